What follows belongs to an exercise in optimizing a design on an open flow for small area, a short achievable clock period and few clock cycles per item; a production flow would make more cautious choices. Where RTL was checked, it was by simulation tests only, not by an equivalence proof against the original. Order is by start time. A run may have started before the one above it ended, and the first run may already hold edits. The series may have gaps, and a smaller design here may also do less where the tests do not look. For runs 2 to 9, 12 to 14, 21 and 22, only the layout was checked, not whether the RTL still works.

==> design.v <==
module LUT (input [3:0] adr, output [15:0] data);
reg [15:0] datat;
	always @(adr) begin
		case(adr)
			0: datat = 16'hFFFF;
			1: datat = 16'h8000; 
			2: datat = 16'h5555; 
			3: datat = 16'h4000; 
			4: datat = 16'h3333; 
			5: datat = 16'h2AAA; 
			6: datat = 16'h2492; 
			7: datat = 16'h2000; 
			default : datat = 16'h0;
		endcase
	end
assign data = datat;
endmodule
`timescale 1 ns/ 100 ps
module counter (input clk,rst,zero,ld,enb, input [2:0] in ,output reg [3:0] out, output  co);
	always@(posedge clk, posedge rst)begin
		if(rst == 1'b1)
			out <= 0;
		else
			if(zero == 1'b1)
				out <= 0;
			else if(ld == 1'b1)
				out <= in;
			else if(enb == 1'b1)
				out <= out + 1'b1;
	end
	assign co = (out >= 4'b1000)? 1'b1: 1'b0;
endmodule 
`timescale 1 ns/ 100 ps
module register (input clk,rst,zero,init,ld, input [15:0] r_in, output reg [15:0] r_out);
	always@(posedge clk, posedge rst)begin
		if(rst == 1'b1)
			r_out <= 0;
		else
			if(zero == 1'b1)
				r_out <= 0;
			else if (init == 1'b1)
				r_out <= 16'hFFFF;
			else if(ld == 1'b1)
				r_out <= r_in;
	end
 endmodule
`timescale 1 ns/ 100 ps
module register18 (input clk,rst,zero,init,ld, input [17:0] r_in, output reg [17:0] r_out);
	always@(posedge clk, posedge rst)begin
		if(rst == 1'b1)
			r_out <= 0;
		else
			if(zero == 1'b1)
				r_out <= 0;
			else if (init == 1'b1)
				r_out <= 16'hFFFF;
			else if(ld == 1'b1)
				r_out <= r_in;
	end
 endmodule
`timescale 1 ns/ 100 ps
module mux2to1(input [15:0] a,b, input s, output [15:0] y);
	assign y = (~s)? a:b;
endmodule 
`timescale 1 ns/ 100 ps
module multiplier(input [15:0] a,b, output [15:0] c);
wire [31:0]temp;
	assign temp = a*b;
	assign c = temp[31:16];
endmodule
module adder(input [17:0] a,b, output [17:0] s);
assign s = a+b;
endmodule
module datapath(input clk,rst, zx,initx,ldx, zt,initt,ldt, zr,initr,ldr, zc,ldc,enc, s,
		 input [15:0] x, output co,output [17:0]result);
	wire [15:0] xptwo;
	wire [2:0] c_in = 0;
	wire [15:0] data,m_out,temp_in,ymux;
	wire [15:0] xptwor,temp_out, xr;
	wire [17:0] res_in;
	wire [3:0] adr;
	register regx(clk,rst,zx,initx,ldx,x,xr);
	counter count(clk,rst,zc,ldc,enc,c_in,adr,co);
	LUT lut(adr,data);
	mux2to1 mux(xr,data,s,m_out);
	multiplier mult(m_out,temp_out,temp_in);
	register rtemp(clk,rst,zt,initt,ldt,temp_in,temp_out);
	adder add(result,{2'b00,temp_out},res_in);
	register18 rres(clk,rst,zr,initr,ldr,res_in,result);
endmodule
module controller(input clk,rst,start,co,
		    output reg done, zx,initx,ldx, zt,initt,ldt, zr,initr,ldr, zc,ldc,enc, s);
	reg [2:0] ps, ns;
	parameter [2:0]
	Idle = 0, Initialization = 1, Begin = 2, Mult1 = 3, Mult2 = 4, Add=5;
	always@(ps,co,start)begin
		ns = Idle;
		case(ps)
			Idle:
				ns = (start)? Initialization : Idle;
			Initialization:
				ns = (start)? Initialization : Begin;
			Begin:
				ns = Mult1;
			Mult1:
				ns = Mult2;
			Mult2:
				ns = Add;
			Add:
				ns = (co)? Idle : Mult1;
		endcase
	end
	always@(ps,co,start)begin
	done = 1'b0; zx = 1'b0; initx = 1'b0; ldx = 1'b0; zt = 1'b0; initt = 1'b0; ldt = 1'b0; 
	zr = 1'b0; initr = 1'b0; ldr = 1'b0;  zc = 1'b0; ldc = 1'b0; enc = 1'b0; s = 1'b0;
		case(ps)
			Idle:begin
				zx = 1'b1;
				zt = 1'b1;
				zc = 1'b1;
				done = 1'b1;
			end
			Initialization: begin
				ldx = 1'b1;
			end
			Begin:begin
				initr = 1'b1;
				initt = 1'b1;
			end
			Mult1:begin
				s = 1'b0;
				ldt = 1'b1;
			end
			Mult2:begin
				s = 1'b1;
				ldt = 1'b1;
			end
			Add:begin
				enc =1'b1;
				ldr = 1'b1;
			end
		endcase
	end
	always@(posedge clk,posedge rst)begin
		if(rst == 1'b1)
			ps <= Idle;
		else
			ps <= ns;
	end
endmodule
module exponential(input clk,rst,start, input [15:0] x, 
		   output done, output[1:0] intpart, output [15:0]fracpart);
	wire co,zx,initx,ldx,zt,initt,ldt,zr,initr,ldr,zc,ldc,enc,s;
	controller control(clk,rst,start,co,done, zx,initx,ldx, 
			  zt,initt,ldt, zr,initr,ldr, zc,ldc,enc, s);
	datapath dP(clk,rst, zx,initx,ldx, zt,initt,ldt,
		    zr,initr,ldr, zc,ldc,enc, s,x,co,{intpart,fracpart});
endmodule
==> run.sh <==
#!/bin/bash
# synth_recipe.tcl (not shown) runs the flow's synth.tcl, then flattens the netlist and writes it again
# the make line also repeats each setting of config.mk as NAME=value (left out here)
make -C /OpenROAD-flow-scripts/flow DESIGN_CONFIG=/design/flow/config.mk WORK_HOME=/design/flow/orfs CLKGATE_MAP_FILE= SYNTH_SCRIPT=/design/flow/synth_recipe.tcl finish
==> config.mk <==
export PLATFORM = sky130hd
export DESIGN_NAME = exponential
export DESIGN_NICKNAME = exponential
export VERILOG_FILES = /design/flow/design.v
export SDC_FILE = /design/flow/constraint.sdc
export NUM_CORES = 4
export LEC_CHECK = 0
export CAP_MARGIN = 20
export CORE_MARGIN = 2
export CORE_UTILIZATION = 40
export SLEW_MARGIN = 20
==> constraint.sdc <==
create_clock -name core_clock -period 9.0 [get_ports {clk}]
set_input_delay 1.8000 -clock core_clock [delete_from_list [all_inputs] [get_ports {clk}]]
set_output_delay 1.8000 -clock core_clock [all_outputs]
set_load 0.01 [all_outputs]
==> run summary, run 1 <==
crit path max fanout 31; met1 WL between 10 and 15 mm; met3 wire len just under 1 mm; global route total overflow 0; Distinct cells, synth 60; kind of critical path reg -> reg; worst hold path type reg -> reg; CORE AREA 27700 um2; Multi-input gate area 8740 um2; CTS clk-pin slew, worst paths around 0.060 ns; area leader, netlist fa_1; Reg area 1430 um2; # resized after CTS 0; Slew Viols, Final 0; final setup violation count 0; cell mode on critical path fa_1; Post-DP HPWL 21.2 mm; Commonest cells post-synth inv_1 (238), nand2_1 (195), fa_1 (194), ha_1 (122), and2_1 (115); maxcap violations 0; Final Critical Period between 8 and 9 ns; mapped cell area between 10000 and 15000 um2; number of synthesized flops with an enable pin 0; Top Ports 38; Worst Path Required approximately 9.2 ns; status complete, no violations; Seq/Total Area, Yosys 0.127; first-pass GRT wire length 45.8 mm; largest net degree at the start of global routing 58; worst-path cell chain or3b_4, a211oi_2, a21o_1, nand2_1, fa_1, fa_1, inv_1, fa_1, fa_1, fa_1, inv_1, fa_1, inv_1, ha_1, a21o_1, a21o_1, a211oi_1, o21ai_0, o211ai_2, o21ai_2, a221o_2, a211o_1, o211ai_1, o211ai_1; initial antenna violation count 0; share of post-route cells with drive strength above 1 0.0382; Clk Latency, worst-skew pair ~0.33 ns; Fillers 2711; setup slack, reg-to-reg 0.66 ns; Slowest Stage Delay on Critical Path approximately 0.73 ns; Routed WL per cell between 15 and 20 um; vias in the first global route 8844; main flop type after synthesis dfrtp_1; Syn Area/Cell 8.98 um2; fmax ~120 MHz; final hold vios 0; Die H around 170 um; cells after synthesis around 1300; Worst path slowest cell dfrtp_1; Synth top area share 0.345; DR pass1 iterations 5; Starting DRT DRC Count about 420; routability cong. 0.847; GRT Util Overall 0.198; CTS Buf Count 9; top-count cell post-synth inv_1; CP Launch Type flop; Longest Clk Path Bufs 2; vias roughly 8300; hold path endpoint dP.rres.r_out[17]; FF-to-FF path depth 24; Worst Skew between 0.007 and 0.008 ns; Worst Tran Pin Value between 1 and 1.5 ns; FF-to-FF Start control.ps[2]; antenna cells 0; Nets roughly 1600; Vias/cell between 5 and 6; ranking of synthesized cells by area fa_1 (35%), ha_1 (14%), dfrtp_1 (13%), inv_1 (7.9%), nand2_1 (6.5%); Port Buffers 37; post-route ant nets 0; Slew headroom 0.270; Final Util 0.444; Top Metal Used met4; flops & latches, synth between 50 and 60; Syn. warnings 5; Setup Buffers After CTS 0; wire length on met2 13.1 mm; H-tree depth 3; DR DRC count 0; Die Footprint around 29000 um2; CP arrival between 8 and 9 ns; drt total wl about 27 mm; CTS tree done; Async SR Flop Fraction 1.00; # rows between 60 and 70; Hold Crit Depth 1; R2R Path End dP.rtemp.r_out[15]; CTS root buf clkbuf_16; total negative slack 0 ns; area grow syn2layout 9.30%; Initial Util 0.406; crit share post-route 0.927; die width about 170 um; unrepaired setup endpoints after global routing false; worst hold start dP.rres.r_out[17]; Clock Sinks 57; CTS Hold Bufs 0; syn nets ~1600; crit end category flop
cell families (layout without fill, tap and decap cells):
group,Yosys count,in the layout,share of synthesized area
buffers and inverters,294,299,0.0988
adder cells (fa/ha/maj),316,316,0.481
AO/OA/AOI/OAI,166,166,0.101
flip-flops,57,57,0.127
AND/OR/NAND/NOR,386,386,0.165
XOR/XNOR,28,28,0.0218
multiplexers,6,6,0.00556
cell usage in the layout, fill, tap and decap left out, types with 3 or more instances in the layout:
master,instances
nor2b_1,4
o22ai_1,8
a21oi_1,43
xnor2_1,17
nand2b_1,5
o31ai_2,3
inv_1,237
a21o_1,20
or3_1,3
nor3_1,7
a21boi_0,3
or2_2,5
ha_1,122
o21a_1,3
clkdlybuf4s50_1,37
o21bai_1,3
nand2_1,195
and2_1,115
fa_1,194
nand4_1,4
a22o_1,16
clkbuf_16,9
buf_4,8
o211ai_1,13
nor2_1,27
dfrtp_1,57
nand3_1,11
xor2_1,11
o21ai_0,25
o21ai_1,3
mux2i_1,4
through the flow:
stage | cell area (um2) | hold slack (ns) | setup slack [ns] | std cells
after floorplan | 11200 | 0.461 | 1.59 | 1253
after global placement | 12000 | 0.469 | 1.03 | 1620
after detailed placement | 12000 | 0.482 | 0.732 | 1620
after CTS | 12300 | 0.489 | 0.724 | 1636
after global routing | 12300 | 0.527 | 0.172 | 1636
final | 12300 | 0.484 | 0.657 | 1636
sequential cells by signal, summed over array words and instances, names as in the netlist:
| register | count |
|---|---|
| dP.rres.r_out | 18 |
| dP.regx.r_out | 16 |
| dP.rtemp.r_out | 16 |
| dP.count.out | 4 |
| control.ps | 3 |
worst max-delay path by stage:
stage | start | end | slack [ns] | cells after the start
CTS | control.ps[2] | dP.rtemp.r_out[15] | 0.72 | 24
detailed placement | control.ps[2] | dP.rtemp.r_out[15] | 0.73 | 24
global route | control.ps[2] | dP.rtemp.r_out[15] | 0.17 | 24
finish | control.ps[2] | dP.rtemp.r_out[15] | 0.66 | 24
global placement | control.ps[2] | dP.rtemp.r_out[15] | 1.03 | 24
floorplan | control.ps[1] | dP.rtemp.r_out[15] | 1.59 | 26
worst max-delay path, delay by kind of cell, from the launching register on:
| family | cells | cell delay, ns |
|---|---|---|
| AOI/OAI and AO/OA | 12 | 3.15 |
| buffers and inverters | 3 | 0.16 |
| adders and majority gates | 7 | 3.32 |
| and+or+nand+nor | 2 | 0.80 |
| DFF | 1 | 0.73 |
metal layers:
layer	vias up	track usage
li1	3894	-
met1	4178	0.269
met2	161	0.340
met3	27	0.0255
met4	0	0.0409
met5	-	0
final cells by class:
type / count / share of cell area
clock buffer: 11 / 0.0206
clock inverter: 5 / 0.00631
inverter: 238 / 0.0727
multi-input combinational: 902 / 0.711
sequential: 57 / 0.116
tap: 378 / 0.0385
timing repair buffer: 45 / 0.0350
Testbench counts, summed over its fixed seeds: cycles 240,000, items 8,000.
Power of run 1 is not shown: default switching activity piles up to over one toggle a cycle in this logic, so the estimate is an artifact.
==> run 2, diff against run 1 <==
==> design.v (replaced) <==
module exponential(input clk, rst, start, input [15:0] x,
                   output done, output [1:0] intpart, output [15:0] fracpart);
  reg  [3:0]  s;
  wire        idle = ~|s;
  reg  [15:0] u;
  reg  [17:0] r;
  always @(posedge clk or posedge rst)
    if (rst) s <= 4'b0;
    else     s <= {s[2:0], idle & start};
  assign done = idle;
  wire [30:0] p5555 = 16'h5555 * u[14:0];
  wire [27:0] p3333 = 16'h3333 * u[11:0];
  wire [25:0] p2aaa = 16'h2AAA * u[9:0];
  reg  [15:0] t;
  always @* begin
    case (1'b1)
      s[0]:    t = {1'b0, u[15:1]};
      s[1]:    t = {2'b0, p5555[29:16]};
      s[2]:    t = {2'b0, u[15:2]};
      s[3]:    t = {4'b0, p3333[27:16]};
      default: t = {6'b0, p2aaa[25:16]};
    endcase
  end
  wire        xge2 = |x[15:1];
  wire [15:0] t0 = xge2 ? x - 16'd2 : 16'd0;
  wire [3:0] t67 = (x >= 16'd46904) + (x >= 16'd51031) + (x >= 16'd53627) +
                   (x >= 16'd55899) + (x >= 16'd57544) + (x >= 16'd58980) +
                   (x >= 16'd60309) + (x >= 16'd61357) +
                   ((x >= 16'd62481) ? 4'd2 : 4'd0) +
                   (x >= 16'd63365) + (x >= 16'd64192) + (x >= 16'd64957);
  wire [17:0] r0 = 18'h0FFFF + {2'b0, t0} + {14'b0, t67};
  wire [15:0] b = idle ? t0 : t;
  wire [31:0] prod = x * b;
  wire [17:0] sum = r + {2'b0, t};
  always @(posedge clk)
    if (start | ~idle) begin
      u <= prod[31:16];
      r <= idle ? r0 : sum;
    end
  assign {intpart, fracpart} = sum;
endmodule
==> run summary, run 2 <==
largest net degree at the start of global routing 36 (-38%); routability cong. 0.933 (+10%); final hold vios 0 (unchanged); Slowest Stage Delay on Critical Path 0.55 ns (-0.18 ns); unrepaired setup endpoints after global routing true; CORE AREA 47900 um2 (+73%); GRT Util Overall 0.237 (+0.0385); most common cell after layout, fill and taps aside inv_1; CTS tree done; syn nets 2858 (+80%); H-tree depth 2 (-1); DR pass1 iterations 6 (+1); Syn. warnings 1 (-4); crit path max fanout 6 (-81%); crit share post-route 1.21 (+0.283); # rows 80 (+31%); drt total wl 59.1 mm (+120%); CTS clk-pin slew, worst paths 0.07 ns (about the same); Initial Util 0.407 (+0.000925); Seq/Total Area, Yosys 0.0575 (-0.0693); crit end category flop; status finished with violations; Post-DP HPWL 48.0 mm (+130%); flops & latches, synth 38 (-33%); Worst Tran Pin Value 1.02 ns (-0.0768 ns); Failed Checks negative setup slack; CP arrival 10.96 ns (+2.43 ns); DR DRC count 0 (unchanged); FF-to-FF Start u[9]; Critical Path Source u[9]; share of post-route cells with drive strength above 1 0.256 (+0.218); Routed WL per cell 18.5 um (+12%); Commonest cells post-synth inv_1 (433), ha_1 (384), fa_1 (303), nand2_1 (183), nor2_1 (89); setup slack, reg-to-reg -1.89 ns (-2.55 ns); Slew headroom 0.321 (+0.0512); Top Registers r (18), u (16), s (4); cells after synthesis 2152 (+72%); Async SR Flop Fraction 0.105 (-0.895); placed inst area 23700 um2 (+98%); final setup violation count 24 (+24); Clk Latency, worst-skew pair 0.32 ns (about the same); Die Footprint 50600 um2 (+72%); Vias/cell 5.24 (+3.8%); Syn Area/Cell 9.07 um2 (+0.99%); worst hold start s[1]; CTS Buf Count 5 (-4); Top Ports 38 (unchanged); kind of critical path reg -> reg; most frequent cells in the layout inv_1 (420), buf_4 (419), ha_1 (361); Final Util 0.523 (+0.0793); Longest Clk Path Bufs 2 (unchanged); maxcap violations 0 (unchanged); number of synthesized flops with an enable pin 34 (+34); Clock Sinks 38 (-33%); ranking of synthesized cells by area fa_1 (31%), ha_1 (25%), inv_1 (8.3%), edfxtp_1 (5.2%), nand2_1 (3.5%); Port Buffers 37 (unchanged); Setup WS post-layout -1.89 ns (-2.55 ns); CTS root buf clkbuf_16; max reg flops 18 (unchanged); CP Launch Type flop; fmax 91.8 MHz (-23%); first-pass GRT wire length 94.4 mm (+110%); mapped cell area 19500 um2 (+73%); Starting DRT DRC Count 1003 (+140%); CTS Hold Bufs 0 (unchanged); Slew Viols, Final 0 (unchanged); antenna cells 0 (unchanged); Worst Skew 0.0149 ns (+0.00740 ns); Worst Path Required 9.07 ns (-0.12 ns); worst hold path type reg -> reg; initial antenna violation count 0 (unchanged); area grow syn2layout 28.5%; post-route ant nets 0 (unchanged); Final Critical Period 10.89 ns (+2.55 ns); Nets 3279 (+110%); cell mode on critical path fa_1; Largest Register r; Synth top area share 0.311 (-0.0344); Die H 225 um (+31%); vias in the first global route 17900 (+100%); Distinct cells, synth 89 (+48%); vias 16700 (+100%); area leader, netlist fa_1; die width 225 um (+31%); final instance area 25100 um2 (+100%); top-count cell post-synth inv_1; global route total overflow 0 (unchanged); Worst path slowest cell fa_1; main flop type after synthesis edfxtp_1; total negative slack -32.00 ns (-32.00 ns)
==> run 2: area by class of cell <==
type | instances | area (um2)
repair buffers | 484 | 3900
flip-flops and latches | 38 | 1120
fillers | 4343 | 22900
clock inverters | 3 | 68.8
multi-input cells | 1611 | 17500
well taps | 615 | 769
inverters | 433 | 1630
clock buffers | 5 | 125
==> run 2: cell families after synthesis <==
kind of cell / count (synthesis) / share of synthesized area
adder cells (fa/ha/maj): 687 / 0.557
AND/OR/NAND/NOR: 519 / 0.129
buffers and inverters: 505 / 0.0991
AO/OA/AOI/OAI: 308 / 0.113
XOR/XNOR: 85 / 0.0382
flip-flops: 38 / 0.0575
multiplexers: 10 / 0.00596
==> run 2: critical path: cells and delay by family (launching register included) <==
| kind | cells | cell delay [ns] |
|---|---|---|
| AOI/OAI and AO/OA | 12 | 2.35 |
| xor gates and xnor gates | 2 | 0.23 |
| adders and majority gates | 14 | 6.26 |
| buffers and inverters | 10 | 0.68 |
| DFF | 1 | 0.52 |
| muxes | 1 | 0.30 |
| and+or+nand+nor | 2 | 0.25 |
==> run 2: path summary, 6_finish.rpt <==
path	endpoint	cells past startpoint
max in group asynchronous	s[3]	2
worst max-delay path	u[13]	41
worst min register to register	s[2]	0
min in group asynchronous	s[0]	2
worst max register to register	u[13]	41
worst min-delay path	s[2]	0
==> run 2: repair_timing <==
action                                 4_1_cts  5_1_grt
pin swaps                                   74       64
gates resized for setup                    133       77
endpoints found under the hold margin        0        0
setup endpoints to repair                   30       33
cloned                                       1        2
buffers inserted                            28       24
==> run 2: metrics by stage <==
step / setup slack (ns) / cells / hold WS, ns
floorplan: -1.68 / 2152 / 0.352
global placement: -2.31 / 3129 / 0.476
detailed placement: -2.46 / 3129 / 0.471
CTS: -1.92 / 3164 / 0.486
global route: -2.25 / 3189 / 0.528
finish: -1.89 / 3189 / 0.519
==> run 2: layer usage <==
layer / share of wire / up-vias / track usage
li1: - / 7870 / -
met1: 0.44 / 8364 / 0.316
met2: 0.49 / 398 / 0.415
met3: 0.042 / 81 / 0.0226
met4: 0.026 / 0 / 0.0553
met5: 0 / - / 0
Power of run 2 is left out for the same reason.
==> run 3, diff against run 2 <==
--- a/design.v
+++ b/design.v
@@ -31,11 +31,35 @@
   wire [17:0] r0 = 18'h0FFFF + {2'b0, t0} + {14'b0, t67};
   wire [15:0] b = idle ? t0 : t;
-  wire [31:0] prod = x * b;
+  wire [15:0] prod_hi;
+  booth_mul16 mul(.a(x), .b(b), .hi(prod_hi));
   wire [17:0] sum = r + {2'b0, t};
   always @(posedge clk)
     if (start | ~idle) begin
-      u <= prod[31:16];
+      u <= prod_hi;
       r <= idle ? r0 : sum;
     end
   assign {intpart, fracpart} = sum;
 endmodule
+module booth_mul16(input [15:0] a, input [15:0] b, output [15:0] hi);
+  wire [17:0] ae = {1'b0, a, 1'b0};
+  wire [31:0] rows [0:8];
+  wire [8:0]  neg;
+  genvar i;
+  generate
+    for (i = 0; i < 8; i = i + 1) begin : g
+      wire x0 = ae[2*i], x1 = ae[2*i+1], x2 = ae[2*i+2];
+      wire one = x1 ^ x0;
+      wire two = (x2 & ~x1 & ~x0) | (~x2 & x1 & x0);
+      assign neg[i] = x2;
+      wire [16:0] m = ({17{one}} & {1'b0, b}) | ({17{two}} & {b, 1'b0});
+      wire [16:0] p = m ^ {17{x2}};
+      assign rows[i] = {13'b0, ~x2, p} << (2*i);
+    end
+  endgenerate
+  assign neg[8] = 1'b0;
+  assign rows[8] = a[15] ? {b, 16'b0} : 32'b0;
+  localparam [31:0] K = 32'h5556_0000;
+  wire [31:0] negs = {15'b0, 1'b0, neg[7], 1'b0, neg[6], 1'b0, neg[5], 1'b0, neg[4], 1'b0, neg[3], 1'b0, neg[2], 1'b0, neg[1], 1'b0, neg[0]};
+  wire [31:0] s = rows[0] + rows[1] + rows[2] + rows[3] + rows[4] + rows[5] + rows[6] + rows[7] + rows[8] + negs + K;
+  assign hi = s[31:16];
+endmodule
==> run summary, run 3 <==
CP arrival 12.04 ns (+1.08 ns); Largest Register r; placed inst area 23800 um2 (+0.42%); post-route ant nets 0 (unchanged); Worst Skew 0.00717 ns (-0.00776 ns); initial antenna violation count 1 (+1); Worst path slowest cell fa_2; Worst Tran Pin Value 0.819 ns (-0.200 ns); Syn Area/Cell 8.56 um2 (-5.6%); flops & latches, synth 38 (unchanged); global route total overflow 0 (unchanged); Synth Area in Compound Gates 0.191 (+0.0773); CTS clk-pin slew, worst paths 0.06 ns (about the same); Syn. warnings 2 (+1); Commonest cells post-synth ha_1 (389), inv_1 (321), fa_1 (195), xnor2_1 (157), nand2_1 (130); area leader, netlist ha_1; vias 18500 (+11%); Slowest Stage Delay on Critical Path 0.56 ns (about the same); routability cong. 0.962 (+3.1%); crit end category flop; Fillers 4413 (+1.6%); Post-DP HPWL 52.2 mm (+8.8%); maxcap violations 0 (unchanged); Failed Checks negative setup slack; Reg area 1120 um2 (unchanged); Hold Crit Depth 0 (unchanged); Clock Sinks 38 (unchanged); Seq/Total Area, Yosys 0.0584 (+0.000989); FF-to-FF path depth 52 (+27%); drt total wl 64.5 mm (+9.2%); # rows 80 (unchanged); grt met3 use 0.0157 (-0.00693); Final Critical Period 12.00 ns (+1.11 ns); Worst Path Required 9.04 ns (-0.03 ns); Vias/cell 5.57 (+6.2%); number of synthesized flops with an enable pin 34 (unchanged); Multi-input gate area 17400 um2 (-0.68%); Distinct cells, synth 87 (-2.2%); area grow syn2layout 30.1%; pre-CTS setup slack -3.26 ns (-0.803 ns); max reg flops 18 (unchanged); main flop type after synthesis edfxtp_1; kind of critical path reg -> reg; Starting DRT DRC Count 1331 (+33%); crit share post-route 1.33 (+0.124); final hold vios 0 (unchanged); GRT Util Overall 0.259 (+0.0219); CORE AREA 47500 um2 (-0.84%); CTS root buf clkbuf_16; Die Footprint 49700 um2 (-1.7%); final setup violation count 28 (+17%); CP Launch Type flop; Die H 223 um (-0.84%); worst hold path type reg -> reg; global routing's busiest layer met2; cells after synthesis 2240 (+4.1%); Top Registers r (18), u (16), s (4); largest net degree at the start of global routing 35 (-2.8%); DR DRC count 0 (unchanged); unrepaired setup endpoints after global routing true; Synth top area share 0.254 (-0.0571); Nets 3313 (+1.0%); Simple-Gate Fraction of Synth Area 0.109 (-0.0201); mux cell area share after synthesis 0.0172 (+0.0113); top-count cell post-synth ha_1; Clk Latency, worst-skew pair 0.29 ns (-0.03 ns); Routed WL per cell 19.4 um (+4.7%); CTS tree done; Top Ports 38 (unchanged); Slew headroom 0.454 (+0.133); Initial Util 0.403 (-0.00352); first-pass GRT wire length 103 mm (+9.0%); share of post-route cells with drive strength above 1 0.275 (+0.0188); H-tree depth 2 (unchanged); Setup WS post-layout -3.00 ns (-1.11 ns); CTS Buf Count 5 (unchanged); Synth Area in XOR/XNOR 0.0813 (+0.0431); die width 223 um (-0.84%); final instance area 25000 um2 (-0.46%); CTS Hold Bufs 0 (unchanged); Synth Area in Adders 0.458 (-0.0987); DR pass1 iterations 5 (-1); crit path max fanout 4 (-2); largest family of logic cells by synthesized area adder cells; most common cell after layout, fill and taps aside buf_4; vias in the first global route 19200 (+7.2%); Async SR Flop Fraction 0.105 (unchanged); ranking of synthesized cells by area ha_1 (25%), fa_1 (20%), xnor2_1 (7.2%), inv_1 (6.3%), edfxtp_1 (5.3%); GR Util met2 0.447 (+0.0328); status finished with violations; Port Buffers 37 (unchanged); syn nets 2843 (-0.52%); fmax 83.3 MHz (-9.3%); Longest Clk Path Bufs 2 (unchanged); Slew Viols, Final 0 (unchanged); mapped cell area 19200 um2 (-1.7%); most frequent cells in the layout buf_4 (514), ha_1 (368), inv_1 (312); met1 GRT Util 0.336 (+0.0200)
-- run 3: cell count changes in the layout (fill, tap and decap cells not counted), sizes merged, moves of 21 or more --
cell and delta:
a21oi +45, a22oi +92, and2 -67, buf +83, fa -108, inv -108
nand2 -53, nor2 +21, nor3 +22, o21ai +54, xnor2 +106
-- run 3: timing repair --
item                       CTS  global route
buffers inserted            26            16
pin swaps                   91            94
gates cloned                 0             0
gates resized for setup    131            96
setup endpoints to repair   34            38
-- run 3: worst max-delay path: cells and delay by family (launching register included) --
kind | cells | cell delay (ns)
AOI/OAI and AO/OA | 22 | 3.92
xor gates and xnor gates | 2 | 0.28
adders and majority gates | 13 | 5.40
buffers and inverters | 10 | 0.99
DFF | 1 | 0.39
and+or+nand+nor | 5 | 0.78
-- run 3: through the flow --
stage | utilization | cells | hold WS [ns] | setup TNS (ns)
after floorplan | - | 2240 | 0.352 | -37.41
after global placement | 0.500 | 3278 | 0.568 | -58.28
after detailed placement | 0.500 | 3278 | 0.571 | -63.34
after CTS | 0.513 | 3310 | 0.580 | -56.60
after global routing | 0.525 | 3326 | 0.621 | -67.31
final | 0.525 | 3327 | 0.593 | -56.24
-- run 3: cells by family (layout without fill, tap and decap cells) --
group,count (synthesis),after routing
fa+ha+maj,586,586
compound gates,540,540
simple gates,438,438
buf+inv,429,900
xor+xnor,178,178
flops,38,38
mux,31,31
other cells,0,1
-- run 3: layout make-up --
class / count / area share
Tap cell: 615 / 0.0308
Multi-Input combinational cell: 1773 / 0.695
Inverter: 328 / 0.0493
Sequential cell: 38 / 0.0449
Timing Repair Buffer: 564 / 0.174
Clock buffer: 5 / 0.00501
Clock inverter: 3 / 0.000652
Antenna cell: 1 / 0.000100
-- run 3: final timing paths --
path	from	end	slack (ns)
setup / recovery	u[0]	u[8]	-3.00
hold reg to reg	s[2]	s[3]	0.59
setup reg to reg	u[0]	u[8]	-3.00
max in group asynchronous	rst	s[1]	7.10
min in group asynchronous	rst	s[2]	1.74
hold / removal	s[2]	s[3]	0.59
-- run 3: routing by layer --
metal | wire, um | vias to the layer above
met5 | 0 | -
met4 | 3050 | 0
met3 | 3530 | 159
met2 | 30800 | 629
met1 | 27100 | 8981
li1 | - | 8756
Power of run 3 is left out for the same reason.
==> run 4, diff against run 3 <==
==> design.v (replaced) <==
module exponential(input clk, rst, start, input [15:0] x,
                   output done, output [1:0] intpart, output [15:0] fracpart);
  reg  [5:0]  s;           
  wire        idle = ~|s;
  reg  [15:0] u;
  reg  [17:0] r;
  always @(posedge clk or posedge rst)
    if (rst) s <= 6'b0;
    else     s <= {s[4:0], idle & start};
  assign done = idle;
  wire        xge2 = |x[15:1];
  wire [15:0] t0 = xge2 ? x - 16'd2 : 16'd0;
  wire [11:0] g;
  assign g[0]  = x >= 16'd46904;
  assign g[1]  = x >= 16'd51031;
  assign g[2]  = x >= 16'd53627;
  assign g[3]  = x >= 16'd55899;
  assign g[4]  = x >= 16'd57544;
  assign g[5]  = x >= 16'd58980;
  assign g[6]  = x >= 16'd60309;
  assign g[7]  = x >= 16'd61357;
  assign g[8]  = x >= 16'd62481;
  assign g[9]  = x >= 16'd63365;
  assign g[10] = x >= 16'd64192;
  assign g[11] = x >= 16'd64957;
  reg [3:0] t67;
  always @* begin
    casez (g)
      12'b1???????????: t67 = 4'd13;
      12'b01??????????: t67 = 4'd12;
      12'b001?????????: t67 = 4'd11;
      12'b0001????????: t67 = 4'd10;
      12'b00001???????: t67 = 4'd8;
      12'b000001??????: t67 = 4'd7;
      12'b0000001?????: t67 = 4'd6;
      12'b00000001????: t67 = 4'd5;
      12'b000000001???: t67 = 4'd4;
      12'b0000000001??: t67 = 4'd3;
      12'b00000000001?: t67 = 4'd2;
      12'b000000000001: t67 = 4'd1;
      default:          t67 = 4'd0;
    endcase
  end
  wire [17:0] r0 = 18'h0FFFF + {2'b0, t0} + {14'b0, t67};
  wire [15:0] b = idle ? t0 : s[0] ? {1'b0, u[15:1]} : s[3] ? {2'b0, u[15:2]} : u;
  wire [15:0] a = s[1] ? 16'h5555 : s[4] ? 16'h3333 : x;
  wire [15:0] hi;
  mul16hi mul(.a(a), .b(b), .hi(hi));
  wire [21:0] p5 = 12'h2AA * u[9:0];
  wire [15:0] t5 = {9'b0, p5[18:12]};
  wire [17:0] sum = r + {2'b0, idle ? t5 : b};
  always @(posedge clk) begin
    if (start | ~idle) u <= hi;
    if (idle & start)  r <= r0;
    else if (s[0] | s[2] | s[3] | s[5]) r <= sum;
  end
  assign {intpart, fracpart} = sum;
endmodule
module mul16hi(input [15:0] a, input [15:0] b, output [15:0] hi);
  wire [17:0] be = {1'b0, b, 1'b0};
  wire [31:0] rows [0:8];
  wire [7:0]  neg;
  genvar i;
  generate
    for (i = 0; i < 8; i = i + 1) begin : g
      wire y0 = be[2*i], y1 = be[2*i+1], y2 = be[2*i+2];
      wire one = y1 ^ y0;
      wire two = (y2 & ~y1 & ~y0) | (~y2 & y1 & y0);
      assign neg[i] = y2;
      wire [16:0] m = ({17{one}} & {1'b0, a}) | ({17{two}} & {a, 1'b0});
      wire [16:0] p = m ^ {17{y2}};
      assign rows[i] = {13'b0, ~y2, p} << (2*i);
    end
  endgenerate
  assign rows[8] = b[15] ? {a, 16'b0} : 32'b0;
  wire [31:0] negs = {16'b0, 1'b0, neg[7], 1'b0, neg[6], 1'b0, neg[5], 1'b0, neg[4],
                      1'b0, neg[3], 1'b0, neg[2], 1'b0, neg[1], 1'b0, neg[0]};
  wire [31:0] s = rows[0] + rows[1] + rows[2] + rows[3] + rows[4] + rows[5] +
                  rows[6] + rows[7] + rows[8] + negs + 32'h5556_0000;
  assign hi = s[31:16];
endmodule
==> run summary, run 4 <==
area leader, netlist fa_1; Setup WS post-layout -0.381 ns (+2.62 ns); global route total overflow 0 (unchanged); Clk Latency, worst-skew pair 0.29 ns (about the same); Commonest cells post-synth a21oi_1 (204), o21ai_0 (178), ha_1 (166), inv_1 (165), nand2_1 (141); Starting DRT DRC Count 1708 (+28%); CORE AREA 35300 um2 (-26%); Failed Checks negative setup slack; crit end category flop; Die Footprint 37100 um2 (-25%); Seq/Total Area, Yosys 0.0823 (+0.0239); Vias/cell 6.13 (+10%); Async SR Flop Fraction 0.150 (+0.0447); maxcap violations 0 (unchanged); ranking of synthesized cells by area fa_1 (15%), ha_1 (15%), a21oi_1 (7.2%), edfxtp_1 (7.2%), o21ai_0 (6.3%); Worst path slowest cell fa_2; max reg flops 18 (unchanged); DR pass1 iterations 8 (+3); Worst Path Required 9.04 ns (about the same); CTS clk-pin slew, worst paths 0.06 ns (about the same); kind of cell adding the most delay to the critical path adder cells; Worst Tran Pin Value 0.878 ns (+0.0591 ns); routability cong. 0.961 (about the same); drt total wl 54.1 mm (-16%); CTS tree done; CTS root buf clkbuf_16; DR DRC count 0 (unchanged); Syn. warnings 2 (unchanged); cells after synthesis 1904 (-15%); Slew headroom 0.413 (-0.0408); final hold vios 0 (unchanged); Longest Clk Path Bufs 2 (unchanged); unrepaired setup endpoints after global routing true; Hold Worst Slack 0.393 ns (-0.200 ns); vias 15800 (-15%); crit share post-route 1.04 (-0.291); most common cell after layout, fill and taps aside buf_4; CP Launch Type input pin; Final Util 0.505 (-0.0199); vias in the first global route 15200 (-21%); number of synthesized flops with an enable pin 34 (unchanged); Port Buffers 37 (unchanged); Post-DP HPWL 42.5 mm (-19%); final setup violation count 12 (-57%); Reg area 1170 um2 (+4.5%); Clock Sinks 40 (+5.3%); die width 193 um (-14%); crit path max fanout 8 (+4); # rows 69 (-14%); Synth top area share 0.148 (-0.106); Top Registers r (18), u (16), s (6); Slew Viols, Final 0 (unchanged); antenna cells 0 (-1); Final Critical Period 9.38 ns (-2.62 ns); Distinct cells, synth 82 (-5.7%); syn nets 2194 (-23%); Fillers 3453 (-22%); Syn Area/Cell 7.47 um2 (-13%); mapped cell area 14200 um2 (-26%); Top Ports 38 (unchanged); GRT Util Overall 0.291 (+0.0320); Worst Skew 0.00764 ns (+0.000467 ns); cell mode on critical path ha_4; largest net degree at the start of global routing 30 (-14%); CTS Buf Count 5 (unchanged); status finished with violations; area grow syn2layout 25.4%; share of post-route cells with drive strength above 1 0.231 (-0.0440); flops & latches, synth 40 (+5.3%); initial antenna violation count 0 (-1); kind of critical path in -> reg; CP arrival 9.42 ns (-2.62 ns); most frequent cells in the layout buf_4 (326), a21oi_1 (188), o21ai_0 (168); Nets 2408 (-27%); Routed WL per cell 21.0 um (+8.2%); Largest Register r; H-tree depth 2 (unchanged); Initial Util 0.403 (-0.000662); Buf/Inv on CP 4 (-6); first-pass GRT wire length 84.3 mm (-18%); Multi-input gate area 12300 um2 (-29%); Slowest Stage Delay on Critical Path 0.55 ns (about the same); main flop type after synthesis edfxtp_1; fmax 107 MHz (+28%); post-route ant nets 0 (unchanged); worst hold path type reg -> reg; top-count cell post-synth a21oi_1; Die H 193 um (-14%)
-- run 4: cell families (layout without fill, tap and decap cells) --
| kind of cell | after synthesis | in the layout | synth area share |
|---|---|---|---|
| AO/OA/AOI/OAI | 722 | 722 | 0.318 |
| AND/OR/NAND/NOR | 420 | 420 | 0.140 |
| buffers and inverters | 337 | 552 | 0.0925 |
| adder cells (fa/ha/maj) | 282 | 282 | 0.302 |
| XOR/XNOR | 85 | 85 | 0.0523 |
| flip-flops | 40 | 40 | 0.0823 |
| multiplexers | 18 | 18 | 0.0133 |
-- run 4: per-layer routing --
layer  global-route usage  wire length, um  vias to the layer above
met5                    0                0                        -
met4                0.107             2150                        0
met3               0.0375             4370                      153
met2                0.480            24900                      729
met1                0.388            22700                     7614
li1                     -                -                     7316
-- run 4: cell type report --
type,count,share of cell area
Multi-Input combinational cell,1527,0.691
Timing Repair Buffer,372,0.165
Tap cell,461,0.0323
Sequential cell,40,0.0657
Clock buffer,7,0.00863
Clock inverter,1,0.000281
Inverter,172,0.0369
-- run 4: path summary, 6_finish.rpt --
path	start	endpoint	slack, ns	cells past startpoint
setup / recovery	x[1]	u[8]	-0.38	36
hold / removal	s[2]	s[3]	0.39	0
setup reg to reg	s[3]	u[8]	0.54	33
hold reg to reg	s[2]	s[3]	0.39	0
max in group asynchronous	rst	s[0]	7.06	2
min in group asynchronous	rst	s[3]	1.75	2
-- run 4: through the flow --
step	TNS (ns)	worst slack, ns	std cells	instance area [um2]
2_1_floorplan	-3.02	-0.427	1904	14600
3_3_place_gp	-12.88	-1.05	2547	17200
3_5_place_dp	-14.99	-1.21	2547	17200
4_1_cts	-2.83	-0.325	2566	17600
5_1_grt	-7.03	-0.657	2580	17800
6_report	-3.87	-0.381	2580	17800
-- run 4: worst reg2reg max path: cells and delay by family (launching register included) --
family | cells | cell delay, ns
AO/OA/AOI/OAI | 16 | 3.23
XOR/XNOR | 2 | 0.36
adder cells (fa/ha/maj) | 6 | 2.41
buffers and inverters | 3 | 0.30
flip-flops | 1 | 0.46
AND/OR/NAND/NOR | 6 | 1.45
-- run 4: timing repair --
item	in CTS	in global routing
hold buffers	0	0
pin swaps	50	31
endpoints found under the setup margin	18	19
setup buffers	11	14
gates resized for setup	71	40
Power of run 4 is left out for the same reason.
==> run 5, diff against run 4 <==
==> design.v (replaced) <==
module mul16hi(input [15:0] b, input [7:0] one, input [7:0] two, input [7:0] neg,
               input d8, output [15:0] hi);
  wire [16:0] pp0, pp1, pp2, pp3, pp4, pp5, pp6, pp7;
  wire [15:0] p8 = b & {16{d8}};
  wire [7:0] ng = neg, nn = ~neg;
  wire [17:0] be = {1'b0, b, 1'b0};
  assign pp0 = (({17{one[0]}} & {1'b0, b}) | ({17{two[0]}} & {b, 1'b0})) ^ {17{neg[0]}};
  assign pp1 = (({17{one[1]}} & {1'b0, b}) | ({17{two[1]}} & {b, 1'b0})) ^ {17{neg[1]}};
  assign pp2 = (({17{one[2]}} & {1'b0, b}) | ({17{two[2]}} & {b, 1'b0})) ^ {17{neg[2]}};
  assign pp3 = (({17{one[3]}} & {1'b0, b}) | ({17{two[3]}} & {b, 1'b0})) ^ {17{neg[3]}};
  assign pp4 = (({17{one[4]}} & {1'b0, b}) | ({17{two[4]}} & {b, 1'b0})) ^ {17{neg[4]}};
  assign pp5 = (({17{one[5]}} & {1'b0, b}) | ({17{two[5]}} & {b, 1'b0})) ^ {17{neg[5]}};
  assign pp6 = (({17{one[6]}} & {1'b0, b}) | ({17{two[6]}} & {b, 1'b0})) ^ {17{neg[6]}};
  assign pp7 = (({17{one[7]}} & {1'b0, b}) | ({17{two[7]}} & {b, 1'b0})) ^ {17{neg[7]}};
  wire n1, n2, n3, n4, n5, n6, n7, n8, n9, n10, n11, n12, n13, n14, n15, n16, n17, n18, n19, n20, n21, n22, n23, n24, n25, n26, n27, n28, n29, n30, n31, n32, n33, n34, n35, n36, n37, n38, n39, n40, n41, n42, n43, n44, n45, n46, n47, n48, n49, n50, n51, n52, n53, n54, n55, n56, n57, n58, n59, n60, n61, n62, n63, n64, n65, n66, n67, n68, n69, n70, n71, n72, n73, n74, n75, n76, n77, n78, n79, n80, n81, n82, n83, n84, n85, n86, n87, n88, n89, n90, n91, n92, n93, n94, n95, n96, n97, n98, n99, n100, n101, n102, n103, n104, n105, n106, n107, n108, n109, n110, n111, n112, n113, n114, n115, n116, n117, n118, n119, n120, n121, n122, n123, n124, n125, n126, n127, n128, n129, n130, n131, n132, n133, n134, n135, n136, n137, n138, n139, n140, n141, n142, n143, n144, n145, n146, n147, n148, n149, n150, n151, n152, n153, n154, n155, n156, n157, n158, n159, n160, n161, n162, n163, n164, n165, n166, n167, n168, n169, n170, n171, n172, n173, n174, n175, n176, n177, n178, n179, n180, n181, n182, n183, n184, n185, n186, n187, n188, n189, n190, n191, n192, n193, n194, n195, n196, n197, n198, n199, n200, n201, n202, n203, n204, n205, n206, n207, n208, n209, n210, n211, n212, n213, n214, n215, n216, n217, n218, n219, n220, n221, n222, n223, n224, n225, n226, n227, n228, n229, n230, n231, n232, n233, n234, n235, n236, n237, n238, n239, n240, n241, n242, n243, n244, n245, n246, n247, n248, n249, n250, n251, n252, n253, n254, n255, n256, n257, n258, n259, n260, n261, n262, n263, n264, n265, n266, n267, n268;
  assign n1 = nn[0] ^ pp1[15];
  assign n2 = nn[0] & pp1[15];
  assign n3 = pp1[16] ^ pp2[14];
  assign n4 = pp1[16] & pp2[14];
  assign n5 = pp0[10] ^ pp1[8];
  assign n6 = pp0[10] & pp1[8];
  assign n7 = pp0[11] ^ pp1[9];
  assign n8 = pp0[11] & pp1[9];
  assign n9 = pp0[12] ^ pp1[10] ^ pp2[8];
  assign n10 = (pp0[12] & pp1[10]) | (pp0[12] & pp2[8]) | (pp1[10] & pp2[8]);
  assign n11 = pp3[6] ^ pp4[4];
  assign n12 = pp3[6] & pp4[4];
  assign n13 = pp0[13] ^ pp1[11] ^ pp2[9];
  assign n14 = (pp0[13] & pp1[11]) | (pp0[13] & pp2[9]) | (pp1[11] & pp2[9]);
  assign n15 = pp3[7] ^ pp4[5];
  assign n16 = pp3[7] & pp4[5];
  assign n17 = pp0[14] ^ pp1[12] ^ pp2[10];
  assign n18 = (pp0[14] & pp1[12]) | (pp0[14] & pp2[10]) | (pp1[12] & pp2[10]);
  assign n19 = pp3[8] ^ pp4[6] ^ pp5[4];
  assign n20 = (pp3[8] & pp4[6]) | (pp3[8] & pp5[4]) | (pp4[6] & pp5[4]);
  assign n21 = pp6[2] ^ pp7[0];
  assign n22 = pp6[2] & pp7[0];
  assign n23 = pp0[15] ^ pp1[13] ^ pp2[11];
  assign n24 = (pp0[15] & pp1[13]) | (pp0[15] & pp2[11]) | (pp1[13] & pp2[11]);
  assign n25 = pp3[9] ^ pp4[7] ^ pp5[5];
  assign n26 = (pp3[9] & pp4[7]) | (pp3[9] & pp5[5]) | (pp4[7] & pp5[5]);
  assign n27 = pp6[3] ^ pp7[1];
  assign n28 = pp6[3] & pp7[1];
  assign n29 = pp0[16] ^ pp1[14] ^ pp2[12];
  assign n30 = (pp0[16] & pp1[14]) | (pp0[16] & pp2[12]) | (pp1[14] & pp2[12]);
  assign n31 = pp3[10] ^ pp4[8] ^ pp5[6];
  assign n32 = (pp3[10] & pp4[8]) | (pp3[10] & pp5[6]) | (pp4[8] & pp5[6]);
  assign n33 = pp6[4] ^ pp7[2] ^ p8[0];
  assign n34 = (pp6[4] & pp7[2]) | (pp6[4] & p8[0]) | (pp7[2] & p8[0]);
  assign n35 = pp2[13] ^ pp3[11] ^ pp4[9];
  assign n36 = (pp2[13] & pp3[11]) | (pp2[13] & pp4[9]) | (pp3[11] & pp4[9]);
  assign n37 = pp5[7] ^ pp6[5] ^ pp7[3];
  assign n38 = (pp5[7] & pp6[5]) | (pp5[7] & pp7[3]) | (pp6[5] & pp7[3]);
  assign n39 = p8[1] ^ 1'b1 ^ n1;
  assign n40 = (p8[1] & 1'b1) | (p8[1] & n1) | (1'b1 & n1);
  assign n41 = pp3[12] ^ pp4[10] ^ pp5[8];
  assign n42 = (pp3[12] & pp4[10]) | (pp3[12] & pp5[8]) | (pp4[10] & pp5[8]);
  assign n43 = pp6[6] ^ pp7[4] ^ p8[2];
  assign n44 = (pp6[6] & pp7[4]) | (pp6[6] & p8[2]) | (pp7[4] & p8[2]);
  assign n45 = 1'b1 ^ n2 ^ n3;
  assign n46 = (1'b1 & n2) | (1'b1 & n3) | (n2 & n3);
  assign n47 = nn[1] ^ pp2[15] ^ pp3[13];
  assign n48 = (nn[1] & pp2[15]) | (nn[1] & pp3[13]) | (pp2[15] & pp3[13]);
  assign n49 = pp4[11] ^ pp5[9] ^ pp6[7];
  assign n50 = (pp4[11] & pp5[9]) | (pp4[11] & pp6[7]) | (pp5[9] & pp6[7]);
  assign n51 = pp7[5] ^ p8[3] ^ n4;
  assign n52 = (pp7[5] & p8[3]) | (pp7[5] & n4) | (p8[3] & n4);
  assign n53 = pp2[16] ^ pp3[14] ^ pp4[12];
  assign n54 = (pp2[16] & pp3[14]) | (pp2[16] & pp4[12]) | (pp3[14] & pp4[12]);
  assign n55 = pp5[10] ^ pp6[8] ^ pp7[6];
  assign n56 = (pp5[10] & pp6[8]) | (pp5[10] & pp7[6]) | (pp6[8] & pp7[6]);
  assign n57 = p8[4] ^ 1'b1;
  assign n58 = p8[4] & 1'b1;
  assign n59 = nn[2] ^ pp3[15] ^ pp4[13];
  assign n60 = (nn[2] & pp3[15]) | (nn[2] & pp4[13]) | (pp3[15] & pp4[13]);
  assign n61 = pp5[11] ^ pp6[9] ^ pp7[7];
  assign n62 = (pp5[11] & pp6[9]) | (pp5[11] & pp7[7]) | (pp6[9] & pp7[7]);
  assign n63 = pp3[16] ^ pp4[14] ^ pp5[12];
  assign n64 = (pp3[16] & pp4[14]) | (pp3[16] & pp5[12]) | (pp4[14] & pp5[12]);
  assign n65 = pp6[10] ^ pp7[8];
  assign n66 = pp6[10] & pp7[8];
  assign n67 = nn[3] ^ pp4[15] ^ pp5[13];
  assign n68 = (nn[3] & pp4[15]) | (nn[3] & pp5[13]) | (pp4[15] & pp5[13]);
  assign n69 = pp4[16] ^ pp5[14];
  assign n70 = pp4[16] & pp5[14];
  assign n71 = pp0[6] ^ pp1[4];
  assign n72 = pp0[6] & pp1[4];
  assign n73 = pp0[7] ^ pp1[5];
  assign n74 = pp0[7] & pp1[5];
  assign n75 = pp0[8] ^ pp1[6] ^ pp2[4];
  assign n76 = (pp0[8] & pp1[6]) | (pp0[8] & pp2[4]) | (pp1[6] & pp2[4]);
  assign n77 = pp3[2] ^ pp4[0];
  assign n78 = pp3[2] & pp4[0];
  assign n79 = pp0[9] ^ pp1[7] ^ pp2[5];
  assign n80 = (pp0[9] & pp1[7]) | (pp0[9] & pp2[5]) | (pp1[7] & pp2[5]);
  assign n81 = pp3[3] ^ pp4[1];
  assign n82 = pp3[3] & pp4[1];
  assign n83 = pp2[6] ^ pp3[4] ^ pp4[2];
  assign n84 = (pp2[6] & pp3[4]) | (pp2[6] & pp4[2]) | (pp3[4] & pp4[2]);
  assign n85 = pp5[0] ^ ng[5] ^ n5;
  assign n86 = (pp5[0] & ng[5]) | (pp5[0] & n5) | (ng[5] & n5);
  assign n87 = pp2[7] ^ pp3[5] ^ pp4[3];
  assign n88 = (pp2[7] & pp3[5]) | (pp2[7] & pp4[3]) | (pp3[5] & pp4[3]);
  assign n89 = pp5[1] ^ n6 ^ n7;
  assign n90 = (pp5[1] & n6) | (pp5[1] & n7) | (n6 & n7);
  assign n91 = pp5[2] ^ pp6[0] ^ ng[6];
  assign n92 = (pp5[2] & pp6[0]) | (pp5[2] & ng[6]) | (pp6[0] & ng[6]);
  assign n93 = n8 ^ n9 ^ n11;
  assign n94 = (n8 & n9) | (n8 & n11) | (n9 & n11);
  assign n95 = pp5[3] ^ pp6[1] ^ n10;
  assign n96 = (pp5[3] & pp6[1]) | (pp5[3] & n10) | (pp6[1] & n10);
  assign n97 = n12 ^ n13 ^ n15;
  assign n98 = (n12 & n13) | (n12 & n15) | (n13 & n15);
  assign n99 = ng[7] ^ n14 ^ n16;
  assign n100 = (ng[7] & n14) | (ng[7] & n16) | (n14 & n16);
  assign n101 = n17 ^ n19 ^ n21;
  assign n102 = (n17 & n19) | (n17 & n21) | (n19 & n21);
  assign n103 = n18 ^ n20 ^ n22;
  assign n104 = (n18 & n20) | (n18 & n22) | (n20 & n22);
  assign n105 = n23 ^ n25 ^ n27;
  assign n106 = (n23 & n25) | (n23 & n27) | (n25 & n27);
  assign n107 = n24 ^ n26 ^ n28;
  assign n108 = (n24 & n26) | (n24 & n28) | (n26 & n28);
  assign n109 = n29 ^ n31 ^ n33;
  assign n110 = (n29 & n31) | (n29 & n33) | (n31 & n33);
  assign n111 = n30 ^ n32 ^ n34;
  assign n112 = (n30 & n32) | (n30 & n34) | (n32 & n34);
  assign n113 = n35 ^ n37 ^ n39;
  assign n114 = (n35 & n37) | (n35 & n39) | (n37 & n39);
  assign n115 = n36 ^ n38 ^ n40;
  assign n116 = (n36 & n38) | (n36 & n40) | (n38 & n40);
  assign n117 = n41 ^ n43 ^ n45;
  assign n118 = (n41 & n43) | (n41 & n45) | (n43 & n45);
  assign n119 = n42 ^ n44 ^ n46;
  assign n120 = (n42 & n44) | (n42 & n46) | (n44 & n46);
  assign n121 = n47 ^ n49 ^ n51;
  assign n122 = (n47 & n49) | (n47 & n51) | (n49 & n51);
  assign n123 = n48 ^ n50 ^ n52;
  assign n124 = (n48 & n50) | (n48 & n52) | (n50 & n52);
  assign n125 = n53 ^ n55 ^ n57;
  assign n126 = (n53 & n55) | (n53 & n57) | (n55 & n57);
  assign n127 = p8[5] ^ n54 ^ n56;
  assign n128 = (p8[5] & n54) | (p8[5] & n56) | (n54 & n56);
  assign n129 = n58 ^ n59 ^ n61;
  assign n130 = (n58 & n59) | (n58 & n61) | (n59 & n61);
  assign n131 = p8[6] ^ 1'b1 ^ n60;
  assign n132 = (p8[6] & 1'b1) | (p8[6] & n60) | (1'b1 & n60);
  assign n133 = n62 ^ n63 ^ n65;
  assign n134 = (n62 & n63) | (n62 & n65) | (n63 & n65);
  assign n135 = pp6[11] ^ pp7[9] ^ p8[7];
  assign n136 = (pp6[11] & pp7[9]) | (pp6[11] & p8[7]) | (pp7[9] & p8[7]);
  assign n137 = n64 ^ n66 ^ n67;
  assign n138 = (n64 & n66) | (n64 & n67) | (n66 & n67);
  assign n139 = pp6[12] ^ pp7[10] ^ p8[8];
  assign n140 = (pp6[12] & pp7[10]) | (pp6[12] & p8[8]) | (pp7[10] & p8[8]);
  assign n141 = 1'b1 ^ n68 ^ n69;
  assign n142 = (1'b1 & n68) | (1'b1 & n69) | (n68 & n69);
  assign n143 = nn[4] ^ pp5[15] ^ pp6[13];
  assign n144 = (nn[4] & pp5[15]) | (nn[4] & pp6[13]) | (pp5[15] & pp6[13]);
  assign n145 = pp7[11] ^ p8[9] ^ n70;
  assign n146 = (pp7[11] & p8[9]) | (pp7[11] & n70) | (p8[9] & n70);
  assign n147 = pp5[16] ^ pp6[14] ^ pp7[12];
  assign n148 = (pp5[16] & pp6[14]) | (pp5[16] & pp7[12]) | (pp6[14] & pp7[12]);
  assign n149 = p8[10] ^ 1'b1;
  assign n150 = p8[10] & 1'b1;
  assign n151 = nn[5] ^ pp6[15] ^ pp7[13];
  assign n152 = (nn[5] & pp6[15]) | (nn[5] & pp7[13]) | (pp6[15] & pp7[13]);
  assign n153 = pp6[16] ^ pp7[14];
  assign n154 = pp6[16] & pp7[14];
  assign n155 = pp0[4] ^ pp1[2];
  assign n156 = pp0[4] & pp1[2];
  assign n157 = pp0[5] ^ pp1[3];
  assign n158 = pp0[5] & pp1[3];
  assign n159 = pp2[2] ^ pp3[0] ^ ng[3];
  assign n160 = (pp2[2] & pp3[0]) | (pp2[2] & ng[3]) | (pp3[0] & ng[3]);
  assign n161 = pp2[3] ^ pp3[1] ^ n72;
  assign n162 = (pp2[3] & pp3[1]) | (pp2[3] & n72) | (pp3[1] & n72);
  assign n163 = ng[4] ^ n74 ^ n75;
  assign n164 = (ng[4] & n74) | (ng[4] & n75) | (n74 & n75);
  assign n165 = n76 ^ n78 ^ n79;
  assign n166 = (n76 & n78) | (n76 & n79) | (n78 & n79);
  assign n167 = n80 ^ n82 ^ n83;
  assign n168 = (n80 & n82) | (n80 & n83) | (n82 & n83);
  assign n169 = n84 ^ n86 ^ n87;
  assign n170 = (n84 & n86) | (n84 & n87) | (n86 & n87);
  assign n171 = n88 ^ n90 ^ n91;
  assign n172 = (n88 & n90) | (n88 & n91) | (n90 & n91);
  assign n173 = n92 ^ n94 ^ n95;
  assign n174 = (n92 & n94) | (n92 & n95) | (n94 & n95);
  assign n175 = n96 ^ n98 ^ n99;
  assign n176 = (n96 & n98) | (n96 & n99) | (n98 & n99);
  assign n177 = n100 ^ n102 ^ n103;
  assign n178 = (n100 & n102) | (n100 & n103) | (n102 & n103);
  assign n179 = n104 ^ n106 ^ n107;
  assign n180 = (n104 & n106) | (n104 & n107) | (n106 & n107);
  assign n181 = n108 ^ n110 ^ n111;
  assign n182 = (n108 & n110) | (n108 & n111) | (n110 & n111);
  assign n183 = n112 ^ n114 ^ n115;
  assign n184 = (n112 & n114) | (n112 & n115) | (n114 & n115);
  assign n185 = n116 ^ n118 ^ n119;
  assign n186 = (n116 & n118) | (n116 & n119) | (n118 & n119);
  assign n187 = n120 ^ n122 ^ n123;
  assign n188 = (n120 & n122) | (n120 & n123) | (n122 & n123);
  assign n189 = n124 ^ n126 ^ n127;
  assign n190 = (n124 & n126) | (n124 & n127) | (n126 & n127);
  assign n191 = n128 ^ n130 ^ n131;
  assign n192 = (n128 & n130) | (n128 & n131) | (n130 & n131);
  assign n193 = n132 ^ n134 ^ n135;
  assign n194 = (n132 & n134) | (n132 & n135) | (n134 & n135);
  assign n195 = n136 ^ n138 ^ n139;
  assign n196 = (n136 & n138) | (n136 & n139) | (n138 & n139);
  assign n197 = n140 ^ n142 ^ n143;
  assign n198 = (n140 & n142) | (n140 & n143) | (n142 & n143);
  assign n199 = n144 ^ n146 ^ n147;
  assign n200 = (n144 & n146) | (n144 & n147) | (n146 & n147);
  assign n201 = p8[11] ^ n148 ^ n150;
  assign n202 = (p8[11] & n148) | (p8[11] & n150) | (n148 & n150);
  assign n203 = p8[12] ^ 1'b1 ^ n152;
  assign n204 = (p8[12] & 1'b1) | (p8[12] & n152) | (1'b1 & n152);
  assign n205 = nn[6] ^ pp7[15] ^ p8[13];
  assign n206 = (nn[6] & pp7[15]) | (nn[6] & p8[13]) | (pp7[15] & p8[13]);
  assign n207 = pp7[16] ^ p8[14];
  assign n208 = pp7[16] & p8[14];
  assign n209 = pp0[2] ^ pp1[0];
  assign n210 = pp0[2] & pp1[0];
  assign n211 = pp0[3] ^ pp1[1];
  assign n212 = pp0[3] & pp1[1];
  assign n213 = pp2[0] ^ ng[2] ^ n155;
  assign n214 = (pp2[0] & ng[2]) | (pp2[0] & n155) | (ng[2] & n155);
  assign n215 = pp2[1] ^ n156 ^ n157;
  assign n216 = (pp2[1] & n156) | (pp2[1] & n157) | (n156 & n157);
  assign n217 = n71 ^ n158 ^ n159;
  assign n218 = (n71 & n158) | (n71 & n159) | (n158 & n159);
  assign n219 = n73 ^ n160 ^ n161;
  assign n220 = (n73 & n160) | (n73 & n161) | (n160 & n161);
  assign n221 = n77 ^ n162 ^ n163;
  assign n222 = (n77 & n162) | (n77 & n163) | (n162 & n163);
  assign n223 = n81 ^ n164 ^ n165;
  assign n224 = (n81 & n164) | (n81 & n165) | (n164 & n165);
  assign n225 = n85 ^ n166 ^ n167;
  assign n226 = (n85 & n166) | (n85 & n167) | (n166 & n167);
  assign n227 = n89 ^ n168 ^ n169;
  assign n228 = (n89 & n168) | (n89 & n169) | (n168 & n169);
  assign n229 = n93 ^ n170 ^ n171;
  assign n230 = (n93 & n170) | (n93 & n171) | (n170 & n171);
  assign n231 = n97 ^ n172 ^ n173;
  assign n232 = (n97 & n172) | (n97 & n173) | (n172 & n173);
  assign n233 = n101 ^ n174 ^ n175;
  assign n234 = (n101 & n174) | (n101 & n175) | (n174 & n175);
  assign n235 = n105 ^ n176 ^ n177;
  assign n236 = (n105 & n176) | (n105 & n177) | (n176 & n177);
  assign n237 = n109 ^ n178 ^ n179;
  assign n238 = (n109 & n178) | (n109 & n179) | (n178 & n179);
  assign n239 = n113 ^ n180 ^ n181;
  assign n240 = (n113 & n180) | (n113 & n181) | (n180 & n181);
  assign n241 = n117 ^ n182 ^ n183;
  assign n242 = (n117 & n182) | (n117 & n183) | (n182 & n183);
  assign n243 = n121 ^ n184 ^ n185;
  assign n244 = (n121 & n184) | (n121 & n185) | (n184 & n185);
  assign n245 = n125 ^ n186 ^ n187;
  assign n246 = (n125 & n186) | (n125 & n187) | (n186 & n187);
  assign n247 = n129 ^ n188 ^ n189;
  assign n248 = (n129 & n188) | (n129 & n189) | (n188 & n189);
  assign n249 = n133 ^ n190 ^ n191;
  assign n250 = (n133 & n190) | (n133 & n191) | (n190 & n191);
  assign n251 = n137 ^ n192 ^ n193;
  assign n252 = (n137 & n192) | (n137 & n193) | (n192 & n193);
  assign n253 = n141 ^ n194 ^ n195;
  assign n254 = (n141 & n194) | (n141 & n195) | (n194 & n195);
  assign n255 = n145 ^ n196 ^ n197;
  assign n256 = (n145 & n196) | (n145 & n197) | (n196 & n197);
  assign n257 = n149 ^ n198 ^ n199;
  assign n258 = (n149 & n198) | (n149 & n199) | (n198 & n199);
  assign n259 = n151 ^ n200 ^ n201;
  assign n260 = (n151 & n200) | (n151 & n201) | (n200 & n201);
  assign n261 = n153 ^ n202 ^ n203;
  assign n262 = (n153 & n202) | (n153 & n203) | (n202 & n203);
  assign n263 = n154 ^ n204 ^ n205;
  assign n264 = (n154 & n204) | (n154 & n205) | (n204 & n205);
  assign n265 = 1'b1 ^ n206 ^ n207;
  assign n266 = (1'b1 & n206) | (1'b1 & n207) | (n206 & n207);
  assign n267 = nn[7] ^ p8[15] ^ n208;
  assign n268 = (nn[7] & p8[15]) | (nn[7] & n208) | (p8[15] & n208);
  wire [31:0] ra = {n266, n264, n262, n260, n258, n256, n254, n252, n250, n248, n246, n244, n242, n240, n238, n236, n234, n232, n230, n228, n226, n224, n222, n220, n218, n216, n214, n212, n210, ng[1], pp0[1], pp0[0]};
  wire [31:0] rb = {n267, n265, n263, n261, n259, n257, n255, n253, n251, n249, n247, n245, n243, n241, n239, n237, n235, n233, n231, n229, n227, n225, n223, n221, n219, n217, n215, n213, n211, n209, 1'b0, ng[0]};
  wire [31:0] s = ra + rb;
  assign hi = s[31:16];
endmodule
module exponential(input clk, rst, start, input [15:0] x,
                   output done, output [1:0] intpart, output [15:0] fracpart);
  reg  [7:1]  s;           
  wire        idle = ~|s;
  reg  [15:0] u;
  reg  [17:0] r;
  reg  [7:0]  xone, xtwo, xneg;    
  reg         x15;
  always @(posedge clk or posedge rst)
    if (rst) s <= 7'b0;
    else     s <= {s[6:1], idle & start};
  assign done = idle;
  wire [16:0] xe = {x, 1'b0};
  wire [7:0]  eone, etwo, eneg;
  genvar k;
  generate
    for (k = 0; k < 8; k = k + 1) begin : enc
      assign eone[k] = xe[2*k+1] ^ xe[2*k];
      assign etwo[k] = (xe[2*k+2] & ~xe[2*k+1] & ~xe[2*k]) |
                       (~xe[2*k+2] & xe[2*k+1] & xe[2*k]);
      assign eneg[k] = xe[2*k+2];
    end
  endgenerate
  wire [11:0] g;
  assign g[0]  = x >= 16'd46904;
  assign g[1]  = x >= 16'd51031;
  assign g[2]  = x >= 16'd53627;
  assign g[3]  = x >= 16'd55899;
  assign g[4]  = x >= 16'd57544;
  assign g[5]  = x >= 16'd58980;
  assign g[6]  = x >= 16'd60309;
  assign g[7]  = x >= 16'd61357;
  assign g[8]  = x >= 16'd62481;
  assign g[9]  = x >= 16'd63365;
  assign g[10] = x >= 16'd64192;
  assign g[11] = x >= 16'd64957;
  reg [17:0] r0;
  always @* begin
    casez (g)
      12'b1???????????: r0 = 18'h0FFFF + 18'd13;
      12'b01??????????: r0 = 18'h0FFFF + 18'd12;
      12'b001?????????: r0 = 18'h0FFFF + 18'd11;
      12'b0001????????: r0 = 18'h0FFFF + 18'd10;
      12'b00001???????: r0 = 18'h0FFFF + 18'd8;
      12'b000001??????: r0 = 18'h0FFFF + 18'd7;
      12'b0000001?????: r0 = 18'h0FFFF + 18'd6;
      12'b00000001????: r0 = 18'h0FFFF + 18'd5;
      12'b000000001???: r0 = 18'h0FFFF + 18'd4;
      12'b0000000001??: r0 = 18'h0FFFF + 18'd3;
      12'b00000000001?: r0 = 18'h0FFFF + 18'd2;
      12'b000000000001: r0 = 18'h0FFFF + 18'd1;
      default:          r0 = 18'h0FFFF;
    endcase
  end
  wire [15:0] t0 = |x[15:1] ? x - 16'd2 : 16'd0;
  wire c5 = s[3], c3 = s[6], c = c5 | c3;
  wire [7:0] one = c ? 8'hFF : xone;
  wire [7:0] two = c ? 8'h00 : xtwo;
  wire [7:0] neg = c5 ? 8'h00 : c3 ? 8'h55 : xneg;
  wire       d8  = ~c & x15;
  wire [15:0] b = s[2] ? {1'b0, u[15:1]} : s[5] ? {2'b0, u[15:2]} : u;
  wire [15:0] hi;
  mul16hi mul(.b(b), .one(one), .two(two), .neg(neg), .d8(d8), .hi(hi));
  wire [21:0] p5 = 12'h2AA * u[9:0];
  wire [6:0]  t5 = p5[18:12];
  always @(posedge clk) begin
    if (idle & start) begin
      xone <= eone; xtwo <= etwo; xneg <= eneg; x15 <= x[15];
      u <= t0;
      r <= r0;
    end else if (~idle) begin
      u <= hi;
      if (s[1] | s[2] | s[4] | s[5] | s[7]) r <= r + {2'b0, b};
    end
  end
  assign {intpart, fracpart} = r + {11'b0, t5};
endmodule
==> run summary, run 5 <==
vias 12300 (-22%); CTS root buf clkbuf_16; fmax 123 MHz (+15%); unrepaired setup endpoints after global routing false; cells after synthesis 1590 (-16%); Worst Skew 0.0110 ns (+0.00334 ns); main flop type after synthesis edfxtp_1; area leader, netlist fa_1; Syn Area/Cell 8.46 um2 (+13%); flops & latches, synth 65 (+63%); final hold vios 0 (unchanged); Commonest cells post-synth inv_1 (198), ha_1 (132), fa_1 (120), o21ai_0 (104), nand2_1 (95); H-tree depth 3 (+1); antenna cells 0 (unchanged); Longest Clk Path Bufs 2 (unchanged); Synth top area share 0.178 (+0.0307); CORE AREA 33400 um2 (-5.5%); Clk Latency, worst-skew pair 0.34 ns (+0.05 ns); total negative slack 0 ns (+3.87 ns); status complete, no violations; Die H 187 um (-2.7%); Vias/cell 6.09 (-0.59%); number of synthesized flops with an enable pin 58 (+71%); area grow syn2layout 8.65%; CTS Hold Bufs 0 (unchanged); initial antenna violation count 0 (unchanged); CP arrival 6.35 ns (-3.07 ns); routability cong. 0.979 (+1.9%); CTS clk-pin slew, worst paths 0.06 ns (about the same); drt total wl 44.2 mm (-18%); kind of critical path reg -> out; post-route ant nets 0 (unchanged); Slew headroom 0.245 (-0.168); Die Footprint 35100 um2 (-5.3%); share of post-route cells with drive strength above 1 0.0773 (-0.153); CTS tree done; global route total overflow 0 (unchanged); Top Registers r (18), u (16); met1 GRT Util 0.354 (-0.0337); CP Launch Type flop; Setup Buffers After CTS 0 (-11); largest net degree at the start of global routing 50 (+67%); Syn. warnings 1 (-1); most common cell after layout, fill and taps aside inv_1; Port Buffers 37 (unchanged); Post-DP HPWL 33.8 mm (-21%); # rows 67 (-2.9%); Routed WL per cell 21.8 um (+3.9%); GRT Util Overall 0.250 (-0.0409); Largest Register r; Worst Tran Pin Value 1.13 ns (+0.250 ns); # resized after CTS 0 (-100%); Slew Viols, Final 0 (unchanged); Final Critical Period 8.15 ns (-1.23 ns); Seq/Total Area, Yosys 0.142 (+0.0601); Initial Util 0.403 (+0.000612); crit end category output port; crit share post-route 0.905 (-0.137); grt met3 use 0.0341 (-0.00332); most frequent cells in the layout inv_1 (197), ha_1 (132), fa_1 (120); top-count cell post-synth inv_1; syn nets 1861 (-15%); crit path max fanout 7 (-1); Top Ports 38 (unchanged); first-pass GRT wire length 68.9 mm (-18%); GR Util met2 0.391 (-0.0887); vias in the first global route 11900 (-22%); Clock Sinks 65 (+63%); die width 187 um (-2.7%); ranking of synthesized cells by area fa_1 (18%), edfxtp_1 (13%), ha_1 (12%), xnor2_1 (5.5%), inv_1 (5.5%); global routing's busiest layer met2; FF-to-FF path depth 19 (-42%); Hold Crit Depth 0 (unchanged); Distinct cells, synth 85 (+3.7%); DR DRC count 0 (unchanged); Starting DRT DRC Count 1238 (-28%); mapped cell area 13500 um2 (-5.4%); final setup violation count 0 (-12); DR pass1 iterations 6 (-2); Nets 1844 (-23%); worst hold path type reg -> reg; max reg flops 18 (unchanged); Worst Path Required 7.20 ns (-1.84 ns); CTS Buf Count 9 (+4); Async SR Flop Fraction 0.108 (-0.0423); maxcap violations 0 (unchanged)
-- run 5: changes by cell type in the layout (fill, tap and decap cells not counted), moves of 25 or more --
cell / before / now
buf_4: 326 / 50
a21oi_1: 188 / 55
o21ai_0: 168 / 104
nand2_1: 135 / 95
nor2_1: 104 / 64
inv_1: 161 / 197
xnor2_1: 53 / 85
and3_1: 12 / 38
ha_1: 157 / 132
-- run 5: path summary, 6_finish.rpt --
kind                            from            to  slack [ns]
worst max register to register  s[5]         u[14]        1.62
max in group asynchronous        rst          s[1]        7.03
worst max-delay path            u[2]  fracpart[13]        0.85
min in group asynchronous        rst          s[6]        1.75
worst min-delay path            s[4]          s[5]        0.38
worst min register to register  s[4]          s[5]        0.38
-- run 5: layer usage --
layer	wire, um	share of wire	vias up
met5	0	0	-
met4	1590	0.036	0
met3	3670	0.083	99
met2	19500	0.44	634
met1	19400	0.44	5932
li1	-	-	5679
-- run 5: layout make-up --
cell class | count | area [um2]
inverters | 202 | 758
fillers | 3352 | 18700
repair buffers | 87 | 746
clock inverters | 6 | 67.6
multi-input cells | 1208 | 10300
clock buffers | 10 | 229
well taps | 448 | 561
flip-flops and latches | 65 | 1920
-- run 5: cells by family (layout without fill, tap and decap cells) --
logic type,Yosys count,after routing,share of synthesized area
compound gates,501,501,0.255
xor+xnor,126,126,0.0820
fa+ha+maj,253,253,0.302
buf+inv,317,305,0.0905
flops,65,65,0.142
mux,16,16,0.0119
simple gates,312,312,0.116
-- run 5: critical path: stages (launching register included) --
cell,delay [ns]
edfxtp_1,0.49
ha_1,0.39
fa_1,0.52
inv_1,0.06
fa_1,0.53
inv_1,0.05
fa_1,0.48
ha_1,0.33
inv_1,0.08
nor2_1,0.04
o21ai_0,0.19
nand2_1,0.12
nor2_1,0.14
xnor2_1,0.19
ha_1,0.30
a21o_1,0.18
a21oi_1,0.22
o21bai_1,0.09
a21oi_1,0.22
o21bai_1,0.09
a21oi_1,0.45
nor4b_1,0.14
xor2_1,0.17
clkdlybuf4s50_1,0.56
-- run 5: stage by stage --
step | area, um2 | std cells | hold WS [ns] | util | setup slack [ns]
after floorplan | 13500 | 1590 | 0.349 | - | 2.14
after global placement | 14300 | 2010 | 0.359 | 0.429 | 1.31
after detailed placement | 14300 | 2010 | 0.363 | 0.429 | 1.14
after CTS | 14600 | 2026 | 0.376 | 0.438 | 0.780
after global routing | 14600 | 2026 | 0.403 | 0.438 | 0.248
final | 14600 | 2026 | 0.377 | 0.438 | 0.852
Power of run 5 is left out for the same reason.
==> run 6, diff against run 5 <==
--- a/design.v
+++ b/design.v
@@ -289,5 +289,5 @@
 module exponential(input clk, rst, start, input [15:0] x,
                    output done, output [1:0] intpart, output [15:0] fracpart);
-  reg  [7:1]  s;           
+  reg  [8:1]  s;           
   wire        idle = ~|s;
   reg  [15:0] u;
@@ -296,31 +296,46 @@
   reg         x15;
   always @(posedge clk or posedge rst)
-    if (rst) s <= 7'b0;
-    else     s <= {s[6:1], idle & start};
+    if (rst) s <= 8'b0;
+    else     s <= {s[7:1], idle & start};
   assign done = idle;
-  wire [16:0] xe = {x, 1'b0};
-  wire [7:0]  eone, etwo, eneg;
-  genvar k;
-  generate
-    for (k = 0; k < 8; k = k + 1) begin : enc
-      assign eone[k] = xe[2*k+1] ^ xe[2*k];
-      assign etwo[k] = (xe[2*k+2] & ~xe[2*k+1] & ~xe[2*k]) |
-                       (~xe[2*k+2] & xe[2*k+1] & xe[2*k]);
-      assign eneg[k] = xe[2*k+2];
+  function ge(input [15:0] v, input [15:0] k);
+    integer i;
+    reg q;
+    begin
+      q = 1'b1;
+      for (i = 0; i < 16; i = i + 1)
+        q = k[i] ? (v[i] & q) : (v[i] | q);
+      ge = q;
     end
-  endgenerate
+  endfunction
+  function [23:0] enc(input [15:0] v);
+    integer i;
+    reg [16:0] e;
+    reg [7:0] o, t, n;
+    begin
+      e = {v, 1'b0};
+      for (i = 0; i < 8; i = i + 1) begin
+        o[i] = e[2*i+1] ^ e[2*i];
+        t[i] = (e[2*i+2] & ~e[2*i+1] & ~e[2*i]) | (~e[2*i+2] & e[2*i+1] & e[2*i]);
+        n[i] = e[2*i+2];
+      end
+      enc = {o, t, n};
+    end
+  endfunction
+  wire [7:0] eone, etwo, eneg;
+  assign {eone, etwo, eneg} = enc(x);
   wire [11:0] g;
-  assign g[0]  = x >= 16'd46904;
-  assign g[1]  = x >= 16'd51031;
-  assign g[2]  = x >= 16'd53627;
-  assign g[3]  = x >= 16'd55899;
-  assign g[4]  = x >= 16'd57544;
-  assign g[5]  = x >= 16'd58980;
-  assign g[6]  = x >= 16'd60309;
-  assign g[7]  = x >= 16'd61357;
-  assign g[8]  = x >= 16'd62481;
-  assign g[9]  = x >= 16'd63365;
-  assign g[10] = x >= 16'd64192;
-  assign g[11] = x >= 16'd64957;
+  assign g[0] = ge(x, 16'd46904);
+  assign g[1] = ge(x, 16'd51031);
+  assign g[2] = ge(x, 16'd53627);
+  assign g[3] = ge(x, 16'd55899);
+  assign g[4] = ge(x, 16'd57544);
+  assign g[5] = ge(x, 16'd58980);
+  assign g[6] = ge(x, 16'd60309);
+  assign g[7] = ge(x, 16'd61357);
+  assign g[8] = ge(x, 16'd62481);
+  assign g[9] = ge(x, 16'd63365);
+  assign g[10] = ge(x, 16'd64192);
+  assign g[11] = ge(x, 16'd64957);
   reg [17:0] r0;
   always @* begin
@@ -342,24 +357,23 @@
   end
   wire [15:0] t0 = |x[15:1] ? x - 16'd2 : 16'd0;
-  wire c5 = s[3], c3 = s[6], c = c5 | c3;
-  wire [7:0] one = c ? 8'hFF : xone;
-  wire [7:0] two = c ? 8'h00 : xtwo;
-  wire [7:0] neg = c5 ? 8'h00 : c3 ? 8'h55 : xneg;
-  wire       d8  = ~c & x15;
+  localparam [23:0] E5 = enc(16'h5555), E3 = enc(16'h3333), E2 = enc(16'h2AAA);
+  wire c5 = s[3], c3 = s[6], c2 = s[8];
+  wire [7:0] one, two, neg;
+  assign {one, two, neg} = c5 ? E5 : c3 ? E3 : c2 ? E2 : {xone, xtwo, xneg};
+  wire       d8  = ~(c5 | c3 | c2) & x15;
   wire [15:0] b = s[2] ? {1'b0, u[15:1]} : s[5] ? {2'b0, u[15:2]} : u;
   wire [15:0] hi;
   mul16hi mul(.b(b), .one(one), .two(two), .neg(neg), .d8(d8), .hi(hi));
-  wire [21:0] p5 = 12'h2AA * u[9:0];
-  wire [6:0]  t5 = p5[18:12];
+  wire [17:0] sum = r + {2'b0, b};
   always @(posedge clk) begin
+    xone <= eone; xtwo <= etwo; xneg <= eneg; x15 <= x[15];
     if (idle & start) begin
-      xone <= eone; xtwo <= etwo; xneg <= eneg; x15 <= x[15];
       u <= t0;
       r <= r0;
     end else if (~idle) begin
       u <= hi;
-      if (s[1] | s[2] | s[4] | s[5] | s[7]) r <= r + {2'b0, b};
+      if (s[1] | s[2] | s[4] | s[5] | s[7]) r <= sum;
     end
   end
-  assign {intpart, fracpart} = r + {11'b0, t5};
+  assign {intpart, fracpart} = sum;
 endmodule
==> run summary, run 6 <==
status complete, no violations; CORE AREA 25300 um2 (-24%); routability cong. 0.904 (-7.6%); setup slack, reg-to-reg 1.85 ns (+0.23 ns); # rows 58 (-13%); CTS clk-pin slew, worst paths 0.06 ns (about the same); total negative slack 0 ns (unchanged); CTS Buf Count 9 (unchanged); Starting DRT DRC Count 591 (-52%); final setup violation count 0 (unchanged); Slew Viols, Final 0 (unchanged); FF-to-FF Start s[5]; GRT Util Overall 0.240 (-0.0101); top-count cell post-synth xnor2_1; largest net degree at the start of global routing 35 (-30%); maxcap violations 0 (unchanged); Routed WL per cell 20.3 um (-6.8%); Slew headroom 0.241 (-0.00487); die width 165 um (-12%); Final Critical Period 7.15 ns (-0.993 ns); # resized after CTS 0 (unchanged); CTS tree done; unrepaired setup endpoints after global routing false; flops & latches, synth 66 (+1.5%); Die H 165 um (-12%); crit share post-route 0.795 (-0.110); worst hold path type reg -> reg; number of synthesized flops with an enable pin 34 (-41%); Seq/Total Area, Yosys 0.165 (+0.0225); Commonest cells post-synth xnor2_1 (142), inv_1 (140), o22ai_1 (129), fa_1 (102), nor2_1 (85); Clock Sinks 66 (+1.5%); syn nets 1394 (-25%); first-pass GRT wire length 50.5 mm (-27%); fmax 140 MHz (+14%); final hold vios 0 (unchanged); vias in the first global route 9281 (-22%); Port Buffers 37 (unchanged); Worst Skew 0.00809 ns (-0.00289 ns); Die Footprint 27100 um2 (-23%); Top Registers r (18), u (16); DR pass1 iterations 5 (-1); kind of critical path reg -> reg; worst hold start s[4]; Longest Clk Path Bufs 2 (unchanged); Clk Latency, worst-skew pair 0.33 ns (about the same); most common cell after layout, fill and taps aside xnor2_1; Synth top area share 0.198 (+0.0194); crit end category flop; area grow syn2layout 10.4%; Worst Path Required 9.08 ns (+1.88 ns); Syn Area/Cell 8.64 um2 (+2.1%); Initial Util 0.409 (+0.00519); Top Ports 38 (unchanged); Largest Register r; CP arrival 7.23 ns (+0.88 ns); DR DRC count 0 (unchanged); most frequent cells in the layout xnor2_1 (142), inv_1 (140), o22ai_1 (129); main flop type after synthesis edfxtp_1; crit path max fanout 16 (+9); Setup Buffers After CTS 0 (unchanged); CTS root buf clkbuf_16; ranking of synthesized cells by area fa_1 (20%), xnor2_1 (12%), edfxtp_1 (9.9%), ha_1 (9.6%), o22ai_1 (7.8%); Distinct cells, synth 66 (-22%); area leader, netlist fa_1; Vias/cell 5.88 (-3.5%); Post-DP HPWL 23.8 mm (-30%); cells after synthesis 1194 (-25%); vias 9034 (-27%); share of post-route cells with drive strength above 1 0.0531 (-0.0242); drt total wl 31.2 mm (-29%); initial antenna violation count 1 (+1); Nets 1401 (-24%); Worst Tran Pin Value 1.14 ns (+0.00727 ns); Syn. warnings 1 (unchanged); CP Launch Type flop; Async SR Flop Fraction 0.121 (+0.0135); H-tree depth 3 (unchanged); post-route ant nets 0 (unchanged); mapped cell area 10300 um2 (-23%); max reg flops 18 (unchanged); global route total overflow 0 (unchanged); CTS Hold Bufs 0 (unchanged); Critical Path Source s[5]
## run 6: cell count changes after synthesis, moves of 24 or more
cell and change:
inv_1 -58, and3_1 -29, dfxtp_1 +24, ha_1 -53
xnor2_1 +57, nand2_1 -40, a221oi_1 -56, edfxtp_1 -24
o21ai_0 -65, o22ai_1 +52
## run 6: cell families after synthesis
| logic type | synth area share |
|---|---|
| DFF | 0.165 |
| muxes | 0.0215 |
| buffers and inverters | 0.0787 |
| AOI/OAI and AO/OA | 0.195 |
| adders and majority gates | 0.294 |
| and+or+nand+nor | 0.102 |
| xor gates and xnor gates | 0.144 |
## run 6: final cells by class
| type | instances | area (um2) |
|---|---|---|
| Sequential cell | 66 | 1700 |
| Antenna cell | 1 | 2.50 |
| Tap cell | 330 | 413 |
| Multi-Input combinational cell | 914 | 7820 |
| Clock buffer | 9 | 225 |
| Inverter | 144 | 541 |
| Fill cell | 2538 | 13900 |
| Timing Repair Buffer | 66 | 592 |
| Clock inverter | 7 | 101 |
## run 6: through the flow
step / instance area, um2 / worst slack [ns] / utilization / cells / hold slack, ns
floorplan: 10300 / 2.83 / - / 1194 / 0.349
global placement: 11000 / 1.74 / 0.437 / 1519 / 0.359
detailed placement: 11100 / 1.93 / 0.438 / 1520 / 0.364
CTS: 11400 / 1.91 / 0.451 / 1536 / 0.378
global route: 11400 / 1.42 / 0.451 / 1536 / 0.380
finish: 11400 / 1.85 / 0.451 / 1537 / 0.377
## run 6: path summary, 6_finish.rpt
kind | depth (start not counted) | endpoint
setup / recovery | 19 | u[15]
max in group asynchronous | 2 | s[5]
min in group asynchronous | 2 | s[7]
hold reg to reg | 0 | s[5]
hold / removal | 0 | s[5]
setup reg to reg | 19 | u[15]
## run 6: critical path, stage by stage (launching register included)
cell and delay (ns):
dfrtp_1 0.88, mux2i_1 0.26, nor2_1 0.06, a21oi_1 0.69, buf_4 0.35, o22ai_1 0.10
xnor2_1 0.24, fa_1 0.47, fa_1 0.43, fa_1 0.54, fa_1 0.41, ha_1 0.32
a21oi_1 0.24, o21ai_0 0.15, a311oi_1 0.56, a2bb2oi_1 0.39, and3_4 0.28, nor3_1 0.09
nor4_1 0.32, o31ai_2 0.11
## run 6: layer usage
metal  GRT usage  share of wire  vias up
met5           0              0        -
met4      0.0858          0.026        0
met3      0.0319          0.068       60
met2       0.397           0.47      372
met1       0.322           0.43     4432
li1            -              -     4170
Power of run 6 is left out for the same reason.
==> run 7, diff against run 6 <==
--- a/config.mk
+++ b/config.mk
@@ -9,3 +9,4 @@
 export CORE_MARGIN = 2
 export CORE_UTILIZATION = 40
+export SETUP_SLACK_MARGIN = 2.5
 export SLEW_MARGIN = 20
==> run summary, run 7 <==
Worst Path Required 9.12 ns (+0.04 ns); share of post-route cells with drive strength above 1 0.0868 (+0.0337); Buf/Inv on CP 6 (+5); CTS root buf clkbuf_16; Distinct cells, synth 66 (unchanged); Nets 1416 (+1.1%); Final Critical Period 6.20 ns (-0.956 ns); Worst path slowest cell fa_1; Top Registers r (18), u (16); setup slack, reg-to-reg 2.80 ns (+0.96 ns); global route total overflow 0 (unchanged); status complete, no violations; R2R Path End u[13]; placed inst area 11100 um2 (unchanged); first-pass GRT wire length 50.8 mm (+0.73%); Syn. warnings 1 (unchanged); Slowest Stage Delay on Critical Path 0.55 ns (-0.33 ns); routability cong. 0.904 (unchanged); Post-DP HPWL 23.8 mm (unchanged); # rows 58 (unchanged); Starting DRT DRC Count 651 (+10%); number of synthesized flops with an enable pin 34 (unchanged); main flop type after synthesis edfxtp_1; Setup WS post-layout 2.80 ns (+0.956 ns); CTS Hold Bufs 0 (unchanged); GRT Util Overall 0.242 (+0.00203); top-count cell post-synth xnor2_1; Top Ports 38 (unchanged); total negative slack 0 ns (unchanged); Final Util 0.461 (+0.00981); cells after synthesis 1194 (unchanged); Seq/Total Area, Yosys 0.165 (unchanged); DR pass1 iterations 5 (unchanged); Slew Viols, Final 0 (unchanged); CP arrival 6.32 ns (-0.91 ns); die width 165 um (unchanged); crit share post-route 0.689 (-0.106); DR DRC count 0 (unchanged); Clk Latency, worst-skew pair 0.33 ns (about the same); fmax 161 MHz (+15%); max reg flops 18 (unchanged); Largest Register r; kind of cell adding the most delay to the critical path adder cells; Async SR Flop Fraction 0.121 (unchanged); crit end category flop; Synth top area share 0.198 (unchanged); mapped cell area 10300 um2 (unchanged); final hold vios 0 (unchanged); Die Footprint 27100 um2 (unchanged); syn nets 1394 (unchanged); CTS tree done; FF-to-FF path depth 22 (+3); crit path max fanout 8 (-8); worst-path cell chain nor2_2, o21a_1, clkinvlp_4, buf_4, buf_4, buf_4, xnor2_1, fa_1, inv_1, fa_1, inv_1, fa_1, fa_1, ha_1, a21o_1, a21oi_1, o21ai_0, a21oi_1, o21ai_0, o31ai_1, nand4_1, o311ai_0; vias 9033 (-0.011%); ranking of synthesized cells by area fa_1 (20%), xnor2_1 (12%), edfxtp_1 (9.9%), ha_1 (9.6%), o22ai_1 (7.8%); Worst Tran Pin Value 1.00 ns (-0.135 ns); unrepaired setup endpoints after global routing true; kind of critical path reg -> reg; CTS Buf Count 9 (unchanged); Longest Clk Path Bufs 2 (unchanged); worst hold path type reg -> reg; Routed WL per cell 20.3 um (about the same); H-tree depth 3 (unchanged); most frequent cells in the layout xnor2_1 (142), inv_1 (136), o22ai_1 (129); post-route ant nets 0 (unchanged); Initial Util 0.409 (unchanged); Fillers 2512 (-1.0%); vias in the first global route 9310 (+0.31%); final instance area 11600 um2 (+2.2%); Die H 165 um (unchanged); cell mode on critical path fa_1; area grow syn2layout 12.8%; maxcap violations 0 (unchanged); Syn Area/Cell 8.64 um2 (unchanged); drt total wl 31.6 mm (+1.0%); Hold Crit Depth 0 (unchanged); CORE AREA 25300 um2 (unchanged); most common cell after layout, fill and taps aside xnor2_1; worst hold start s[4]; flops & latches, synth 66 (unchanged); Vias/cell 5.82 (-0.98%); Commonest cells post-synth xnor2_1 (142), inv_1 (140), o22ai_1 (129), fa_1 (102), nor2_1 (85); initial antenna violation count 1 (unchanged); area leader, netlist fa_1; CP Launch Type flop; FF-to-FF Start s[3]; Port Buffers 37 (unchanged); CTS clk-pin slew, worst paths 0.06 ns (about the same); largest net degree at the start of global routing 35 (unchanged); Slew headroom 0.331 (+0.0910); Worst Skew 0.00675 ns (-0.00134 ns); final setup violation count 0 (unchanged); Critical Path Source s[3]; Clock Sinks 66 (unchanged); pre-CTS setup slack 1.93 ns (unchanged); hold path endpoint s[5]
==> run 7: metal layers <==
layer / GRT usage / up-vias / routed length, um
met3: 0.0316 / 62 / 2010
met4: 0.0854 / 0 / 944
met1: 0.326 / 4410 / 13900
met2: 0.399 / 363 / 14700
li1: - / 4198 / -
met5: 0 / - / 0
==> run 7: cell families after synthesis <==
logic type,after synthesis,share of synthesized area
AOI/OAI and AO/OA,312,0.195
and+or+nand+nor,231,0.102
buffers and inverters,214,0.0787
adders and majority gates,181,0.294
xor gates and xnor gates,170,0.144
DFF,66,0.165
muxes,20,0.0215
==> run 7: area by class of cell <==
type,instances,area [um2],share of cell area
multi-input cells,914,7910,0.680
well taps,330,413,0.0355
repair buffers,81,717,0.0616
diodes,1,2.50,0.000215
inverters,144,558,0.0479
flip-flops and latches,66,1710,0.147
clock inverters,7,101,0.00871
clock buffers,9,225,0.0194
==> run 7: timing repair <==
item / CTS / global route
setup endpoints to repair: 21 / 13
buffers inserted: 9 / 6
gates resized for setup: 20 / 14
pin swaps: 1 / 1
==> run 7: worst register-to-register path, delay by kind of cell, from the launching register on <==
family,cells,cell delay (ns)
adder cells (fa/ha/maj),5,2.29
AO/OA/AOI/OAI,8,1.84
buffers and inverters,6,0.80
flip-flops,1,0.50
AND/OR/NAND/NOR,2,0.43
XOR/XNOR,1,0.15
==> run 7: metrics by stage <==
step,hold slack [ns],cells
finish,0.379,1552
global route,0.380,1551
CTS,0.378,1545
detailed placement,0.364,1520
global placement,0.359,1519
floorplan,0.349,1194
==> run 7: how the worst max path moves through the flow <==
stage	slack [ns]	endpoint	depth (start not counted)
2_1_floorplan	2.83	u[15]	21
3_3_place_gp	1.74	u[15]	18
3_5_place_dp	1.93	u[15]	17
4_1_cts	2.48	u[15]	19
5_1_grt	2.49	u[15]	19
6_report	2.80	u[13]	22
Power of run 7 is left out for the same reason.
==> run 8, diff against run 7 <==
--- a/design.v
+++ b/design.v
@@ -358,19 +358,18 @@
   wire [15:0] t0 = |x[15:1] ? x - 16'd2 : 16'd0;
   localparam [23:0] E5 = enc(16'h5555), E3 = enc(16'h3333), E2 = enc(16'h2AAA);
-  wire c5 = s[3], c3 = s[6], c2 = s[8];
-  wire [7:0] one, two, neg;
-  assign {one, two, neg} = c5 ? E5 : c3 ? E3 : c2 ? E2 : {xone, xtwo, xneg};
-  wire       d8  = ~(c5 | c3 | c2) & x15;
-  wire [15:0] b = s[2] ? {1'b0, u[15:1]} : s[5] ? {2'b0, u[15:2]} : u;
+  wire [7:0] one = xone, two = xtwo, neg = xneg;
+  wire       d8  = x15;
+  wire [15:0] b = u;
   wire [15:0] hi;
   mul16hi mul(.b(b), .one(one), .two(two), .neg(neg), .d8(d8), .hi(hi));
   wire [17:0] sum = r + {2'b0, b};
   always @(posedge clk) begin
-    xone <= eone; xtwo <= etwo; xneg <= eneg; x15 <= x[15];
+    {xone, xtwo, xneg} <= s[2] ? E5 : s[5] ? E3 : s[7] ? E2 : {eone, etwo, eneg};
+    x15 <= ~(s[2] | s[5] | s[7]) & x[15];
     if (idle & start) begin
       u <= t0;
       r <= r0;
     end else if (~idle) begin
-      u <= hi;
+      u <= s[1] ? {1'b0, hi[15:1]} : s[4] ? {2'b0, hi[15:2]} : hi;
       if (s[1] | s[2] | s[4] | s[5] | s[7]) r <= sum;
     end
--- a/config.mk
+++ b/config.mk
@@ -9,4 +9,4 @@
 export CORE_MARGIN = 2
 export CORE_UTILIZATION = 40
-export SETUP_SLACK_MARGIN = 2.5
+export SETUP_SLACK_MARGIN = 3.5
 export SLEW_MARGIN = 20
==> run summary, run 8 <==
routability cong. 0.894 (-1.2%); Worst Path Required 9.09 ns (-0.03 ns); met1 WL 14.3 mm (+3.3%); CTS clk-pin slew, worst paths 0.06 ns (about the same); Worst Tran Pin Value 1.14 ns (+0.138 ns); flops & latches, synth 67 (+1.5%); GRT Util Overall 0.239 (-0.00308); CORE AREA 27000 um2 (+6.7%); met3 wire len 2.48 mm (+23%); CTS root buf clkbuf_16; top-count cell post-synth inv_1; CTS tree done; Worst Skew 0.00905 ns (+0.00230 ns); cells after synthesis 1302 (+9.0%); Simple-Gate Fraction of Synth Area 0.108 (+0.00614); Hold Crit Depth 0 (unchanged); crit path max fanout 5 (-3); most frequent cells in the layout inv_1 (207), xnor2_1 (140), fa_1 (93); Synth Area in Adders 0.276 (-0.0175); H-tree depth 3 (unchanged); share of post-route cells with drive strength above 1 0.181 (+0.0947); CTS Hold Bufs 0 (unchanged); main flop type after synthesis edfxtp_1; Slew Viols, Final 0 (unchanged); vias 9760 (+8.0%); total negative slack 0 ns (unchanged); status complete, no violations; R2R Path End u[12]; Vias/cell 5.81 (-0.24%); FF-to-FF Start u[6]; Post-DP HPWL 24.3 mm (+2.2%); kind of critical path reg -> reg; vias in the first global route 9599 (+3.1%); wire length on met2 16.0 mm (+8.5%); first-pass GRT wire length 53.2 mm (+4.6%); mapped cell area 11000 um2 (+6.3%); area grow syn2layout 18.8%; largest net degree at the start of global routing 24 (-31%); Final Critical Period 5.57 ns (-0.633 ns); mux cell area share after synthesis 0.00764 (-0.0138); Multi-input gate area 8600 um2 (+8.7%); final hold vios 0 (unchanged); setup slack, reg-to-reg 3.43 ns (+0.63 ns); final setup violation count 0 (unchanged); die width 170 um (+3.0%); max reg flops 18 (unchanged); DR pass1 iterations 5 (unchanged); crit share post-route 0.618 (-0.0704); drt total wl 34.7 mm (+10%); Top Metal Used met4; syn nets 1502 (+7.7%); DR DRC count 0 (unchanged); hold path endpoint s[4]; Distinct cells, synth 70 (+6.1%); Synth top area share 0.186 (-0.0118); Seq/Total Area, Yosys 0.157 (-0.00801); Nets 1534 (+8.3%); Fillers 2599 (+3.5%); ranking of synthesized cells by area fa_1 (19%), xnor2_1 (12%), edfxtp_1 (9.3%), ha_1 (9.0%), a22oi_1 (8.3%); Die H 170 um (+3.0%); Final Util 0.484 (+0.0230); Slew headroom 0.236 (-0.0959); CTS Buf Count 9 (unchanged); Commonest cells post-synth inv_1 (216), xnor2_1 (152), a22oi_1 (122), fa_1 (102), clkbuf_1 (93); Reg area 1790 um2 (+5.0%); Syn Area/Cell 8.43 um2 (-2.5%); Top Registers r (18), u (16); fmax 180 MHz (+11%); Async SR Flop Fraction 0.119 (-0.00181); initial antenna violation count 1 (unchanged); maxcap violations 0 (unchanged); worst hold start s[3]; FF-to-FF path depth 21 (-4.5%); Routed WL per cell 20.6 um (+1.5%); crit end category flop; Synth Area in Compound Gates 0.203 (+0.00739); Die Footprint 28800 um2 (+6.2%); CP Launch Type flop; Top Ports 38 (unchanged); most common cell after layout, fill and taps aside inv_1; Longest Clk Path Bufs 2 (unchanged); area leader, netlist fa_1; unrepaired setup endpoints after global routing true; Clock Sinks 67 (+1.5%); cell count after placement 1584 (+4.2%); # rows 60 (+3.4%); global route total overflow 0 (unchanged); Syn. warnings 1 (unchanged); Initial Util 0.407 (-0.00144); Non-Filler Instances 1681 (+8.3%); CP arrival 5.65 ns (-0.67 ns); Starting DRT DRC Count 876 (+35%); placed inst area 11400 um2 (+3.2%); final instance area 13000 um2 (+12%); Largest Register r; largest family of logic cells by synthesized area adder cells; Clk Latency, worst-skew pair 0.35 ns (+0.02 ns); number of synthesized flops with an enable pin 34 (unchanged); worst hold path type reg -> reg; Synth Area in XOR/XNOR 0.137 (-0.00701); Port Buffers 37 (unchanged); post-route ant nets 0 (unchanged)
run 8: changes by cell type after synthesis, sizes merged, moves of 12 or more:
| cell | before | now |
|---|---|---|
| and2 | 4 | 18 |
| inv | 140 | 220 |
| o22ai | 129 | 3 |
| clkbuf | 61 | 93 |
| a22oi | 1 | 122 |
| nand3 | 29 | 17 |
| nor2 | 86 | 68 |
run 8: layer usage:
metal,track usage,vias up
met3,0.0415,115
met2,0.381,440
met1,0.310,4755
li1,-,4450
met4,0.124,0
met5,0,-
run 8: critical path, stage by stage, from the launching register on:
cell and delay, ns:
edfxtp_1 0.51, buf_4 0.19, buf_4 0.15, a22oi_2 0.13, xnor2_1 0.17, fa_2 0.22, inv_1 0.05, fa_1 0.50
inv_1 0.05, fa_1 0.60, inv_2 0.05, fa_1 0.51, inv_2 0.05, ha_4 0.24, nand4_1 0.22, nor2_4 0.09
a22oi_2 0.31, nand4_1 0.28, a31oi_1 0.27, xor2_1 0.24, o22ai_1 0.15, a221o_1 0.32
run 8: worst max path at each step:
stage	startpoint	end	cells after the start	slack [ns]
2_1_floorplan	xtwo[7]	u[13]	21	3.50
3_3_place_gp	xneg[4]	u[12]	18	2.67
3_5_place_dp	xneg[4]	u[12]	18	2.67
4_1_cts	u[6]	u[13]	18	3.43
5_1_grt	u[5]	u[12]	22	3.25
6_report	u[6]	u[12]	21	3.43
run 8: metrics by stage:
step	setup WS, ns	hold slack (ns)
after floorplan	3.50	0.347
after global placement	2.67	0.348
after detailed placement	2.67	0.361
after CTS	3.43	0.373
after global routing	3.25	0.387
final	3.43	0.371
run 8: area by class of cell:
class | count | area share
Multi-Input combinational cell | 912 | 0.660
Sequential cell | 67 | 0.138
Timing Repair Buffer | 122 | 0.0822
Inverter | 222 | 0.0639
Tap cell | 341 | 0.0327
Clock buffer | 12 | 0.0214
Clock inverter | 4 | 0.00221
Antenna cell | 1 | 0.000192
run 8: logic make-up (layout without fill, tap and decap cells):
group,count (synthesis),in the layout
buffers and inverters,323,360
AOI/OAI and AO/OA,307,307
and+or+nand+nor,244,244
adders and majority gates,181,181
xor gates and xnor gates,172,172
DFF,67,67
muxes,8,8
other,0,1
run 8: what timing repair did:
action                                  4_1_cts  5_1_grt
hold endpoints to repair                      0        0
pin swaps                                     8       61
cloned                                        0        3
resized for setup                            61      114
setup buffers                                51       26
endpoints found under the setup margin       21       17
Power of run 8 is left out for the same reason.
==> run 9, diff against run 8 <==
--- a/design.v
+++ b/design.v
@@ -358,18 +358,19 @@
   wire [15:0] t0 = |x[15:1] ? x - 16'd2 : 16'd0;
   localparam [23:0] E5 = enc(16'h5555), E3 = enc(16'h3333), E2 = enc(16'h2AAA);
-  wire [7:0] one = xone, two = xtwo, neg = xneg;
-  wire       d8  = x15;
-  wire [15:0] b = u;
+  wire c5 = s[3], c3 = s[6], c2 = s[8];
+  wire [7:0] one, two, neg;
+  assign {one, two, neg} = c5 ? E5 : c3 ? E3 : c2 ? E2 : {xone, xtwo, xneg};
+  wire       d8  = ~(c5 | c3 | c2) & x15;
+  wire [15:0] b = s[2] ? {1'b0, u[15:1]} : s[5] ? {2'b0, u[15:2]} : u;
   wire [15:0] hi;
   mul16hi mul(.b(b), .one(one), .two(two), .neg(neg), .d8(d8), .hi(hi));
   wire [17:0] sum = r + {2'b0, b};
   always @(posedge clk) begin
-    {xone, xtwo, xneg} <= s[2] ? E5 : s[5] ? E3 : s[7] ? E2 : {eone, etwo, eneg};
-    x15 <= ~(s[2] | s[5] | s[7]) & x[15];
+    xone <= eone; xtwo <= etwo; xneg <= eneg; x15 <= x[15];
     if (idle & start) begin
       u <= t0;
       r <= r0;
     end else if (~idle) begin
-      u <= s[1] ? {1'b0, hi[15:1]} : s[4] ? {2'b0, hi[15:2]} : hi;
+      u <= hi;
       if (s[1] | s[2] | s[4] | s[5] | s[7]) r <= sum;
     end
--- a/config.mk
+++ b/config.mk
@@ -9,4 +9,4 @@
 export CORE_MARGIN = 2
 export CORE_UTILIZATION = 40
-export SETUP_SLACK_MARGIN = 3.5
+export SETUP_SLACK_MARGIN = 4
 export SLEW_MARGIN = 20
==> run summary, run 9 <==
status complete, no violations; area grow syn2layout 36.8%; largest net degree at the start of global routing 36 (+50%); DR DRC count 0 (unchanged); cells after synthesis 1194 (-8.3%); share of post-route cells with drive strength above 1 0.310 (+0.128); CTS Buf Count 9 (unchanged); Buf/Inv on CP 10 (+4); unrepaired setup endpoints after global routing true; CTS Hold Bufs 0 (unchanged); Fillers 2201 (-15%); most common cell after layout, fill and taps aside buf_4; top-count cell post-synth xnor2_1; Synth top area share 0.198 (+0.0118); Die H 165 um (-3.0%); cell mode on critical path buf_4; CTS root buf clkbuf_16; CP arrival 5.77 ns (+0.12 ns); drt total wl 37.1 mm (+6.9%); final hold vios 0 (unchanged); crit end category flop; Largest Register r; Nets 1554 (+1.3%); Syn Area/Cell 8.64 um2 (+2.5%); global route total overflow 0 (unchanged); Slowest Stage Delay on Critical Path 0.52 ns (-0.08 ns); mapped cell area 10300 um2 (-6.0%); Slew Viols, Final 0 (unchanged); fmax 175 MHz (-2.5%); Worst Tran Pin Value 0.967 ns (-0.171 ns); final instance area 14100 um2 (+8.2%); crit share post-route 0.634 (+0.0161); CTS clk-pin slew, worst paths 0.06 ns (about the same); Top Registers r (18), u (16); kind of cell adding the most delay to the critical path adder cells; Port Buffers 37 (unchanged); Final Critical Period 5.71 ns (+0.145 ns); Clock Sinks 66 (-1.5%); Seq/Total Area, Yosys 0.165 (+0.00801); kind of critical path reg -> reg; antenna cells 0 (-1); Commonest cells post-synth xnor2_1 (142), inv_1 (140), o22ai_1 (129), fa_1 (102), nor2_1 (85); maxcap violations 0 (unchanged); total negative slack 0 ns (unchanged); GRT Util Overall 0.274 (+0.0349); final setup violation count 0 (unchanged); ranking of synthesized cells by area fa_1 (20%), xnor2_1 (12%), edfxtp_1 (9.9%), ha_1 (9.6%), o22ai_1 (7.8%); crit path max fanout 9 (+4); Slew headroom 0.353 (+0.118); syn nets 1394 (-7.2%); routability cong. 0.880 (-1.6%); vias in the first global route 10200 (+6.8%); Worst path slowest cell fa_1; Routed WL per cell 22.0 um (+6.3%); CORE AREA 25300 um2 (-6.3%); vias 10000 (+2.9%); Syn. warnings 1 (unchanged); first-pass GRT wire length 56.9 mm (+7.0%); most frequent cells in the layout buf_4 (137), xnor2_1 (130), inv_1 (126); Final Util 0.559 (+0.0750); flops & latches, synth 66 (-1.5%); post-route ant nets 0 (unchanged); Worst Skew 0.0105 ns (+0.00149 ns); placed inst area 11300 um2 (-1.5%); Initial Util 0.409 (+0.00144); max reg flops 18 (unchanged); H-tree depth 3 (unchanged); Die Footprint 27100 um2 (-5.8%); area leader, netlist fa_1; worst hold path type reg -> reg; initial antenna violation count 0 (-1); CP Launch Type flop; Worst Path Required 9.06 ns (-0.03 ns); Top Ports 38 (unchanged); die width 165 um (-3.0%); Distinct cells, synth 66 (-5.7%); # rows 58 (-3.3%); Async SR Flop Fraction 0.121 (+0.00181); CTS tree done; number of synthesized flops with an enable pin 34 (unchanged); DR pass1 iterations 5 (unchanged); main flop type after synthesis edfxtp_1; Post-DP HPWL 24.1 mm (-0.57%); Clk Latency, worst-skew pair 0.34 ns (about the same); Vias/cell 5.94 (+2.4%); Starting DRT DRC Count 743 (-15%); Longest Clk Path Bufs 2 (unchanged)
## run 9: cell types whose count changed after synthesis, sizes merged, moves of 14 or more
cell	previous run	this run
o22ai	3	129
nor2	68	86
inv	220	140
clkbuf	93	61
a22oi	122	1
and2	18	4
## run 9: cell families after synthesis
kind of cell	Yosys count	synth area share
AO/OA/AOI/OAI	312	0.195
XOR/XNOR	170	0.144
adder cells (fa/ha/maj)	181	0.294
buffers and inverters	214	0.0787
flip-flops	66	0.165
multiplexers	20	0.0215
AND/OR/NAND/NOR	231	0.102
## run 9: stage by stage
step / cells / hold WS [ns] / setup WS (ns)
finish: 1689 / 0.379 / 3.29
global route: 1689 / 0.386 / 3.15
CTS: 1650 / 0.381 / 3.34
detailed placement: 1509 / 0.371 / 2.33
global placement: 1509 / 0.365 / 2.21
floorplan: 1194 / 0.349 / 3.73
## run 9: metal layers
metal	routed length (um)	vias up	GRT usage
met5	0	-	0
met4	1430	0	0.0996
met3	2690	118	0.0324
met2	18200	502	0.467
met1	14800	4947	0.357
li1	-	4474	-
## run 9: path summary, 6_finish.rpt
check	startpoint	end	slack, ns	cells after the start
setup / recovery	s[5]	u[12]	3.29	27
hold / removal	s[1]	s[2]	0.38	0
setup reg to reg	s[5]	u[12]	3.29	27
hold reg to reg	s[1]	s[2]	0.38	0
max in group asynchronous	rst	s[5]	7.02	2
min in group asynchronous	rst	s[4]	1.70	2
## run 9: timing repair
action,CTS,global route
pin swaps,89,88
gates cloned,0,1
endpoints found under the setup margin,34,29
setup buffers,125,38
gates resized for setup,196,97
## run 9: worst reg2reg max path: stages, from the launching register on
cell       delay [ns]
dfrtp_4          0.51
buf_8            0.15
buf_4            0.15
mux2i_1          0.19
nor2_1           0.07
a21oi_2          0.12
buf_6            0.16
buf_4            0.13
buf_12           0.10
buf_4            0.11
o22ai_2          0.06
xnor2_1          0.14
fa_1             0.37
inv_1            0.11
fa_1             0.44
inv_1            0.09
fa_1             0.41
fa_1             0.52
ha_4             0.31
and3_4           0.20
nand2_1          0.08
a2bb2oi_2        0.18
buf_4            0.15
buf_4            0.13
a21oi_4          0.20
nor3_2           0.07
xnor2_1          0.15
o22ai_1          0.10
## run 9: cell type report
class	count	area (um2)	share of cell area
Clock inverter	7	73.8	0.00523
Tap cell	330	413	0.0293
Inverter	144	574	0.0407
Multi-Input combinational cell	914	9100	0.645
Sequential cell	66	1710	0.121
Clock buffer	9	225	0.0160
Timing Repair Buffer	219	2020	0.143
Power of run 9 is left out for the same reason.
==> run 10, diff against run 9 <==
==> design.v (replaced) <==
module mul16hi(input [15:0] b, input [7:0] one, input [7:0] two, input [7:0] neg,
               input d8, output [15:0] hi);
  wire [16:0] pp0, pp1, pp2, pp3, pp4, pp5, pp6, pp7;
  wire [15:0] p8 = b & {16{d8}};
  wire [7:0] ng = neg, nn = ~neg;
  wire [17:0] be = {1'b0, b, 1'b0};
  assign pp0 = (({17{one[0]}} & {1'b0, b}) | ({17{two[0]}} & {b, 1'b0})) ^ {17{neg[0]}};
  assign pp1 = (({17{one[1]}} & {1'b0, b}) | ({17{two[1]}} & {b, 1'b0})) ^ {17{neg[1]}};
  assign pp2 = (({17{one[2]}} & {1'b0, b}) | ({17{two[2]}} & {b, 1'b0})) ^ {17{neg[2]}};
  assign pp3 = (({17{one[3]}} & {1'b0, b}) | ({17{two[3]}} & {b, 1'b0})) ^ {17{neg[3]}};
  assign pp4 = (({17{one[4]}} & {1'b0, b}) | ({17{two[4]}} & {b, 1'b0})) ^ {17{neg[4]}};
  assign pp5 = (({17{one[5]}} & {1'b0, b}) | ({17{two[5]}} & {b, 1'b0})) ^ {17{neg[5]}};
  assign pp6 = (({17{one[6]}} & {1'b0, b}) | ({17{two[6]}} & {b, 1'b0})) ^ {17{neg[6]}};
  assign pp7 = (({17{one[7]}} & {1'b0, b}) | ({17{two[7]}} & {b, 1'b0})) ^ {17{neg[7]}};
  wire n1, n2, n3, n4, n5, n6, n7, n8, n9, n10, n11, n12, n13, n14, n15, n16, n17, n18, n19, n20, n21, n22, n23, n24, n25, n26, n27, n28, n29, n30, n31, n32, n33, n34, n35, n36, n37, n38, n39, n40, n41, n42, n43, n44, n45, n46, n47, n48, n49, n50, n51, n52, n53, n54, n55, n56, n57, n58, n59, n60, n61, n62, n63, n64, n65, n66, n67, n68, n69, n70, n71, n72, n73, n74, n75, n76, n77, n78, n79, n80, n81, n82, n83, n84, n85, n86, n87, n88, n89, n90, n91, n92, n93, n94, n95, n96, n97, n98, n99, n100, n101, n102, n103, n104, n105, n106, n107, n108, n109, n110, n111, n112, n113, n114, n115, n116, n117, n118, n119, n120, n121, n122, n123, n124, n125, n126, n127, n128, n129, n130, n131, n132, n133, n134, n135, n136, n137, n138, n139, n140, n141, n142, n143, n144, n145, n146, n147, n148, n149, n150, n151, n152, n153, n154, n155, n156, n157, n158, n159, n160, n161, n162, n163, n164, n165, n166, n167, n168, n169, n170, n171, n172, n173, n174, n175, n176, n177, n178, n179, n180, n181, n182, n183, n184, n185, n186, n187, n188, n189, n190, n191, n192, n193, n194, n195, n196, n197, n198, n199, n200, n201, n202, n203, n204, n205, n206, n207, n208, n209, n210, n211, n212, n213, n214, n215, n216, n217, n218, n219, n220, n221, n222, n223, n224, n225, n226, n227, n228, n229, n230, n231, n232, n233, n234, n235, n236, n237, n238, n239, n240, n241, n242, n243, n244, n245, n246, n247, n248, n249, n250, n251, n252, n253, n254, n255, n256, n257, n258, n259, n260, n261, n262, n263, n264;
  assign n1 = pp0[10] ^ pp1[8];
  assign n2 = pp0[10] & pp1[8];
  assign n3 = pp0[11] ^ pp1[9];
  assign n4 = pp0[11] & pp1[9];
  assign n5 = pp0[12] ^ pp1[10] ^ pp2[8];
  assign n6 = (pp0[12] & pp1[10]) | (pp0[12] & pp2[8]) | (pp1[10] & pp2[8]);
  assign n7 = pp3[6] ^ pp4[4];
  assign n8 = pp3[6] & pp4[4];
  assign n9 = pp0[13] ^ pp1[11] ^ pp2[9];
  assign n10 = (pp0[13] & pp1[11]) | (pp0[13] & pp2[9]) | (pp1[11] & pp2[9]);
  assign n11 = pp3[7] ^ pp4[5];
  assign n12 = pp3[7] & pp4[5];
  assign n13 = pp0[14] ^ pp1[12] ^ pp2[10];
  assign n14 = (pp0[14] & pp1[12]) | (pp0[14] & pp2[10]) | (pp1[12] & pp2[10]);
  assign n15 = pp3[8] ^ pp4[6] ^ pp5[4];
  assign n16 = (pp3[8] & pp4[6]) | (pp3[8] & pp5[4]) | (pp4[6] & pp5[4]);
  assign n17 = pp6[2] ^ pp7[0];
  assign n18 = pp6[2] & pp7[0];
  assign n19 = pp0[15] ^ pp1[13] ^ pp2[11];
  assign n20 = (pp0[15] & pp1[13]) | (pp0[15] & pp2[11]) | (pp1[13] & pp2[11]);
  assign n21 = pp3[9] ^ pp4[7] ^ pp5[5];
  assign n22 = (pp3[9] & pp4[7]) | (pp3[9] & pp5[5]) | (pp4[7] & pp5[5]);
  assign n23 = pp6[3] ^ pp7[1];
  assign n24 = pp6[3] & pp7[1];
  assign n25 = pp0[16] ^ pp1[14] ^ pp2[12];
  assign n26 = (pp0[16] & pp1[14]) | (pp0[16] & pp2[12]) | (pp1[14] & pp2[12]);
  assign n27 = pp3[10] ^ pp4[8] ^ pp5[6];
  assign n28 = (pp3[10] & pp4[8]) | (pp3[10] & pp5[6]) | (pp4[8] & pp5[6]);
  assign n29 = pp6[4] ^ pp7[2] ^ p8[0];
  assign n30 = (pp6[4] & pp7[2]) | (pp6[4] & p8[0]) | (pp7[2] & p8[0]);
  assign n31 = ng[0] ^ pp1[15] ^ pp2[13];
  assign n32 = (ng[0] & pp1[15]) | (ng[0] & pp2[13]) | (pp1[15] & pp2[13]);
  assign n33 = pp3[11] ^ pp4[9] ^ pp5[7];
  assign n34 = (pp3[11] & pp4[9]) | (pp3[11] & pp5[7]) | (pp4[9] & pp5[7]);
  assign n35 = pp6[5] ^ pp7[3] ^ p8[1];
  assign n36 = (pp6[5] & pp7[3]) | (pp6[5] & p8[1]) | (pp7[3] & p8[1]);
  assign n37 = ng[0] ^ pp1[16] ^ pp2[14];
  assign n38 = (ng[0] & pp1[16]) | (ng[0] & pp2[14]) | (pp1[16] & pp2[14]);
  assign n39 = pp3[12] ^ pp4[10] ^ pp5[8];
  assign n40 = (pp3[12] & pp4[10]) | (pp3[12] & pp5[8]) | (pp4[10] & pp5[8]);
  assign n41 = pp6[6] ^ pp7[4] ^ p8[2];
  assign n42 = (pp6[6] & pp7[4]) | (pp6[6] & p8[2]) | (pp7[4] & p8[2]);
  assign n43 = nn[0] ^ nn[1] ^ pp2[15];
  assign n44 = (nn[0] & nn[1]) | (nn[0] & pp2[15]) | (nn[1] & pp2[15]);
  assign n45 = pp3[13] ^ pp4[11] ^ pp5[9];
  assign n46 = (pp3[13] & pp4[11]) | (pp3[13] & pp5[9]) | (pp4[11] & pp5[9]);
  assign n47 = pp6[7] ^ pp7[5] ^ p8[3];
  assign n48 = (pp6[7] & pp7[5]) | (pp6[7] & p8[3]) | (pp7[5] & p8[3]);
  assign n49 = 1'b1 ^ pp2[16] ^ pp3[14];
  assign n50 = (1'b1 & pp2[16]) | (1'b1 & pp3[14]) | (pp2[16] & pp3[14]);
  assign n51 = pp4[12] ^ pp5[10] ^ pp6[8];
  assign n52 = (pp4[12] & pp5[10]) | (pp4[12] & pp6[8]) | (pp5[10] & pp6[8]);
  assign n53 = pp7[6] ^ p8[4];
  assign n54 = pp7[6] & p8[4];
  assign n55 = nn[2] ^ pp3[15] ^ pp4[13];
  assign n56 = (nn[2] & pp3[15]) | (nn[2] & pp4[13]) | (pp3[15] & pp4[13]);
  assign n57 = pp5[11] ^ pp6[9] ^ pp7[7];
  assign n58 = (pp5[11] & pp6[9]) | (pp5[11] & pp7[7]) | (pp6[9] & pp7[7]);
  assign n59 = 1'b1 ^ pp3[16] ^ pp4[14];
  assign n60 = (1'b1 & pp3[16]) | (1'b1 & pp4[14]) | (pp3[16] & pp4[14]);
  assign n61 = pp5[12] ^ pp6[10];
  assign n62 = pp5[12] & pp6[10];
  assign n63 = nn[3] ^ pp4[15] ^ pp5[13];
  assign n64 = (nn[3] & pp4[15]) | (nn[3] & pp5[13]) | (pp4[15] & pp5[13]);
  assign n65 = 1'b1 ^ pp4[16];
  assign n66 = 1'b1 & pp4[16];
  assign n67 = pp0[6] ^ pp1[4];
  assign n68 = pp0[6] & pp1[4];
  assign n69 = pp0[7] ^ pp1[5];
  assign n70 = pp0[7] & pp1[5];
  assign n71 = pp0[8] ^ pp1[6] ^ pp2[4];
  assign n72 = (pp0[8] & pp1[6]) | (pp0[8] & pp2[4]) | (pp1[6] & pp2[4]);
  assign n73 = pp3[2] ^ pp4[0];
  assign n74 = pp3[2] & pp4[0];
  assign n75 = pp0[9] ^ pp1[7] ^ pp2[5];
  assign n76 = (pp0[9] & pp1[7]) | (pp0[9] & pp2[5]) | (pp1[7] & pp2[5]);
  assign n77 = pp3[3] ^ pp4[1];
  assign n78 = pp3[3] & pp4[1];
  assign n79 = pp2[6] ^ pp3[4] ^ pp4[2];
  assign n80 = (pp2[6] & pp3[4]) | (pp2[6] & pp4[2]) | (pp3[4] & pp4[2]);
  assign n81 = pp5[0] ^ ng[5] ^ n1;
  assign n82 = (pp5[0] & ng[5]) | (pp5[0] & n1) | (ng[5] & n1);
  assign n83 = pp2[7] ^ pp3[5] ^ pp4[3];
  assign n84 = (pp2[7] & pp3[5]) | (pp2[7] & pp4[3]) | (pp3[5] & pp4[3]);
  assign n85 = pp5[1] ^ n2 ^ n3;
  assign n86 = (pp5[1] & n2) | (pp5[1] & n3) | (n2 & n3);
  assign n87 = pp5[2] ^ pp6[0] ^ ng[6];
  assign n88 = (pp5[2] & pp6[0]) | (pp5[2] & ng[6]) | (pp6[0] & ng[6]);
  assign n89 = n4 ^ n5 ^ n7;
  assign n90 = (n4 & n5) | (n4 & n7) | (n5 & n7);
  assign n91 = pp5[3] ^ pp6[1] ^ n6;
  assign n92 = (pp5[3] & pp6[1]) | (pp5[3] & n6) | (pp6[1] & n6);
  assign n93 = n8 ^ n9 ^ n11;
  assign n94 = (n8 & n9) | (n8 & n11) | (n9 & n11);
  assign n95 = ng[7] ^ n10 ^ n12;
  assign n96 = (ng[7] & n10) | (ng[7] & n12) | (n10 & n12);
  assign n97 = n13 ^ n15 ^ n17;
  assign n98 = (n13 & n15) | (n13 & n17) | (n15 & n17);
  assign n99 = n14 ^ n16 ^ n18;
  assign n100 = (n14 & n16) | (n14 & n18) | (n16 & n18);
  assign n101 = n19 ^ n21 ^ n23;
  assign n102 = (n19 & n21) | (n19 & n23) | (n21 & n23);
  assign n103 = n20 ^ n22 ^ n24;
  assign n104 = (n20 & n22) | (n20 & n24) | (n22 & n24);
  assign n105 = n25 ^ n27 ^ n29;
  assign n106 = (n25 & n27) | (n25 & n29) | (n27 & n29);
  assign n107 = n26 ^ n28 ^ n30;
  assign n108 = (n26 & n28) | (n26 & n30) | (n28 & n30);
  assign n109 = n31 ^ n33 ^ n35;
  assign n110 = (n31 & n33) | (n31 & n35) | (n33 & n35);
  assign n111 = n32 ^ n34 ^ n36;
  assign n112 = (n32 & n34) | (n32 & n36) | (n34 & n36);
  assign n113 = n37 ^ n39 ^ n41;
  assign n114 = (n37 & n39) | (n37 & n41) | (n39 & n41);
  assign n115 = n38 ^ n40 ^ n42;
  assign n116 = (n38 & n40) | (n38 & n42) | (n40 & n42);
  assign n117 = n43 ^ n45 ^ n47;
  assign n118 = (n43 & n45) | (n43 & n47) | (n45 & n47);
  assign n119 = n44 ^ n46 ^ n48;
  assign n120 = (n44 & n46) | (n44 & n48) | (n46 & n48);
  assign n121 = n49 ^ n51 ^ n53;
  assign n122 = (n49 & n51) | (n49 & n53) | (n51 & n53);
  assign n123 = p8[5] ^ n50 ^ n52;
  assign n124 = (p8[5] & n50) | (p8[5] & n52) | (n50 & n52);
  assign n125 = n54 ^ n55 ^ n57;
  assign n126 = (n54 & n55) | (n54 & n57) | (n55 & n57);
  assign n127 = pp7[8] ^ p8[6] ^ n56;
  assign n128 = (pp7[8] & p8[6]) | (pp7[8] & n56) | (p8[6] & n56);
  assign n129 = n58 ^ n59 ^ n61;
  assign n130 = (n58 & n59) | (n58 & n61) | (n59 & n61);
  assign n131 = pp6[11] ^ pp7[9] ^ p8[7];
  assign n132 = (pp6[11] & pp7[9]) | (pp6[11] & p8[7]) | (pp7[9] & p8[7]);
  assign n133 = n60 ^ n62 ^ n63;
  assign n134 = (n60 & n62) | (n60 & n63) | (n62 & n63);
  assign n135 = pp5[14] ^ pp6[12] ^ pp7[10];
  assign n136 = (pp5[14] & pp6[12]) | (pp5[14] & pp7[10]) | (pp6[12] & pp7[10]);
  assign n137 = p8[8] ^ n64 ^ n65;
  assign n138 = (p8[8] & n64) | (p8[8] & n65) | (n64 & n65);
  assign n139 = nn[4] ^ pp5[15] ^ pp6[13];
  assign n140 = (nn[4] & pp5[15]) | (nn[4] & pp6[13]) | (pp5[15] & pp6[13]);
  assign n141 = pp7[11] ^ p8[9] ^ n66;
  assign n142 = (pp7[11] & p8[9]) | (pp7[11] & n66) | (p8[9] & n66);
  assign n143 = 1'b1 ^ pp5[16] ^ pp6[14];
  assign n144 = (1'b1 & pp5[16]) | (1'b1 & pp6[14]) | (pp5[16] & pp6[14]);
  assign n145 = pp7[12] ^ p8[10];
  assign n146 = pp7[12] & p8[10];
  assign n147 = nn[5] ^ pp6[15] ^ pp7[13];
  assign n148 = (nn[5] & pp6[15]) | (nn[5] & pp7[13]) | (pp6[15] & pp7[13]);
  assign n149 = 1'b1 ^ pp6[16];
  assign n150 = 1'b1 & pp6[16];
  assign n151 = pp0[4] ^ pp1[2];
  assign n152 = pp0[4] & pp1[2];
  assign n153 = pp0[5] ^ pp1[3];
  assign n154 = pp0[5] & pp1[3];
  assign n155 = pp2[2] ^ pp3[0] ^ ng[3];
  assign n156 = (pp2[2] & pp3[0]) | (pp2[2] & ng[3]) | (pp3[0] & ng[3]);
  assign n157 = pp2[3] ^ pp3[1] ^ n68;
  assign n158 = (pp2[3] & pp3[1]) | (pp2[3] & n68) | (pp3[1] & n68);
  assign n159 = ng[4] ^ n70 ^ n71;
  assign n160 = (ng[4] & n70) | (ng[4] & n71) | (n70 & n71);
  assign n161 = n72 ^ n74 ^ n75;
  assign n162 = (n72 & n74) | (n72 & n75) | (n74 & n75);
  assign n163 = n76 ^ n78 ^ n79;
  assign n164 = (n76 & n78) | (n76 & n79) | (n78 & n79);
  assign n165 = n80 ^ n82 ^ n83;
  assign n166 = (n80 & n82) | (n80 & n83) | (n82 & n83);
  assign n167 = n84 ^ n86 ^ n87;
  assign n168 = (n84 & n86) | (n84 & n87) | (n86 & n87);
  assign n169 = n88 ^ n90 ^ n91;
  assign n170 = (n88 & n90) | (n88 & n91) | (n90 & n91);
  assign n171 = n92 ^ n94 ^ n95;
  assign n172 = (n92 & n94) | (n92 & n95) | (n94 & n95);
  assign n173 = n96 ^ n98 ^ n99;
  assign n174 = (n96 & n98) | (n96 & n99) | (n98 & n99);
  assign n175 = n100 ^ n102 ^ n103;
  assign n176 = (n100 & n102) | (n100 & n103) | (n102 & n103);
  assign n177 = n104 ^ n106 ^ n107;
  assign n178 = (n104 & n106) | (n104 & n107) | (n106 & n107);
  assign n179 = n108 ^ n110 ^ n111;
  assign n180 = (n108 & n110) | (n108 & n111) | (n110 & n111);
  assign n181 = n112 ^ n114 ^ n115;
  assign n182 = (n112 & n114) | (n112 & n115) | (n114 & n115);
  assign n183 = n116 ^ n118 ^ n119;
  assign n184 = (n116 & n118) | (n116 & n119) | (n118 & n119);
  assign n185 = n120 ^ n122 ^ n123;
  assign n186 = (n120 & n122) | (n120 & n123) | (n122 & n123);
  assign n187 = n124 ^ n126 ^ n127;
  assign n188 = (n124 & n126) | (n124 & n127) | (n126 & n127);
  assign n189 = n128 ^ n130 ^ n131;
  assign n190 = (n128 & n130) | (n128 & n131) | (n130 & n131);
  assign n191 = n132 ^ n134 ^ n135;
  assign n192 = (n132 & n134) | (n132 & n135) | (n134 & n135);
  assign n193 = n136 ^ n138 ^ n139;
  assign n194 = (n136 & n138) | (n136 & n139) | (n138 & n139);
  assign n195 = n140 ^ n142 ^ n143;
  assign n196 = (n140 & n142) | (n140 & n143) | (n142 & n143);
  assign n197 = p8[11] ^ n144 ^ n146;
  assign n198 = (p8[11] & n144) | (p8[11] & n146) | (n144 & n146);
  assign n199 = pp7[14] ^ p8[12] ^ n148;
  assign n200 = (pp7[14] & p8[12]) | (pp7[14] & n148) | (p8[12] & n148);
  assign n201 = nn[6] ^ pp7[15] ^ p8[13];
  assign n202 = (nn[6] & pp7[15]) | (nn[6] & p8[13]) | (pp7[15] & p8[13]);
  assign n203 = 1'b1 ^ pp7[16];
  assign n204 = 1'b1 & pp7[16];
  assign n205 = pp0[2] ^ pp1[0];
  assign n206 = pp0[2] & pp1[0];
  assign n207 = pp0[3] ^ pp1[1];
  assign n208 = pp0[3] & pp1[1];
  assign n209 = pp2[0] ^ ng[2] ^ n151;
  assign n210 = (pp2[0] & ng[2]) | (pp2[0] & n151) | (ng[2] & n151);
  assign n211 = pp2[1] ^ n152 ^ n153;
  assign n212 = (pp2[1] & n152) | (pp2[1] & n153) | (n152 & n153);
  assign n213 = n67 ^ n154 ^ n155;
  assign n214 = (n67 & n154) | (n67 & n155) | (n154 & n155);
  assign n215 = n69 ^ n156 ^ n157;
  assign n216 = (n69 & n156) | (n69 & n157) | (n156 & n157);
  assign n217 = n73 ^ n158 ^ n159;
  assign n218 = (n73 & n158) | (n73 & n159) | (n158 & n159);
  assign n219 = n77 ^ n160 ^ n161;
  assign n220 = (n77 & n160) | (n77 & n161) | (n160 & n161);
  assign n221 = n81 ^ n162 ^ n163;
  assign n222 = (n81 & n162) | (n81 & n163) | (n162 & n163);
  assign n223 = n85 ^ n164 ^ n165;
  assign n224 = (n85 & n164) | (n85 & n165) | (n164 & n165);
  assign n225 = n89 ^ n166 ^ n167;
  assign n226 = (n89 & n166) | (n89 & n167) | (n166 & n167);
  assign n227 = n93 ^ n168 ^ n169;
  assign n228 = (n93 & n168) | (n93 & n169) | (n168 & n169);
  assign n229 = n97 ^ n170 ^ n171;
  assign n230 = (n97 & n170) | (n97 & n171) | (n170 & n171);
  assign n231 = n101 ^ n172 ^ n173;
  assign n232 = (n101 & n172) | (n101 & n173) | (n172 & n173);
  assign n233 = n105 ^ n174 ^ n175;
  assign n234 = (n105 & n174) | (n105 & n175) | (n174 & n175);
  assign n235 = n109 ^ n176 ^ n177;
  assign n236 = (n109 & n176) | (n109 & n177) | (n176 & n177);
  assign n237 = n113 ^ n178 ^ n179;
  assign n238 = (n113 & n178) | (n113 & n179) | (n178 & n179);
  assign n239 = n117 ^ n180 ^ n181;
  assign n240 = (n117 & n180) | (n117 & n181) | (n180 & n181);
  assign n241 = n121 ^ n182 ^ n183;
  assign n242 = (n121 & n182) | (n121 & n183) | (n182 & n183);
  assign n243 = n125 ^ n184 ^ n185;
  assign n244 = (n125 & n184) | (n125 & n185) | (n184 & n185);
  assign n245 = n129 ^ n186 ^ n187;
  assign n246 = (n129 & n186) | (n129 & n187) | (n186 & n187);
  assign n247 = n133 ^ n188 ^ n189;
  assign n248 = (n133 & n188) | (n133 & n189) | (n188 & n189);
  assign n249 = n137 ^ n190 ^ n191;
  assign n250 = (n137 & n190) | (n137 & n191) | (n190 & n191);
  assign n251 = n141 ^ n192 ^ n193;
  assign n252 = (n141 & n192) | (n141 & n193) | (n192 & n193);
  assign n253 = n145 ^ n194 ^ n195;
  assign n254 = (n145 & n194) | (n145 & n195) | (n194 & n195);
  assign n255 = n147 ^ n196 ^ n197;
  assign n256 = (n147 & n196) | (n147 & n197) | (n196 & n197);
  assign n257 = n149 ^ n198 ^ n199;
  assign n258 = (n149 & n198) | (n149 & n199) | (n198 & n199);
  assign n259 = n150 ^ n200 ^ n201;
  assign n260 = (n150 & n200) | (n150 & n201) | (n200 & n201);
  assign n261 = p8[14] ^ n202 ^ n203;
  assign n262 = (p8[14] & n202) | (p8[14] & n203) | (n202 & n203);
  assign n263 = nn[7] ^ p8[15] ^ n204;
  assign n264 = (nn[7] & p8[15]) | (nn[7] & n204) | (p8[15] & n204);
  wire [31:0] ra = {n262, n260, n258, n256, n254, n252, n250, n248, n246, n244, n242, n240, n238, n236, n234, n232, n230, n228, n226, n224, n222, n220, n218, n216, n214, n212, n210, n208, n206, ng[1], pp0[1], pp0[0]};
  wire [31:0] rb = {n263, n261, n259, n257, n255, n253, n251, n249, n247, n245, n243, n241, n239, n237, n235, n233, n231, n229, n227, n225, n223, n221, n219, n217, n215, n213, n211, n209, n207, n205, 1'b0, ng[0]};
  wire [31:0] s = ra + rb;
  assign hi = s[31:16];
endmodule
module exponential(input clk, rst, start, input [15:0] x,
                   output done, output [1:0] intpart, output [15:0] fracpart);
  reg  [8:1]  s;           
  wire        idle = ~|s;
  reg  [15:0] u;
  reg  [17:0] r;
  reg  [7:0]  xone, xtwo, xneg;    
  reg         x15;
  always @(posedge clk or posedge rst)
    if (rst) s <= 8'b0;
    else     s <= {s[7:1], idle & start};
  assign done = idle;
  function ge(input [15:0] v, input [15:0] k);
    integer i;
    reg q;
    begin
      q = 1'b1;
      for (i = 0; i < 16; i = i + 1)
        q = k[i] ? (v[i] & q) : (v[i] | q);
      ge = q;
    end
  endfunction
  function [23:0] enc(input [15:0] v);
    integer i;
    reg [16:0] e;
    reg [7:0] o, t, n;
    begin
      e = {v, 1'b0};
      for (i = 0; i < 8; i = i + 1) begin
        o[i] = e[2*i+1] ^ e[2*i];
        t[i] = (e[2*i+2] & ~e[2*i+1] & ~e[2*i]) | (~e[2*i+2] & e[2*i+1] & e[2*i]);
        n[i] = e[2*i+2];
      end
      enc = {o, t, n};
    end
  endfunction
  wire [7:0] eone, etwo, eneg;
  assign {eone, etwo, eneg} = enc(x);
  wire [11:0] g;
  assign g[0] = ge(x, 16'd46904);
  assign g[1] = ge(x, 16'd51031);
  assign g[2] = ge(x, 16'd53627);
  assign g[3] = ge(x, 16'd55899);
  assign g[4] = ge(x, 16'd57544);
  assign g[5] = ge(x, 16'd58980);
  assign g[6] = ge(x, 16'd60309);
  assign g[7] = ge(x, 16'd61357);
  assign g[8] = ge(x, 16'd62481);
  assign g[9] = ge(x, 16'd63365);
  assign g[10] = ge(x, 16'd64192);
  assign g[11] = ge(x, 16'd64957);
  reg [17:0] r0;
  always @* begin
    casez (g)
      12'b1???????????: r0 = 18'h0FFFF + 18'd13;
      12'b01??????????: r0 = 18'h0FFFF + 18'd12;
      12'b001?????????: r0 = 18'h0FFFF + 18'd11;
      12'b0001????????: r0 = 18'h0FFFF + 18'd10;
      12'b00001???????: r0 = 18'h0FFFF + 18'd8;
      12'b000001??????: r0 = 18'h0FFFF + 18'd7;
      12'b0000001?????: r0 = 18'h0FFFF + 18'd6;
      12'b00000001????: r0 = 18'h0FFFF + 18'd5;
      12'b000000001???: r0 = 18'h0FFFF + 18'd4;
      12'b0000000001??: r0 = 18'h0FFFF + 18'd3;
      12'b00000000001?: r0 = 18'h0FFFF + 18'd2;
      12'b000000000001: r0 = 18'h0FFFF + 18'd1;
      default:          r0 = 18'h0FFFF;
    endcase
  end
  wire [15:0] t0 = |x[15:1] ? x - 16'd2 : 16'd0;
  localparam [23:0] E5 = enc(16'h5555), E3 = enc(16'h3333), E2 = enc(16'h2AAA);
  wire [7:0] one = xone, two = xtwo, neg = xneg;
  wire       d8  = x15;
  wire [15:0] b = u;
  wire [15:0] hi;
  mul16hi mul(.b(b), .one(one), .two(two), .neg(neg), .d8(d8), .hi(hi));
  wire [17:0] sum = r + {2'b0, b};
  always @(posedge clk) begin
    {xone, xtwo, xneg} <= s[2] ? E5 : s[5] ? E3 : s[7] ? E2 : {eone, etwo, eneg};
    x15 <= ~(s[2] | s[5] | s[7]) & x[15];
    if (idle & start) begin
      u <= t0;
      r <= r0;
    end else if (~idle) begin
      u <= s[1] ? {1'b0, hi[15:1]} : s[4] ? {2'b0, hi[15:2]} : hi;
      if (s[1] | s[2] | s[4] | s[5] | s[7]) r <= sum;
    end
  end
  assign {intpart, fracpart} = sum;
endmodule
--- a/config.mk
+++ b/config.mk
@@ -9,4 +9,4 @@
 export CORE_MARGIN = 2
 export CORE_UTILIZATION = 40
-export SETUP_SLACK_MARGIN = 4
+export SETUP_SLACK_MARGIN = 2
 export SLEW_MARGIN = 20
==> run summary, run 10 <==
status complete, no violations; drt total wl 30.3 mm (-18%); final setup violation count 0 (unchanged); Top Registers r (18), u (16); Buf/Inv on CP 4 (-6); Nets 1405 (-9.6%); Syn. warnings 1 (unchanged); total negative slack 0 ns (unchanged); Die H 166 um (+1.1%); CTS Hold Bufs 0 (unchanged); Initial Util 0.406 (-0.00224); Commonest cells post-synth inv_1 (196), xnor2_1 (150), a22oi_1 (125), fa_1 (105), clkbuf_1 (92); CTS root buf clkbuf_16; Longest Clk Path Bufs 2 (unchanged); CTS clk-pin slew, worst paths 0.05 ns (about the same); ranking of synthesized cells by area fa_1 (20%), xnor2_1 (12%), edfxtp_1 (9.7%), a22oi_1 (8.9%), ha_1 (8.7%); Worst Tran Pin Value 1.05 ns (+0.0862 ns); most frequent cells in the layout inv_1 (196), xnor2_1 (150), a22oi_1 (125); H-tree depth 3 (unchanged); share of post-route cells with drive strength above 1 0.0347 (-0.275); worst hold path type reg -> reg; crit path max fanout 11 (+2); FF-to-FF Start xneg[6]; cells after synthesis 1246 (+4.4%); Synth top area share 0.199 (+0.00119); CORE AREA 26000 um2 (+2.9%); flops & latches, synth 67 (+1.5%); most common cell after layout, fill and taps aside inv_1; routability cong. 0.960 (+9.2%); Worst Skew 0.00569 ns (-0.00485 ns); kind of critical path reg -> reg; # rows 59 (+1.7%); global route total overflow 0 (unchanged); Slew Viols, Final 0 (unchanged); Vias/cell 5.61 (-5.6%); Slew headroom 0.293 (-0.0604); crit share post-route 0.736 (+0.102); CTS tree done; Syn Area/Cell 8.47 um2 (-1.9%); Clk Latency, worst-skew pair 0.33 ns (about the same); Post-DP HPWL 23.0 mm (-4.8%); Largest Register r; GRT Util Overall 0.223 (-0.0509); Setup Buffers After CTS 0 (-100%); top-count cell post-synth inv_1; area leader, netlist fa_1; Async SR Flop Fraction 0.119 (-0.00181); Top Ports 38 (unchanged); initial antenna violation count 0 (unchanged); mapped cell area 10600 um2 (+2.3%); fmax 151 MHz (-14%); main flop type after synthesis edfxtp_1; post-route ant nets 0 (unchanged); Seq/Total Area, Yosys 0.163 (-0.00186); syn nets 1443 (+3.5%); Slowest Stage Delay on Critical Path 0.73 ns (+0.21 ns); Starting DRT DRC Count 701 (-5.7%); Die Footprint 27700 um2 (+2.3%); vias in the first global route 8793 (-14%); Critical Path Source xneg[6]; max reg flops 18 (unchanged); worst-path cell chain inv_1, xnor2_1, fa_1, fa_1, inv_1, fa_1, inv_1, fa_1, inv_1, ha_1, a211o_1, o32a_1, and4_4, a21boi_4, o21ai_2, a311o_1, a21oi_2, xor2_1, a221o_1; kind of cell adding the most delay to the critical path adder cells; antenna cells 0 (unchanged); crit end category flop; CTS Buf Count 9 (unchanged); unrepaired setup endpoints after global routing false; worst hold start s[6]; CP Launch Type flop; Clock Sinks 67 (+1.5%); Worst Path Required 9.08 ns (+0.02 ns); Routed WL per cell 19.6 um (-11%); DR pass1 iterations 6 (+1); DR DRC count 0 (unchanged); die width 166 um (+1.1%); Final Critical Period 6.63 ns (+0.918 ns); area grow syn2layout 7.55%; maxcap violations 0 (unchanged); Fillers 2625 (+19%); first-pass GRT wire length 49.2 mm (-14%); vias 8686 (-13%); final hold vios 0 (unchanged); number of synthesized flops with an enable pin 34 (unchanged); Port Buffers 37 (unchanged); Worst path slowest cell dfxtp_1; # resized after CTS 0 (-100%); CP arrival 6.70 ns (+0.93 ns); largest net degree at the start of global routing 23 (-36%); Distinct cells, synth 66 (unchanged)
[run 10: metrics by stage]
| step | setup WS (ns) | utilization | instances | hold WS, ns | cell area, um2 |
|---|---|---|---|---|---|
| 2_1_floorplan | 2.99 | - | 1246 | 0.347 | 10600 |
| 3_3_place_gp | 2.44 | 0.426 | 1532 | 0.352 | 11100 |
| 3_5_place_dp | 2.40 | 0.426 | 1532 | 0.360 | 11100 |
| 4_1_cts | 2.39 | 0.437 | 1547 | 0.371 | 11400 |
| 5_1_grt | 2.09 | 0.437 | 1547 | 0.398 | 11400 |
| 6_report | 2.37 | 0.437 | 1547 | 0.366 | 11400 |
[run 10: cells by family (layout without fill, tap and decap cells)]
kind of cell             after synthesis  count (layout)  synth area share
adder cells (fa/ha/maj)              178             178             0.286
flip-flops                            67              67             0.163
AND/OR/NAND/NOR                      226             226            0.0973
buffers and inverters                300             266             0.107
XOR/XNOR                             176             176             0.146
AO/OA/AOI/OAI                        292             292             0.194
multiplexers                           7               7           0.00711
[run 10: worst paths after layout]
kind	to	slack, ns	cells after the start
setup / recovery	u[14]	2.37	19
hold / removal	s[7]	0.37	0
setup reg to reg	u[14]	2.37	19
min in group asynchronous	s[8]	1.74	2
hold reg to reg	s[7]	0.37	0
max in group asynchronous	s[4]	7.03	2
[run 10: layout make-up]
type                    count  area (um2)  area share
clock buffers              11         233      0.0205
repair buffers             50         468      0.0412
clock inverters             4        45.0     0.00397
multi-input cells         879        7710       0.679
inverters                 201         754      0.0664
flip-flops and latches     67        1720       0.152
well taps                 335         419      0.0369
[run 10: routing by layer]
| metal | track usage | vias to the layer above | routed length (um) |
|---|---|---|---|
| met5 | 0 | - | 0 |
| met4 | 0.0720 | 0 | 758 |
| met3 | 0.0404 | 50 | 2170 |
| met2 | 0.342 | 347 | 13600 |
| met1 | 0.319 | 4223 | 13900 |
| li1 | - | 4066 | - |
Testbench counts for the RTL of run 10, summed over its fixed seeds: cycles 72,000, items 8,000.
Power of run 10 is left out for the same reason.
==> run 11, diff against run 10 <==
--- a/config.mk
+++ b/config.mk
@@ -9,4 +9,4 @@
 export CORE_MARGIN = 2
 export CORE_UTILIZATION = 40
-export SETUP_SLACK_MARGIN = 2
+export SETUP_SLACK_MARGIN = 3
 export SLEW_MARGIN = 20
==> run summary, run 11 <==
status complete, no violations; top-count cell post-synth inv_1; Port Buffers 37 (unchanged); worst-path cell chain buf_4, a22oi_1, xnor2_1, fa_2, fa_1, inv_1, fa_1, inv_1, fa_1, inv_1, ha_1, a211o_1, o32a_4, and4_4, a21boi_4, o21ai_2, a311o_1, a21oi_2, xor2_1, a221o_1; Simple-Gate Fraction of Synth Area 0.0973 (unchanged); Final Util 0.458 (+0.0207); initial antenna violation count 0 (unchanged); Buf/Inv on CP 4 (unchanged); first-pass GRT wire length 49.9 mm (+1.6%); # rows 59 (unchanged); most common cell after layout, fill and taps aside inv_1; CTS Buf Count 9 (unchanged); hold path endpoint s[7]; DR DRC count 0 (unchanged); fmax 173 MHz (+14%); most frequent cells in the layout inv_1 (195), xnor2_1 (150), a22oi_1 (123); Nets 1464 (+4.2%); Hold Crit Depth 0 (unchanged); Slew headroom 0.293 (about the same); Commonest cells post-synth inv_1 (196), xnor2_1 (150), a22oi_1 (125), fa_1 (105), clkbuf_1 (92); Synth Area in Compound Gates 0.194 (unchanged); Routed WL per cell 19.5 um (-0.82%); antenna cells 0 (unchanged); mux cell area share after synthesis 0.00711 (unchanged); routability cong. 0.947 (-1.4%); unrepaired setup endpoints after global routing true; CTS tree done; share of post-route cells with drive strength above 1 0.102 (+0.0675); CP Launch Type flop; drt total wl 31.3 mm (+3.0%); Top Registers r (18), u (16); FF-to-FF path depth 20 (+1); final setup violation count 0 (unchanged); crit path max fanout 5 (-6); Syn Area/Cell 8.47 um2 (unchanged); Final Critical Period 5.79 ns (-0.838 ns); CTS clk-pin slew, worst paths 0.06 ns (about the same); Worst Path Required 9.07 ns (about the same); global route total overflow 0 (unchanged); Initial Util 0.406 (unchanged); Longest Clk Path Bufs 2 (unchanged); vias 8880 (+2.2%); Largest Register r; area leader, netlist fa_1; Async SR Flop Fraction 0.119 (unchanged); CTS Hold Bufs 0 (unchanged); crit share post-route 0.643 (-0.0931); CORE AREA 26000 um2 (unchanged); vias in the first global route 8897 (+1.2%); Synth top area share 0.199 (unchanged); flops & latches, synth 67 (unchanged); worst hold path type reg -> reg; setup slack, reg-to-reg 3.21 ns (+0.84 ns); CTS root buf clkbuf_16; main flop type after synthesis edfxtp_1; Setup WS post-layout 3.21 ns (+0.838 ns); mapped cell area 10600 um2 (unchanged); kind of critical path reg -> reg; worst hold start s[6]; Hold Worst Slack 0.369 ns (+0.00239 ns); Clock Sinks 67 (unchanged); pre-CTS setup slack 2.36 ns (-0.0380 ns); post-route ant nets 0 (unchanged); total negative slack 0 ns (unchanged); GRT Util Overall 0.226 (+0.00304); Top Ports 38 (unchanged); Slew Viols, Final 0 (unchanged); Synth Area in XOR/XNOR 0.146 (unchanged); Worst path slowest cell fa_1; Starting DRT DRC Count 857 (+22%); final hold vios 0 (unchanged); Worst Skew 0.0123 ns (+0.00659 ns); number of synthesized flops with an enable pin 34 (unchanged); Fillers 2593 (-1.2%); CP arrival 5.86 ns (-0.84 ns); Die H 166 um (unchanged); Syn. warnings 1 (unchanged); largest net degree at the start of global routing 22 (-4.3%); H-tree depth 3 (unchanged); cells after synthesis 1246 (unchanged); FF-to-FF Start u[3]; area grow syn2layout 12.6%; max reg flops 18 (unchanged); syn nets 1443 (unchanged); Seq/Total Area, Yosys 0.163 (unchanged); crit end category flop; ranking of synthesized cells by area fa_1 (20%), xnor2_1 (12%), edfxtp_1 (9.7%), a22oi_1 (8.9%), ha_1 (8.7%); Distinct cells, synth 66 (unchanged); DR pass1 iterations 6 (unchanged); R2R Path End u[14]; Slowest Stage Delay on Critical Path 0.54 ns (-0.19 ns); maxcap violations 0 (unchanged); die width 166 um (unchanged); kind of cell adding the most delay to the critical path adder cells; Worst Tran Pin Value 1.05 ns (-0.0000450 ns); largest family of logic cells by synthesized area adder cells; Vias/cell 5.53 (-1.6%); Die Footprint 27700 um2 (unchanged); Clk Latency, worst-skew pair 0.33 ns (about the same); Post-DP HPWL 23.0 mm (-0.11%); Synth Area in Adders 0.286 (unchanged)
run 11: changes by cell type in the layout (fill, tap and decap cells not counted), moves of 3 or more:
cell / change
buf_4: +56
dfxtp_1: -20
dfxtp_2: +11
dfxtp_4: +9
clkinvlp_4: +3
run 11: logic make-up after synthesis:
group / after synthesis
AOI/OAI and AO/OA: 292
xor gates and xnor gates: 176
adders and majority gates: 178
buffers and inverters: 300
DFF: 67
muxes: 7
and+or+nand+nor: 226
run 11: how the worst max path moves through the flow:
stage	start	endpoint	slack, ns	cells after the start
after global placement	xneg[6]	u[14]	2.44	19
after CTS	xtwo[1]	u[14]	3.00	20
final	u[3]	u[14]	3.21	20
after floorplan	xneg[6]	u[14]	3.05	21
after detailed placement	xneg[6]	u[14]	2.36	19
after global routing	u[5]	u[10]	2.99	23
run 11: worst reg2reg max path: cells and delay by family, from the launching register on:
kind / cells / cell delay [ns]
XOR/XNOR: 2 / 0.24
adder cells (fa/ha/maj): 5 / 2.18
buffers and inverters: 4 / 0.35
AO/OA/AOI/OAI: 8 / 2.09
flip-flops: 1 / 0.46
AND/OR/NAND/NOR: 1 / 0.21
run 11: area by class of cell:
type	instances	area (um2)	share of cell area
multi-input combinational	879	7740	0.651
tap	335	419	0.0352
inverter	201	762	0.0641
clock inverter	6	41.3	0.00347
clock buffer	10	229	0.0193
sequential	67	1770	0.149
timing repair buffer	109	931	0.0783
run 11: repair_timing:
| action | CTS | global route |
|---|---|---|
| pin swaps | 0 | 3 |
| setup endpoints to repair | 15 | 10 |
| buffers inserted | 51 | 10 |
| gates resized for setup | 21 | 19 |
run 11: metrics by stage:
stage	cell area, um2	std cells
after global placement	11100	1530
after detailed placement	11100	1530
after CTS	11800	1597
final	11900	1607
after global routing	11900	1607
after floorplan	10600	1246
run 11: metal layers:
layer | up-vias | GRT usage | wire (um)
met5 | - | 0 | 0
met4 | 0 | 0.0577 | 587
met3 | 29 | 0.0418 | 2430
met2 | 347 | 0.358 | 14300
met1 | 4313 | 0.318 | 14000
li1 | 4191 | - | -
Power of run 11 is left out for the same reason.
==> run 12, diff against run 11 <==
==> design.v (replaced) <==
module mul16hi(input [15:0] b, input [7:0] one, input [7:0] two, input [7:0] neg,
               input d8, output [15:0] hi);
  wire [16:0] pp0, pp1, pp2, pp3, pp4, pp5, pp6, pp7;
  wire [15:0] p8 = b & {16{d8}};
  wire [7:0] ng = neg, nn = ~neg;
  wire [17:0] be = {1'b0, b, 1'b0};
  assign pp0 = (({17{one[0]}} & {1'b0, b}) | ({17{two[0]}} & {b, 1'b0})) ^ {17{neg[0]}};
  assign pp1 = (({17{one[1]}} & {1'b0, b}) | ({17{two[1]}} & {b, 1'b0})) ^ {17{neg[1]}};
  assign pp2 = (({17{one[2]}} & {1'b0, b}) | ({17{two[2]}} & {b, 1'b0})) ^ {17{neg[2]}};
  assign pp3 = (({17{one[3]}} & {1'b0, b}) | ({17{two[3]}} & {b, 1'b0})) ^ {17{neg[3]}};
  assign pp4 = (({17{one[4]}} & {1'b0, b}) | ({17{two[4]}} & {b, 1'b0})) ^ {17{neg[4]}};
  assign pp5 = (({17{one[5]}} & {1'b0, b}) | ({17{two[5]}} & {b, 1'b0})) ^ {17{neg[5]}};
  assign pp6 = (({17{one[6]}} & {1'b0, b}) | ({17{two[6]}} & {b, 1'b0})) ^ {17{neg[6]}};
  assign pp7 = (({17{one[7]}} & {1'b0, b}) | ({17{two[7]}} & {b, 1'b0})) ^ {17{neg[7]}};
  wire n1, n2, n3, n4, n5, n6, n7, n8, n9, n10, n11, n12, n13, n14, n15, n16, n17, n18, n19, n20, n21, n22, n23, n24, n25, n26, n27, n28, n29, n30, n31, n32, n33, n34, n35, n36, n37, n38, n39, n40, n41, n42, n43, n44, n45, n46, n47, n48, n49, n50, n51, n52, n53, n54, n55, n56, n57, n58, n59, n60, n61, n62, n63, n64, n65, n66, n67, n68, n69, n70, n71, n72, n73, n74, n75, n76, n77, n78, n79, n80, n81, n82, n83, n84, n85, n86, n87, n88, n89, n90, n91, n92, n93, n94, n95, n96, n97, n98, n99, n100, n101, n102, n103, n104, n105, n106, n107, n108, n109, n110, n111, n112, n113, n114, n115, n116, n117, n118, n119, n120, n121, n122, n123, n124, n125, n126, n127, n128, n129, n130, n131, n132, n133, n134, n135, n136, n137, n138, n139, n140, n141, n142, n143, n144, n145, n146, n147, n148, n149, n150, n151, n152, n153, n154, n155, n156, n157, n158, n159, n160, n161, n162, n163, n164, n165, n166, n167, n168, n169, n170, n171, n172, n173, n174, n175, n176, n177, n178, n179, n180, n181, n182, n183, n184, n185, n186, n187, n188, n189, n190, n191, n192, n193, n194, n195, n196, n197, n198, n199, n200, n201, n202, n203, n204, n205, n206, n207, n208, n209, n210, n211, n212, n213, n214, n215, n216, n217, n218, n219, n220, n221, n222, n223, n224, n225, n226, n227, n228, n229, n230, n231, n232, n233, n234, n235, n236, n237, n238, n239, n240, n241, n242, n243, n244, n245, n246, n247, n248, n249, n250, n251, n252, n253, n254, n255, n256, n257, n258, n259, n260, n261, n262, n263, n264;
  assign n1 = pp0[10] ^ pp1[8];
  assign n2 = pp0[10] & pp1[8];
  assign n3 = pp0[11] ^ pp1[9];
  assign n4 = pp0[11] & pp1[9];
  assign n5 = (pp0[12] ^ pp1[10]) ^ pp2[8];
  assign n6 = (pp0[12] & pp1[10]) | ((pp0[12] ^ pp1[10]) & pp2[8]);
  assign n7 = pp3[6] ^ pp4[4];
  assign n8 = pp3[6] & pp4[4];
  assign n9 = (pp0[13] ^ pp1[11]) ^ pp2[9];
  assign n10 = (pp0[13] & pp1[11]) | ((pp0[13] ^ pp1[11]) & pp2[9]);
  assign n11 = pp3[7] ^ pp4[5];
  assign n12 = pp3[7] & pp4[5];
  assign n13 = (pp0[14] ^ pp1[12]) ^ pp2[10];
  assign n14 = (pp0[14] & pp1[12]) | ((pp0[14] ^ pp1[12]) & pp2[10]);
  assign n15 = (pp3[8] ^ pp4[6]) ^ pp5[4];
  assign n16 = (pp3[8] & pp4[6]) | ((pp3[8] ^ pp4[6]) & pp5[4]);
  assign n17 = pp6[2] ^ pp7[0];
  assign n18 = pp6[2] & pp7[0];
  assign n19 = (pp0[15] ^ pp1[13]) ^ pp2[11];
  assign n20 = (pp0[15] & pp1[13]) | ((pp0[15] ^ pp1[13]) & pp2[11]);
  assign n21 = (pp3[9] ^ pp4[7]) ^ pp5[5];
  assign n22 = (pp3[9] & pp4[7]) | ((pp3[9] ^ pp4[7]) & pp5[5]);
  assign n23 = pp6[3] ^ pp7[1];
  assign n24 = pp6[3] & pp7[1];
  assign n25 = (pp0[16] ^ pp1[14]) ^ pp2[12];
  assign n26 = (pp0[16] & pp1[14]) | ((pp0[16] ^ pp1[14]) & pp2[12]);
  assign n27 = (pp3[10] ^ pp4[8]) ^ pp5[6];
  assign n28 = (pp3[10] & pp4[8]) | ((pp3[10] ^ pp4[8]) & pp5[6]);
  assign n29 = (pp6[4] ^ pp7[2]) ^ p8[0];
  assign n30 = (pp6[4] & pp7[2]) | ((pp6[4] ^ pp7[2]) & p8[0]);
  assign n31 = (ng[0] ^ pp1[15]) ^ pp2[13];
  assign n32 = (ng[0] & pp1[15]) | ((ng[0] ^ pp1[15]) & pp2[13]);
  assign n33 = (pp3[11] ^ pp4[9]) ^ pp5[7];
  assign n34 = (pp3[11] & pp4[9]) | ((pp3[11] ^ pp4[9]) & pp5[7]);
  assign n35 = (pp6[5] ^ pp7[3]) ^ p8[1];
  assign n36 = (pp6[5] & pp7[3]) | ((pp6[5] ^ pp7[3]) & p8[1]);
  assign n37 = (ng[0] ^ pp1[16]) ^ pp2[14];
  assign n38 = (ng[0] & pp1[16]) | ((ng[0] ^ pp1[16]) & pp2[14]);
  assign n39 = (pp3[12] ^ pp4[10]) ^ pp5[8];
  assign n40 = (pp3[12] & pp4[10]) | ((pp3[12] ^ pp4[10]) & pp5[8]);
  assign n41 = (pp6[6] ^ pp7[4]) ^ p8[2];
  assign n42 = (pp6[6] & pp7[4]) | ((pp6[6] ^ pp7[4]) & p8[2]);
  assign n43 = (nn[0] ^ nn[1]) ^ pp2[15];
  assign n44 = (nn[0] & nn[1]) | ((nn[0] ^ nn[1]) & pp2[15]);
  assign n45 = (pp3[13] ^ pp4[11]) ^ pp5[9];
  assign n46 = (pp3[13] & pp4[11]) | ((pp3[13] ^ pp4[11]) & pp5[9]);
  assign n47 = (pp6[7] ^ pp7[5]) ^ p8[3];
  assign n48 = (pp6[7] & pp7[5]) | ((pp6[7] ^ pp7[5]) & p8[3]);
  assign n49 = (1'b1 ^ pp2[16]) ^ pp3[14];
  assign n50 = (1'b1 & pp2[16]) | ((1'b1 ^ pp2[16]) & pp3[14]);
  assign n51 = (pp4[12] ^ pp5[10]) ^ pp6[8];
  assign n52 = (pp4[12] & pp5[10]) | ((pp4[12] ^ pp5[10]) & pp6[8]);
  assign n53 = pp7[6] ^ p8[4];
  assign n54 = pp7[6] & p8[4];
  assign n55 = (nn[2] ^ pp3[15]) ^ pp4[13];
  assign n56 = (nn[2] & pp3[15]) | ((nn[2] ^ pp3[15]) & pp4[13]);
  assign n57 = (pp5[11] ^ pp6[9]) ^ pp7[7];
  assign n58 = (pp5[11] & pp6[9]) | ((pp5[11] ^ pp6[9]) & pp7[7]);
  assign n59 = (1'b1 ^ pp3[16]) ^ pp4[14];
  assign n60 = (1'b1 & pp3[16]) | ((1'b1 ^ pp3[16]) & pp4[14]);
  assign n61 = pp5[12] ^ pp6[10];
  assign n62 = pp5[12] & pp6[10];
  assign n63 = (nn[3] ^ pp4[15]) ^ pp5[13];
  assign n64 = (nn[3] & pp4[15]) | ((nn[3] ^ pp4[15]) & pp5[13]);
  assign n65 = 1'b1 ^ pp4[16];
  assign n66 = 1'b1 & pp4[16];
  assign n67 = pp0[6] ^ pp1[4];
  assign n68 = pp0[6] & pp1[4];
  assign n69 = pp0[7] ^ pp1[5];
  assign n70 = pp0[7] & pp1[5];
  assign n71 = (pp0[8] ^ pp1[6]) ^ pp2[4];
  assign n72 = (pp0[8] & pp1[6]) | ((pp0[8] ^ pp1[6]) & pp2[4]);
  assign n73 = pp3[2] ^ pp4[0];
  assign n74 = pp3[2] & pp4[0];
  assign n75 = (pp0[9] ^ pp1[7]) ^ pp2[5];
  assign n76 = (pp0[9] & pp1[7]) | ((pp0[9] ^ pp1[7]) & pp2[5]);
  assign n77 = pp3[3] ^ pp4[1];
  assign n78 = pp3[3] & pp4[1];
  assign n79 = (pp2[6] ^ pp3[4]) ^ pp4[2];
  assign n80 = (pp2[6] & pp3[4]) | ((pp2[6] ^ pp3[4]) & pp4[2]);
  assign n81 = (pp5[0] ^ ng[5]) ^ n1;
  assign n82 = (pp5[0] & ng[5]) | ((pp5[0] ^ ng[5]) & n1);
  assign n83 = (pp2[7] ^ pp3[5]) ^ pp4[3];
  assign n84 = (pp2[7] & pp3[5]) | ((pp2[7] ^ pp3[5]) & pp4[3]);
  assign n85 = (pp5[1] ^ n2) ^ n3;
  assign n86 = (pp5[1] & n2) | ((pp5[1] ^ n2) & n3);
  assign n87 = (pp5[2] ^ pp6[0]) ^ ng[6];
  assign n88 = (pp5[2] & pp6[0]) | ((pp5[2] ^ pp6[0]) & ng[6]);
  assign n89 = (n4 ^ n5) ^ n7;
  assign n90 = (n4 & n5) | ((n4 ^ n5) & n7);
  assign n91 = (pp5[3] ^ pp6[1]) ^ n6;
  assign n92 = (pp5[3] & pp6[1]) | ((pp5[3] ^ pp6[1]) & n6);
  assign n93 = (n8 ^ n9) ^ n11;
  assign n94 = (n8 & n9) | ((n8 ^ n9) & n11);
  assign n95 = (ng[7] ^ n10) ^ n12;
  assign n96 = (ng[7] & n10) | ((ng[7] ^ n10) & n12);
  assign n97 = (n13 ^ n15) ^ n17;
  assign n98 = (n13 & n15) | ((n13 ^ n15) & n17);
  assign n99 = (n14 ^ n16) ^ n18;
  assign n100 = (n14 & n16) | ((n14 ^ n16) & n18);
  assign n101 = (n19 ^ n21) ^ n23;
  assign n102 = (n19 & n21) | ((n19 ^ n21) & n23);
  assign n103 = (n20 ^ n22) ^ n24;
  assign n104 = (n20 & n22) | ((n20 ^ n22) & n24);
  assign n105 = (n25 ^ n27) ^ n29;
  assign n106 = (n25 & n27) | ((n25 ^ n27) & n29);
  assign n107 = (n26 ^ n28) ^ n30;
  assign n108 = (n26 & n28) | ((n26 ^ n28) & n30);
  assign n109 = (n31 ^ n33) ^ n35;
  assign n110 = (n31 & n33) | ((n31 ^ n33) & n35);
  assign n111 = (n32 ^ n34) ^ n36;
  assign n112 = (n32 & n34) | ((n32 ^ n34) & n36);
  assign n113 = (n37 ^ n39) ^ n41;
  assign n114 = (n37 & n39) | ((n37 ^ n39) & n41);
  assign n115 = (n38 ^ n40) ^ n42;
  assign n116 = (n38 & n40) | ((n38 ^ n40) & n42);
  assign n117 = (n43 ^ n45) ^ n47;
  assign n118 = (n43 & n45) | ((n43 ^ n45) & n47);
  assign n119 = (n44 ^ n46) ^ n48;
  assign n120 = (n44 & n46) | ((n44 ^ n46) & n48);
  assign n121 = (n49 ^ n51) ^ n53;
  assign n122 = (n49 & n51) | ((n49 ^ n51) & n53);
  assign n123 = (p8[5] ^ n50) ^ n52;
  assign n124 = (p8[5] & n50) | ((p8[5] ^ n50) & n52);
  assign n125 = (n54 ^ n55) ^ n57;
  assign n126 = (n54 & n55) | ((n54 ^ n55) & n57);
  assign n127 = (pp7[8] ^ p8[6]) ^ n56;
  assign n128 = (pp7[8] & p8[6]) | ((pp7[8] ^ p8[6]) & n56);
  assign n129 = (n58 ^ n59) ^ n61;
  assign n130 = (n58 & n59) | ((n58 ^ n59) & n61);
  assign n131 = (pp6[11] ^ pp7[9]) ^ p8[7];
  assign n132 = (pp6[11] & pp7[9]) | ((pp6[11] ^ pp7[9]) & p8[7]);
  assign n133 = (n60 ^ n62) ^ n63;
  assign n134 = (n60 & n62) | ((n60 ^ n62) & n63);
  assign n135 = (pp5[14] ^ pp6[12]) ^ pp7[10];
  assign n136 = (pp5[14] & pp6[12]) | ((pp5[14] ^ pp6[12]) & pp7[10]);
  assign n137 = (p8[8] ^ n64) ^ n65;
  assign n138 = (p8[8] & n64) | ((p8[8] ^ n64) & n65);
  assign n139 = (nn[4] ^ pp5[15]) ^ pp6[13];
  assign n140 = (nn[4] & pp5[15]) | ((nn[4] ^ pp5[15]) & pp6[13]);
  assign n141 = (pp7[11] ^ p8[9]) ^ n66;
  assign n142 = (pp7[11] & p8[9]) | ((pp7[11] ^ p8[9]) & n66);
  assign n143 = (1'b1 ^ pp5[16]) ^ pp6[14];
  assign n144 = (1'b1 & pp5[16]) | ((1'b1 ^ pp5[16]) & pp6[14]);
  assign n145 = pp7[12] ^ p8[10];
  assign n146 = pp7[12] & p8[10];
  assign n147 = (nn[5] ^ pp6[15]) ^ pp7[13];
  assign n148 = (nn[5] & pp6[15]) | ((nn[5] ^ pp6[15]) & pp7[13]);
  assign n149 = 1'b1 ^ pp6[16];
  assign n150 = 1'b1 & pp6[16];
  assign n151 = pp0[4] ^ pp1[2];
  assign n152 = pp0[4] & pp1[2];
  assign n153 = pp0[5] ^ pp1[3];
  assign n154 = pp0[5] & pp1[3];
  assign n155 = (pp2[2] ^ pp3[0]) ^ ng[3];
  assign n156 = (pp2[2] & pp3[0]) | ((pp2[2] ^ pp3[0]) & ng[3]);
  assign n157 = (pp2[3] ^ pp3[1]) ^ n68;
  assign n158 = (pp2[3] & pp3[1]) | ((pp2[3] ^ pp3[1]) & n68);
  assign n159 = (ng[4] ^ n70) ^ n71;
  assign n160 = (ng[4] & n70) | ((ng[4] ^ n70) & n71);
  assign n161 = (n72 ^ n74) ^ n75;
  assign n162 = (n72 & n74) | ((n72 ^ n74) & n75);
  assign n163 = (n76 ^ n78) ^ n79;
  assign n164 = (n76 & n78) | ((n76 ^ n78) & n79);
  assign n165 = (n80 ^ n82) ^ n83;
  assign n166 = (n80 & n82) | ((n80 ^ n82) & n83);
  assign n167 = (n84 ^ n86) ^ n87;
  assign n168 = (n84 & n86) | ((n84 ^ n86) & n87);
  assign n169 = (n88 ^ n90) ^ n91;
  assign n170 = (n88 & n90) | ((n88 ^ n90) & n91);
  assign n171 = (n92 ^ n94) ^ n95;
  assign n172 = (n92 & n94) | ((n92 ^ n94) & n95);
  assign n173 = (n96 ^ n98) ^ n99;
  assign n174 = (n96 & n98) | ((n96 ^ n98) & n99);
  assign n175 = (n100 ^ n102) ^ n103;
  assign n176 = (n100 & n102) | ((n100 ^ n102) & n103);
  assign n177 = (n104 ^ n106) ^ n107;
  assign n178 = (n104 & n106) | ((n104 ^ n106) & n107);
  assign n179 = (n108 ^ n110) ^ n111;
  assign n180 = (n108 & n110) | ((n108 ^ n110) & n111);
  assign n181 = (n112 ^ n114) ^ n115;
  assign n182 = (n112 & n114) | ((n112 ^ n114) & n115);
  assign n183 = (n116 ^ n118) ^ n119;
  assign n184 = (n116 & n118) | ((n116 ^ n118) & n119);
  assign n185 = (n120 ^ n122) ^ n123;
  assign n186 = (n120 & n122) | ((n120 ^ n122) & n123);
  assign n187 = (n124 ^ n126) ^ n127;
  assign n188 = (n124 & n126) | ((n124 ^ n126) & n127);
  assign n189 = (n128 ^ n130) ^ n131;
  assign n190 = (n128 & n130) | ((n128 ^ n130) & n131);
  assign n191 = (n132 ^ n134) ^ n135;
  assign n192 = (n132 & n134) | ((n132 ^ n134) & n135);
  assign n193 = (n136 ^ n138) ^ n139;
  assign n194 = (n136 & n138) | ((n136 ^ n138) & n139);
  assign n195 = (n140 ^ n142) ^ n143;
  assign n196 = (n140 & n142) | ((n140 ^ n142) & n143);
  assign n197 = (p8[11] ^ n144) ^ n146;
  assign n198 = (p8[11] & n144) | ((p8[11] ^ n144) & n146);
  assign n199 = (pp7[14] ^ p8[12]) ^ n148;
  assign n200 = (pp7[14] & p8[12]) | ((pp7[14] ^ p8[12]) & n148);
  assign n201 = (nn[6] ^ pp7[15]) ^ p8[13];
  assign n202 = (nn[6] & pp7[15]) | ((nn[6] ^ pp7[15]) & p8[13]);
  assign n203 = 1'b1 ^ pp7[16];
  assign n204 = 1'b1 & pp7[16];
  assign n205 = pp0[2] ^ pp1[0];
  assign n206 = pp0[2] & pp1[0];
  assign n207 = pp0[3] ^ pp1[1];
  assign n208 = pp0[3] & pp1[1];
  assign n209 = (pp2[0] ^ ng[2]) ^ n151;
  assign n210 = (pp2[0] & ng[2]) | ((pp2[0] ^ ng[2]) & n151);
  assign n211 = (pp2[1] ^ n152) ^ n153;
  assign n212 = (pp2[1] & n152) | ((pp2[1] ^ n152) & n153);
  assign n213 = (n67 ^ n154) ^ n155;
  assign n214 = (n67 & n154) | ((n67 ^ n154) & n155);
  assign n215 = (n69 ^ n156) ^ n157;
  assign n216 = (n69 & n156) | ((n69 ^ n156) & n157);
  assign n217 = (n73 ^ n158) ^ n159;
  assign n218 = (n73 & n158) | ((n73 ^ n158) & n159);
  assign n219 = (n77 ^ n160) ^ n161;
  assign n220 = (n77 & n160) | ((n77 ^ n160) & n161);
  assign n221 = (n81 ^ n162) ^ n163;
  assign n222 = (n81 & n162) | ((n81 ^ n162) & n163);
  assign n223 = (n85 ^ n164) ^ n165;
  assign n224 = (n85 & n164) | ((n85 ^ n164) & n165);
  assign n225 = (n89 ^ n166) ^ n167;
  assign n226 = (n89 & n166) | ((n89 ^ n166) & n167);
  assign n227 = (n93 ^ n168) ^ n169;
  assign n228 = (n93 & n168) | ((n93 ^ n168) & n169);
  assign n229 = (n97 ^ n170) ^ n171;
  assign n230 = (n97 & n170) | ((n97 ^ n170) & n171);
  assign n231 = (n101 ^ n172) ^ n173;
  assign n232 = (n101 & n172) | ((n101 ^ n172) & n173);
  assign n233 = (n105 ^ n174) ^ n175;
  assign n234 = (n105 & n174) | ((n105 ^ n174) & n175);
  assign n235 = (n109 ^ n176) ^ n177;
  assign n236 = (n109 & n176) | ((n109 ^ n176) & n177);
  assign n237 = (n113 ^ n178) ^ n179;
  assign n238 = (n113 & n178) | ((n113 ^ n178) & n179);
  assign n239 = (n117 ^ n180) ^ n181;
  assign n240 = (n117 & n180) | ((n117 ^ n180) & n181);
  assign n241 = (n121 ^ n182) ^ n183;
  assign n242 = (n121 & n182) | ((n121 ^ n182) & n183);
  assign n243 = (n125 ^ n184) ^ n185;
  assign n244 = (n125 & n184) | ((n125 ^ n184) & n185);
  assign n245 = (n129 ^ n186) ^ n187;
  assign n246 = (n129 & n186) | ((n129 ^ n186) & n187);
  assign n247 = (n133 ^ n188) ^ n189;
  assign n248 = (n133 & n188) | ((n133 ^ n188) & n189);
  assign n249 = (n137 ^ n190) ^ n191;
  assign n250 = (n137 & n190) | ((n137 ^ n190) & n191);
  assign n251 = (n141 ^ n192) ^ n193;
  assign n252 = (n141 & n192) | ((n141 ^ n192) & n193);
  assign n253 = (n145 ^ n194) ^ n195;
  assign n254 = (n145 & n194) | ((n145 ^ n194) & n195);
  assign n255 = (n147 ^ n196) ^ n197;
  assign n256 = (n147 & n196) | ((n147 ^ n196) & n197);
  assign n257 = (n149 ^ n198) ^ n199;
  assign n258 = (n149 & n198) | ((n149 ^ n198) & n199);
  assign n259 = (n150 ^ n200) ^ n201;
  assign n260 = (n150 & n200) | ((n150 ^ n200) & n201);
  assign n261 = (p8[14] ^ n202) ^ n203;
  assign n262 = (p8[14] & n202) | ((p8[14] ^ n202) & n203);
  assign n263 = (nn[7] ^ p8[15]) ^ n204;
  assign n264 = (nn[7] & p8[15]) | ((nn[7] ^ p8[15]) & n204);
  wire [31:0] ra = {n262, n260, n258, n256, n254, n252, n250, n248, n246, n244, n242, n240, n238, n236, n234, n232, n230, n228, n226, n224, n222, n220, n218, n216, n214, n212, n210, n208, n206, ng[1], pp0[1], pp0[0]};
  wire [31:0] rb = {n263, n261, n259, n257, n255, n253, n251, n249, n247, n245, n243, n241, n239, n237, n235, n233, n231, n229, n227, n225, n223, n221, n219, n217, n215, n213, n211, n209, n207, n205, 1'b0, ng[0]};
  wire [31:0] s = ra + rb;
  assign hi = s[31:16];
endmodule
module exponential(input clk, rst, start, input [15:0] x,
                   output done, output [1:0] intpart, output [15:0] fracpart);
  reg  [8:1]  s;           
  wire        idle = ~|s;
  reg  [15:0] u;
  reg  [17:0] r;
  reg  [7:0]  xone, xtwo, xneg;    
  reg         x15;
  always @(posedge clk or posedge rst)
    if (rst) s <= 8'b0;
    else     s <= {s[7:1], idle & start};
  assign done = idle;
  function ge(input [15:0] v, input [15:0] k);
    integer i;
    reg q;
    begin
      q = 1'b1;
      for (i = 0; i < 16; i = i + 1)
        q = k[i] ? (v[i] & q) : (v[i] | q);
      ge = q;
    end
  endfunction
  function [23:0] enc(input [15:0] v);
    integer i;
    reg [16:0] e;
    reg [7:0] o, t, n;
    begin
      e = {v, 1'b0};
      for (i = 0; i < 8; i = i + 1) begin
        o[i] = e[2*i+1] ^ e[2*i];
        t[i] = (e[2*i+2] & ~e[2*i+1] & ~e[2*i]) | (~e[2*i+2] & e[2*i+1] & e[2*i]);
        n[i] = e[2*i+2];
      end
      enc = {o, t, n};
    end
  endfunction
  wire [7:0] eone, etwo, eneg;
  assign {eone, etwo, eneg} = enc(x);
  wire [11:0] g;
  assign g[0] = ge(x, 16'd46904);
  assign g[1] = ge(x, 16'd51031);
  assign g[2] = ge(x, 16'd53627);
  assign g[3] = ge(x, 16'd55899);
  assign g[4] = ge(x, 16'd57544);
  assign g[5] = ge(x, 16'd58980);
  assign g[6] = ge(x, 16'd60309);
  assign g[7] = ge(x, 16'd61357);
  assign g[8] = ge(x, 16'd62481);
  assign g[9] = ge(x, 16'd63365);
  assign g[10] = ge(x, 16'd64192);
  assign g[11] = ge(x, 16'd64957);
  reg [17:0] r0;
  always @* begin
    casez (g)
      12'b1???????????: r0 = 18'h0FFFF + 18'd13;
      12'b01??????????: r0 = 18'h0FFFF + 18'd12;
      12'b001?????????: r0 = 18'h0FFFF + 18'd11;
      12'b0001????????: r0 = 18'h0FFFF + 18'd10;
      12'b00001???????: r0 = 18'h0FFFF + 18'd8;
      12'b000001??????: r0 = 18'h0FFFF + 18'd7;
      12'b0000001?????: r0 = 18'h0FFFF + 18'd6;
      12'b00000001????: r0 = 18'h0FFFF + 18'd5;
      12'b000000001???: r0 = 18'h0FFFF + 18'd4;
      12'b0000000001??: r0 = 18'h0FFFF + 18'd3;
      12'b00000000001?: r0 = 18'h0FFFF + 18'd2;
      12'b000000000001: r0 = 18'h0FFFF + 18'd1;
      default:          r0 = 18'h0FFFF;
    endcase
  end
  wire [15:0] t0 = |x[15:1] ? x - 16'd2 : 16'd0;
  localparam [23:0] E5 = enc(16'h5555), E3 = enc(16'h3333), E2 = enc(16'h2AAA);
  wire [7:0] one = xone, two = xtwo, neg = xneg;
  wire       d8  = x15;
  wire [15:0] b = u;
  wire [15:0] hi;
  mul16hi mul(.b(b), .one(one), .two(two), .neg(neg), .d8(d8), .hi(hi));
  wire [17:0] sum = r + {2'b0, b};
  always @(posedge clk) begin
    {xone, xtwo, xneg} <= s[2] ? E5 : s[5] ? E3 : s[7] ? E2 : {eone, etwo, eneg};
    x15 <= ~(s[2] | s[5] | s[7]) & x[15];
    if (idle & start) begin
      u <= t0;
      r <= r0;
    end else if (~idle) begin
      u <= s[1] ? {1'b0, hi[15:1]} : s[4] ? {2'b0, hi[15:2]} : hi;
      if (s[1] | s[2] | s[4] | s[5] | s[7]) r <= sum;
    end
  end
  assign {intpart, fracpart} = sum;
endmodule
==> run summary, run 12 <==
Slew Viols, Final 0 (unchanged); area leader, netlist fa_1; Longest Clk Path Bufs 2 (unchanged); Final Critical Period 5.79 ns (+0.00452 ns); Top Registers r (18), u (16); status complete, no violations; Clock Sinks 67 (unchanged); Slowest Stage Delay on Critical Path 0.61 ns (+0.07 ns); unrepaired setup endpoints after global routing false; Worst Skew 0.0112 ns (-0.00104 ns); drt total wl 30.2 mm (-3.3%); Routed WL per cell 20.2 um (+3.6%); final setup violation count 0 (unchanged); hold path endpoint s[7]; Seq/Total Area, Yosys 0.166 (+0.00297); # rows 58 (-1.7%); Top Ports 38 (unchanged); kind of critical path reg -> out; total negative slack 0 ns (unchanged); main flop type after synthesis edfxtp_1; Die Footprint 27200 um2 (-1.7%); initial antenna violation count 0 (unchanged); FF-to-FF path depth 18 (-10%); R2R Path End u[5]; Async SR Flop Fraction 0.119 (unchanged); die width 165 um (-0.88%); DR DRC count 0 (unchanged); worst hold path type reg -> reg; Commonest cells post-synth inv_1 (131), a22oi_1 (121), xnor2_1 (114), fa_1 (105), clkbuf_1 (92); syn nets 1361 (-5.7%); Clk Latency, worst-skew pair 0.33 ns (about the same); Nets 1361 (-7.0%); fmax 173 MHz (about the same); vias in the first global route 8749 (-1.7%); vias 8607 (-3.1%); crit path max fanout 19 (+14); area grow syn2layout 12.0%; first-pass GRT wire length 48.6 mm (-2.7%); top-count cell post-synth inv_1; Die H 165 um (-0.88%); Distinct cells, synth 70 (+6.1%); Syn Area/Cell 8.91 um2 (+5.1%); Starting DRT DRC Count 778 (-9.2%); worst-path cell chain buf_4, ha_1, a21o_1, a21oi_1, o211ai_1, a41o_1, a31o_2, a2111oi_2, o31ai_1, xnor2_1, clkdlybuf4s50_1; Worst Tran Pin Value 0.897 ns (-0.156 ns); most common cell after layout, fill and taps aside inv_1; GRT Util Overall 0.230 (+0.00391); Initial Util 0.409 (+0.00310); ranking of synthesized cells by area fa_1 (20%), edfxtp_1 (9.8%), xnor2_1 (9.6%), ha_1 (8.8%), a22oi_1 (8.8%); crit share post-route 0.644 (about the same); Reg area 1740 um2 (-1.5%); CP Launch Type flop; most frequent cells in the layout inv_1 (131), a22oi_1 (121), xnor2_1 (114); flops & latches, synth 67 (unchanged); max reg flops 18 (unchanged); CTS clk-pin slew, worst paths 0.06 ns (about the same); Worst Path Required 7.20 ns (-1.87 ns); Vias/cell 5.74 (+3.9%); Slew headroom 0.400 (+0.107); Port Buffers 37 (unchanged); CTS root buf clkbuf_16; CTS Buf Count 9 (unchanged); largest net degree at the start of global routing 20 (-9.1%); CTS Hold Bufs 0 (unchanged); H-tree depth 3 (unchanged); mapped cell area 10400 um2 (-1.8%); number of synthesized flops with an enable pin 34 (unchanged); setup slack, reg-to-reg 3.35 ns (+0.14 ns); final hold vios 0 (unchanged); maxcap violations 0 (unchanged); CP arrival 3.99 ns (-1.87 ns); Post-DP HPWL 22.1 mm (-3.5%); Hold Crit Depth 0 (unchanged); Syn. warnings 1 (unchanged); antenna cells 0 (unchanged); worst hold start s[6]; cells after synthesis 1164 (-6.6%); FF-to-FF Start u[10]; Worst path slowest cell clkdlybuf4s50_1; crit end category output port; DR pass1 iterations 6 (unchanged); share of post-route cells with drive strength above 1 0.0924 (-0.00981); Synth top area share 0.203 (+0.00363); Multi-input gate area 7770 um2 (+0.34%); post-route ant nets 0 (unchanged); Largest Register r; Fillers 2439 (-5.9%); global route total overflow 0 (unchanged); CTS tree done; routability cong. 0.863 (-8.9%); CORE AREA 25300 um2 (-2.5%)
==> run 12: cell types whose count changed in the layout (fill, tap and decap cells not counted), sizes merged, moves of 6 or more <==
cell / previous run / this run
o21ba: 0 / 6
o211ai: 2 / 10
nor3: 22 / 16
a211oi: 12 / 3
inv: 199 / 134
o21a: 14 / 5
xnor2: 150 / 114
o21ai: 40 / 31
nor2: 81 / 50
xor2: 26 / 62
a21o: 8 / 17
buf: 72 / 53
==> run 12: layout make-up <==
cell class	count	share of cell area
flip-flops and latches	67	0.150
clock inverters	4	0.00399
multi-input cells	859	0.669
well taps	330	0.0356
clock buffers	12	0.0231
inverters	137	0.0445
repair buffers	90	0.0739
==> run 12: worst max-delay path by stage <==
stage	startpoint	to	slack [ns]
2_1_floorplan	xneg[4]	u[13]	3.25
3_3_place_gp	xneg[4]	u[8]	2.83
3_5_place_dp	xneg[4]	u[8]	2.72
4_1_cts	u[8]	u[8]	3.02
5_1_grt	u[11]	u[5]	2.97
6_report	u[1]	fracpart[15]	3.21
==> run 12: metrics by stage <==
step	cell area [um2]	hold WS, ns	std cells	setup WS, ns	utilization
after global placement	10900	0.353	1443	2.83	0.429
after CTS	11400	0.375	1486	3.02	0.452
final	11600	0.368	1499	3.21	0.459
after detailed placement	10900	0.363	1443	2.72	0.429
after floorplan	10400	0.347	1164	3.25	-
after global routing	11600	0.388	1499	2.97	0.459
==> run 12: logic make-up (layout without fill, tap and decap cells) <==
group | Yosys count | in the layout | synth area share
multiplexers | 6 | 6 | 0.00591
buffers and inverters | 238 | 243 | 0.0874
AO/OA/AOI/OAI | 298 | 298 | 0.208
AND/OR/NAND/NOR | 201 | 201 | 0.0934
adder cells (fa/ha/maj) | 178 | 178 | 0.291
XOR/XNOR | 176 | 176 | 0.149
flip-flops | 67 | 67 | 0.166
==> run 12: repair_timing <==
action	in CTS	in global routing
setup endpoints to repair	13	15
pin swaps	1	2
hold endpoints to repair	0	0
gates resized for setup	5	21
setup buffers	27	13
==> run 12: layer usage <==
| metal | track usage | part of all wire |
|---|---|---|
| met5 | 0 | 0 |
| met3 | 0.0357 | 0.066 |
| met2 | 0.365 | 0.46 |
| met4 | 0.0866 | 0.037 |
| met1 | 0.315 | 0.43 |
==> run 12: critical path, delay by kind of cell (launching register included) <==
kind / cells / cell delay, ns
fa+ha+maj: 1 / 0.32
flops: 1 / 0.35
buf+inv: 2 / 0.83
compound gates: 7 / 1.95
xor+xnor: 1 / 0.21
Power of run 12 is left out for the same reason.
==> run 13, diff against run 12 <==
--- a/design.v
+++ b/design.v
@@ -360,14 +360,11 @@
   mul16hi mul(.b(b), .one(one), .two(two), .neg(neg), .d8(d8), .hi(hi));
   wire [17:0] sum = r + {2'b0, b};
+  wire nxt_idle = s[8] | (idle & ~start);
   always @(posedge clk) begin
-    {xone, xtwo, xneg} <= s[2] ? E5 : s[5] ? E3 : s[7] ? E2 : {eone, etwo, eneg};
-    x15 <= ~(s[2] | s[5] | s[7]) & x[15];
-    if (idle & start) begin
-      u <= t0;
-      r <= r0;
-    end else if (~idle) begin
-      u <= s[1] ? {1'b0, hi[15:1]} : s[4] ? {2'b0, hi[15:2]} : hi;
-      if (s[1] | s[2] | s[4] | s[5] | s[7]) r <= sum;
-    end
+    {xone, xtwo, xneg} <= s[2] ? E5 : s[5] ? E3 : s[7] ? E2 : nxt_idle ? 24'b0 : {eone, etwo, eneg};
+    x15 <= nxt_idle | (~(s[2] | s[5] | s[7]) & x[15]);
+    u <= (idle & start) ? t0 : s[1] ? {1'b0, hi[15:1]} : s[4] ? {2'b0, hi[15:2]} : hi;
+    if (idle & start) r <= r0;
+    else if (s[1] | s[2] | s[4] | s[5] | s[7]) r <= sum;
   end
   assign {intpart, fracpart} = sum;
==> run summary, run 13 <==
Clock Sinks 67 (unchanged); Setup Buffers After CTS 0 (-100%); post-route ant nets 0 (unchanged); final setup violation count 0 (unchanged); DR pass1 iterations 7 (+1); area leader, netlist fa_1; DR DRC count 0 (unchanged); share of post-route cells with drive strength above 1 0.0618 (-0.0306); Worst Skew 0.0101 ns (-0.00116 ns); unrepaired setup endpoints after global routing false; CTS clk-pin slew, worst paths 0.07 ns (about the same); Top Ports 38 (unchanged); initial antenna violation count 0 (unchanged); Slowest Stage Delay on Critical Path 0.84 ns (+0.23 ns); maxcap violations 0 (unchanged); Port Buffers 37 (unchanged); Commonest cells post-synth a22oi_1 (126), inv_1 (126), xnor2_1 (115), fa_1 (105), nand2_1 (101); Distinct cells, synth 70 (unchanged); crit share post-route 0.631 (-0.0132); Hold Worst Slack 0.373 ns (+0.00536 ns); Starting DRT DRC Count 795 (+2.2%); Simple-Gate Fraction of Synth Area 0.105 (+0.0114); Nets 1389 (+2.1%); mux cell area share after synthesis 0.00789 (+0.00198); vias 9042 (+5.1%); CP Launch Type flop; flops & latches, synth 67 (unchanged); Fillers 2590 (+6.2%); status complete, no violations; final instance area 11400 um2 (-2.2%); Initial Util 0.404 (-0.00537); most frequent cells in the layout inv_1 (126), a22oi_1 (126), xnor2_1 (115); kind of cell adding the most delay to the critical path adder cells; routability cong. 0.925 (+7.2%); total negative slack 0 ns (unchanged); largest family of logic cells by synthesized area adder cells; Synth Area in Adders 0.288 (-0.00278); first-pass GRT wire length 51.4 mm (+5.7%); Synth Area in Compound Gates 0.221 (+0.0131); global route total overflow 0 (unchanged); Buf/Inv on CP 1 (-1); vias in the first global route 9176 (+4.9%); Final Critical Period 5.68 ns (-0.119 ns); Longest Clk Path Bufs 2 (unchanged); crit end category flop; crit path max fanout 16 (-3); Synth top area share 0.201 (-0.00194); area grow syn2layout 8.51%; antenna cells 0 (unchanged); cell mode on critical path fa_1; Worst path slowest cell dfxtp_1; worst-path cell chain a22oi_1, xnor2_1, fa_1, fa_1, fa_1, fa_1, inv_1, ha_1, a21oi_1, o21ai_0, a21oi_1, o31ai_1, a221o_1, a21oi_1, xor2_1, a221o_1; Vias/cell 5.90 (+2.8%); die width 166 um (+0.47%); Synth Area in XOR/XNOR 0.145 (-0.00393); Worst Tran Pin Value 0.851 ns (-0.0467 ns); Syn Area/Cell 8.54 um2 (-4.1%); Post-DP HPWL 23.5 mm (+6.1%); cell count after placement 1516 (+5.1%); Slew Viols, Final 0 (unchanged); final hold vios 0 (unchanged); syn nets 1423 (+4.6%); H-tree depth 3 (unchanged); CTS tree done; Largest Register r; max reg flops 18 (unchanged); Top Registers r (18), u (16); main flop type after synthesis dfxtp_1; Async SR Flop Fraction 0.119 (unchanged); Seq/Total Area, Yosys 0.149 (-0.0169); largest net degree at the start of global routing 20 (unchanged); Die H 166 um (+0.47%); fmax 176 MHz (+2.1%); GRT Util Overall 0.234 (+0.00424); mapped cell area 10500 um2 (+0.97%); number of synthesized flops with an enable pin 18 (-47%); drt total wl 32.1 mm (+6.2%); worst hold path type reg -> reg; CTS Buf Count 9 (unchanged); CTS root buf clkbuf_16; kind of critical path reg -> reg; Die Footprint 27500 um2 (+0.94%); cells after synthesis 1226 (+5.3%); Routed WL per cell 20.9 um (+3.9%); placed inst area 11000 um2 (+1.5%); Clk Latency, worst-skew pair 0.34 ns (about the same); Syn. warnings 1 (unchanged); Slew headroom 0.432 (+0.0312); Non-Filler Instances 1532 (+2.2%); ranking of synthesized cells by area fa_1 (20%), xnor2_1 (9.6%), a22oi_1 (9.0%), ha_1 (8.7%), dfxtp_1 (7.8%); CP arrival 5.91 ns (+1.92 ns); Worst Path Required 9.23 ns (+2.03 ns); CORE AREA 25900 um2 (+2.3%); # rows 59 (+1.7%)
-- run 13: area by class of cell --
class / count / area, um2 / share of cell area
timing repair buffer: 58 / 528 / 0.0465
multi-input combinational: 926 / 8030 / 0.707
clock inverter: 5 / 40.0 / 0.00352
clock buffer: 11 / 275 / 0.0242
sequential: 67 / 1580 / 0.139
tap: 335 / 419 / 0.0369
inverter: 130 / 490 / 0.0432
-- run 13: timing repair --
item                       in CTS  in global routing
pin swaps                       0                  0
hold endpoints to repair        0                  0
gates cloned                    0                  0
hold buffers                    0                  0
gates resized for setup         1                 16
setup endpoints to repair       8                 10
-- run 13: logic make-up (layout without fill, tap and decap cells) --
logic type               Yosys count  after routing
XOR/XNOR                         173            173
AO/OA/AOI/OAI                    326            326
flip-flops                        67             67
AND/OR/NAND/NOR                  241            241
adder cells (fa/ha/maj)          178            178
multiplexers                       8              8
buffers and inverters            233            204
-- run 13: metal layers --
metal / vias up / track usage / part of all wire
li1: 4143 / - / -
met1: 4478 / 0.318 / 0.43
met2: 355 / 0.389 / 0.48
met3: 66 / 0.0241 / 0.062
met4: 0 / 0.0828 / 0.028
met5: - / 0 / 0
-- run 13: worst paths after layout --
kind                          from    end  slack (ns)  depth (start not counted)
hold reg to reg               s[6]   s[7]        0.37                          0
max in group asynchronous      rst   s[1]        7.08                          2
min in group asynchronous      rst   s[5]        1.70                          2
hold / removal                s[6]   s[7]        0.37                          0
setup reg to reg           xone[6]  u[14]        3.32                         16
setup / recovery           xone[6]  u[14]        3.32                         16
-- run 13: worst reg2reg max path, cell delays in order, from the launching register on --
cell and delay, ns:
dfxtp_1 0.84, a22oi_1 0.23, xnor2_1 0.24, fa_1 0.49, fa_1 0.46, fa_1 0.50
fa_1 0.55, inv_1 0.06, ha_1 0.33, a21oi_1 0.20, o21ai_0 0.15, a21oi_1 0.30
o31ai_1 0.16, a221o_1 0.40, a21oi_1 0.18, xor2_1 0.11, a221o_1 0.37
-- run 13: metrics by stage --
step | setup slack, ns | util
final | 3.32 | 0.438
after global routing | 3.00 | 0.438
after global placement | 2.76 | 0.425
after CTS | 3.12 | 0.438
after floorplan | 3.57 | -
after detailed placement | 2.75 | 0.425
Power of run 13 is left out for the same reason.
==> run 14, diff against run 13 <==
--- a/design.v
+++ b/design.v
@@ -360,11 +360,14 @@
   mul16hi mul(.b(b), .one(one), .two(two), .neg(neg), .d8(d8), .hi(hi));
   wire [17:0] sum = r + {2'b0, b};
-  wire nxt_idle = s[8] | (idle & ~start);
   always @(posedge clk) begin
-    {xone, xtwo, xneg} <= s[2] ? E5 : s[5] ? E3 : s[7] ? E2 : nxt_idle ? 24'b0 : {eone, etwo, eneg};
-    x15 <= nxt_idle | (~(s[2] | s[5] | s[7]) & x[15]);
-    u <= (idle & start) ? t0 : s[1] ? {1'b0, hi[15:1]} : s[4] ? {2'b0, hi[15:2]} : hi;
-    if (idle & start) r <= r0;
-    else if (s[1] | s[2] | s[4] | s[5] | s[7]) r <= sum;
+    {xone, xtwo, xneg} <= s[2] ? E5 : s[5] ? E3 : s[7] ? E2 : {eone, etwo, eneg};
+    x15 <= ~(s[2] | s[5] | s[7]) & x[15];
+    if (idle & start) begin
+      u <= t0;
+      r <= r0;
+    end else if (~idle) begin
+      u <= s[1] ? {1'b0, hi[15:1]} : s[4] ? {2'b0, hi[15:2]} : hi;
+      if (s[1] | s[2] | s[4] | s[5] | s[7]) r <= sum;
+    end
   end
   assign {intpart, fracpart} = sum;
--- a/config.mk
+++ b/config.mk
@@ -8,5 +8,5 @@
 export CAP_MARGIN = 20
 export CORE_MARGIN = 2
-export CORE_UTILIZATION = 40
+export CORE_UTILIZATION = 65
 export SETUP_SLACK_MARGIN = 3
 export SLEW_MARGIN = 20
==> run summary, run 14 <==
Async SR Flop Fraction 0.119 (unchanged); Nets 1352 (-2.7%); Worst Skew 0.00529 ns (-0.00480 ns); maxcap violations 0 (unchanged); # rows 46 (-22%); Distinct cells, synth 70 (unchanged); Synth top area share 0.203 (+0.00194); DR pass1 iterations 8 (+1); Worst Path Required 9.09 ns (-0.14 ns); CP Launch Type flop; largest net degree at the start of global routing 23 (+15%); Worst path slowest cell dfxtp_1; Post-DP HPWL 20.5 mm (-13%); Largest Register r; Clk Latency, worst-skew pair 0.33 ns (about the same); Reg area 1750 um2 (+11%); CORE AREA 15700 um2 (-39%); Top Registers r (18), u (16); cell count after placement 1326 (-13%); vias 8762 (-3.1%); Final Critical Period 5.76 ns (+0.0830 ns); pre-CTS setup slack 2.81 ns (+0.0627 ns); Die Footprint 17000 um2 (-38%); routability cong. 0.952 (+2.9%); die width 130 um (-21%); drt total wl 28.8 mm (-10%); DR DRC count 0 (unchanged); Slew Viols, Final 0 (unchanged); worst-path cell chain buf_4, xnor2_1, ha_1, inv_1, fa_1, fa_1, fa_1, inv_1, ha_1, a21oi_1, o21ai_0, o21ai_0, nor2_2, a221oi_4, a31oi_4, a211o_1, a32o_1, a221o_1; cells after synthesis 1164 (-5.1%); Clock Sinks 67 (unchanged); unrepaired setup endpoints after global routing false; post-route ant nets 0 (unchanged); status complete, no violations; crit end category flop; CTS tree done; Syn Area/Cell 8.91 um2 (+4.3%); Worst Tran Pin Value 0.855 ns (+0.00417 ns); Seq/Total Area, Yosys 0.166 (+0.0169); mapped cell area 10400 um2 (-0.96%); Port Buffers 37 (unchanged); fmax 174 MHz (-1.4%); final setup violation count 0 (unchanged); Commonest cells post-synth inv_1 (131), a22oi_1 (121), xnor2_1 (114), fa_1 (105), clkbuf_1 (92); crit path max fanout 15 (-1); kind of critical path reg -> reg; cell mode on critical path fa_1; Initial Util 0.660 (+0.256); worst hold path type reg -> reg; most common cell after layout, fill and taps aside inv_1; Multi-input gate area 7760 um2 (-3.4%); Die H 130 um (-21%); ranking of synthesized cells by area fa_1 (20%), edfxtp_1 (9.8%), xnor2_1 (9.6%), ha_1 (8.8%), a22oi_1 (8.8%); Longest Clk Path Bufs 2 (unchanged); CTS Hold Bufs 0 (unchanged); Top Ports 38 (unchanged); kind of cell adding the most delay to the critical path compound AO/OA/AOI/OAI gates; first-pass GRT wire length 44.8 mm (-13%); global route total overflow 0 (unchanged); CTS Buf Count 9 (unchanged); initial antenna violation count 0 (unchanged); placed inst area 10700 um2 (-3.0%); Routed WL per cell 20.9 um (-0.24%); Slowest Stage Delay on Critical Path 0.55 ns (-0.29 ns); share of post-route cells with drive strength above 1 0.0853 (+0.0235); GRT Util Overall 0.347 (+0.113); CP arrival 5.85 ns (-0.06 ns); CTS clk-pin slew, worst paths 0.06 ns (about the same); syn nets 1361 (-4.4%); final hold vios 0 (unchanged); Vias/cell 6.37 (+7.9%); Fillers 1253 (-52%); number of synthesized flops with an enable pin 34 (+16); area leader, netlist fa_1; crit share post-route 0.640 (+0.00922); Setup WS post-layout 3.24 ns (-0.0829 ns); main flop type after synthesis edfxtp_1; vias in the first global route 8300 (-9.5%); CTS root buf clkbuf_16; total negative slack 0 ns (unchanged); area grow syn2layout 9.59%; Syn. warnings 1 (unchanged); top-count cell post-synth inv_1; final instance area 11400 um2 (about the same); H-tree depth 3 (unchanged); Slew headroom 0.429 (-0.00279); Non-Filler Instances 1376 (-10%); max reg flops 18 (unchanged); antenna cells 0 (unchanged); Starting DRT DRC Count 1139 (+43%); flops & latches, synth 67 (unchanged); most frequent cells in the layout inv_1 (131), a22oi_1 (121), xnor2_1 (114); Buf/Inv on CP 3 (+2)
==> run 14: logic make-up (layout without fill, tap and decap cells) <==
group | Yosys count | after routing | share of synthesized area
compound gates | 298 | 298 | 0.208
simple gates | 201 | 201 | 0.0934
mux | 6 | 6 | 0.00591
fa+ha+maj | 178 | 178 | 0.291
buf+inv | 238 | 234 | 0.0874
xor+xnor | 176 | 176 | 0.149
flops | 67 | 67 | 0.166
==> run 14: worst paths after layout <==
| check | slack, ns | cells after the start | start | end |
|---|---|---|---|---|
| hold / removal | 0.38 | 0 | s[3] | s[4] |
| max in group asynchronous | 7.06 | 2 | rst | s[2] |
| hold reg to reg | 0.38 | 0 | s[3] | s[4] |
| setup reg to reg | 3.24 | 18 | xneg[1] | u[13] |
| min in group asynchronous | 1.72 | 2 | rst | s[4] |
| setup / recovery | 3.24 | 18 | xneg[1] | u[13] |
==> run 14: timing repair <==
action                     CTS  global route
setup endpoints to repair   11            16
buffers inserted             6            28
pin swaps                    0             0
resized for setup            1            22
==> run 14: area by class of cell <==
class                   instances  share of cell area
clock inverters                 5             0.00517
inverters                     137              0.0455
multi-input cells             859               0.682
well taps                     216              0.0238
repair buffers                 81              0.0672
flip-flops and latches         67               0.154
clock buffers                  11              0.0223
==> run 14: per-layer routing <==
metal / part of all wire / global-route usage / wire (um)
met1: 0.41 / 0.484 / 11900
met4: 0.034 / 0.133 / 984
met3: 0.089 / 0.0590 / 2550
met5: 0 / 0 / 0
met2: 0.46 / 0.544 / 13300
==> run 14: metrics by stage <==
stage,utilization,hold slack (ns)
global placement,0.681,0.357
CTS,0.703,0.368
detailed placement,0.681,0.355
floorplan,-,0.347
global route,0.723,0.383
finish,0.723,0.378
Power of run 14 is left out for the same reason.
==> run 15, diff against run 14 <==
--- a/design.v
+++ b/design.v
@@ -334,23 +334,24 @@
   assign g[10] = ge(x, 16'd64192);
   assign g[11] = ge(x, 16'd64957);
-  reg [17:0] r0;
+  reg [17:0] r0g;
   always @* begin
     casez (g)
-      12'b1???????????: r0 = 18'h0FFFF + 18'd13;
-      12'b01??????????: r0 = 18'h0FFFF + 18'd12;
-      12'b001?????????: r0 = 18'h0FFFF + 18'd11;
-      12'b0001????????: r0 = 18'h0FFFF + 18'd10;
-      12'b00001???????: r0 = 18'h0FFFF + 18'd8;
-      12'b000001??????: r0 = 18'h0FFFF + 18'd7;
-      12'b0000001?????: r0 = 18'h0FFFF + 18'd6;
-      12'b00000001????: r0 = 18'h0FFFF + 18'd5;
-      12'b000000001???: r0 = 18'h0FFFF + 18'd4;
-      12'b0000000001??: r0 = 18'h0FFFF + 18'd3;
-      12'b00000000001?: r0 = 18'h0FFFF + 18'd2;
-      12'b000000000001: r0 = 18'h0FFFF + 18'd1;
-      default:          r0 = 18'h0FFFF;
+      12'b1???????????: r0g = 18'h0FFFF + 18'd13;
+      12'b01??????????: r0g = 18'h0FFFF + 18'd12;
+      12'b001?????????: r0g = 18'h0FFFF + 18'd11;
+      12'b0001????????: r0g = 18'h0FFFF + 18'd10;
+      12'b00001???????: r0g = 18'h0FFFF + 18'd8;
+      12'b000001??????: r0g = 18'h0FFFF + 18'd7;
+      12'b0000001?????: r0g = 18'h0FFFF + 18'd6;
+      12'b00000001????: r0g = 18'h0FFFF + 18'd5;
+      12'b000000001???: r0g = 18'h0FFFF + 18'd4;
+      12'b0000000001??: r0g = 18'h0FFFF + 18'd3;
+      12'b00000000001?: r0g = 18'h0FFFF + 18'd2;
+      12'b000000000001: r0g = 18'h0FFFF + 18'd1;
+      default:          r0g = 18'h0FFFF;
     endcase
   end
-  wire [15:0] t0 = |x[15:1] ? x - 16'd2 : 16'd0;
+  wire [15:0] t0 = x - 16'd2;
+  wire [17:0] r0 = |x[15:1] ? r0g : {17'b0, ~x[0]};
   localparam [23:0] E5 = enc(16'h5555), E3 = enc(16'h3333), E2 = enc(16'h2AAA);
   wire [7:0] one = xone, two = xtwo, neg = xneg;
@@ -360,14 +361,11 @@
   mul16hi mul(.b(b), .one(one), .two(two), .neg(neg), .d8(d8), .hi(hi));
   wire [17:0] sum = r + {2'b0, b};
+  wire nxt_idle = s[8] | (idle & ~start);
   always @(posedge clk) begin
-    {xone, xtwo, xneg} <= s[2] ? E5 : s[5] ? E3 : s[7] ? E2 : {eone, etwo, eneg};
-    x15 <= ~(s[2] | s[5] | s[7]) & x[15];
-    if (idle & start) begin
-      u <= t0;
-      r <= r0;
-    end else if (~idle) begin
-      u <= s[1] ? {1'b0, hi[15:1]} : s[4] ? {2'b0, hi[15:2]} : hi;
-      if (s[1] | s[2] | s[4] | s[5] | s[7]) r <= sum;
-    end
+    {xone, xtwo, xneg} <= s[2] ? E5 : s[5] ? E3 : s[7] ? E2 : nxt_idle ? 24'b0 : {eone, etwo, eneg};
+    x15 <= nxt_idle | (~(s[2] | s[5] | s[7]) & x[15]);
+    u <= (idle & start) ? t0 : s[1] ? {1'b0, hi[15:1]} : s[4] ? {2'b0, hi[15:2]} : hi;
+    if (idle & start) r <= r0;
+    else if (s[1] | s[2] | s[4] | s[5] | s[7]) r <= sum;
   end
   assign {intpart, fracpart} = sum;
--- a/config.mk
+++ b/config.mk
@@ -8,5 +8,5 @@
 export CAP_MARGIN = 20
 export CORE_MARGIN = 2
-export CORE_UTILIZATION = 65
+export CORE_UTILIZATION = 40
 export SETUP_SLACK_MARGIN = 3
 export SLEW_MARGIN = 20
==> run summary, run 15 <==
kind of critical path reg -> reg; unrepaired setup endpoints after global routing true; CORE AREA 25100 um2 (+60%); Seq/Total Area, Yosys 0.153 (-0.0130); Slew Viols, Final 0 (unchanged); FF-to-FF path depth 18 (unchanged); Synth Area in Compound Gates 0.202 (-0.00608); CP Launch Type flop; Clk Latency, worst-skew pair 0.34 ns (about the same); Longest Clk Path Bufs 2 (unchanged); R2R Path End u[7]; Final Critical Period 5.73 ns (-0.0333 ns); DR pass1 iterations 10 (+2); drt total wl 30.2 mm (+5.0%); Reg area 1610 um2 (-7.6%); Async SR Flop Fraction 0.119 (unchanged); crit path max fanout 18 (+3); DR DRC count 0 (unchanged); worst hold start s[6]; Post-DP HPWL 21.7 mm (+5.8%); Worst Path Required 9.27 ns (+0.18 ns); # rows 58 (+26%); Nets 1348 (-0.30%); hold path endpoint s[7]; max reg flops 18 (unchanged); Port Buffers 37 (unchanged); Top Registers r (18), u (16); maxcap violations 0 (unchanged); vias 8663 (-1.1%); cells after synthesis 1184 (+1.7%); Starting DRT DRC Count 827 (-27%); CP arrival 5.99 ns (+0.14 ns); Vias/cell 5.83 (-8.4%); area leader, netlist fa_1; crit end category flop; Die Footprint 26800 um2 (+58%); Die H 164 um (+26%); most common cell after layout, fill and taps aside inv_1; Synth Area in Adders 0.297 (+0.00593); mux cell area share after synthesis 0.00699 (+0.00108); global route total overflow 0 (unchanged); largest family of logic cells by synthesized area adder cells; die width 164 um (+26%); Initial Util 0.406 (-0.254); top-count cell post-synth inv_1; crit share post-route 0.636 (-0.00370); GRT Util Overall 0.234 (-0.113); CTS tree done; fmax 175 MHz (+0.58%); Multi-input gate area 7790 um2 (+0.44%); Non-Filler Instances 1485 (+7.9%); share of post-route cells with drive strength above 1 0.0788 (-0.00656); Largest Register r; CTS Hold Bufs 0 (unchanged); Fillers 2513 (+100%); final setup violation count 0 (unchanged); final hold vios 0 (unchanged); status complete, no violations; ranking of synthesized cells by area fa_1 (21%), xnor2_1 (10%), a22oi_1 (9.1%), ha_1 (9.1%), dfxtp_1 (8.0%); Distinct cells, synth 73 (+4.3%); antenna cells 0 (unchanged); Synth top area share 0.206 (+0.00328); Worst Skew 0.00882 ns (+0.00353 ns); Setup WS post-layout 3.27 ns (+0.0333 ns); Syn. warnings 1 (unchanged); routability cong. 0.922 (-3.1%); setup slack, reg-to-reg 3.27 ns (+0.03 ns); Synth Area in XOR/XNOR 0.151 (+0.00228); Syn Area/Cell 8.62 um2 (-3.3%); largest net degree at the start of global routing 36 (+57%); H-tree depth 3 (unchanged); Simple-Gate Fraction of Synth Area 0.105 (+0.0117); Hold Crit Depth 0 (unchanged); Hold Worst Slack 0.379 ns (+0.000671 ns); Routed WL per cell 20.3 um (-2.7%); Clock Sinks 67 (unchanged); main flop type after synthesis dfxtp_1; Worst Tran Pin Value 0.842 ns (-0.0125 ns); Slew headroom 0.437 (+0.00836); cell count after placement 1466 (+11%); vias in the first global route 8891 (+7.1%); initial antenna violation count 0 (unchanged); pre-CTS setup slack 2.70 ns (-0.113 ns); mapped cell area 10200 um2 (-1.6%); post-route ant nets 0 (unchanged); syn nets 1382 (+1.5%); Commonest cells post-synth inv_1 (126), a22oi_1 (124), xnor2_1 (116), fa_1 (105), nand2_1 (100); flops & latches, synth 67 (unchanged); area grow syn2layout 9.22%; CTS Buf Count 9 (unchanged); FF-to-FF Start u[15]; CTS root buf clkbuf_16; Top Ports 38 (unchanged); most frequent cells in the layout inv_1 (125), a22oi_1 (124), xnor2_1 (115); total negative slack 0 ns (unchanged); first-pass GRT wire length 48.5 mm (+8.2%); CTS clk-pin slew, worst paths 0.07 ns (about the same); number of synthesized flops with an enable pin 18 (-47%); worst hold path type reg -> reg
## run 15: repair_timing
action,4_1_cts,5_1_grt
pin swaps,0,1
resized for setup,12,34
setup buffers,0,3
gates cloned,0,0
endpoints found under the setup margin,13,17
## run 15: how the worst max path moves through the flow
stage	from	end	slack, ns
after floorplan	xneg[4]	u[11]	3.30
after global placement	xneg[4]	u[12]	2.89
after detailed placement	xneg[4]	u[12]	2.70
after CTS	u[2]	intpart[0]	2.97
after global routing	u[1]	intpart[0]	2.96
final	u[15]	u[7]	3.27
## run 15: final cells by class
cell class              instances  share of cell area
clock buffers                   9              0.0202
clock inverters                 7             0.00741
inverters                     131              0.0447
multi-input cells             885               0.699
flip-flops and latches         67               0.145
well taps                     330              0.0370
repair buffers                 56              0.0470
## run 15: cells by family (layout without fill, tap and decap cells)
group                    Yosys count  after routing
flip-flops                        67             67
buffers and inverters            232            203
multiplexers                       7              7
AND/OR/NAND/NOR                  235            235
adder cells (fa/ha/maj)          179            179
AO/OA/AOI/OAI                    289            289
XOR/XNOR                         175            175
## run 15: metal layers
metal	vias to the layer above	track usage	wire, um
met1	4303	0.317	13200
met5	-	0	0
met3	55	0.0409	2230
li1	3955	-	-
met2	350	0.382	14100
met4	0	0.0690	673
## run 15: through the flow
stage          area [um2]   util
2_1_floorplan       10200      -
6_report            11100  0.444
3_3_place_gp        10700  0.427
4_1_cts             11100  0.440
3_5_place_dp        10700  0.427
5_1_grt             11100  0.444
## run 15: critical path: stages, from the launching register on
cell and delay, ns:
dfxtp_2 0.65, a22oi_1 0.15, xor2_1 0.19, fa_1 0.54
fa_1 0.46, fa_1 0.49, fa_1 0.50, inv_1 0.05
ha_1 0.35, and4_4 0.23, and2_1 0.18, a221o_1 0.34
a21oi_1 0.25, a21oi_2 0.14, or3_1 0.40, a31oi_2 0.21
xnor2_1 0.23, mux2i_1 0.13, a21oi_1 0.16
Testbench counts for the RTL of run 15, summed over its fixed seeds: cycles 72,000, items 8,000.
Power of run 15 is left out for the same reason.
==> run 16, diff against run 15 <==
--- a/config.mk
+++ b/config.mk
@@ -6,4 +6,5 @@
 export NUM_CORES = 4
 export LEC_CHECK = 0
+export ABC_CLOCK_PERIOD_IN_PS = 4000
 export CAP_MARGIN = 20
 export CORE_MARGIN = 2
==> run summary, run 16 <==
status complete, no violations; FF-to-FF path depth 18 (unchanged); CTS clk-pin slew, worst paths 0.07 ns (about the same); Clk Latency, worst-skew pair 0.34 ns (about the same); Clock Sinks 67 (unchanged); Syn Area/Cell 8.62 um2 (unchanged); kind of critical path reg -> reg; CORE AREA 25100 um2 (unchanged); CTS Buf Count 9 (unchanged); top-count cell post-synth inv_1; kind of cell adding the most delay to the critical path adder cells; area grow syn2layout 9.22% (unchanged); largest net degree at the start of global routing 36 (unchanged); Commonest cells post-synth inv_1 (126), a22oi_1 (124), xnor2_1 (116), fa_1 (105), nand2_1 (100); CP arrival 5.99 ns (about the same); Initial Util 0.406 (unchanged); Top Registers r (18), u (16); Multi-input gate area 7790 um2 (unchanged); Synth top area share 0.206 (unchanged); vias 8663 (unchanged); vias in the first global route 8891 (unchanged); CTS Hold Bufs 0 (unchanged); Syn. warnings 1 (unchanged); main flop type after synthesis dfxtp_1; Async SR Flop Fraction 0.119 (unchanged); Port Buffers 37 (unchanged); cells after synthesis 1184 (unchanged); crit share post-route 0.636 (unchanged); crit end category flop; Nets 1348 (unchanged); worst hold start s[6]; initial antenna violation count 0 (unchanged); maxcap violations 0 (unchanged); Reg area 1610 um2 (unchanged); final hold vios 0 (unchanged); routability cong. 0.922 (unchanged); number of synthesized flops with an enable pin 18 (unchanged); Largest Register r; Worst path slowest cell dfxtp_2; Routed WL per cell 20.3 um (unchanged); drt total wl 30.2 mm (unchanged); fmax 175 MHz (unchanged); # rows 58 (unchanged); R2R Path End u[7]; CTS root buf clkbuf_16; Worst Tran Pin Value 0.842 ns (unchanged); most frequent cells in the layout inv_1 (125), a22oi_1 (124), xnor2_1 (115); mapped cell area 10200 um2 (unchanged); GRT Util Overall 0.234 (unchanged); Worst Path Required 9.27 ns (about the same); Seq/Total Area, Yosys 0.153 (unchanged); worst hold path type reg -> reg; Buf/Inv on CP 1 (unchanged); Longest Clk Path Bufs 2 (unchanged); worst-path cell chain a22oi_1, xor2_1, fa_1, fa_1, fa_1, fa_1, inv_1, ha_1, and4_4, and2_1, a221o_1, a21oi_1, a21oi_2, or3_1, a31oi_2, xnor2_1, mux2i_1, a21oi_1; Top Ports 38 (unchanged); DR DRC count 0 (unchanged); setup slack, reg-to-reg 3.27 ns (about the same); Slowest Stage Delay on Critical Path 0.65 ns (about the same); DR pass1 iterations 10 (unchanged); final setup violation count 0 (unchanged); H-tree depth 3 (unchanged); Post-DP HPWL 21.7 mm (unchanged); die width 164 um (unchanged); hold path endpoint s[7]; Die H 164 um (unchanged); CP Launch Type flop; cell mode on critical path fa_1; syn nets 1382 (unchanged); most common cell after layout, fill and taps aside inv_1; Vias/cell 5.83 (unchanged); FF-to-FF Start u[15]; global route total overflow 0 (unchanged); post-route ant nets 0 (unchanged); Distinct cells, synth 73 (unchanged); Slew Viols, Final 0 (unchanged); Worst Skew 0.00882 ns (unchanged); CTS tree done; unrepaired setup endpoints after global routing true; Die Footprint 26800 um2 (unchanged); Hold Crit Depth 0 (unchanged); max reg flops 18 (unchanged); ranking of synthesized cells by area fa_1 (21%), xnor2_1 (10%), a22oi_1 (9.1%), ha_1 (9.1%), dfxtp_1 (8.0%); Starting DRT DRC Count 827 (unchanged); Final Critical Period 5.73 ns (unchanged); share of post-route cells with drive strength above 1 0.0788 (unchanged); cell count after placement 1466 (unchanged); crit path max fanout 18 (unchanged); total negative slack 0 ns (unchanged); flops & latches, synth 67 (unchanged); Slew headroom 0.437 (unchanged); antenna cells 0 (unchanged); Fillers 2513 (unchanged); area leader, netlist fa_1; Non-Filler Instances 1485 (unchanged); first-pass GRT wire length 48.5 mm (unchanged)
-- run 16: cell counts in the layout (fill, tap and decap cells not counted) --
No cell type changed its count.
-- run 16: how the worst max path moves through the flow --
| stage | cells past startpoint | end | start | slack [ns] |
|---|---|---|---|---|
| final | 18 | u[7] | u[15] | 3.27 |
| after global routing | 14 | intpart[0] | u[1] | 2.96 |
| after CTS | 12 | intpart[0] | u[2] | 2.97 |
| after detailed placement | 18 | u[12] | xneg[4] | 2.70 |
| after global placement | 18 | u[12] | xneg[4] | 2.89 |
| after floorplan | 19 | u[11] | xneg[4] | 3.30 |
-- run 16: repair_timing --
action,in CTS,in global routing
endpoints found under the setup margin,13,17
resized for setup,12,34
buffers inserted,0,3
pin swaps,0,1
-- run 16: metal layers --
metal	share of wire	wire length, um	GRT usage
met3	0.074	2230	0.0409
met5	0	0	0
met2	0.47	14100	0.382
met1	0.44	13200	0.317
met4	0.022	673	0.0690
-- run 16: area by class of cell --
class / count / share of cell area
multi-input combinational: 885 / 0.699
sequential: 67 / 0.145
timing repair buffer: 56 / 0.0470
inverter: 131 / 0.0447
tap: 330 / 0.0370
clock buffer: 9 / 0.0202
clock inverter: 7 / 0.00741
-- run 16: worst register-to-register path: stages, from the launching register on --
cell     delay [ns]
dfxtp_2        0.65
a22oi_1        0.16
xor2_1         0.19
fa_1           0.54
fa_1           0.46
fa_1           0.49
fa_1           0.50
inv_1          0.05
ha_1           0.35
and4_4         0.23
and2_1         0.18
a221o_1        0.34
a21oi_1        0.25
a21oi_2        0.14
or3_1          0.40
a31oi_2        0.21
xnor2_1        0.23
mux2i_1        0.13
a21oi_1        0.16
-- run 16: kinds of logic (layout without fill, tap and decap cells) --
logic type	count (synthesis)	count (layout)	synth area share
adder cells (fa/ha/maj)	179	179	0.297
AND/OR/NAND/NOR	235	235	0.105
buffers and inverters	232	203	0.0855
flip-flops	67	67	0.153
XOR/XNOR	175	175	0.151
multiplexers	7	7	0.00699
AO/OA/AOI/OAI	289	289	0.202
-- run 16: stage by stage --
stage,setup WS (ns),cell area (um2),util,hold WS (ns)
6_report,3.27,11100,0.444,0.379
5_1_grt,2.96,11100,0.444,0.399
4_1_cts,2.97,11100,0.440,0.378
3_5_place_dp,2.70,10700,0.427,0.363
3_3_place_gp,2.89,10700,0.427,0.361
2_1_floorplan,3.30,10200,-,0.352
Power of run 16 is left out for the same reason.
==> run 17, diff against run 16 <==
--- a/config.mk
+++ b/config.mk
@@ -6,5 +6,5 @@
 export NUM_CORES = 4
 export LEC_CHECK = 0
-export ABC_CLOCK_PERIOD_IN_PS = 4000
+export ABC_AREA = 1
 export CAP_MARGIN = 20
 export CORE_MARGIN = 2
==> run summary, run 17 <==
flops & latches, synth 67 (unchanged); largest net degree at the start of global routing 37 (+2.8%); first-pass GRT wire length 59.9 mm (+24%); worst hold path type reg -> reg; final setup violation count 0 (unchanged); mux cell area share after synthesis 0.00101 (-0.00598); CTS Hold Bufs 0 (unchanged); largest family of logic cells by synthesized area adder cells; Synth top area share 0.188 (-0.0181); post-route ant nets 0 (unchanged); mapped cell area 11200 um2 (+9.6%); Commonest cells post-synth nand2_1 (308), inv_1 (251), xor2_1 (148), o22ai_1 (119), fa_1 (105); Final Util 0.441 (-0.00312); total negative slack 0 ns (unchanged); routability cong. 0.965 (+4.6%); number of synthesized flops with an enable pin 18 (unchanged); CP Launch Type flop; Syn. warnings 1 (unchanged); Worst Path Required 9.24 ns (-0.03 ns); syn nets 1753 (+27%); Simple-Gate Fraction of Synth Area 0.215 (+0.110); Largest Register r; Slowest Stage Delay on Critical Path 0.58 ns (-0.07 ns); Post-DP HPWL 30.5 mm (+41%); pre-CTS setup slack 3.09 ns (+0.393 ns); area grow syn2layout 8.83%; final hold vios 0 (unchanged); Worst Tran Pin Value 0.841 ns (-0.00170 ns); vias 10700 (+24%); global route total overflow 0 (unchanged); die width 171 um (+4.6%); cell mode on critical path fa_1; initial antenna violation count 1 (+1); CORE AREA 27600 um2 (+10%); DR pass1 iterations 7 (-3); CTS Buf Count 9 (unchanged); CTS tree done; crit end category flop; Syn Area/Cell 7.20 um2 (-17%); CTS root buf clkbuf_16; Seq/Total Area, Yosys 0.140 (-0.0135); Top Ports 38 (unchanged); Slew Viols, Final 0 (unchanged); Top Registers r (18), u (16); area leader, netlist fa_1; Synth Area in XOR/XNOR 0.121 (-0.0296); fmax 179 MHz (+2.7%); Die H 171 um (+4.6%); H-tree depth 3 (unchanged); Nets 1752 (+30%); Vias/cell 5.53 (-5.2%); Initial Util 0.405 (-0.00143); Port Buffers 37 (unchanged); max reg flops 18 (unchanged); Distinct cells, synth 47 (-36%); Final Critical Period 5.57 ns (-0.151 ns); Worst Skew 0.0152 ns (+0.00641 ns); share of post-route cells with drive strength above 1 0.0308 (-0.0480); GRT Util Overall 0.269 (+0.0355); Setup WS post-layout 3.43 ns (+0.151 ns); placed inst area 11800 um2 (+10%); ranking of synthesized cells by area fa_1 (19%), xor2_1 (12%), nand2_1 (10%), inv_1 (8.4%), ha_1 (8.3%); vias in the first global route 10600 (+20%); maxcap violations 0 (unchanged); Die Footprint 29300 um2 (+9.4%); crit share post-route 0.619 (-0.0168); drt total wl 38.4 mm (+27%); most frequent cells in the layout nand2_1 (308), inv_1 (250), xor2_1 (148); Synth Area in Compound Gates 0.142 (-0.0594); status complete, no violations; worst-path cell chain inv_1, o22ai_1, xor2_1, fa_1, fa_1, fa_1, fa_1, inv_1, ha_1, nand2_1, nor2_1, inv_1, nor3_1, nand4_1, nand4_1, nand2_1, nand2_1, nand3_1, nor2_1, nor2_1; CP arrival 5.82 ns (-0.17 ns); Worst path slowest cell dfxtp_1; final instance area 12200 um2 (+9.3%); unrepaired setup endpoints after global routing false; top-count cell post-synth nand2_1; Fillers 2965 (+18%); Async SR Flop Fraction 0.119 (unchanged); Synth Area in Adders 0.271 (-0.0261); Slew headroom 0.438 (+0.00113); Starting DRT DRC Count 899 (+8.7%); crit path max fanout 16 (-2); # rows 61 (+5.2%); Clock Sinks 67 (unchanged); cells after synthesis 1555 (+31%); kind of critical path reg -> reg; most common cell after layout, fill and taps aside nand2_1; Clk Latency, worst-skew pair 0.36 ns (+0.02 ns); main flop type after synthesis dfxtp_1; DR DRC count 0 (unchanged); CTS clk-pin slew, worst paths 0.06 ns (about the same); Routed WL per cell 19.8 um (-2.6%); antenna cells 0 (unchanged); Longest Clk Path Bufs 2 (unchanged)
## run 17: changes by cell type after synthesis, sizes merged, moves of 9 or more
cell,delta
a21oi,+24
nor2,+57
o22ai,+112
and3,-9
xnor2,-110
inv,+130
a22oi,-124
buf,+20
clkbuf,-61
nand4,+14
o21ai,+11
nand3,+72
xor2,+90
nand2,+211
## run 17: worst max-delay path: cells and delay by family, from the launching register on
kind | cells | cell delay, ns
adders and majority gates | 5 | 2.27
and+or+nand+nor | 10 | 1.49
DFF | 1 | 0.58
buffers and inverters | 3 | 0.56
AOI/OAI and AO/OA | 1 | 0.31
xor gates and xnor gates | 1 | 0.23
## run 17: logic make-up after synthesis
| logic type | after synthesis |
|---|---|
| AO/OA/AOI/OAI | 271 |
| XOR/XNOR | 155 |
| buffers and inverters | 321 |
| flip-flops | 67 |
| adder cells (fa/ha/maj) | 179 |
| AND/OR/NAND/NOR | 561 |
| multiplexers | 1 |
## run 17: stage by stage
| step | hold slack (ns) | cells |
|---|---|---|
| detailed placement | 0.402 | 1915 |
| global route | 0.454 | 1937 |
| global placement | 0.417 | 1915 |
| finish | 0.421 | 1937 |
| floorplan | 0.352 | 1555 |
| CTS | 0.427 | 1931 |
## run 17: final cells by class
type	count	area [um2]	share of cell area
repair buffers	48	453	0.0372
inverters	261	987	0.0811
well taps	378	473	0.0388
clock inverters	6	71.3	0.00586
clock buffers	10	239	0.0196
multi-input cells	1167	8390	0.689
flip-flops and latches	67	1560	0.128
## run 17: what timing repair did
item / 4_1_cts / 5_1_grt
endpoints found under the setup margin: 0 / 15
endpoints found under the hold margin: 0 / 0
resized for setup: 0 / 3
buffers inserted: 0 / 6
## run 17: final timing paths
path	cells after the start	start	slack, ns	end
max	20	u[4]	3.43	u[2]
min	0	s[5]	0.42	s[6]
max reg2reg	20	u[4]	3.43	u[2]
min reg2reg	0	s[5]	0.42	s[6]
max in group asynchronous	2	rst	7.09	s[2]
min in group asynchronous	2	rst	1.69	s[6]
## run 17: metal layers
layer / vias up / global-route usage / wire, um
li1: 5064 / - / -
met1: 5127 / 0.344 / 16000
met2: 425 / 0.444 / 18000
met3: 98 / 0.0527 / 2820
met4: 2 / 0.113 / 1480
met5: - / 0 / 13
Power of run 17 is left out for the same reason.
==> run 18, diff against run 17 <==
--- a/config.mk
+++ b/config.mk
@@ -6,8 +6,7 @@
 export NUM_CORES = 4
 export LEC_CHECK = 0
-export ABC_AREA = 1
 export CAP_MARGIN = 20
 export CORE_MARGIN = 2
 export CORE_UTILIZATION = 40
-export SETUP_SLACK_MARGIN = 3
+export SETUP_SLACK_MARGIN = 3.6
 export SLEW_MARGIN = 20
==> run summary, run 18 <==
global route total overflow 0 (unchanged); CTS tree done; maxcap violations 0 (unchanged); ranking of synthesized cells by area fa_1 (21%), xnor2_1 (10%), a22oi_1 (9.1%), ha_1 (9.1%), dfxtp_1 (8.0%); Final Util 0.489 (+0.0486); Nets 1410 (-20%); CTS clk-pin slew, worst paths 0.07 ns (about the same); crit end category flop; total negative slack 0 ns (unchanged); Syn Area/Cell 8.62 um2 (+20%); Hold Worst Slack 0.373 ns (-0.0478 ns); post-route ant nets 0 (unchanged); Synth Area in Compound Gates 0.202 (+0.0594); antenna cells 0 (unchanged); Distinct cells, synth 73 (+55%); mapped cell area 10200 um2 (-8.8%); Final Critical Period 5.27 ns (-0.307 ns); Top Ports 38 (unchanged); number of synthesized flops with an enable pin 18 (unchanged); worst hold start s[6]; Post-DP HPWL 21.5 mm (-30%); Top Registers r (18), u (16); Die H 164 um (-4.4%); drt total wl 31.4 mm (-18%); final instance area 12300 um2 (+0.89%); DR pass1 iterations 5 (-2); top-count cell post-synth inv_1; CTS Buf Count 9 (unchanged); FF-to-FF path depth 21 (+5.0%); Synth Area in XOR/XNOR 0.151 (+0.0296); Worst Skew 0.00818 ns (-0.00705 ns); CP Launch Type flop; FF-to-FF Start u[12]; final setup violation count 0 (unchanged); Port Buffers 37 (unchanged); Slew Viols, Final 0 (unchanged); CORE AREA 25100 um2 (-9.1%); GRT Util Overall 0.234 (-0.0350); Worst Path Required 9.27 ns (+0.03 ns); Vias/cell 5.83 (+5.4%); Synth Area in Adders 0.297 (+0.0261); status complete, no violations; Syn. warnings 1 (unchanged); CP arrival 5.54 ns (-0.28 ns); Die Footprint 26800 um2 (-8.6%); max reg flops 18 (unchanged); mux cell area share after synthesis 0.00699 (+0.00598); Largest Register r; initial antenna violation count 0 (-1); Commonest cells post-synth inv_1 (126), a22oi_1 (124), xnor2_1 (116), fa_1 (105), nand2_1 (100); Starting DRT DRC Count 748 (-17%); final hold vios 0 (unchanged); crit path max fanout 12 (-4); Initial Util 0.406 (+0.00143); area grow syn2layout 20.4%; largest family of logic cells by synthesized area adder cells; share of post-route cells with drive strength above 1 0.197 (+0.166); CTS root buf clkbuf_16; largest net degree at the start of global routing 36 (-2.7%); most frequent cells in the layout inv_1 (121), xnor2_1 (111), nand2_1 (100); Synth top area share 0.206 (+0.0181); kind of critical path reg -> reg; area leader, netlist fa_1; routability cong. 0.915 (-5.2%); # rows 58 (-4.9%); Clk Latency, worst-skew pair 0.35 ns (about the same); main flop type after synthesis dfxtp_1; Worst Tran Pin Value 0.881 ns (+0.0400 ns); Seq/Total Area, Yosys 0.153 (+0.0135); most common cell after layout, fill and taps aside inv_1; syn nets 1382 (-21%); first-pass GRT wire length 48.5 mm (-19%); vias in the first global route 8841 (-17%); DR DRC count 0 (unchanged); placed inst area 10700 um2 (-9.1%); unrepaired setup endpoints after global routing true; Longest Clk Path Bufs 2 (unchanged); Hold Crit Depth 0 (unchanged); worst hold path type reg -> reg; Simple-Gate Fraction of Synth Area 0.105 (-0.110); Critical Path Source u[12]; Clock Sinks 67 (unchanged); vias 9018 (-16%); Slew headroom 0.411 (-0.0267); Routed WL per cell 20.3 um (+2.5%); H-tree depth 3 (unchanged); Async SR Flop Fraction 0.119 (unchanged); fmax 190 MHz (+5.8%); crit share post-route 0.585 (-0.0341); flops & latches, synth 67 (unchanged); cells after synthesis 1184 (-24%); die width 164 um (-4.4%)
==> run 18: cell type report <==
cell class,count,area (um2)
Multi-Input combinational cell,885,8230
Inverter,131,510
Fill cell,2413,12800
Sequential cell,67,1670
Tap cell,330,413
Clock inverter,7,80.1
Clock buffer,9,225
Timing Repair Buffer,118,1160
==> run 18: layer usage <==
layer  routed length, um  vias to the layer above  global-route usage
met5                   0                        -                   0
met4                 639                        0              0.0754
met3                2060                       49              0.0374
met2               15000                      363               0.375
met1               13700                     4527               0.324
li1                    -                     4079                   -
==> run 18: worst paths after layout <==
kind | endpoint | slack [ns]
min reg2reg | s[7] | 0.37
min in group asynchronous | s[8] | 1.70
max reg2reg | u[13] | 3.73
max | u[13] | 3.73
max in group asynchronous | s[2] | 7.07
min | s[7] | 0.37
==> run 18: worst max-delay path, stage by stage (launching register included) <==
cell	delay [ns]
dfxtp_4	0.36
buf_12	0.15
a22oi_2	0.13
xor2_1	0.22
fa_2	0.48
fa_2	0.34
fa_1	0.47
fa_1	0.57
inv_2	0.05
ha_4	0.26
o21ai_2	0.05
o21bai_1	0.25
buf_4	0.16
o21a_1	0.26
o2111ai_4	0.19
a21oi_4	0.24
a311oi_4	0.11
buf_4	0.17
a21oi_2	0.13
xor2_1	0.29
nor2_1	0.09
a211oi_2	0.19
==> run 18: through the flow <==
stage,instances,setup WS [ns]
2_1_floorplan,1184,3.60
3_3_place_gp,1468,2.89
3_5_place_dp,1468,2.77
4_1_cts,1492,3.61
5_1_grt,1547,3.56
6_report,1547,3.73
==> run 18: cell families (layout without fill, tap and decap cells) <==
| logic type | count (synthesis) | in the layout |
|---|---|---|
| AO/OA/AOI/OAI | 289 | 289 |
| XOR/XNOR | 175 | 175 |
| adder cells (fa/ha/maj) | 179 | 179 |
| buffers and inverters | 232 | 265 |
| flip-flops | 67 | 67 |
| multiplexers | 7 | 7 |
| AND/OR/NAND/NOR | 235 | 235 |
==> run 18: what timing repair did <==
action | 4_1_cts | 5_1_grt
hold buffers | 0 | 0
pin swaps | 8 | 73
resized for setup | 101 | 108
setup buffers | 8 | 55
endpoints found under the setup margin | 23 | 18
Power of run 18 is left out for the same reason.
==> run 19, diff against run 18 <==
--- a/config.mk
+++ b/config.mk
@@ -8,5 +8,5 @@
 export CAP_MARGIN = 20
 export CORE_MARGIN = 2
-export CORE_UTILIZATION = 40
-export SETUP_SLACK_MARGIN = 3.6
+export CORE_UTILIZATION = 60
+export SETUP_SLACK_MARGIN = 3.2
 export SLEW_MARGIN = 20
==> run summary, run 19 <==
Clock Sinks 67 (unchanged); most frequent cells in the layout inv_1 (125), a22oi_1 (121), xnor2_1 (116); Worst Tran Pin Value 0.841 ns (-0.0398 ns); CTS tree done; largest net degree at the start of global routing 36 (unchanged); Port Buffers 37 (unchanged); CP arrival 5.78 ns (+0.24 ns); flops & latches, synth 67 (unchanged); Hold Crit Depth 0 (unchanged); top-count cell post-synth inv_1; maxcap violations 0 (unchanged); crit path max fanout 18 (+6); DR pass1 iterations 6 (+1); CTS Buf Count 9 (unchanged); CTS root buf clkbuf_16; Worst Skew 0.0115 ns (+0.00337 ns); FF-to-FF path depth 19 (-9.5%); Slew Viols, Final 0 (unchanged); Commonest cells post-synth inv_1 (126), a22oi_1 (124), xnor2_1 (116), fa_1 (105), nand2_1 (100); Top Ports 38 (unchanged); CTS Hold Bufs 0 (unchanged); Die Footprint 18100 um2 (-33%); syn nets 1382 (unchanged); R2R Path End u[11]; CORE AREA 16600 um2 (-34%); final setup violation count 0 (unchanged); Largest Register r; CP Launch Type flop; Final Critical Period 5.55 ns (+0.286 ns); area grow syn2layout 8.89%; Syn. warnings 1 (unchanged); first-pass GRT wire length 47.5 mm (-2.0%); ranking of synthesized cells by area fa_1 (21%), xnor2_1 (10%), a22oi_1 (9.1%), ha_1 (9.1%), dfxtp_1 (8.0%); Routed WL per cell 21.1 um (+3.8%); crit end category flop; Longest Clk Path Bufs 2 (unchanged); routability cong. 0.928 (+1.4%); Seq/Total Area, Yosys 0.153 (unchanged); Nets 1353 (-4.0%); area leader, netlist fa_1; Worst Path Required 9.23 ns (-0.04 ns); mapped cell area 10200 um2 (unchanged); Post-DP HPWL 21.0 mm (-2.6%); Distinct cells, synth 73 (unchanged); Die H 134 um (-18%); # rows 47 (-19%); global route total overflow 0 (unchanged); final hold vios 0 (unchanged); setup slack, reg-to-reg 3.45 ns (-0.29 ns); DR DRC count 0 (unchanged); fmax 180 MHz (-5.2%); total negative slack 0 ns (unchanged); H-tree depth 3 (unchanged); Async SR Flop Fraction 0.119 (unchanged); Syn Area/Cell 8.62 um2 (unchanged); hold path endpoint s[4]; status complete, no violations; Initial Util 0.615 (+0.209); post-route ant nets 0 (unchanged); die width 134 um (-18%); drt total wl 29.1 mm (-7.3%); worst hold path type reg -> reg; number of synthesized flops with an enable pin 18 (unchanged); Vias/cell 6.25 (+7.3%); Top Registers r (18), u (16); vias in the first global route 8713 (-1.4%); max reg flops 18 (unchanged); GRT Util Overall 0.341 (+0.107); worst hold start s[3]; FF-to-FF Start u[15]; most common cell after layout, fill and taps aside inv_1; cells after synthesis 1184 (unchanged); Synth top area share 0.206 (unchanged); Starting DRT DRC Count 855 (+14%); unrepaired setup endpoints after global routing false; share of post-route cells with drive strength above 1 0.0871 (-0.110); Clk Latency, worst-skew pair 0.34 ns (about the same); crit share post-route 0.617 (+0.0318); CTS clk-pin slew, worst paths 0.06 ns (about the same); initial antenna violation count 0 (unchanged); main flop type after synthesis dfxtp_1; kind of critical path reg -> reg; vias 8635 (-4.2%); Slew headroom 0.438 (+0.0266)
==> run 19: logic make-up (layout without fill, tap and decap cells) <==
group | count (synthesis) | after routing | synth area share
buf+inv | 232 | 208 | 0.0855
compound gates | 289 | 289 | 0.202
other cells | 0 | 1 | 0
xor+xnor | 175 | 175 | 0.151
mux | 7 | 7 | 0.00699
flops | 67 | 67 | 0.153
simple gates | 235 | 235 | 0.105
fa+ha+maj | 179 | 179 | 0.297
==> run 19: layer usage <==
layer  up-vias  track usage  wire length, um  part of all wire
met5         -            0                0                 0
met4         0        0.105              839             0.029
met3        56       0.0695             2530             0.087
met2       428        0.544            13500              0.46
met1      4186        0.470            12200              0.42
li1       3965            -                -                 -
==> run 19: stage by stage <==
stage	hold WS, ns	instance area (um2)	cells	util	setup WS (ns)
2_1_floorplan	0.352	10200	1184	-	3.30
3_3_place_gp	0.357	10600	1353	0.637	2.83
3_5_place_dp	0.359	10600	1353	0.637	2.71
4_1_cts	0.373	10900	1371	0.660	3.20
5_1_grt	0.381	11100	1380	0.670	3.20
6_report	0.374	11100	1381	0.670	3.45
==> run 19: repair_timing <==
item	4_1_cts	5_1_grt
endpoints found under the setup margin	17	15
pin swaps	1	6
buffers inserted	2	9
endpoints found under the hold margin	0	0
cloned	0	0
resized for setup	30	37
==> run 19: worst max path at each step <==
stage | from | to | cells after the start
6_report | u[15] | u[11] | 19
3_5_place_dp | xneg[4] | u[12] | 18
5_1_grt | u[9] | u[11] | 18
2_1_floorplan | xneg[4] | u[11] | 19
3_3_place_gp | xneg[4] | u[12] | 18
4_1_cts | xone[7] | u[12] | 18
==> run 19: cell type report <==
cell class	instances	area, um2
inverters	131	503
clock buffers	10	250
clock inverters	6	70.1
well taps	220	275
fillers	1425	5470
multi-input cells	885	7800
flip-flops and latches	67	1660
repair buffers	61	557
diodes	1	2.50
==> run 19: critical path, stage by stage, from the launching register on <==
cell	delay, ns
dfxtp_1	0.30
buf_4	0.30
a22oi_2	0.12
xor2_2	0.18
fa_1	0.53
fa_1	0.46
fa_1	0.48
fa_1	0.49
inv_1	0.04
ha_1	0.35
and4_4	0.23
and2_1	0.17
a221o_1	0.34
a21oi_2	0.18
a21oi_2	0.12
a311oi_4	0.37
buf_4	0.19
a21oi_1	0.07
xor2_1	0.19
a221o_1	0.35
Power of run 19 is left out for the same reason.
==> run 20, diff against run 19 <==
--- a/config.mk
+++ b/config.mk
@@ -8,5 +8,5 @@
 export CAP_MARGIN = 20
 export CORE_MARGIN = 2
-export CORE_UTILIZATION = 60
-export SETUP_SLACK_MARGIN = 3.2
+export CORE_UTILIZATION = 75
+export SETUP_SLACK_MARGIN = 3.4
 export SLEW_MARGIN = 20
==> run summary, run 20 <==
status complete, no violations; Largest Register r; Hold Crit Depth 0 (unchanged); Die Footprint 14600 um2 (-19%); area leader, netlist fa_1; Syn. warnings 1 (unchanged); vias 9259 (+7.2%); Port Buffers 37 (unchanged); area grow syn2layout 11.3%; Starting DRT DRC Count 1525 (+78%); mapped cell area 10200 um2 (unchanged); Top Registers r (18), u (16); Clk Latency, worst-skew pair 0.34 ns (about the same); number of synthesized flops with an enable pin 18 (unchanged); CTS tree done; crit path max fanout 4 (-14); Clock Sinks 67 (unchanged); share of post-route cells with drive strength above 1 0.120 (+0.0329); crit share post-route 0.610 (-0.00751); syn nets 1382 (unchanged); Top Ports 38 (unchanged); hold path endpoint s[7]; worst hold path type reg -> reg; Longest Clk Path Bufs 2 (unchanged); Nets 1368 (+1.1%); total negative slack 0 ns (unchanged); antenna cells 0 (-1); Final Critical Period 5.49 ns (-0.0676 ns); Worst Path Required 7.20 ns (-2.03 ns); Slew headroom 0.419 (-0.0189); Slew Viols, Final 0 (unchanged); Commonest cells post-synth inv_1 (126), a22oi_1 (124), xnor2_1 (116), fa_1 (105), nand2_1 (100); Routed WL per cell 22.3 um (+6.0%); final setup violation count 0 (unchanged); ranking of synthesized cells by area fa_1 (21%), xnor2_1 (10%), a22oi_1 (9.1%), ha_1 (9.1%), dfxtp_1 (8.0%); Distinct cells, synth 73 (unchanged); # rows 42 (-11%); DR DRC count 0 (unchanged); flops & latches, synth 67 (unchanged); max reg flops 18 (unchanged); FF-to-FF Start u[15]; Final Util 0.857 (+0.187); Post-DP HPWL 20.2 mm (-3.4%); H-tree depth 3 (unchanged); main flop type after synthesis dfxtp_1; die width 121 um (-10%); Async SR Flop Fraction 0.119 (unchanged); most common cell after layout, fill and taps aside inv_1; Vias/cell 6.85 (+9.6%); maxcap violations 0 (unchanged); Worst Tran Pin Value 0.869 ns (+0.0283 ns); largest net degree at the start of global routing 36 (unchanged); Die H 121 um (-10%); Fillers 765 (-46%); CP Launch Type flop; Synth top area share 0.206 (unchanged); post-route ant nets 0 (unchanged); cells after synthesis 1184 (unchanged); vias in the first global route 8931 (+2.5%); CORE AREA 13200 um2 (-20%); most frequent cells in the layout inv_1 (125), xnor2_1 (114), a22oi_1 (112); CTS clk-pin slew, worst paths 0.06 ns (about the same); first-pass GRT wire length 46.3 mm (-2.5%); crit end category output port; R2R Path End u[7]; Syn Area/Cell 8.62 um2 (unchanged); kind of critical path reg -> out; Initial Util 0.771 (+0.155); routability cong. 0.998 (+7.6%); CP arrival 3.69 ns (-2.09 ns); drt total wl 30.2 mm (+3.7%); unrepaired setup endpoints after global routing false; worst hold start s[6]; global route total overflow 0 (unchanged); top-count cell post-synth inv_1; Seq/Total Area, Yosys 0.153 (unchanged); CTS Hold Bufs 0 (unchanged); fmax 182 MHz (+1.2%); Worst Skew 0.00793 ns (-0.00362 ns); setup slack, reg-to-reg 3.57 ns (+0.12 ns); final hold vios 0 (unchanged); GRT Util Overall 0.408 (+0.0670); CTS root buf clkbuf_16; CTS Buf Count 9 (unchanged); initial antenna violation count 0 (unchanged); DR pass1 iterations 7 (+1); FF-to-FF path depth 19 (unchanged)
run 20: cell count changes in the layout (fill, tap and decap cells not counted), sizes merged:
cell and delta:
clkinvlp -2, buf +15, bufinv -1, clkinv +4, diode -1, inv -1
run 20: worst max path at each step:
stage,start,to,slack (ns),depth (start not counted)
after floorplan,xneg[6],u[11],3.41,19
after global placement,xneg[4],u[12],2.95,18
after detailed placement,xneg[4],u[12],2.84,18
after CTS,u[13],u[12],3.42,20
after global routing,u[2],fracpart[14],3.33,11
final,u[1],fracpart[9],3.51,12
run 20: what timing repair did:
action / CTS / global route
gates cloned: 0 / 0
pin swaps: 1 / 11
setup endpoints to repair: 23 / 16
setup buffers: 7 / 20
gates resized for setup: 51 / 62
run 20: layer usage:
layer  wire (um)  global-route usage
met5           0                   0
met4        1290               0.167
met3        3520               0.103
met2       14300               0.643
met1       11100               0.540
run 20: cell families (layout without fill, tap and decap cells):
logic type / after synthesis / after routing / share of synthesized area
compound gates: 289 / 289 / 0.202
simple gates: 235 / 235 / 0.105
buf+inv: 232 / 223 / 0.0855
fa+ha+maj: 179 / 179 / 0.297
xor+xnor: 175 / 175 / 0.151
flops: 67 / 67 / 0.153
mux: 7 / 7 / 0.00699
run 20: final cells by class:
class / count / area [um2] / area share
clock buffer: 10 / 239 / 0.0210
clock inverter: 6 / 40.0 / 0.00353
inverter: 131 / 503 / 0.0443
multi-input combinational: 885 / 7940 / 0.700
sequential: 67 / 1680 / 0.148
tap: 176 / 220 / 0.0194
timing repair buffer: 76 / 726 / 0.0639
run 20: worst max-delay path: stages, from the launching register on:
cell and delay [ns]:
dfxtp_4 0.35, buf_4 0.17, ha_1 0.29, a21o_1 0.18, a21oi_1 0.22, o21ai_0 0.15
a21oi_1 0.40, o21ai_0 0.19, a21oi_1 0.32, o21bai_1 0.10, a21oi_1 0.22, xnor2_1 0.18
clkdlybuf4s50_1 0.57
run 20: metrics by stage:
step                hold slack (ns)  setup WS, ns  cell area, um2  std cells
detailed placement            0.363          2.84           10500       1308
floorplan                     0.352          3.41           10200       1184
CTS                           0.384          3.42           10900       1331
finish                        0.381          3.51           11400       1351
global placement              0.365          2.95           10500       1308
global route                  0.385          3.33           11400       1351
Power of run 20 is left out for the same reason.
==> run 21, diff against run 20 <==
--- a/design.v
+++ b/design.v
@@ -285,6 +285,13 @@
 module exponential(input clk, rst, start, input [15:0] x,
                    output done, output [1:0] intpart, output [15:0] fracpart);
-  reg  [8:1]  s;           
-  wire        idle = ~|s;
+  reg  [3:0]  n;           
+  wire        idle = (n == 4'd0);
+  wire [8:1]  s;           
+  genvar j;
+  generate
+    for (j = 1; j <= 8; j = j + 1) begin : dec
+      assign s[j] = (n == j);
+    end
+  endgenerate
   reg  [15:0] u;
   reg  [17:0] r;
@@ -292,6 +299,7 @@
   reg         x15;
   always @(posedge clk or posedge rst)
-    if (rst) s <= 8'b0;
-    else     s <= {s[7:1], idle & start};
+    if (rst)            n <= 4'd0;
+    else if (s[8])      n <= 4'd0;
+    else if (~idle | start) n <= n + 4'd1;
   assign done = idle;
   function ge(input [15:0] v, input [15:0] k);
--- a/config.mk
+++ b/config.mk
@@ -8,5 +8,5 @@
 export CAP_MARGIN = 20
 export CORE_MARGIN = 2
-export CORE_UTILIZATION = 75
-export SETUP_SLACK_MARGIN = 3.4
+export CORE_UTILIZATION = 60
+export SETUP_SLACK_MARGIN = 3.2
 export SLEW_MARGIN = 20
==> run summary, run 21 <==
Port Buffers 37 (unchanged); ranking of synthesized cells by area fa_1 (20%), xnor2_1 (9.8%), ha_1 (9.3%), a22oi_1 (8.7%), dfxtp_1 (7.8%); area grow syn2layout 7.98%; vias 9193 (-0.71%); final setup violation count 0 (unchanged); mapped cell area 10500 um2 (+2.9%); pre-CTS setup slack 2.77 ns (-0.0655 ns); Clk Latency, worst-skew pair 0.34 ns (about the same); global route total overflow 0 (unchanged); Syn. warnings 1 (unchanged); Initial Util 0.612 (-0.159); CTS Buf Count 9 (unchanged); Final Util 0.660 (-0.197); Longest Clk Path Bufs 2 (unchanged); crit share post-route 0.625 (+0.0153); Syn Area/Cell 8.40 um2 (-2.6%); flops & latches, synth 63 (-6.0%); initial antenna violation count 0 (unchanged); most frequent cells in the layout a22oi_1 (120), inv_1 (119), xnor2_1 (118); DR DRC count 0 (unchanged); unrepaired setup endpoints after global routing false; CTS root buf clkbuf_16; Clock Sinks 63 (-6.0%); routability cong. 0.969 (-2.9%); status complete, no violations; top-count cell post-synth a22oi_1; maxcap violations 0 (unchanged); Worst Skew 0.00885 ns (+0.000926 ns); Slew headroom 0.351 (-0.0686); Nets 1420 (+3.8%); Setup WS post-layout 3.38 ns (-0.138 ns); Final Critical Period 5.62 ns (+0.138 ns); GRT Util Overall 0.349 (-0.0590); CTS Hold Bufs 0 (unchanged); max reg flops 18 (unchanged); die width 136 um (+13%); worst hold path type reg -> reg; cells after synthesis 1251 (+5.7%); Worst Tran Pin Value 0.971 ns (+0.102 ns); # rows 48 (+14%); most common cell after layout, fill and taps aside a22oi_1; Slew Viols, Final 0 (unchanged); syn nets 1453 (+5.1%); FF-to-FF Start u[12]; share of post-route cells with drive strength above 1 0.0728 (-0.0472); DR pass1 iterations 6 (-1); fmax 178 MHz (-2.5%); Critical Path Source u[12]; Top Registers r (18), u (16); Die H 136 um (+13%); largest net degree at the start of global routing 37 (+2.8%); post-route ant nets 0 (unchanged); Distinct cells, synth 68 (-6.8%); Post-DP HPWL 22.7 mm (+12%); Vias/cell 6.35 (-7.4%); Commonest cells post-synth a22oi_1 (122), inv_1 (120), xnor2_1 (118), nand2_1 (112), fa_1 (105); Worst Path Required 9.25 ns (+2.05 ns); Seq/Total Area, Yosys 0.139 (-0.0139); area leader, netlist fa_1; worst hold start n[3]; Largest Register r; crit end category flop; crit path max fanout 17 (+13); first-pass GRT wire length 49.8 mm (+7.5%); Top Ports 38 (unchanged); CTS tree done; main flop type after synthesis dfxtp_1; H-tree depth 3 (unchanged); number of synthesized flops with an enable pin 18 (unchanged); Async SR Flop Fraction 0.0635 (-0.0559); CP Launch Type flop; final hold vios 0 (unchanged); drt total wl 30.9 mm (+2.4%); kind of critical path reg -> reg; Starting DRT DRC Count 890 (-42%); antenna cells 0 (unchanged); CTS clk-pin slew, worst paths 0.06 ns (about the same); vias in the first global route 8916 (-0.17%); Routed WL per cell 21.3 um (-4.4%); CORE AREA 17200 um2 (+30%); Die Footprint 18600 um2 (+28%); CP arrival 5.87 ns (+2.18 ns); Synth top area share 0.200 (-0.00586); total negative slack 0 ns (unchanged)
## run 21: cell type report
class                           instances  area, um2
Multi-Input combinational cell        961       8220
Inverter                              123        470
Tap cell                              225        282
Clock inverter                          5       28.8
Clock buffer                           11        264
Fill cell                            1480       5830
Sequential cell                        63       1510
Timing Repair Buffer                   60        567
## run 21: kinds of logic after synthesis
group,Yosys count,share of synthesized area
AO/OA/AOI/OAI,323,0.213
XOR/XNOR,178,0.148
adder cells (fa/ha/maj),183,0.293
buffers and inverters,227,0.0818
flip-flops,63,0.139
multiplexers,7,0.00703
AND/OR/NAND/NOR,270,0.117
## run 21: per-stage QoR
| step | hold slack (ns) | cell area, um2 | cells |
|---|---|---|---|
| floorplan | 0.520 | 10500 | 1251 |
| global placement | 0.561 | 10900 | 1425 |
| global route | 0.642 | 11300 | 1448 |
| CTS | 0.571 | 11200 | 1444 |
| finish | 0.567 | 11300 | 1448 |
| detailed placement | 0.561 | 10900 | 1425 |
## run 21: final timing paths
check,to,slack [ns],cells past startpoint
min in group asynchronous,n[2],1.64,2
hold / removal,n[3],0.57,1
max in group asynchronous,n[0],7.22,2
setup reg to reg,u[13],3.38,18
hold reg to reg,n[3],0.57,1
setup / recovery,u[13],3.38,18
## run 21: critical path: stages, from the launching register on
cell	delay, ns
dfxtp_1	0.45
buf_12	0.21
a22oi_1	0.11
xor2_1	0.19
fa_1	0.47
fa_1	0.56
fa_1	0.46
fa_1	0.49
inv_1	0.04
ha_1	0.36
a21o_1	0.19
a31o_2	0.23
a311oi_1	0.27
o211ai_1	0.12
buf_4	0.18
a221o_2	0.44
or4_1	0.47
and3_1	0.15
a22oi_1	0.15
## run 21: metal layers
layer	GRT usage	part of all wire	up-vias
li1	-	-	4223
met4	0.105	0.024	0
met1	0.496	0.43	4418
met5	0	0	-
met3	0.0727	0.096	62
met2	0.536	0.45	490
## run 21: timing repair
action | in CTS | in global routing
resized for setup | 17 | 35
endpoints found under the hold margin | 0 | 0
pin swaps | 0 | 5
setup endpoints to repair | 16 | 19
setup buffers | 3 | 4
Power of run 21 is left out for the same reason.
==> run 22, diff against run 21 <==
--- a/design.v
+++ b/design.v
@@ -280,18 +280,42 @@
   wire [31:0] ra = {n262, n260, n258, n256, n254, n252, n250, n248, n246, n244, n242, n240, n238, n236, n234, n232, n230, n228, n226, n224, n222, n220, n218, n216, n214, n212, n210, n208, n206, ng[1], pp0[1], pp0[0]};
   wire [31:0] rb = {n263, n261, n259, n257, n255, n253, n251, n249, n247, n245, n243, n241, n239, n237, n235, n233, n231, n229, n227, n225, n223, n221, n219, n217, n215, n213, n211, n209, n207, n205, 1'b0, ng[0]};
-  wire [31:0] s = ra + rb;
-  assign hi = s[31:16];
+  wire [15:0] gl = ra[15:0] & rb[15:0], pl = ra[15:0] | rb[15:0];
+  wire cg1 = gl[1] | (pl[1] & gl[0]);
+  wire cp1 = pl[1] & pl[0];
+  wire cg2 = gl[3] | (pl[3] & gl[2]);
+  wire cp2 = pl[3] & pl[2];
+  wire cg3 = gl[5] | (pl[5] & gl[4]);
+  wire cp3 = pl[5] & pl[4];
+  wire cg4 = gl[7] | (pl[7] & gl[6]);
+  wire cp4 = pl[7] & pl[6];
+  wire cg5 = gl[9] | (pl[9] & gl[8]);
+  wire cp5 = pl[9] & pl[8];
+  wire cg6 = gl[11] | (pl[11] & gl[10]);
+  wire cp6 = pl[11] & pl[10];
+  wire cg7 = gl[13] | (pl[13] & gl[12]);
+  wire cp7 = pl[13] & pl[12];
+  wire cg8 = gl[15] | (pl[15] & gl[14]);
+  wire cp8 = pl[15] & pl[14];
+  wire cg9 = cg2 | (cp2 & cg1);
+  wire cp9 = cp2 & cp1;
+  wire cg10 = cg4 | (cp4 & cg3);
+  wire cp10 = cp4 & cp3;
+  wire cg11 = cg6 | (cp6 & cg5);
+  wire cp11 = cp6 & cp5;
+  wire cg12 = cg8 | (cp8 & cg7);
+  wire cp12 = cp8 & cp7;
+  wire cg13 = cg10 | (cp10 & cg9);
+  wire cp13 = cp10 & cp9;
+  wire cg14 = cg12 | (cp12 & cg11);
+  wire cp14 = cp12 & cp11;
+  wire cg15 = cg14 | (cp14 & cg13);
+  wire cp15 = cp14 & cp13;
+  wire c16 = cg15;
+  assign hi = ra[31:16] + rb[31:16] + {15'b0, c16};
 endmodule
 module exponential(input clk, rst, start, input [15:0] x,
                    output done, output [1:0] intpart, output [15:0] fracpart);
-  reg  [3:0]  n;           
-  wire        idle = (n == 4'd0);
-  wire [8:1]  s;           
-  genvar j;
-  generate
-    for (j = 1; j <= 8; j = j + 1) begin : dec
-      assign s[j] = (n == j);
-    end
-  endgenerate
+  reg  [8:1]  s;           
+  wire        idle = ~|s;
   reg  [15:0] u;
   reg  [17:0] r;
@@ -299,7 +323,6 @@
   reg         x15;
   always @(posedge clk or posedge rst)
-    if (rst)            n <= 4'd0;
-    else if (s[8])      n <= 4'd0;
-    else if (~idle | start) n <= n + 4'd1;
+    if (rst) s <= 8'b0;
+    else     s <= {s[7:1], idle & start};
   assign done = idle;
   function ge(input [15:0] v, input [15:0] k);
==> run summary, run 22 <==
FF-to-FF Start u[5]; flops & latches, synth 67 (+6.3%); Worst Tran Pin Value 0.915 ns (-0.0567 ns); Syn. warnings 1 (unchanged); unrepaired setup endpoints after global routing false; final hold vios 0 (unchanged); GRT Util Overall 0.346 (-0.00349); crit end category flop; Distinct cells, synth 78 (+15%); Top Ports 38 (unchanged); antenna cells 0 (unchanged); global route total overflow 0 (unchanged); worst-path cell chain buf_12, a22oi_2, xor2_1, fa_1, fa_1, inv_1, fa_1, a31oi_1, nor2_1, a31o_2, o31a_1, o21ai_1, a21oi_1, o221ai_2, fa_2, fa_2, nor2b_4, o31a_1, o41a_4, nor4b_4, a221oi_2, mux2_4, a221oi_2; Worst path slowest cell fa_1; vias in the first global route 8990 (+0.83%); CTS root buf clkbuf_16; Reg area 1620 um2 (+7.6%); Multi-input gate area 8090 um2 (-1.7%); Worst Path Required 9.27 ns (+0.02 ns); Commonest cells post-synth inv_1 (131), a22oi_1 (119), xnor2_1 (114), fa_1 (107), nand2_1 (106); worst hold start s[6]; CORE AREA 17200 um2 (unchanged); Starting DRT DRC Count 907 (+1.9%); mapped cell area 10500 um2 (-0.29%); number of synthesized flops with an enable pin 18 (unchanged); CTS tree done; most common cell after layout, fill and taps aside inv_1; post-route ant nets 0 (unchanged); # rows 48 (unchanged); CP Launch Type flop; CTS clk-pin slew, worst paths 0.07 ns (about the same); top-count cell post-synth inv_1; Buf/Inv on CP 2 (-1); crit share post-route 0.629 (+0.00412); DR pass1 iterations 5 (-1); kind of critical path reg -> reg; critical path depth in cells 23 (+5); maxcap violations 0 (unchanged); Die H 136 um (-0.14%); DR DRC count 0 (unchanged); die width 136 um (-0.14%); Slew headroom 0.389 (+0.0381); kind of cell adding the most delay to the critical path compound AO/OA/AOI/OAI gates; Die Footprint 18500 um2 (-0.28%); Async SR Flop Fraction 0.119 (+0.0559); Synth top area share 0.205 (+0.00440); Longest Clk Path Bufs 2 (unchanged); Worst Skew 0.0118 ns (+0.00296 ns); Slew Viols, Final 0 (unchanged); final setup violation count 0 (unchanged); Initial Util 0.610 (-0.00175); CTS Hold Bufs 0 (unchanged); drt total wl 31.1 mm (+0.67%); Critical Path Source u[5]; Syn Area/Cell 8.45 um2 (+0.60%); Port Buffers 37 (unchanged); area grow syn2layout 11.9%; Vias/cell 6.30 (-0.73%); Largest Register r; Routed WL per cell 21.3 um (-0.37%); ranking of synthesized cells by area fa_1 (20%), xnor2_1 (9.5%), a22oi_1 (8.5%), dfxtp_1 (7.8%), ha_1 (7.0%); Slowest Stage Delay on Critical Path 0.49 ns (-0.07 ns); total negative slack 0 ns (unchanged); crit path max fanout 10 (-7); fmax 177 MHz (-0.66%); largest net degree at the start of global routing 37 (unchanged); Post-DP HPWL 21.6 mm (-4.8%); status complete, no violations; cell mode on critical path fa_1; Seq/Total Area, Yosys 0.149 (+0.00996); cells after synthesis 1240 (-0.88%); CP arrival 5.93 ns (+0.06 ns); routability cong. 1.00 (+3.4%); main flop type after synthesis dfxtp_1; H-tree depth 3 (unchanged); most frequent cells in the layout inv_1 (131), xnor2_1 (114), a22oi_1 (109); Clk Latency, worst-skew pair 0.35 ns (about the same); initial antenna violation count 0 (unchanged); worst hold path type reg -> reg; first-pass GRT wire length 49.0 mm (-1.5%); CTS Buf Count 9 (unchanged); syn nets 1425 (-1.9%); area leader, netlist fa_1; Top Registers r (18), u (16); max reg flops 18 (unchanged); Hold Crit Depth 0 (-1); Fillers 1500 (+1.4%); FF-to-FF path depth 23 (+5); Clock Sinks 67 (+6.3%); Nets 1418 (-0.14%); Final Critical Period 5.66 ns (+0.0371 ns); vias 9220 (+0.29%); share of post-route cells with drive strength above 1 0.109 (+0.0363)
==> run 22: layout make-up <==
| class | count | area share |
|---|---|---|
| Multi-Input combinational cell | 925 | 0.690 |
| Sequential cell | 67 | 0.139 |
| Timing Repair Buffer | 92 | 0.0783 |
| Inverter | 138 | 0.0449 |
| Tap cell | 225 | 0.0240 |
| Clock buffer | 9 | 0.0192 |
| Clock inverter | 7 | 0.00491 |
==> run 22: metrics by stage <==
step	utilization	std cells	setup slack [ns]	hold slack (ns)	area (um2)
floorplan	-	1240	3.22	0.349	10500
global placement	0.634	1417	2.52	0.365	10900
detailed placement	0.634	1417	2.41	0.366	10900
CTS	0.654	1433	3.23	0.383	11200
global route	0.682	1463	3.14	0.387	11700
finish	0.682	1463	3.34	0.381	11700
==> run 22: per-layer routing <==
metal	share of wire	track usage	vias up
met5	0	0	-
met1	0.43	0.473	4488
met4	0.027	0.137	0
met3	0.081	0.0641	68
met2	0.47	0.543	435
li1	-	-	4229
==> run 22: final timing paths <==
path	end	slack, ns
max	u[10]	3.34
min	s[7]	0.38
max reg2reg	u[10]	3.34
min reg2reg	s[7]	0.38
max in group asynchronous	s[1]	7.10
min in group asynchronous	s[7]	1.69
==> run 22: repair_timing <==
item / 4_1_cts / 5_1_grt
gates resized for setup: 29 / 68
buffers inserted: 0 / 30
pin swaps: 2 / 10
endpoints found under the setup margin: 16 / 13
==> run 22: logic make-up (layout without fill, tap and decap cells) <==
| kind of cell | after synthesis | count (layout) | synth area share |
|---|---|---|---|
| AOI/OAI and AO/OA | 327 | 327 | 0.218 |
| and+or+nand+nor | 248 | 248 | 0.112 |
| buffers and inverters | 248 | 246 | 0.0901 |
| muxes | 11 | 11 | 0.0106 |
| xor gates and xnor gates | 172 | 172 | 0.144 |
| DFF | 67 | 67 | 0.149 |
| adders and majority gates | 167 | 167 | 0.276 |
Power of run 22 is left out for the same reason.
==> run 23, diff against run 22 <==
--- a/design.v
+++ b/design.v
@@ -280,37 +280,6 @@
   wire [31:0] ra = {n262, n260, n258, n256, n254, n252, n250, n248, n246, n244, n242, n240, n238, n236, n234, n232, n230, n228, n226, n224, n222, n220, n218, n216, n214, n212, n210, n208, n206, ng[1], pp0[1], pp0[0]};
   wire [31:0] rb = {n263, n261, n259, n257, n255, n253, n251, n249, n247, n245, n243, n241, n239, n237, n235, n233, n231, n229, n227, n225, n223, n221, n219, n217, n215, n213, n211, n209, n207, n205, 1'b0, ng[0]};
-  wire [15:0] gl = ra[15:0] & rb[15:0], pl = ra[15:0] | rb[15:0];
-  wire cg1 = gl[1] | (pl[1] & gl[0]);
-  wire cp1 = pl[1] & pl[0];
-  wire cg2 = gl[3] | (pl[3] & gl[2]);
-  wire cp2 = pl[3] & pl[2];
-  wire cg3 = gl[5] | (pl[5] & gl[4]);
-  wire cp3 = pl[5] & pl[4];
-  wire cg4 = gl[7] | (pl[7] & gl[6]);
-  wire cp4 = pl[7] & pl[6];
-  wire cg5 = gl[9] | (pl[9] & gl[8]);
-  wire cp5 = pl[9] & pl[8];
-  wire cg6 = gl[11] | (pl[11] & gl[10]);
-  wire cp6 = pl[11] & pl[10];
-  wire cg7 = gl[13] | (pl[13] & gl[12]);
-  wire cp7 = pl[13] & pl[12];
-  wire cg8 = gl[15] | (pl[15] & gl[14]);
-  wire cp8 = pl[15] & pl[14];
-  wire cg9 = cg2 | (cp2 & cg1);
-  wire cp9 = cp2 & cp1;
-  wire cg10 = cg4 | (cp4 & cg3);
-  wire cp10 = cp4 & cp3;
-  wire cg11 = cg6 | (cp6 & cg5);
-  wire cp11 = cp6 & cp5;
-  wire cg12 = cg8 | (cp8 & cg7);
-  wire cp12 = cp8 & cp7;
-  wire cg13 = cg10 | (cp10 & cg9);
-  wire cp13 = cp10 & cp9;
-  wire cg14 = cg12 | (cp12 & cg11);
-  wire cp14 = cp12 & cp11;
-  wire cg15 = cg14 | (cp14 & cg13);
-  wire cp15 = cp14 & cp13;
-  wire c16 = cg15;
-  assign hi = ra[31:16] + rb[31:16] + {15'b0, c16};
+  wire [31:0] s = ra + rb;
+  assign hi = s[31:16];
 endmodule
 module exponential(input clk, rst, start, input [15:0] x,
--- a/config.mk
+++ b/config.mk
@@ -9,4 +9,4 @@
 export CORE_MARGIN = 2
 export CORE_UTILIZATION = 60
-export SETUP_SLACK_MARGIN = 3.2
+export SETUP_SLACK_MARGIN = 2.8
 export SLEW_MARGIN = 20
==> run summary, run 23 <==
status complete, no violations; CP Launch Type flop; ranking of synthesized cells by area fa_1 (21%), xnor2_1 (10%), a22oi_1 (9.1%), ha_1 (9.1%), dfxtp_1 (8.0%); CTS Hold Bufs 0 (unchanged); unrepaired setup endpoints after global routing false; grt met3 use 0.0669 (+0.00276); post-route ant nets 0 (unchanged); share of post-route cells with drive strength above 1 0.0704 (-0.0386); vias in the first global route 8644 (-3.8%); area leader, netlist fa_1; GRT Util Overall 0.340 (-0.00591); final hold vios 0 (unchanged); crit end category flop; H-tree depth 3 (unchanged); Port Buffers 37 (unchanged); crit share post-route 0.649 (+0.0196); Die Footprint 18100 um2 (-2.5%); die width 134 um (-1.3%); Slew Viols, Final 0 (unchanged); number of synthesized flops with an enable pin 18 (unchanged); Worst Path Required 9.20 ns (-0.07 ns); area grow syn2layout 7.23%; Syn. warnings 1 (unchanged); most frequent cells in the layout inv_1 (125), a22oi_1 (124), xnor2_1 (116); Distinct cells, synth 73 (-6.4%); DR DRC count 0 (unchanged); Worst Skew 0.0108 ns (-0.00104 ns); CORE AREA 16600 um2 (-3.5%); crit path max fanout 17 (+7); worst hold start s[3]; global route total overflow 0 (unchanged); DR pass1 iterations 6 (+1); Async SR Flop Fraction 0.119 (unchanged); Top Ports 38 (unchanged); Syn Area/Cell 8.62 um2 (+2.0%); mapped cell area 10200 um2 (-2.6%); Routed WL per cell 21.2 um (-0.13%); CTS root buf clkbuf_16; CTS tree done; FF-to-FF Start xtwo[7]; total negative slack 0 ns (unchanged); fmax 171 MHz (-3.0%); syn nets 1382 (-3.0%); Synth top area share 0.206 (+0.00147); Largest Register r; Initial Util 0.615 (+0.00559); # rows 47 (-2.1%); Clk Latency, worst-skew pair 0.34 ns (about the same); Nets 1343 (-5.3%); Starting DRT DRC Count 930 (+2.5%); flops & latches, synth 67 (unchanged); CTS clk-pin slew, worst paths 0.06 ns (about the same); kind of critical path reg -> reg; maxcap violations 0 (unchanged); Final Critical Period 5.84 ns (+0.177 ns); CP arrival 6.04 ns (+0.11 ns); routability cong. 0.928 (-7.4%); worst hold path type reg -> reg; Commonest cells post-synth inv_1 (126), a22oi_1 (124), xnor2_1 (116), fa_1 (105), nand2_1 (100); vias 8565 (-7.1%); drt total wl 29.1 mm (-6.5%); initial antenna violation count 0 (unchanged); most common cell after layout, fill and taps aside inv_1; Final Util 0.660 (-0.0222); Clock Sinks 67 (unchanged); Worst Tran Pin Value 0.867 ns (-0.0480 ns); final setup violation count 0 (unchanged); setup slack, reg-to-reg 3.16 ns (-0.18 ns); Post-DP HPWL 21.0 mm (-2.9%); met1 GRT Util 0.471 (-0.00228); Longest Clk Path Bufs 2 (unchanged); Vias/cell 6.25 (-0.80%); first-pass GRT wire length 47.3 mm (-3.6%); cells after synthesis 1184 (-4.5%); Top Registers r (18), u (16); main flop type after synthesis dfxtp_1; largest net degree at the start of global routing 36 (-2.7%); Seq/Total Area, Yosys 0.153 (+0.00393); global routing's busiest layer met2; antenna cells 0 (unchanged); CTS Buf Count 9 (unchanged); Critical Path Source xtwo[7]; max reg flops 18 (unchanged); top-count cell post-synth inv_1; GR Util met2 0.540 (-0.00302); Slew headroom 0.421 (+0.0321); Die H 134 um (-1.3%)
==> run 23: cell count changes after synthesis, sizes merged, moves of 6 or more <==
cell	delta
o21ai	-8
o31a	-6
nand2	-7
ha	+15
a21oi	-13
o211ai	-8
nor3	+8
and3	+8
buf	-10
==> run 23: per-layer routing <==
metal / vias to the layer above / share of wire
li1: 3946 / -
met1: 4112 / 0.41
met2: 456 / 0.46
met3: 51 / 0.093
met4: 0 / 0.030
met5: - / 0
==> run 23: area by class of cell <==
type                    instances  area (um2)
fillers                      1447        5640
clock buffers                  10         250
repair buffers                 51         475
flip-flops and latches         67        1600
clock inverters                 6        70.1
well taps                     220         275
multi-input cells             885        7770
inverters                     131         498
==> run 23: critical path: stages, from the launching register on <==
cell	delay (ns)
dfxtp_1	0.77
a22oi_1	0.21
xnor2_1	0.21
fa_1	0.44
fa_1	0.57
fa_1	0.43
fa_1	0.49
inv_1	0.04
ha_1	0.33
and4_4	0.21
and2_1	0.17
a221o_1	0.32
a21oi_1	0.26
a21oi_2	0.14
a311oi_4	0.40
o21ai_1	0.15
xnor2_1	0.29
a2bb2oi_1	0.19
o21ai_0	0.08
==> run 23: timing repair <==
item	CTS	global route
resized for setup	2	31
setup endpoints to repair	5	14
setup buffers	0	1
==> run 23: kinds of logic after synthesis <==
family	synth area share
xor+xnor	0.151
compound gates	0.202
fa+ha+maj	0.297
buf+inv	0.0855
mux	0.00699
flops	0.153
simple gates	0.105
==> run 23: final timing paths <==
kind / cells past startpoint / to
worst min-delay path: 0 / s[4]
worst max-delay path: 18 / u[12]
worst min register to register: 0 / s[4]
min in group asynchronous: 2 / s[5]
worst max register to register: 18 / u[12]
max in group asynchronous: 2 / s[1]
==> run 23: per-stage QoR <==
stage                     instance area (um2)  setup slack, ns  hold WS [ns]  instances
after floorplan                         10200             3.30         0.352       1184
after global placement                  10600             2.83         0.357       1353
after detailed placement                10600             2.71         0.359       1353
after CTS                               10900             2.79         0.373       1369
after global routing                    10900             2.80         0.381       1370
final                                   10900             3.16         0.374       1370
Testbench counts for the RTL of run 23, summed over its fixed seeds: cycles 72,000, items 8,000.
Power of run 23 is left out for the same reason.
==> run 24, diff against run 23 <==
--- a/config.mk
+++ b/config.mk
@@ -9,4 +9,4 @@
 export CORE_MARGIN = 2
 export CORE_UTILIZATION = 60
-export SETUP_SLACK_MARGIN = 2.8
+export SETUP_SLACK_MARGIN = 3.45
 export SLEW_MARGIN = 20
==> run summary, run 24 <==
status complete, no violations; Critical Path Source u[15]; final hold vios 0 (unchanged); Slowest Stage Delay on Critical Path 0.51 ns (-0.26 ns); first-pass GRT wire length 47.0 mm (-0.57%); Slew headroom 0.433 (+0.0123); top-count cell post-synth inv_1; FF-to-FF path depth 20 (+2); worst-path cell chain buf_12, a22oi_2, xor2_2, fa_1, fa_1, fa_1, fa_1, inv_1, ha_1, and4_4, and2_1, a221o_1, a21oi_2, a21oi_4, a311oi_4, buf_4, o221ai_2, xnor2_2, o22ai_1, a211oi_2; CTS root buf clkbuf_16; crit share post-route 0.603 (-0.0458); GRT Util Overall 0.337 (-0.00272); Top Ports 38 (unchanged); Post-DP HPWL 20.9 mm (-0.41%); Port Buffers 37 (unchanged); total negative slack 0 ns (unchanged); Multi-input gate area 7940 um2 (+2.1%); ranking of synthesized cells by area fa_1 (21%), xnor2_1 (10%), a22oi_1 (9.1%), ha_1 (9.1%), dfxtp_1 (8.0%); setup slack, reg-to-reg 3.57 ns (+0.41 ns); crit end category flop; DR DRC count 0 (unchanged); largest net degree at the start of global routing 36 (unchanged); Async SR Flop Fraction 0.119 (unchanged); main flop type after synthesis dfxtp_1; Reg area 1680 um2 (+4.9%); mapped cell area 10200 um2 (unchanged); Top Registers r (18), u (16); share of post-route cells with drive strength above 1 0.125 (+0.0541); cell count after placement 1354 (+0.074%); initial antenna violation count 0 (unchanged); Clock Sinks 67 (unchanged); Vias/cell 6.20 (-0.90%); Longest Clk Path Bufs 2 (unchanged); area leader, netlist fa_1; CTS clk-pin slew, worst paths 0.06 ns (about the same); number of synthesized flops with an enable pin 18 (unchanged); FF-to-FF Start u[15]; Largest Register r; Nets 1381 (+2.8%); max reg flops 18 (unchanged); die width 134 um (unchanged); CORE AREA 16600 um2 (unchanged); R2R Path End u[13]; Worst Skew 0.0138 ns (+0.00305 ns); Syn Area/Cell 8.62 um2 (unchanged); CP Launch Type flop; Worst Tran Pin Value 0.848 ns (-0.0184 ns); CTS tree done; global route total overflow 0 (unchanged); end of the critical path u[13]; CTS Hold Bufs 0 (unchanged); antenna cells 0 (unchanged); worst hold path type reg -> reg; fmax 184 MHz (+7.6%); Fillers 1377 (-4.8%); Worst Path Required 9.21 ns (about the same); Clk Latency, worst-skew pair 0.35 ns (about the same); Distinct cells, synth 73 (unchanged); most frequent cells in the layout inv_1 (125), a22oi_1 (116), xnor2_1 (114); kind of critical path reg -> reg; vias 8723 (+1.8%); DR pass1 iterations 6 (unchanged); unrepaired setup endpoints after global routing false; H-tree depth 3 (unchanged); drt total wl 29.6 mm (+1.9%); crit path max fanout 18 (+1); most common cell after layout, fill and taps aside inv_1; Initial Util 0.615 (unchanged); cell mode on critical path fa_1; final setup violation count 0 (unchanged); Routed WL per cell 21.0 um (-0.84%); CTS Buf Count 9 (unchanged); area grow syn2layout 12.8%; Slew Viols, Final 0 (unchanged); syn nets 1382 (unchanged); Seq/Total Area, Yosys 0.153 (unchanged); Die H 134 um (unchanged); Die Footprint 18100 um2 (unchanged); cells after synthesis 1184 (unchanged); post-route ant nets 0 (unchanged); Hold Crit Depth 0 (unchanged); Synth top area share 0.206 (unchanged); Commonest cells post-synth inv_1 (126), a22oi_1 (124), xnor2_1 (116), fa_1 (105), nand2_1 (100); vias in the first global route 8543 (-1.2%); # rows 47 (unchanged); Final Critical Period 5.43 ns (-0.413 ns); CP arrival 5.63 ns (-0.41 ns); maxcap violations 0 (unchanged); Starting DRT DRC Count 831 (-11%); Worst path slowest cell fa_1; routability cong. 0.967 (+4.2%); Syn. warnings 1 (unchanged); Non-Filler Instances 1408 (+2.8%); flops & latches, synth 67 (unchanged)
-- run 24: changes by cell type in the layout (fill, tap and decap cells not counted), sizes merged, moves of 2 or more --
cell           before  now
clkinv              3    5
buf                14   52
clkdlybuf4s50      37   35
clkinvlp            4    1
-- run 24: what timing repair did --
item,4_1_cts,5_1_grt
endpoints found under the setup margin,22,16
resized for setup,53,58
pin swaps,3,12
hold endpoints to repair,0,0
buffers inserted,4,34
-- run 24: worst min-delay path by stage --
stage                     from    to  slack, ns
after floorplan           s[1]  s[2]       0.35
after CTS                 s[3]  s[4]       0.38
after detailed placement  s[3]  s[4]       0.37
after global routing      s[6]  s[7]       0.39
final                     s[3]  s[4]       0.38
after global placement    s[3]  s[4]       0.36
-- run 24: area by class of cell --
cell class,count,share of cell area
Clock buffer,10,0.0208
Timing Repair Buffer,89,0.0711
Inverter,131,0.0437
Tap cell,220,0.0239
Clock inverter,6,0.00532
Multi-Input combinational cell,885,0.690
Sequential cell,67,0.146
-- run 24: kinds of logic (layout without fill, tap and decap cells) --
| kind of cell | after synthesis | count (layout) | synth area share |
|---|---|---|---|
| simple gates | 235 | 235 | 0.105 |
| xor+xnor | 175 | 175 | 0.151 |
| mux | 7 | 7 | 0.00699 |
| buf+inv | 232 | 236 | 0.0855 |
| compound gates | 289 | 289 | 0.202 |
| flops | 67 | 67 | 0.153 |
| fa+ha+maj | 179 | 179 | 0.297 |
-- run 24: metal layers --
layer / vias to the layer above / wire [um] / track usage
li1: 4030 / - / -
met2: 382 / 13800 / 0.529
met1: 4252 / 12500 / 0.464
met4: 0 / 823 / 0.102
met3: 59 / 2520 / 0.0813
met5: - / 0 / 0
-- run 24: metrics by stage --
step,cell area (um2),setup slack [ns],util,hold WS (ns)
4_1_cts,11000,3.45,0.664,0.379
3_3_place_gp,10600,2.92,0.638,0.359
6_report,11500,3.57,0.694,0.378
2_1_floorplan,10200,3.50,-,0.352
5_1_grt,11500,3.37,0.694,0.387
3_5_place_dp,10600,2.76,0.638,0.365
-- run 24: critical path, delay by kind of cell (launching register included) --
kind / cells / cell delay (ns)
buf+inv: 3 / 0.40
flops: 1 / 0.33
fa+ha+maj: 5 / 2.23
simple gates: 2 / 0.37
xor+xnor: 2 / 0.39
compound gates: 8 / 1.57
Power of run 24 is left out for the same reason.
==> run 25, diff against run 24 <==
--- a/config.mk
+++ b/config.mk
@@ -8,5 +8,5 @@
 export CAP_MARGIN = 20
 export CORE_MARGIN = 2
-export CORE_UTILIZATION = 60
-export SETUP_SLACK_MARGIN = 3.45
+export CORE_UTILIZATION = 50
+export SETUP_SLACK_MARGIN = 3.2
 export SLEW_MARGIN = 20
==> run summary, run 25 <==
Top Ports 38 (unchanged); vias in the first global route 8619 (+0.89%); number of synthesized flops with an enable pin 18 (unchanged); routability cong. 0.871 (-10%); most common cell after layout, fill and taps aside inv_1; max reg flops 18 (unchanged); # rows 52 (+11%); main flop type after synthesis dfxtp_1; Worst Path Required 9.21 ns (about the same); worst-path cell chain buf_4, clkinvlp_4, xnor2_1, fa_1, fa_1, fa_1, fa_1, inv_1, ha_1, and4_4, and2_1, a221o_1, a21oi_1, a21oi_2, or3_1, a31oi_2, xnor2_1, a221o_1; CP Launch Type flop; CTS clk-pin slew, worst paths 0.07 ns (about the same); global route total overflow 0 (unchanged); Clock Sinks 67 (unchanged); Clk Latency, worst-skew pair 0.34 ns (about the same); Slew headroom 0.417 (-0.0157); Die Footprint 21600 um2 (+19%); Syn Area/Cell 8.62 um2 (unchanged); Top Registers r (18), u (16); drt total wl 29.9 mm (+0.80%); area grow syn2layout 8.66%; Nets 1346 (-2.5%); first-pass GRT wire length 48.0 mm (+2.2%); flops & latches, synth 67 (unchanged); CTS Hold Bufs 0 (unchanged); Syn. warnings 1 (unchanged); share of post-route cells with drive strength above 1 0.0789 (-0.0457); die width 147 um (+9.3%); Largest Register r; Slowest Stage Delay on Critical Path 0.57 ns (+0.06 ns); kind of critical path reg -> reg; cells after synthesis 1184 (unchanged); Starting DRT DRC Count 774 (-6.9%); Longest Clk Path Bufs 2 (unchanged); Buf/Inv on CP 3 (unchanged); Port Buffers 37 (unchanged); CORE AREA 20100 um2 (+21%); final hold vios 0 (unchanged); setup slack, reg-to-reg 3.37 ns (-0.20 ns); DR DRC count 0 (unchanged); Initial Util 0.508 (-0.108); cell mode on critical path fa_1; Hold Worst Slack 0.388 ns (+0.0102 ns); CP arrival 5.84 ns (+0.21 ns); Seq/Total Area, Yosys 0.153 (unchanged); ranking of synthesized cells by area fa_1 (21%), xnor2_1 (10%), a22oi_1 (9.1%), ha_1 (9.1%), dfxtp_1 (8.0%); CTS Buf Count 9 (unchanged); Async SR Flop Fraction 0.119 (unchanged); Vias/cell 6.00 (-3.1%); syn nets 1382 (unchanged); Final Critical Period 5.63 ns (+0.203 ns); total negative slack 0 ns (unchanged); worst hold path type reg -> reg; Worst Tran Pin Value 0.872 ns (+0.0234 ns); vias 8545 (-2.0%); Worst path slowest cell fa_1; Routed WL per cell 21.0 um (-0.33%); largest net degree at the start of global routing 36 (unchanged); Die H 147 um (+9.3%); Fillers 1817 (+32%); most frequent cells in the layout inv_1 (125), a22oi_1 (124), xnor2_1 (115); CTS root buf clkbuf_16; unrepaired setup endpoints after global routing false; top-count cell post-synth inv_1; DR pass1 iterations 6 (unchanged); Commonest cells post-synth inv_1 (126), a22oi_1 (124), xnor2_1 (116), fa_1 (105), nand2_1 (100); fmax 178 MHz (-3.6%); status complete, no violations; H-tree depth 3 (unchanged); mapped cell area 10200 um2 (unchanged); CTS tree done; maxcap violations 0 (unchanged); Post-DP HPWL 21.3 mm (+1.9%); initial antenna violation count 0 (unchanged); kind of cell adding the most delay to the critical path adder cells; final setup violation count 0 (unchanged); crit end category flop; Worst Skew 0.0124 ns (-0.00140 ns); crit share post-route 0.625 (+0.0226); post-route ant nets 0 (unchanged); GRT Util Overall 0.285 (-0.0518); area leader, netlist fa_1; crit path max fanout 8 (-10); Synth top area share 0.206 (unchanged); Distinct cells, synth 73 (unchanged); Slew Viols, Final 0 (unchanged)
==> run 25: cell types whose count changed in the layout (fill, tap and decap cells not counted), moves of 3 or more <==
cell,previous run,this run
fa_2,3,0
a22oi_2,8,0
fa_1,102,105
buf_4,45,16
buf_12,3,0
dfxtp_2,2,14
dfxtp_4,30,16
ha_1,71,74
a22oi_1,116,124
==> run 25: routing by layer <==
layer	global-route usage	wire length, um	up-vias
met4	0.0864	705	0
met3	0.0320	1890	48
li1	-	-	3956
met2	0.488	14600	337
met5	0	0	-
met1	0.382	12700	4204
==> run 25: path summary, 6_finish.rpt <==
path                          from   end  cells past startpoint
min reg2reg                   s[3]  s[4]                      0
max reg2reg                xneg[6]  u[9]                     18
max                        xneg[6]  u[9]                     18
min                           s[3]  s[4]                      0
min in group asynchronous      rst  s[1]                      2
max in group asynchronous      rst  s[2]                      2
==> run 25: layout make-up <==
cell class,count,area [um2],area share
Inverter,131,500,0.0451
Multi-Input combinational cell,885,7800,0.703
Clock buffer,9,225,0.0203
Clock inverter,7,81.3,0.00733
Timing Repair Buffer,54,504,0.0455
Tap cell,270,338,0.0305
Sequential cell,67,1640,0.148
Antenna cell,1,2.50,0.000226
==> run 25: per-stage QoR <==
step / area (um2) / worst slack [ns] / cells / util
after floorplan: 10200 / 3.30 / 1184 / -
after global placement: 10600 / 2.89 / 1405 / 0.530
after detailed placement: 10600 / 2.78 / 1405 / 0.530
after CTS: 11000 / 3.20 / 1423 / 0.548
after global routing: 11100 / 3.17 / 1423 / 0.551
final: 11100 / 3.37 / 1424 / 0.552
==> run 25: cell families (layout without fill, tap and decap cells) <==
kind of cell	Yosys count	in the layout	synth area share
xor gates and xnor gates	175	175	0.151
and+or+nand+nor	235	235	0.105
other	0	1	0
muxes	7	7	0.00699
AOI/OAI and AO/OA	289	289	0.202
adders and majority gates	179	179	0.297
DFF	67	67	0.153
buffers and inverters	232	201	0.0855
==> run 25: what timing repair did <==
item,4_1_cts,5_1_grt
cloned,0,0
setup endpoints to repair,18,15
endpoints found under the hold margin,0,0
resized for setup,30,27
setup buffers,2,0
pin swaps,0,2
Power of run 25 is left out for the same reason.
==> run 26, diff against run 25 <==
--- a/config.mk
+++ b/config.mk
@@ -7,6 +7,8 @@
 export LEC_CHECK = 0
 export CAP_MARGIN = 20
+export CELL_PAD_IN_SITES_DETAIL_PLACEMENT = 0
+export CELL_PAD_IN_SITES_GLOBAL_PLACEMENT = 0
 export CORE_MARGIN = 2
-export CORE_UTILIZATION = 50
+export CORE_UTILIZATION = 60
 export SETUP_SLACK_MARGIN = 3.2
 export SLEW_MARGIN = 20
==> run summary, run 26 <==
status complete, no violations; final hold vios 0 (unchanged); drt total wl 29.1 mm (-2.6%); routability cong. 0.928 (+6.6%); # rows 47 (-9.6%); Post-DP HPWL 21.0 mm (-1.5%); CTS tree done; CTS clk-pin slew, worst paths 0.06 ns (about the same); kind of critical path reg -> reg; total negative slack 0 ns (unchanged); Clock Sinks 67 (unchanged); CP arrival 5.78 ns (-0.06 ns); Synth top area share 0.206 (unchanged); area leader, netlist fa_1; H-tree depth 3 (unchanged); Slew headroom 0.438 (+0.0207); Longest Clk Path Bufs 2 (unchanged); Worst Tran Pin Value 0.841 ns (-0.0309 ns); initial antenna violation count 0 (unchanged); Nets 1353 (+0.52%); kind of cell adding the most delay to the critical path adder cells; crit share post-route 0.617 (-0.00831); Fillers 1425 (-22%); Clk Latency, worst-skew pair 0.34 ns (about the same); area grow syn2layout 8.89%; Initial Util 0.615 (+0.108); Multi-input gate area 7800 um2 (unchanged); grt met3 use 0.0695 (+0.0376); unrepaired setup endpoints after global routing false; Worst Path Required 9.23 ns (+0.02 ns); share of post-route cells with drive strength above 1 0.0871 (+0.00814); mapped cell area 10200 um2 (unchanged); Syn Area/Cell 8.62 um2 (unchanged); GRT Util Overall 0.341 (+0.0558); DR pass1 iterations 6 (unchanged); CTS Buf Count 9 (unchanged); flops & latches, synth 67 (unchanged); number of synthesized flops with an enable pin 18 (unchanged); top-count cell post-synth inv_1; Worst Skew 0.0115 ns (-0.000874 ns); Vias/cell 6.25 (+4.2%); Distinct cells, synth 73 (unchanged); worst-path cell chain buf_4, a22oi_2, xor2_2, fa_1, fa_1, fa_1, fa_1, inv_1, ha_1, and4_4, and2_1, a221o_1, a21oi_2, a21oi_2, a311oi_4, buf_4, a21oi_1, xor2_1, a221o_1; syn nets 1382 (unchanged); FF-to-FF path depth 19 (+1); global routing's busiest layer met2; Syn. warnings 1 (unchanged); R2R Path End u[11]; Top Registers r (18), u (16); Largest Register r; largest net degree at the start of global routing 36 (unchanged); Die Footprint 18100 um2 (-16%); CP Launch Type flop; Routed WL per cell 21.1 um (+0.41%); crit end category flop; most frequent cells in the layout inv_1 (125), a22oi_1 (121), xnor2_1 (116); fmax 180 MHz (+1.3%); GR Util met2 0.544 (+0.0561); Die H 134 um (-8.5%); vias 8635 (+1.1%); Seq/Total Area, Yosys 0.153 (unchanged); Commonest cells post-synth inv_1 (126), a22oi_1 (124), xnor2_1 (116), fa_1 (105), nand2_1 (100); maxcap violations 0 (unchanged); crit path max fanout 18 (+10); Buf/Inv on CP 3 (unchanged); met1 GRT Util 0.470 (+0.0876); worst hold path type reg -> reg; Reg area 1660 um2 (+1.1%); Port Buffers 37 (unchanged); end of the critical path u[11]; critical path depth in cells 19 (+1); die width 134 um (-8.5%); DR DRC count 0 (unchanged); cell mode on critical path fa_1; max reg flops 18 (unchanged); post-route ant nets 0 (unchanged); ranking of synthesized cells by area fa_1 (21%), xnor2_1 (10%), a22oi_1 (9.1%), ha_1 (9.1%), dfxtp_1 (8.0%); Worst path slowest cell fa_1; FF-to-FF Start u[15]; CORE AREA 16600 um2 (-18%); Final Critical Period 5.55 ns (-0.0748 ns); Slowest Stage Delay on Critical Path 0.53 ns (-0.04 ns); most common cell after layout, fill and taps aside inv_1; Async SR Flop Fraction 0.119 (unchanged); Critical Path Source u[15]; final setup violation count 0 (unchanged); Top Ports 38 (unchanged); CTS root buf clkbuf_16; Starting DRT DRC Count 855 (+10%); vias in the first global route 8713 (+1.1%); main flop type after synthesis dfxtp_1; first-pass GRT wire length 47.5 mm (-1.1%); cells after synthesis 1184 (unchanged); CTS Hold Bufs 0 (unchanged); Slew Viols, Final 0 (unchanged); setup slack, reg-to-reg 3.45 ns (+0.07 ns); global route total overflow 0 (unchanged)
run 26: cell counts after synthesis:
Identical to the previous run, type by type.
run 26: what timing repair did:
action                     in CTS  in global routing
pin swaps                       1                  6
resized for setup              30                 37
setup buffers                   2                  9
gates cloned                    0                  0
setup endpoints to repair      17                 15
run 26: cell type report:
cell class              count  area share
multi-input cells         885       0.702
flip-flops and latches     67       0.149
clock inverters             6     0.00631
repair buffers             61      0.0501
well taps                 220      0.0248
diodes                      1    0.000225
clock buffers              10      0.0225
inverters                 131      0.0453
run 26: worst min-delay path by stage:
stage                     startpoint    to  slack (ns)  cells after the start
after floorplan                 s[1]  s[2]        0.35                      0
after global placement          s[3]  s[4]        0.36                      0
after detailed placement        s[3]  s[4]        0.36                      0
after CTS                       s[3]  s[4]        0.37                      0
after global routing            s[3]  s[4]        0.38                      0
final                           s[3]  s[4]        0.37                      0
run 26: routing by layer:
metal / share of wire / vias up
met5: 0 / -
met4: 0.029 / 0
met3: 0.087 / 56
met2: 0.46 / 428
met1: 0.42 / 4186
li1: - / 3965
run 26: kinds of logic (layout without fill, tap and decap cells):
logic type / after synthesis / after routing / share of synthesized area
flops: 67 / 67 / 0.153
compound gates: 289 / 289 / 0.202
fa+ha+maj: 179 / 179 / 0.297
simple gates: 235 / 235 / 0.105
buf+inv: 232 / 208 / 0.0855
xor+xnor: 175 / 175 / 0.151
mux: 7 / 7 / 0.00699
other cells: 0 / 1 / 0
run 26: per-stage QoR:
| step | setup slack, ns | cells | hold WS (ns) | instance area, um2 | utilization |
|---|---|---|---|---|---|
| finish | 3.45 | 1381 | 0.374 | 11100 | 0.670 |
| global route | 3.20 | 1380 | 0.381 | 11100 | 0.670 |
| CTS | 3.20 | 1371 | 0.373 | 10900 | 0.660 |
| detailed placement | 2.71 | 1353 | 0.359 | 10600 | 0.637 |
| global placement | 2.83 | 1353 | 0.357 | 10600 | 0.637 |
| floorplan | 3.30 | 1184 | 0.352 | 10200 | - |
Power of run 26 is left out for the same reason.
==> run 27, diff against run 26 <==
==> config.mk (replaced) <==
export PLATFORM = sky130hd
export DESIGN_NAME = exponential
export DESIGN_NICKNAME = exponential
export VERILOG_FILES = /design/flow/design.v
export SDC_FILE = /design/flow/constraint.sdc
export NUM_CORES = 4
export LEC_CHECK = 0
export CAP_MARGIN = 5
export CORE_MARGIN = 2
export CORE_UTILIZATION = 60
export SETUP_SLACK_MARGIN = 3.2
export SLEW_MARGIN = 5
==> run summary, run 27 <==
worst hold path type reg -> reg; first-pass GRT wire length 47.5 mm (unchanged); DR DRC count 0 (unchanged); Final Critical Period 5.55 ns (unchanged); syn nets 1382 (unchanged); H-tree depth 3 (unchanged); most frequent cells in the layout inv_1 (125), a22oi_1 (121), xnor2_1 (116); CP Launch Type flop; Top Ports 38 (unchanged); Die H 134 um (unchanged); final hold vios 0 (unchanged); top-count cell post-synth inv_1; CTS root buf clkbuf_16; share of post-route cells with drive strength above 1 0.0871 (unchanged); Hold Worst Slack 0.374 ns (unchanged); CTS clk-pin slew, worst paths 0.06 ns (about the same); Async SR Flop Fraction 0.119 (unchanged); mapped cell area 10200 um2 (unchanged); Distinct cells, synth 73 (unchanged); Largest Register r; routability cong. 0.928 (unchanged); Commonest cells post-synth inv_1 (126), a22oi_1 (124), xnor2_1 (116), fa_1 (105), nand2_1 (100); cells after synthesis 1184 (unchanged); crit end category flop; drt total wl 29.1 mm (unchanged); die width 134 um (unchanged); Slew headroom 0.438 (unchanged); global route total overflow 0 (unchanged); crit share post-route 0.617 (unchanged); # rows 47 (unchanged); main flop type after synthesis dfxtp_1; max reg flops 18 (unchanged); post-route ant nets 0 (unchanged); Syn. warnings 1 (unchanged); Worst Tran Pin Value 0.841 ns (unchanged); Slowest Stage Delay on Critical Path 0.53 ns (about the same); GRT Util Overall 0.341 (unchanged); vias 8635 (unchanged); area leader, netlist fa_1; CTS tree done; CTS Buf Count 9 (unchanged); Clk Latency, worst-skew pair 0.34 ns (about the same); Synth top area share 0.206 (unchanged); crit path max fanout 18 (unchanged); Post-DP HPWL 21.0 mm (unchanged); DR pass1 iterations 6 (unchanged); Seq/Total Area, Yosys 0.153 (unchanged); status complete, no violations; Worst Path Required 9.23 ns (about the same); Worst path slowest cell fa_1; fmax 180 MHz (unchanged); Top Registers r (18), u (16); number of synthesized flops with an enable pin 18 (unchanged); Slew Viols, Final 0 (unchanged); Clock Sinks 67 (unchanged); Longest Clk Path Bufs 2 (unchanged); Worst Skew 0.0115 ns (unchanged); flops & latches, synth 67 (unchanged); Vias/cell 6.25 (unchanged); Starting DRT DRC Count 855 (unchanged); largest net degree at the start of global routing 36 (unchanged); Port Buffers 37 (unchanged); Die Footprint 18100 um2 (unchanged); final setup violation count 0 (unchanged); most common cell after layout, fill and taps aside inv_1; Buf/Inv on CP 3 (unchanged); Nets 1353 (unchanged); ranking of synthesized cells by area fa_1 (21%), xnor2_1 (10%), a22oi_1 (9.1%), ha_1 (9.1%), dfxtp_1 (8.0%); area grow syn2layout 8.89% (unchanged); CP arrival 5.78 ns (about the same); kind of critical path reg -> reg; kind of cell adding the most delay to the critical path adder cells; Routed WL per cell 21.1 um (unchanged); vias in the first global route 8713 (unchanged); Initial Util 0.615 (unchanged); Syn Area/Cell 8.62 um2 (unchanged); cell mode on critical path fa_1; total negative slack 0 ns (unchanged); CORE AREA 16600 um2 (unchanged); unrepaired setup endpoints after global routing false; maxcap violations 0 (unchanged); worst-path cell chain buf_4, a22oi_2, xor2_2, fa_1, fa_1, fa_1, fa_1, inv_1, ha_1, and4_4, and2_1, a221o_1, a21oi_2, a21oi_2, a311oi_4, buf_4, a21oi_1, xor2_1, a221o_1; initial antenna violation count 0 (unchanged)
[run 27: cell counts in the layout (fill, tap and decap cells not counted)]
No cell type changed its count.
[run 27: worst paths after layout]
path / startpoint / endpoint / slack (ns) / cells after the start
setup / recovery: u[15] / u[11] / 3.45 / 19
setup reg to reg: u[15] / u[11] / 3.45 / 19
hold reg to reg: s[3] / s[4] / 0.37 / 0
hold / removal: s[3] / s[4] / 0.37 / 0
min in group asynchronous: rst / s[5] / 1.71 / 2
max in group asynchronous: rst / s[1] / 7.07 / 2
[run 27: worst reg2reg max path, delay by kind of cell (launching register included)]
kind | cells | cell delay (ns)
buf+inv | 3 | 0.53
compound gates | 7 | 1.55
simple gates | 2 | 0.40
fa+ha+maj | 5 | 2.31
flops | 1 | 0.30
xor+xnor | 2 | 0.37
[run 27: cell type report]
cell class                 instances  area (um2)
fill                            1425        5470
antenna                            1        2.50
multi-input combinational        885        7800
tap                              220         275
clock buffer                      10         250
clock inverter                     6        70.1
inverter                         131         503
timing repair buffer              61         557
sequential                        67        1660
[run 27: cells by family (layout without fill, tap and decap cells)]
| family | Yosys count | after routing | synth area share |
|---|---|---|---|
| compound gates | 289 | 289 | 0.202 |
| mux | 7 | 7 | 0.00699 |
| xor+xnor | 175 | 175 | 0.151 |
| fa+ha+maj | 179 | 179 | 0.297 |
| simple gates | 235 | 235 | 0.105 |
| other cells | 0 | 1 | 0 |
| buf+inv | 232 | 208 | 0.0855 |
| flops | 67 | 67 | 0.153 |
[run 27: per-stage QoR]
step | cell area (um2) | util | instances | setup slack [ns]
after floorplan | 10200 | - | 1184 | 3.30
final | 11100 | 0.670 | 1381 | 3.45
after detailed placement | 10600 | 0.637 | 1353 | 2.71
after CTS | 10900 | 0.660 | 1371 | 3.20
after global routing | 11100 | 0.670 | 1380 | 3.20
after global placement | 10600 | 0.637 | 1353 | 2.83
[run 27: what timing repair did]
item,in CTS,in global routing
pin swaps,1,6
hold buffers,0,0
setup endpoints to repair,17,15
gates resized for setup,30,37
setup buffers,2,9
[run 27: layer usage]
metal	up-vias	wire length, um	track usage
met5	-	0	0
met4	0	839	0.105
met3	56	2530	0.0695
met2	428	13500	0.544
met1	4186	12200	0.470
li1	3965	-	-
Power of run 27 is left out for the same reason.
==> run 28, diff against run 27 <==
--- a/config.mk
+++ b/config.mk
@@ -6,7 +6,7 @@
 export NUM_CORES = 4
 export LEC_CHECK = 0
-export CAP_MARGIN = 5
+export CAP_MARGIN = 10
 export CORE_MARGIN = 2
-export CORE_UTILIZATION = 60
-export SETUP_SLACK_MARGIN = 3.2
-export SLEW_MARGIN = 5
+export CORE_UTILIZATION = 55
+export SETUP_SLACK_MARGIN = 3.3
+export SLEW_MARGIN = 10
==> run summary, run 28 <==
largest net degree at the start of global routing 36 (unchanged); final setup violation count 0 (unchanged); Worst Skew 0.00792 ns (-0.00362 ns); DR DRC count 0 (unchanged); hold path endpoint s[4]; Seq/Total Area, Yosys 0.153 (unchanged); crit end category flop; Nets 1358 (+0.37%); crit path max fanout 10 (-8); status complete, no violations; GRT Util Overall 0.312 (-0.0291); Commonest cells post-synth inv_1 (126), a22oi_1 (124), xnor2_1 (116), fa_1 (105), nand2_1 (100); Syn Area/Cell 8.62 um2 (unchanged); ranking of synthesized cells by area fa_1 (21%), xnor2_1 (10%), a22oi_1 (9.1%), ha_1 (9.1%), dfxtp_1 (8.0%); pre-CTS setup slack 2.81 ns (+0.101 ns); initial antenna violation count 0 (unchanged); Port Buffers 37 (unchanged); total negative slack 0 ns (unchanged); die width 140 um (+4.3%); worst hold start s[3]; mapped cell area 10200 um2 (unchanged); Largest Register r; FF-to-FF path depth 20 (+1); most common cell after layout, fill and taps aside inv_1; crit share post-route 0.604 (-0.0134); setup slack, reg-to-reg 3.57 ns (+0.12 ns); CTS Buf Count 9 (unchanged); cells after synthesis 1184 (unchanged); final hold vios 0 (unchanged); CTS clk-pin slew, worst paths 0.06 ns (about the same); Syn. warnings 1 (unchanged); Final Critical Period 5.43 ns (-0.121 ns); number of synthesized flops with an enable pin 18 (unchanged); Slew headroom 0.432 (-0.00574); Synth top area share 0.206 (unchanged); R2R Path End u[13]; Clock Sinks 67 (unchanged); Die Footprint 19700 um2 (+8.8%); worst hold path type reg -> reg; max reg flops 18 (unchanged); fmax 184 MHz (+2.2%); post-route ant nets 0 (unchanged); syn nets 1382 (unchanged); antenna cells 0 (-1); Starting DRT DRC Count 925 (+8.2%); area grow syn2layout 9.99%; Hold Crit Depth 0 (unchanged); Longest Clk Path Bufs 2 (unchanged); Async SR Flop Fraction 0.119 (unchanged); unrepaired setup endpoints after global routing false; Initial Util 0.564 (-0.0511); # rows 49 (+4.3%); Routed WL per cell 21.3 um (+1.2%); Vias/cell 6.15 (-1.6%); CTS tree done; DR pass1 iterations 5 (-1); Worst Path Required 9.19 ns (-0.04 ns); Distinct cells, synth 73 (unchanged); global route total overflow 0 (unchanged); CP Launch Type flop; Clk Latency, worst-skew pair 0.34 ns (about the same); FF-to-FF Start u[1]; Setup WS post-layout 3.57 ns (+0.121 ns); Top Registers r (18), u (16); Post-DP HPWL 21.2 mm (+1.2%); CTS Hold Bufs 0 (unchanged); main flop type after synthesis dfxtp_1; Worst Tran Pin Value 0.849 ns (+0.00859 ns); Top Ports 38 (unchanged); Slew Viols, Final 0 (unchanged); area leader, netlist fa_1; H-tree depth 3 (unchanged); flops & latches, synth 67 (unchanged); routability cong. 0.868 (-6.5%); first-pass GRT wire length 48.1 mm (+1.1%); Die H 140 um (+4.3%); top-count cell post-synth inv_1; most frequent cells in the layout inv_1 (125), a22oi_1 (119), xnor2_1 (114); CTS root buf clkbuf_16; maxcap violations 0 (unchanged); drt total wl 29.7 mm (+2.2%); share of post-route cells with drive strength above 1 0.0927 (+0.00563); kind of critical path reg -> reg; CORE AREA 18100 um2 (+9.1%); vias 8578 (-0.66%); CP arrival 5.62 ns (-0.16 ns); vias in the first global route 8646 (-0.77%)
## run 28: changes by cell type in the layout (fill, tap and decap cells not counted), moves of 2 or more
cell        previous run  this run
dfxtp_2               10         1
dfxtp_4               22        27
buf_6                  1         5
dfxtp_1                9        13
clkinvlp_4             4         1
a22oi_1              121       119
a22oi_2                3         5
xnor2_1              116       114
xnor2_2                1         3
## run 28: repair_timing
item	in CTS	in global routing
gates resized for setup	35	48
setup buffers	2	10
hold endpoints to repair	0	0
pin swaps	1	10
endpoints found under the setup margin	18	16
## run 28: logic make-up (layout without fill, tap and decap cells)
kind of cell | Yosys count | after routing | share of synthesized area
DFF | 67 | 67 | 0.153
buffers and inverters | 232 | 213 | 0.0855
adders and majority gates | 179 | 179 | 0.297
and+or+nand+nor | 235 | 235 | 0.105
muxes | 7 | 7 | 0.00699
AOI/OAI and AO/OA | 289 | 289 | 0.202
xor gates and xnor gates | 175 | 175 | 0.151
## run 28: final cells by class
| class | count | area [um2] |
|---|---|---|
| Clock buffer | 10 | 250 |
| Clock inverter | 6 | 73.8 |
| Fill cell | 1612 | 6860 |
| Inverter | 131 | 503 |
| Multi-Input combinational cell | 885 | 7830 |
| Sequential cell | 67 | 1660 |
| Tap cell | 229 | 287 |
| Timing Repair Buffer | 66 | 614 |
## run 28: through the flow
stage           util  instance area [um2]  std cells  hold WS (ns)
6_report       0.621                11200       1394         0.381
5_1_grt        0.621                11200       1394         0.383
4_1_cts        0.608                11000       1384         0.380
3_5_place_dp   0.587                10600       1366         0.366
3_3_place_gp   0.587                10600       1366         0.361
2_1_floorplan      -                10200       1184         0.352
## run 28: critical path, stage by stage (launching register included)
cell	delay, ns
dfxtp_4	0.43
buf_4	0.24
a22oi_1	0.11
xnor2_1	0.21
fa_1	0.49
fa_1	0.40
fa_1	0.48
fa_1	0.49
inv_1	0.04
ha_1	0.35
and4_4	0.18
and2_1	0.17
a221o_1	0.32
a21oi_2	0.17
a21oi_2	0.12
a311oi_4	0.38
buf_4	0.18
o221ai_2	0.10
xnor2_2	0.16
o22ai_1	0.20
a211oi_2	0.05
## run 28: metal layers
| layer | up-vias | global-route usage | wire, um |
|---|---|---|---|
| li1 | 3976 | - | - |
| met1 | 4215 | 0.432 | 12800 |
| met2 | 331 | 0.510 | 14500 |
| met3 | 56 | 0.0366 | 1790 |
| met4 | 0 | 0.108 | 726 |
| met5 | - | 0 | 0 |
## run 28: how the worst max path moves through the flow
stage | cells past startpoint | end | slack [ns] | startpoint
2_1_floorplan | 19 | u[11] | 3.32 | xneg[2]
3_3_place_gp | 18 | u[12] | 2.91 | xneg[4]
3_5_place_dp | 18 | u[12] | 2.81 | xneg[4]
4_1_cts | 18 | u[12] | 3.36 | u[10]
5_1_grt | 20 | u[12] | 3.30 | u[15]
6_report | 20 | u[13] | 3.57 | u[1]
Power of run 28 is left out for the same reason.
==> run 29, diff against run 28 <==
--- a/config.mk
+++ b/config.mk
@@ -6,7 +6,7 @@
 export NUM_CORES = 4
 export LEC_CHECK = 0
-export CAP_MARGIN = 10
+export CAP_MARGIN = 20
 export CORE_MARGIN = 2
 export CORE_UTILIZATION = 55
-export SETUP_SLACK_MARGIN = 3.3
-export SLEW_MARGIN = 10
+export SETUP_SLACK_MARGIN = 3.4
+export SLEW_MARGIN = 20
==> run summary, run 29 <==
Worst Path Required 9.20 ns (about the same); Seq/Total Area, Yosys 0.153 (unchanged); Longest Clk Path Bufs 2 (unchanged); crit share post-route 0.608 (+0.00384); # rows 49 (unchanged); FF-to-FF Start u[2]; post-route ant nets 0 (unchanged); vias in the first global route 8742 (+1.1%); top-count cell post-synth inv_1; Starting DRT DRC Count 753 (-19%); Syn. warnings 1 (unchanged); fmax 183 MHz (-0.63%); cell mode on critical path fa_1; Reg area 1670 um2 (+0.38%); Top Ports 38 (unchanged); die width 140 um (unchanged); Largest Register r; number of synthesized flops with an enable pin 18 (unchanged); most common cell after layout, fill and taps aside inv_1; Slowest Stage Delay on Critical Path 0.50 ns (about the same); worst-path cell chain buf_8, a22oi_1, xnor2_1, fa_2, fa_1, fa_1, fa_1, inv_1, ha_1, and4_4, and2_1, a221o_1, a21oi_2, a21oi_4, a311oi_4, o21ai_1, xnor2_2, a2bb2oi_1, o21ai_0; final hold vios 0 (unchanged); Final Critical Period 5.47 ns (+0.0346 ns); Worst Skew 0.0121 ns (+0.00420 ns); H-tree depth 3 (unchanged); max reg flops 18 (unchanged); Port Buffers 37 (unchanged); flops & latches, synth 67 (unchanged); initial antenna violation count 0 (unchanged); vias 8840 (+3.1%); antenna cells 0 (unchanged); Clk Latency, worst-skew pair 0.34 ns (about the same); Final Util 0.646 (+0.0255); ranking of synthesized cells by area fa_1 (21%), xnor2_1 (10%), a22oi_1 (9.1%), ha_1 (9.1%), dfxtp_1 (8.0%); CP Launch Type flop; Vias/cell 6.17 (+0.32%); area grow syn2layout 14.5%; syn nets 1382 (unchanged); CTS root buf clkbuf_16; CTS clk-pin slew, worst paths 0.07 ns (about the same); routability cong. 0.857 (-1.2%); mapped cell area 10200 um2 (unchanged); Slew headroom 0.441 (+0.00908); Initial Util 0.564 (unchanged); Top Registers r (18), u (16); cells after synthesis 1184 (unchanged); Fillers 1573 (-2.4%); final setup violation count 0 (unchanged); crit path max fanout 18 (+8); Clock Sinks 67 (unchanged); area leader, netlist fa_1; Post-DP HPWL 21.6 mm (+2.1%); unrepaired setup endpoints after global routing true; global route total overflow 0 (unchanged); most frequent cells in the layout inv_1 (125), a22oi_1 (115), xnor2_1 (109); maxcap violations 0 (unchanged); Syn Area/Cell 8.62 um2 (unchanged); Commonest cells post-synth inv_1 (126), a22oi_1 (124), xnor2_1 (116), fa_1 (105), nand2_1 (100); Routed WL per cell 21.6 um (+1.1%); Nets 1396 (+2.8%); Multi-input gate area 7920 um2 (+1.1%); largest net degree at the start of global routing 36 (unchanged); CTS tree done; Distinct cells, synth 73 (unchanged); DR DRC count 0 (unchanged); main flop type after synthesis dfxtp_1; CP arrival 5.67 ns (+0.05 ns); DR pass1 iterations 5 (unchanged); share of post-route cells with drive strength above 1 0.133 (+0.0403); Critical Path Source u[2]; FF-to-FF path depth 19 (-5.0%); Die Footprint 19700 um2 (unchanged); Worst path slowest cell fa_1; status complete, no violations; Worst Tran Pin Value 0.836 ns (-0.0136 ns); worst hold path type reg -> reg; Die H 140 um (unchanged); Hold Crit Depth 0 (unchanged); drt total wl 30.9 mm (+3.9%); total negative slack 0 ns (unchanged); CORE AREA 18100 um2 (unchanged); first-pass GRT wire length 48.7 mm (+1.2%); Slew Viols, Final 0 (unchanged); Synth top area share 0.206 (unchanged); crit end category flop; GRT Util Overall 0.318 (+0.00554); Async SR Flop Fraction 0.119 (unchanged); kind of critical path reg -> reg; worst hold start s[3]; CTS Buf Count 9 (unchanged)
run 29: critical path: cells and delay by family (launching register included):
family	cells	cell delay, ns
adders and majority gates	5	2.22
DFF	1	0.34
buffers and inverters	2	0.24
and+or+nand+nor	2	0.37
AOI/OAI and AO/OA	8	1.64
xor gates and xnor gates	2	0.51
run 29: per-layer routing:
metal / global-route usage / vias up / routed length, um
li1: - / 4060 / -
met1: 0.429 / 4364 / 13300
met2: 0.529 / 352 / 14700
met3: 0.0390 / 64 / 1930
met4: 0.112 / 0 / 899
met5: 0 / - / 0
run 29: repair_timing:
item | 4_1_cts | 5_1_grt
buffers inserted | 3 | 48
gates cloned | 0 | 0
hold buffers | 0 | 0
endpoints found under the setup margin | 21 | 17
pin swaps | 1 | 17
resized for setup | 49 | 62
run 29: final timing paths:
path / to / slack (ns)
worst max-delay path: u[12] / 3.53
worst min-delay path: s[4] / 0.38
worst max register to register: u[12] / 3.53
worst min register to register: s[4] / 0.38
max in group asynchronous: s[5] / 7.04
min in group asynchronous: s[2] / 1.72
run 29: stage by stage:
| stage | instance area [um2] | hold WS [ns] | setup WS (ns) | instances |
|---|---|---|---|---|
| floorplan | 10200 | 0.352 | 3.41 | 1184 |
| global placement | 10600 | 0.357 | 2.90 | 1365 |
| detailed placement | 10600 | 0.366 | 2.79 | 1365 |
| CTS | 11000 | 0.380 | 3.40 | 1384 |
| global route | 11700 | 0.383 | 3.37 | 1432 |
| finish | 11700 | 0.380 | 3.53 | 1432 |
run 29: final cells by class:
cell class | instances | area share
clock buffer | 9 | 0.0193
clock inverter | 7 | 0.00696
inverter | 131 | 0.0430
multi-input combinational | 885 | 0.678
sequential | 67 | 0.143
tap | 229 | 0.0245
timing repair buffer | 104 | 0.0857
run 29: cells by family after synthesis:
group                    Yosys count  synth area share
buffers and inverters            232            0.0855
flip-flops                        67             0.153
AND/OR/NAND/NOR                  235             0.105
AO/OA/AOI/OAI                    289             0.202
XOR/XNOR                         175             0.151
adder cells (fa/ha/maj)          179             0.297
multiplexers                       7           0.00699
Power of run 29 is left out for the same reason.
==> run 30, diff against run 29 <==
--- a/config.mk
+++ b/config.mk
@@ -6,7 +6,7 @@
 export NUM_CORES = 4
 export LEC_CHECK = 0
-export CAP_MARGIN = 20
+export CAP_MARGIN = 10
 export CORE_MARGIN = 2
 export CORE_UTILIZATION = 55
-export SETUP_SLACK_MARGIN = 3.4
-export SLEW_MARGIN = 20
+export SETUP_SLACK_MARGIN = 3.2
+export SLEW_MARGIN = 10
==> run summary, run 30 <==
setup slack, reg-to-reg 3.43 ns (-0.10 ns); Starting DRT DRC Count 770 (+2.3%); Buf/Inv on CP 3 (+1); Routed WL per cell 21.6 um (+0.14%); Syn. warnings 1 (unchanged); CTS tree done; Initial Util 0.564 (unchanged); die width 140 um (unchanged); antenna cells 0 (unchanged); initial antenna violation count 0 (unchanged); Slew headroom 0.441 (about the same); critical path depth in cells 19 (unchanged); Clk Latency, worst-skew pair 0.34 ns (about the same); Async SR Flop Fraction 0.119 (unchanged); most frequent cells in the layout inv_1 (125), a22oi_1 (123), xnor2_1 (115); H-tree depth 3 (unchanged); cell mode on critical path fa_1; drt total wl 29.8 mm (-3.4%); worst-path cell chain buf_4, clkinvlp_4, xnor2_1, fa_1, fa_1, fa_1, fa_1, inv_1, ha_1, and4_4, and2_1, a221o_1, a21oi_2, a21oi_2, a311oi_4, o21ai_1, xnor2_2, a2bb2oi_1, o21ai_0; area grow syn2layout 8.21%; CTS clk-pin slew, worst paths 0.07 ns (about the same); Top Ports 38 (unchanged); CP arrival 5.77 ns (+0.10 ns); maxcap violations 0 (unchanged); status complete, no violations; CTS root buf clkbuf_16; final setup violation count 0 (unchanged); area leader, netlist fa_1; worst hold path type reg -> reg; Vias/cell 6.20 (+0.45%); FF-to-FF Start xneg[6]; Slowest Stage Delay on Critical Path 0.57 ns (+0.07 ns); Top Registers r (18), u (16); syn nets 1382 (unchanged); Commonest cells post-synth inv_1 (126), a22oi_1 (124), xnor2_1 (116), fa_1 (105), nand2_1 (100); CORE AREA 18100 um2 (unchanged); Die Footprint 19700 um2 (unchanged); total negative slack 0 ns (unchanged); Clock Sinks 67 (unchanged); GRT Util Overall 0.315 (-0.00309); end of the critical path u[12]; global route total overflow 0 (unchanged); top-count cell post-synth inv_1; CTS Buf Count 9 (unchanged); Worst Skew 0.0126 ns (+0.000508 ns); Longest Clk Path Bufs 2 (unchanged); Syn Area/Cell 8.62 um2 (unchanged); ranking of synthesized cells by area fa_1 (21%), xnor2_1 (10%), a22oi_1 (9.1%), ha_1 (9.1%), dfxtp_1 (8.0%); fmax 180 MHz (-1.7%); # rows 49 (unchanged); mapped cell area 10200 um2 (unchanged); flops & latches, synth 67 (unchanged); Final Critical Period 5.57 ns (+0.0974 ns); kind of critical path reg -> reg; Nets 1346 (-3.6%); first-pass GRT wire length 48.0 mm (-1.4%); DR pass1 iterations 5 (unchanged); Worst Path Required 9.20 ns (about the same); unrepaired setup endpoints after global routing false; cells after synthesis 1184 (unchanged); final hold vios 0 (unchanged); Die H 140 um (unchanged); kind of cell adding the most delay to the critical path adder cells; post-route ant nets 0 (unchanged); largest net degree at the start of global routing 36 (unchanged); vias 8570 (-3.1%); Synth top area share 0.206 (unchanged); FF-to-FF path depth 19 (unchanged); CTS Hold Bufs 0 (unchanged); DR DRC count 0 (unchanged); Post-DP HPWL 21.3 mm (-1.7%); Slew Viols, Final 0 (unchanged); Worst Tran Pin Value 0.836 ns (+0.000554 ns); Critical Path Source xneg[6]; max reg flops 18 (unchanged); crit share post-route 0.618 (+0.0108); routability cong. 0.876 (+2.2%); Port Buffers 37 (unchanged); crit end category flop; CP Launch Type flop; Worst path slowest cell fa_1; Distinct cells, synth 73 (unchanged); crit path max fanout 8 (-10); Seq/Total Area, Yosys 0.153 (unchanged); share of post-route cells with drive strength above 1 0.0789 (-0.0541); vias in the first global route 8715 (-0.31%); Largest Register r; most common cell after layout, fill and taps aside inv_1; R2R Path End u[12]; number of synthesized flops with an enable pin 18 (unchanged); main flop type after synthesis dfxtp_1
-- run 30: repair_timing --
action / 4_1_cts / 5_1_grt
setup endpoints to repair: 17 / 15
gates cloned: 0 / 0
buffers inserted: 1 / 0
gates resized for setup: 29 / 31
pin swaps: 0 / 2
-- run 30: layer usage --
metal / track usage / up-vias / wire length, um
li1: - / 3952 / -
met1: 0.424 / 4214 / 12700
met2: 0.514 / 330 / 14100
met3: 0.0482 / 74 / 1950
met4: 0.116 / 0 / 1090
met5: 0 / - / 0
-- run 30: logic make-up (layout without fill, tap and decap cells) --
| group | after synthesis | count (layout) | synth area share |
|---|---|---|---|
| AO/OA/AOI/OAI | 289 | 289 | 0.202 |
| AND/OR/NAND/NOR | 235 | 235 | 0.105 |
| buffers and inverters | 232 | 201 | 0.0855 |
| adder cells (fa/ha/maj) | 179 | 179 | 0.297 |
| XOR/XNOR | 175 | 175 | 0.151 |
| flip-flops | 67 | 67 | 0.153 |
| multiplexers | 7 | 7 | 0.00699 |
-- run 30: layout make-up --
type | instances | area (um2)
Clock buffer | 9 | 225
Clock inverter | 7 | 83.8
Fill cell | 1629 | 7040
Inverter | 131 | 500
Multi-Input combinational cell | 885 | 7800
Sequential cell | 67 | 1650
Tap cell | 229 | 287
Timing Repair Buffer | 54 | 497
-- run 30: worst min-delay path by stage --
stage               startpoint  endpoint  slack, ns  cells past startpoint
floorplan                 s[1]      s[2]       0.35                      0
global placement          s[3]      s[4]       0.36                      0
detailed placement        s[3]      s[4]       0.37                      0
CTS                       s[3]      s[4]       0.38                      0
global route              s[3]      s[4]       0.40                      0
finish                    s[3]      s[4]       0.38                      0
-- run 30: worst reg2reg max path, delay by kind of cell, from the launching register on --
kind / cells / cell delay (ns)
and+or+nand+nor: 2 / 0.38
buffers and inverters: 3 / 0.54
xor gates and xnor gates: 2 / 0.43
DFF: 1 / 0.31
adders and majority gates: 5 / 2.27
AOI/OAI and AO/OA: 7 / 1.51
-- run 30: per-stage QoR --
step	hold WS, ns	cells	utilization	area, um2	setup WS, ns
after global routing	0.403	1382	0.611	11000	3.21
final	0.380	1382	0.611	11000	3.43
after global placement	0.357	1365	0.586	10600	2.88
after floorplan	0.352	1184	-	10200	3.30
after detailed placement	0.368	1365	0.586	10600	2.76
after CTS	0.381	1382	0.606	11000	3.20
Power of run 30 is left out for the same reason.
==> run 31, diff against run 30 <==
--- a/config.mk
+++ b/config.mk
@@ -8,5 +8,5 @@
 export CAP_MARGIN = 10
 export CORE_MARGIN = 2
-export CORE_UTILIZATION = 55
-export SETUP_SLACK_MARGIN = 3.2
+export CORE_UTILIZATION = 65
+export SETUP_SLACK_MARGIN = 3.3
 export SLEW_MARGIN = 10
==> run summary, run 31 <==
status complete, no violations; CTS root buf clkbuf_16; total negative slack 0 ns (unchanged); crit end category flop; CP Launch Type flop; final setup violation count 0 (unchanged); die width 129 um (-7.8%); Synth Area in Adders 0.297 (unchanged); syn nets 1382 (unchanged); vias 8723 (+1.8%); cell mode on critical path fa_1; Worst Skew 0.0128 ns (+0.000119 ns); CTS Buf Count 9 (unchanged); worst hold path type reg -> reg; antenna cells 0 (unchanged); Clock Sinks 67 (unchanged); Top Ports 38 (unchanged); routability cong. 0.933 (+6.6%); Syn Area/Cell 8.62 um2 (unchanged); R2R Path End u[13]; Slew Viols, Final 0 (unchanged); Largest Register r; area leader, netlist fa_1; mapped cell area 10200 um2 (unchanged); CORE AREA 15300 um2 (-16%); worst hold start s[3]; Worst path slowest cell fa_1; cells after synthesis 1184 (unchanged); post-route ant nets 0 (unchanged); Simple-Gate Fraction of Synth Area 0.105 (unchanged); CTS clk-pin slew, worst paths 0.06 ns (about the same); H-tree depth 3 (unchanged); global route total overflow 0 (unchanged); worst-path cell chain a22oi_1, xnor2_2, fa_1, fa_1, fa_1, fa_1, inv_1, ha_1, and4_4, and2_1, a221o_1, a21oi_4, a21oi_4, a311oi_4, buf_4, o221ai_2, xnor2_2, o22ai_1, a211oi_2; main flop type after synthesis dfxtp_1; largest net degree at the start of global routing 36 (unchanged); Post-DP HPWL 20.5 mm (-3.6%); flops & latches, synth 67 (unchanged); DR pass1 iterations 6 (+1); first-pass GRT wire length 46.2 mm (-3.6%); number of synthesized flops with an enable pin 18 (unchanged); hold path endpoint s[4]; unrepaired setup endpoints after global routing true; cell count after placement 1344 (-1.5%); Async SR Flop Fraction 0.119 (unchanged); Fillers 1221 (-25%); CTS tree done; Syn. warnings 1 (unchanged); final hold vios 0 (unchanged); Longest Clk Path Bufs 2 (unchanged); most common cell after layout, fill and taps aside inv_1; FF-to-FF path depth 19 (unchanged); ranking of synthesized cells by area fa_1 (21%), xnor2_1 (10%), a22oi_1 (9.1%), ha_1 (9.1%), dfxtp_1 (8.0%); Synth Area in Compound Gates 0.202 (unchanged); kind of critical path reg -> reg; CP arrival 5.77 ns (about the same); Worst Path Required 9.25 ns (+0.05 ns); initial antenna violation count 0 (unchanged); Worst Tran Pin Value 0.802 ns (-0.0343 ns); Routed WL per cell 20.9 um (-3.1%); Synth top area share 0.206 (unchanged); Distinct cells, synth 73 (unchanged); Initial Util 0.669 (+0.105); Critical Path Source xone[7]; Die H 129 um (-7.8%); Final Critical Period 5.52 ns (-0.0457 ns); crit share post-route 0.613 (-0.00508); Hold Crit Depth 0 (unchanged); crit path max fanout 16 (+8); setup slack, reg-to-reg 3.48 ns (+0.05 ns); top-count cell post-synth inv_1; drt total wl 28.7 mm (-3.8%); DR DRC count 0 (unchanged); Synth Area in XOR/XNOR 0.151 (unchanged); Die Footprint 16700 um2 (-15%); vias in the first global route 8641 (-0.85%); Port Buffers 37 (unchanged); mux cell area share after synthesis 0.00699 (unchanged); maxcap violations 0 (unchanged); Vias/cell 6.36 (+2.5%); Starting DRT DRC Count 858 (+11%); max reg flops 18 (unchanged); Nets 1354 (+0.59%); area grow syn2layout 8.94%; GRT Util Overall 0.360 (+0.0450); most frequent cells in the layout inv_1 (125), a22oi_1 (123), xnor2_1 (114); Non-Filler Instances 1372 (-0.72%); share of post-route cells with drive strength above 1 0.0887 (+0.00979); Reg area 1670 um2 (+1.5%); fmax 181 MHz (+0.83%); Slowest Stage Delay on Critical Path 0.58 ns (about the same); Slew headroom 0.464 (+0.0229); Commonest cells post-synth inv_1 (126), a22oi_1 (124), xnor2_1 (116), fa_1 (105), nand2_1 (100); # rows 45 (-8.2%); FF-to-FF Start xone[7]; largest family of logic cells by synthesized area adder cells; Top Registers r (18), u (16); Clk Latency, worst-skew pair 0.34 ns (about the same); Seq/Total Area, Yosys 0.153 (unchanged); Multi-input gate area 7820 um2 (+0.22%)
-- run 31: cell counts after synthesis --
Identical to the previous run, type by type.
-- run 31: final cells by class --
class	instances	share of cell area
multi-input combinational	885	0.703
sequential	67	0.150
timing repair buffer	62	0.0508
clock inverter	3	0.00360
inverter	131	0.0455
clock buffer	13	0.0225
tap	211	0.0237
-- run 31: how the worst max path moves through the flow --
stage | to | slack (ns) | cells past startpoint
2_1_floorplan | u[11] | 3.32 | 19
3_5_place_dp | u[12] | 2.84 | 18
4_1_cts | u[12] | 3.31 | 18
6_report | u[13] | 3.48 | 19
3_3_place_gp | u[12] | 2.90 | 18
5_1_grt | u[12] | 3.24 | 19
-- run 31: cells by family after synthesis --
logic type               count (synthesis)
AO/OA/AOI/OAI                          289
AND/OR/NAND/NOR                        235
buffers and inverters                  232
adder cells (fa/ha/maj)                179
XOR/XNOR                               175
flip-flops                              67
multiplexers                             7
-- run 31: routing by layer --
layer / up-vias / wire length, um / track usage
li1: 3969 / - / -
met1: 4226 / 11700 / 0.490
met2: 467 / 13400 / 0.575
met3: 61 / 2760 / 0.0751
met4: 0 / 813 / 0.121
met5: - / 0 / 0
-- run 31: through the flow --
step / area (um2) / utilization / setup slack [ns] / hold slack [ns]
floorplan: 10200 / - / 3.32 / 0.352
global placement: 10600 / 0.692 / 2.90 / 0.369
detailed placement: 10600 / 0.692 / 2.84 / 0.373
CTS: 10900 / 0.716 / 3.31 / 0.382
global route: 11100 / 0.729 / 3.24 / 0.384
finish: 11100 / 0.729 / 3.48 / 0.381
-- run 31: worst max-delay path: cells and delay by family, from the launching register on --
kind            cells  cell delay (ns)
fa+ha+maj           5             2.27
compound gates      8             1.63
simple gates        2             0.38
buf+inv             2             0.22
flops               1             0.53
xor+xnor            2             0.40
-- run 31: what timing repair did --
action,4_1_cts,5_1_grt
buffers inserted,2,10
cloned,0,0
endpoints found under the setup margin,19,15
pin swaps,1,9
resized for setup,42,39
hold buffers,0,0
Power of run 31 is left out for the same reason.

## what the ideal ports hide
The results above use ideal ports. As a check the final layouts listed here were re-extracted and re-timed, cells and wires unchanged. Step 1 sets driving cells, clkbuf_16 on the clock port and buf_2 on the other inputs (assumed; they add their load-dependent delay and slew). Step 2 moves the port delays by t, midway between the first and last clock arrival at a register: inputs arrive t later, outputs are due t later. That takes back most of the time a late clock gives input paths. a / b / c = ideal ports / drivers / drivers and shift; a / b = the first two.
run | shift t [ns] | setup WS [ns] | hold slack, ns | worst setup path at the end | worst slew at a driven data input, ns
run 1 | 0.362 | 0.657 / 0.657 / 0.657 | 0.484 / 0.484 / 0.484 | register to register | 0.07
run 2 | 0.351 | -1.890 / -1.890 / -1.890 | 0.519 / 0.519 / 0.519 | register to register | 0.08
run 3 | 0.328 | -3.002 / -3.002 / -3.002 | 0.593 / 0.593 / 0.593 | register to register | 0.07
run 4 | 0.316 | -0.381 / -0.392 / -0.708 | 0.393 / 0.393 / 0.393 | input to register | 0.05
run 5 | 0.373 | 0.852 / 0.811 / 1.184 | 0.377 / 0.377 / 0.377 | register to output | 0.05
run 6 | 0.371 | 1.845 / 1.845 / 1.845 | 0.377 / 0.377 / 0.377 | register to register | 0.03
run 7 | 0.372 | 2.801 / 2.801 / 2.801 | 0.379 / 0.379 / 0.379 | register to register | 0.03
run 8 | 0.383 | 3.435 / 3.435 / 3.435 | 0.371 / 0.371 / 0.371 | register to register | 0.05
run 9 | 0.378 | 3.290 / 3.290 / 3.290 | 0.379 / 0.379 / 0.379 | register to register | 0.03
run 10 | 0.358 | 2.372 / 2.372 / 2.372 | 0.366 / 0.366 / 0.366 | register to register | 0.04
run 11 | 0.358 | 3.210 / 3.210 / 3.210 | 0.369 / 0.369 / 0.369 | register to register | 0.04
run 12 | 0.358 | 3.205 / 3.168 / 3.348 | 0.368 / 0.368 / 0.368 | register to register | 0.04
run 13 | 0.382 | 3.324 / 3.324 / 3.324 | 0.373 / 0.373 / 0.373 | register to register | 0.05
run 14 | 0.372 | 3.241 / 3.241 / 3.241 | 0.378 / 0.378 / 0.378 | register to register | 0.03
run 15 | 0.387 | 3.275 / 3.275 / 3.275 | 0.379 / 0.379 / 0.379 | register to register | 0.03
run 16 | 0.387 | 3.275 / 3.275 / 3.275 | 0.379 / 0.379 / 0.379 | register to register | 0.03
run 17 | 0.398 | 3.426 / 3.426 / 3.426 | 0.421 / 0.421 / 0.421 | register to register | 0.03
run 18 | 0.393 | 3.732 / 3.732 / 3.732 | 0.373 / 0.373 / 0.373 | register to register | 0.04
run 19 | 0.381 | 3.446 / 3.446 / 3.446 | 0.374 / 0.374 / 0.374 | register to register | 0.03
run 20 | 0.379 | 3.514 / 3.473 / 3.574 | 0.381 / 0.381 / 0.381 | register to register | 0.04
run 21 | 0.373 | 3.376 / 3.376 / 3.376 | 0.567 / 0.567 / 0.567 | register to register | 0.03
run 22 | 0.383 | 3.339 / 3.339 / 3.339 | 0.381 / 0.381 / 0.381 | register to register | 0.03
run 23 | 0.381 | 3.162 / 3.162 / 3.162 | 0.374 / 0.374 / 0.374 | register to register | 0.03
run 24 | 0.387 | 3.574 / 3.574 / 3.574 | 0.378 / 0.378 / 0.378 | register to register | 0.03
run 25 | 0.380 | 3.371 / 3.371 / 3.371 | 0.388 / 0.388 / 0.388 | register to register | 0.04
run 26 | 0.381 | 3.446 / 3.446 / 3.446 | 0.374 / 0.374 / 0.374 | register to register | 0.03
run 27 | 0.381 | 3.446 / 3.446 / 3.446 | 0.374 / 0.374 / 0.374 | register to register | 0.03
run 28 | 0.373 | 3.567 / 3.549 / 3.567 | 0.381 / 0.381 / 0.381 | register to register | 0.03
run 29 | 0.380 | 3.532 / 3.532 / 3.532 | 0.380 / 0.380 / 0.380 | register to register | 0.03
run 30 | 0.379 | 3.435 / 3.435 / 3.435 | 0.380 / 0.380 / 0.380 | register to register | 0.03
run 31 | 0.373 | 3.480 / 3.480 / 3.480 | 0.381 / 0.381 / 0.381 | register to register | 0.03
The setup slack of run 4, which loses most, moves by -0.011 ns with the drivers and by -0.327 ns with both steps.
